This is an optimization exercise on Yosys and OpenROAD, whose aim is small area, a short achievable clock period and few clock cycles per item, not a production implementation. Only simulation tests tie the RTL to the original design; equivalence was not proved. The runs stand in the order in which they began. Some may have run side by side, so a run need not build on the results above it, and the first need not be the original design. Not every run is shown, and edits may drop behaviour that the tests do not exercise.

[config.mk]
export PLATFORM = sky130hd
export DESIGN_NAME = bbs_generator
export DESIGN_NICKNAME = bbs_generator
export VERILOG_FILES = /design/flow/design.v
export SDC_FILE = /design/flow/constraint.sdc
export NUM_CORES = 4
export LEC_CHECK = 0
export CAP_MARGIN = 20
export CORE_MARGIN = 2
export CORE_UTILIZATION = 40
export SETUP_SLACK_MARGIN = 0.5
export SLEW_MARGIN = 20
[constraint.sdc]
create_clock -name core_clock -period 12.0 [get_ports {CLOCK_50}]
set_input_delay 2.4000 -clock core_clock [delete_from_list [all_inputs] [get_ports {CLOCK_50}]]
set_output_delay 2.4000 -clock core_clock [all_outputs]
set_load 0.01 [all_outputs]
[design.v]
module sq_mod_p (
    input  wire [30:0] a,
    input  wire [63:0] sd,
    output wire [30:0] r
);
    wire tp1 = a[0] ^ (a[0] & a[30]) ^ (a[1] & a[29]);
    wire tp2 = (a[0] & (a[0] & a[30])) | (a[0] & (a[1] & a[29])) | ((a[0] & a[30]) & (a[1] & a[29]));
    wire tp3 = (a[2] & a[28]) ^ (a[3] & a[27]) ^ (a[4] & a[26]);
    wire tp4 = ((a[2] & a[28]) & (a[3] & a[27])) | ((a[2] & a[28]) & (a[4] & a[26])) | ((a[3] & a[27]) & (a[4] & a[26]));
    wire tp5 = (a[5] & a[25]) ^ (a[6] & a[24]) ^ (a[7] & a[23]);
    wire tp6 = ((a[5] & a[25]) & (a[6] & a[24])) | ((a[5] & a[25]) & (a[7] & a[23])) | ((a[6] & a[24]) & (a[7] & a[23]));
    wire tp7 = (a[8] & a[22]) ^ (a[9] & a[21]) ^ (a[10] & a[20]);
    wire tp8 = ((a[8] & a[22]) & (a[9] & a[21])) | ((a[8] & a[22]) & (a[10] & a[20])) | ((a[9] & a[21]) & (a[10] & a[20]));
    wire tp9 = (a[11] & a[19]) ^ (a[12] & a[18]) ^ (a[13] & a[17]);
    wire tp10 = ((a[11] & a[19]) & (a[12] & a[18])) | ((a[11] & a[19]) & (a[13] & a[17])) | ((a[12] & a[18]) & (a[13] & a[17]));
    wire tp11 = (a[1] & a[30]) ^ (a[2] & a[29]) ^ (a[3] & a[28]);
    wire tp12 = ((a[1] & a[30]) & (a[2] & a[29])) | ((a[1] & a[30]) & (a[3] & a[28])) | ((a[2] & a[29]) & (a[3] & a[28]));
    wire tp13 = (a[4] & a[27]) ^ (a[5] & a[26]) ^ (a[6] & a[25]);
    wire tp14 = ((a[4] & a[27]) & (a[5] & a[26])) | ((a[4] & a[27]) & (a[6] & a[25])) | ((a[5] & a[26]) & (a[6] & a[25]));
    wire tp15 = (a[7] & a[24]) ^ (a[8] & a[23]) ^ (a[9] & a[22]);
    wire tp16 = ((a[7] & a[24]) & (a[8] & a[23])) | ((a[7] & a[24]) & (a[9] & a[22])) | ((a[8] & a[23]) & (a[9] & a[22]));
    wire tp17 = (a[10] & a[21]) ^ (a[11] & a[20]) ^ (a[12] & a[19]);
    wire tp18 = ((a[10] & a[21]) & (a[11] & a[20])) | ((a[10] & a[21]) & (a[12] & a[19])) | ((a[11] & a[20]) & (a[12] & a[19]));
    wire tp19 = (a[13] & a[18]) ^ (a[14] & a[17]) ^ (a[15] & a[16]);
    wire tp20 = ((a[13] & a[18]) & (a[14] & a[17])) | ((a[13] & a[18]) & (a[15] & a[16])) | ((a[14] & a[17]) & (a[15] & a[16]));
    wire tp21 = (a[0] & a[1]) ^ a[1] ^ (a[2] & a[30]);
    wire tp22 = ((a[0] & a[1]) & a[1]) | ((a[0] & a[1]) & (a[2] & a[30])) | (a[1] & (a[2] & a[30]));
    wire tp23 = (a[3] & a[29]) ^ (a[4] & a[28]) ^ (a[5] & a[27]);
    wire tp24 = ((a[3] & a[29]) & (a[4] & a[28])) | ((a[3] & a[29]) & (a[5] & a[27])) | ((a[4] & a[28]) & (a[5] & a[27]));
    wire tp25 = (a[6] & a[26]) ^ (a[7] & a[25]) ^ (a[8] & a[24]);
    wire tp26 = ((a[6] & a[26]) & (a[7] & a[25])) | ((a[6] & a[26]) & (a[8] & a[24])) | ((a[7] & a[25]) & (a[8] & a[24]));
    wire tp27 = (a[9] & a[23]) ^ (a[10] & a[22]) ^ (a[11] & a[21]);
    wire tp28 = ((a[9] & a[23]) & (a[10] & a[22])) | ((a[9] & a[23]) & (a[11] & a[21])) | ((a[10] & a[22]) & (a[11] & a[21]));
    wire tp29 = (a[12] & a[20]) ^ (a[13] & a[19]) ^ (a[14] & a[18]);
    wire tp30 = ((a[12] & a[20]) & (a[13] & a[19])) | ((a[12] & a[20]) & (a[14] & a[18])) | ((a[13] & a[19]) & (a[14] & a[18]));
    wire tp31 = (a[0] & a[2]) ^ (a[3] & a[30]) ^ (a[4] & a[29]);
    wire tp32 = ((a[0] & a[2]) & (a[3] & a[30])) | ((a[0] & a[2]) & (a[4] & a[29])) | ((a[3] & a[30]) & (a[4] & a[29]));
    wire tp33 = (a[5] & a[28]) ^ (a[6] & a[27]) ^ (a[7] & a[26]);
    wire tp34 = ((a[5] & a[28]) & (a[6] & a[27])) | ((a[5] & a[28]) & (a[7] & a[26])) | ((a[6] & a[27]) & (a[7] & a[26]));
    wire tp35 = (a[8] & a[25]) ^ (a[9] & a[24]) ^ (a[10] & a[23]);
    wire tp36 = ((a[8] & a[25]) & (a[9] & a[24])) | ((a[8] & a[25]) & (a[10] & a[23])) | ((a[9] & a[24]) & (a[10] & a[23]));
    wire tp37 = (a[11] & a[22]) ^ (a[12] & a[21]) ^ (a[13] & a[20]);
    wire tp38 = ((a[11] & a[22]) & (a[12] & a[21])) | ((a[11] & a[22]) & (a[13] & a[20])) | ((a[12] & a[21]) & (a[13] & a[20]));
    wire tp39 = (a[14] & a[19]) ^ (a[15] & a[18]) ^ (a[16] & a[17]);
    wire tp40 = ((a[14] & a[19]) & (a[15] & a[18])) | ((a[14] & a[19]) & (a[16] & a[17])) | ((a[15] & a[18]) & (a[16] & a[17]));
    wire tp41 = (a[0] & a[3]) ^ (a[1] & a[2]) ^ a[2];
    wire tp42 = ((a[0] & a[3]) & (a[1] & a[2])) | ((a[0] & a[3]) & a[2]) | ((a[1] & a[2]) & a[2]);
    wire tp43 = (a[4] & a[30]) ^ (a[5] & a[29]) ^ (a[6] & a[28]);
    wire tp44 = ((a[4] & a[30]) & (a[5] & a[29])) | ((a[4] & a[30]) & (a[6] & a[28])) | ((a[5] & a[29]) & (a[6] & a[28]));
    wire tp45 = (a[7] & a[27]) ^ (a[8] & a[26]) ^ (a[9] & a[25]);
    wire tp46 = ((a[7] & a[27]) & (a[8] & a[26])) | ((a[7] & a[27]) & (a[9] & a[25])) | ((a[8] & a[26]) & (a[9] & a[25]));
    wire tp47 = (a[10] & a[24]) ^ (a[11] & a[23]) ^ (a[12] & a[22]);
    wire tp48 = ((a[10] & a[24]) & (a[11] & a[23])) | ((a[10] & a[24]) & (a[12] & a[22])) | ((a[11] & a[23]) & (a[12] & a[22]));
    wire tp49 = (a[13] & a[21]) ^ (a[14] & a[20]) ^ (a[15] & a[19]);
    wire tp50 = ((a[13] & a[21]) & (a[14] & a[20])) | ((a[13] & a[21]) & (a[15] & a[19])) | ((a[14] & a[20]) & (a[15] & a[19]));
    wire tp51 = (a[0] & a[4]) ^ (a[1] & a[3]) ^ (a[5] & a[30]);
    wire tp52 = ((a[0] & a[4]) & (a[1] & a[3])) | ((a[0] & a[4]) & (a[5] & a[30])) | ((a[1] & a[3]) & (a[5] & a[30]));
    wire tp53 = (a[6] & a[29]) ^ (a[7] & a[28]) ^ (a[8] & a[27]);
    wire tp54 = ((a[6] & a[29]) & (a[7] & a[28])) | ((a[6] & a[29]) & (a[8] & a[27])) | ((a[7] & a[28]) & (a[8] & a[27]));
    wire tp55 = (a[9] & a[26]) ^ (a[10] & a[25]) ^ (a[11] & a[24]);
    wire tp56 = ((a[9] & a[26]) & (a[10] & a[25])) | ((a[9] & a[26]) & (a[11] & a[24])) | ((a[10] & a[25]) & (a[11] & a[24]));
    wire tp57 = (a[12] & a[23]) ^ (a[13] & a[22]) ^ (a[14] & a[21]);
    wire tp58 = ((a[12] & a[23]) & (a[13] & a[22])) | ((a[12] & a[23]) & (a[14] & a[21])) | ((a[13] & a[22]) & (a[14] & a[21]));
    wire tp59 = (a[15] & a[20]) ^ (a[16] & a[19]) ^ (a[17] & a[18]);
    wire tp60 = ((a[15] & a[20]) & (a[16] & a[19])) | ((a[15] & a[20]) & (a[17] & a[18])) | ((a[16] & a[19]) & (a[17] & a[18]));
    wire tp61 = (a[0] & a[5]) ^ (a[1] & a[4]) ^ (a[2] & a[3]);
    wire tp62 = ((a[0] & a[5]) & (a[1] & a[4])) | ((a[0] & a[5]) & (a[2] & a[3])) | ((a[1] & a[4]) & (a[2] & a[3]));
    wire tp63 = a[3] ^ (a[6] & a[30]) ^ (a[7] & a[29]);
    wire tp64 = (a[3] & (a[6] & a[30])) | (a[3] & (a[7] & a[29])) | ((a[6] & a[30]) & (a[7] & a[29]));
    wire tp65 = (a[8] & a[28]) ^ (a[9] & a[27]) ^ (a[10] & a[26]);
    wire tp66 = ((a[8] & a[28]) & (a[9] & a[27])) | ((a[8] & a[28]) & (a[10] & a[26])) | ((a[9] & a[27]) & (a[10] & a[26]));
    wire tp67 = (a[11] & a[25]) ^ (a[12] & a[24]) ^ (a[13] & a[23]);
    wire tp68 = ((a[11] & a[25]) & (a[12] & a[24])) | ((a[11] & a[25]) & (a[13] & a[23])) | ((a[12] & a[24]) & (a[13] & a[23]));
    wire tp69 = (a[14] & a[22]) ^ (a[15] & a[21]) ^ (a[16] & a[20]);
    wire tp70 = ((a[14] & a[22]) & (a[15] & a[21])) | ((a[14] & a[22]) & (a[16] & a[20])) | ((a[15] & a[21]) & (a[16] & a[20]));
    wire tp71 = (a[0] & a[6]) ^ (a[1] & a[5]) ^ (a[2] & a[4]);
    wire tp72 = ((a[0] & a[6]) & (a[1] & a[5])) | ((a[0] & a[6]) & (a[2] & a[4])) | ((a[1] & a[5]) & (a[2] & a[4]));
    wire tp73 = (a[7] & a[30]) ^ (a[8] & a[29]) ^ (a[9] & a[28]);
    wire tp74 = ((a[7] & a[30]) & (a[8] & a[29])) | ((a[7] & a[30]) & (a[9] & a[28])) | ((a[8] & a[29]) & (a[9] & a[28]));
    wire tp75 = (a[10] & a[27]) ^ (a[11] & a[26]) ^ (a[12] & a[25]);
    wire tp76 = ((a[10] & a[27]) & (a[11] & a[26])) | ((a[10] & a[27]) & (a[12] & a[25])) | ((a[11] & a[26]) & (a[12] & a[25]));
    wire tp77 = (a[13] & a[24]) ^ (a[14] & a[23]) ^ (a[15] & a[22]);
    wire tp78 = ((a[13] & a[24]) & (a[14] & a[23])) | ((a[13] & a[24]) & (a[15] & a[22])) | ((a[14] & a[23]) & (a[15] & a[22]));
    wire tp79 = (a[16] & a[21]) ^ (a[17] & a[20]) ^ (a[18] & a[19]);
    wire tp80 = ((a[16] & a[21]) & (a[17] & a[20])) | ((a[16] & a[21]) & (a[18] & a[19])) | ((a[17] & a[20]) & (a[18] & a[19]));
    wire tp81 = (a[0] & a[7]) ^ (a[1] & a[6]) ^ (a[2] & a[5]);
    wire tp82 = ((a[0] & a[7]) & (a[1] & a[6])) | ((a[0] & a[7]) & (a[2] & a[5])) | ((a[1] & a[6]) & (a[2] & a[5]));
    wire tp83 = (a[3] & a[4]) ^ a[4] ^ (a[8] & a[30]);
    wire tp84 = ((a[3] & a[4]) & a[4]) | ((a[3] & a[4]) & (a[8] & a[30])) | (a[4] & (a[8] & a[30]));
    wire tp85 = (a[9] & a[29]) ^ (a[10] & a[28]) ^ (a[11] & a[27]);
    wire tp86 = ((a[9] & a[29]) & (a[10] & a[28])) | ((a[9] & a[29]) & (a[11] & a[27])) | ((a[10] & a[28]) & (a[11] & a[27]));
    wire tp87 = (a[12] & a[26]) ^ (a[13] & a[25]) ^ (a[14] & a[24]);
    wire tp88 = ((a[12] & a[26]) & (a[13] & a[25])) | ((a[12] & a[26]) & (a[14] & a[24])) | ((a[13] & a[25]) & (a[14] & a[24]));
    wire tp89 = (a[15] & a[23]) ^ (a[16] & a[22]) ^ (a[17] & a[21]);
    wire tp90 = ((a[15] & a[23]) & (a[16] & a[22])) | ((a[15] & a[23]) & (a[17] & a[21])) | ((a[16] & a[22]) & (a[17] & a[21]));
    wire tp91 = (a[0] & a[8]) ^ (a[1] & a[7]) ^ (a[2] & a[6]);
    wire tp92 = ((a[0] & a[8]) & (a[1] & a[7])) | ((a[0] & a[8]) & (a[2] & a[6])) | ((a[1] & a[7]) & (a[2] & a[6]));
    wire tp93 = (a[3] & a[5]) ^ (a[9] & a[30]) ^ (a[10] & a[29]);
    wire tp94 = ((a[3] & a[5]) & (a[9] & a[30])) | ((a[3] & a[5]) & (a[10] & a[29])) | ((a[9] & a[30]) & (a[10] & a[29]));
    wire tp95 = (a[11] & a[28]) ^ (a[12] & a[27]) ^ (a[13] & a[26]);
    wire tp96 = ((a[11] & a[28]) & (a[12] & a[27])) | ((a[11] & a[28]) & (a[13] & a[26])) | ((a[12] & a[27]) & (a[13] & a[26]));
    wire tp97 = (a[14] & a[25]) ^ (a[15] & a[24]) ^ (a[16] & a[23]);
    wire tp98 = ((a[14] & a[25]) & (a[15] & a[24])) | ((a[14] & a[25]) & (a[16] & a[23])) | ((a[15] & a[24]) & (a[16] & a[23]));
    wire tp99 = (a[17] & a[22]) ^ (a[18] & a[21]) ^ (a[19] & a[20]);
    wire tp100 = ((a[17] & a[22]) & (a[18] & a[21])) | ((a[17] & a[22]) & (a[19] & a[20])) | ((a[18] & a[21]) & (a[19] & a[20]));
    wire tp101 = (a[0] & a[9]) ^ (a[1] & a[8]) ^ (a[2] & a[7]);
    wire tp102 = ((a[0] & a[9]) & (a[1] & a[8])) | ((a[0] & a[9]) & (a[2] & a[7])) | ((a[1] & a[8]) & (a[2] & a[7]));
    wire tp103 = (a[3] & a[6]) ^ (a[4] & a[5]) ^ a[5];
    wire tp104 = ((a[3] & a[6]) & (a[4] & a[5])) | ((a[3] & a[6]) & a[5]) | ((a[4] & a[5]) & a[5]);
    wire tp105 = (a[10] & a[30]) ^ (a[11] & a[29]) ^ (a[12] & a[28]);
    wire tp106 = ((a[10] & a[30]) & (a[11] & a[29])) | ((a[10] & a[30]) & (a[12] & a[28])) | ((a[11] & a[29]) & (a[12] & a[28]));
    wire tp107 = (a[13] & a[27]) ^ (a[14] & a[26]) ^ (a[15] & a[25]);
    wire tp108 = ((a[13] & a[27]) & (a[14] & a[26])) | ((a[13] & a[27]) & (a[15] & a[25])) | ((a[14] & a[26]) & (a[15] & a[25]));
    wire tp109 = (a[16] & a[24]) ^ (a[17] & a[23]) ^ (a[18] & a[22]);
    wire tp110 = ((a[16] & a[24]) & (a[17] & a[23])) | ((a[16] & a[24]) & (a[18] & a[22])) | ((a[17] & a[23]) & (a[18] & a[22]));
    wire tp111 = (a[0] & a[10]) ^ (a[1] & a[9]) ^ (a[2] & a[8]);
    wire tp112 = ((a[0] & a[10]) & (a[1] & a[9])) | ((a[0] & a[10]) & (a[2] & a[8])) | ((a[1] & a[9]) & (a[2] & a[8]));
    wire tp113 = (a[3] & a[7]) ^ (a[4] & a[6]) ^ (a[11] & a[30]);
    wire tp114 = ((a[3] & a[7]) & (a[4] & a[6])) | ((a[3] & a[7]) & (a[11] & a[30])) | ((a[4] & a[6]) & (a[11] & a[30]));
    wire tp115 = (a[12] & a[29]) ^ (a[13] & a[28]) ^ (a[14] & a[27]);
    wire tp116 = ((a[12] & a[29]) & (a[13] & a[28])) | ((a[12] & a[29]) & (a[14] & a[27])) | ((a[13] & a[28]) & (a[14] & a[27]));
    wire tp117 = (a[15] & a[26]) ^ (a[16] & a[25]) ^ (a[17] & a[24]);
    wire tp118 = ((a[15] & a[26]) & (a[16] & a[25])) | ((a[15] & a[26]) & (a[17] & a[24])) | ((a[16] & a[25]) & (a[17] & a[24]));
    wire tp119 = (a[18] & a[23]) ^ (a[19] & a[22]) ^ (a[20] & a[21]);
    wire tp120 = ((a[18] & a[23]) & (a[19] & a[22])) | ((a[18] & a[23]) & (a[20] & a[21])) | ((a[19] & a[22]) & (a[20] & a[21]));
    wire tp121 = (a[0] & a[11]) ^ (a[1] & a[10]) ^ (a[2] & a[9]);
    wire tp122 = ((a[0] & a[11]) & (a[1] & a[10])) | ((a[0] & a[11]) & (a[2] & a[9])) | ((a[1] & a[10]) & (a[2] & a[9]));
    wire tp123 = (a[3] & a[8]) ^ (a[4] & a[7]) ^ (a[5] & a[6]);
    wire tp124 = ((a[3] & a[8]) & (a[4] & a[7])) | ((a[3] & a[8]) & (a[5] & a[6])) | ((a[4] & a[7]) & (a[5] & a[6]));
    wire tp125 = a[6] ^ (a[12] & a[30]) ^ (a[13] & a[29]);
    wire tp126 = (a[6] & (a[12] & a[30])) | (a[6] & (a[13] & a[29])) | ((a[12] & a[30]) & (a[13] & a[29]));
    wire tp127 = (a[14] & a[28]) ^ (a[15] & a[27]) ^ (a[16] & a[26]);
    wire tp128 = ((a[14] & a[28]) & (a[15] & a[27])) | ((a[14] & a[28]) & (a[16] & a[26])) | ((a[15] & a[27]) & (a[16] & a[26]));
    wire tp129 = (a[17] & a[25]) ^ (a[18] & a[24]) ^ (a[19] & a[23]);
    wire tp130 = ((a[17] & a[25]) & (a[18] & a[24])) | ((a[17] & a[25]) & (a[19] & a[23])) | ((a[18] & a[24]) & (a[19] & a[23]));
    wire tp131 = (a[0] & a[12]) ^ (a[1] & a[11]) ^ (a[2] & a[10]);
    wire tp132 = ((a[0] & a[12]) & (a[1] & a[11])) | ((a[0] & a[12]) & (a[2] & a[10])) | ((a[1] & a[11]) & (a[2] & a[10]));
    wire tp133 = (a[3] & a[9]) ^ (a[4] & a[8]) ^ (a[5] & a[7]);
    wire tp134 = ((a[3] & a[9]) & (a[4] & a[8])) | ((a[3] & a[9]) & (a[5] & a[7])) | ((a[4] & a[8]) & (a[5] & a[7]));
    wire tp135 = (a[13] & a[30]) ^ (a[14] & a[29]) ^ (a[15] & a[28]);
    wire tp136 = ((a[13] & a[30]) & (a[14] & a[29])) | ((a[13] & a[30]) & (a[15] & a[28])) | ((a[14] & a[29]) & (a[15] & a[28]));
    wire tp137 = (a[16] & a[27]) ^ (a[17] & a[26]) ^ (a[18] & a[25]);
    wire tp138 = ((a[16] & a[27]) & (a[17] & a[26])) | ((a[16] & a[27]) & (a[18] & a[25])) | ((a[17] & a[26]) & (a[18] & a[25]));
    wire tp139 = (a[19] & a[24]) ^ (a[20] & a[23]) ^ (a[21] & a[22]);
    wire tp140 = ((a[19] & a[24]) & (a[20] & a[23])) | ((a[19] & a[24]) & (a[21] & a[22])) | ((a[20] & a[23]) & (a[21] & a[22]));
    wire tp141 = (a[0] & a[13]) ^ (a[1] & a[12]) ^ (a[2] & a[11]);
    wire tp142 = ((a[0] & a[13]) & (a[1] & a[12])) | ((a[0] & a[13]) & (a[2] & a[11])) | ((a[1] & a[12]) & (a[2] & a[11]));
    wire tp143 = (a[3] & a[10]) ^ (a[4] & a[9]) ^ (a[5] & a[8]);
    wire tp144 = ((a[3] & a[10]) & (a[4] & a[9])) | ((a[3] & a[10]) & (a[5] & a[8])) | ((a[4] & a[9]) & (a[5] & a[8]));
    wire tp145 = (a[6] & a[7]) ^ a[7] ^ (a[14] & a[30]);
    wire tp146 = ((a[6] & a[7]) & a[7]) | ((a[6] & a[7]) & (a[14] & a[30])) | (a[7] & (a[14] & a[30]));
    wire tp147 = (a[15] & a[29]) ^ (a[16] & a[28]) ^ (a[17] & a[27]);
    wire tp148 = ((a[15] & a[29]) & (a[16] & a[28])) | ((a[15] & a[29]) & (a[17] & a[27])) | ((a[16] & a[28]) & (a[17] & a[27]));
    wire tp149 = (a[18] & a[26]) ^ (a[19] & a[25]) ^ (a[20] & a[24]);
    wire tp150 = ((a[18] & a[26]) & (a[19] & a[25])) | ((a[18] & a[26]) & (a[20] & a[24])) | ((a[19] & a[25]) & (a[20] & a[24]));
    wire tp151 = (a[0] & a[14]) ^ (a[1] & a[13]) ^ (a[2] & a[12]);
    wire tp152 = ((a[0] & a[14]) & (a[1] & a[13])) | ((a[0] & a[14]) & (a[2] & a[12])) | ((a[1] & a[13]) & (a[2] & a[12]));
    wire tp153 = (a[3] & a[11]) ^ (a[4] & a[10]) ^ (a[5] & a[9]);
    wire tp154 = ((a[3] & a[11]) & (a[4] & a[10])) | ((a[3] & a[11]) & (a[5] & a[9])) | ((a[4] & a[10]) & (a[5] & a[9]));
    wire tp155 = (a[6] & a[8]) ^ (a[15] & a[30]) ^ (a[16] & a[29]);
    wire tp156 = ((a[6] & a[8]) & (a[15] & a[30])) | ((a[6] & a[8]) & (a[16] & a[29])) | ((a[15] & a[30]) & (a[16] & a[29]));
    wire tp157 = (a[17] & a[28]) ^ (a[18] & a[27]) ^ (a[19] & a[26]);
    wire tp158 = ((a[17] & a[28]) & (a[18] & a[27])) | ((a[17] & a[28]) & (a[19] & a[26])) | ((a[18] & a[27]) & (a[19] & a[26]));
    wire tp159 = (a[20] & a[25]) ^ (a[21] & a[24]) ^ (a[22] & a[23]);
    wire tp160 = ((a[20] & a[25]) & (a[21] & a[24])) | ((a[20] & a[25]) & (a[22] & a[23])) | ((a[21] & a[24]) & (a[22] & a[23]));
    wire tp161 = (a[0] & a[15]) ^ (a[1] & a[14]) ^ (a[2] & a[13]);
    wire tp162 = ((a[0] & a[15]) & (a[1] & a[14])) | ((a[0] & a[15]) & (a[2] & a[13])) | ((a[1] & a[14]) & (a[2] & a[13]));
    wire tp163 = (a[3] & a[12]) ^ (a[4] & a[11]) ^ (a[5] & a[10]);
    wire tp164 = ((a[3] & a[12]) & (a[4] & a[11])) | ((a[3] & a[12]) & (a[5] & a[10])) | ((a[4] & a[11]) & (a[5] & a[10]));
    wire tp165 = (a[6] & a[9]) ^ (a[7] & a[8]) ^ a[8];
    wire tp166 = ((a[6] & a[9]) & (a[7] & a[8])) | ((a[6] & a[9]) & a[8]) | ((a[7] & a[8]) & a[8]);
    wire tp167 = (a[16] & a[30]) ^ (a[17] & a[29]) ^ (a[18] & a[28]);
    wire tp168 = ((a[16] & a[30]) & (a[17] & a[29])) | ((a[16] & a[30]) & (a[18] & a[28])) | ((a[17] & a[29]) & (a[18] & a[28]));
    wire tp169 = (a[19] & a[27]) ^ (a[20] & a[26]) ^ (a[21] & a[25]);
    wire tp170 = ((a[19] & a[27]) & (a[20] & a[26])) | ((a[19] & a[27]) & (a[21] & a[25])) | ((a[20] & a[26]) & (a[21] & a[25]));
    wire tp171 = (a[0] & a[16]) ^ (a[1] & a[15]) ^ (a[2] & a[14]);
    wire tp172 = ((a[0] & a[16]) & (a[1] & a[15])) | ((a[0] & a[16]) & (a[2] & a[14])) | ((a[1] & a[15]) & (a[2] & a[14]));
    wire tp173 = (a[3] & a[13]) ^ (a[4] & a[12]) ^ (a[5] & a[11]);
    wire tp174 = ((a[3] & a[13]) & (a[4] & a[12])) | ((a[3] & a[13]) & (a[5] & a[11])) | ((a[4] & a[12]) & (a[5] & a[11]));
    wire tp175 = (a[6] & a[10]) ^ (a[7] & a[9]) ^ (a[17] & a[30]);
    wire tp176 = ((a[6] & a[10]) & (a[7] & a[9])) | ((a[6] & a[10]) & (a[17] & a[30])) | ((a[7] & a[9]) & (a[17] & a[30]));
    wire tp177 = (a[18] & a[29]) ^ (a[19] & a[28]) ^ (a[20] & a[27]);
    wire tp178 = ((a[18] & a[29]) & (a[19] & a[28])) | ((a[18] & a[29]) & (a[20] & a[27])) | ((a[19] & a[28]) & (a[20] & a[27]));
    wire tp179 = (a[21] & a[26]) ^ (a[22] & a[25]) ^ (a[23] & a[24]);
    wire tp180 = ((a[21] & a[26]) & (a[22] & a[25])) | ((a[21] & a[26]) & (a[23] & a[24])) | ((a[22] & a[25]) & (a[23] & a[24]));
    wire tp181 = (a[0] & a[17]) ^ (a[1] & a[16]) ^ (a[2] & a[15]);
    wire tp182 = ((a[0] & a[17]) & (a[1] & a[16])) | ((a[0] & a[17]) & (a[2] & a[15])) | ((a[1] & a[16]) & (a[2] & a[15]));
    wire tp183 = (a[3] & a[14]) ^ (a[4] & a[13]) ^ (a[5] & a[12]);
    wire tp184 = ((a[3] & a[14]) & (a[4] & a[13])) | ((a[3] & a[14]) & (a[5] & a[12])) | ((a[4] & a[13]) & (a[5] & a[12]));
    wire tp185 = (a[6] & a[11]) ^ (a[7] & a[10]) ^ (a[8] & a[9]);
    wire tp186 = ((a[6] & a[11]) & (a[7] & a[10])) | ((a[6] & a[11]) & (a[8] & a[9])) | ((a[7] & a[10]) & (a[8] & a[9]));
    wire tp187 = a[9] ^ (a[18] & a[30]) ^ (a[19] & a[29]);
    wire tp188 = (a[9] & (a[18] & a[30])) | (a[9] & (a[19] & a[29])) | ((a[18] & a[30]) & (a[19] & a[29]));
    wire tp189 = (a[20] & a[28]) ^ (a[21] & a[27]) ^ (a[22] & a[26]);
    wire tp190 = ((a[20] & a[28]) & (a[21] & a[27])) | ((a[20] & a[28]) & (a[22] & a[26])) | ((a[21] & a[27]) & (a[22] & a[26]));
    wire tp191 = (a[0] & a[18]) ^ (a[1] & a[17]) ^ (a[2] & a[16]);
    wire tp192 = ((a[0] & a[18]) & (a[1] & a[17])) | ((a[0] & a[18]) & (a[2] & a[16])) | ((a[1] & a[17]) & (a[2] & a[16]));
    wire tp193 = (a[3] & a[15]) ^ (a[4] & a[14]) ^ (a[5] & a[13]);
    wire tp194 = ((a[3] & a[15]) & (a[4] & a[14])) | ((a[3] & a[15]) & (a[5] & a[13])) | ((a[4] & a[14]) & (a[5] & a[13]));
    wire tp195 = (a[6] & a[12]) ^ (a[7] & a[11]) ^ (a[8] & a[10]);
    wire tp196 = ((a[6] & a[12]) & (a[7] & a[11])) | ((a[6] & a[12]) & (a[8] & a[10])) | ((a[7] & a[11]) & (a[8] & a[10]));
    wire tp197 = (a[19] & a[30]) ^ (a[20] & a[29]) ^ (a[21] & a[28]);
    wire tp198 = ((a[19] & a[30]) & (a[20] & a[29])) | ((a[19] & a[30]) & (a[21] & a[28])) | ((a[20] & a[29]) & (a[21] & a[28]));
    wire tp199 = (a[22] & a[27]) ^ (a[23] & a[26]) ^ (a[24] & a[25]);
    wire tp200 = ((a[22] & a[27]) & (a[23] & a[26])) | ((a[22] & a[27]) & (a[24] & a[25])) | ((a[23] & a[26]) & (a[24] & a[25]));
    wire tp201 = (a[0] & a[19]) ^ (a[1] & a[18]) ^ (a[2] & a[17]);
    wire tp202 = ((a[0] & a[19]) & (a[1] & a[18])) | ((a[0] & a[19]) & (a[2] & a[17])) | ((a[1] & a[18]) & (a[2] & a[17]));
    wire tp203 = (a[3] & a[16]) ^ (a[4] & a[15]) ^ (a[5] & a[14]);
    wire tp204 = ((a[3] & a[16]) & (a[4] & a[15])) | ((a[3] & a[16]) & (a[5] & a[14])) | ((a[4] & a[15]) & (a[5] & a[14]));
    wire tp205 = (a[6] & a[13]) ^ (a[7] & a[12]) ^ (a[8] & a[11]);
    wire tp206 = ((a[6] & a[13]) & (a[7] & a[12])) | ((a[6] & a[13]) & (a[8] & a[11])) | ((a[7] & a[12]) & (a[8] & a[11]));
    wire tp207 = (a[9] & a[10]) ^ a[10] ^ (a[20] & a[30]);
    wire tp208 = ((a[9] & a[10]) & a[10]) | ((a[9] & a[10]) & (a[20] & a[30])) | (a[10] & (a[20] & a[30]));
    wire tp209 = (a[21] & a[29]) ^ (a[22] & a[28]) ^ (a[23] & a[27]);
    wire tp210 = ((a[21] & a[29]) & (a[22] & a[28])) | ((a[21] & a[29]) & (a[23] & a[27])) | ((a[22] & a[28]) & (a[23] & a[27]));
    wire tp211 = (a[0] & a[20]) ^ (a[1] & a[19]) ^ (a[2] & a[18]);
    wire tp212 = ((a[0] & a[20]) & (a[1] & a[19])) | ((a[0] & a[20]) & (a[2] & a[18])) | ((a[1] & a[19]) & (a[2] & a[18]));
    wire tp213 = (a[3] & a[17]) ^ (a[4] & a[16]) ^ (a[5] & a[15]);
    wire tp214 = ((a[3] & a[17]) & (a[4] & a[16])) | ((a[3] & a[17]) & (a[5] & a[15])) | ((a[4] & a[16]) & (a[5] & a[15]));
    wire tp215 = (a[6] & a[14]) ^ (a[7] & a[13]) ^ (a[8] & a[12]);
    wire tp216 = ((a[6] & a[14]) & (a[7] & a[13])) | ((a[6] & a[14]) & (a[8] & a[12])) | ((a[7] & a[13]) & (a[8] & a[12]));
    wire tp217 = (a[9] & a[11]) ^ (a[21] & a[30]) ^ (a[22] & a[29]);
    wire tp218 = ((a[9] & a[11]) & (a[21] & a[30])) | ((a[9] & a[11]) & (a[22] & a[29])) | ((a[21] & a[30]) & (a[22] & a[29]));
    wire tp219 = (a[23] & a[28]) ^ (a[24] & a[27]) ^ (a[25] & a[26]);
    wire tp220 = ((a[23] & a[28]) & (a[24] & a[27])) | ((a[23] & a[28]) & (a[25] & a[26])) | ((a[24] & a[27]) & (a[25] & a[26]));
    wire tp221 = (a[0] & a[21]) ^ (a[1] & a[20]) ^ (a[2] & a[19]);
    wire tp222 = ((a[0] & a[21]) & (a[1] & a[20])) | ((a[0] & a[21]) & (a[2] & a[19])) | ((a[1] & a[20]) & (a[2] & a[19]));
    wire tp223 = (a[3] & a[18]) ^ (a[4] & a[17]) ^ (a[5] & a[16]);
    wire tp224 = ((a[3] & a[18]) & (a[4] & a[17])) | ((a[3] & a[18]) & (a[5] & a[16])) | ((a[4] & a[17]) & (a[5] & a[16]));
    wire tp225 = (a[6] & a[15]) ^ (a[7] & a[14]) ^ (a[8] & a[13]);
    wire tp226 = ((a[6] & a[15]) & (a[7] & a[14])) | ((a[6] & a[15]) & (a[8] & a[13])) | ((a[7] & a[14]) & (a[8] & a[13]));
    wire tp227 = (a[9] & a[12]) ^ (a[10] & a[11]) ^ a[11];
    wire tp228 = ((a[9] & a[12]) & (a[10] & a[11])) | ((a[9] & a[12]) & a[11]) | ((a[10] & a[11]) & a[11]);
    wire tp229 = (a[22] & a[30]) ^ (a[23] & a[29]) ^ (a[24] & a[28]);
    wire tp230 = ((a[22] & a[30]) & (a[23] & a[29])) | ((a[22] & a[30]) & (a[24] & a[28])) | ((a[23] & a[29]) & (a[24] & a[28]));
    wire tp231 = (a[0] & a[22]) ^ (a[1] & a[21]) ^ (a[2] & a[20]);
    wire tp232 = ((a[0] & a[22]) & (a[1] & a[21])) | ((a[0] & a[22]) & (a[2] & a[20])) | ((a[1] & a[21]) & (a[2] & a[20]));
    wire tp233 = (a[3] & a[19]) ^ (a[4] & a[18]) ^ (a[5] & a[17]);
    wire tp234 = ((a[3] & a[19]) & (a[4] & a[18])) | ((a[3] & a[19]) & (a[5] & a[17])) | ((a[4] & a[18]) & (a[5] & a[17]));
    wire tp235 = (a[6] & a[16]) ^ (a[7] & a[15]) ^ (a[8] & a[14]);
    wire tp236 = ((a[6] & a[16]) & (a[7] & a[15])) | ((a[6] & a[16]) & (a[8] & a[14])) | ((a[7] & a[15]) & (a[8] & a[14]));
    wire tp237 = (a[9] & a[13]) ^ (a[10] & a[12]) ^ (a[23] & a[30]);
    wire tp238 = ((a[9] & a[13]) & (a[10] & a[12])) | ((a[9] & a[13]) & (a[23] & a[30])) | ((a[10] & a[12]) & (a[23] & a[30]));
    wire tp239 = (a[24] & a[29]) ^ (a[25] & a[28]) ^ (a[26] & a[27]);
    wire tp240 = ((a[24] & a[29]) & (a[25] & a[28])) | ((a[24] & a[29]) & (a[26] & a[27])) | ((a[25] & a[28]) & (a[26] & a[27]));
    wire tp241 = (a[0] & a[23]) ^ (a[1] & a[22]) ^ (a[2] & a[21]);
    wire tp242 = ((a[0] & a[23]) & (a[1] & a[22])) | ((a[0] & a[23]) & (a[2] & a[21])) | ((a[1] & a[22]) & (a[2] & a[21]));
    wire tp243 = (a[3] & a[20]) ^ (a[4] & a[19]) ^ (a[5] & a[18]);
    wire tp244 = ((a[3] & a[20]) & (a[4] & a[19])) | ((a[3] & a[20]) & (a[5] & a[18])) | ((a[4] & a[19]) & (a[5] & a[18]));
    wire tp245 = (a[6] & a[17]) ^ (a[7] & a[16]) ^ (a[8] & a[15]);
    wire tp246 = ((a[6] & a[17]) & (a[7] & a[16])) | ((a[6] & a[17]) & (a[8] & a[15])) | ((a[7] & a[16]) & (a[8] & a[15]));
    wire tp247 = (a[9] & a[14]) ^ (a[10] & a[13]) ^ (a[11] & a[12]);
    wire tp248 = ((a[9] & a[14]) & (a[10] & a[13])) | ((a[9] & a[14]) & (a[11] & a[12])) | ((a[10] & a[13]) & (a[11] & a[12]));
    wire tp249 = a[12] ^ (a[24] & a[30]) ^ (a[25] & a[29]);
    wire tp250 = (a[12] & (a[24] & a[30])) | (a[12] & (a[25] & a[29])) | ((a[24] & a[30]) & (a[25] & a[29]));
    wire tp251 = (a[0] & a[24]) ^ (a[1] & a[23]) ^ (a[2] & a[22]);
    wire tp252 = ((a[0] & a[24]) & (a[1] & a[23])) | ((a[0] & a[24]) & (a[2] & a[22])) | ((a[1] & a[23]) & (a[2] & a[22]));
    wire tp253 = (a[3] & a[21]) ^ (a[4] & a[20]) ^ (a[5] & a[19]);
    wire tp254 = ((a[3] & a[21]) & (a[4] & a[20])) | ((a[3] & a[21]) & (a[5] & a[19])) | ((a[4] & a[20]) & (a[5] & a[19]));
    wire tp255 = (a[6] & a[18]) ^ (a[7] & a[17]) ^ (a[8] & a[16]);
    wire tp256 = ((a[6] & a[18]) & (a[7] & a[17])) | ((a[6] & a[18]) & (a[8] & a[16])) | ((a[7] & a[17]) & (a[8] & a[16]));
    wire tp257 = (a[9] & a[15]) ^ (a[10] & a[14]) ^ (a[11] & a[13]);
    wire tp258 = ((a[9] & a[15]) & (a[10] & a[14])) | ((a[9] & a[15]) & (a[11] & a[13])) | ((a[10] & a[14]) & (a[11] & a[13]));
    wire tp259 = (a[25] & a[30]) ^ (a[26] & a[29]) ^ (a[27] & a[28]);
    wire tp260 = ((a[25] & a[30]) & (a[26] & a[29])) | ((a[25] & a[30]) & (a[27] & a[28])) | ((a[26] & a[29]) & (a[27] & a[28]));
    wire tp261 = (a[0] & a[25]) ^ (a[1] & a[24]) ^ (a[2] & a[23]);
    wire tp262 = ((a[0] & a[25]) & (a[1] & a[24])) | ((a[0] & a[25]) & (a[2] & a[23])) | ((a[1] & a[24]) & (a[2] & a[23]));
    wire tp263 = (a[3] & a[22]) ^ (a[4] & a[21]) ^ (a[5] & a[20]);
    wire tp264 = ((a[3] & a[22]) & (a[4] & a[21])) | ((a[3] & a[22]) & (a[5] & a[20])) | ((a[4] & a[21]) & (a[5] & a[20]));
    wire tp265 = (a[6] & a[19]) ^ (a[7] & a[18]) ^ (a[8] & a[17]);
    wire tp266 = ((a[6] & a[19]) & (a[7] & a[18])) | ((a[6] & a[19]) & (a[8] & a[17])) | ((a[7] & a[18]) & (a[8] & a[17]));
    wire tp267 = (a[9] & a[16]) ^ (a[10] & a[15]) ^ (a[11] & a[14]);
    wire tp268 = ((a[9] & a[16]) & (a[10] & a[15])) | ((a[9] & a[16]) & (a[11] & a[14])) | ((a[10] & a[15]) & (a[11] & a[14]));
    wire tp269 = (a[12] & a[13]) ^ a[13] ^ (a[26] & a[30]);
    wire tp270 = ((a[12] & a[13]) & a[13]) | ((a[12] & a[13]) & (a[26] & a[30])) | (a[13] & (a[26] & a[30]));
    wire tp271 = (a[0] & a[26]) ^ (a[1] & a[25]) ^ (a[2] & a[24]);
    wire tp272 = ((a[0] & a[26]) & (a[1] & a[25])) | ((a[0] & a[26]) & (a[2] & a[24])) | ((a[1] & a[25]) & (a[2] & a[24]));
    wire tp273 = (a[3] & a[23]) ^ (a[4] & a[22]) ^ (a[5] & a[21]);
    wire tp274 = ((a[3] & a[23]) & (a[4] & a[22])) | ((a[3] & a[23]) & (a[5] & a[21])) | ((a[4] & a[22]) & (a[5] & a[21]));
    wire tp275 = (a[6] & a[20]) ^ (a[7] & a[19]) ^ (a[8] & a[18]);
    wire tp276 = ((a[6] & a[20]) & (a[7] & a[19])) | ((a[6] & a[20]) & (a[8] & a[18])) | ((a[7] & a[19]) & (a[8] & a[18]));
    wire tp277 = (a[9] & a[17]) ^ (a[10] & a[16]) ^ (a[11] & a[15]);
    wire tp278 = ((a[9] & a[17]) & (a[10] & a[16])) | ((a[9] & a[17]) & (a[11] & a[15])) | ((a[10] & a[16]) & (a[11] & a[15]));
    wire tp279 = (a[12] & a[14]) ^ (a[27] & a[30]) ^ (a[28] & a[29]);
    wire tp280 = ((a[12] & a[14]) & (a[27] & a[30])) | ((a[12] & a[14]) & (a[28] & a[29])) | ((a[27] & a[30]) & (a[28] & a[29]));
    wire tp281 = (a[0] & a[27]) ^ (a[1] & a[26]) ^ (a[2] & a[25]);
    wire tp282 = ((a[0] & a[27]) & (a[1] & a[26])) | ((a[0] & a[27]) & (a[2] & a[25])) | ((a[1] & a[26]) & (a[2] & a[25]));
    wire tp283 = (a[3] & a[24]) ^ (a[4] & a[23]) ^ (a[5] & a[22]);
    wire tp284 = ((a[3] & a[24]) & (a[4] & a[23])) | ((a[3] & a[24]) & (a[5] & a[22])) | ((a[4] & a[23]) & (a[5] & a[22]));
    wire tp285 = (a[6] & a[21]) ^ (a[7] & a[20]) ^ (a[8] & a[19]);
    wire tp286 = ((a[6] & a[21]) & (a[7] & a[20])) | ((a[6] & a[21]) & (a[8] & a[19])) | ((a[7] & a[20]) & (a[8] & a[19]));
    wire tp287 = (a[9] & a[18]) ^ (a[10] & a[17]) ^ (a[11] & a[16]);
    wire tp288 = ((a[9] & a[18]) & (a[10] & a[17])) | ((a[9] & a[18]) & (a[11] & a[16])) | ((a[10] & a[17]) & (a[11] & a[16]));
    wire tp289 = (a[12] & a[15]) ^ (a[13] & a[14]) ^ a[14];
    wire tp290 = ((a[12] & a[15]) & (a[13] & a[14])) | ((a[12] & a[15]) & a[14]) | ((a[13] & a[14]) & a[14]);
    wire tp291 = (a[0] & a[28]) ^ (a[1] & a[27]) ^ (a[2] & a[26]);
    wire tp292 = ((a[0] & a[28]) & (a[1] & a[27])) | ((a[0] & a[28]) & (a[2] & a[26])) | ((a[1] & a[27]) & (a[2] & a[26]));
    wire tp293 = (a[3] & a[25]) ^ (a[4] & a[24]) ^ (a[5] & a[23]);
    wire tp294 = ((a[3] & a[25]) & (a[4] & a[24])) | ((a[3] & a[25]) & (a[5] & a[23])) | ((a[4] & a[24]) & (a[5] & a[23]));
    wire tp295 = (a[6] & a[22]) ^ (a[7] & a[21]) ^ (a[8] & a[20]);
    wire tp296 = ((a[6] & a[22]) & (a[7] & a[21])) | ((a[6] & a[22]) & (a[8] & a[20])) | ((a[7] & a[21]) & (a[8] & a[20]));
    wire tp297 = (a[9] & a[19]) ^ (a[10] & a[18]) ^ (a[11] & a[17]);
    wire tp298 = ((a[9] & a[19]) & (a[10] & a[18])) | ((a[9] & a[19]) & (a[11] & a[17])) | ((a[10] & a[18]) & (a[11] & a[17]));
    wire tp299 = (a[12] & a[16]) ^ (a[13] & a[15]) ^ (a[29] & a[30]);
    wire tp300 = ((a[12] & a[16]) & (a[13] & a[15])) | ((a[12] & a[16]) & (a[29] & a[30])) | ((a[13] & a[15]) & (a[29] & a[30]));
    wire tp301 = (a[0] & a[29]) ^ (a[1] & a[28]) ^ (a[2] & a[27]);
    wire tp302 = ((a[0] & a[29]) & (a[1] & a[28])) | ((a[0] & a[29]) & (a[2] & a[27])) | ((a[1] & a[28]) & (a[2] & a[27]));
    wire tp303 = (a[3] & a[26]) ^ (a[4] & a[25]) ^ (a[5] & a[24]);
    wire tp304 = ((a[3] & a[26]) & (a[4] & a[25])) | ((a[3] & a[26]) & (a[5] & a[24])) | ((a[4] & a[25]) & (a[5] & a[24]));
    wire tp305 = (a[6] & a[23]) ^ (a[7] & a[22]) ^ (a[8] & a[21]);
    wire tp306 = ((a[6] & a[23]) & (a[7] & a[22])) | ((a[6] & a[23]) & (a[8] & a[21])) | ((a[7] & a[22]) & (a[8] & a[21]));
    wire tp307 = (a[9] & a[20]) ^ (a[10] & a[19]) ^ (a[11] & a[18]);
    wire tp308 = ((a[9] & a[20]) & (a[10] & a[19])) | ((a[9] & a[20]) & (a[11] & a[18])) | ((a[10] & a[19]) & (a[11] & a[18]));
    wire tp309 = (a[12] & a[17]) ^ (a[13] & a[16]) ^ (a[14] & a[15]);
    wire tp310 = ((a[12] & a[17]) & (a[13] & a[16])) | ((a[12] & a[17]) & (a[14] & a[15])) | ((a[13] & a[16]) & (a[14] & a[15]));
    wire tp311 = (a[14] & a[16]) ^ tp1 ^ tp3;
    wire tp312 = ((a[14] & a[16]) & tp1) | ((a[14] & a[16]) & tp3) | (tp1 & tp3);
    wire tp313 = tp5 ^ tp7 ^ tp9;
    wire tp314 = (tp5 & tp7) | (tp5 & tp9) | (tp7 & tp9);
    wire tp315 = tp302 ^ tp304 ^ tp306;
    wire tp316 = (tp302 & tp304) | (tp302 & tp306) | (tp304 & tp306);
    wire tp317 = a[16] ^ tp11 ^ tp13;
    wire tp318 = (a[16] & tp11) | (a[16] & tp13) | (tp11 & tp13);
    wire tp319 = tp15 ^ tp17 ^ tp19;
    wire tp320 = (tp15 & tp17) | (tp15 & tp19) | (tp17 & tp19);
    wire tp321 = tp2 ^ tp4 ^ tp6;
    wire tp322 = (tp2 & tp4) | (tp2 & tp6) | (tp4 & tp6);
    wire tp323 = (a[15] & a[17]) ^ tp21 ^ tp23;
    wire tp324 = ((a[15] & a[17]) & tp21) | ((a[15] & a[17]) & tp23) | (tp21 & tp23);
    wire tp325 = tp25 ^ tp27 ^ tp29;
    wire tp326 = (tp25 & tp27) | (tp25 & tp29) | (tp27 & tp29);
    wire tp327 = tp12 ^ tp14 ^ tp16;
    wire tp328 = (tp12 & tp14) | (tp12 & tp16) | (tp14 & tp16);
    wire tp329 = a[17] ^ tp31 ^ tp33;
    wire tp330 = (a[17] & tp31) | (a[17] & tp33) | (tp31 & tp33);
    wire tp331 = tp35 ^ tp37 ^ tp39;
    wire tp332 = (tp35 & tp37) | (tp35 & tp39) | (tp37 & tp39);
    wire tp333 = tp22 ^ tp24 ^ tp26;
    wire tp334 = (tp22 & tp24) | (tp22 & tp26) | (tp24 & tp26);
    wire tp335 = (a[16] & a[18]) ^ tp41 ^ tp43;
    wire tp336 = ((a[16] & a[18]) & tp41) | ((a[16] & a[18]) & tp43) | (tp41 & tp43);
    wire tp337 = tp45 ^ tp47 ^ tp49;
    wire tp338 = (tp45 & tp47) | (tp45 & tp49) | (tp47 & tp49);
    wire tp339 = tp32 ^ tp34 ^ tp36;
    wire tp340 = (tp32 & tp34) | (tp32 & tp36) | (tp34 & tp36);
    wire tp341 = a[18] ^ tp51 ^ tp53;
    wire tp342 = (a[18] & tp51) | (a[18] & tp53) | (tp51 & tp53);
    wire tp343 = tp55 ^ tp57 ^ tp59;
    wire tp344 = (tp55 & tp57) | (tp55 & tp59) | (tp57 & tp59);
    wire tp345 = tp42 ^ tp44 ^ tp46;
    wire tp346 = (tp42 & tp44) | (tp42 & tp46) | (tp44 & tp46);
    wire tp347 = (a[17] & a[19]) ^ tp61 ^ tp63;
    wire tp348 = ((a[17] & a[19]) & tp61) | ((a[17] & a[19]) & tp63) | (tp61 & tp63);
    wire tp349 = tp65 ^ tp67 ^ tp69;
    wire tp350 = (tp65 & tp67) | (tp65 & tp69) | (tp67 & tp69);
    wire tp351 = tp52 ^ tp54 ^ tp56;
    wire tp352 = (tp52 & tp54) | (tp52 & tp56) | (tp54 & tp56);
    wire tp353 = a[19] ^ tp71 ^ tp73;
    wire tp354 = (a[19] & tp71) | (a[19] & tp73) | (tp71 & tp73);
    wire tp355 = tp75 ^ tp77 ^ tp79;
    wire tp356 = (tp75 & tp77) | (tp75 & tp79) | (tp77 & tp79);
    wire tp357 = tp62 ^ tp64 ^ tp66;
    wire tp358 = (tp62 & tp64) | (tp62 & tp66) | (tp64 & tp66);
    wire tp359 = (a[18] & a[20]) ^ tp81 ^ tp83;
    wire tp360 = ((a[18] & a[20]) & tp81) | ((a[18] & a[20]) & tp83) | (tp81 & tp83);
    wire tp361 = tp85 ^ tp87 ^ tp89;
    wire tp362 = (tp85 & tp87) | (tp85 & tp89) | (tp87 & tp89);
    wire tp363 = tp72 ^ tp74 ^ tp76;
    wire tp364 = (tp72 & tp74) | (tp72 & tp76) | (tp74 & tp76);
    wire tp365 = a[20] ^ tp91 ^ tp93;
    wire tp366 = (a[20] & tp91) | (a[20] & tp93) | (tp91 & tp93);
    wire tp367 = tp95 ^ tp97 ^ tp99;
    wire tp368 = (tp95 & tp97) | (tp95 & tp99) | (tp97 & tp99);
    wire tp369 = tp82 ^ tp84 ^ tp86;
    wire tp370 = (tp82 & tp84) | (tp82 & tp86) | (tp84 & tp86);
    wire tp371 = (a[19] & a[21]) ^ tp101 ^ tp103;
    wire tp372 = ((a[19] & a[21]) & tp101) | ((a[19] & a[21]) & tp103) | (tp101 & tp103);
    wire tp373 = tp105 ^ tp107 ^ tp109;
    wire tp374 = (tp105 & tp107) | (tp105 & tp109) | (tp107 & tp109);
    wire tp375 = tp92 ^ tp94 ^ tp96;
    wire tp376 = (tp92 & tp94) | (tp92 & tp96) | (tp94 & tp96);
    wire tp377 = a[21] ^ tp111 ^ tp113;
    wire tp378 = (a[21] & tp111) | (a[21] & tp113) | (tp111 & tp113);
    wire tp379 = tp115 ^ tp117 ^ tp119;
    wire tp380 = (tp115 & tp117) | (tp115 & tp119) | (tp117 & tp119);
    wire tp381 = tp102 ^ tp104 ^ tp106;
    wire tp382 = (tp102 & tp104) | (tp102 & tp106) | (tp104 & tp106);
    wire tp383 = (a[20] & a[22]) ^ tp121 ^ tp123;
    wire tp384 = ((a[20] & a[22]) & tp121) | ((a[20] & a[22]) & tp123) | (tp121 & tp123);
    wire tp385 = tp125 ^ tp127 ^ tp129;
    wire tp386 = (tp125 & tp127) | (tp125 & tp129) | (tp127 & tp129);
    wire tp387 = tp112 ^ tp114 ^ tp116;
    wire tp388 = (tp112 & tp114) | (tp112 & tp116) | (tp114 & tp116);
    wire tp389 = a[22] ^ tp131 ^ tp133;
    wire tp390 = (a[22] & tp131) | (a[22] & tp133) | (tp131 & tp133);
    wire tp391 = tp135 ^ tp137 ^ tp139;
    wire tp392 = (tp135 & tp137) | (tp135 & tp139) | (tp137 & tp139);
    wire tp393 = tp122 ^ tp124 ^ tp126;
    wire tp394 = (tp122 & tp124) | (tp122 & tp126) | (tp124 & tp126);
    wire tp395 = (a[21] & a[23]) ^ tp141 ^ tp143;
    wire tp396 = ((a[21] & a[23]) & tp141) | ((a[21] & a[23]) & tp143) | (tp141 & tp143);
    wire tp397 = tp145 ^ tp147 ^ tp149;
    wire tp398 = (tp145 & tp147) | (tp145 & tp149) | (tp147 & tp149);
    wire tp399 = tp132 ^ tp134 ^ tp136;
    wire tp400 = (tp132 & tp134) | (tp132 & tp136) | (tp134 & tp136);
    wire tp401 = a[23] ^ tp151 ^ tp153;
    wire tp402 = (a[23] & tp151) | (a[23] & tp153) | (tp151 & tp153);
    wire tp403 = tp155 ^ tp157 ^ tp159;
    wire tp404 = (tp155 & tp157) | (tp155 & tp159) | (tp157 & tp159);
    wire tp405 = tp142 ^ tp144 ^ tp146;
    wire tp406 = (tp142 & tp144) | (tp142 & tp146) | (tp144 & tp146);
    wire tp407 = (a[22] & a[24]) ^ tp161 ^ tp163;
    wire tp408 = ((a[22] & a[24]) & tp161) | ((a[22] & a[24]) & tp163) | (tp161 & tp163);
    wire tp409 = tp165 ^ tp167 ^ tp169;
    wire tp410 = (tp165 & tp167) | (tp165 & tp169) | (tp167 & tp169);
    wire tp411 = tp152 ^ tp154 ^ tp156;
    wire tp412 = (tp152 & tp154) | (tp152 & tp156) | (tp154 & tp156);
    wire tp413 = a[24] ^ tp171 ^ tp173;
    wire tp414 = (a[24] & tp171) | (a[24] & tp173) | (tp171 & tp173);
    wire tp415 = tp175 ^ tp177 ^ tp179;
    wire tp416 = (tp175 & tp177) | (tp175 & tp179) | (tp177 & tp179);
    wire tp417 = tp162 ^ tp164 ^ tp166;
    wire tp418 = (tp162 & tp164) | (tp162 & tp166) | (tp164 & tp166);
    wire tp419 = (a[23] & a[25]) ^ tp181 ^ tp183;
    wire tp420 = ((a[23] & a[25]) & tp181) | ((a[23] & a[25]) & tp183) | (tp181 & tp183);
    wire tp421 = tp185 ^ tp187 ^ tp189;
    wire tp422 = (tp185 & tp187) | (tp185 & tp189) | (tp187 & tp189);
    wire tp423 = tp172 ^ tp174 ^ tp176;
    wire tp424 = (tp172 & tp174) | (tp172 & tp176) | (tp174 & tp176);
    wire tp425 = a[25] ^ tp191 ^ tp193;
    wire tp426 = (a[25] & tp191) | (a[25] & tp193) | (tp191 & tp193);
    wire tp427 = tp195 ^ tp197 ^ tp199;
    wire tp428 = (tp195 & tp197) | (tp195 & tp199) | (tp197 & tp199);
    wire tp429 = tp182 ^ tp184 ^ tp186;
    wire tp430 = (tp182 & tp184) | (tp182 & tp186) | (tp184 & tp186);
    wire tp431 = (a[24] & a[26]) ^ tp201 ^ tp203;
    wire tp432 = ((a[24] & a[26]) & tp201) | ((a[24] & a[26]) & tp203) | (tp201 & tp203);
    wire tp433 = tp205 ^ tp207 ^ tp209;
    wire tp434 = (tp205 & tp207) | (tp205 & tp209) | (tp207 & tp209);
    wire tp435 = tp192 ^ tp194 ^ tp196;
    wire tp436 = (tp192 & tp194) | (tp192 & tp196) | (tp194 & tp196);
    wire tp437 = a[26] ^ tp211 ^ tp213;
    wire tp438 = (a[26] & tp211) | (a[26] & tp213) | (tp211 & tp213);
    wire tp439 = tp215 ^ tp217 ^ tp219;
    wire tp440 = (tp215 & tp217) | (tp215 & tp219) | (tp217 & tp219);
    wire tp441 = tp202 ^ tp204 ^ tp206;
    wire tp442 = (tp202 & tp204) | (tp202 & tp206) | (tp204 & tp206);
    wire tp443 = (a[25] & a[27]) ^ tp221 ^ tp223;
    wire tp444 = ((a[25] & a[27]) & tp221) | ((a[25] & a[27]) & tp223) | (tp221 & tp223);
    wire tp445 = tp225 ^ tp227 ^ tp229;
    wire tp446 = (tp225 & tp227) | (tp225 & tp229) | (tp227 & tp229);
    wire tp447 = tp212 ^ tp214 ^ tp216;
    wire tp448 = (tp212 & tp214) | (tp212 & tp216) | (tp214 & tp216);
    wire tp449 = a[27] ^ tp231 ^ tp233;
    wire tp450 = (a[27] & tp231) | (a[27] & tp233) | (tp231 & tp233);
    wire tp451 = tp235 ^ tp237 ^ tp239;
    wire tp452 = (tp235 & tp237) | (tp235 & tp239) | (tp237 & tp239);
    wire tp453 = tp222 ^ tp224 ^ tp226;
    wire tp454 = (tp222 & tp224) | (tp222 & tp226) | (tp224 & tp226);
    wire tp455 = (a[26] & a[28]) ^ tp241 ^ tp243;
    wire tp456 = ((a[26] & a[28]) & tp241) | ((a[26] & a[28]) & tp243) | (tp241 & tp243);
    wire tp457 = tp245 ^ tp247 ^ tp249;
    wire tp458 = (tp245 & tp247) | (tp245 & tp249) | (tp247 & tp249);
    wire tp459 = tp232 ^ tp234 ^ tp236;
    wire tp460 = (tp232 & tp234) | (tp232 & tp236) | (tp234 & tp236);
    wire tp461 = a[28] ^ tp251 ^ tp253;
    wire tp462 = (a[28] & tp251) | (a[28] & tp253) | (tp251 & tp253);
    wire tp463 = tp255 ^ tp257 ^ tp259;
    wire tp464 = (tp255 & tp257) | (tp255 & tp259) | (tp257 & tp259);
    wire tp465 = tp242 ^ tp244 ^ tp246;
    wire tp466 = (tp242 & tp244) | (tp242 & tp246) | (tp244 & tp246);
    wire tp467 = (a[27] & a[29]) ^ tp261 ^ tp263;
    wire tp468 = ((a[27] & a[29]) & tp261) | ((a[27] & a[29]) & tp263) | (tp261 & tp263);
    wire tp469 = tp265 ^ tp267 ^ tp269;
    wire tp470 = (tp265 & tp267) | (tp265 & tp269) | (tp267 & tp269);
    wire tp471 = tp252 ^ tp254 ^ tp256;
    wire tp472 = (tp252 & tp254) | (tp252 & tp256) | (tp254 & tp256);
    wire tp473 = a[29] ^ tp271 ^ tp273;
    wire tp474 = (a[29] & tp271) | (a[29] & tp273) | (tp271 & tp273);
    wire tp475 = tp275 ^ tp277 ^ tp279;
    wire tp476 = (tp275 & tp277) | (tp275 & tp279) | (tp277 & tp279);
    wire tp477 = tp262 ^ tp264 ^ tp266;
    wire tp478 = (tp262 & tp264) | (tp262 & tp266) | (tp264 & tp266);
    wire tp479 = (a[28] & a[30]) ^ tp281 ^ tp283;
    wire tp480 = ((a[28] & a[30]) & tp281) | ((a[28] & a[30]) & tp283) | (tp281 & tp283);
    wire tp481 = tp285 ^ tp287 ^ tp289;
    wire tp482 = (tp285 & tp287) | (tp285 & tp289) | (tp287 & tp289);
    wire tp483 = tp272 ^ tp274 ^ tp276;
    wire tp484 = (tp272 & tp274) | (tp272 & tp276) | (tp274 & tp276);
    wire tp485 = a[30] ^ tp291 ^ tp293;
    wire tp486 = (a[30] & tp291) | (a[30] & tp293) | (tp291 & tp293);
    wire tp487 = tp295 ^ tp297 ^ tp299;
    wire tp488 = (tp295 & tp297) | (tp295 & tp299) | (tp297 & tp299);
    wire tp489 = tp282 ^ tp284 ^ tp286;
    wire tp490 = (tp282 & tp284) | (tp282 & tp286) | (tp284 & tp286);
    wire tp491 = a[15] ^ tp301 ^ tp303;
    wire tp492 = (a[15] & tp301) | (a[15] & tp303) | (tp301 & tp303);
    wire tp493 = tp305 ^ tp307 ^ tp309;
    wire tp494 = (tp305 & tp307) | (tp305 & tp309) | (tp307 & tp309);
    wire tp495 = tp292 ^ tp294 ^ tp296;
    wire tp496 = (tp292 & tp294) | (tp292 & tp296) | (tp294 & tp296);
    wire tp497 = tp308 ^ tp310 ^ tp311;
    wire tp498 = (tp308 & tp310) | (tp308 & tp311) | (tp310 & tp311);
    wire tp499 = tp313 ^ tp315 ^ tp492;
    wire tp500 = (tp313 & tp315) | (tp313 & tp492) | (tp315 & tp492);
    wire tp501 = tp8 ^ tp10 ^ tp317;
    wire tp502 = (tp8 & tp10) | (tp8 & tp317) | (tp10 & tp317);
    wire tp503 = tp319 ^ tp321 ^ tp312;
    wire tp504 = (tp319 & tp321) | (tp319 & tp312) | (tp321 & tp312);
    wire tp505 = tp18 ^ tp20 ^ tp323;
    wire tp506 = (tp18 & tp20) | (tp18 & tp323) | (tp20 & tp323);
    wire tp507 = tp325 ^ tp327 ^ tp318;
    wire tp508 = (tp325 & tp327) | (tp325 & tp318) | (tp327 & tp318);
    wire tp509 = tp28 ^ tp30 ^ tp329;
    wire tp510 = (tp28 & tp30) | (tp28 & tp329) | (tp30 & tp329);
    wire tp511 = tp331 ^ tp333 ^ tp324;
    wire tp512 = (tp331 & tp333) | (tp331 & tp324) | (tp333 & tp324);
    wire tp513 = tp38 ^ tp40 ^ tp335;
    wire tp514 = (tp38 & tp40) | (tp38 & tp335) | (tp40 & tp335);
    wire tp515 = tp337 ^ tp339 ^ tp330;
    wire tp516 = (tp337 & tp339) | (tp337 & tp330) | (tp339 & tp330);
    wire tp517 = tp48 ^ tp50 ^ tp341;
    wire tp518 = (tp48 & tp50) | (tp48 & tp341) | (tp50 & tp341);
    wire tp519 = tp343 ^ tp345 ^ tp336;
    wire tp520 = (tp343 & tp345) | (tp343 & tp336) | (tp345 & tp336);
    wire tp521 = tp58 ^ tp60 ^ tp347;
    wire tp522 = (tp58 & tp60) | (tp58 & tp347) | (tp60 & tp347);
    wire tp523 = tp349 ^ tp351 ^ tp342;
    wire tp524 = (tp349 & tp351) | (tp349 & tp342) | (tp351 & tp342);
    wire tp525 = tp68 ^ tp70 ^ tp353;
    wire tp526 = (tp68 & tp70) | (tp68 & tp353) | (tp70 & tp353);
    wire tp527 = tp355 ^ tp357 ^ tp348;
    wire tp528 = (tp355 & tp357) | (tp355 & tp348) | (tp357 & tp348);
    wire tp529 = tp78 ^ tp80 ^ tp359;
    wire tp530 = (tp78 & tp80) | (tp78 & tp359) | (tp80 & tp359);
    wire tp531 = tp361 ^ tp363 ^ tp354;
    wire tp532 = (tp361 & tp363) | (tp361 & tp354) | (tp363 & tp354);
    wire tp533 = tp88 ^ tp90 ^ tp365;
    wire tp534 = (tp88 & tp90) | (tp88 & tp365) | (tp90 & tp365);
    wire tp535 = tp367 ^ tp369 ^ tp360;
    wire tp536 = (tp367 & tp369) | (tp367 & tp360) | (tp369 & tp360);
    wire tp537 = tp98 ^ tp100 ^ tp371;
    wire tp538 = (tp98 & tp100) | (tp98 & tp371) | (tp100 & tp371);
    wire tp539 = tp373 ^ tp375 ^ tp366;
    wire tp540 = (tp373 & tp375) | (tp373 & tp366) | (tp375 & tp366);
    wire tp541 = tp108 ^ tp110 ^ tp377;
    wire tp542 = (tp108 & tp110) | (tp108 & tp377) | (tp110 & tp377);
    wire tp543 = tp379 ^ tp381 ^ tp372;
    wire tp544 = (tp379 & tp381) | (tp379 & tp372) | (tp381 & tp372);
    wire tp545 = tp118 ^ tp120 ^ tp383;
    wire tp546 = (tp118 & tp120) | (tp118 & tp383) | (tp120 & tp383);
    wire tp547 = tp385 ^ tp387 ^ tp378;
    wire tp548 = (tp385 & tp387) | (tp385 & tp378) | (tp387 & tp378);
    wire tp549 = tp128 ^ tp130 ^ tp389;
    wire tp550 = (tp128 & tp130) | (tp128 & tp389) | (tp130 & tp389);
    wire tp551 = tp391 ^ tp393 ^ tp384;
    wire tp552 = (tp391 & tp393) | (tp391 & tp384) | (tp393 & tp384);
    wire tp553 = tp138 ^ tp140 ^ tp395;
    wire tp554 = (tp138 & tp140) | (tp138 & tp395) | (tp140 & tp395);
    wire tp555 = tp397 ^ tp399 ^ tp390;
    wire tp556 = (tp397 & tp399) | (tp397 & tp390) | (tp399 & tp390);
    wire tp557 = tp148 ^ tp150 ^ tp401;
    wire tp558 = (tp148 & tp150) | (tp148 & tp401) | (tp150 & tp401);
    wire tp559 = tp403 ^ tp405 ^ tp396;
    wire tp560 = (tp403 & tp405) | (tp403 & tp396) | (tp405 & tp396);
    wire tp561 = tp158 ^ tp160 ^ tp407;
    wire tp562 = (tp158 & tp160) | (tp158 & tp407) | (tp160 & tp407);
    wire tp563 = tp409 ^ tp411 ^ tp402;
    wire tp564 = (tp409 & tp411) | (tp409 & tp402) | (tp411 & tp402);
    wire tp565 = tp168 ^ tp170 ^ tp413;
    wire tp566 = (tp168 & tp170) | (tp168 & tp413) | (tp170 & tp413);
    wire tp567 = tp415 ^ tp417 ^ tp408;
    wire tp568 = (tp415 & tp417) | (tp415 & tp408) | (tp417 & tp408);
    wire tp569 = tp178 ^ tp180 ^ tp419;
    wire tp570 = (tp178 & tp180) | (tp178 & tp419) | (tp180 & tp419);
    wire tp571 = tp421 ^ tp423 ^ tp414;
    wire tp572 = (tp421 & tp423) | (tp421 & tp414) | (tp423 & tp414);
    wire tp573 = tp188 ^ tp190 ^ tp425;
    wire tp574 = (tp188 & tp190) | (tp188 & tp425) | (tp190 & tp425);
    wire tp575 = tp427 ^ tp429 ^ tp420;
    wire tp576 = (tp427 & tp429) | (tp427 & tp420) | (tp429 & tp420);
    wire tp577 = tp198 ^ tp200 ^ tp431;
    wire tp578 = (tp198 & tp200) | (tp198 & tp431) | (tp200 & tp431);
    wire tp579 = tp433 ^ tp435 ^ tp426;
    wire tp580 = (tp433 & tp435) | (tp433 & tp426) | (tp435 & tp426);
    wire tp581 = tp208 ^ tp210 ^ tp437;
    wire tp582 = (tp208 & tp210) | (tp208 & tp437) | (tp210 & tp437);
    wire tp583 = tp439 ^ tp441 ^ tp432;
    wire tp584 = (tp439 & tp441) | (tp439 & tp432) | (tp441 & tp432);
    wire tp585 = tp218 ^ tp220 ^ tp443;
    wire tp586 = (tp218 & tp220) | (tp218 & tp443) | (tp220 & tp443);
    wire tp587 = tp445 ^ tp447 ^ tp438;
    wire tp588 = (tp445 & tp447) | (tp445 & tp438) | (tp447 & tp438);
    wire tp589 = tp228 ^ tp230 ^ tp449;
    wire tp590 = (tp228 & tp230) | (tp228 & tp449) | (tp230 & tp449);
    wire tp591 = tp451 ^ tp453 ^ tp444;
    wire tp592 = (tp451 & tp453) | (tp451 & tp444) | (tp453 & tp444);
    wire tp593 = tp238 ^ tp240 ^ tp455;
    wire tp594 = (tp238 & tp240) | (tp238 & tp455) | (tp240 & tp455);
    wire tp595 = tp457 ^ tp459 ^ tp450;
    wire tp596 = (tp457 & tp459) | (tp457 & tp450) | (tp459 & tp450);
    wire tp597 = tp248 ^ tp250 ^ tp461;
    wire tp598 = (tp248 & tp250) | (tp248 & tp461) | (tp250 & tp461);
    wire tp599 = tp463 ^ tp465 ^ tp456;
    wire tp600 = (tp463 & tp465) | (tp463 & tp456) | (tp465 & tp456);
    wire tp601 = tp258 ^ tp260 ^ tp467;
    wire tp602 = (tp258 & tp260) | (tp258 & tp467) | (tp260 & tp467);
    wire tp603 = tp469 ^ tp471 ^ tp462;
    wire tp604 = (tp469 & tp471) | (tp469 & tp462) | (tp471 & tp462);
    wire tp605 = tp268 ^ tp270 ^ tp473;
    wire tp606 = (tp268 & tp270) | (tp268 & tp473) | (tp270 & tp473);
    wire tp607 = tp475 ^ tp477 ^ tp468;
    wire tp608 = (tp475 & tp477) | (tp475 & tp468) | (tp477 & tp468);
    wire tp609 = tp278 ^ tp280 ^ tp479;
    wire tp610 = (tp278 & tp280) | (tp278 & tp479) | (tp280 & tp479);
    wire tp611 = tp481 ^ tp483 ^ tp474;
    wire tp612 = (tp481 & tp483) | (tp481 & tp474) | (tp483 & tp474);
    wire tp613 = tp288 ^ tp290 ^ tp485;
    wire tp614 = (tp288 & tp290) | (tp288 & tp485) | (tp290 & tp485);
    wire tp615 = tp487 ^ tp489 ^ tp480;
    wire tp616 = (tp487 & tp489) | (tp487 & tp480) | (tp489 & tp480);
    wire tp617 = tp298 ^ tp300 ^ tp491;
    wire tp618 = (tp298 & tp300) | (tp298 & tp491) | (tp300 & tp491);
    wire tp619 = tp493 ^ tp495 ^ tp486;
    wire tp620 = (tp493 & tp495) | (tp493 & tp486) | (tp495 & tp486);
    wire tp621 = tp494 ^ tp496 ^ tp497;
    wire tp622 = (tp494 & tp496) | (tp494 & tp497) | (tp496 & tp497);
    wire tp623 = tp499 ^ tp618 ^ tp620;
    wire tp624 = (tp499 & tp618) | (tp499 & tp620) | (tp618 & tp620);
    wire tp625 = tp314 ^ tp316 ^ tp501;
    wire tp626 = (tp314 & tp316) | (tp314 & tp501) | (tp316 & tp501);
    wire tp627 = tp503 ^ tp498 ^ tp500;
    wire tp628 = (tp503 & tp498) | (tp503 & tp500) | (tp498 & tp500);
    wire tp629 = tp320 ^ tp322 ^ tp505;
    wire tp630 = (tp320 & tp322) | (tp320 & tp505) | (tp322 & tp505);
    wire tp631 = tp507 ^ tp502 ^ tp504;
    wire tp632 = (tp507 & tp502) | (tp507 & tp504) | (tp502 & tp504);
    wire tp633 = tp326 ^ tp328 ^ tp509;
    wire tp634 = (tp326 & tp328) | (tp326 & tp509) | (tp328 & tp509);
    wire tp635 = tp511 ^ tp506 ^ tp508;
    wire tp636 = (tp511 & tp506) | (tp511 & tp508) | (tp506 & tp508);
    wire tp637 = tp332 ^ tp334 ^ tp513;
    wire tp638 = (tp332 & tp334) | (tp332 & tp513) | (tp334 & tp513);
    wire tp639 = tp515 ^ tp510 ^ tp512;
    wire tp640 = (tp515 & tp510) | (tp515 & tp512) | (tp510 & tp512);
    wire tp641 = tp338 ^ tp340 ^ tp517;
    wire tp642 = (tp338 & tp340) | (tp338 & tp517) | (tp340 & tp517);
    wire tp643 = tp519 ^ tp514 ^ tp516;
    wire tp644 = (tp519 & tp514) | (tp519 & tp516) | (tp514 & tp516);
    wire tp645 = tp344 ^ tp346 ^ tp521;
    wire tp646 = (tp344 & tp346) | (tp344 & tp521) | (tp346 & tp521);
    wire tp647 = tp523 ^ tp518 ^ tp520;
    wire tp648 = (tp523 & tp518) | (tp523 & tp520) | (tp518 & tp520);
    wire tp649 = tp350 ^ tp352 ^ tp525;
    wire tp650 = (tp350 & tp352) | (tp350 & tp525) | (tp352 & tp525);
    wire tp651 = tp527 ^ tp522 ^ tp524;
    wire tp652 = (tp527 & tp522) | (tp527 & tp524) | (tp522 & tp524);
    wire tp653 = tp356 ^ tp358 ^ tp529;
    wire tp654 = (tp356 & tp358) | (tp356 & tp529) | (tp358 & tp529);
    wire tp655 = tp531 ^ tp526 ^ tp528;
    wire tp656 = (tp531 & tp526) | (tp531 & tp528) | (tp526 & tp528);
    wire tp657 = tp362 ^ tp364 ^ tp533;
    wire tp658 = (tp362 & tp364) | (tp362 & tp533) | (tp364 & tp533);
    wire tp659 = tp535 ^ tp530 ^ tp532;
    wire tp660 = (tp535 & tp530) | (tp535 & tp532) | (tp530 & tp532);
    wire tp661 = tp368 ^ tp370 ^ tp537;
    wire tp662 = (tp368 & tp370) | (tp368 & tp537) | (tp370 & tp537);
    wire tp663 = tp539 ^ tp534 ^ tp536;
    wire tp664 = (tp539 & tp534) | (tp539 & tp536) | (tp534 & tp536);
    wire tp665 = tp374 ^ tp376 ^ tp541;
    wire tp666 = (tp374 & tp376) | (tp374 & tp541) | (tp376 & tp541);
    wire tp667 = tp543 ^ tp538 ^ tp540;
    wire tp668 = (tp543 & tp538) | (tp543 & tp540) | (tp538 & tp540);
    wire tp669 = tp380 ^ tp382 ^ tp545;
    wire tp670 = (tp380 & tp382) | (tp380 & tp545) | (tp382 & tp545);
    wire tp671 = tp547 ^ tp542 ^ tp544;
    wire tp672 = (tp547 & tp542) | (tp547 & tp544) | (tp542 & tp544);
    wire tp673 = tp386 ^ tp388 ^ tp549;
    wire tp674 = (tp386 & tp388) | (tp386 & tp549) | (tp388 & tp549);
    wire tp675 = tp551 ^ tp546 ^ tp548;
    wire tp676 = (tp551 & tp546) | (tp551 & tp548) | (tp546 & tp548);
    wire tp677 = tp392 ^ tp394 ^ tp553;
    wire tp678 = (tp392 & tp394) | (tp392 & tp553) | (tp394 & tp553);
    wire tp679 = tp555 ^ tp550 ^ tp552;
    wire tp680 = (tp555 & tp550) | (tp555 & tp552) | (tp550 & tp552);
    wire tp681 = tp398 ^ tp400 ^ tp557;
    wire tp682 = (tp398 & tp400) | (tp398 & tp557) | (tp400 & tp557);
    wire tp683 = tp559 ^ tp554 ^ tp556;
    wire tp684 = (tp559 & tp554) | (tp559 & tp556) | (tp554 & tp556);
    wire tp685 = tp404 ^ tp406 ^ tp561;
    wire tp686 = (tp404 & tp406) | (tp404 & tp561) | (tp406 & tp561);
    wire tp687 = tp563 ^ tp558 ^ tp560;
    wire tp688 = (tp563 & tp558) | (tp563 & tp560) | (tp558 & tp560);
    wire tp689 = tp410 ^ tp412 ^ tp565;
    wire tp690 = (tp410 & tp412) | (tp410 & tp565) | (tp412 & tp565);
    wire tp691 = tp567 ^ tp562 ^ tp564;
    wire tp692 = (tp567 & tp562) | (tp567 & tp564) | (tp562 & tp564);
    wire tp693 = tp416 ^ tp418 ^ tp569;
    wire tp694 = (tp416 & tp418) | (tp416 & tp569) | (tp418 & tp569);
    wire tp695 = tp571 ^ tp566 ^ tp568;
    wire tp696 = (tp571 & tp566) | (tp571 & tp568) | (tp566 & tp568);
    wire tp697 = tp422 ^ tp424 ^ tp573;
    wire tp698 = (tp422 & tp424) | (tp422 & tp573) | (tp424 & tp573);
    wire tp699 = tp575 ^ tp570 ^ tp572;
    wire tp700 = (tp575 & tp570) | (tp575 & tp572) | (tp570 & tp572);
    wire tp701 = tp428 ^ tp430 ^ tp577;
    wire tp702 = (tp428 & tp430) | (tp428 & tp577) | (tp430 & tp577);
    wire tp703 = tp579 ^ tp574 ^ tp576;
    wire tp704 = (tp579 & tp574) | (tp579 & tp576) | (tp574 & tp576);
    wire tp705 = tp434 ^ tp436 ^ tp581;
    wire tp706 = (tp434 & tp436) | (tp434 & tp581) | (tp436 & tp581);
    wire tp707 = tp583 ^ tp578 ^ tp580;
    wire tp708 = (tp583 & tp578) | (tp583 & tp580) | (tp578 & tp580);
    wire tp709 = tp440 ^ tp442 ^ tp585;
    wire tp710 = (tp440 & tp442) | (tp440 & tp585) | (tp442 & tp585);
    wire tp711 = tp587 ^ tp582 ^ tp584;
    wire tp712 = (tp587 & tp582) | (tp587 & tp584) | (tp582 & tp584);
    wire tp713 = tp446 ^ tp448 ^ tp589;
    wire tp714 = (tp446 & tp448) | (tp446 & tp589) | (tp448 & tp589);
    wire tp715 = tp591 ^ tp586 ^ tp588;
    wire tp716 = (tp591 & tp586) | (tp591 & tp588) | (tp586 & tp588);
    wire tp717 = tp452 ^ tp454 ^ tp593;
    wire tp718 = (tp452 & tp454) | (tp452 & tp593) | (tp454 & tp593);
    wire tp719 = tp595 ^ tp590 ^ tp592;
    wire tp720 = (tp595 & tp590) | (tp595 & tp592) | (tp590 & tp592);
    wire tp721 = tp458 ^ tp460 ^ tp597;
    wire tp722 = (tp458 & tp460) | (tp458 & tp597) | (tp460 & tp597);
    wire tp723 = tp599 ^ tp594 ^ tp596;
    wire tp724 = (tp599 & tp594) | (tp599 & tp596) | (tp594 & tp596);
    wire tp725 = tp464 ^ tp466 ^ tp601;
    wire tp726 = (tp464 & tp466) | (tp464 & tp601) | (tp466 & tp601);
    wire tp727 = tp603 ^ tp598 ^ tp600;
    wire tp728 = (tp603 & tp598) | (tp603 & tp600) | (tp598 & tp600);
    wire tp729 = tp470 ^ tp472 ^ tp605;
    wire tp730 = (tp470 & tp472) | (tp470 & tp605) | (tp472 & tp605);
    wire tp731 = tp607 ^ tp602 ^ tp604;
    wire tp732 = (tp607 & tp602) | (tp607 & tp604) | (tp602 & tp604);
    wire tp733 = tp476 ^ tp478 ^ tp609;
    wire tp734 = (tp476 & tp478) | (tp476 & tp609) | (tp478 & tp609);
    wire tp735 = tp611 ^ tp606 ^ tp608;
    wire tp736 = (tp611 & tp606) | (tp611 & tp608) | (tp606 & tp608);
    wire tp737 = tp482 ^ tp484 ^ tp613;
    wire tp738 = (tp482 & tp484) | (tp482 & tp613) | (tp484 & tp613);
    wire tp739 = tp615 ^ tp610 ^ tp612;
    wire tp740 = (tp615 & tp610) | (tp615 & tp612) | (tp610 & tp612);
    wire tp741 = tp488 ^ tp490 ^ tp617;
    wire tp742 = (tp488 & tp490) | (tp488 & tp617) | (tp490 & tp617);
    wire tp743 = tp619 ^ tp614 ^ tp616;
    wire tp744 = (tp619 & tp614) | (tp619 & tp616) | (tp614 & tp616);
    wire tp745 = tp621 ^ tp623 ^ tp742;
    wire tp746 = (tp621 & tp623) | (tp621 & tp742) | (tp623 & tp742);
    wire tp747 = tp625 ^ tp627 ^ tp622;
    wire tp748 = (tp625 & tp627) | (tp625 & tp622) | (tp627 & tp622);
    wire tp749 = tp629 ^ tp631 ^ tp626;
    wire tp750 = (tp629 & tp631) | (tp629 & tp626) | (tp631 & tp626);
    wire tp751 = tp633 ^ tp635 ^ tp630;
    wire tp752 = (tp633 & tp635) | (tp633 & tp630) | (tp635 & tp630);
    wire tp753 = tp637 ^ tp639 ^ tp634;
    wire tp754 = (tp637 & tp639) | (tp637 & tp634) | (tp639 & tp634);
    wire tp755 = tp641 ^ tp643 ^ tp638;
    wire tp756 = (tp641 & tp643) | (tp641 & tp638) | (tp643 & tp638);
    wire tp757 = tp645 ^ tp647 ^ tp642;
    wire tp758 = (tp645 & tp647) | (tp645 & tp642) | (tp647 & tp642);
    wire tp759 = tp649 ^ tp651 ^ tp646;
    wire tp760 = (tp649 & tp651) | (tp649 & tp646) | (tp651 & tp646);
    wire tp761 = tp653 ^ tp655 ^ tp650;
    wire tp762 = (tp653 & tp655) | (tp653 & tp650) | (tp655 & tp650);
    wire tp763 = tp657 ^ tp659 ^ tp654;
    wire tp764 = (tp657 & tp659) | (tp657 & tp654) | (tp659 & tp654);
    wire tp765 = tp661 ^ tp663 ^ tp658;
    wire tp766 = (tp661 & tp663) | (tp661 & tp658) | (tp663 & tp658);
    wire tp767 = tp665 ^ tp667 ^ tp662;
    wire tp768 = (tp665 & tp667) | (tp665 & tp662) | (tp667 & tp662);
    wire tp769 = tp669 ^ tp671 ^ tp666;
    wire tp770 = (tp669 & tp671) | (tp669 & tp666) | (tp671 & tp666);
    wire tp771 = tp673 ^ tp675 ^ tp670;
    wire tp772 = (tp673 & tp675) | (tp673 & tp670) | (tp675 & tp670);
    wire tp773 = tp677 ^ tp679 ^ tp674;
    wire tp774 = (tp677 & tp679) | (tp677 & tp674) | (tp679 & tp674);
    wire tp775 = tp681 ^ tp683 ^ tp678;
    wire tp776 = (tp681 & tp683) | (tp681 & tp678) | (tp683 & tp678);
    wire tp777 = tp685 ^ tp687 ^ tp682;
    wire tp778 = (tp685 & tp687) | (tp685 & tp682) | (tp687 & tp682);
    wire tp779 = tp689 ^ tp691 ^ tp686;
    wire tp780 = (tp689 & tp691) | (tp689 & tp686) | (tp691 & tp686);
    wire tp781 = tp693 ^ tp695 ^ tp690;
    wire tp782 = (tp693 & tp695) | (tp693 & tp690) | (tp695 & tp690);
    wire tp783 = tp697 ^ tp699 ^ tp694;
    wire tp784 = (tp697 & tp699) | (tp697 & tp694) | (tp699 & tp694);
    wire tp785 = tp701 ^ tp703 ^ tp698;
    wire tp786 = (tp701 & tp703) | (tp701 & tp698) | (tp703 & tp698);
    wire tp787 = tp705 ^ tp707 ^ tp702;
    wire tp788 = (tp705 & tp707) | (tp705 & tp702) | (tp707 & tp702);
    wire tp789 = tp709 ^ tp711 ^ tp706;
    wire tp790 = (tp709 & tp711) | (tp709 & tp706) | (tp711 & tp706);
    wire tp791 = tp713 ^ tp715 ^ tp710;
    wire tp792 = (tp713 & tp715) | (tp713 & tp710) | (tp715 & tp710);
    wire tp793 = tp717 ^ tp719 ^ tp714;
    wire tp794 = (tp717 & tp719) | (tp717 & tp714) | (tp719 & tp714);
    wire tp795 = tp721 ^ tp723 ^ tp718;
    wire tp796 = (tp721 & tp723) | (tp721 & tp718) | (tp723 & tp718);
    wire tp797 = tp725 ^ tp727 ^ tp722;
    wire tp798 = (tp725 & tp727) | (tp725 & tp722) | (tp727 & tp722);
    wire tp799 = tp729 ^ tp731 ^ tp726;
    wire tp800 = (tp729 & tp731) | (tp729 & tp726) | (tp731 & tp726);
    wire tp801 = tp733 ^ tp735 ^ tp730;
    wire tp802 = (tp733 & tp735) | (tp733 & tp730) | (tp735 & tp730);
    wire tp803 = tp737 ^ tp739 ^ tp734;
    wire tp804 = (tp737 & tp739) | (tp737 & tp734) | (tp739 & tp734);
    wire tp805 = tp741 ^ tp743 ^ tp738;
    wire tp806 = (tp741 & tp743) | (tp741 & tp738) | (tp743 & tp738);
    wire tp807 = tp744 ^ tp745 ^ sd[0];
    wire tp808 = (tp744 & tp745) | (tp744 & sd[0]) | (tp745 & sd[0]);
    wire tp809 = sd[31] ^ sd[62] ^ tp806;
    wire tp810 = (sd[31] & sd[62]) | (sd[31] & tp806) | (sd[62] & tp806);
    wire tp811 = tp624 ^ tp747 ^ sd[1];
    wire tp812 = (tp624 & tp747) | (tp624 & sd[1]) | (tp747 & sd[1]);
    wire tp813 = sd[32] ^ sd[63] ^ tp746;
    wire tp814 = (sd[32] & sd[63]) | (sd[32] & tp746) | (sd[63] & tp746);
    wire tp815 = tp628 ^ tp749 ^ sd[2];
    wire tp816 = (tp628 & tp749) | (tp628 & sd[2]) | (tp749 & sd[2]);
    wire tp817 = tp632 ^ tp751 ^ sd[3];
    wire tp818 = (tp632 & tp751) | (tp632 & sd[3]) | (tp751 & sd[3]);
    wire tp819 = tp636 ^ tp753 ^ sd[4];
    wire tp820 = (tp636 & tp753) | (tp636 & sd[4]) | (tp753 & sd[4]);
    wire tp821 = tp640 ^ tp755 ^ sd[5];
    wire tp822 = (tp640 & tp755) | (tp640 & sd[5]) | (tp755 & sd[5]);
    wire tp823 = tp644 ^ tp757 ^ sd[6];
    wire tp824 = (tp644 & tp757) | (tp644 & sd[6]) | (tp757 & sd[6]);
    wire tp825 = tp648 ^ tp759 ^ sd[7];
    wire tp826 = (tp648 & tp759) | (tp648 & sd[7]) | (tp759 & sd[7]);
    wire tp827 = tp652 ^ tp761 ^ sd[8];
    wire tp828 = (tp652 & tp761) | (tp652 & sd[8]) | (tp761 & sd[8]);
    wire tp829 = tp656 ^ tp763 ^ sd[9];
    wire tp830 = (tp656 & tp763) | (tp656 & sd[9]) | (tp763 & sd[9]);
    wire tp831 = tp660 ^ tp765 ^ sd[10];
    wire tp832 = (tp660 & tp765) | (tp660 & sd[10]) | (tp765 & sd[10]);
    wire tp833 = tp664 ^ tp767 ^ sd[11];
    wire tp834 = (tp664 & tp767) | (tp664 & sd[11]) | (tp767 & sd[11]);
    wire tp835 = tp668 ^ tp769 ^ sd[12];
    wire tp836 = (tp668 & tp769) | (tp668 & sd[12]) | (tp769 & sd[12]);
    wire tp837 = tp672 ^ tp771 ^ sd[13];
    wire tp838 = (tp672 & tp771) | (tp672 & sd[13]) | (tp771 & sd[13]);
    wire tp839 = tp676 ^ tp773 ^ sd[14];
    wire tp840 = (tp676 & tp773) | (tp676 & sd[14]) | (tp773 & sd[14]);
    wire tp841 = tp680 ^ tp775 ^ sd[15];
    wire tp842 = (tp680 & tp775) | (tp680 & sd[15]) | (tp775 & sd[15]);
    wire tp843 = tp684 ^ tp777 ^ sd[16];
    wire tp844 = (tp684 & tp777) | (tp684 & sd[16]) | (tp777 & sd[16]);
    wire tp845 = tp688 ^ tp779 ^ sd[17];
    wire tp846 = (tp688 & tp779) | (tp688 & sd[17]) | (tp779 & sd[17]);
    wire tp847 = tp692 ^ tp781 ^ sd[18];
    wire tp848 = (tp692 & tp781) | (tp692 & sd[18]) | (tp781 & sd[18]);
    wire tp849 = tp696 ^ tp783 ^ sd[19];
    wire tp850 = (tp696 & tp783) | (tp696 & sd[19]) | (tp783 & sd[19]);
    wire tp851 = tp700 ^ tp785 ^ sd[20];
    wire tp852 = (tp700 & tp785) | (tp700 & sd[20]) | (tp785 & sd[20]);
    wire tp853 = tp704 ^ tp787 ^ sd[21];
    wire tp854 = (tp704 & tp787) | (tp704 & sd[21]) | (tp787 & sd[21]);
    wire tp855 = tp708 ^ tp789 ^ sd[22];
    wire tp856 = (tp708 & tp789) | (tp708 & sd[22]) | (tp789 & sd[22]);
    wire tp857 = tp712 ^ tp791 ^ sd[23];
    wire tp858 = (tp712 & tp791) | (tp712 & sd[23]) | (tp791 & sd[23]);
    wire tp859 = tp716 ^ tp793 ^ sd[24];
    wire tp860 = (tp716 & tp793) | (tp716 & sd[24]) | (tp793 & sd[24]);
    wire tp861 = tp720 ^ tp795 ^ sd[25];
    wire tp862 = (tp720 & tp795) | (tp720 & sd[25]) | (tp795 & sd[25]);
    wire tp863 = tp724 ^ tp797 ^ sd[26];
    wire tp864 = (tp724 & tp797) | (tp724 & sd[26]) | (tp797 & sd[26]);
    wire tp865 = tp728 ^ tp799 ^ sd[27];
    wire tp866 = (tp728 & tp799) | (tp728 & sd[27]) | (tp799 & sd[27]);
    wire tp867 = tp732 ^ tp801 ^ sd[28];
    wire tp868 = (tp732 & tp801) | (tp732 & sd[28]) | (tp801 & sd[28]);
    wire tp869 = tp736 ^ tp803 ^ sd[29];
    wire tp870 = (tp736 & tp803) | (tp736 & sd[29]) | (tp803 & sd[29]);
    wire tp871 = tp740 ^ tp805 ^ sd[30];
    wire tp872 = (tp740 & tp805) | (tp740 & sd[30]) | (tp805 & sd[30]);
    wire tp873 = tp807 ^ tp809 ^ tp872;
    wire tp874 = (tp807 & tp809) | (tp807 & tp872) | (tp809 & tp872);
    wire tp875 = tp811 ^ tp813 ^ tp808;
    wire tp876 = (tp811 & tp813) | (tp811 & tp808) | (tp813 & tp808);
    wire tp877 = sd[33] ^ tp748 ^ tp815;
    wire tp878 = (sd[33] & tp748) | (sd[33] & tp815) | (tp748 & tp815);
    wire tp879 = sd[34] ^ tp750 ^ tp817;
    wire tp880 = (sd[34] & tp750) | (sd[34] & tp817) | (tp750 & tp817);
    wire tp881 = sd[35] ^ tp752 ^ tp819;
    wire tp882 = (sd[35] & tp752) | (sd[35] & tp819) | (tp752 & tp819);
    wire tp883 = sd[36] ^ tp754 ^ tp821;
    wire tp884 = (sd[36] & tp754) | (sd[36] & tp821) | (tp754 & tp821);
    wire tp885 = sd[37] ^ tp756 ^ tp823;
    wire tp886 = (sd[37] & tp756) | (sd[37] & tp823) | (tp756 & tp823);
    wire tp887 = sd[38] ^ tp758 ^ tp825;
    wire tp888 = (sd[38] & tp758) | (sd[38] & tp825) | (tp758 & tp825);
    wire tp889 = sd[39] ^ tp760 ^ tp827;
    wire tp890 = (sd[39] & tp760) | (sd[39] & tp827) | (tp760 & tp827);
    wire tp891 = sd[40] ^ tp762 ^ tp829;
    wire tp892 = (sd[40] & tp762) | (sd[40] & tp829) | (tp762 & tp829);
    wire tp893 = sd[41] ^ tp764 ^ tp831;
    wire tp894 = (sd[41] & tp764) | (sd[41] & tp831) | (tp764 & tp831);
    wire tp895 = sd[42] ^ tp766 ^ tp833;
    wire tp896 = (sd[42] & tp766) | (sd[42] & tp833) | (tp766 & tp833);
    wire tp897 = sd[43] ^ tp768 ^ tp835;
    wire tp898 = (sd[43] & tp768) | (sd[43] & tp835) | (tp768 & tp835);
    wire tp899 = sd[44] ^ tp770 ^ tp837;
    wire tp900 = (sd[44] & tp770) | (sd[44] & tp837) | (tp770 & tp837);
    wire tp901 = sd[45] ^ tp772 ^ tp839;
    wire tp902 = (sd[45] & tp772) | (sd[45] & tp839) | (tp772 & tp839);
    wire tp903 = sd[46] ^ tp774 ^ tp841;
    wire tp904 = (sd[46] & tp774) | (sd[46] & tp841) | (tp774 & tp841);
    wire tp905 = sd[47] ^ tp776 ^ tp843;
    wire tp906 = (sd[47] & tp776) | (sd[47] & tp843) | (tp776 & tp843);
    wire tp907 = sd[48] ^ tp778 ^ tp845;
    wire tp908 = (sd[48] & tp778) | (sd[48] & tp845) | (tp778 & tp845);
    wire tp909 = sd[49] ^ tp780 ^ tp847;
    wire tp910 = (sd[49] & tp780) | (sd[49] & tp847) | (tp780 & tp847);
    wire tp911 = sd[50] ^ tp782 ^ tp849;
    wire tp912 = (sd[50] & tp782) | (sd[50] & tp849) | (tp782 & tp849);
    wire tp913 = sd[51] ^ tp784 ^ tp851;
    wire tp914 = (sd[51] & tp784) | (sd[51] & tp851) | (tp784 & tp851);
    wire tp915 = sd[52] ^ tp786 ^ tp853;
    wire tp916 = (sd[52] & tp786) | (sd[52] & tp853) | (tp786 & tp853);
    wire tp917 = sd[53] ^ tp788 ^ tp855;
    wire tp918 = (sd[53] & tp788) | (sd[53] & tp855) | (tp788 & tp855);
    wire tp919 = sd[54] ^ tp790 ^ tp857;
    wire tp920 = (sd[54] & tp790) | (sd[54] & tp857) | (tp790 & tp857);
    wire tp921 = sd[55] ^ tp792 ^ tp859;
    wire tp922 = (sd[55] & tp792) | (sd[55] & tp859) | (tp792 & tp859);
    wire tp923 = sd[56] ^ tp794 ^ tp861;
    wire tp924 = (sd[56] & tp794) | (sd[56] & tp861) | (tp794 & tp861);
    wire tp925 = sd[57] ^ tp796 ^ tp863;
    wire tp926 = (sd[57] & tp796) | (sd[57] & tp863) | (tp796 & tp863);
    wire tp927 = sd[58] ^ tp798 ^ tp865;
    wire tp928 = (sd[58] & tp798) | (sd[58] & tp865) | (tp798 & tp865);
    wire tp929 = sd[59] ^ tp800 ^ tp867;
    wire tp930 = (sd[59] & tp800) | (sd[59] & tp867) | (tp800 & tp867);
    wire tp931 = sd[60] ^ tp802 ^ tp869;
    wire tp932 = (sd[60] & tp802) | (sd[60] & tp869) | (tp802 & tp869);
    wire tp933 = sd[61] ^ tp804 ^ tp871;
    wire tp934 = (sd[61] & tp804) | (sd[61] & tp871) | (tp804 & tp871);
    wire tp935 = tp810 ^ tp875 ^ tp874;
    wire tp936 = (tp810 & tp875) | (tp810 & tp874) | (tp875 & tp874);
    wire tp937 = tp812 ^ tp814 ^ tp877;
    wire tp938 = (tp812 & tp814) | (tp812 & tp877) | (tp814 & tp877);
    wire tp939 = tp816 ^ tp879 ^ tp878;
    wire tp940 = (tp816 & tp879) | (tp816 & tp878) | (tp879 & tp878);
    wire tp941 = tp818 ^ tp881 ^ tp880;
    wire tp942 = (tp818 & tp881) | (tp818 & tp880) | (tp881 & tp880);
    wire tp943 = tp820 ^ tp883 ^ tp882;
    wire tp944 = (tp820 & tp883) | (tp820 & tp882) | (tp883 & tp882);
    wire tp945 = tp822 ^ tp885 ^ tp884;
    wire tp946 = (tp822 & tp885) | (tp822 & tp884) | (tp885 & tp884);
    wire tp947 = tp824 ^ tp887 ^ tp886;
    wire tp948 = (tp824 & tp887) | (tp824 & tp886) | (tp887 & tp886);
    wire tp949 = tp826 ^ tp889 ^ tp888;
    wire tp950 = (tp826 & tp889) | (tp826 & tp888) | (tp889 & tp888);
    wire tp951 = tp828 ^ tp891 ^ tp890;
    wire tp952 = (tp828 & tp891) | (tp828 & tp890) | (tp891 & tp890);
    wire tp953 = tp830 ^ tp893 ^ tp892;
    wire tp954 = (tp830 & tp893) | (tp830 & tp892) | (tp893 & tp892);
    wire tp955 = tp832 ^ tp895 ^ tp894;
    wire tp956 = (tp832 & tp895) | (tp832 & tp894) | (tp895 & tp894);
    wire tp957 = tp834 ^ tp897 ^ tp896;
    wire tp958 = (tp834 & tp897) | (tp834 & tp896) | (tp897 & tp896);
    wire tp959 = tp836 ^ tp899 ^ tp898;
    wire tp960 = (tp836 & tp899) | (tp836 & tp898) | (tp899 & tp898);
    wire tp961 = tp838 ^ tp901 ^ tp900;
    wire tp962 = (tp838 & tp901) | (tp838 & tp900) | (tp901 & tp900);
    wire tp963 = tp840 ^ tp903 ^ tp902;
    wire tp964 = (tp840 & tp903) | (tp840 & tp902) | (tp903 & tp902);
    wire tp965 = tp842 ^ tp905 ^ tp904;
    wire tp966 = (tp842 & tp905) | (tp842 & tp904) | (tp905 & tp904);
    wire tp967 = tp844 ^ tp907 ^ tp906;
    wire tp968 = (tp844 & tp907) | (tp844 & tp906) | (tp907 & tp906);
    wire tp969 = tp846 ^ tp909 ^ tp908;
    wire tp970 = (tp846 & tp909) | (tp846 & tp908) | (tp909 & tp908);
    wire tp971 = tp848 ^ tp911 ^ tp910;
    wire tp972 = (tp848 & tp911) | (tp848 & tp910) | (tp911 & tp910);
    wire tp973 = tp850 ^ tp913 ^ tp912;
    wire tp974 = (tp850 & tp913) | (tp850 & tp912) | (tp913 & tp912);
    wire tp975 = tp852 ^ tp915 ^ tp914;
    wire tp976 = (tp852 & tp915) | (tp852 & tp914) | (tp915 & tp914);
    wire tp977 = tp854 ^ tp917 ^ tp916;
    wire tp978 = (tp854 & tp917) | (tp854 & tp916) | (tp917 & tp916);
    wire tp979 = tp856 ^ tp919 ^ tp918;
    wire tp980 = (tp856 & tp919) | (tp856 & tp918) | (tp919 & tp918);
    wire tp981 = tp858 ^ tp921 ^ tp920;
    wire tp982 = (tp858 & tp921) | (tp858 & tp920) | (tp921 & tp920);
    wire tp983 = tp860 ^ tp923 ^ tp922;
    wire tp984 = (tp860 & tp923) | (tp860 & tp922) | (tp923 & tp922);
    wire tp985 = tp862 ^ tp925 ^ tp924;
    wire tp986 = (tp862 & tp925) | (tp862 & tp924) | (tp925 & tp924);
    wire tp987 = tp864 ^ tp927 ^ tp926;
    wire tp988 = (tp864 & tp927) | (tp864 & tp926) | (tp927 & tp926);
    wire tp989 = tp866 ^ tp929 ^ tp928;
    wire tp990 = (tp866 & tp929) | (tp866 & tp928) | (tp929 & tp928);
    wire tp991 = tp868 ^ tp931 ^ tp930;
    wire tp992 = (tp868 & tp931) | (tp868 & tp930) | (tp931 & tp930);
    wire tp993 = tp870 ^ tp933 ^ tp932;
    wire tp994 = (tp870 & tp933) | (tp870 & tp932) | (tp933 & tp932);
    wire tp995 = tp873 ^ tp934 ^ tp994;
    wire tp996 = (tp873 & tp934) | (tp873 & tp994) | (tp934 & tp994);
    wire tp997 = tp937 ^ tp876 ^ tp936;
    wire tp998 = (tp937 & tp876) | (tp937 & tp936) | (tp876 & tp936);
    wire tp999 = tp939 ^ tp938;
    wire tp1000 = tp939 & tp938;
    wire tp1001 = tp941 ^ tp940;
    wire tp1002 = tp941 & tp940;
    wire tp1003 = tp943 ^ tp942;
    wire tp1004 = tp943 & tp942;
    wire tp1005 = tp945 ^ tp944;
    wire tp1006 = tp945 & tp944;
    wire tp1007 = tp947 ^ tp946;
    wire tp1008 = tp947 & tp946;
    wire tp1009 = tp949 ^ tp948;
    wire tp1010 = tp949 & tp948;
    wire tp1011 = tp951 ^ tp950;
    wire tp1012 = tp951 & tp950;
    wire tp1013 = tp953 ^ tp952;
    wire tp1014 = tp953 & tp952;
    wire tp1015 = tp955 ^ tp954;
    wire tp1016 = tp955 & tp954;
    wire tp1017 = tp957 ^ tp956;
    wire tp1018 = tp957 & tp956;
    wire tp1019 = tp959 ^ tp958;
    wire tp1020 = tp959 & tp958;
    wire tp1021 = tp961 ^ tp960;
    wire tp1022 = tp961 & tp960;
    wire tp1023 = tp963 ^ tp962;
    wire tp1024 = tp963 & tp962;
    wire tp1025 = tp965 ^ tp964;
    wire tp1026 = tp965 & tp964;
    wire tp1027 = tp967 ^ tp966;
    wire tp1028 = tp967 & tp966;
    wire tp1029 = tp969 ^ tp968;
    wire tp1030 = tp969 & tp968;
    wire tp1031 = tp971 ^ tp970;
    wire tp1032 = tp971 & tp970;
    wire tp1033 = tp973 ^ tp972;
    wire tp1034 = tp973 & tp972;
    wire tp1035 = tp975 ^ tp974;
    wire tp1036 = tp975 & tp974;
    wire tp1037 = tp977 ^ tp976;
    wire tp1038 = tp977 & tp976;
    wire tp1039 = tp979 ^ tp978;
    wire tp1040 = tp979 & tp978;
    wire tp1041 = tp981 ^ tp980;
    wire tp1042 = tp981 & tp980;
    wire tp1043 = tp983 ^ tp982;
    wire tp1044 = tp983 & tp982;
    wire tp1045 = tp985 ^ tp984;
    wire tp1046 = tp985 & tp984;
    wire tp1047 = tp987 ^ tp986;
    wire tp1048 = tp987 & tp986;
    wire tp1049 = tp989 ^ tp988;
    wire tp1050 = tp989 & tp988;
    wire tp1051 = tp991 ^ tp990;
    wire tp1052 = tp991 & tp990;
    wire tp1053 = tp993 ^ tp992;
    wire tp1054 = tp993 & tp992;
    wire [30:0] s0 = {tp1053, tp1051, tp1049, tp1047, tp1045, tp1043, tp1041, tp1039, tp1037, tp1035, tp1033, tp1031, tp1029, tp1027, tp1025, tp1023, tp1021, tp1019, tp1017, tp1015, tp1013, tp1011, tp1009, tp1007, tp1005, tp1003, tp1001, tp999, tp997, tp935, tp995};
    wire [30:0] s1 = {tp1052, tp1050, tp1048, tp1046, tp1044, tp1042, tp1040, tp1038, tp1036, tp1034, tp1032, tp1030, tp1028, tp1026, tp1024, tp1022, tp1020, tp1018, tp1016, tp1014, tp1012, tp1010, tp1008, tp1006, tp1004, tp1002, tp1000, tp998, 1'b0, tp996, tp1054};
    wire [31:0] u0 = {1'b0, s0} + {1'b0, s1};
    wire [31:0] u1 = {1'b0, s0} + {1'b0, s1} + 32'd1;
    assign r = u1[31] ? u1[30:0] : u0[30:0];
endmodule
module sq_mod_q (
    input  wire [30:0] b,
    input  wire [63:0] sd,
    output wire [30:0] r
);
    wire tq1 = (b[0] & b[3]) ^ (b[1] & b[2]) ^ b[2];
    wire tq2 = ((b[0] & b[3]) & (b[1] & b[2])) | ((b[0] & b[3]) & b[2]) | ((b[1] & b[2]) & b[2]);
    wire tq3 = (b[0] & b[5]) ^ (b[1] & b[4]) ^ (b[2] & b[3]);
    wire tq4 = ((b[0] & b[5]) & (b[1] & b[4])) | ((b[0] & b[5]) & (b[2] & b[3])) | ((b[1] & b[4]) & (b[2] & b[3]));
    wire tq5 = (b[0] & b[6]) ^ (b[1] & b[5]) ^ (b[2] & b[4]);
    wire tq6 = ((b[0] & b[6]) & (b[1] & b[5])) | ((b[0] & b[6]) & (b[2] & b[4])) | ((b[1] & b[5]) & (b[2] & b[4]));
    wire tq7 = (b[0] & b[7]) ^ (b[1] & b[6]) ^ (b[2] & b[5]);
    wire tq8 = ((b[0] & b[7]) & (b[1] & b[6])) | ((b[0] & b[7]) & (b[2] & b[5])) | ((b[1] & b[6]) & (b[2] & b[5]));
    wire tq9 = (b[0] & b[8]) ^ (b[1] & b[7]) ^ (b[2] & b[6]);
    wire tq10 = ((b[0] & b[8]) & (b[1] & b[7])) | ((b[0] & b[8]) & (b[2] & b[6])) | ((b[1] & b[7]) & (b[2] & b[6]));
    wire tq11 = (b[0] & b[9]) ^ (b[1] & b[8]) ^ (b[2] & b[7]);
    wire tq12 = ((b[0] & b[9]) & (b[1] & b[8])) | ((b[0] & b[9]) & (b[2] & b[7])) | ((b[1] & b[8]) & (b[2] & b[7]));
    wire tq13 = (b[3] & b[6]) ^ (b[4] & b[5]) ^ b[5];
    wire tq14 = ((b[3] & b[6]) & (b[4] & b[5])) | ((b[3] & b[6]) & b[5]) | ((b[4] & b[5]) & b[5]);
    wire tq15 = (b[0] & b[10]) ^ (b[1] & b[9]) ^ (b[2] & b[8]);
    wire tq16 = ((b[0] & b[10]) & (b[1] & b[9])) | ((b[0] & b[10]) & (b[2] & b[8])) | ((b[1] & b[9]) & (b[2] & b[8]));
    wire tq17 = (b[0] & b[11]) ^ (b[1] & b[10]) ^ (b[2] & b[9]);
    wire tq18 = ((b[0] & b[11]) & (b[1] & b[10])) | ((b[0] & b[11]) & (b[2] & b[9])) | ((b[1] & b[10]) & (b[2] & b[9]));
    wire tq19 = (b[3] & b[8]) ^ (b[4] & b[7]) ^ (b[5] & b[6]);
    wire tq20 = ((b[3] & b[8]) & (b[4] & b[7])) | ((b[3] & b[8]) & (b[5] & b[6])) | ((b[4] & b[7]) & (b[5] & b[6]));
    wire tq21 = (b[0] & b[12]) ^ (b[1] & b[11]) ^ (b[2] & b[10]);
    wire tq22 = ((b[0] & b[12]) & (b[1] & b[11])) | ((b[0] & b[12]) & (b[2] & b[10])) | ((b[1] & b[11]) & (b[2] & b[10]));
    wire tq23 = (b[3] & b[9]) ^ (b[4] & b[8]) ^ (b[5] & b[7]);
    wire tq24 = ((b[3] & b[9]) & (b[4] & b[8])) | ((b[3] & b[9]) & (b[5] & b[7])) | ((b[4] & b[8]) & (b[5] & b[7]));
    wire tq25 = (b[0] & b[13]) ^ (b[1] & b[12]) ^ (b[2] & b[11]);
    wire tq26 = ((b[0] & b[13]) & (b[1] & b[12])) | ((b[0] & b[13]) & (b[2] & b[11])) | ((b[1] & b[12]) & (b[2] & b[11]));
    wire tq27 = (b[3] & b[10]) ^ (b[4] & b[9]) ^ (b[5] & b[8]);
    wire tq28 = ((b[3] & b[10]) & (b[4] & b[9])) | ((b[3] & b[10]) & (b[5] & b[8])) | ((b[4] & b[9]) & (b[5] & b[8]));
    wire tq29 = (b[0] & b[14]) ^ (b[1] & b[13]) ^ (b[2] & b[12]);
    wire tq30 = ((b[0] & b[14]) & (b[1] & b[13])) | ((b[0] & b[14]) & (b[2] & b[12])) | ((b[1] & b[13]) & (b[2] & b[12]));
    wire tq31 = (b[3] & b[11]) ^ (b[4] & b[10]) ^ (b[5] & b[9]);
    wire tq32 = ((b[3] & b[11]) & (b[4] & b[10])) | ((b[3] & b[11]) & (b[5] & b[9])) | ((b[4] & b[10]) & (b[5] & b[9]));
    wire tq33 = (b[0] & b[15]) ^ (b[1] & b[14]) ^ (b[2] & b[13]);
    wire tq34 = ((b[0] & b[15]) & (b[1] & b[14])) | ((b[0] & b[15]) & (b[2] & b[13])) | ((b[1] & b[14]) & (b[2] & b[13]));
    wire tq35 = (b[3] & b[12]) ^ (b[4] & b[11]) ^ (b[5] & b[10]);
    wire tq36 = ((b[3] & b[12]) & (b[4] & b[11])) | ((b[3] & b[12]) & (b[5] & b[10])) | ((b[4] & b[11]) & (b[5] & b[10]));
    wire tq37 = (b[6] & b[9]) ^ (b[7] & b[8]) ^ b[8];
    wire tq38 = ((b[6] & b[9]) & (b[7] & b[8])) | ((b[6] & b[9]) & b[8]) | ((b[7] & b[8]) & b[8]);
    wire tq39 = (b[0] & b[16]) ^ (b[1] & b[15]) ^ (b[2] & b[14]);
    wire tq40 = ((b[0] & b[16]) & (b[1] & b[15])) | ((b[0] & b[16]) & (b[2] & b[14])) | ((b[1] & b[15]) & (b[2] & b[14]));
    wire tq41 = (b[3] & b[13]) ^ (b[4] & b[12]) ^ (b[5] & b[11]);
    wire tq42 = ((b[3] & b[13]) & (b[4] & b[12])) | ((b[3] & b[13]) & (b[5] & b[11])) | ((b[4] & b[12]) & (b[5] & b[11]));
    wire tq43 = (b[0] & b[17]) ^ (b[1] & b[16]) ^ (b[2] & b[15]);
    wire tq44 = ((b[0] & b[17]) & (b[1] & b[16])) | ((b[0] & b[17]) & (b[2] & b[15])) | ((b[1] & b[16]) & (b[2] & b[15]));
    wire tq45 = (b[3] & b[14]) ^ (b[4] & b[13]) ^ (b[5] & b[12]);
    wire tq46 = ((b[3] & b[14]) & (b[4] & b[13])) | ((b[3] & b[14]) & (b[5] & b[12])) | ((b[4] & b[13]) & (b[5] & b[12]));
    wire tq47 = (b[6] & b[11]) ^ (b[7] & b[10]) ^ (b[8] & b[9]);
    wire tq48 = ((b[6] & b[11]) & (b[7] & b[10])) | ((b[6] & b[11]) & (b[8] & b[9])) | ((b[7] & b[10]) & (b[8] & b[9]));
    wire tq49 = (b[0] & b[18]) ^ (b[1] & b[17]) ^ (b[2] & b[16]);
    wire tq50 = ((b[0] & b[18]) & (b[1] & b[17])) | ((b[0] & b[18]) & (b[2] & b[16])) | ((b[1] & b[17]) & (b[2] & b[16]));
    wire tq51 = (b[3] & b[15]) ^ (b[4] & b[14]) ^ (b[5] & b[13]);
    wire tq52 = ((b[3] & b[15]) & (b[4] & b[14])) | ((b[3] & b[15]) & (b[5] & b[13])) | ((b[4] & b[14]) & (b[5] & b[13]));
    wire tq53 = (b[6] & b[12]) ^ (b[7] & b[11]) ^ (b[8] & b[10]);
    wire tq54 = ((b[6] & b[12]) & (b[7] & b[11])) | ((b[6] & b[12]) & (b[8] & b[10])) | ((b[7] & b[11]) & (b[8] & b[10]));
    wire tq55 = (b[0] & b[19]) ^ (b[1] & b[18]) ^ (b[2] & b[17]);
    wire tq56 = ((b[0] & b[19]) & (b[1] & b[18])) | ((b[0] & b[19]) & (b[2] & b[17])) | ((b[1] & b[18]) & (b[2] & b[17]));
    wire tq57 = (b[3] & b[16]) ^ (b[4] & b[15]) ^ (b[5] & b[14]);
    wire tq58 = ((b[3] & b[16]) & (b[4] & b[15])) | ((b[3] & b[16]) & (b[5] & b[14])) | ((b[4] & b[15]) & (b[5] & b[14]));
    wire tq59 = (b[6] & b[13]) ^ (b[7] & b[12]) ^ (b[8] & b[11]);
    wire tq60 = ((b[6] & b[13]) & (b[7] & b[12])) | ((b[6] & b[13]) & (b[8] & b[11])) | ((b[7] & b[12]) & (b[8] & b[11]));
    wire tq61 = (b[0] & b[20]) ^ (b[1] & b[19]) ^ (b[2] & b[18]);
    wire tq62 = ((b[0] & b[20]) & (b[1] & b[19])) | ((b[0] & b[20]) & (b[2] & b[18])) | ((b[1] & b[19]) & (b[2] & b[18]));
    wire tq63 = (b[3] & b[17]) ^ (b[4] & b[16]) ^ (b[5] & b[15]);
    wire tq64 = ((b[3] & b[17]) & (b[4] & b[16])) | ((b[3] & b[17]) & (b[5] & b[15])) | ((b[4] & b[16]) & (b[5] & b[15]));
    wire tq65 = (b[6] & b[14]) ^ (b[7] & b[13]) ^ (b[8] & b[12]);
    wire tq66 = ((b[6] & b[14]) & (b[7] & b[13])) | ((b[6] & b[14]) & (b[8] & b[12])) | ((b[7] & b[13]) & (b[8] & b[12]));
    wire tq67 = (b[0] & b[21]) ^ (b[1] & b[20]) ^ (b[2] & b[19]);
    wire tq68 = ((b[0] & b[21]) & (b[1] & b[20])) | ((b[0] & b[21]) & (b[2] & b[19])) | ((b[1] & b[20]) & (b[2] & b[19]));
    wire tq69 = (b[3] & b[18]) ^ (b[4] & b[17]) ^ (b[5] & b[16]);
    wire tq70 = ((b[3] & b[18]) & (b[4] & b[17])) | ((b[3] & b[18]) & (b[5] & b[16])) | ((b[4] & b[17]) & (b[5] & b[16]));
    wire tq71 = (b[6] & b[15]) ^ (b[7] & b[14]) ^ (b[8] & b[13]);
    wire tq72 = ((b[6] & b[15]) & (b[7] & b[14])) | ((b[6] & b[15]) & (b[8] & b[13])) | ((b[7] & b[14]) & (b[8] & b[13]));
    wire tq73 = (b[9] & b[12]) ^ (b[10] & b[11]) ^ b[11];
    wire tq74 = ((b[9] & b[12]) & (b[10] & b[11])) | ((b[9] & b[12]) & b[11]) | ((b[10] & b[11]) & b[11]);
    wire tq75 = (b[0] & b[22]) ^ (b[1] & b[21]) ^ (b[2] & b[20]);
    wire tq76 = ((b[0] & b[22]) & (b[1] & b[21])) | ((b[0] & b[22]) & (b[2] & b[20])) | ((b[1] & b[21]) & (b[2] & b[20]));
    wire tq77 = (b[3] & b[19]) ^ (b[4] & b[18]) ^ (b[5] & b[17]);
    wire tq78 = ((b[3] & b[19]) & (b[4] & b[18])) | ((b[3] & b[19]) & (b[5] & b[17])) | ((b[4] & b[18]) & (b[5] & b[17]));
    wire tq79 = (b[6] & b[16]) ^ (b[7] & b[15]) ^ (b[8] & b[14]);
    wire tq80 = ((b[6] & b[16]) & (b[7] & b[15])) | ((b[6] & b[16]) & (b[8] & b[14])) | ((b[7] & b[15]) & (b[8] & b[14]));
    wire tq81 = (b[0] & b[23]) ^ (b[1] & b[22]) ^ (b[2] & b[21]);
    wire tq82 = ((b[0] & b[23]) & (b[1] & b[22])) | ((b[0] & b[23]) & (b[2] & b[21])) | ((b[1] & b[22]) & (b[2] & b[21]));
    wire tq83 = (b[3] & b[20]) ^ (b[4] & b[19]) ^ (b[5] & b[18]);
    wire tq84 = ((b[3] & b[20]) & (b[4] & b[19])) | ((b[3] & b[20]) & (b[5] & b[18])) | ((b[4] & b[19]) & (b[5] & b[18]));
    wire tq85 = (b[6] & b[17]) ^ (b[7] & b[16]) ^ (b[8] & b[15]);
    wire tq86 = ((b[6] & b[17]) & (b[7] & b[16])) | ((b[6] & b[17]) & (b[8] & b[15])) | ((b[7] & b[16]) & (b[8] & b[15]));
    wire tq87 = (b[9] & b[14]) ^ (b[10] & b[13]) ^ (b[11] & b[12]);
    wire tq88 = ((b[9] & b[14]) & (b[10] & b[13])) | ((b[9] & b[14]) & (b[11] & b[12])) | ((b[10] & b[13]) & (b[11] & b[12]));
    wire tq89 = (b[0] & b[24]) ^ (b[1] & b[23]) ^ (b[2] & b[22]);
    wire tq90 = ((b[0] & b[24]) & (b[1] & b[23])) | ((b[0] & b[24]) & (b[2] & b[22])) | ((b[1] & b[23]) & (b[2] & b[22]));
    wire tq91 = (b[3] & b[21]) ^ (b[4] & b[20]) ^ (b[5] & b[19]);
    wire tq92 = ((b[3] & b[21]) & (b[4] & b[20])) | ((b[3] & b[21]) & (b[5] & b[19])) | ((b[4] & b[20]) & (b[5] & b[19]));
    wire tq93 = (b[6] & b[18]) ^ (b[7] & b[17]) ^ (b[8] & b[16]);
    wire tq94 = ((b[6] & b[18]) & (b[7] & b[17])) | ((b[6] & b[18]) & (b[8] & b[16])) | ((b[7] & b[17]) & (b[8] & b[16]));
    wire tq95 = (b[9] & b[15]) ^ (b[10] & b[14]) ^ (b[11] & b[13]);
    wire tq96 = ((b[9] & b[15]) & (b[10] & b[14])) | ((b[9] & b[15]) & (b[11] & b[13])) | ((b[10] & b[14]) & (b[11] & b[13]));
    wire tq97 = (b[0] & b[25]) ^ (b[1] & b[24]) ^ (b[2] & b[23]);
    wire tq98 = ((b[0] & b[25]) & (b[1] & b[24])) | ((b[0] & b[25]) & (b[2] & b[23])) | ((b[1] & b[24]) & (b[2] & b[23]));
    wire tq99 = (b[3] & b[22]) ^ (b[4] & b[21]) ^ (b[5] & b[20]);
    wire tq100 = ((b[3] & b[22]) & (b[4] & b[21])) | ((b[3] & b[22]) & (b[5] & b[20])) | ((b[4] & b[21]) & (b[5] & b[20]));
    wire tq101 = (b[6] & b[19]) ^ (b[7] & b[18]) ^ (b[8] & b[17]);
    wire tq102 = ((b[6] & b[19]) & (b[7] & b[18])) | ((b[6] & b[19]) & (b[8] & b[17])) | ((b[7] & b[18]) & (b[8] & b[17]));
    wire tq103 = (b[9] & b[16]) ^ (b[10] & b[15]) ^ (b[11] & b[14]);
    wire tq104 = ((b[9] & b[16]) & (b[10] & b[15])) | ((b[9] & b[16]) & (b[11] & b[14])) | ((b[10] & b[15]) & (b[11] & b[14]));
    wire tq105 = (b[0] & b[26]) ^ (b[1] & b[25]) ^ (b[2] & b[24]);
    wire tq106 = ((b[0] & b[26]) & (b[1] & b[25])) | ((b[0] & b[26]) & (b[2] & b[24])) | ((b[1] & b[25]) & (b[2] & b[24]));
    wire tq107 = (b[3] & b[23]) ^ (b[4] & b[22]) ^ (b[5] & b[21]);
    wire tq108 = ((b[3] & b[23]) & (b[4] & b[22])) | ((b[3] & b[23]) & (b[5] & b[21])) | ((b[4] & b[22]) & (b[5] & b[21]));
    wire tq109 = (b[6] & b[20]) ^ (b[7] & b[19]) ^ (b[8] & b[18]);
    wire tq110 = ((b[6] & b[20]) & (b[7] & b[19])) | ((b[6] & b[20]) & (b[8] & b[18])) | ((b[7] & b[19]) & (b[8] & b[18]));
    wire tq111 = (b[9] & b[17]) ^ (b[10] & b[16]) ^ (b[11] & b[15]);
    wire tq112 = ((b[9] & b[17]) & (b[10] & b[16])) | ((b[9] & b[17]) & (b[11] & b[15])) | ((b[10] & b[16]) & (b[11] & b[15]));
    wire tq113 = (b[0] & b[27]) ^ (b[1] & b[26]) ^ (b[2] & b[25]);
    wire tq114 = ((b[0] & b[27]) & (b[1] & b[26])) | ((b[0] & b[27]) & (b[2] & b[25])) | ((b[1] & b[26]) & (b[2] & b[25]));
    wire tq115 = (b[3] & b[24]) ^ (b[4] & b[23]) ^ (b[5] & b[22]);
    wire tq116 = ((b[3] & b[24]) & (b[4] & b[23])) | ((b[3] & b[24]) & (b[5] & b[22])) | ((b[4] & b[23]) & (b[5] & b[22]));
    wire tq117 = (b[6] & b[21]) ^ (b[7] & b[20]) ^ (b[8] & b[19]);
    wire tq118 = ((b[6] & b[21]) & (b[7] & b[20])) | ((b[6] & b[21]) & (b[8] & b[19])) | ((b[7] & b[20]) & (b[8] & b[19]));
    wire tq119 = (b[9] & b[18]) ^ (b[10] & b[17]) ^ (b[11] & b[16]);
    wire tq120 = ((b[9] & b[18]) & (b[10] & b[17])) | ((b[9] & b[18]) & (b[11] & b[16])) | ((b[10] & b[17]) & (b[11] & b[16]));
    wire tq121 = (b[12] & b[15]) ^ (b[13] & b[14]) ^ b[14];
    wire tq122 = ((b[12] & b[15]) & (b[13] & b[14])) | ((b[12] & b[15]) & b[14]) | ((b[13] & b[14]) & b[14]);
    wire tq123 = (b[0] & b[28]) ^ (b[1] & b[27]) ^ (b[2] & b[26]);
    wire tq124 = ((b[0] & b[28]) & (b[1] & b[27])) | ((b[0] & b[28]) & (b[2] & b[26])) | ((b[1] & b[27]) & (b[2] & b[26]));
    wire tq125 = (b[3] & b[25]) ^ (b[4] & b[24]) ^ (b[5] & b[23]);
    wire tq126 = ((b[3] & b[25]) & (b[4] & b[24])) | ((b[3] & b[25]) & (b[5] & b[23])) | ((b[4] & b[24]) & (b[5] & b[23]));
    wire tq127 = (b[6] & b[22]) ^ (b[7] & b[21]) ^ (b[8] & b[20]);
    wire tq128 = ((b[6] & b[22]) & (b[7] & b[21])) | ((b[6] & b[22]) & (b[8] & b[20])) | ((b[7] & b[21]) & (b[8] & b[20]));
    wire tq129 = (b[9] & b[19]) ^ (b[10] & b[18]) ^ (b[11] & b[17]);
    wire tq130 = ((b[9] & b[19]) & (b[10] & b[18])) | ((b[9] & b[19]) & (b[11] & b[17])) | ((b[10] & b[18]) & (b[11] & b[17]));
    wire tq131 = (b[0] & b[29]) ^ (b[1] & b[28]) ^ (b[2] & b[27]);
    wire tq132 = ((b[0] & b[29]) & (b[1] & b[28])) | ((b[0] & b[29]) & (b[2] & b[27])) | ((b[1] & b[28]) & (b[2] & b[27]));
    wire tq133 = (b[3] & b[26]) ^ (b[4] & b[25]) ^ (b[5] & b[24]);
    wire tq134 = ((b[3] & b[26]) & (b[4] & b[25])) | ((b[3] & b[26]) & (b[5] & b[24])) | ((b[4] & b[25]) & (b[5] & b[24]));
    wire tq135 = (b[6] & b[23]) ^ (b[7] & b[22]) ^ (b[8] & b[21]);
    wire tq136 = ((b[6] & b[23]) & (b[7] & b[22])) | ((b[6] & b[23]) & (b[8] & b[21])) | ((b[7] & b[22]) & (b[8] & b[21]));
    wire tq137 = (b[9] & b[20]) ^ (b[10] & b[19]) ^ (b[11] & b[18]);
    wire tq138 = ((b[9] & b[20]) & (b[10] & b[19])) | ((b[9] & b[20]) & (b[11] & b[18])) | ((b[10] & b[19]) & (b[11] & b[18]));
    wire tq139 = (b[12] & b[17]) ^ (b[13] & b[16]) ^ (b[14] & b[15]);
    wire tq140 = ((b[12] & b[17]) & (b[13] & b[16])) | ((b[12] & b[17]) & (b[14] & b[15])) | ((b[13] & b[16]) & (b[14] & b[15]));
    wire tq141 = (b[0] & b[30]) ^ (b[1] & b[29]) ^ (b[2] & b[28]);
    wire tq142 = ((b[0] & b[30]) & (b[1] & b[29])) | ((b[0] & b[30]) & (b[2] & b[28])) | ((b[1] & b[29]) & (b[2] & b[28]));
    wire tq143 = (b[3] & b[27]) ^ (b[4] & b[26]) ^ (b[5] & b[25]);
    wire tq144 = ((b[3] & b[27]) & (b[4] & b[26])) | ((b[3] & b[27]) & (b[5] & b[25])) | ((b[4] & b[26]) & (b[5] & b[25]));
    wire tq145 = (b[6] & b[24]) ^ (b[7] & b[23]) ^ (b[8] & b[22]);
    wire tq146 = ((b[6] & b[24]) & (b[7] & b[23])) | ((b[6] & b[24]) & (b[8] & b[22])) | ((b[7] & b[23]) & (b[8] & b[22]));
    wire tq147 = (b[9] & b[21]) ^ (b[10] & b[20]) ^ (b[11] & b[19]);
    wire tq148 = ((b[9] & b[21]) & (b[10] & b[20])) | ((b[9] & b[21]) & (b[11] & b[19])) | ((b[10] & b[20]) & (b[11] & b[19]));
    wire tq149 = (b[12] & b[18]) ^ (b[13] & b[17]) ^ (b[14] & b[16]);
    wire tq150 = ((b[12] & b[18]) & (b[13] & b[17])) | ((b[12] & b[18]) & (b[14] & b[16])) | ((b[13] & b[17]) & (b[14] & b[16]));
    wire tq151 = (b[1] & b[30]) ^ (b[2] & b[29]) ^ (b[3] & b[28]);
    wire tq152 = ((b[1] & b[30]) & (b[2] & b[29])) | ((b[1] & b[30]) & (b[3] & b[28])) | ((b[2] & b[29]) & (b[3] & b[28]));
    wire tq153 = (b[4] & b[27]) ^ (b[5] & b[26]) ^ (b[6] & b[25]);
    wire tq154 = ((b[4] & b[27]) & (b[5] & b[26])) | ((b[4] & b[27]) & (b[6] & b[25])) | ((b[5] & b[26]) & (b[6] & b[25]));
    wire tq155 = (b[7] & b[24]) ^ (b[8] & b[23]) ^ (b[9] & b[22]);
    wire tq156 = ((b[7] & b[24]) & (b[8] & b[23])) | ((b[7] & b[24]) & (b[9] & b[22])) | ((b[8] & b[23]) & (b[9] & b[22]));
    wire tq157 = (b[10] & b[21]) ^ (b[11] & b[20]) ^ (b[12] & b[19]);
    wire tq158 = ((b[10] & b[21]) & (b[11] & b[20])) | ((b[10] & b[21]) & (b[12] & b[19])) | ((b[11] & b[20]) & (b[12] & b[19]));
    wire tq159 = (b[13] & b[18]) ^ (b[14] & b[17]) ^ (b[15] & b[16]);
    wire tq160 = ((b[13] & b[18]) & (b[14] & b[17])) | ((b[13] & b[18]) & (b[15] & b[16])) | ((b[14] & b[17]) & (b[15] & b[16]));
    wire tq161 = (b[2] & b[30]) ^ (b[3] & b[29]) ^ (b[4] & b[28]);
    wire tq162 = ((b[2] & b[30]) & (b[3] & b[29])) | ((b[2] & b[30]) & (b[4] & b[28])) | ((b[3] & b[29]) & (b[4] & b[28]));
    wire tq163 = (b[5] & b[27]) ^ (b[6] & b[26]) ^ (b[7] & b[25]);
    wire tq164 = ((b[5] & b[27]) & (b[6] & b[26])) | ((b[5] & b[27]) & (b[7] & b[25])) | ((b[6] & b[26]) & (b[7] & b[25]));
    wire tq165 = (b[8] & b[24]) ^ (b[9] & b[23]) ^ (b[10] & b[22]);
    wire tq166 = ((b[8] & b[24]) & (b[9] & b[23])) | ((b[8] & b[24]) & (b[10] & b[22])) | ((b[9] & b[23]) & (b[10] & b[22]));
    wire tq167 = (b[11] & b[21]) ^ (b[12] & b[20]) ^ (b[13] & b[19]);
    wire tq168 = ((b[11] & b[21]) & (b[12] & b[20])) | ((b[11] & b[21]) & (b[13] & b[19])) | ((b[12] & b[20]) & (b[13] & b[19]));
    wire tq169 = (b[3] & b[30]) ^ (b[4] & b[29]) ^ (b[5] & b[28]);
    wire tq170 = ((b[3] & b[30]) & (b[4] & b[29])) | ((b[3] & b[30]) & (b[5] & b[28])) | ((b[4] & b[29]) & (b[5] & b[28]));
    wire tq171 = (b[6] & b[27]) ^ (b[7] & b[26]) ^ (b[8] & b[25]);
    wire tq172 = ((b[6] & b[27]) & (b[7] & b[26])) | ((b[6] & b[27]) & (b[8] & b[25])) | ((b[7] & b[26]) & (b[8] & b[25]));
    wire tq173 = (b[9] & b[24]) ^ (b[10] & b[23]) ^ (b[11] & b[22]);
    wire tq174 = ((b[9] & b[24]) & (b[10] & b[23])) | ((b[9] & b[24]) & (b[11] & b[22])) | ((b[10] & b[23]) & (b[11] & b[22]));
    wire tq175 = (b[12] & b[21]) ^ (b[13] & b[20]) ^ (b[14] & b[19]);
    wire tq176 = ((b[12] & b[21]) & (b[13] & b[20])) | ((b[12] & b[21]) & (b[14] & b[19])) | ((b[13] & b[20]) & (b[14] & b[19]));
    wire tq177 = (b[15] & b[18]) ^ (b[16] & b[17]) ^ b[17];
    wire tq178 = ((b[15] & b[18]) & (b[16] & b[17])) | ((b[15] & b[18]) & b[17]) | ((b[16] & b[17]) & b[17]);
    wire tq179 = (b[4] & b[30]) ^ (b[5] & b[29]) ^ (b[6] & b[28]);
    wire tq180 = ((b[4] & b[30]) & (b[5] & b[29])) | ((b[4] & b[30]) & (b[6] & b[28])) | ((b[5] & b[29]) & (b[6] & b[28]));
    wire tq181 = (b[7] & b[27]) ^ (b[8] & b[26]) ^ (b[9] & b[25]);
    wire tq182 = ((b[7] & b[27]) & (b[8] & b[26])) | ((b[7] & b[27]) & (b[9] & b[25])) | ((b[8] & b[26]) & (b[9] & b[25]));
    wire tq183 = (b[10] & b[24]) ^ (b[11] & b[23]) ^ (b[12] & b[22]);
    wire tq184 = ((b[10] & b[24]) & (b[11] & b[23])) | ((b[10] & b[24]) & (b[12] & b[22])) | ((b[11] & b[23]) & (b[12] & b[22]));
    wire tq185 = (b[13] & b[21]) ^ (b[14] & b[20]) ^ (b[15] & b[19]);
    wire tq186 = ((b[13] & b[21]) & (b[14] & b[20])) | ((b[13] & b[21]) & (b[15] & b[19])) | ((b[14] & b[20]) & (b[15] & b[19]));
    wire tq187 = (b[5] & b[30]) ^ (b[6] & b[29]) ^ (b[7] & b[28]);
    wire tq188 = ((b[5] & b[30]) & (b[6] & b[29])) | ((b[5] & b[30]) & (b[7] & b[28])) | ((b[6] & b[29]) & (b[7] & b[28]));
    wire tq189 = (b[8] & b[27]) ^ (b[9] & b[26]) ^ (b[10] & b[25]);
    wire tq190 = ((b[8] & b[27]) & (b[9] & b[26])) | ((b[8] & b[27]) & (b[10] & b[25])) | ((b[9] & b[26]) & (b[10] & b[25]));
    wire tq191 = (b[11] & b[24]) ^ (b[12] & b[23]) ^ (b[13] & b[22]);
    wire tq192 = ((b[11] & b[24]) & (b[12] & b[23])) | ((b[11] & b[24]) & (b[13] & b[22])) | ((b[12] & b[23]) & (b[13] & b[22]));
    wire tq193 = (b[14] & b[21]) ^ (b[15] & b[20]) ^ (b[16] & b[19]);
    wire tq194 = ((b[14] & b[21]) & (b[15] & b[20])) | ((b[14] & b[21]) & (b[16] & b[19])) | ((b[15] & b[20]) & (b[16] & b[19]));
    wire tq195 = (b[6] & b[30]) ^ (b[7] & b[29]) ^ (b[8] & b[28]);
    wire tq196 = ((b[6] & b[30]) & (b[7] & b[29])) | ((b[6] & b[30]) & (b[8] & b[28])) | ((b[7] & b[29]) & (b[8] & b[28]));
    wire tq197 = (b[9] & b[27]) ^ (b[10] & b[26]) ^ (b[11] & b[25]);
    wire tq198 = ((b[9] & b[27]) & (b[10] & b[26])) | ((b[9] & b[27]) & (b[11] & b[25])) | ((b[10] & b[26]) & (b[11] & b[25]));
    wire tq199 = (b[12] & b[24]) ^ (b[13] & b[23]) ^ (b[14] & b[22]);
    wire tq200 = ((b[12] & b[24]) & (b[13] & b[23])) | ((b[12] & b[24]) & (b[14] & b[22])) | ((b[13] & b[23]) & (b[14] & b[22]));
    wire tq201 = (b[15] & b[21]) ^ (b[16] & b[20]) ^ (b[17] & b[19]);
    wire tq202 = ((b[15] & b[21]) & (b[16] & b[20])) | ((b[15] & b[21]) & (b[17] & b[19])) | ((b[16] & b[20]) & (b[17] & b[19]));
    wire tq203 = (b[7] & b[30]) ^ (b[8] & b[29]) ^ (b[9] & b[28]);
    wire tq204 = ((b[7] & b[30]) & (b[8] & b[29])) | ((b[7] & b[30]) & (b[9] & b[28])) | ((b[8] & b[29]) & (b[9] & b[28]));
    wire tq205 = (b[10] & b[27]) ^ (b[11] & b[26]) ^ (b[12] & b[25]);
    wire tq206 = ((b[10] & b[27]) & (b[11] & b[26])) | ((b[10] & b[27]) & (b[12] & b[25])) | ((b[11] & b[26]) & (b[12] & b[25]));
    wire tq207 = (b[13] & b[24]) ^ (b[14] & b[23]) ^ (b[15] & b[22]);
    wire tq208 = ((b[13] & b[24]) & (b[14] & b[23])) | ((b[13] & b[24]) & (b[15] & b[22])) | ((b[14] & b[23]) & (b[15] & b[22]));
    wire tq209 = (b[16] & b[21]) ^ (b[17] & b[20]) ^ (b[18] & b[19]);
    wire tq210 = ((b[16] & b[21]) & (b[17] & b[20])) | ((b[16] & b[21]) & (b[18] & b[19])) | ((b[17] & b[20]) & (b[18] & b[19]));
    wire tq211 = (b[8] & b[30]) ^ (b[9] & b[29]) ^ (b[10] & b[28]);
    wire tq212 = ((b[8] & b[30]) & (b[9] & b[29])) | ((b[8] & b[30]) & (b[10] & b[28])) | ((b[9] & b[29]) & (b[10] & b[28]));
    wire tq213 = (b[11] & b[27]) ^ (b[12] & b[26]) ^ (b[13] & b[25]);
    wire tq214 = ((b[11] & b[27]) & (b[12] & b[26])) | ((b[11] & b[27]) & (b[13] & b[25])) | ((b[12] & b[26]) & (b[13] & b[25]));
    wire tq215 = (b[14] & b[24]) ^ (b[15] & b[23]) ^ (b[16] & b[22]);
    wire tq216 = ((b[14] & b[24]) & (b[15] & b[23])) | ((b[14] & b[24]) & (b[16] & b[22])) | ((b[15] & b[23]) & (b[16] & b[22]));
    wire tq217 = (b[9] & b[30]) ^ (b[10] & b[29]) ^ (b[11] & b[28]);
    wire tq218 = ((b[9] & b[30]) & (b[10] & b[29])) | ((b[9] & b[30]) & (b[11] & b[28])) | ((b[10] & b[29]) & (b[11] & b[28]));
    wire tq219 = (b[12] & b[27]) ^ (b[13] & b[26]) ^ (b[14] & b[25]);
    wire tq220 = ((b[12] & b[27]) & (b[13] & b[26])) | ((b[12] & b[27]) & (b[14] & b[25])) | ((b[13] & b[26]) & (b[14] & b[25]));
    wire tq221 = (b[15] & b[24]) ^ (b[16] & b[23]) ^ (b[17] & b[22]);
    wire tq222 = ((b[15] & b[24]) & (b[16] & b[23])) | ((b[15] & b[24]) & (b[17] & b[22])) | ((b[16] & b[23]) & (b[17] & b[22]));
    wire tq223 = (b[18] & b[21]) ^ (b[19] & b[20]) ^ b[20];
    wire tq224 = ((b[18] & b[21]) & (b[19] & b[20])) | ((b[18] & b[21]) & b[20]) | ((b[19] & b[20]) & b[20]);
    wire tq225 = (b[10] & b[30]) ^ (b[11] & b[29]) ^ (b[12] & b[28]);
    wire tq226 = ((b[10] & b[30]) & (b[11] & b[29])) | ((b[10] & b[30]) & (b[12] & b[28])) | ((b[11] & b[29]) & (b[12] & b[28]));
    wire tq227 = (b[13] & b[27]) ^ (b[14] & b[26]) ^ (b[15] & b[25]);
    wire tq228 = ((b[13] & b[27]) & (b[14] & b[26])) | ((b[13] & b[27]) & (b[15] & b[25])) | ((b[14] & b[26]) & (b[15] & b[25]));
    wire tq229 = (b[16] & b[24]) ^ (b[17] & b[23]) ^ (b[18] & b[22]);
    wire tq230 = ((b[16] & b[24]) & (b[17] & b[23])) | ((b[16] & b[24]) & (b[18] & b[22])) | ((b[17] & b[23]) & (b[18] & b[22]));
    wire tq231 = (b[11] & b[30]) ^ (b[12] & b[29]) ^ (b[13] & b[28]);
    wire tq232 = ((b[11] & b[30]) & (b[12] & b[29])) | ((b[11] & b[30]) & (b[13] & b[28])) | ((b[12] & b[29]) & (b[13] & b[28]));
    wire tq233 = (b[14] & b[27]) ^ (b[15] & b[26]) ^ (b[16] & b[25]);
    wire tq234 = ((b[14] & b[27]) & (b[15] & b[26])) | ((b[14] & b[27]) & (b[16] & b[25])) | ((b[15] & b[26]) & (b[16] & b[25]));
    wire tq235 = (b[17] & b[24]) ^ (b[18] & b[23]) ^ (b[19] & b[22]);
    wire tq236 = ((b[17] & b[24]) & (b[18] & b[23])) | ((b[17] & b[24]) & (b[19] & b[22])) | ((b[18] & b[23]) & (b[19] & b[22]));
    wire tq237 = (b[12] & b[30]) ^ (b[13] & b[29]) ^ (b[14] & b[28]);
    wire tq238 = ((b[12] & b[30]) & (b[13] & b[29])) | ((b[12] & b[30]) & (b[14] & b[28])) | ((b[13] & b[29]) & (b[14] & b[28]));
    wire tq239 = (b[15] & b[27]) ^ (b[16] & b[26]) ^ (b[17] & b[25]);
    wire tq240 = ((b[15] & b[27]) & (b[16] & b[26])) | ((b[15] & b[27]) & (b[17] & b[25])) | ((b[16] & b[26]) & (b[17] & b[25]));
    wire tq241 = (b[18] & b[24]) ^ (b[19] & b[23]) ^ (b[20] & b[22]);
    wire tq242 = ((b[18] & b[24]) & (b[19] & b[23])) | ((b[18] & b[24]) & (b[20] & b[22])) | ((b[19] & b[23]) & (b[20] & b[22]));
    wire tq243 = (b[13] & b[30]) ^ (b[14] & b[29]) ^ (b[15] & b[28]);
    wire tq244 = ((b[13] & b[30]) & (b[14] & b[29])) | ((b[13] & b[30]) & (b[15] & b[28])) | ((b[14] & b[29]) & (b[15] & b[28]));
    wire tq245 = (b[16] & b[27]) ^ (b[17] & b[26]) ^ (b[18] & b[25]);
    wire tq246 = ((b[16] & b[27]) & (b[17] & b[26])) | ((b[16] & b[27]) & (b[18] & b[25])) | ((b[17] & b[26]) & (b[18] & b[25]));
    wire tq247 = (b[19] & b[24]) ^ (b[20] & b[23]) ^ (b[21] & b[22]);
    wire tq248 = ((b[19] & b[24]) & (b[20] & b[23])) | ((b[19] & b[24]) & (b[21] & b[22])) | ((b[20] & b[23]) & (b[21] & b[22]));
    wire tq249 = (b[14] & b[30]) ^ (b[15] & b[29]) ^ (b[16] & b[28]);
    wire tq250 = ((b[14] & b[30]) & (b[15] & b[29])) | ((b[14] & b[30]) & (b[16] & b[28])) | ((b[15] & b[29]) & (b[16] & b[28]));
    wire tq251 = (b[17] & b[27]) ^ (b[18] & b[26]) ^ (b[19] & b[25]);
    wire tq252 = ((b[17] & b[27]) & (b[18] & b[26])) | ((b[17] & b[27]) & (b[19] & b[25])) | ((b[18] & b[26]) & (b[19] & b[25]));
    wire tq253 = (b[15] & b[30]) ^ (b[16] & b[29]) ^ (b[17] & b[28]);
    wire tq254 = ((b[15] & b[30]) & (b[16] & b[29])) | ((b[15] & b[30]) & (b[17] & b[28])) | ((b[16] & b[29]) & (b[17] & b[28]));
    wire tq255 = (b[18] & b[27]) ^ (b[19] & b[26]) ^ (b[20] & b[25]);
    wire tq256 = ((b[18] & b[27]) & (b[19] & b[26])) | ((b[18] & b[27]) & (b[20] & b[25])) | ((b[19] & b[26]) & (b[20] & b[25]));
    wire tq257 = (b[21] & b[24]) ^ (b[22] & b[23]) ^ b[23];
    wire tq258 = ((b[21] & b[24]) & (b[22] & b[23])) | ((b[21] & b[24]) & b[23]) | ((b[22] & b[23]) & b[23]);
    wire tq259 = (b[16] & b[30]) ^ (b[17] & b[29]) ^ (b[18] & b[28]);
    wire tq260 = ((b[16] & b[30]) & (b[17] & b[29])) | ((b[16] & b[30]) & (b[18] & b[28])) | ((b[17] & b[29]) & (b[18] & b[28]));
    wire tq261 = (b[19] & b[27]) ^ (b[20] & b[26]) ^ (b[21] & b[25]);
    wire tq262 = ((b[19] & b[27]) & (b[20] & b[26])) | ((b[19] & b[27]) & (b[21] & b[25])) | ((b[20] & b[26]) & (b[21] & b[25]));
    wire tq263 = (b[17] & b[30]) ^ (b[18] & b[29]) ^ (b[19] & b[28]);
    wire tq264 = ((b[17] & b[30]) & (b[18] & b[29])) | ((b[17] & b[30]) & (b[19] & b[28])) | ((b[18] & b[29]) & (b[19] & b[28]));
    wire tq265 = (b[20] & b[27]) ^ (b[21] & b[26]) ^ (b[22] & b[25]);
    wire tq266 = ((b[20] & b[27]) & (b[21] & b[26])) | ((b[20] & b[27]) & (b[22] & b[25])) | ((b[21] & b[26]) & (b[22] & b[25]));
    wire tq267 = (b[18] & b[30]) ^ (b[19] & b[29]) ^ (b[20] & b[28]);
    wire tq268 = ((b[18] & b[30]) & (b[19] & b[29])) | ((b[18] & b[30]) & (b[20] & b[28])) | ((b[19] & b[29]) & (b[20] & b[28]));
    wire tq269 = (b[21] & b[27]) ^ (b[22] & b[26]) ^ (b[23] & b[25]);
    wire tq270 = ((b[21] & b[27]) & (b[22] & b[26])) | ((b[21] & b[27]) & (b[23] & b[25])) | ((b[22] & b[26]) & (b[23] & b[25]));
    wire tq271 = (b[19] & b[30]) ^ (b[20] & b[29]) ^ (b[21] & b[28]);
    wire tq272 = ((b[19] & b[30]) & (b[20] & b[29])) | ((b[19] & b[30]) & (b[21] & b[28])) | ((b[20] & b[29]) & (b[21] & b[28]));
    wire tq273 = (b[22] & b[27]) ^ (b[23] & b[26]) ^ (b[24] & b[25]);
    wire tq274 = ((b[22] & b[27]) & (b[23] & b[26])) | ((b[22] & b[27]) & (b[24] & b[25])) | ((b[23] & b[26]) & (b[24] & b[25]));
    wire tq275 = (b[20] & b[30]) ^ (b[21] & b[29]) ^ (b[22] & b[28]);
    wire tq276 = ((b[20] & b[30]) & (b[21] & b[29])) | ((b[20] & b[30]) & (b[22] & b[28])) | ((b[21] & b[29]) & (b[22] & b[28]));
    wire tq277 = (b[21] & b[30]) ^ (b[22] & b[29]) ^ (b[23] & b[28]);
    wire tq278 = ((b[21] & b[30]) & (b[22] & b[29])) | ((b[21] & b[30]) & (b[23] & b[28])) | ((b[22] & b[29]) & (b[23] & b[28]));
    wire tq279 = (b[24] & b[27]) ^ (b[25] & b[26]) ^ b[26];
    wire tq280 = ((b[24] & b[27]) & (b[25] & b[26])) | ((b[24] & b[27]) & b[26]) | ((b[25] & b[26]) & b[26]);
    wire tq281 = (b[22] & b[30]) ^ (b[23] & b[29]) ^ (b[24] & b[28]);
    wire tq282 = ((b[22] & b[30]) & (b[23] & b[29])) | ((b[22] & b[30]) & (b[24] & b[28])) | ((b[23] & b[29]) & (b[24] & b[28]));
    wire tq283 = (b[23] & b[30]) ^ (b[24] & b[29]) ^ (b[25] & b[28]);
    wire tq284 = ((b[23] & b[30]) & (b[24] & b[29])) | ((b[23] & b[30]) & (b[25] & b[28])) | ((b[24] & b[29]) & (b[25] & b[28]));
    wire tq285 = (b[24] & b[30]) ^ (b[25] & b[29]) ^ (b[26] & b[28]);
    wire tq286 = ((b[24] & b[30]) & (b[25] & b[29])) | ((b[24] & b[30]) & (b[26] & b[28])) | ((b[25] & b[29]) & (b[26] & b[28]));
    wire tq287 = (b[25] & b[30]) ^ (b[26] & b[29]) ^ (b[27] & b[28]);
    wire tq288 = ((b[25] & b[30]) & (b[26] & b[29])) | ((b[25] & b[30]) & (b[27] & b[28])) | ((b[26] & b[29]) & (b[27] & b[28]));
    wire tq289 = (b[27] & b[30]) ^ (b[28] & b[29]) ^ b[29];
    wire tq290 = ((b[27] & b[30]) & (b[28] & b[29])) | ((b[27] & b[30]) & b[29]) | ((b[28] & b[29]) & b[29]);
    wire tq291 = (b[0] & b[4]) ^ (b[1] & b[3]) ^ tq2;
    wire tq292 = ((b[0] & b[4]) & (b[1] & b[3])) | ((b[0] & b[4]) & tq2) | ((b[1] & b[3]) & tq2);
    wire tq293 = (b[3] & b[4]) ^ b[4] ^ tq7;
    wire tq294 = ((b[3] & b[4]) & b[4]) | ((b[3] & b[4]) & tq7) | (b[4] & tq7);
    wire tq295 = (b[3] & b[5]) ^ tq9 ^ tq8;
    wire tq296 = ((b[3] & b[5]) & tq9) | ((b[3] & b[5]) & tq8) | (tq9 & tq8);
    wire tq297 = tq11 ^ tq13 ^ tq10;
    wire tq298 = (tq11 & tq13) | (tq11 & tq10) | (tq13 & tq10);
    wire tq299 = (b[3] & b[7]) ^ (b[4] & b[6]) ^ tq15;
    wire tq300 = ((b[3] & b[7]) & (b[4] & b[6])) | ((b[3] & b[7]) & tq15) | ((b[4] & b[6]) & tq15);
    wire tq301 = b[6] ^ tq17 ^ tq19;
    wire tq302 = (b[6] & tq17) | (b[6] & tq19) | (tq17 & tq19);
    wire tq303 = tq21 ^ tq23 ^ tq18;
    wire tq304 = (tq21 & tq23) | (tq21 & tq18) | (tq23 & tq18);
    wire tq305 = (b[6] & b[7]) ^ b[7] ^ tq25;
    wire tq306 = ((b[6] & b[7]) & b[7]) | ((b[6] & b[7]) & tq25) | (b[7] & tq25);
    wire tq307 = tq27 ^ tq22 ^ tq24;
    wire tq308 = (tq27 & tq22) | (tq27 & tq24) | (tq22 & tq24);
    wire tq309 = (b[6] & b[8]) ^ tq29 ^ tq31;
    wire tq310 = ((b[6] & b[8]) & tq29) | ((b[6] & b[8]) & tq31) | (tq29 & tq31);
    wire tq311 = tq33 ^ tq35 ^ tq37;
    wire tq312 = (tq33 & tq35) | (tq33 & tq37) | (tq35 & tq37);
    wire tq313 = (b[6] & b[10]) ^ (b[7] & b[9]) ^ tq39;
    wire tq314 = ((b[6] & b[10]) & (b[7] & b[9])) | ((b[6] & b[10]) & tq39) | ((b[7] & b[9]) & tq39);
    wire tq315 = tq41 ^ tq34 ^ tq36;
    wire tq316 = (tq41 & tq34) | (tq41 & tq36) | (tq34 & tq36);
    wire tq317 = b[9] ^ tq43 ^ tq45;
    wire tq318 = (b[9] & tq43) | (b[9] & tq45) | (tq43 & tq45);
    wire tq319 = tq47 ^ tq40 ^ tq42;
    wire tq320 = (tq47 & tq40) | (tq47 & tq42) | (tq40 & tq42);
    wire tq321 = tq49 ^ tq51 ^ tq53;
    wire tq322 = (tq49 & tq51) | (tq49 & tq53) | (tq51 & tq53);
    wire tq323 = tq44 ^ tq46 ^ tq48;
    wire tq324 = (tq44 & tq46) | (tq44 & tq48) | (tq46 & tq48);
    wire tq325 = (b[9] & b[10]) ^ b[10] ^ tq55;
    wire tq326 = ((b[9] & b[10]) & b[10]) | ((b[9] & b[10]) & tq55) | (b[10] & tq55);
    wire tq327 = tq57 ^ tq59 ^ tq50;
    wire tq328 = (tq57 & tq59) | (tq57 & tq50) | (tq59 & tq50);
    wire tq329 = (b[9] & b[11]) ^ tq61 ^ tq63;
    wire tq330 = ((b[9] & b[11]) & tq61) | ((b[9] & b[11]) & tq63) | (tq61 & tq63);
    wire tq331 = tq65 ^ tq56 ^ tq58;
    wire tq332 = (tq65 & tq56) | (tq65 & tq58) | (tq56 & tq58);
    wire tq333 = tq67 ^ tq69 ^ tq71;
    wire tq334 = (tq67 & tq69) | (tq67 & tq71) | (tq69 & tq71);
    wire tq335 = tq73 ^ tq62 ^ tq64;
    wire tq336 = (tq73 & tq62) | (tq73 & tq64) | (tq62 & tq64);
    wire tq337 = (b[9] & b[13]) ^ (b[10] & b[12]) ^ tq75;
    wire tq338 = ((b[9] & b[13]) & (b[10] & b[12])) | ((b[9] & b[13]) & tq75) | ((b[10] & b[12]) & tq75);
    wire tq339 = tq77 ^ tq79 ^ tq68;
    wire tq340 = (tq77 & tq79) | (tq77 & tq68) | (tq79 & tq68);
    wire tq341 = tq70 ^ tq72 ^ tq74;
    wire tq342 = (tq70 & tq72) | (tq70 & tq74) | (tq72 & tq74);
    wire tq343 = b[12] ^ tq81 ^ tq83;
    wire tq344 = (b[12] & tq81) | (b[12] & tq83) | (tq81 & tq83);
    wire tq345 = tq85 ^ tq87 ^ tq76;
    wire tq346 = (tq85 & tq87) | (tq85 & tq76) | (tq87 & tq76);
    wire tq347 = tq89 ^ tq91 ^ tq93;
    wire tq348 = (tq89 & tq91) | (tq89 & tq93) | (tq91 & tq93);
    wire tq349 = tq95 ^ tq82 ^ tq84;
    wire tq350 = (tq95 & tq82) | (tq95 & tq84) | (tq82 & tq84);
    wire tq351 = (b[12] & b[13]) ^ b[13] ^ tq97;
    wire tq352 = ((b[12] & b[13]) & b[13]) | ((b[12] & b[13]) & tq97) | (b[13] & tq97);
    wire tq353 = tq99 ^ tq101 ^ tq103;
    wire tq354 = (tq99 & tq101) | (tq99 & tq103) | (tq101 & tq103);
    wire tq355 = tq90 ^ tq92 ^ tq94;
    wire tq356 = (tq90 & tq92) | (tq90 & tq94) | (tq92 & tq94);
    wire tq357 = (b[12] & b[14]) ^ tq105 ^ tq107;
    wire tq358 = ((b[12] & b[14]) & tq105) | ((b[12] & b[14]) & tq107) | (tq105 & tq107);
    wire tq359 = tq109 ^ tq111 ^ tq98;
    wire tq360 = (tq109 & tq111) | (tq109 & tq98) | (tq111 & tq98);
    wire tq361 = tq100 ^ tq102 ^ tq104;
    wire tq362 = (tq100 & tq102) | (tq100 & tq104) | (tq102 & tq104);
    wire tq363 = tq113 ^ tq115 ^ tq117;
    wire tq364 = (tq113 & tq115) | (tq113 & tq117) | (tq115 & tq117);
    wire tq365 = tq119 ^ tq121 ^ tq106;
    wire tq366 = (tq119 & tq121) | (tq119 & tq106) | (tq121 & tq106);
    wire tq367 = tq108 ^ tq110 ^ tq112;
    wire tq368 = (tq108 & tq110) | (tq108 & tq112) | (tq110 & tq112);
    wire tq369 = (b[12] & b[16]) ^ (b[13] & b[15]) ^ tq123;
    wire tq370 = ((b[12] & b[16]) & (b[13] & b[15])) | ((b[12] & b[16]) & tq123) | ((b[13] & b[15]) & tq123);
    wire tq371 = tq125 ^ tq127 ^ tq129;
    wire tq372 = (tq125 & tq127) | (tq125 & tq129) | (tq127 & tq129);
    wire tq373 = tq114 ^ tq116 ^ tq118;
    wire tq374 = (tq114 & tq116) | (tq114 & tq118) | (tq116 & tq118);
    wire tq375 = b[15] ^ tq131 ^ tq133;
    wire tq376 = (b[15] & tq131) | (b[15] & tq133) | (tq131 & tq133);
    wire tq377 = tq135 ^ tq137 ^ tq139;
    wire tq378 = (tq135 & tq137) | (tq135 & tq139) | (tq137 & tq139);
    wire tq379 = tq124 ^ tq126 ^ tq128;
    wire tq380 = (tq124 & tq126) | (tq124 & tq128) | (tq126 & tq128);
    wire tq381 = tq141 ^ tq143 ^ tq145;
    wire tq382 = (tq141 & tq143) | (tq141 & tq145) | (tq143 & tq145);
    wire tq383 = tq147 ^ tq149 ^ tq132;
    wire tq384 = (tq147 & tq149) | (tq147 & tq132) | (tq149 & tq132);
    wire tq385 = tq134 ^ tq136 ^ tq138;
    wire tq386 = (tq134 & tq136) | (tq134 & tq138) | (tq136 & tq138);
    wire tq387 = b[16] ^ tq151 ^ tq153;
    wire tq388 = (b[16] & tq151) | (b[16] & tq153) | (tq151 & tq153);
    wire tq389 = tq155 ^ tq157 ^ tq159;
    wire tq390 = (tq155 & tq157) | (tq155 & tq159) | (tq157 & tq159);
    wire tq391 = tq142 ^ tq144 ^ tq146;
    wire tq392 = (tq142 & tq144) | (tq142 & tq146) | (tq144 & tq146);
    wire tq393 = (b[14] & b[18]) ^ (b[15] & b[17]) ^ tq161;
    wire tq394 = ((b[14] & b[18]) & (b[15] & b[17])) | ((b[14] & b[18]) & tq161) | ((b[15] & b[17]) & tq161);
    wire tq395 = tq163 ^ tq165 ^ tq167;
    wire tq396 = (tq163 & tq165) | (tq163 & tq167) | (tq165 & tq167);
    wire tq397 = tq152 ^ tq154 ^ tq156;
    wire tq398 = (tq152 & tq154) | (tq152 & tq156) | (tq154 & tq156);
    wire tq399 = tq169 ^ tq171 ^ tq173;
    wire tq400 = (tq169 & tq171) | (tq169 & tq173) | (tq171 & tq173);
    wire tq401 = tq175 ^ tq177 ^ tq162;
    wire tq402 = (tq175 & tq177) | (tq175 & tq162) | (tq177 & tq162);
    wire tq403 = tq164 ^ tq166 ^ tq168;
    wire tq404 = (tq164 & tq166) | (tq164 & tq168) | (tq166 & tq168);
    wire tq405 = (b[16] & b[18]) ^ tq179 ^ tq181;
    wire tq406 = ((b[16] & b[18]) & tq179) | ((b[16] & b[18]) & tq181) | (tq179 & tq181);
    wire tq407 = tq183 ^ tq185 ^ tq170;
    wire tq408 = (tq183 & tq185) | (tq183 & tq170) | (tq185 & tq170);
    wire tq409 = tq172 ^ tq174 ^ tq176;
    wire tq410 = (tq172 & tq174) | (tq172 & tq176) | (tq174 & tq176);
    wire tq411 = (b[17] & b[18]) ^ b[18] ^ tq187;
    wire tq412 = ((b[17] & b[18]) & b[18]) | ((b[17] & b[18]) & tq187) | (b[18] & tq187);
    wire tq413 = tq189 ^ tq191 ^ tq193;
    wire tq414 = (tq189 & tq191) | (tq189 & tq193) | (tq191 & tq193);
    wire tq415 = tq180 ^ tq182 ^ tq184;
    wire tq416 = (tq180 & tq182) | (tq180 & tq184) | (tq182 & tq184);
    wire tq417 = tq195 ^ tq197 ^ tq199;
    wire tq418 = (tq195 & tq197) | (tq195 & tq199) | (tq197 & tq199);
    wire tq419 = tq201 ^ tq188 ^ tq190;
    wire tq420 = (tq201 & tq188) | (tq201 & tq190) | (tq188 & tq190);
    wire tq421 = b[19] ^ tq203 ^ tq205;
    wire tq422 = (b[19] & tq203) | (b[19] & tq205) | (tq203 & tq205);
    wire tq423 = tq207 ^ tq209 ^ tq196;
    wire tq424 = (tq207 & tq209) | (tq207 & tq196) | (tq209 & tq196);
    wire tq425 = tq198 ^ tq200 ^ tq202;
    wire tq426 = (tq198 & tq200) | (tq198 & tq202) | (tq200 & tq202);
    wire tq427 = (b[17] & b[21]) ^ (b[18] & b[20]) ^ tq211;
    wire tq428 = ((b[17] & b[21]) & (b[18] & b[20])) | ((b[17] & b[21]) & tq211) | ((b[18] & b[20]) & tq211);
    wire tq429 = tq213 ^ tq215 ^ tq204;
    wire tq430 = (tq213 & tq215) | (tq213 & tq204) | (tq215 & tq204);
    wire tq431 = tq206 ^ tq208 ^ tq210;
    wire tq432 = (tq206 & tq208) | (tq206 & tq210) | (tq208 & tq210);
    wire tq433 = tq217 ^ tq219 ^ tq221;
    wire tq434 = (tq217 & tq219) | (tq217 & tq221) | (tq219 & tq221);
    wire tq435 = tq223 ^ tq212 ^ tq214;
    wire tq436 = (tq223 & tq212) | (tq223 & tq214) | (tq212 & tq214);
    wire tq437 = (b[19] & b[21]) ^ tq225 ^ tq227;
    wire tq438 = ((b[19] & b[21]) & tq225) | ((b[19] & b[21]) & tq227) | (tq225 & tq227);
    wire tq439 = tq229 ^ tq218 ^ tq220;
    wire tq440 = (tq229 & tq218) | (tq229 & tq220) | (tq218 & tq220);
    wire tq441 = (b[20] & b[21]) ^ b[21] ^ tq231;
    wire tq442 = ((b[20] & b[21]) & b[21]) | ((b[20] & b[21]) & tq231) | (b[21] & tq231);
    wire tq443 = tq233 ^ tq235 ^ tq226;
    wire tq444 = (tq233 & tq235) | (tq233 & tq226) | (tq235 & tq226);
    wire tq445 = tq237 ^ tq239 ^ tq241;
    wire tq446 = (tq237 & tq239) | (tq237 & tq241) | (tq239 & tq241);
    wire tq447 = tq232 ^ tq234 ^ tq236;
    wire tq448 = (tq232 & tq234) | (tq232 & tq236) | (tq234 & tq236);
    wire tq449 = b[22] ^ tq243 ^ tq245;
    wire tq450 = (b[22] & tq243) | (b[22] & tq245) | (tq243 & tq245);
    wire tq451 = tq247 ^ tq238 ^ tq240;
    wire tq452 = (tq247 & tq238) | (tq247 & tq240) | (tq238 & tq240);
    wire tq453 = (b[20] & b[24]) ^ (b[21] & b[23]) ^ tq249;
    wire tq454 = ((b[20] & b[24]) & (b[21] & b[23])) | ((b[20] & b[24]) & tq249) | ((b[21] & b[23]) & tq249);
    wire tq455 = tq251 ^ tq244 ^ tq246;
    wire tq456 = (tq251 & tq244) | (tq251 & tq246) | (tq244 & tq246);
    wire tq457 = tq253 ^ tq255 ^ tq257;
    wire tq458 = (tq253 & tq255) | (tq253 & tq257) | (tq255 & tq257);
    wire tq459 = (b[22] & b[24]) ^ tq259 ^ tq261;
    wire tq460 = ((b[22] & b[24]) & tq259) | ((b[22] & b[24]) & tq261) | (tq259 & tq261);
    wire tq461 = tq254 ^ tq256 ^ tq258;
    wire tq462 = (tq254 & tq256) | (tq254 & tq258) | (tq256 & tq258);
    wire tq463 = (b[23] & b[24]) ^ b[24] ^ tq263;
    wire tq464 = ((b[23] & b[24]) & b[24]) | ((b[23] & b[24]) & tq263) | (b[24] & tq263);
    wire tq465 = tq265 ^ tq260 ^ tq262;
    wire tq466 = (tq265 & tq260) | (tq265 & tq262) | (tq260 & tq262);
    wire tq467 = tq267 ^ tq269 ^ tq264;
    wire tq468 = (tq267 & tq269) | (tq267 & tq264) | (tq269 & tq264);
    wire tq469 = b[25] ^ tq271 ^ tq273;
    wire tq470 = (b[25] & tq271) | (b[25] & tq273) | (tq271 & tq273);
    wire tq471 = (b[23] & b[27]) ^ (b[24] & b[26]) ^ tq275;
    wire tq472 = ((b[23] & b[27]) & (b[24] & b[26])) | ((b[23] & b[27]) & tq275) | ((b[24] & b[26]) & tq275);
    wire tq473 = tq277 ^ tq279 ^ tq276;
    wire tq474 = (tq277 & tq279) | (tq277 & tq276) | (tq279 & tq276);
    wire tq475 = (b[25] & b[27]) ^ tq281 ^ tq278;
    wire tq476 = ((b[25] & b[27]) & tq281) | ((b[25] & b[27]) & tq278) | (tq281 & tq278);
    wire tq477 = (b[26] & b[27]) ^ b[27] ^ tq283;
    wire tq478 = ((b[26] & b[27]) & b[27]) | ((b[26] & b[27]) & tq283) | (b[27] & tq283);
    wire tq479 = b[28] ^ tq287 ^ tq286;
    wire tq480 = (b[28] & tq287) | (b[28] & tq286) | (tq287 & tq286);
    wire tq481 = (b[26] & b[30]) ^ (b[27] & b[29]) ^ tq288;
    wire tq482 = ((b[26] & b[30]) & (b[27] & b[29])) | ((b[26] & b[30]) & tq288) | ((b[27] & b[29]) & tq288);
    wire tq483 = b[3] ^ tq3 ^ tq292;
    wire tq484 = (b[3] & tq3) | (b[3] & tq292) | (tq3 & tq292);
    wire tq485 = tq12 ^ tq14 ^ tq299;
    wire tq486 = (tq12 & tq14) | (tq12 & tq299) | (tq14 & tq299);
    wire tq487 = tq16 ^ tq301 ^ tq300;
    wire tq488 = (tq16 & tq301) | (tq16 & tq300) | (tq301 & tq300);
    wire tq489 = tq20 ^ tq303 ^ tq302;
    wire tq490 = (tq20 & tq303) | (tq20 & tq302) | (tq303 & tq302);
    wire tq491 = tq305 ^ tq307 ^ tq304;
    wire tq492 = (tq305 & tq307) | (tq305 & tq304) | (tq307 & tq304);
    wire tq493 = tq26 ^ tq28 ^ tq309;
    wire tq494 = (tq26 & tq28) | (tq26 & tq309) | (tq28 & tq309);
    wire tq495 = tq30 ^ tq32 ^ tq311;
    wire tq496 = (tq30 & tq32) | (tq30 & tq311) | (tq32 & tq311);
    wire tq497 = tq38 ^ tq313 ^ tq315;
    wire tq498 = (tq38 & tq313) | (tq38 & tq315) | (tq313 & tq315);
    wire tq499 = tq317 ^ tq319 ^ tq314;
    wire tq500 = (tq317 & tq319) | (tq317 & tq314) | (tq319 & tq314);
    wire tq501 = tq321 ^ tq323 ^ tq318;
    wire tq502 = (tq321 & tq323) | (tq321 & tq318) | (tq323 & tq318);
    wire tq503 = tq52 ^ tq54 ^ tq325;
    wire tq504 = (tq52 & tq54) | (tq52 & tq325) | (tq54 & tq325);
    wire tq505 = tq327 ^ tq322 ^ tq324;
    wire tq506 = (tq327 & tq322) | (tq327 & tq324) | (tq322 & tq324);
    wire tq507 = tq60 ^ tq329 ^ tq331;
    wire tq508 = (tq60 & tq329) | (tq60 & tq331) | (tq329 & tq331);
    wire tq509 = tq66 ^ tq333 ^ tq335;
    wire tq510 = (tq66 & tq333) | (tq66 & tq335) | (tq333 & tq335);
    wire tq511 = tq337 ^ tq339 ^ tq341;
    wire tq512 = (tq337 & tq339) | (tq337 & tq341) | (tq339 & tq341);
    wire tq513 = tq78 ^ tq80 ^ tq343;
    wire tq514 = (tq78 & tq80) | (tq78 & tq343) | (tq80 & tq343);
    wire tq515 = tq345 ^ tq338 ^ tq340;
    wire tq516 = (tq345 & tq338) | (tq345 & tq340) | (tq338 & tq340);
    wire tq517 = tq86 ^ tq88 ^ tq347;
    wire tq518 = (tq86 & tq88) | (tq86 & tq347) | (tq88 & tq347);
    wire tq519 = tq349 ^ tq344 ^ tq346;
    wire tq520 = (tq349 & tq344) | (tq349 & tq346) | (tq344 & tq346);
    wire tq521 = tq96 ^ tq351 ^ tq353;
    wire tq522 = (tq96 & tq351) | (tq96 & tq353) | (tq351 & tq353);
    wire tq523 = tq355 ^ tq348 ^ tq350;
    wire tq524 = (tq355 & tq348) | (tq355 & tq350) | (tq348 & tq350);
    wire tq525 = tq289 ^ tq357 ^ tq359;
    wire tq526 = (tq289 & tq357) | (tq289 & tq359) | (tq357 & tq359);
    wire tq527 = tq361 ^ tq352 ^ tq354;
    wire tq528 = (tq361 & tq352) | (tq361 & tq354) | (tq352 & tq354);
    wire tq529 = tq289 ^ tq363 ^ tq365;
    wire tq530 = (tq289 & tq363) | (tq289 & tq365) | (tq363 & tq365);
    wire tq531 = tq367 ^ tq358 ^ tq360;
    wire tq532 = (tq367 & tq358) | (tq367 & tq360) | (tq358 & tq360);
    wire tq533 = tq120 ^ tq122 ^ tq369;
    wire tq534 = (tq120 & tq122) | (tq120 & tq369) | (tq122 & tq369);
    wire tq535 = tq371 ^ tq373 ^ tq364;
    wire tq536 = (tq371 & tq373) | (tq371 & tq364) | (tq373 & tq364);
    wire tq537 = tq366 ^ tq368 ^ tq479;
    wire tq538 = (tq366 & tq368) | (tq366 & tq479) | (tq368 & tq479);
    wire tq539 = tq130 ^ tq375 ^ tq377;
    wire tq540 = (tq130 & tq375) | (tq130 & tq377) | (tq375 & tq377);
    wire tq541 = tq379 ^ tq370 ^ tq372;
    wire tq542 = (tq379 & tq370) | (tq379 & tq372) | (tq370 & tq372);
    wire tq543 = tq140 ^ tq289 ^ tq381;
    wire tq544 = (tq140 & tq289) | (tq140 & tq381) | (tq289 & tq381);
    wire tq545 = tq383 ^ tq385 ^ tq376;
    wire tq546 = (tq383 & tq385) | (tq383 & tq376) | (tq385 & tq376);
    wire tq547 = tq378 ^ tq380 ^ tq482;
    wire tq548 = (tq378 & tq380) | (tq378 & tq482) | (tq380 & tq482);
    wire tq549 = tq148 ^ tq150 ^ tq387;
    wire tq550 = (tq148 & tq150) | (tq148 & tq387) | (tq150 & tq387);
    wire tq551 = tq389 ^ tq391 ^ tq382;
    wire tq552 = (tq389 & tq391) | (tq389 & tq382) | (tq391 & tq382);
    wire tq553 = tq158 ^ tq160 ^ tq393;
    wire tq554 = (tq158 & tq160) | (tq158 & tq393) | (tq160 & tq393);
    wire tq555 = tq395 ^ tq397 ^ tq388;
    wire tq556 = (tq395 & tq397) | (tq395 & tq388) | (tq397 & tq388);
    wire tq557 = tq399 ^ tq401 ^ tq403;
    wire tq558 = (tq399 & tq401) | (tq399 & tq403) | (tq401 & tq403);
    wire tq559 = tq394 ^ tq396 ^ tq398;
    wire tq560 = (tq394 & tq396) | (tq394 & tq398) | (tq396 & tq398);
    wire tq561 = tq178 ^ tq405 ^ tq407;
    wire tq562 = (tq178 & tq405) | (tq178 & tq407) | (tq405 & tq407);
    wire tq563 = tq409 ^ tq400 ^ tq402;
    wire tq564 = (tq409 & tq400) | (tq409 & tq402) | (tq400 & tq402);
    wire tq565 = tq186 ^ tq411 ^ tq413;
    wire tq566 = (tq186 & tq411) | (tq186 & tq413) | (tq411 & tq413);
    wire tq567 = tq415 ^ tq406 ^ tq408;
    wire tq568 = (tq415 & tq406) | (tq415 & tq408) | (tq406 & tq408);
    wire tq569 = tq192 ^ tq194 ^ tq417;
    wire tq570 = (tq192 & tq194) | (tq192 & tq417) | (tq194 & tq417);
    wire tq571 = tq419 ^ tq412 ^ tq414;
    wire tq572 = (tq419 & tq412) | (tq419 & tq414) | (tq412 & tq414);
    wire tq573 = tq421 ^ tq423 ^ tq425;
    wire tq574 = (tq421 & tq423) | (tq421 & tq425) | (tq423 & tq425);
    wire tq575 = tq427 ^ tq429 ^ tq431;
    wire tq576 = (tq427 & tq429) | (tq427 & tq431) | (tq429 & tq431);
    wire tq577 = tq422 ^ tq424 ^ tq426;
    wire tq578 = (tq422 & tq424) | (tq422 & tq426) | (tq424 & tq426);
    wire tq579 = tq216 ^ tq433 ^ tq435;
    wire tq580 = (tq216 & tq433) | (tq216 & tq435) | (tq433 & tq435);
    wire tq581 = tq428 ^ tq430 ^ tq432;
    wire tq582 = (tq428 & tq430) | (tq428 & tq432) | (tq430 & tq432);
    wire tq583 = tq222 ^ tq224 ^ tq437;
    wire tq584 = (tq222 & tq224) | (tq222 & tq437) | (tq224 & tq437);
    wire tq585 = tq439 ^ tq434 ^ tq436;
    wire tq586 = (tq439 & tq434) | (tq439 & tq436) | (tq434 & tq436);
    wire tq587 = tq228 ^ tq230 ^ tq441;
    wire tq588 = (tq228 & tq230) | (tq228 & tq441) | (tq230 & tq441);
    wire tq589 = tq443 ^ tq438 ^ tq440;
    wire tq590 = (tq443 & tq438) | (tq443 & tq440) | (tq438 & tq440);
    wire tq591 = tq445 ^ tq447 ^ tq442;
    wire tq592 = (tq445 & tq447) | (tq445 & tq442) | (tq447 & tq442);
    wire tq593 = tq242 ^ tq449 ^ tq451;
    wire tq594 = (tq242 & tq449) | (tq242 & tq451) | (tq449 & tq451);
    wire tq595 = tq248 ^ tq453 ^ tq455;
    wire tq596 = (tq248 & tq453) | (tq248 & tq455) | (tq453 & tq455);
    wire tq597 = tq250 ^ tq252 ^ tq457;
    wire tq598 = (tq250 & tq252) | (tq250 & tq457) | (tq252 & tq457);
    wire tq599 = tq459 ^ tq461 ^ tq458;
    wire tq600 = (tq459 & tq461) | (tq459 & tq458) | (tq461 & tq458);
    wire tq601 = tq463 ^ tq465 ^ tq460;
    wire tq602 = (tq463 & tq465) | (tq463 & tq460) | (tq465 & tq460);
    wire tq603 = tq266 ^ tq467 ^ tq464;
    wire tq604 = (tq266 & tq467) | (tq266 & tq464) | (tq467 & tq464);
    wire tq605 = tq268 ^ tq270 ^ tq469;
    wire tq606 = (tq268 & tq270) | (tq268 & tq469) | (tq270 & tq469);
    wire tq607 = tq272 ^ tq274 ^ tq471;
    wire tq608 = (tq272 & tq274) | (tq272 & tq471) | (tq274 & tq471);
    wire tq609 = tq280 ^ tq475 ^ tq474;
    wire tq610 = (tq280 & tq475) | (tq280 & tq474) | (tq475 & tq474);
    wire tq611 = tq282 ^ tq477 ^ tq476;
    wire tq612 = (tq282 & tq477) | (tq282 & tq476) | (tq477 & tq476);
    wire tq613 = tq285 ^ tq284 ^ tq478;
    wire tq614 = (tq285 & tq284) | (tq285 & tq478) | (tq284 & tq478);
    wire tq615 = tq5 ^ tq4 ^ tq484;
    wire tq616 = (tq5 & tq4) | (tq5 & tq484) | (tq4 & tq484);
    wire tq617 = tq306 ^ tq308 ^ tq493;
    wire tq618 = (tq306 & tq308) | (tq306 & tq493) | (tq308 & tq493);
    wire tq619 = tq310 ^ tq495 ^ tq494;
    wire tq620 = (tq310 & tq495) | (tq310 & tq494) | (tq495 & tq494);
    wire tq621 = tq312 ^ tq497 ^ tq496;
    wire tq622 = (tq312 & tq497) | (tq312 & tq496) | (tq497 & tq496);
    wire tq623 = tq316 ^ tq499 ^ tq498;
    wire tq624 = (tq316 & tq499) | (tq316 & tq498) | (tq499 & tq498);
    wire tq625 = tq320 ^ tq501 ^ tq500;
    wire tq626 = (tq320 & tq501) | (tq320 & tq500) | (tq501 & tq500);
    wire tq627 = tq503 ^ tq505 ^ tq502;
    wire tq628 = (tq503 & tq505) | (tq503 & tq502) | (tq505 & tq502);
    wire tq629 = tq326 ^ tq328 ^ tq507;
    wire tq630 = (tq326 & tq328) | (tq326 & tq507) | (tq328 & tq507);
    wire tq631 = tq330 ^ tq332 ^ tq509;
    wire tq632 = (tq330 & tq332) | (tq330 & tq509) | (tq332 & tq509);
    wire tq633 = tq334 ^ tq336 ^ tq511;
    wire tq634 = (tq334 & tq336) | (tq334 & tq511) | (tq336 & tq511);
    wire tq635 = tq342 ^ tq513 ^ tq515;
    wire tq636 = (tq342 & tq513) | (tq342 & tq515) | (tq513 & tq515);
    wire tq637 = tq479 ^ tq517 ^ tq519;
    wire tq638 = (tq479 & tq517) | (tq479 & tq519) | (tq517 & tq519);
    wire tq639 = tq514 ^ tq516 ^ tq614;
    wire tq640 = (tq514 & tq516) | (tq514 & tq614) | (tq516 & tq614);
    wire tq641 = tq479 ^ tq521 ^ tq523;
    wire tq642 = (tq479 & tq521) | (tq479 & tq523) | (tq521 & tq523);
    wire tq643 = tq518 ^ tq520 ^ tq609;
    wire tq644 = (tq518 & tq520) | (tq518 & tq609) | (tq520 & tq609);
    wire tq645 = tq356 ^ tq482 ^ tq525;
    wire tq646 = (tq356 & tq482) | (tq356 & tq525) | (tq482 & tq525);
    wire tq647 = tq527 ^ tq522 ^ tq524;
    wire tq648 = (tq527 & tq522) | (tq527 & tq524) | (tq522 & tq524);
    wire tq649 = tq362 ^ tq482 ^ tq529;
    wire tq650 = (tq362 & tq482) | (tq362 & tq529) | (tq482 & tq529);
    wire tq651 = tq531 ^ tq526 ^ tq528;
    wire tq652 = (tq531 & tq526) | (tq531 & tq528) | (tq526 & tq528);
    wire tq653 = tq533 ^ tq535 ^ tq537;
    wire tq654 = (tq533 & tq535) | (tq533 & tq537) | (tq535 & tq537);
    wire tq655 = tq530 ^ tq532 ^ tq614;
    wire tq656 = (tq530 & tq532) | (tq530 & tq614) | (tq532 & tq614);
    wire tq657 = tq374 ^ tq539 ^ tq541;
    wire tq658 = (tq374 & tq539) | (tq374 & tq541) | (tq539 & tq541);
    wire tq659 = tq534 ^ tq536 ^ tq538;
    wire tq660 = (tq534 & tq536) | (tq534 & tq538) | (tq536 & tq538);
    wire tq661 = tq543 ^ tq545 ^ tq547;
    wire tq662 = (tq543 & tq545) | (tq543 & tq547) | (tq545 & tq547);
    wire tq663 = tq384 ^ tq386 ^ tq549;
    wire tq664 = (tq384 & tq386) | (tq384 & tq549) | (tq386 & tq549);
    wire tq665 = tq551 ^ tq544 ^ tq546;
    wire tq666 = (tq551 & tq544) | (tq551 & tq546) | (tq544 & tq546);
    wire tq667 = tq390 ^ tq392 ^ tq553;
    wire tq668 = (tq390 & tq392) | (tq390 & tq553) | (tq392 & tq553);
    wire tq669 = tq555 ^ tq550 ^ tq552;
    wire tq670 = (tq555 & tq550) | (tq555 & tq552) | (tq550 & tq552);
    wire tq671 = tq557 ^ tq559 ^ tq554;
    wire tq672 = (tq557 & tq559) | (tq557 & tq554) | (tq559 & tq554);
    wire tq673 = tq404 ^ tq561 ^ tq563;
    wire tq674 = (tq404 & tq561) | (tq404 & tq563) | (tq561 & tq563);
    wire tq675 = tq410 ^ tq565 ^ tq567;
    wire tq676 = (tq410 & tq565) | (tq410 & tq567) | (tq565 & tq567);
    wire tq677 = tq416 ^ tq569 ^ tq571;
    wire tq678 = (tq416 & tq569) | (tq416 & tq571) | (tq569 & tq571);
    wire tq679 = tq418 ^ tq420 ^ tq573;
    wire tq680 = (tq418 & tq420) | (tq418 & tq573) | (tq420 & tq573);
    wire tq681 = tq575 ^ tq577 ^ tq574;
    wire tq682 = (tq575 & tq577) | (tq575 & tq574) | (tq577 & tq574);
    wire tq683 = tq579 ^ tq581 ^ tq576;
    wire tq684 = (tq579 & tq581) | (tq579 & tq576) | (tq581 & tq576);
    wire tq685 = tq583 ^ tq585 ^ tq580;
    wire tq686 = (tq583 & tq585) | (tq583 & tq580) | (tq585 & tq580);
    wire tq687 = tq587 ^ tq589 ^ tq584;
    wire tq688 = (tq587 & tq589) | (tq587 & tq584) | (tq589 & tq584);
    wire tq689 = tq444 ^ tq591 ^ tq588;
    wire tq690 = (tq444 & tq591) | (tq444 & tq588) | (tq591 & tq588);
    wire tq691 = tq446 ^ tq448 ^ tq593;
    wire tq692 = (tq446 & tq448) | (tq446 & tq593) | (tq448 & tq593);
    wire tq693 = tq450 ^ tq452 ^ tq595;
    wire tq694 = (tq450 & tq452) | (tq450 & tq595) | (tq452 & tq595);
    wire tq695 = tq454 ^ tq456 ^ tq597;
    wire tq696 = (tq454 & tq456) | (tq454 & tq597) | (tq456 & tq597);
    wire tq697 = tq462 ^ tq601 ^ tq600;
    wire tq698 = (tq462 & tq601) | (tq462 & tq600) | (tq601 & tq600);
    wire tq699 = tq466 ^ tq603 ^ tq602;
    wire tq700 = (tq466 & tq603) | (tq466 & tq602) | (tq603 & tq602);
    wire tq701 = tq468 ^ tq605 ^ tq604;
    wire tq702 = (tq468 & tq605) | (tq468 & tq604) | (tq605 & tq604);
    wire tq703 = tq470 ^ tq607 ^ tq606;
    wire tq704 = (tq470 & tq607) | (tq470 & tq606) | (tq607 & tq606);
    wire tq705 = tq473 ^ tq472 ^ tq608;
    wire tq706 = (tq473 & tq472) | (tq473 & tq608) | (tq472 & tq608);
    wire tq707 = tq6 ^ tq293 ^ tq616;
    wire tq708 = (tq6 & tq293) | (tq6 & tq616) | (tq293 & tq616);
    wire tq709 = tq621 ^ tq620 ^ tq697;
    wire tq710 = (tq621 & tq620) | (tq621 & tq697) | (tq620 & tq697);
    wire tq711 = tq623 ^ tq622 ^ tq697;
    wire tq712 = (tq623 & tq622) | (tq623 & tq697) | (tq622 & tq697);
    wire tq713 = tq504 ^ tq506 ^ tq629;
    wire tq714 = (tq504 & tq506) | (tq504 & tq629) | (tq506 & tq629);
    wire tq715 = tq508 ^ tq609 ^ tq631;
    wire tq716 = (tq508 & tq609) | (tq508 & tq631) | (tq609 & tq631);
    wire tq717 = tq510 ^ tq609 ^ tq633;
    wire tq718 = (tq510 & tq609) | (tq510 & tq633) | (tq609 & tq633);
    wire tq719 = tq512 ^ tq635 ^ tq634;
    wire tq720 = (tq512 & tq635) | (tq512 & tq634) | (tq635 & tq634);
    wire tq721 = tq637 ^ tq639 ^ tq636;
    wire tq722 = (tq637 & tq639) | (tq637 & tq636) | (tq639 & tq636);
    wire tq723 = tq614 ^ tq641 ^ tq643;
    wire tq724 = (tq614 & tq641) | (tq614 & tq643) | (tq641 & tq643);
    wire tq725 = tq638 ^ tq640 ^ tq706;
    wire tq726 = (tq638 & tq640) | (tq638 & tq706) | (tq640 & tq706);
    wire tq727 = tq645 ^ tq647 ^ tq642;
    wire tq728 = (tq645 & tq647) | (tq645 & tq642) | (tq647 & tq642);
    wire tq729 = tq649 ^ tq651 ^ tq646;
    wire tq730 = (tq649 & tq651) | (tq649 & tq646) | (tq651 & tq646);
    wire tq731 = tq653 ^ tq655 ^ tq650;
    wire tq732 = (tq653 & tq655) | (tq653 & tq650) | (tq655 & tq650);
    wire tq733 = tq657 ^ tq659 ^ tq654;
    wire tq734 = (tq657 & tq659) | (tq657 & tq654) | (tq659 & tq654);
    wire tq735 = tq540 ^ tq542 ^ tq661;
    wire tq736 = (tq540 & tq542) | (tq540 & tq661) | (tq542 & tq661);
    wire tq737 = tq548 ^ tq663 ^ tq665;
    wire tq738 = (tq548 & tq663) | (tq548 & tq665) | (tq663 & tq665);
    wire tq739 = tq667 ^ tq669 ^ tq664;
    wire tq740 = (tq667 & tq669) | (tq667 & tq664) | (tq669 & tq664);
    wire tq741 = tq556 ^ tq671 ^ tq668;
    wire tq742 = (tq556 & tq671) | (tq556 & tq668) | (tq671 & tq668);
    wire tq743 = tq558 ^ tq560 ^ tq673;
    wire tq744 = (tq558 & tq560) | (tq558 & tq673) | (tq560 & tq673);
    wire tq745 = tq562 ^ tq564 ^ tq675;
    wire tq746 = (tq562 & tq564) | (tq562 & tq675) | (tq564 & tq675);
    wire tq747 = tq566 ^ tq568 ^ tq677;
    wire tq748 = (tq566 & tq568) | (tq566 & tq677) | (tq568 & tq677);
    wire tq749 = tq570 ^ tq572 ^ tq679;
    wire tq750 = (tq570 & tq572) | (tq570 & tq679) | (tq572 & tq679);
    wire tq751 = tq578 ^ tq683 ^ tq682;
    wire tq752 = (tq578 & tq683) | (tq578 & tq682) | (tq683 & tq682);
    wire tq753 = tq582 ^ tq685 ^ tq684;
    wire tq754 = (tq582 & tq685) | (tq582 & tq684) | (tq685 & tq684);
    wire tq755 = tq586 ^ tq687 ^ tq686;
    wire tq756 = (tq586 & tq687) | (tq586 & tq686) | (tq687 & tq686);
    wire tq757 = tq590 ^ tq689 ^ tq688;
    wire tq758 = (tq590 & tq689) | (tq590 & tq688) | (tq689 & tq688);
    wire tq759 = tq592 ^ tq691 ^ tq690;
    wire tq760 = (tq592 & tq691) | (tq592 & tq690) | (tq691 & tq690);
    wire tq761 = tq594 ^ tq693 ^ tq692;
    wire tq762 = (tq594 & tq693) | (tq594 & tq692) | (tq693 & tq692);
    wire tq763 = tq596 ^ tq695 ^ tq694;
    wire tq764 = (tq596 & tq695) | (tq596 & tq694) | (tq695 & tq694);
    wire tq765 = tq599 ^ tq598 ^ tq696;
    wire tq766 = (tq599 & tq598) | (tq599 & tq696) | (tq598 & tq696);
    wire tq767 = (b[0] & b[1]) ^ b[1] ^ sd[2];
    wire tq768 = ((b[0] & b[1]) & b[1]) | ((b[0] & b[1]) & sd[2]) | (b[1] & sd[2]);
    wire tq769 = tq295 ^ tq294 ^ sd[9];
    wire tq770 = (tq295 & tq294) | (tq295 & sd[9]) | (tq294 & sd[9]);
    wire tq771 = tq708 ^ tq751 ^ sd[40];
    wire tq772 = (tq708 & tq751) | (tq708 & sd[40]) | (tq751 & sd[40]);
    wire tq773 = tq297 ^ tq296 ^ sd[10];
    wire tq774 = (tq297 & tq296) | (tq297 & sd[10]) | (tq296 & sd[10]);
    wire tq775 = tq298 ^ tq485 ^ sd[11];
    wire tq776 = (tq298 & tq485) | (tq298 & sd[11]) | (tq485 & sd[11]);
    wire tq777 = tq487 ^ tq486 ^ sd[12];
    wire tq778 = (tq487 & tq486) | (tq487 & sd[12]) | (tq486 & sd[12]);
    wire tq779 = tq489 ^ tq488 ^ sd[13];
    wire tq780 = (tq489 & tq488) | (tq489 & sd[13]) | (tq488 & sd[13]);
    wire tq781 = tq491 ^ tq490 ^ sd[14];
    wire tq782 = (tq491 & tq490) | (tq491 & sd[14]) | (tq490 & sd[14]);
    wire tq783 = tq492 ^ tq617 ^ sd[15];
    wire tq784 = (tq492 & tq617) | (tq492 & sd[15]) | (tq617 & sd[15]);
    wire tq785 = tq619 ^ tq618 ^ sd[16];
    wire tq786 = (tq619 & tq618) | (tq619 & sd[16]) | (tq618 & sd[16]);
    wire tq787 = tq709 ^ sd[17] ^ sd[48];
    wire tq788 = (tq709 & sd[17]) | (tq709 & sd[48]) | (sd[17] & sd[48]);
    wire tq789 = tq711 ^ sd[18] ^ sd[48];
    wire tq790 = (tq711 & sd[18]) | (tq711 & sd[48]) | (sd[18] & sd[48]);
    wire tq791 = tq625 ^ tq624 ^ sd[19];
    wire tq792 = (tq625 & tq624) | (tq625 & sd[19]) | (tq624 & sd[19]);
    wire tq793 = tq627 ^ tq626 ^ sd[20];
    wire tq794 = (tq627 & tq626) | (tq627 & sd[20]) | (tq626 & sd[20]);
    wire tq795 = tq628 ^ tq697 ^ tq713;
    wire tq796 = (tq628 & tq697) | (tq628 & tq713) | (tq697 & tq713);
    wire tq797 = sd[21] ^ sd[48] ^ tq766;
    wire tq798 = (sd[21] & sd[48]) | (sd[21] & tq766) | (sd[48] & tq766);
    wire tq799 = tq630 ^ tq706 ^ tq715;
    wire tq800 = (tq630 & tq706) | (tq630 & tq715) | (tq706 & tq715);
    wire tq801 = sd[22] ^ sd[53] ^ tq714;
    wire tq802 = (sd[22] & sd[53]) | (sd[22] & tq714) | (sd[53] & tq714);
    wire tq803 = tq632 ^ tq706 ^ tq717;
    wire tq804 = (tq632 & tq706) | (tq632 & tq717) | (tq706 & tq717);
    wire tq805 = sd[23] ^ sd[53] ^ tq716;
    wire tq806 = (sd[23] & sd[53]) | (sd[23] & tq716) | (sd[53] & tq716);
    wire tq807 = tq719 ^ sd[24] ^ tq718;
    wire tq808 = (tq719 & sd[24]) | (tq719 & tq718) | (sd[24] & tq718);
    wire tq809 = tq721 ^ sd[25] ^ sd[56];
    wire tq810 = (tq721 & sd[25]) | (tq721 & sd[56]) | (sd[25] & sd[56]);
    wire tq811 = tq723 ^ tq725 ^ sd[26];
    wire tq812 = (tq723 & tq725) | (tq723 & sd[26]) | (tq725 & sd[26]);
    wire tq813 = sd[56] ^ sd[53] ^ tq722;
    wire tq814 = (sd[56] & sd[53]) | (sd[56] & tq722) | (sd[53] & tq722);
    wire tq815 = tq644 ^ tq727 ^ sd[27];
    wire tq816 = (tq644 & tq727) | (tq644 & sd[27]) | (tq727 & sd[27]);
    wire tq817 = sd[58] ^ tq724 ^ tq726;
    wire tq818 = (sd[58] & tq724) | (sd[58] & tq726) | (tq724 & tq726);
    wire tq819 = tq648 ^ tq729 ^ sd[28];
    wire tq820 = (tq648 & tq729) | (tq648 & sd[28]) | (tq729 & sd[28]);
    wire tq821 = tq652 ^ tq731 ^ sd[29];
    wire tq822 = (tq652 & tq731) | (tq652 & sd[29]) | (tq731 & sd[29]);
    wire tq823 = tq656 ^ tq733 ^ sd[30];
    wire tq824 = (tq656 & tq733) | (tq656 & sd[30]) | (tq733 & sd[30]);
    wire tq825 = tq658 ^ tq660 ^ tq735;
    wire tq826 = (tq658 & tq660) | (tq658 & tq735) | (tq660 & tq735);
    wire tq827 = sd[31] ^ sd[58] ^ sd[61];
    wire tq828 = (sd[31] & sd[58]) | (sd[31] & sd[61]) | (sd[58] & sd[61]);
    wire tq829 = tq662 ^ tq737 ^ sd[32];
    wire tq830 = (tq662 & tq737) | (tq662 & sd[32]) | (tq737 & sd[32]);
    wire tq831 = sd[62] ^ sd[63] ^ tq736;
    wire tq832 = (sd[62] & sd[63]) | (sd[62] & tq736) | (sd[63] & tq736);
    wire tq833 = tq666 ^ tq739 ^ sd[33];
    wire tq834 = (tq666 & tq739) | (tq666 & sd[33]) | (tq739 & sd[33]);
    wire tq835 = tq670 ^ tq741 ^ sd[34];
    wire tq836 = (tq670 & tq741) | (tq670 & sd[34]) | (tq741 & sd[34]);
    wire tq837 = tq672 ^ tq743 ^ sd[35];
    wire tq838 = (tq672 & tq743) | (tq672 & sd[35]) | (tq743 & sd[35]);
    wire tq839 = tq674 ^ tq745 ^ sd[36];
    wire tq840 = (tq674 & tq745) | (tq674 & sd[36]) | (tq745 & sd[36]);
    wire tq841 = tq676 ^ tq747 ^ sd[37];
    wire tq842 = (tq676 & tq747) | (tq676 & sd[37]) | (tq747 & sd[37]);
    wire tq843 = tq678 ^ tq749 ^ sd[38];
    wire tq844 = (tq678 & tq749) | (tq678 & sd[38]) | (tq749 & sd[38]);
    wire tq845 = tq681 ^ tq680 ^ sd[39];
    wire tq846 = (tq681 & tq680) | (tq681 & sd[39]) | (tq680 & sd[39]);
    wire tq847 = tq753 ^ sd[41] ^ tq752;
    wire tq848 = (tq753 & sd[41]) | (tq753 & tq752) | (sd[41] & tq752);
    wire tq849 = tq755 ^ sd[42] ^ tq754;
    wire tq850 = (tq755 & sd[42]) | (tq755 & tq754) | (sd[42] & tq754);
    wire tq851 = tq757 ^ sd[43] ^ tq756;
    wire tq852 = (tq757 & sd[43]) | (tq757 & tq756) | (sd[43] & tq756);
    wire tq853 = tq759 ^ sd[44] ^ tq758;
    wire tq854 = (tq759 & sd[44]) | (tq759 & tq758) | (sd[44] & tq758);
    wire tq855 = tq761 ^ sd[45] ^ tq760;
    wire tq856 = (tq761 & sd[45]) | (tq761 & tq760) | (sd[45] & tq760);
    wire tq857 = tq763 ^ sd[46] ^ tq762;
    wire tq858 = (tq763 & sd[46]) | (tq763 & tq762) | (sd[46] & tq762);
    wire tq859 = tq765 ^ sd[47] ^ tq764;
    wire tq860 = (tq765 & sd[47]) | (tq765 & tq764) | (sd[47] & tq764);
    wire tq861 = tq699 ^ tq698 ^ sd[49];
    wire tq862 = (tq699 & tq698) | (tq699 & sd[49]) | (tq698 & sd[49]);
    wire tq863 = tq701 ^ tq700 ^ sd[50];
    wire tq864 = (tq701 & tq700) | (tq701 & sd[50]) | (tq700 & sd[50]);
    wire tq865 = tq703 ^ tq702 ^ sd[51];
    wire tq866 = (tq703 & tq702) | (tq703 & sd[51]) | (tq702 & sd[51]);
    wire tq867 = tq705 ^ tq704 ^ sd[52];
    wire tq868 = (tq705 & tq704) | (tq705 & sd[52]) | (tq704 & sd[52]);
    wire tq869 = tq611 ^ tq610 ^ sd[54];
    wire tq870 = (tq611 & tq610) | (tq611 & sd[54]) | (tq610 & sd[54]);
    wire tq871 = tq613 ^ tq612 ^ sd[55];
    wire tq872 = (tq613 & tq612) | (tq613 & sd[55]) | (tq612 & sd[55]);
    wire tq873 = tq481 ^ tq480 ^ sd[57];
    wire tq874 = (tq481 & tq480) | (tq481 & sd[57]) | (tq480 & sd[57]);
    wire tq875 = (b[28] & b[30]) ^ tq290 ^ sd[59];
    wire tq876 = ((b[28] & b[30]) & tq290) | ((b[28] & b[30]) & sd[59]) | (tq290 & sd[59]);
    wire tq877 = (b[29] & b[30]) ^ b[30] ^ sd[60];
    wire tq878 = ((b[29] & b[30]) & b[30]) | ((b[29] & b[30]) & sd[60]) | (b[30] & sd[60]);
    wire tq879 = (b[0] & b[2]) ^ sd[3] ^ tq768;
    wire tq880 = ((b[0] & b[2]) & sd[3]) | ((b[0] & b[2]) & tq768) | (sd[3] & tq768);
    wire tq881 = tq769 ^ tq771 ^ tq846;
    wire tq882 = (tq769 & tq771) | (tq769 & tq846) | (tq771 & tq846);
    wire tq883 = tq751 ^ sd[40] ^ tq773;
    wire tq884 = (tq751 & sd[40]) | (tq751 & tq773) | (sd[40] & tq773);
    wire tq885 = tq770 ^ tq772 ^ tq846;
    wire tq886 = (tq770 & tq772) | (tq770 & tq846) | (tq772 & tq846);
    wire tq887 = tq775 ^ tq774 ^ tq847;
    wire tq888 = (tq775 & tq774) | (tq775 & tq847) | (tq774 & tq847);
    wire tq889 = tq777 ^ tq776 ^ tq849;
    wire tq890 = (tq777 & tq776) | (tq777 & tq849) | (tq776 & tq849);
    wire tq891 = tq848 ^ tq851 ^ tq850;
    wire tq892 = (tq848 & tq851) | (tq848 & tq850) | (tq851 & tq850);
    wire tq893 = tq751 ^ sd[40] ^ tq779;
    wire tq894 = (tq751 & sd[40]) | (tq751 & tq779) | (sd[40] & tq779);
    wire tq895 = tq778 ^ tq846 ^ tq851;
    wire tq896 = (tq778 & tq846) | (tq778 & tq851) | (tq846 & tq851);
    wire tq897 = tq850 ^ tq853 ^ tq852;
    wire tq898 = (tq850 & tq853) | (tq850 & tq852) | (tq853 & tq852);
    wire tq899 = tq781 ^ tq780 ^ tq847;
    wire tq900 = (tq781 & tq780) | (tq781 & tq847) | (tq780 & tq847);
    wire tq901 = tq853 ^ tq852 ^ tq855;
    wire tq902 = (tq853 & tq852) | (tq853 & tq855) | (tq852 & tq855);
    wire tq903 = tq783 ^ tq782 ^ tq849;
    wire tq904 = (tq783 & tq782) | (tq783 & tq849) | (tq782 & tq849);
    wire tq905 = tq848 ^ tq855 ^ tq854;
    wire tq906 = (tq848 & tq855) | (tq848 & tq854) | (tq855 & tq854);
    wire tq907 = tq785 ^ tq784 ^ tq851;
    wire tq908 = (tq785 & tq784) | (tq785 & tq851) | (tq784 & tq851);
    wire tq909 = tq850 ^ tq857 ^ tq856;
    wire tq910 = (tq850 & tq857) | (tq850 & tq856) | (tq857 & tq856);
    wire tq911 = tq766 ^ tq787 ^ tq786;
    wire tq912 = (tq766 & tq787) | (tq766 & tq786) | (tq787 & tq786);
    wire tq913 = tq853 ^ tq852 ^ tq859;
    wire tq914 = (tq853 & tq852) | (tq853 & tq859) | (tq852 & tq859);
    wire tq915 = tq710 ^ tq766 ^ tq789;
    wire tq916 = (tq710 & tq766) | (tq710 & tq789) | (tq766 & tq789);
    wire tq917 = tq788 ^ tq855 ^ tq854;
    wire tq918 = (tq788 & tq855) | (tq788 & tq854) | (tq855 & tq854);
    wire tq919 = tq712 ^ tq791 ^ tq790;
    wire tq920 = (tq712 & tq791) | (tq712 & tq790) | (tq791 & tq790);
    wire tq921 = tq857 ^ tq856 ^ tq861;
    wire tq922 = (tq857 & tq856) | (tq857 & tq861) | (tq856 & tq861);
    wire tq923 = tq793 ^ tq792 ^ tq859;
    wire tq924 = (tq793 & tq792) | (tq793 & tq859) | (tq792 & tq859);
    wire tq925 = tq858 ^ tq863 ^ tq862;
    wire tq926 = (tq858 & tq863) | (tq858 & tq862) | (tq863 & tq862);
    wire tq927 = tq795 ^ tq797 ^ tq794;
    wire tq928 = (tq795 & tq797) | (tq795 & tq794) | (tq797 & tq794);
    wire tq929 = tq860 ^ tq865 ^ tq864;
    wire tq930 = (tq860 & tq865) | (tq860 & tq864) | (tq865 & tq864);
    wire tq931 = tq799 ^ tq801 ^ tq796;
    wire tq932 = (tq799 & tq801) | (tq799 & tq796) | (tq801 & tq796);
    wire tq933 = tq798 ^ tq861 ^ tq867;
    wire tq934 = (tq798 & tq861) | (tq798 & tq867) | (tq861 & tq867);
    wire tq935 = tq803 ^ tq805 ^ tq800;
    wire tq936 = (tq803 & tq805) | (tq803 & tq800) | (tq805 & tq800);
    wire tq937 = tq802 ^ tq863 ^ tq862;
    wire tq938 = (tq802 & tq863) | (tq802 & tq862) | (tq863 & tq862);
    wire tq939 = tq807 ^ tq804 ^ tq806;
    wire tq940 = (tq807 & tq804) | (tq807 & tq806) | (tq804 & tq806);
    wire tq941 = tq865 ^ tq864 ^ tq869;
    wire tq942 = (tq865 & tq864) | (tq865 & tq869) | (tq864 & tq869);
    wire tq943 = tq720 ^ tq809 ^ tq808;
    wire tq944 = (tq720 & tq809) | (tq720 & tq808) | (tq809 & tq808);
    wire tq945 = tq867 ^ tq866 ^ tq871;
    wire tq946 = (tq867 & tq866) | (tq867 & tq871) | (tq866 & tq871);
    wire tq947 = tq811 ^ tq813 ^ tq810;
    wire tq948 = (tq811 & tq813) | (tq811 & tq810) | (tq813 & tq810);
    wire tq949 = tq868 ^ tq872 ^ tq873;
    wire tq950 = (tq868 & tq872) | (tq868 & tq873) | (tq872 & tq873);
    wire tq951 = tq815 ^ tq817 ^ tq812;
    wire tq952 = (tq815 & tq817) | (tq815 & tq812) | (tq817 & tq812);
    wire tq953 = tq814 ^ tq869 ^ tq873;
    wire tq954 = (tq814 & tq869) | (tq814 & tq873) | (tq869 & tq873);
    wire tq955 = sd[58] ^ tq728 ^ tq819;
    wire tq956 = (sd[58] & tq728) | (sd[58] & tq819) | (tq728 & tq819);
    wire tq957 = tq816 ^ tq818 ^ tq871;
    wire tq958 = (tq816 & tq818) | (tq816 & tq871) | (tq818 & tq871);
    wire tq959 = tq870 ^ tq874 ^ tq875;
    wire tq960 = (tq870 & tq874) | (tq870 & tq875) | (tq874 & tq875);
    wire tq961 = sd[56] ^ tq730 ^ tq821;
    wire tq962 = (sd[56] & tq730) | (sd[56] & tq821) | (tq730 & tq821);
    wire tq963 = tq820 ^ tq872 ^ tq875;
    wire tq964 = (tq820 & tq872) | (tq820 & tq875) | (tq872 & tq875);
    wire tq965 = sd[61] ^ tq732 ^ tq823;
    wire tq966 = (sd[61] & tq732) | (sd[61] & tq823) | (tq732 & tq823);
    wire tq967 = tq822 ^ tq873 ^ tq877;
    wire tq968 = (tq822 & tq873) | (tq822 & tq877) | (tq873 & tq877);
    wire tq969 = sd[62] ^ tq734 ^ tq825;
    wire tq970 = (sd[62] & tq734) | (sd[62] & tq825) | (tq734 & tq825);
    wire tq971 = tq827 ^ tq824 ^ tq874;
    wire tq972 = (tq827 & tq824) | (tq827 & tq874) | (tq824 & tq874);
    wire tq973 = tq829 ^ tq831 ^ tq826;
    wire tq974 = (tq829 & tq831) | (tq829 & tq826) | (tq831 & tq826);
    wire tq975 = sd[63] ^ tq738 ^ tq833;
    wire tq976 = (sd[63] & tq738) | (sd[63] & tq833) | (tq738 & tq833);
    wire tq977 = tq830 ^ tq832 ^ tq877;
    wire tq978 = (tq830 & tq832) | (tq830 & tq877) | (tq832 & tq877);
    wire tq979 = sd[61] ^ tq740 ^ tq835;
    wire tq980 = (sd[61] & tq740) | (sd[61] & tq835) | (tq740 & tq835);
    wire tq981 = sd[62] ^ tq742 ^ tq837;
    wire tq982 = (sd[62] & tq742) | (sd[62] & tq837) | (tq742 & tq837);
    wire tq983 = sd[63] ^ tq744 ^ tq839;
    wire tq984 = (sd[63] & tq744) | (sd[63] & tq839) | (tq744 & tq839);
    wire tq985 = tq746 ^ tq841 ^ tq840;
    wire tq986 = (tq746 & tq841) | (tq746 & tq840) | (tq841 & tq840);
    wire tq987 = tq748 ^ tq843 ^ tq842;
    wire tq988 = (tq748 & tq843) | (tq748 & tq842) | (tq843 & tq842);
    wire tq989 = tq750 ^ tq845 ^ tq844;
    wire tq990 = (tq750 & tq845) | (tq750 & tq844) | (tq845 & tq844);
    wire tq991 = tq1 ^ sd[4] ^ tq880;
    wire tq992 = (tq1 & sd[4]) | (tq1 & tq880) | (sd[4] & tq880);
    wire tq993 = tq483 ^ sd[6] ^ tq985;
    wire tq994 = (tq483 & sd[6]) | (tq483 & tq985) | (sd[6] & tq985);
    wire tq995 = tq615 ^ sd[7] ^ tq985;
    wire tq996 = (tq615 & sd[7]) | (tq615 & tq985) | (sd[7] & tq985);
    wire tq997 = tq984 ^ tq987 ^ tq986;
    wire tq998 = (tq984 & tq987) | (tq984 & tq986) | (tq987 & tq986);
    wire tq999 = tq707 ^ sd[8] ^ tq987;
    wire tq1000 = (tq707 & sd[8]) | (tq707 & tq987) | (sd[8] & tq987);
    wire tq1001 = tq986 ^ tq989 ^ tq988;
    wire tq1002 = (tq986 & tq989) | (tq986 & tq988) | (tq989 & tq988);
    wire tq1003 = tq881 ^ tq989 ^ tq988;
    wire tq1004 = (tq881 & tq989) | (tq881 & tq988) | (tq989 & tq988);
    wire tq1005 = tq847 ^ tq883 ^ tq885;
    wire tq1006 = (tq847 & tq883) | (tq847 & tq885) | (tq883 & tq885);
    wire tq1007 = tq882 ^ tq985 ^ tq984;
    wire tq1008 = (tq882 & tq985) | (tq882 & tq984) | (tq985 & tq984);
    wire tq1009 = tq849 ^ tq848 ^ tq887;
    wire tq1010 = (tq849 & tq848) | (tq849 & tq887) | (tq848 & tq887);
    wire tq1011 = tq884 ^ tq886 ^ tq987;
    wire tq1012 = (tq884 & tq886) | (tq884 & tq987) | (tq886 & tq987);
    wire tq1013 = tq889 ^ tq891 ^ tq888;
    wire tq1014 = (tq889 & tq891) | (tq889 & tq888) | (tq891 & tq888);
    wire tq1015 = tq893 ^ tq895 ^ tq897;
    wire tq1016 = (tq893 & tq895) | (tq893 & tq897) | (tq895 & tq897);
    wire tq1017 = tq890 ^ tq892 ^ tq990;
    wire tq1018 = (tq890 & tq892) | (tq890 & tq990) | (tq892 & tq990);
    wire tq1019 = tq854 ^ tq899 ^ tq901;
    wire tq1020 = (tq854 & tq899) | (tq854 & tq901) | (tq899 & tq901);
    wire tq1021 = tq894 ^ tq896 ^ tq898;
    wire tq1022 = (tq894 & tq896) | (tq894 & tq898) | (tq896 & tq898);
    wire tq1023 = tq857 ^ tq856 ^ tq903;
    wire tq1024 = (tq857 & tq856) | (tq857 & tq903) | (tq856 & tq903);
    wire tq1025 = tq905 ^ tq900 ^ tq902;
    wire tq1026 = (tq905 & tq900) | (tq905 & tq902) | (tq900 & tq902);
    wire tq1027 = tq859 ^ tq858 ^ tq907;
    wire tq1028 = (tq859 & tq858) | (tq859 & tq907) | (tq858 & tq907);
    wire tq1029 = tq909 ^ tq904 ^ tq906;
    wire tq1030 = (tq909 & tq904) | (tq909 & tq906) | (tq904 & tq906);
    wire tq1031 = tq858 ^ tq860 ^ tq911;
    wire tq1032 = (tq858 & tq860) | (tq858 & tq911) | (tq860 & tq911);
    wire tq1033 = tq913 ^ tq908 ^ tq910;
    wire tq1034 = (tq913 & tq908) | (tq913 & tq910) | (tq908 & tq910);
    wire tq1035 = tq860 ^ tq861 ^ tq915;
    wire tq1036 = (tq860 & tq861) | (tq860 & tq915) | (tq861 & tq915);
    wire tq1037 = tq917 ^ tq912 ^ tq914;
    wire tq1038 = (tq917 & tq912) | (tq917 & tq914) | (tq912 & tq914);
    wire tq1039 = tq863 ^ tq862 ^ tq919;
    wire tq1040 = (tq863 & tq862) | (tq863 & tq919) | (tq862 & tq919);
    wire tq1041 = tq921 ^ tq916 ^ tq918;
    wire tq1042 = (tq921 & tq916) | (tq921 & tq918) | (tq916 & tq918);
    wire tq1043 = tq865 ^ tq864 ^ tq923;
    wire tq1044 = (tq865 & tq864) | (tq865 & tq923) | (tq864 & tq923);
    wire tq1045 = tq925 ^ tq920 ^ tq922;
    wire tq1046 = (tq925 & tq920) | (tq925 & tq922) | (tq920 & tq922);
    wire tq1047 = tq867 ^ tq866 ^ tq927;
    wire tq1048 = (tq867 & tq866) | (tq867 & tq927) | (tq866 & tq927);
    wire tq1049 = tq929 ^ tq924 ^ tq926;
    wire tq1050 = (tq929 & tq924) | (tq929 & tq926) | (tq924 & tq926);
    wire tq1051 = tq866 ^ tq868 ^ tq931;
    wire tq1052 = (tq866 & tq868) | (tq866 & tq931) | (tq868 & tq931);
    wire tq1053 = tq933 ^ tq928 ^ tq930;
    wire tq1054 = (tq933 & tq928) | (tq933 & tq930) | (tq928 & tq930);
    wire tq1055 = tq868 ^ tq869 ^ tq935;
    wire tq1056 = (tq868 & tq869) | (tq868 & tq935) | (tq869 & tq935);
    wire tq1057 = tq937 ^ tq932 ^ tq934;
    wire tq1058 = (tq937 & tq932) | (tq937 & tq934) | (tq932 & tq934);
    wire tq1059 = tq871 ^ tq870 ^ tq939;
    wire tq1060 = (tq871 & tq870) | (tq871 & tq939) | (tq870 & tq939);
    wire tq1061 = tq941 ^ tq936 ^ tq938;
    wire tq1062 = (tq941 & tq936) | (tq941 & tq938) | (tq936 & tq938);
    wire tq1063 = tq870 ^ tq872 ^ tq943;
    wire tq1064 = (tq870 & tq872) | (tq870 & tq943) | (tq872 & tq943);
    wire tq1065 = tq945 ^ tq940 ^ tq942;
    wire tq1066 = (tq945 & tq940) | (tq945 & tq942) | (tq940 & tq942);
    wire tq1067 = tq947 ^ tq949 ^ tq944;
    wire tq1068 = (tq947 & tq949) | (tq947 & tq944) | (tq949 & tq944);
    wire tq1069 = tq874 ^ tq951 ^ tq953;
    wire tq1070 = (tq874 & tq951) | (tq874 & tq953) | (tq951 & tq953);
    wire tq1071 = tq955 ^ tq957 ^ tq959;
    wire tq1072 = (tq955 & tq957) | (tq955 & tq959) | (tq957 & tq959);
    wire tq1073 = tq877 ^ tq876 ^ tq961;
    wire tq1074 = (tq877 & tq876) | (tq877 & tq961) | (tq876 & tq961);
    wire tq1075 = tq963 ^ tq956 ^ tq958;
    wire tq1076 = (tq963 & tq956) | (tq963 & tq958) | (tq956 & tq958);
    wire tq1077 = tq876 ^ tq878 ^ tq965;
    wire tq1078 = (tq876 & tq878) | (tq876 & tq965) | (tq878 & tq965);
    wire tq1079 = tq967 ^ tq962 ^ tq964;
    wire tq1080 = (tq967 & tq962) | (tq967 & tq964) | (tq962 & tq964);
    wire tq1081 = tq878 ^ tq969 ^ tq971;
    wire tq1082 = (tq878 & tq969) | (tq878 & tq971) | (tq969 & tq971);
    wire tq1083 = tq828 ^ tq875 ^ tq973;
    wire tq1084 = (tq828 & tq875) | (tq828 & tq973) | (tq875 & tq973);
    wire tq1085 = tq876 ^ tq975 ^ tq977;
    wire tq1086 = (tq876 & tq975) | (tq876 & tq977) | (tq975 & tq977);
    wire tq1087 = tq834 ^ tq878 ^ tq979;
    wire tq1088 = (tq834 & tq878) | (tq834 & tq979) | (tq878 & tq979);
    wire tq1089 = tq836 ^ tq981 ^ tq980;
    wire tq1090 = (tq836 & tq981) | (tq836 & tq980) | (tq981 & tq980);
    wire tq1091 = tq838 ^ tq983 ^ tq982;
    wire tq1092 = (tq838 & tq983) | (tq838 & tq982) | (tq983 & tq982);
    wire tq1093 = tq991 ^ tq1089 ^ tq1088;
    wire tq1094 = (tq991 & tq1089) | (tq991 & tq1088) | (tq1089 & tq1088);
    wire tq1095 = tq291 ^ sd[5] ^ tq992;
    wire tq1096 = (tq291 & sd[5]) | (tq291 & tq992) | (sd[5] & tq992);
    wire tq1097 = tq1089 ^ tq1088 ^ tq1091;
    wire tq1098 = (tq1089 & tq1088) | (tq1089 & tq1091) | (tq1088 & tq1091);
    wire tq1099 = tq984 ^ tq993 ^ tq1091;
    wire tq1100 = (tq984 & tq993) | (tq984 & tq1091) | (tq993 & tq1091);
    wire tq1101 = tq995 ^ tq997 ^ tq994;
    wire tq1102 = (tq995 & tq997) | (tq995 & tq994) | (tq997 & tq994);
    wire tq1103 = tq999 ^ tq1001 ^ tq996;
    wire tq1104 = (tq999 & tq1001) | (tq999 & tq996) | (tq1001 & tq996);
    wire tq1105 = tq998 ^ tq1089 ^ tq1088;
    wire tq1106 = (tq998 & tq1089) | (tq998 & tq1088) | (tq1089 & tq1088);
    wire tq1107 = tq990 ^ tq1003 ^ tq1000;
    wire tq1108 = (tq990 & tq1003) | (tq990 & tq1000) | (tq1003 & tq1000);
    wire tq1109 = tq1002 ^ tq1091 ^ tq1090;
    wire tq1110 = (tq1002 & tq1091) | (tq1002 & tq1090) | (tq1091 & tq1090);
    wire tq1111 = tq990 ^ tq1005 ^ tq1007;
    wire tq1112 = (tq990 & tq1005) | (tq990 & tq1007) | (tq1005 & tq1007);
    wire tq1113 = tq986 ^ tq1009 ^ tq1011;
    wire tq1114 = (tq986 & tq1009) | (tq986 & tq1011) | (tq1009 & tq1011);
    wire tq1115 = tq989 ^ tq988 ^ tq1013;
    wire tq1116 = (tq989 & tq988) | (tq989 & tq1013) | (tq988 & tq1013);
    wire tq1117 = tq1015 ^ tq1017 ^ tq1014;
    wire tq1118 = (tq1015 & tq1017) | (tq1015 & tq1014) | (tq1017 & tq1014);
    wire tq1119 = tq1019 ^ tq1021 ^ tq1016;
    wire tq1120 = (tq1019 & tq1021) | (tq1019 & tq1016) | (tq1021 & tq1016);
    wire tq1121 = tq1023 ^ tq1025 ^ tq1020;
    wire tq1122 = (tq1023 & tq1025) | (tq1023 & tq1020) | (tq1025 & tq1020);
    wire tq1123 = tq1027 ^ tq1029 ^ tq1024;
    wire tq1124 = (tq1027 & tq1029) | (tq1027 & tq1024) | (tq1029 & tq1024);
    wire tq1125 = tq1031 ^ tq1033 ^ tq1028;
    wire tq1126 = (tq1031 & tq1033) | (tq1031 & tq1028) | (tq1033 & tq1028);
    wire tq1127 = tq1035 ^ tq1037 ^ tq1032;
    wire tq1128 = (tq1035 & tq1037) | (tq1035 & tq1032) | (tq1037 & tq1032);
    wire tq1129 = tq1039 ^ tq1041 ^ tq1036;
    wire tq1130 = (tq1039 & tq1041) | (tq1039 & tq1036) | (tq1041 & tq1036);
    wire tq1131 = tq1043 ^ tq1045 ^ tq1040;
    wire tq1132 = (tq1043 & tq1045) | (tq1043 & tq1040) | (tq1045 & tq1040);
    wire tq1133 = tq1047 ^ tq1049 ^ tq1044;
    wire tq1134 = (tq1047 & tq1049) | (tq1047 & tq1044) | (tq1049 & tq1044);
    wire tq1135 = tq1051 ^ tq1053 ^ tq1048;
    wire tq1136 = (tq1051 & tq1053) | (tq1051 & tq1048) | (tq1053 & tq1048);
    wire tq1137 = tq1055 ^ tq1057 ^ tq1052;
    wire tq1138 = (tq1055 & tq1057) | (tq1055 & tq1052) | (tq1057 & tq1052);
    wire tq1139 = tq1059 ^ tq1061 ^ tq1056;
    wire tq1140 = (tq1059 & tq1061) | (tq1059 & tq1056) | (tq1061 & tq1056);
    wire tq1141 = tq1063 ^ tq1065 ^ tq1060;
    wire tq1142 = (tq1063 & tq1065) | (tq1063 & tq1060) | (tq1065 & tq1060);
    wire tq1143 = tq946 ^ tq1067 ^ tq1064;
    wire tq1144 = (tq946 & tq1067) | (tq946 & tq1064) | (tq1067 & tq1064);
    wire tq1145 = tq948 ^ tq950 ^ tq1069;
    wire tq1146 = (tq948 & tq950) | (tq948 & tq1069) | (tq950 & tq1069);
    wire tq1147 = tq952 ^ tq954 ^ tq1071;
    wire tq1148 = (tq952 & tq954) | (tq952 & tq1071) | (tq954 & tq1071);
    wire tq1149 = tq960 ^ tq1073 ^ tq1075;
    wire tq1150 = (tq960 & tq1073) | (tq960 & tq1075) | (tq1073 & tq1075);
    wire tq1151 = tq1077 ^ tq1079 ^ tq1074;
    wire tq1152 = (tq1077 & tq1079) | (tq1077 & tq1074) | (tq1079 & tq1074);
    wire tq1153 = tq966 ^ tq968 ^ tq1081;
    wire tq1154 = (tq966 & tq968) | (tq966 & tq1081) | (tq968 & tq1081);
    wire tq1155 = tq970 ^ tq972 ^ tq1083;
    wire tq1156 = (tq970 & tq972) | (tq970 & tq1083) | (tq972 & tq1083);
    wire tq1157 = tq974 ^ tq1085 ^ tq1084;
    wire tq1158 = (tq974 & tq1085) | (tq974 & tq1084) | (tq1085 & tq1084);
    wire tq1159 = tq976 ^ tq978 ^ tq1087;
    wire tq1160 = (tq976 & tq978) | (tq976 & tq1087) | (tq978 & tq1087);
    wire tq1161 = tq767 ^ tq1157 ^ tq1156;
    wire tq1162 = (tq767 & tq1157) | (tq767 & tq1156) | (tq1157 & tq1156);
    wire tq1163 = tq879 ^ tq1157 ^ tq1156;
    wire tq1164 = (tq879 & tq1157) | (tq879 & tq1156) | (tq1157 & tq1156);
    wire tq1165 = tq1090 ^ tq1095 ^ tq1097;
    wire tq1166 = (tq1090 & tq1095) | (tq1090 & tq1097) | (tq1095 & tq1097);
    wire tq1167 = tq1090 ^ tq1092 ^ tq1099;
    wire tq1168 = (tq1090 & tq1092) | (tq1090 & tq1099) | (tq1092 & tq1099);
    wire tq1169 = tq1096 ^ tq1098 ^ tq1157;
    wire tq1170 = (tq1096 & tq1098) | (tq1096 & tq1157) | (tq1098 & tq1157);
    wire tq1171 = tq1092 ^ tq1101 ^ tq1100;
    wire tq1172 = (tq1092 & tq1101) | (tq1092 & tq1100) | (tq1101 & tq1100);
    wire tq1173 = tq1103 ^ tq1105 ^ tq1102;
    wire tq1174 = (tq1103 & tq1105) | (tq1103 & tq1102) | (tq1105 & tq1102);
    wire tq1175 = tq1107 ^ tq1109 ^ tq1104;
    wire tq1176 = (tq1107 & tq1109) | (tq1107 & tq1104) | (tq1109 & tq1104);
    wire tq1177 = tq1004 ^ tq1092 ^ tq1111;
    wire tq1178 = (tq1004 & tq1092) | (tq1004 & tq1111) | (tq1092 & tq1111);
    wire tq1179 = tq1006 ^ tq1008 ^ tq1113;
    wire tq1180 = (tq1006 & tq1008) | (tq1006 & tq1113) | (tq1008 & tq1113);
    wire tq1181 = tq1010 ^ tq1012 ^ tq1115;
    wire tq1182 = (tq1010 & tq1012) | (tq1010 & tq1115) | (tq1012 & tq1115);
    wire tq1183 = tq1018 ^ tq1119 ^ tq1118;
    wire tq1184 = (tq1018 & tq1119) | (tq1018 & tq1118) | (tq1119 & tq1118);
    wire tq1185 = tq1022 ^ tq1121 ^ tq1120;
    wire tq1186 = (tq1022 & tq1121) | (tq1022 & tq1120) | (tq1121 & tq1120);
    wire tq1187 = tq1026 ^ tq1123 ^ tq1122;
    wire tq1188 = (tq1026 & tq1123) | (tq1026 & tq1122) | (tq1123 & tq1122);
    wire tq1189 = tq1030 ^ tq1125 ^ tq1124;
    wire tq1190 = (tq1030 & tq1125) | (tq1030 & tq1124) | (tq1125 & tq1124);
    wire tq1191 = tq1034 ^ tq1127 ^ tq1126;
    wire tq1192 = (tq1034 & tq1127) | (tq1034 & tq1126) | (tq1127 & tq1126);
    wire tq1193 = tq1038 ^ tq1129 ^ tq1128;
    wire tq1194 = (tq1038 & tq1129) | (tq1038 & tq1128) | (tq1129 & tq1128);
    wire tq1195 = tq1042 ^ tq1131 ^ tq1130;
    wire tq1196 = (tq1042 & tq1131) | (tq1042 & tq1130) | (tq1131 & tq1130);
    wire tq1197 = tq1046 ^ tq1133 ^ tq1132;
    wire tq1198 = (tq1046 & tq1133) | (tq1046 & tq1132) | (tq1133 & tq1132);
    wire tq1199 = tq1050 ^ tq1135 ^ tq1134;
    wire tq1200 = (tq1050 & tq1135) | (tq1050 & tq1134) | (tq1135 & tq1134);
    wire tq1201 = tq1054 ^ tq1137 ^ tq1136;
    wire tq1202 = (tq1054 & tq1137) | (tq1054 & tq1136) | (tq1137 & tq1136);
    wire tq1203 = tq1058 ^ tq1139 ^ tq1138;
    wire tq1204 = (tq1058 & tq1139) | (tq1058 & tq1138) | (tq1139 & tq1138);
    wire tq1205 = tq1062 ^ tq1141 ^ tq1140;
    wire tq1206 = (tq1062 & tq1141) | (tq1062 & tq1140) | (tq1141 & tq1140);
    wire tq1207 = tq1066 ^ tq1143 ^ tq1142;
    wire tq1208 = (tq1066 & tq1143) | (tq1066 & tq1142) | (tq1143 & tq1142);
    wire tq1209 = tq1068 ^ tq1145 ^ tq1144;
    wire tq1210 = (tq1068 & tq1145) | (tq1068 & tq1144) | (tq1145 & tq1144);
    wire tq1211 = tq1070 ^ tq1147 ^ tq1146;
    wire tq1212 = (tq1070 & tq1147) | (tq1070 & tq1146) | (tq1147 & tq1146);
    wire tq1213 = tq1072 ^ tq1149 ^ tq1148;
    wire tq1214 = (tq1072 & tq1149) | (tq1072 & tq1148) | (tq1149 & tq1148);
    wire tq1215 = tq1076 ^ tq1151 ^ tq1150;
    wire tq1216 = (tq1076 & tq1151) | (tq1076 & tq1150) | (tq1151 & tq1150);
    wire tq1217 = tq1078 ^ tq1080 ^ tq1153;
    wire tq1218 = (tq1078 & tq1080) | (tq1078 & tq1153) | (tq1080 & tq1153);
    wire tq1219 = tq1082 ^ tq1155 ^ tq1154;
    wire tq1220 = (tq1082 & tq1155) | (tq1082 & tq1154) | (tq1155 & tq1154);
    wire tq1221 = tq1086 ^ tq1159 ^ tq1158;
    wire tq1222 = (tq1086 & tq1159) | (tq1086 & tq1158) | (tq1159 & tq1158);
    wire tq1223 = sd[1] ^ tq1219 ^ tq1218;
    wire tq1224 = (sd[1] & tq1219) | (sd[1] & tq1218) | (tq1219 & tq1218);
    wire tq1225 = tq1161 ^ tq1219 ^ tq1218;
    wire tq1226 = (tq1161 & tq1219) | (tq1161 & tq1218) | (tq1219 & tq1218);
    wire tq1227 = tq1163 ^ tq1162 ^ tq1220;
    wire tq1228 = (tq1163 & tq1162) | (tq1163 & tq1220) | (tq1162 & tq1220);
    wire tq1229 = tq1093 ^ tq1160 ^ tq1164;
    wire tq1230 = (tq1093 & tq1160) | (tq1093 & tq1164) | (tq1160 & tq1164);
    wire tq1231 = tq1094 ^ tq1160 ^ tq1165;
    wire tq1232 = (tq1094 & tq1160) | (tq1094 & tq1165) | (tq1160 & tq1165);
    wire tq1233 = tq1219 ^ tq1218 ^ tq1222;
    wire tq1234 = (tq1219 & tq1218) | (tq1219 & tq1222) | (tq1218 & tq1222);
    wire tq1235 = tq1156 ^ tq1167 ^ tq1169;
    wire tq1236 = (tq1156 & tq1167) | (tq1156 & tq1169) | (tq1167 & tq1169);
    wire tq1237 = tq1171 ^ tq1168 ^ tq1170;
    wire tq1238 = (tq1171 & tq1168) | (tq1171 & tq1170) | (tq1168 & tq1170);
    wire tq1239 = tq1160 ^ tq1173 ^ tq1172;
    wire tq1240 = (tq1160 & tq1173) | (tq1160 & tq1172) | (tq1173 & tq1172);
    wire tq1241 = tq1106 ^ tq1175 ^ tq1174;
    wire tq1242 = (tq1106 & tq1175) | (tq1106 & tq1174) | (tq1175 & tq1174);
    wire tq1243 = tq1108 ^ tq1110 ^ tq1177;
    wire tq1244 = (tq1108 & tq1110) | (tq1108 & tq1177) | (tq1110 & tq1177);
    wire tq1245 = tq1112 ^ tq1179 ^ tq1178;
    wire tq1246 = (tq1112 & tq1179) | (tq1112 & tq1178) | (tq1179 & tq1178);
    wire tq1247 = tq1114 ^ tq1181 ^ tq1180;
    wire tq1248 = (tq1114 & tq1181) | (tq1114 & tq1180) | (tq1181 & tq1180);
    wire tq1249 = tq1117 ^ tq1116 ^ tq1182;
    wire tq1250 = (tq1117 & tq1116) | (tq1117 & tq1182) | (tq1116 & tq1182);
    wire tq1251 = tq1152 ^ tq1217 ^ tq1216;
    wire tq1252 = (tq1152 & tq1217) | (tq1152 & tq1216) | (tq1217 & tq1216);
    wire tq1253 = b[0] ^ sd[0] ^ tq1251;
    wire tq1254 = (b[0] & sd[0]) | (b[0] & tq1251) | (sd[0] & tq1251);
    wire tq1255 = tq1223 ^ tq1251 ^ tq1252;
    wire tq1256 = (tq1223 & tq1251) | (tq1223 & tq1252) | (tq1251 & tq1252);
    wire tq1257 = tq1220 ^ tq1225 ^ tq1224;
    wire tq1258 = (tq1220 & tq1225) | (tq1220 & tq1224) | (tq1225 & tq1224);
    wire tq1259 = tq1221 ^ tq1227 ^ tq1226;
    wire tq1260 = (tq1221 & tq1227) | (tq1221 & tq1226) | (tq1227 & tq1226);
    wire tq1261 = tq1221 ^ tq1222 ^ tq1229;
    wire tq1262 = (tq1221 & tq1222) | (tq1221 & tq1229) | (tq1222 & tq1229);
    wire tq1263 = tq1231 ^ tq1233 ^ tq1230;
    wire tq1264 = (tq1231 & tq1233) | (tq1231 & tq1230) | (tq1233 & tq1230);
    wire tq1265 = tq1166 ^ tq1220 ^ tq1235;
    wire tq1266 = (tq1166 & tq1220) | (tq1166 & tq1235) | (tq1220 & tq1235);
    wire tq1267 = tq1221 ^ tq1237 ^ tq1236;
    wire tq1268 = (tq1221 & tq1237) | (tq1221 & tq1236) | (tq1237 & tq1236);
    wire tq1269 = tq1222 ^ tq1239 ^ tq1238;
    wire tq1270 = (tq1222 & tq1239) | (tq1222 & tq1238) | (tq1239 & tq1238);
    wire tq1271 = tq1176 ^ tq1243 ^ tq1242;
    wire tq1272 = (tq1176 & tq1243) | (tq1176 & tq1242) | (tq1243 & tq1242);
    wire tq1273 = tq1252 ^ tq1257 ^ tq1256;
    wire tq1274 = (tq1252 & tq1257) | (tq1252 & tq1256) | (tq1257 & tq1256);
    wire tq1275 = tq1228 ^ tq1251 ^ tq1261;
    wire tq1276 = (tq1228 & tq1251) | (tq1228 & tq1261) | (tq1251 & tq1261);
    wire tq1277 = tq1252 ^ tq1263 ^ tq1262;
    wire tq1278 = (tq1252 & tq1263) | (tq1252 & tq1262) | (tq1263 & tq1262);
    wire tq1279 = tq1232 ^ tq1234 ^ tq1265;
    wire tq1280 = (tq1232 & tq1234) | (tq1232 & tq1265) | (tq1234 & tq1265);
    wire tq1281 = tq1241 ^ tq1240 ^ tq1270;
    wire tq1282 = (tq1241 & tq1240) | (tq1241 & tq1270) | (tq1240 & tq1270);
    wire tq1283 = tq1245 ^ tq1244 ^ tq1272;
    wire tq1284 = (tq1245 & tq1244) | (tq1245 & tq1272) | (tq1244 & tq1272);
    wire tq1285 = tq1259 ^ tq1258 ^ tq1274;
    wire tq1286 = (tq1259 & tq1258) | (tq1259 & tq1274) | (tq1258 & tq1274);
    wire tq1287 = tq1275 ^ tq1260;
    wire tq1288 = tq1275 & tq1260;
    wire tq1289 = tq1277 ^ tq1276;
    wire tq1290 = tq1277 & tq1276;
    wire tq1291 = tq1279 ^ tq1264 ^ tq1278;
    wire tq1292 = (tq1279 & tq1264) | (tq1279 & tq1278) | (tq1264 & tq1278);
    wire tq1293 = tq1267 ^ tq1266 ^ tq1280;
    wire tq1294 = (tq1267 & tq1266) | (tq1267 & tq1280) | (tq1266 & tq1280);
    wire tq1295 = tq1269 ^ tq1268;
    wire tq1296 = tq1269 & tq1268;
    wire tq1297 = tq1247 ^ tq1246 ^ tq1284;
    wire tq1298 = (tq1247 & tq1246) | (tq1247 & tq1284) | (tq1246 & tq1284);
    wire tq1299 = tq1249 ^ tq1248;
    wire tq1300 = tq1249 & tq1248;
    wire tq1301 = tq1183 ^ tq1250;
    wire tq1302 = tq1183 & tq1250;
    wire tq1303 = tq1185 ^ tq1184;
    wire tq1304 = tq1185 & tq1184;
    wire tq1305 = tq1187 ^ tq1186;
    wire tq1306 = tq1187 & tq1186;
    wire tq1307 = tq1189 ^ tq1188;
    wire tq1308 = tq1189 & tq1188;
    wire tq1309 = tq1191 ^ tq1190;
    wire tq1310 = tq1191 & tq1190;
    wire tq1311 = tq1193 ^ tq1192;
    wire tq1312 = tq1193 & tq1192;
    wire tq1313 = tq1195 ^ tq1194;
    wire tq1314 = tq1195 & tq1194;
    wire tq1315 = tq1197 ^ tq1196;
    wire tq1316 = tq1197 & tq1196;
    wire tq1317 = tq1199 ^ tq1198;
    wire tq1318 = tq1199 & tq1198;
    wire tq1319 = tq1201 ^ tq1200;
    wire tq1320 = tq1201 & tq1200;
    wire tq1321 = tq1203 ^ tq1202;
    wire tq1322 = tq1203 & tq1202;
    wire tq1323 = tq1205 ^ tq1204;
    wire tq1324 = tq1205 & tq1204;
    wire tq1325 = tq1207 ^ tq1206;
    wire tq1326 = tq1207 & tq1206;
    wire tq1327 = tq1209 ^ tq1208;
    wire tq1328 = tq1209 & tq1208;
    wire tq1329 = tq1211 ^ tq1210;
    wire tq1330 = tq1211 & tq1210;
    wire tq1331 = tq1213 ^ tq1212;
    wire tq1332 = tq1213 & tq1212;
    wire tq1333 = tq1215 ^ tq1214;
    wire tq1334 = tq1215 & tq1214;
    wire [30:0] s0 = {tq1333, tq1331, tq1329, tq1327, tq1325, tq1323, tq1321, tq1319, tq1317, tq1315, tq1313, tq1311, tq1309, tq1307, tq1305, tq1303, tq1301, tq1299, tq1297, tq1283, tq1271, tq1281, tq1295, tq1293, tq1291, tq1289, tq1287, tq1285, tq1273, tq1255, tq1253};
    wire [30:0] s1 = {tq1332, tq1330, tq1328, tq1326, tq1324, tq1322, tq1320, tq1318, tq1316, tq1314, tq1312, tq1310, tq1308, tq1306, tq1304, tq1302, tq1300, tq1298, 1'b0, 1'b0, tq1282, tq1296, tq1294, tq1292, tq1290, tq1288, tq1286, 1'b0, 1'b0, tq1254, 1'b0};
    wire e = tq1334;
    wire [32:0] y0 = {2'b0, s0} + {2'b0, s1};
    wire [32:0] y1 = {2'b0, s0} + {2'b0, s1} + 33'd19;
    wire [32:0] y2 = {2'b0, s0} + {2'b0, s1} + 33'd38;
    wire [32:0] y3 = {2'b0, s0} + {2'b0, s1} + 33'd57;
    wire [2:0] h1 = {1'b0, y1[32:31]} + {2'b0, e};
    wire [2:0] h2 = {1'b0, y2[32:31]} + {2'b0, e};
    wire [2:0] h3 = {1'b0, y3[32:31]} + {2'b0, e};
    assign r = (h3 >= 3'd3) ? y3[30:0] : (h2 >= 3'd2) ? y2[30:0] :
               (h1 >= 3'd1) ? y1[30:0] : y0[30:0];
endmodule
module crt_pq (
    input  wire [30:0] a,
    input  wire [30:0] b,
    output wire [61:0] x
);
    wire [31:0] e0 = {1'b0, b} + {1'b0, ~a};
    wire [31:0] e1 = {1'b0, b} + {1'b0, ~a} + 32'd1;
    wire [30:0] d  = e1[31] ? e1[30:0] : e0[30:0];
    wire [30:0] dn = ~d;
    wire tc1 = dn[28] ^ d[25] ^ dn[22];
    wire tc2 = (dn[28] & d[25]) | (dn[28] & dn[22]) | (d[25] & dn[22]);
    wire tc3 = d[19] ^ dn[16] ^ d[13];
    wire tc4 = (d[19] & dn[16]) | (d[19] & d[13]) | (dn[16] & d[13]);
    wire tc5 = dn[10] ^ d[7] ^ dn[4];
    wire tc6 = (dn[10] & d[7]) | (dn[10] & dn[4]) | (d[7] & dn[4]);
    wire tc7 = dn[29] ^ d[26] ^ dn[23];
    wire tc8 = (dn[29] & d[26]) | (dn[29] & dn[23]) | (d[26] & dn[23]);
    wire tc9 = d[20] ^ dn[17] ^ d[14];
    wire tc10 = (d[20] & dn[17]) | (d[20] & d[14]) | (dn[17] & d[14]);
    wire tc11 = dn[11] ^ d[8] ^ dn[5];
    wire tc12 = (dn[11] & d[8]) | (dn[11] & dn[5]) | (d[8] & dn[5]);
    wire tc13 = dn[30] ^ d[27] ^ dn[24];
    wire tc14 = (dn[30] & d[27]) | (dn[30] & dn[24]) | (d[27] & dn[24]);
    wire tc15 = d[21] ^ dn[18] ^ d[15];
    wire tc16 = (d[21] & dn[18]) | (d[21] & d[15]) | (dn[18] & d[15]);
    wire tc17 = dn[12] ^ d[9] ^ dn[6];
    wire tc18 = (dn[12] & d[9]) | (dn[12] & dn[6]) | (d[9] & dn[6]);
    wire tc19 = dn[0] ^ d[28] ^ dn[25];
    wire tc20 = (dn[0] & d[28]) | (dn[0] & dn[25]) | (d[28] & dn[25]);
    wire tc21 = d[22] ^ dn[19] ^ d[16];
    wire tc22 = (d[22] & dn[19]) | (d[22] & d[16]) | (dn[19] & d[16]);
    wire tc23 = dn[13] ^ d[10] ^ dn[7];
    wire tc24 = (dn[13] & d[10]) | (dn[13] & dn[7]) | (d[10] & dn[7]);
    wire tc25 = dn[1] ^ d[29] ^ dn[26];
    wire tc26 = (dn[1] & d[29]) | (dn[1] & dn[26]) | (d[29] & dn[26]);
    wire tc27 = d[23] ^ dn[20] ^ d[17];
    wire tc28 = (d[23] & dn[20]) | (d[23] & d[17]) | (dn[20] & d[17]);
    wire tc29 = dn[14] ^ d[11] ^ dn[8];
    wire tc30 = (dn[14] & d[11]) | (dn[14] & dn[8]) | (d[11] & dn[8]);
    wire tc31 = dn[2] ^ d[30] ^ dn[27];
    wire tc32 = (dn[2] & d[30]) | (dn[2] & dn[27]) | (d[30] & dn[27]);
    wire tc33 = d[24] ^ dn[21] ^ d[18];
    wire tc34 = (d[24] & dn[21]) | (d[24] & d[18]) | (dn[21] & d[18]);
    wire tc35 = dn[15] ^ d[12] ^ dn[9];
    wire tc36 = (dn[15] & d[12]) | (dn[15] & dn[9]) | (d[12] & dn[9]);
    wire tc37 = dn[3] ^ d[0] ^ dn[28];
    wire tc38 = (dn[3] & d[0]) | (dn[3] & dn[28]) | (d[0] & dn[28]);
    wire tc39 = d[25] ^ dn[22] ^ d[19];
    wire tc40 = (d[25] & dn[22]) | (d[25] & d[19]) | (dn[22] & d[19]);
    wire tc41 = dn[16] ^ d[13] ^ dn[10];
    wire tc42 = (dn[16] & d[13]) | (dn[16] & dn[10]) | (d[13] & dn[10]);
    wire tc43 = dn[4] ^ d[1] ^ dn[29];
    wire tc44 = (dn[4] & d[1]) | (dn[4] & dn[29]) | (d[1] & dn[29]);
    wire tc45 = d[26] ^ dn[23] ^ d[20];
    wire tc46 = (d[26] & dn[23]) | (d[26] & d[20]) | (dn[23] & d[20]);
    wire tc47 = dn[17] ^ d[14] ^ dn[11];
    wire tc48 = (dn[17] & d[14]) | (dn[17] & dn[11]) | (d[14] & dn[11]);
    wire tc49 = dn[5] ^ d[2] ^ dn[30];
    wire tc50 = (dn[5] & d[2]) | (dn[5] & dn[30]) | (d[2] & dn[30]);
    wire tc51 = d[27] ^ dn[24] ^ d[21];
    wire tc52 = (d[27] & dn[24]) | (d[27] & d[21]) | (dn[24] & d[21]);
    wire tc53 = dn[18] ^ d[15] ^ dn[12];
    wire tc54 = (dn[18] & d[15]) | (dn[18] & dn[12]) | (d[15] & dn[12]);
    wire tc55 = dn[6] ^ d[3] ^ dn[0];
    wire tc56 = (dn[6] & d[3]) | (dn[6] & dn[0]) | (d[3] & dn[0]);
    wire tc57 = d[28] ^ dn[25] ^ d[22];
    wire tc58 = (d[28] & dn[25]) | (d[28] & d[22]) | (dn[25] & d[22]);
    wire tc59 = dn[19] ^ d[16] ^ dn[13];
    wire tc60 = (dn[19] & d[16]) | (dn[19] & dn[13]) | (d[16] & dn[13]);
    wire tc61 = dn[7] ^ d[4] ^ dn[1];
    wire tc62 = (dn[7] & d[4]) | (dn[7] & dn[1]) | (d[4] & dn[1]);
    wire tc63 = d[29] ^ dn[26] ^ d[23];
    wire tc64 = (d[29] & dn[26]) | (d[29] & d[23]) | (dn[26] & d[23]);
    wire tc65 = dn[20] ^ d[17] ^ dn[14];
    wire tc66 = (dn[20] & d[17]) | (dn[20] & dn[14]) | (d[17] & dn[14]);
    wire tc67 = dn[8] ^ d[5] ^ dn[2];
    wire tc68 = (dn[8] & d[5]) | (dn[8] & dn[2]) | (d[5] & dn[2]);
    wire tc69 = d[30] ^ dn[27] ^ d[24];
    wire tc70 = (d[30] & dn[27]) | (d[30] & d[24]) | (dn[27] & d[24]);
    wire tc71 = dn[21] ^ d[18] ^ dn[15];
    wire tc72 = (dn[21] & d[18]) | (dn[21] & dn[15]) | (d[18] & dn[15]);
    wire tc73 = dn[9] ^ d[6] ^ dn[3];
    wire tc74 = (dn[9] & d[6]) | (dn[9] & dn[3]) | (d[6] & dn[3]);
    wire tc75 = d[0] ^ dn[28] ^ d[25];
    wire tc76 = (d[0] & dn[28]) | (d[0] & d[25]) | (dn[28] & d[25]);
    wire tc77 = dn[22] ^ d[19] ^ dn[16];
    wire tc78 = (dn[22] & d[19]) | (dn[22] & dn[16]) | (d[19] & dn[16]);
    wire tc79 = dn[10] ^ d[7] ^ dn[4];
    wire tc80 = (dn[10] & d[7]) | (dn[10] & dn[4]) | (d[7] & dn[4]);
    wire tc81 = d[1] ^ dn[29] ^ d[26];
    wire tc82 = (d[1] & dn[29]) | (d[1] & d[26]) | (dn[29] & d[26]);
    wire tc83 = dn[23] ^ d[20] ^ dn[17];
    wire tc84 = (dn[23] & d[20]) | (dn[23] & dn[17]) | (d[20] & dn[17]);
    wire tc85 = dn[11] ^ d[8] ^ dn[5];
    wire tc86 = (dn[11] & d[8]) | (dn[11] & dn[5]) | (d[8] & dn[5]);
    wire tc87 = d[2] ^ dn[30] ^ d[27];
    wire tc88 = (d[2] & dn[30]) | (d[2] & d[27]) | (dn[30] & d[27]);
    wire tc89 = dn[24] ^ d[21] ^ dn[18];
    wire tc90 = (dn[24] & d[21]) | (dn[24] & dn[18]) | (d[21] & dn[18]);
    wire tc91 = dn[12] ^ d[9] ^ dn[6];
    wire tc92 = (dn[12] & d[9]) | (dn[12] & dn[6]) | (d[9] & dn[6]);
    wire tc93 = d[3] ^ dn[0] ^ d[28];
    wire tc94 = (d[3] & dn[0]) | (d[3] & d[28]) | (dn[0] & d[28]);
    wire tc95 = dn[25] ^ d[22] ^ dn[19];
    wire tc96 = (dn[25] & d[22]) | (dn[25] & dn[19]) | (d[22] & dn[19]);
    wire tc97 = dn[13] ^ d[10] ^ dn[7];
    wire tc98 = (dn[13] & d[10]) | (dn[13] & dn[7]) | (d[10] & dn[7]);
    wire tc99 = d[4] ^ dn[1] ^ d[29];
    wire tc100 = (d[4] & dn[1]) | (d[4] & d[29]) | (dn[1] & d[29]);
    wire tc101 = dn[26] ^ d[23] ^ dn[20];
    wire tc102 = (dn[26] & d[23]) | (dn[26] & dn[20]) | (d[23] & dn[20]);
    wire tc103 = dn[14] ^ d[11] ^ dn[8];
    wire tc104 = (dn[14] & d[11]) | (dn[14] & dn[8]) | (d[11] & dn[8]);
    wire tc105 = d[5] ^ dn[2] ^ d[30];
    wire tc106 = (d[5] & dn[2]) | (d[5] & d[30]) | (dn[2] & d[30]);
    wire tc107 = dn[27] ^ d[24] ^ dn[21];
    wire tc108 = (dn[27] & d[24]) | (dn[27] & dn[21]) | (d[24] & dn[21]);
    wire tc109 = dn[15] ^ d[12] ^ dn[9];
    wire tc110 = (dn[15] & d[12]) | (dn[15] & dn[9]) | (d[12] & dn[9]);
    wire tc111 = d[6] ^ dn[3] ^ d[0];
    wire tc112 = (d[6] & dn[3]) | (d[6] & d[0]) | (dn[3] & d[0]);
    wire tc113 = dn[28] ^ d[25] ^ dn[22];
    wire tc114 = (dn[28] & d[25]) | (dn[28] & dn[22]) | (d[25] & dn[22]);
    wire tc115 = dn[16] ^ d[13] ^ dn[10];
    wire tc116 = (dn[16] & d[13]) | (dn[16] & dn[10]) | (d[13] & dn[10]);
    wire tc117 = d[7] ^ dn[4] ^ d[1];
    wire tc118 = (d[7] & dn[4]) | (d[7] & d[1]) | (dn[4] & d[1]);
    wire tc119 = dn[29] ^ d[26] ^ dn[23];
    wire tc120 = (dn[29] & d[26]) | (dn[29] & dn[23]) | (d[26] & dn[23]);
    wire tc121 = dn[17] ^ d[14] ^ dn[11];
    wire tc122 = (dn[17] & d[14]) | (dn[17] & dn[11]) | (d[14] & dn[11]);
    wire tc123 = d[8] ^ dn[5] ^ d[2];
    wire tc124 = (d[8] & dn[5]) | (d[8] & d[2]) | (dn[5] & d[2]);
    wire tc125 = dn[30] ^ d[27] ^ dn[24];
    wire tc126 = (dn[30] & d[27]) | (dn[30] & dn[24]) | (d[27] & dn[24]);
    wire tc127 = dn[18] ^ d[15] ^ dn[12];
    wire tc128 = (dn[18] & d[15]) | (dn[18] & dn[12]) | (d[15] & dn[12]);
    wire tc129 = d[9] ^ dn[6] ^ d[3];
    wire tc130 = (d[9] & dn[6]) | (d[9] & d[3]) | (dn[6] & d[3]);
    wire tc131 = dn[0] ^ d[28] ^ dn[25];
    wire tc132 = (dn[0] & d[28]) | (dn[0] & dn[25]) | (d[28] & dn[25]);
    wire tc133 = dn[19] ^ d[16] ^ dn[13];
    wire tc134 = (dn[19] & d[16]) | (dn[19] & dn[13]) | (d[16] & dn[13]);
    wire tc135 = d[10] ^ dn[7] ^ d[4];
    wire tc136 = (d[10] & dn[7]) | (d[10] & d[4]) | (dn[7] & d[4]);
    wire tc137 = dn[1] ^ d[29] ^ dn[26];
    wire tc138 = (dn[1] & d[29]) | (dn[1] & dn[26]) | (d[29] & dn[26]);
    wire tc139 = dn[20] ^ d[17] ^ dn[14];
    wire tc140 = (dn[20] & d[17]) | (dn[20] & dn[14]) | (d[17] & dn[14]);
    wire tc141 = d[11] ^ dn[8] ^ d[5];
    wire tc142 = (d[11] & dn[8]) | (d[11] & d[5]) | (dn[8] & d[5]);
    wire tc143 = dn[2] ^ d[30] ^ dn[27];
    wire tc144 = (dn[2] & d[30]) | (dn[2] & dn[27]) | (d[30] & dn[27]);
    wire tc145 = dn[21] ^ d[18] ^ dn[15];
    wire tc146 = (dn[21] & d[18]) | (dn[21] & dn[15]) | (d[18] & dn[15]);
    wire tc147 = d[12] ^ dn[9] ^ d[6];
    wire tc148 = (d[12] & dn[9]) | (d[12] & d[6]) | (dn[9] & d[6]);
    wire tc149 = dn[3] ^ d[0] ^ dn[28];
    wire tc150 = (dn[3] & d[0]) | (dn[3] & dn[28]) | (d[0] & dn[28]);
    wire tc151 = dn[22] ^ d[19] ^ dn[16];
    wire tc152 = (dn[22] & d[19]) | (dn[22] & dn[16]) | (d[19] & dn[16]);
    wire tc153 = d[13] ^ dn[10] ^ d[7];
    wire tc154 = (d[13] & dn[10]) | (d[13] & d[7]) | (dn[10] & d[7]);
    wire tc155 = dn[4] ^ d[1] ^ dn[29];
    wire tc156 = (dn[4] & d[1]) | (dn[4] & dn[29]) | (d[1] & dn[29]);
    wire tc157 = dn[23] ^ d[20] ^ dn[17];
    wire tc158 = (dn[23] & d[20]) | (dn[23] & dn[17]) | (d[20] & dn[17]);
    wire tc159 = d[14] ^ dn[11] ^ d[8];
    wire tc160 = (d[14] & dn[11]) | (d[14] & d[8]) | (dn[11] & d[8]);
    wire tc161 = dn[5] ^ d[2] ^ dn[30];
    wire tc162 = (dn[5] & d[2]) | (dn[5] & dn[30]) | (d[2] & dn[30]);
    wire tc163 = dn[24] ^ d[21] ^ dn[18];
    wire tc164 = (dn[24] & d[21]) | (dn[24] & dn[18]) | (d[21] & dn[18]);
    wire tc165 = d[15] ^ dn[12] ^ d[9];
    wire tc166 = (d[15] & dn[12]) | (d[15] & d[9]) | (dn[12] & d[9]);
    wire tc167 = dn[6] ^ d[3] ^ dn[0];
    wire tc168 = (dn[6] & d[3]) | (dn[6] & dn[0]) | (d[3] & dn[0]);
    wire tc169 = dn[25] ^ d[22] ^ dn[19];
    wire tc170 = (dn[25] & d[22]) | (dn[25] & dn[19]) | (d[22] & dn[19]);
    wire tc171 = d[16] ^ dn[13] ^ d[10];
    wire tc172 = (d[16] & dn[13]) | (d[16] & d[10]) | (dn[13] & d[10]);
    wire tc173 = dn[7] ^ d[4] ^ dn[1];
    wire tc174 = (dn[7] & d[4]) | (dn[7] & dn[1]) | (d[4] & dn[1]);
    wire tc175 = dn[26] ^ d[23] ^ dn[20];
    wire tc176 = (dn[26] & d[23]) | (dn[26] & dn[20]) | (d[23] & dn[20]);
    wire tc177 = d[17] ^ dn[14] ^ d[11];
    wire tc178 = (d[17] & dn[14]) | (d[17] & d[11]) | (dn[14] & d[11]);
    wire tc179 = dn[8] ^ d[5] ^ dn[2];
    wire tc180 = (dn[8] & d[5]) | (dn[8] & dn[2]) | (d[5] & dn[2]);
    wire tc181 = dn[27] ^ d[24] ^ dn[21];
    wire tc182 = (dn[27] & d[24]) | (dn[27] & dn[21]) | (d[24] & dn[21]);
    wire tc183 = d[18] ^ dn[15] ^ d[12];
    wire tc184 = (d[18] & dn[15]) | (d[18] & d[12]) | (dn[15] & d[12]);
    wire tc185 = dn[9] ^ d[6] ^ dn[3];
    wire tc186 = (dn[9] & d[6]) | (dn[9] & dn[3]) | (d[6] & dn[3]);
    wire tc187 = d[0] ^ tc1 ^ tc3;
    wire tc188 = (d[0] & tc1) | (d[0] & tc3) | (tc1 & tc3);
    wire tc189 = tc5 ^ tc182 ^ tc184;
    wire tc190 = (tc5 & tc182) | (tc5 & tc184) | (tc182 & tc184);
    wire tc191 = d[1] ^ tc7 ^ tc9;
    wire tc192 = (d[1] & tc7) | (d[1] & tc9) | (tc7 & tc9);
    wire tc193 = tc11 ^ tc2 ^ tc4;
    wire tc194 = (tc11 & tc2) | (tc11 & tc4) | (tc2 & tc4);
    wire tc195 = d[2] ^ tc13 ^ tc15;
    wire tc196 = (d[2] & tc13) | (d[2] & tc15) | (tc13 & tc15);
    wire tc197 = tc17 ^ tc8 ^ tc10;
    wire tc198 = (tc17 & tc8) | (tc17 & tc10) | (tc8 & tc10);
    wire tc199 = d[3] ^ tc19 ^ tc21;
    wire tc200 = (d[3] & tc19) | (d[3] & tc21) | (tc19 & tc21);
    wire tc201 = tc23 ^ tc14 ^ tc16;
    wire tc202 = (tc23 & tc14) | (tc23 & tc16) | (tc14 & tc16);
    wire tc203 = d[4] ^ tc25 ^ tc27;
    wire tc204 = (d[4] & tc25) | (d[4] & tc27) | (tc25 & tc27);
    wire tc205 = tc29 ^ tc20 ^ tc22;
    wire tc206 = (tc29 & tc20) | (tc29 & tc22) | (tc20 & tc22);
    wire tc207 = d[5] ^ tc31 ^ tc33;
    wire tc208 = (d[5] & tc31) | (d[5] & tc33) | (tc31 & tc33);
    wire tc209 = tc35 ^ tc26 ^ tc28;
    wire tc210 = (tc35 & tc26) | (tc35 & tc28) | (tc26 & tc28);
    wire tc211 = d[6] ^ tc37 ^ tc39;
    wire tc212 = (d[6] & tc37) | (d[6] & tc39) | (tc37 & tc39);
    wire tc213 = tc41 ^ tc32 ^ tc34;
    wire tc214 = (tc41 & tc32) | (tc41 & tc34) | (tc32 & tc34);
    wire tc215 = d[7] ^ tc43 ^ tc45;
    wire tc216 = (d[7] & tc43) | (d[7] & tc45) | (tc43 & tc45);
    wire tc217 = tc47 ^ tc38 ^ tc40;
    wire tc218 = (tc47 & tc38) | (tc47 & tc40) | (tc38 & tc40);
    wire tc219 = d[8] ^ tc49 ^ tc51;
    wire tc220 = (d[8] & tc49) | (d[8] & tc51) | (tc49 & tc51);
    wire tc221 = tc53 ^ tc44 ^ tc46;
    wire tc222 = (tc53 & tc44) | (tc53 & tc46) | (tc44 & tc46);
    wire tc223 = d[9] ^ tc55 ^ tc57;
    wire tc224 = (d[9] & tc55) | (d[9] & tc57) | (tc55 & tc57);
    wire tc225 = tc59 ^ tc50 ^ tc52;
    wire tc226 = (tc59 & tc50) | (tc59 & tc52) | (tc50 & tc52);
    wire tc227 = d[10] ^ tc61 ^ tc63;
    wire tc228 = (d[10] & tc61) | (d[10] & tc63) | (tc61 & tc63);
    wire tc229 = tc65 ^ tc56 ^ tc58;
    wire tc230 = (tc65 & tc56) | (tc65 & tc58) | (tc56 & tc58);
    wire tc231 = d[11] ^ tc67 ^ tc69;
    wire tc232 = (d[11] & tc67) | (d[11] & tc69) | (tc67 & tc69);
    wire tc233 = tc71 ^ tc62 ^ tc64;
    wire tc234 = (tc71 & tc62) | (tc71 & tc64) | (tc62 & tc64);
    wire tc235 = d[12] ^ tc73 ^ tc75;
    wire tc236 = (d[12] & tc73) | (d[12] & tc75) | (tc73 & tc75);
    wire tc237 = tc77 ^ tc68 ^ tc70;
    wire tc238 = (tc77 & tc68) | (tc77 & tc70) | (tc68 & tc70);
    wire tc239 = d[13] ^ tc79 ^ tc81;
    wire tc240 = (d[13] & tc79) | (d[13] & tc81) | (tc79 & tc81);
    wire tc241 = tc83 ^ tc74 ^ tc76;
    wire tc242 = (tc83 & tc74) | (tc83 & tc76) | (tc74 & tc76);
    wire tc243 = d[14] ^ tc85 ^ tc87;
    wire tc244 = (d[14] & tc85) | (d[14] & tc87) | (tc85 & tc87);
    wire tc245 = tc89 ^ tc80 ^ tc82;
    wire tc246 = (tc89 & tc80) | (tc89 & tc82) | (tc80 & tc82);
    wire tc247 = d[15] ^ tc91 ^ tc93;
    wire tc248 = (d[15] & tc91) | (d[15] & tc93) | (tc91 & tc93);
    wire tc249 = tc95 ^ tc86 ^ tc88;
    wire tc250 = (tc95 & tc86) | (tc95 & tc88) | (tc86 & tc88);
    wire tc251 = d[16] ^ tc97 ^ tc99;
    wire tc252 = (d[16] & tc97) | (d[16] & tc99) | (tc97 & tc99);
    wire tc253 = tc101 ^ tc92 ^ tc94;
    wire tc254 = (tc101 & tc92) | (tc101 & tc94) | (tc92 & tc94);
    wire tc255 = d[17] ^ tc103 ^ tc105;
    wire tc256 = (d[17] & tc103) | (d[17] & tc105) | (tc103 & tc105);
    wire tc257 = tc107 ^ tc98 ^ tc100;
    wire tc258 = (tc107 & tc98) | (tc107 & tc100) | (tc98 & tc100);
    wire tc259 = d[18] ^ tc109 ^ tc111;
    wire tc260 = (d[18] & tc109) | (d[18] & tc111) | (tc109 & tc111);
    wire tc261 = tc113 ^ tc104 ^ tc106;
    wire tc262 = (tc113 & tc104) | (tc113 & tc106) | (tc104 & tc106);
    wire tc263 = d[19] ^ tc115 ^ tc117;
    wire tc264 = (d[19] & tc115) | (d[19] & tc117) | (tc115 & tc117);
    wire tc265 = tc119 ^ tc110 ^ tc112;
    wire tc266 = (tc119 & tc110) | (tc119 & tc112) | (tc110 & tc112);
    wire tc267 = d[20] ^ tc121 ^ tc123;
    wire tc268 = (d[20] & tc121) | (d[20] & tc123) | (tc121 & tc123);
    wire tc269 = tc125 ^ tc116 ^ tc118;
    wire tc270 = (tc125 & tc116) | (tc125 & tc118) | (tc116 & tc118);
    wire tc271 = d[21] ^ tc127 ^ tc129;
    wire tc272 = (d[21] & tc127) | (d[21] & tc129) | (tc127 & tc129);
    wire tc273 = tc131 ^ tc122 ^ tc124;
    wire tc274 = (tc131 & tc122) | (tc131 & tc124) | (tc122 & tc124);
    wire tc275 = d[22] ^ tc133 ^ tc135;
    wire tc276 = (d[22] & tc133) | (d[22] & tc135) | (tc133 & tc135);
    wire tc277 = tc137 ^ tc128 ^ tc130;
    wire tc278 = (tc137 & tc128) | (tc137 & tc130) | (tc128 & tc130);
    wire tc279 = d[23] ^ tc139 ^ tc141;
    wire tc280 = (d[23] & tc139) | (d[23] & tc141) | (tc139 & tc141);
    wire tc281 = tc143 ^ tc134 ^ tc136;
    wire tc282 = (tc143 & tc134) | (tc143 & tc136) | (tc134 & tc136);
    wire tc283 = d[24] ^ tc145 ^ tc147;
    wire tc284 = (d[24] & tc145) | (d[24] & tc147) | (tc145 & tc147);
    wire tc285 = tc149 ^ tc140 ^ tc142;
    wire tc286 = (tc149 & tc140) | (tc149 & tc142) | (tc140 & tc142);
    wire tc287 = d[25] ^ tc151 ^ tc153;
    wire tc288 = (d[25] & tc151) | (d[25] & tc153) | (tc151 & tc153);
    wire tc289 = tc155 ^ tc146 ^ tc148;
    wire tc290 = (tc155 & tc146) | (tc155 & tc148) | (tc146 & tc148);
    wire tc291 = d[26] ^ tc157 ^ tc159;
    wire tc292 = (d[26] & tc157) | (d[26] & tc159) | (tc157 & tc159);
    wire tc293 = tc161 ^ tc152 ^ tc154;
    wire tc294 = (tc161 & tc152) | (tc161 & tc154) | (tc152 & tc154);
    wire tc295 = d[27] ^ tc163 ^ tc165;
    wire tc296 = (d[27] & tc163) | (d[27] & tc165) | (tc163 & tc165);
    wire tc297 = tc167 ^ tc158 ^ tc160;
    wire tc298 = (tc167 & tc158) | (tc167 & tc160) | (tc158 & tc160);
    wire tc299 = d[28] ^ tc169 ^ tc171;
    wire tc300 = (d[28] & tc169) | (d[28] & tc171) | (tc169 & tc171);
    wire tc301 = tc173 ^ tc164 ^ tc166;
    wire tc302 = (tc173 & tc164) | (tc173 & tc166) | (tc164 & tc166);
    wire tc303 = d[29] ^ tc175 ^ tc177;
    wire tc304 = (d[29] & tc175) | (d[29] & tc177) | (tc175 & tc177);
    wire tc305 = tc179 ^ tc170 ^ tc172;
    wire tc306 = (tc179 & tc170) | (tc179 & tc172) | (tc170 & tc172);
    wire tc307 = d[30] ^ tc181 ^ tc183;
    wire tc308 = (d[30] & tc181) | (d[30] & tc183) | (tc181 & tc183);
    wire tc309 = tc185 ^ tc176 ^ tc178;
    wire tc310 = (tc185 & tc176) | (tc185 & tc178) | (tc176 & tc178);
    wire tc311 = tc186 ^ tc187 ^ tc189;
    wire tc312 = (tc186 & tc187) | (tc186 & tc189) | (tc187 & tc189);
    wire tc313 = tc6 ^ tc191 ^ tc193;
    wire tc314 = (tc6 & tc191) | (tc6 & tc193) | (tc191 & tc193);
    wire tc315 = tc12 ^ tc195 ^ tc197;
    wire tc316 = (tc12 & tc195) | (tc12 & tc197) | (tc195 & tc197);
    wire tc317 = tc18 ^ tc199 ^ tc201;
    wire tc318 = (tc18 & tc199) | (tc18 & tc201) | (tc199 & tc201);
    wire tc319 = tc24 ^ tc203 ^ tc205;
    wire tc320 = (tc24 & tc203) | (tc24 & tc205) | (tc203 & tc205);
    wire tc321 = tc30 ^ tc207 ^ tc209;
    wire tc322 = (tc30 & tc207) | (tc30 & tc209) | (tc207 & tc209);
    wire tc323 = tc36 ^ tc211 ^ tc213;
    wire tc324 = (tc36 & tc211) | (tc36 & tc213) | (tc211 & tc213);
    wire tc325 = tc42 ^ tc215 ^ tc217;
    wire tc326 = (tc42 & tc215) | (tc42 & tc217) | (tc215 & tc217);
    wire tc327 = tc48 ^ tc219 ^ tc221;
    wire tc328 = (tc48 & tc219) | (tc48 & tc221) | (tc219 & tc221);
    wire tc329 = tc54 ^ tc223 ^ tc225;
    wire tc330 = (tc54 & tc223) | (tc54 & tc225) | (tc223 & tc225);
    wire tc331 = tc60 ^ tc227 ^ tc229;
    wire tc332 = (tc60 & tc227) | (tc60 & tc229) | (tc227 & tc229);
    wire tc333 = tc66 ^ tc231 ^ tc233;
    wire tc334 = (tc66 & tc231) | (tc66 & tc233) | (tc231 & tc233);
    wire tc335 = tc72 ^ tc235 ^ tc237;
    wire tc336 = (tc72 & tc235) | (tc72 & tc237) | (tc235 & tc237);
    wire tc337 = tc78 ^ tc239 ^ tc241;
    wire tc338 = (tc78 & tc239) | (tc78 & tc241) | (tc239 & tc241);
    wire tc339 = tc84 ^ tc243 ^ tc245;
    wire tc340 = (tc84 & tc243) | (tc84 & tc245) | (tc243 & tc245);
    wire tc341 = tc90 ^ tc247 ^ tc249;
    wire tc342 = (tc90 & tc247) | (tc90 & tc249) | (tc247 & tc249);
    wire tc343 = tc96 ^ tc251 ^ tc253;
    wire tc344 = (tc96 & tc251) | (tc96 & tc253) | (tc251 & tc253);
    wire tc345 = tc102 ^ tc255 ^ tc257;
    wire tc346 = (tc102 & tc255) | (tc102 & tc257) | (tc255 & tc257);
    wire tc347 = tc108 ^ tc259 ^ tc261;
    wire tc348 = (tc108 & tc259) | (tc108 & tc261) | (tc259 & tc261);
    wire tc349 = tc114 ^ tc263 ^ tc265;
    wire tc350 = (tc114 & tc263) | (tc114 & tc265) | (tc263 & tc265);
    wire tc351 = tc120 ^ tc267 ^ tc269;
    wire tc352 = (tc120 & tc267) | (tc120 & tc269) | (tc267 & tc269);
    wire tc353 = tc126 ^ tc271 ^ tc273;
    wire tc354 = (tc126 & tc271) | (tc126 & tc273) | (tc271 & tc273);
    wire tc355 = tc132 ^ tc275 ^ tc277;
    wire tc356 = (tc132 & tc275) | (tc132 & tc277) | (tc275 & tc277);
    wire tc357 = tc138 ^ tc279 ^ tc281;
    wire tc358 = (tc138 & tc279) | (tc138 & tc281) | (tc279 & tc281);
    wire tc359 = tc144 ^ tc283 ^ tc285;
    wire tc360 = (tc144 & tc283) | (tc144 & tc285) | (tc283 & tc285);
    wire tc361 = tc150 ^ tc287 ^ tc289;
    wire tc362 = (tc150 & tc287) | (tc150 & tc289) | (tc287 & tc289);
    wire tc363 = tc156 ^ tc291 ^ tc293;
    wire tc364 = (tc156 & tc291) | (tc156 & tc293) | (tc291 & tc293);
    wire tc365 = tc162 ^ tc295 ^ tc297;
    wire tc366 = (tc162 & tc295) | (tc162 & tc297) | (tc295 & tc297);
    wire tc367 = tc168 ^ tc299 ^ tc301;
    wire tc368 = (tc168 & tc299) | (tc168 & tc301) | (tc299 & tc301);
    wire tc369 = tc174 ^ tc303 ^ tc305;
    wire tc370 = (tc174 & tc303) | (tc174 & tc305) | (tc303 & tc305);
    wire tc371 = tc180 ^ tc307 ^ tc309;
    wire tc372 = (tc180 & tc307) | (tc180 & tc309) | (tc307 & tc309);
    wire tc373 = tc308 ^ tc310 ^ tc311;
    wire tc374 = (tc308 & tc310) | (tc308 & tc311) | (tc310 & tc311);
    wire tc375 = tc188 ^ tc190 ^ tc313;
    wire tc376 = (tc188 & tc190) | (tc188 & tc313) | (tc190 & tc313);
    wire tc377 = tc192 ^ tc194 ^ tc315;
    wire tc378 = (tc192 & tc194) | (tc192 & tc315) | (tc194 & tc315);
    wire tc379 = tc196 ^ tc198 ^ tc317;
    wire tc380 = (tc196 & tc198) | (tc196 & tc317) | (tc198 & tc317);
    wire tc381 = tc200 ^ tc202 ^ tc319;
    wire tc382 = (tc200 & tc202) | (tc200 & tc319) | (tc202 & tc319);
    wire tc383 = tc204 ^ tc206 ^ tc321;
    wire tc384 = (tc204 & tc206) | (tc204 & tc321) | (tc206 & tc321);
    wire tc385 = tc208 ^ tc210 ^ tc323;
    wire tc386 = (tc208 & tc210) | (tc208 & tc323) | (tc210 & tc323);
    wire tc387 = tc212 ^ tc214 ^ tc325;
    wire tc388 = (tc212 & tc214) | (tc212 & tc325) | (tc214 & tc325);
    wire tc389 = tc216 ^ tc218 ^ tc327;
    wire tc390 = (tc216 & tc218) | (tc216 & tc327) | (tc218 & tc327);
    wire tc391 = tc220 ^ tc222 ^ tc329;
    wire tc392 = (tc220 & tc222) | (tc220 & tc329) | (tc222 & tc329);
    wire tc393 = tc224 ^ tc226 ^ tc331;
    wire tc394 = (tc224 & tc226) | (tc224 & tc331) | (tc226 & tc331);
    wire tc395 = tc228 ^ tc230 ^ tc333;
    wire tc396 = (tc228 & tc230) | (tc228 & tc333) | (tc230 & tc333);
    wire tc397 = tc232 ^ tc234 ^ tc335;
    wire tc398 = (tc232 & tc234) | (tc232 & tc335) | (tc234 & tc335);
    wire tc399 = tc236 ^ tc238 ^ tc337;
    wire tc400 = (tc236 & tc238) | (tc236 & tc337) | (tc238 & tc337);
    wire tc401 = tc240 ^ tc242 ^ tc339;
    wire tc402 = (tc240 & tc242) | (tc240 & tc339) | (tc242 & tc339);
    wire tc403 = tc244 ^ tc246 ^ tc341;
    wire tc404 = (tc244 & tc246) | (tc244 & tc341) | (tc246 & tc341);
    wire tc405 = tc248 ^ tc250 ^ tc343;
    wire tc406 = (tc248 & tc250) | (tc248 & tc343) | (tc250 & tc343);
    wire tc407 = tc252 ^ tc254 ^ tc345;
    wire tc408 = (tc252 & tc254) | (tc252 & tc345) | (tc254 & tc345);
    wire tc409 = tc256 ^ tc258 ^ tc347;
    wire tc410 = (tc256 & tc258) | (tc256 & tc347) | (tc258 & tc347);
    wire tc411 = tc260 ^ tc262 ^ tc349;
    wire tc412 = (tc260 & tc262) | (tc260 & tc349) | (tc262 & tc349);
    wire tc413 = tc264 ^ tc266 ^ tc351;
    wire tc414 = (tc264 & tc266) | (tc264 & tc351) | (tc266 & tc351);
    wire tc415 = tc268 ^ tc270 ^ tc353;
    wire tc416 = (tc268 & tc270) | (tc268 & tc353) | (tc270 & tc353);
    wire tc417 = tc272 ^ tc274 ^ tc355;
    wire tc418 = (tc272 & tc274) | (tc272 & tc355) | (tc274 & tc355);
    wire tc419 = tc276 ^ tc278 ^ tc357;
    wire tc420 = (tc276 & tc278) | (tc276 & tc357) | (tc278 & tc357);
    wire tc421 = tc280 ^ tc282 ^ tc359;
    wire tc422 = (tc280 & tc282) | (tc280 & tc359) | (tc282 & tc359);
    wire tc423 = tc284 ^ tc286 ^ tc361;
    wire tc424 = (tc284 & tc286) | (tc284 & tc361) | (tc286 & tc361);
    wire tc425 = tc288 ^ tc290 ^ tc363;
    wire tc426 = (tc288 & tc290) | (tc288 & tc363) | (tc290 & tc363);
    wire tc427 = tc292 ^ tc294 ^ tc365;
    wire tc428 = (tc292 & tc294) | (tc292 & tc365) | (tc294 & tc365);
    wire tc429 = tc296 ^ tc298 ^ tc367;
    wire tc430 = (tc296 & tc298) | (tc296 & tc367) | (tc298 & tc367);
    wire tc431 = tc300 ^ tc302 ^ tc369;
    wire tc432 = (tc300 & tc302) | (tc300 & tc369) | (tc302 & tc369);
    wire tc433 = tc304 ^ tc306 ^ tc371;
    wire tc434 = (tc304 & tc306) | (tc304 & tc371) | (tc306 & tc371);
    wire tc435 = tc373 ^ tc372 ^ tc434;
    wire tc436 = (tc373 & tc372) | (tc373 & tc434) | (tc372 & tc434);
    wire tc437 = tc375 ^ tc312 ^ tc374;
    wire tc438 = (tc375 & tc312) | (tc375 & tc374) | (tc312 & tc374);
    wire tc439 = tc377 ^ tc314 ^ tc376;
    wire tc440 = (tc377 & tc314) | (tc377 & tc376) | (tc314 & tc376);
    wire tc441 = tc379 ^ tc316 ^ tc378;
    wire tc442 = (tc379 & tc316) | (tc379 & tc378) | (tc316 & tc378);
    wire tc443 = tc381 ^ tc318 ^ tc380;
    wire tc444 = (tc381 & tc318) | (tc381 & tc380) | (tc318 & tc380);
    wire tc445 = tc383 ^ tc320 ^ tc382;
    wire tc446 = (tc383 & tc320) | (tc383 & tc382) | (tc320 & tc382);
    wire tc447 = tc385 ^ tc322 ^ tc384;
    wire tc448 = (tc385 & tc322) | (tc385 & tc384) | (tc322 & tc384);
    wire tc449 = tc387 ^ tc324 ^ tc386;
    wire tc450 = (tc387 & tc324) | (tc387 & tc386) | (tc324 & tc386);
    wire tc451 = tc389 ^ tc326 ^ tc388;
    wire tc452 = (tc389 & tc326) | (tc389 & tc388) | (tc326 & tc388);
    wire tc453 = tc391 ^ tc328 ^ tc390;
    wire tc454 = (tc391 & tc328) | (tc391 & tc390) | (tc328 & tc390);
    wire tc455 = tc393 ^ tc330 ^ tc392;
    wire tc456 = (tc393 & tc330) | (tc393 & tc392) | (tc330 & tc392);
    wire tc457 = tc395 ^ tc332 ^ tc394;
    wire tc458 = (tc395 & tc332) | (tc395 & tc394) | (tc332 & tc394);
    wire tc459 = tc397 ^ tc334 ^ tc396;
    wire tc460 = (tc397 & tc334) | (tc397 & tc396) | (tc334 & tc396);
    wire tc461 = tc399 ^ tc336 ^ tc398;
    wire tc462 = (tc399 & tc336) | (tc399 & tc398) | (tc336 & tc398);
    wire tc463 = tc401 ^ tc338 ^ tc400;
    wire tc464 = (tc401 & tc338) | (tc401 & tc400) | (tc338 & tc400);
    wire tc465 = tc403 ^ tc340 ^ tc402;
    wire tc466 = (tc403 & tc340) | (tc403 & tc402) | (tc340 & tc402);
    wire tc467 = tc405 ^ tc342 ^ tc404;
    wire tc468 = (tc405 & tc342) | (tc405 & tc404) | (tc342 & tc404);
    wire tc469 = tc407 ^ tc344 ^ tc406;
    wire tc470 = (tc407 & tc344) | (tc407 & tc406) | (tc344 & tc406);
    wire tc471 = tc409 ^ tc346 ^ tc408;
    wire tc472 = (tc409 & tc346) | (tc409 & tc408) | (tc346 & tc408);
    wire tc473 = tc411 ^ tc348 ^ tc410;
    wire tc474 = (tc411 & tc348) | (tc411 & tc410) | (tc348 & tc410);
    wire tc475 = tc413 ^ tc350 ^ tc412;
    wire tc476 = (tc413 & tc350) | (tc413 & tc412) | (tc350 & tc412);
    wire tc477 = tc415 ^ tc352 ^ tc414;
    wire tc478 = (tc415 & tc352) | (tc415 & tc414) | (tc352 & tc414);
    wire tc479 = tc417 ^ tc354 ^ tc416;
    wire tc480 = (tc417 & tc354) | (tc417 & tc416) | (tc354 & tc416);
    wire tc481 = tc419 ^ tc356 ^ tc418;
    wire tc482 = (tc419 & tc356) | (tc419 & tc418) | (tc356 & tc418);
    wire tc483 = tc421 ^ tc358 ^ tc420;
    wire tc484 = (tc421 & tc358) | (tc421 & tc420) | (tc358 & tc420);
    wire tc485 = tc423 ^ tc360 ^ tc422;
    wire tc486 = (tc423 & tc360) | (tc423 & tc422) | (tc360 & tc422);
    wire tc487 = tc425 ^ tc362 ^ tc424;
    wire tc488 = (tc425 & tc362) | (tc425 & tc424) | (tc362 & tc424);
    wire tc489 = tc427 ^ tc364 ^ tc426;
    wire tc490 = (tc427 & tc364) | (tc427 & tc426) | (tc364 & tc426);
    wire tc491 = tc429 ^ tc366 ^ tc428;
    wire tc492 = (tc429 & tc366) | (tc429 & tc428) | (tc366 & tc428);
    wire tc493 = tc431 ^ tc368 ^ tc430;
    wire tc494 = (tc431 & tc368) | (tc431 & tc430) | (tc368 & tc430);
    wire tc495 = tc433 ^ tc370 ^ tc432;
    wire tc496 = (tc433 & tc370) | (tc433 & tc432) | (tc370 & tc432);
    wire [30:0] s0 = {tc495, tc493, tc491, tc489, tc487, tc485, tc483, tc481, tc479, tc477, tc475, tc473, tc471, tc469, tc467, tc465, tc463, tc461, tc459, tc457, tc455, tc453, tc451, tc449, tc447, tc445, tc443, tc441, tc439, tc437, tc435};
    wire [30:0] s1 = {tc494, tc492, tc490, tc488, tc486, tc484, tc482, tc480, tc478, tc476, tc474, tc472, tc470, tc468, tc466, tc464, tc462, tc460, tc458, tc456, tc454, tc452, tc450, tc448, tc446, tc444, tc442, tc440, tc438, tc436, tc496};
    wire [31:0] u0 = {1'b0, s0} + {1'b0, s1};
    wire [31:0] u1 = {1'b0, s0} + {1'b0, s1} + 32'd1;
    wire both_ones = (&s0) & (&s1);
    wire [30:0] s = (u1[31] ? u1[30:0] : u0[30:0]) & {31{~both_ones}};
    assign x = {31'd0, b} + {s, 31'd0} - {27'd0, s, 4'd0} - {30'd0, s, 1'd0} - {31'd0, s};
endmodule
module decode_7seg(
    input [3:0] in,
    output reg [6:0] seg
);
    always @(*) begin
        case (in)
            4'h0: seg = ~7'b0111111;
            4'h1: seg = ~7'b0000110;
            4'h2: seg = ~7'b1011011;
            4'h3: seg = ~7'b1001111;
            4'h4: seg = ~7'b1100110;
            4'h5: seg = ~7'b1101101;
            4'h6: seg = ~7'b1111101;
            4'h7: seg = ~7'b0000111;
            4'h8: seg = ~7'b1111111;
            4'h9: seg = ~7'b1101111;
            4'hA: seg = ~7'b1110111;
            4'hB: seg = ~7'b1111100;
            4'hC: seg = ~7'b1011000;
            4'hD: seg = ~7'b1011110;
            4'hE: seg = ~7'b1111001;
            4'hF: seg = ~7'b1110001;
            default: seg = 7'b0000000;
        endcase
    end
endmodule
module bbs_generator(
    input  wire CLOCK_50,
    input  wire res,
    input  wire [63:0] seed,
    output wire [9:0] LEDR,
    output reg  valid,
    output wire [63:0] x_out,
    output wire [6:0] HEX0,
    output wire [6:0] HEX1,
    output wire [6:0] HEX2,
    output wire [6:0] HEX3,
    output wire [6:0] HEX4,
    output wire [6:0] HEX5
);
    reg  [1:0]  phase;       
    reg  [30:0] a_reg, b_reg;
    reg  [61:0] x_reg;
    reg  [23:0] counter;
    wire [63:0] sd = seed & {64{phase == 2'd0}};
    wire [30:0] a_next, b_next;
    wire [61:0] x_next;
    sq_mod_p sqp (.a(a_reg), .sd(sd), .r(a_next));
    sq_mod_q sqq (.b(b_reg), .sd(sd), .r(b_next));
    crt_pq   crt (.a(a_reg), .b(b_reg), .x(x_next));
    always @(posedge CLOCK_50 or posedge res) begin
        if (res) begin
            phase   <= 2'd0;
            a_reg   <= 31'd0;
            b_reg   <= 31'd0;
            x_reg   <= 62'd0;
            counter <= 24'd0;
            valid   <= 1'b0;
        end else begin
            if (phase != 2'd2)
                phase <= phase + 2'd1;
            a_reg <= a_next;
            b_reg <= b_next;
            x_reg <= x_next;
            valid <= (phase == 2'd2);
            if (phase == 2'd2 && !x_next[0])
                counter <= counter + 24'd1;
        end
    end
    assign x_out = {2'b00, x_reg};
    assign LEDR  = {8'd0, ~x_reg[0], x_reg[0]};
    decode_7seg d0 (.in(counter[3:0]),   .seg(HEX0));
    decode_7seg d1 (.in(counter[7:4]),   .seg(HEX1));
    decode_7seg d2 (.in(counter[11:8]),  .seg(HEX2));
    decode_7seg d3 (.in(counter[15:12]), .seg(HEX3));
    decode_7seg d4 (.in(counter[19:16]), .seg(HEX4));
    decode_7seg d5 (.in(counter[23:20]), .seg(HEX5));
endmodule
[run.sh]
#!/bin/bash
# synth_recipe.tcl (not shown) runs the flow's synth.tcl, then flattens the netlist and writes it again
# the make line also repeats each setting of config.mk as NAME=value (left out here)
make -C /OpenROAD-flow-scripts/flow DESIGN_CONFIG=/design/flow/config.mk WORK_HOME=/design/flow/orfs CLKGATE_MAP_FILE= SYNTH_SCRIPT=/design/flow/synth_recipe.tcl finish
==> summary.json, run 1 <==
{
  "sta": {
    "worst_pin_slew_ns": 1.032,
    "fmax_mhz": 72.52,
    "timing_max_transition_violations_final": 0,
    "final_hold_violation_count": 0,
    "timing.final.crit_period_ns": 13.79,
    "unrepaired_setup_endpoints_after_global_routing": "yes",
    "setup_viol": 89,
    "timing.final.ws_setup_ns": -1.788,
    "maxSlewHeadroom_pct": 31.22,
    "portion_of_the_clock_cycle_consumed_by_the_worst_path_in_the_final_layout_pct": 114.9,
    "post_route_clock_skew_ns": 0.01844,
    "fin_hold_ws_ns": 0.4768
  },
  "synthesis": {
    "synth-seq-area-share_pct": 6.319,
    "cells_after_synth": 6780,
    "synth.mux.area_fraction_pct": 1.163,
    "post_synth_and_or_nand_nor_area_fraction_pct": 15.91,
    "synth_area_in_compound_gates_pct": 8.252,
    "synth-main-ff-cell": "dfrtp_1",
    "ys_warn_count": 2,
    "synth_area_per_cell_um2": 8.820,
    "synthAdderAreaFrac_pct": 49.75,
    "synth_top_family_by_area": "adder cells",
    "synth_unique_cells": 127,
    "async_reset_ff_share_pct": 100.0,
    "synth.cell_area_um2": 59800,
    "xor_xnor_portion_of_the_synthesized_cell_area_pct": 7.641,
    "edff_count_synth": 0,
    "synth-seq-cells": 151
  },
  "critical_path": {
    "timing.critical_path.slowest_cell_delay_ns": 0.59,
    "worst_r2r_endpoint": "x_reg[23]",
    "timing.rr.start": "b_reg[0]",
    "critPathSlowestCell": "or4b_4",
    "reg2reg_setup_slack_ns": -1.79,
    "required_ns": 12.39,
    "start_kind": "flop",
    "critPathArrivalTime_ns": 14.18,
    "critical_path_end_type": "flop",
    "worst-setup-path-type": "flop to flop",
    "critical-path-top-cell-by-count": "buf_4",
    "worst-path-max-fanout": 6,
    "rr_worst_depth": 66
  },
  "outcome": {
    "run_status": "complete, but fails checks",
    "so.violations": "setup timing"
  },
  "cells_and_area": {
    "largest_reg_flops": 62,
    "final.fill_count": 13219,
    "final_non_filler_cell_area_um2": 80680,
    "flow.area_growth_from_synthesis_pct": 34.91,
    "layoutNonFillerInstCount": 10332,
    "layout_commonest_cell": "buf_4",
    "finalCoreUtilization_pct": 54.51,
    "post_route_cells_drive_above_1_share_pct": 29.35,
    "multi_input_comb_area_um2": 53310,
    "nNetsFinal": 10040,
    "final_cell_mix": "1531 x buf_4, 1367 x inv_1, 1224 x fa_1, 689 x nor2_1, 565 x nand2_1",
    "seqCellArea_um2": 3802
  },
  "clock_network": {
    "cts_root_buf": "clkbuf_16",
    "worst_setup_hold_path_clk_slew_ns": 0.07,
    "ctsHoldBuffers": 0,
    "cts_max_path_buffers": 2,
    "tritoncts": "done",
    "cts_htree_levels": 4,
    "cts_inserted_buffers": 17,
    "clock_sinks": 151,
    "insertion_delay_ns": 0.53
  },
  "global_route": {
    "grt_max_degree": 89,
    "first_global_vias": 58613,
    "wire_length_of_the_first_global_routing_pass_mm": 360.2,
    "gr-usage-all-layers_pct": 31.81,
    "globalRouteOverflowTotal": 0,
    "grt_antenna_before_repair": 6
  },
  "floorplanning": {
    "fp.dieArea_um2": 152600,
    "initial_core_utilization_pct": 40.40,
    "die_width_um": 390.7,
    "io_pins": 183,
    "die-height_um": 390.7,
    "std_cell_rows": 141,
    "floorplan_core_area_um2": 148000
  },
  "detailed_routing": {
    "antenna_left": 0,
    "wirelength_mm": 237.4,
    "vias": 54692,
    "wire_per_inst_um": 22.98,
    "drt_iter0_markers": 4615,
    "via_per_inst": 5.293,
    "post-route-drc-count": 0,
    "firstDrtPassIters": 6
  },
  "place": {
    "input_output_buffers": 172,
    "post_place_cells": 10074,
    "gp_routability_congestion": 1.027,
    "hpwl_dp_mm": 195.6,
    "placedInstanceArea_um2": 75240
  },
  "min_path": {
    "min_path_type": "flop to flop",
    "hold_start": "phase[0]",
    "holdPathEnd": "phase[0]",
    "whs_path_depth": 1
  },
  "flow_run": {
    "maxCapViolCount": 0
  }
}
synthesized netlist by cell type, drive strengths merged (13+ instances only):
master	count	area [µm²]
o31ai	21	190.2
nor2	727	2734
fa	1258	25180
dfrtp	151	3779
a31oi	29	209.0
nand2b	26	165.2
a21oi	246	1257
nand3	87	445.4
nor2b	28	175.2
and2	172	1076
and4	14	125.1
o21a	30	225.2
nor4	43	441.7
a21boi	13	101.4
buf	65	335.3
mux2i	38	391.6
a21o	89	668.1
or4	15	112.6
o21ai	146	734.5
or3	28	175.2
a31o	13	113.9
o21bai	28	210.2
a211oi	17	147.6
ha	329	4116
and3	41	257.8
inv	1440	5405
or2	31	196.4
o211ai	16	130.1
nand4	75	481.7
maj3	45	452.9
xor2	123	1224
nor3	82	446.7
nand2	596	2240
clkinv	24	90.09
xnor2	341	3276
clkbuf	191	718.2
critical path, delay by kind of cell (launching register included):
family	cells	cell delay, ns
fa+ha+maj	11	3.98
simple gates	16	3.73
buf+inv	22	2.56
compound gates	9	1.65
xor+xnor	7	1.22
flops	1	0.43
mux	1	0.08
through the flow:
stage	setup WS [ns]	TNS [ns]
5_1_grt	-2.332	-157.30
2_1_floorplan	-1.615	-68.42
6_report	-1.788	-115.14
4_1_cts	-1.529	-99.10
3_5_place_dp	-2.176	-148.25
3_3_place_gp	-1.938	-130.70
area by class of cell:
class                           instances  share of cell area, %
Timing Repair Buffer                 1834                  18.58
Tap cell                             1930                  2.993
Antenna cell                            2               0.006204
Clock inverter                         15                 0.1985
Sequential cell                       151                  4.713
Inverter                             1464                  6.909
Clock buffer                           17                 0.5273
Multi-Input combinational cell       4919                  66.08
timing repair:
item	4_1_cts	5_1_grt
resized for setup	375	241
pin swaps	211	135
setup buffers	171	52
setup endpoints to repair	110	143
gates cloned	1	0
logic make-up (layout without fill, tap and decap cells):
group / count (synthesis) / count (layout)
other: 1 / 12
and+or+nand+nor: 2007 / 2008
xor gates and xnor gates: 467 / 467
AOI/OAI and AO/OA: 748 / 748
buffers and inverters: 1720 / 3330
muxes: 54 / 54
DFF: 151 / 151
adders and majority gates: 1632 / 1632
layer usage:
| metal | wire length (µm) | global-route usage (%) |
|---|---|---|
| met2 | 107000 | 50.41 |
| met5 | 33 | 0 |
| met3 | 22700 | 7.164 |
| met4 | 15620 | 16.33 |
| met1 | 92020 | 40.77 |
how the worst max path moves through the flow:
stage                   from   endpoint  slack (ns)  depth (start not counted)
global route        b_reg[0]  x_reg[53]       -2.33                         66
detailed placement  a_reg[0]  x_reg[53]       -2.18                         64
CTS                 b_reg[0]  x_reg[53]       -1.53                         64
finish              b_reg[0]  x_reg[23]       -1.79                         66
floorplan           a_reg[6]  x_reg[61]       -1.61                         64
global placement    a_reg[0]  x_reg[53]       -1.94                         61
Testbench counts, summed over its fixed seeds: cycles 216, numbers 192.
Power of run 1 is left out: the tool's default activity adds up to more than one toggle a clock period on the data nets, which glitch-free logic cannot reach.
## Run 2: large edit since run 1, in outline
design.v: 3008 -> 2950 lines; modules unchanged: 3
  sq_mod_p: edited, 1065 -> 941 lines, not shown
  sq_mod_q: edited, 1352 -> 1418 lines, shown in part
==> module sq_mod_q as of run 2, first 24 of 1418 lines <==
module sq_mod_q (
    input  wire [30:0] b,
    input  wire [63:0] sd,
    output wire [30:0] r
);
    wire tq1 = (b[0] & b[3]) ^ (b[1] & b[2]) ^ b[2];
    wire tq2 = ((b[0] & b[3]) & (b[1] & b[2])) | ((b[0] & b[3]) & b[2]) | ((b[1] & b[2]) & b[2]);
    wire tq3 = (b[0] & b[5]) ^ (b[1] & b[4]) ^ (b[2] & b[3]);
    wire tq4 = ((b[0] & b[5]) & (b[1] & b[4])) | ((b[0] & b[5]) & (b[2] & b[3])) | ((b[1] & b[4]) & (b[2] & b[3]));
    wire tq5 = (b[0] & b[6]) ^ (b[1] & b[5]) ^ (b[2] & b[4]);
    wire tq6 = ((b[0] & b[6]) & (b[1] & b[5])) | ((b[0] & b[6]) & (b[2] & b[4])) | ((b[1] & b[5]) & (b[2] & b[4]));
    wire tq7 = (b[0] & b[7]) ^ (b[1] & b[6]) ^ (b[2] & b[5]);
    wire tq8 = ((b[0] & b[7]) & (b[1] & b[6])) | ((b[0] & b[7]) & (b[2] & b[5])) | ((b[1] & b[6]) & (b[2] & b[5]));
    wire tq9 = (b[0] & b[8]) ^ (b[1] & b[7]) ^ (b[2] & b[6]);
    wire tq10 = ((b[0] & b[8]) & (b[1] & b[7])) | ((b[0] & b[8]) & (b[2] & b[6])) | ((b[1] & b[7]) & (b[2] & b[6]));
    wire tq11 = (b[0] & b[9]) ^ (b[1] & b[8]) ^ (b[2] & b[7]);
    wire tq12 = ((b[0] & b[9]) & (b[1] & b[8])) | ((b[0] & b[9]) & (b[2] & b[7])) | ((b[1] & b[8]) & (b[2] & b[7]));
    wire tq13 = (b[3] & b[6]) ^ (b[4] & b[5]) ^ b[5];
    wire tq14 = ((b[3] & b[6]) & (b[4] & b[5])) | ((b[3] & b[6]) & b[5]) | ((b[4] & b[5]) & b[5]);
    wire tq15 = (b[0] & b[10]) ^ (b[1] & b[9]) ^ (b[2] & b[8]);
    wire tq16 = ((b[0] & b[10]) & (b[1] & b[9])) | ((b[0] & b[10]) & (b[2] & b[8])) | ((b[1] & b[9]) & (b[2] & b[8]));
    wire tq17 = (b[0] & b[11]) ^ (b[1] & b[10]) ^ (b[2] & b[9]);
    wire tq18 = ((b[0] & b[11]) & (b[1] & b[10])) | ((b[0] & b[11]) & (b[2] & b[9])) | ((b[1] & b[10]) & (b[2] & b[9]));
    wire tq19 = (b[3] & b[8]) ^ (b[4] & b[7]) ^ (b[5] & b[6]);
==> summary.json, run 2 <==
{
  "cells_and_area": {
    "final.fill_count": {"value": 13260, "change": "was 13219"},
    "largest_reg_flops": {"value": 62, "change": "unchanged"},
    "flow.area_growth_from_synthesis": {"value": 32.30, "unit": "%", "change": "was 34.91%"},
    "nNetsFinal": {"value": 9656, "change": "was 10040"},
    "post_route_cells_drive_above_1_share": {"value": 27.98, "unit": "%", "change": "was 29.35%"}
  },
  "sta": {
    "maxSlewHeadroom": {"value": 35.81, "unit": "%", "change": "was 31.22%"},
    "unrepaired_setup_endpoints_after_global_routing": {"value": "yes", "change": "unchanged"},
    "fmax": {"value": 71.62, "unit": "MHz", "change": "was 72.52 MHz"},
    "worst_pin_slew": {"value": 0.9559, "unit": "ns", "change": "was 1.032 ns"},
    "post_route_clock_skew": {"value": 0.02798, "unit": "ns", "change": "was 0.01844 ns"},
    "setup_viol": {"value": 102, "change": "was 89"},
    "timing.final.ws_setup": {"value": -1.962, "unit": "ns", "change": "was -1.788 ns"}
  },
  "synthesis": {
    "synth-seq-cells": {"value": 151, "change": "unchanged"},
    "synthAdderAreaFrac": {"value": 49.82, "unit": "%", "change": "was 49.75%"},
    "synth_area_per_cell": {"value": 8.800, "unit": "µm²", "change": "was 8.820 µm²"},
    "synth_area_leader_cell": {"value": "fa_1", "change": "unchanged"},
    "synth-main-ff-cell": {"value": "dfrtp_1", "change": "unchanged"},
    "synth_top_family_by_area": {"value": "adder cells", "change": "unchanged"},
    "xor_xnor_portion_of_the_synthesized_cell_area": {"value": 6.872, "unit": "%", "change": "was 7.641%"}
  },
  "detailed_routing": {
    "wirelength": {"value": 225.4, "unit": "mm", "change": "was 237.4 mm"},
    "firstDrtPassIters": {"value": 8, "change": "was 6"},
    "drt_iter0_markers": {"value": 4304, "change": "was 4615"},
    "post-route-drc-count": {"value": 0, "change": "unchanged"},
    "wire_per_inst": {"value": 22.65, "unit": "µm", "change": "was 22.98 µm"},
    "via_per_inst": {"value": 5.352, "change": "was 5.293"}
  },
  "global_route": {
    "globalRouteOverflowTotal": {"value": 0, "change": "unchanged"},
    "gr-usage-all-layers": {"value": 30.09, "unit": "%", "change": "was 31.81%"},
    "wire_length_of_the_first_global_routing_pass": {"value": 340.3, "unit": "mm", "change": "was 360.2 mm"},
    "grt_max_degree": {"value": 72, "change": "was 89"}
  },
  "floorplanning": {
    "floorplan_core_area": {"value": 145700, "unit": "µm²", "change": "was 148000 µm²"},
    "initial_core_utilization": {"value": 40.30, "unit": "%", "change": "was 40.40%"},
    "die-height": {"value": 387.2, "unit": "µm", "change": "was 390.7 µm"},
    "io_pins": {"value": 183, "change": "unchanged"}
  },
  "clock_network": {
    "insertion_delay": {"value": 0.54, "unit": "ns", "change": "was 0.53 ns"},
    "cts_root_buf": {"value": "clkbuf_16", "change": "unchanged"},
    "cts_htree_levels": {"value": 4, "change": "unchanged"},
    "ctsHoldBuffers": {"value": 0, "change": "unchanged"},
    "tritoncts": {"value": "done", "change": "unchanged"}
  },
  "place": {
    "input_output_buffers": {"value": 172, "change": "unchanged"},
    "gp_routability_congestion": {"value": 1.020, "change": "was 1.027"}
  },
  "outcome": {
    "run_status": {"value": "complete, but fails checks", "change": "unchanged"},
    "so.violations": {"value": "setup timing", "change": "unchanged"}
  },
  "flow_run": {
    "maxCapViolCount": {"value": 0, "change": "unchanged"}
  },
  "critical_path": {
    "required": {"value": 12.41, "unit": "ns", "change": "was 12.39 ns"},
    "crit_cells": {"value": 61, "change": "was 66"},
    "reg2reg_setup_slack": {"value": -1.96, "unit": "ns", "change": "was -1.79 ns"},
    "critical_path_end_type": {"value": "flop", "change": "unchanged"}
  },
  "min_path": {
    "whs_path_depth": {"value": 1, "change": "unchanged"},
    "min_path_type": {"value": "flop to flop", "change": "unchanged"}
  }
}
## run 2: per-layer routing
metal / up-vias / GRT usage, % / routed length, µm
met3: 548 / 6.230 / 19970
li1: 23339 / - / -
met4: 6 / 14.16 / 13140
met2: 2472 / 47.89 / 103100
met5: - / 0.5742 / 140
met1: 26891 / 39.22 / 89020
## run 2: worst reg2reg max path: cells and delay by family, from the launching register on
kind                       cells  cell delay (ns)
adders and majority gates      9             3.64
buffers and inverters         11             1.39
AOI/OAI and AO/OA             23             4.52
and+or+nand+nor               12             2.74
xor gates and xnor gates       6             1.09
DFF                            1             0.47
## run 2: final cells by class
| cell class | instances | area [µm²] | area share [%] |
|---|---|---|---|
| Sequential cell | 151 | 3800 | 4.890 |
| Antenna cell | 5 | 12.51 | 0.01610 |
| Clock buffer | 20 | 446.7 | 0.5748 |
| Inverter | 1275 | 4860 | 6.253 |
| Tap cell | 1917 | 2399 | 3.086 |
| Timing Repair Buffer | 1579 | 13050 | 16.79 |
| Multi-Input combinational cell | 4991 | 53010 | 68.21 |
| Clock inverter | 12 | 141.4 | 0.1819 |
## run 2: kinds of logic (layout without fill, tap and decap cells)
logic type / Yosys count / after routing
compound gates: 811 / 811
simple gates: 2076 / 2076
buf+inv: 1542 / 2886
other cells: 1 / 15
flops: 151 / 151
fa+ha+maj: 1603 / 1603
mux: 55 / 55
xor+xnor: 436 / 436
## run 2: stage by stage
stage	cells	setup WS (ns)	area (µm²)	util (%)	hold slack, ns
3_5_place_dp	9713	-2.277	71970	49.38	0.4666
2_1_floorplan	6684	-1.450	60010	-	0.4465
5_1_grt	9945	-2.355	77700	53.31	0.5102
3_3_place_gp	9713	-2.073	71970	49.38	0.4607
6_report	9950	-1.962	77710	53.32	0.4827
4_1_cts	9830	-1.703	74630	51.21	0.4812
## run 2: path summary, 6_finish.rpt
kind / from / to
setup / recovery: a_reg[15] / x_reg[48]
hold / removal: phase[0] / phase[0]
setup reg to reg: a_reg[15] / x_reg[48]
hold reg to reg: phase[0] / phase[0]
max in group asynchronous: res / a_reg[3]
min in group asynchronous: res / x_reg[18]
## run 2: repair_timing
item	CTS	global route
gates resized for setup	286	459
setup endpoints to repair	115	129
cloned	0	3
buffers inserted	85	112
pin swaps	128	237
Testbench counts for the RTL of run 2, summed over its fixed seeds: cycles 216, numbers 192.
Power of run 2 is left out for the same reason.
==> run 3, diff against run 2 <==
--- a/config.mk
+++ b/config.mk
@@ -6,7 +6,8 @@
 export NUM_CORES = 4
 export LEC_CHECK = 0
+export ABC_CLOCK_PERIOD_IN_PS = 4000
 export CAP_MARGIN = 20
 export CORE_MARGIN = 2
 export CORE_UTILIZATION = 40
-export SETUP_SLACK_MARGIN = 0.5
+export SETUP_SLACK_MARGIN = 3
 export SLEW_MARGIN = 20
==> summary.json, run 3 <==
{
  "outcome": {
    "run_status": {"value": "complete, but fails checks", "change": "unchanged"},
    "so.violations": {"value": "setup timing", "change": "unchanged"}
  },
  "place": {
    "dpl_worst_slack": {"value": -2.173, "unit": "ns", "change": "was -2.277 ns"},
    "hpwl_dp": {"value": 181.2, "unit": "mm", "change": "was 181.9 mm"}
  },
  "critical_path": {
    "timing.critical_path.slowest_cell_delay": {"value": 0.55, "unit": "ns", "change": "was 0.51 ns"},
    "required": {"value": 12.43, "unit": "ns", "change": "was 12.41 ns"},
    "worst_r2r_endpoint": {"value": "x_reg[48]", "change": "unchanged"},
    "worst-path-max-fanout": {"value": 8, "change": "unchanged"},
    "critPathArrivalTime": {"value": 14.18, "unit": "ns", "change": "was 14.37 ns"},
    "reg2reg_setup_slack": {"value": -1.75, "unit": "ns", "change": "was -1.96 ns"},
    "rr_worst_depth": {"value": 61, "change": "unchanged"},
    "critPathSlowestCell": {"value": "fa_1", "change": "unchanged"}
  },
  "synthesis": {
    "synth-seq-cells": {"value": 151, "change": "unchanged"},
    "synth-main-ff-cell": {"value": "dfrtp_1", "change": "unchanged"},
    "cells_after_synth": {"value": 6675, "change": "unchanged"},
    "synth.top_cells.by_area": {"value": "fa_1 42%, inv_1 8.0%, ha_1 7.2%", "change": "unchanged"},
    "ys_warn_count": {"value": 2, "change": "unchanged"},
    "synth.cell_area": {"value": 58740, "unit": "µm²", "change": "unchanged"},
    "synth_top_cells_by_count": {"value": "1251 x inv_1, 1236 x fa_1, 741 x nor2_1", "change": "unchanged"},
    "synth_area_leader_cell": {"value": "fa_1", "change": "unchanged"}
  },
  "global_route": {
    "grt_antenna_before_repair": {"value": 2, "change": "was 5"},
    "first_global_vias": {"value": 55645, "change": "was 55683"},
    "globalRouteOverflowTotal": {"value": 0, "change": "unchanged"},
    "gr-usage-all-layers": {"value": 29.85, "unit": "%", "change": "was 30.09%"}
  },
  "detailed_routing": {
    "firstDrtPassIters": {"value": 7, "change": "was 8"},
    "post-route-drc-count": {"value": 0, "change": "unchanged"},
    "drt_iter0_markers": {"value": 4173, "change": "was 4304"},
    "via_per_inst": {"value": 5.325, "change": "was 5.352"}
  },
  "sta": {
    "fmax": {"value": 72.73, "unit": "MHz", "change": "was 71.62 MHz"},
    "setup_viol": {"value": 98, "change": "was 102"},
    "timing.final.ws_setup": {"value": -1.749, "unit": "ns", "change": "was -1.962 ns"},
    "timing.final.crit_period": {"value": 13.75, "unit": "ns", "change": "was 13.96 ns"},
    "maxSlewHeadroom": {"value": 36.84, "unit": "%", "change": "was 35.81%"},
    "worst_pin_slew": {"value": 0.9327, "unit": "ns", "change": "was 0.9559 ns"},
    "portion_of_the_clock_cycle_consumed_by_the_worst_path_in_the_final_layout": {"value": 114.6, "unit": "%", "change": "was 116.4%"}
  },
  "min_path": {
    "min_path_type": {"value": "flop to flop", "change": "unchanged"},
    "whs_path_depth": {"value": 1, "change": "unchanged"},
    "holdPathEnd": {"value": "phase[0]", "change": "unchanged"}
  },
  "clock_network": {
    "tritoncts": {"value": "done", "change": "unchanged"},
    "worst_setup_hold_path_clk_slew": {"value": 0.08, "unit": "ns", "change": "about the same"},
    "cts_root_buf": {"value": "clkbuf_16", "change": "unchanged"},
    "insertion_delay": {"value": 0.53, "unit": "ns", "change": "was 0.54 ns"}
  },
  "cells_and_area": {
    "nNetsFinal": {"value": 9603, "change": "was 9656"},
    "layout_commonest_cell": {"value": "buf_4", "change": "unchanged"},
    "final_cell_mix": {"value": "1255 x buf_4, 1211 x fa_1, 1195 x inv_1, 690 x nor2_1, 519 x nand2_1", "change": "was 1283 x buf_4, 1204 x fa_1, 1196 x inv_1, 693 x nor2_1, 518 x nand2_1"},
    "flow.area_growth_from_synthesis": {"value": 31.12, "unit": "%", "change": "was 32.30%"},
    "final.fill_count": {"value": 13476, "change": "was 13260"}
  },
  "floorplanning": {
    "fp.dieArea": {"value": 149900, "unit": "µm²", "change": "unchanged"},
    "std_cell_rows": {"value": 140, "change": "unchanged"}
  }
}
==> run 3: cell counts after synthesis <==
Identical to the previous run, type by type.
==> run 3: metrics by stage <==
| stage | util, % | cells |
|---|---|---|
| after CTS | 51.34 | 9830 |
| after global placement | 49.45 | 9725 |
| after floorplan | - | 6684 |
| after global routing | 52.85 | 9892 |
| after detailed placement | 49.45 | 9725 |
| final | 52.85 | 9892 |
==> run 3: area by class of cell <==
cell class	count	share of cell area, %
Clock inverter	13	0.2518
Timing Repair Buffer	1526	16.32
Sequential cell	151	4.930
Tap cell	1917	3.114
Inverter	1275	6.310
Clock buffer	19	0.5751
Multi-Input combinational cell	4991	68.49
==> run 3: worst max-delay path by stage <==
stage	from	to	slack (ns)
floorplan	a_reg[6]	x_reg[48]	-1.45
global placement	a_reg[16]	x_reg[48]	-2.02
detailed placement	a_reg[18]	x_reg[54]	-2.17
CTS	b_reg[5]	x_reg[54]	-1.61
global route	a_reg[6]	x_reg[48]	-2.30
finish	a_reg[5]	x_reg[48]	-1.75
==> run 3: kinds of logic (layout without fill, tap and decap cells) <==
logic type               after synthesis  count (layout)  share of synthesized area (%)
multiplexers                          55              55                          1.191
AO/OA/AOI/OAI                        811             811                          8.985
adder cells (fa/ha/maj)             1603            1603                          49.82
flip-flops                           151             151                          6.433
other                                  1              10                       0.006384
AND/OR/NAND/NOR                     2076            2076                          16.71
XOR/XNOR                             436             436                          6.872
buffers and inverters               1542            2833                          9.984
==> run 3: repair_timing <==
| action | CTS | global route |
|---|---|---|
| setup buffers | 73 | 62 |
| setup endpoints to repair | 148 | 148 |
| pin swaps | 122 | 166 |
| resized for setup | 296 | 381 |
| hold buffers | 0 | 0 |
==> run 3: critical path: cells and delay by family (launching register included) <==
kind                     cells  cell delay [ns]
adder cells (fa/ha/maj)      9             3.63
AO/OA/AOI/OAI               17             3.56
XOR/XNOR                     6             1.09
buffers and inverters       13             1.59
AND/OR/NAND/NOR             16             3.36
flip-flops                   1             0.43
==> run 3: layer usage <==
metal  vias to the layer above  wire length, µm  global-route usage [%]  part of all wire [%]
met5                         -               12                       0                0.0054
met4                         2            14300                   15.50                   6.5
met3                       617            19550                   5.883                   8.8
met2                      2534            99590                   46.94                    45
met1                     26291            88280                   39.08                    40
li1                      23231                -                       -                     -
Power of run 3 is left out for the same reason.
==> run 4: too many edits to list; what changed since run 3 <==
design.v: 2950 -> 3370 lines; modules unchanged: 2
  fa: new, 4 lines
  ha: new, 4 lines
  sq_mod_p: edited, 941 -> 959 lines, not shown
  sq_mod_q: edited, 1418 -> 1504 lines, shown in part
  crt_pq: edited, 513 -> 821 lines, not shown
==> module fa as of run 4 <==
module fa (input wire a, input wire b, input wire c, output wire s, output wire co);
    assign s  = a ^ b ^ c;
    assign co = (a & b) | (a & c) | (b & c);
endmodule
==> module ha as of run 4 <==
module ha (input wire a, input wire b, output wire s, output wire co);
    assign s  = a ^ b;
    assign co = a & b;
endmodule
==> module sq_mod_q as of run 4, first 24 of 1504 lines <==
module sq_mod_q (
    input  wire [30:0] b,
    input  wire [63:0] sd,
    output wire [30:0] r
);
    wire tq1, tq2;
    fa tq1_fa (.a((b[0] & b[3])), .b((b[1] & b[2])), .c(b[2]), .s(tq1), .co(tq2));
    wire tq3, tq4;
    fa tq3_fa (.a((b[0] & b[5])), .b((b[1] & b[4])), .c((b[2] & b[3])), .s(tq3), .co(tq4));
    wire tq5, tq6;
    fa tq5_fa (.a((b[0] & b[6])), .b((b[1] & b[5])), .c((b[2] & b[4])), .s(tq5), .co(tq6));
    wire tq7, tq8;
    fa tq7_fa (.a((b[0] & b[7])), .b((b[1] & b[6])), .c((b[2] & b[5])), .s(tq7), .co(tq8));
    wire tq9, tq10;
    fa tq9_fa (.a((b[0] & b[8])), .b((b[1] & b[7])), .c((b[2] & b[6])), .s(tq9), .co(tq10));
    wire tq11, tq12;
    fa tq11_fa (.a((b[0] & b[9])), .b((b[1] & b[8])), .c((b[2] & b[7])), .s(tq11), .co(tq12));
    wire tq13, tq14;
    fa tq13_fa (.a((b[3] & b[6])), .b((b[4] & b[5])), .c(b[5]), .s(tq13), .co(tq14));
    wire tq15, tq16;
    fa tq15_fa (.a((b[0] & b[10])), .b((b[1] & b[9])), .c((b[2] & b[8])), .s(tq15), .co(tq16));
    wire tq17, tq18;
    fa tq17_fa (.a((b[0] & b[11])), .b((b[1] & b[10])), .c((b[2] & b[9])), .s(tq17), .co(tq18));
    wire tq19, tq20;
--- a/config.mk
+++ b/config.mk
@@ -6,8 +6,9 @@
 export NUM_CORES = 4
 export LEC_CHECK = 0
-export ABC_CLOCK_PERIOD_IN_PS = 4000
 export CAP_MARGIN = 20
 export CORE_MARGIN = 2
 export CORE_UTILIZATION = 40
-export SETUP_SLACK_MARGIN = 3
+export SETUP_SLACK_MARGIN = 0.5
 export SLEW_MARGIN = 20
+export SYNTH_HIERARCHICAL = 1
+export SYNTH_MINIMUM_KEEP_SIZE = 0
==> summary.json, run 4 <==
{
  "outcome": {
    "run_status": {"value": "no timing/DRC/antenna violations", "change": "was complete, but fails checks"}
  },
  "flow_run": {
    "maxCapViolCount": {"value": 0, "change": "unchanged"}
  },
  "synthesis": {
    "ys_warn_count": {"value": 8, "change": "was 2"},
    "synth.cell_area": {"value": 58990, "unit": "µm²", "change": "was 58740 µm²"},
    "cells_after_synth": {"value": 5567, "change": "was 6675"},
    "synth_area_leader_cell": {"value": "fa_1", "change": "unchanged"},
    "synth.most_common_cell": {"value": "fa_1", "change": "was inv_1"},
    "edff_count_synth": {"value": 0, "change": "unchanged"},
    "synth_top_cells_by_count": {"value": "1438 x fa_1, 1024 x and2_1, 392 x ha_1", "change": "was 1251 x inv_1, 1236 x fa_1, 741 x nor2_1"},
    "synth.top_cells.by_area": {"value": "fa_1 49%, and2_1 11%, ha_1 8.3%", "change": "was fa_1 42%, inv_1 8.0%, ha_1 7.2%"},
    "synth-seq-area-share": {"value": 6.405, "unit": "%", "change": "was 6.433%"},
    "synth_unique_cells": {"value": 120, "change": "was 106"},
    "async_reset_ff_share": {"value": 100.0, "unit": "%", "change": "unchanged"},
    "synth_area_per_cell": {"value": 10.60, "unit": "µm²", "change": "was 8.800 µm²"}
  },
  "critical_path": {
    "required": {"value": 12.39, "unit": "ns", "change": "was 12.43 ns"},
    "worst_r2r_endpoint": {"value": "x_reg[58]", "change": "was x_reg[48]"},
    "critical_path_buf_inv_count": {"value": 7, "change": "was 13"},
    "timing.rr.start": {"value": "a_reg[22]", "change": "was a_reg[5]"},
    "critPathTopFamily": {"value": "adder cells", "change": "unchanged"},
    "critical-path-top-cell-by-count": "fa_1",
    "timing.critical_path.from": {"value": "a_reg[22]", "change": "was a_reg[5]"}
  },
  "floorplanning": {
    "io_pins": {"value": 183, "change": "unchanged"},
    "die-height": {"value": 388.0, "unit": "µm", "change": "was 387.2 µm"}
  },
  "place": {
    "gp_routability_congestion": {"value": 0.9780, "change": "was 1.018"},
    "hpwl_dp": {"value": 161.3, "unit": "mm", "change": "was 181.2 mm"}
  },
  "clock_network": {
    "worst_setup_hold_path_clk_slew": {"value": 0.07, "unit": "ns", "change": "was 0.08 ns"},
    "tritoncts": {"value": "done", "change": "unchanged"},
    "cts_root_buf": {"value": "clkbuf_16", "change": "unchanged"},
    "clock_sinks": {"value": 151, "change": "unchanged"}
  },
  "sta": {
    "worst_pin_slew": {"value": 1.125, "unit": "ns", "change": "was 0.9327 ns"},
    "maxSlewHeadroom": {"value": 24.41, "unit": "%", "change": "was 36.84%"},
    "setup_viol": {"value": 0, "change": "was 98"},
    "timing_max_transition_violations_final": {"value": 0, "change": "unchanged"},
    "post_route_clock_skew": {"value": 0.02295, "unit": "ns", "change": "was 0.03280 ns"},
    "fmax": {"value": 85.04, "unit": "MHz", "change": "was 72.73 MHz"}
  },
  "min_path": {
    "min_path_type": {"value": "flop to flop", "change": "unchanged"}
  },
  "cells_and_area": {
    "layout_commonest_cell": {"value": "fa_1", "change": "was buf_4"},
    "largest_reg_flops": {"value": 62, "change": "unchanged"},
    "nNetsFinal": {"value": 8043, "change": "was 9603"},
    "final_cell_mix": {"value": "1403 x fa_1, 1021 x and2_1, 603 x buf_4, 332 x ha_1, 233 x a21oi_1", "change": "was 1255 x buf_4, 1211 x fa_1, 1195 x inv_1, 690 x nor2_1, 519 x nand2_1"},
    "flow.area_growth_from_synthesis": {"value": 18.85, "unit": "%", "change": "was 31.12%"},
    "final.fill_count": {"value": 13527, "change": "was 13476"}
  },
  "global_route": {
    "grt_antenna_before_repair": {"value": 11, "change": "was 2"},
    "first_global_vias": {"value": 49957, "change": "was 55645"},
    "grt_max_degree": {"value": 63, "change": "was 60"}
  },
  "detailed_routing": {
    "via_per_inst": {"value": 5.641, "change": "was 5.325"},
    "firstDrtPassIters": {"value": 5, "change": "was 7"},
    "wirelength": {"value": 207.0, "unit": "mm", "change": "was 221.7 mm"},
    "vias": {"value": 45593, "change": "was 52675"}
  }
}
-- run 4: how the worst min path moves through the flow --
stage | end | slack [ns] | cells after the start
finish | phase[0] | 0.47 | 1
global route | phase[0] | 0.49 | 1
CTS | phase[0] | 0.47 | 1
detailed placement | phase[0] | 0.46 | 1
global placement | phase[0] | 0.46 | 1
floorplan | phase[0] | 0.44 | 1
-- run 4: cell families (layout without fill, tap and decap cells) --
kind of cell | after synthesis | after routing | share of synthesized area, %
and+or+nand+nor | 1939 | 1940 | 19.03
adders and majority gates | 1830 | 1830 | 57.11
AOI/OAI and AO/OA | 888 | 888 | 9.869
buffers and inverters | 505 | 1055 | 3.555
xor gates and xnor gates | 225 | 225 | 3.417
DFF | 151 | 151 | 6.405
muxes | 27 | 27 | 0.5918
other | 2 | 50 | 0.01273
-- run 4: repair_timing --
item,CTS,global route
cloned,0,1
hold buffers,0,0
setup buffers,52,35
resized for setup,259,160
endpoints found under the setup margin,43,59
pin swaps,204,92
-- run 4: area by class of cell --
class                           count  area [µm²]  area share, %
Multi-Input combinational cell   4952       55600          79.31
Timing Repair Buffer              830        7003          9.989
Sequential cell                   151        3781          5.393
Tap cell                         1917        2399          3.421
Inverter                          195       737.0          1.051
Clock buffer                       19       452.9         0.6460
Clock inverter                     11       113.9         0.1624
Antenna cell                        8       20.02        0.02855
-- run 4: layer usage --
| layer | GRT usage (%) | wire length (µm) | vias to the layer above |
|---|---|---|---|
| met5 | 0 | 19 | - |
| met4 | 7.832 | 6315 | 2 |
| met3 | 5.517 | 15590 | 304 |
| met2 | 44.83 | 96910 | 1825 |
| met1 | 38.63 | 88150 | 23982 |
| li1 | - | - | 19480 |
-- run 4: through the flow --
stage	TNS (ns)	hold slack [ns]	setup slack [ns]	std cells	instance area, µm²
5_1_grt	-0.8649	0.4862	-0.1419	8075	70090
3_3_place_gp	-5.660	0.4573	-0.4288	7957	66590
2_1_floorplan	0	0.4375	0.5039	5607	59390
6_report	0	0.4692	0.2413	8083	70110
4_1_cts	0	0.4721	0.3073	8039	68920
3_5_place_dp	-9.435	0.4580	-0.5828	7957	66590
Testbench counts for the RTL of run 4, summed over its fixed seeds: cycles 216, numbers 192.
Power of run 4 is left out for the same reason.
==> run 5, diff against run 4 <==
--- a/config.mk
+++ b/config.mk
@@ -9,5 +9,5 @@
 export CORE_MARGIN = 2
 export CORE_UTILIZATION = 40
-export SETUP_SLACK_MARGIN = 0.5
+export SETUP_SLACK_MARGIN = 2.5
 export SLEW_MARGIN = 20
 export SYNTH_HIERARCHICAL = 1
==> summary.json, run 5 <==
{
  "outcome": {
    "run_status": {"value": "no timing/DRC/antenna violations", "change": "unchanged"}
  },
  "global_route": {
    "grt_max_degree": {"value": 95, "change": "was 63"},
    "globalRouteOverflowTotal": {"value": 0, "change": "unchanged"},
    "wire_length_of_the_first_global_routing_pass": {"value": 316.4, "unit": "mm", "change": "was 315.9 mm"},
    "gr-max-usage-layer": {"value": "met2", "change": "unchanged"},
    "grt_util_met1": {"value": 38.38, "unit": "%", "change": "was 38.63%"},
    "gr-usage-met3": {"value": 4.949, "unit": "%", "change": "was 5.517%"}
  },
  "cells_and_area": {
    "final_cell_mix": {"value": "1407 x fa_1, 1024 x and2_1, 486 x buf_4, 341 x ha_1, 224 x a21oi_1", "change": "was 1403 x fa_1, 1021 x and2_1, 603 x buf_4, 332 x ha_1, 233 x a21oi_1"},
    "seqCellArea": {"value": 3782, "unit": "µm²", "change": "was 3781 µm²"},
    "nNetsFinal": {"value": 7926, "change": "was 8043"}
  },
  "floorplanning": {
    "fp.dieArea": {"value": 150600, "unit": "µm²", "change": "unchanged"},
    "die-height": {"value": 388.0, "unit": "µm", "change": "unchanged"},
    "io_pins": {"value": 183, "change": "unchanged"},
    "std_cell_rows": {"value": 140, "change": "unchanged"}
  },
  "detailed_routing": {
    "vias": {"value": 45489, "change": "was 45593"},
    "wire_per_inst": {"value": 25.93, "unit": "µm", "change": "was 25.61 µm"},
    "wirelength": {"value": 206.6, "unit": "mm", "change": "was 207.0 mm"}
  },
  "place": {
    "post_place_cells": {"value": 7836, "change": "was 7957"},
    "hpwl_dp": {"value": 161.4, "unit": "mm", "change": "was 161.3 mm"},
    "gp_routability_congestion": {"value": 0.9908, "change": "was 0.9780"}
  },
  "critical_path": {
    "critical_path_end_type": {"value": "flop", "change": "unchanged"},
    "critPathArrivalTime": {"value": 12.14, "unit": "ns", "change": "was 12.15 ns"},
    "worst_r2r_endpoint": {"value": "x_reg[49]", "change": "was x_reg[58]"},
    "timing.rr.start": {"value": "a_reg[4]", "change": "was a_reg[22]"},
    "critPathCapture": {"value": "x_reg[49]", "change": "was x_reg[58]"},
    "rr_worst_depth": {"value": 44, "change": "was 47"}
  },
  "sta": {
    "fmax": {"value": 85.36, "unit": "MHz", "change": "was 85.04 MHz"},
    "setup_total_neg_slack": {"value": 0, "unit": "ns", "change": "unchanged"},
    "portion_of_the_clock_cycle_consumed_by_the_worst_path_in_the_final_layout": {"value": 97.62, "unit": "%", "change": "was 97.99%"},
    "post_route_clock_skew": {"value": 0.01951, "unit": "ns", "change": "was 0.02295 ns"},
    "setup_viol": {"value": 0, "change": "unchanged"},
    "timing.final.crit_period": {"value": 11.71, "unit": "ns", "change": "was 11.76 ns"},
    "final_hold_violation_count": {"value": 0, "change": "unchanged"},
    "worst_pin_slew": {"value": 0.9923, "unit": "ns", "change": "was 1.125 ns"}
  },
  "synthesis": {
    "edff_count_synth": {"value": 0, "change": "unchanged"},
    "synth_unique_cells": {"value": 120, "change": "unchanged"},
    "synth_top_cells_by_count": {"value": "1438 x fa_1, 1024 x and2_1, 392 x ha_1", "change": "unchanged"},
    "synth-main-ff-cell": {"value": "dfrtp_1", "change": "unchanged"},
    "synth.most_common_cell": {"value": "fa_1", "change": "unchanged"},
    "yosys.area.top_type_share": {"value": 48.80, "unit": "%", "change": "unchanged"},
    "ys_warn_count": {"value": 8, "change": "unchanged"},
    "synth_area_leader_cell": {"value": "fa_1", "change": "unchanged"},
    "async_reset_ff_share": {"value": 100.0, "unit": "%", "change": "unchanged"}
  },
  "clock_network": {
    "cts_max_path_buffers": {"value": 2, "change": "unchanged"},
    "cts_root_buf": {"value": "clkbuf_16", "change": "unchanged"},
    "tritoncts": {"value": "done", "change": "unchanged"},
    "worst_setup_hold_path_clk_slew": {"value": 0.08, "unit": "ns", "change": "was 0.07 ns"},
    "clock_sinks": {"value": 151, "change": "unchanged"}
  },
  "min_path": {
    "min_path_type": {"value": "flop to flop", "change": "unchanged"}
  }
}
[run 5: cell counts after synthesis]
No cell type changed its count.
[run 5: metrics by stage]
step | util [%] | instance area [µm²] | setup slack, ns | hold WS, ns
after floorplan | - | 60160 | 0.9308 | 0.4375
after global placement | 45.42 | 66360 | -0.2663 | 0.4560
after detailed placement | 45.42 | 66360 | -0.2227 | 0.4604
after CTS | 46.71 | 68240 | 0.3957 | 0.4820
after global routing | 47.53 | 69440 | -0.1151 | 0.5001
final | 47.54 | 69450 | 0.2854 | 0.4853
[run 5: layout make-up]
| class | instances | share of cell area (%) |
|---|---|---|
| multi-input cells | 4951 | 80.35 |
| repair buffers | 714 | 8.779 |
| flip-flops and latches | 151 | 5.446 |
| well taps | 1917 | 3.454 |
| inverters | 195 | 1.065 |
| clock buffers | 17 | 0.6125 |
| clock inverters | 15 | 0.2720 |
| diodes | 7 | 0.02522 |
[run 5: what timing repair did]
item	in CTS	in global routing
endpoints found under the hold margin	0	0
endpoints found under the setup margin	115	113
gates cloned	0	0
pin swaps	121	108
buffers inserted	60	32
gates resized for setup	157	175
[run 5: kinds of logic (layout without fill, tap and decap cells)]
family                     count (synthesis)  count (layout)  share of synthesized area [%]
xor gates and xnor gates                 225             225                          3.417
other                                      2              49                        0.01273
and+or+nand+nor                         1939            1939                          19.03
AOI/OAI and AO/OA                        888             888                          9.869
adders and majority gates               1830            1830                          57.11
buffers and inverters                    505             941                          3.555
muxes                                     27              27                         0.5918
DFF                                      151             151                          6.405
[run 5: worst min-delay path by stage]
stage / from / to / depth (start not counted)
final: phase[0] / phase[0] / 1
after floorplan: phase[0] / phase[0] / 1
after global routing: phase[0] / phase[0] / 1
after CTS: phase[0] / phase[0] / 1
after detailed placement: phase[0] / phase[0] / 1
after global placement: phase[0] / phase[0] / 1
[run 5: per-layer routing]
metal,wire (µm),vias up
met5,0,-
met4,7737,0
met3,14880,318
met2,96510,1812
met1,87460,24112
li1,-,19247
[run 5: critical path, delay by kind of cell, from the launching register on]
kind	cells	cell delay, ns
adders and majority gates	13	5.27
AOI/OAI and AO/OA	18	4.01
and+or+nand+nor	7	1.19
buffers and inverters	4	0.47
DFF	1	0.36
xor gates and xnor gates	2	0.32
Power of run 5 is left out for the same reason.
==> run 6: too many edits to list; what changed since run 5 <==
design.v: 3370 -> 5583 lines; modules unchanged: 3
  bc: new, 4 lines
  gc: new, 3 lines
  sq_mod_p: edited, 959 -> 1189 lines, not shown
  sq_mod_q: edited, 1504 -> 2476 lines, not shown
  crt_s: new, 1008 lines, not shown
  crt_x: new, 812 lines, not shown
  bbs_generator: edited, 52 -> 57 lines, not shown
  removed: crt_pq
==> module bc as of run 6 <==
module bc (input wire gh, input wire ph, input wire gl, input wire pl, output wire g, output wire p);
    assign g = gh | (ph & gl);
    assign p = ph & pl;
endmodule
==> module gc as of run 6 <==
module gc (input wire gh, input wire ph, input wire gl, output wire g);
    assign g = gh | (ph & gl);
endmodule
--- a/config.mk
+++ b/config.mk
@@ -8,6 +8,6 @@
 export CAP_MARGIN = 20
 export CORE_MARGIN = 2
-export CORE_UTILIZATION = 40
-export SETUP_SLACK_MARGIN = 2.5
+export CORE_UTILIZATION = 60
+export SETUP_SLACK_MARGIN = 0.5
 export SLEW_MARGIN = 20
 export SYNTH_HIERARCHICAL = 1
==> summary.json, run 6 <==
{
  "outcome": {
    "run_status": {"value": "no timing/DRC/antenna violations", "change": "unchanged"}
  },
  "synthesis": {
    "synth_unique_cells": {"value": 52, "change": "was 120"},
    "edff_count_synth": {"value": 0, "change": "unchanged"},
    "async_reset_ff_share": {"value": 100.0, "unit": "%", "change": "unchanged"},
    "cells_after_synth": {"value": 5640, "change": "was 5567"},
    "synth-seq-cells": {"value": 151, "change": "unchanged"},
    "synth_area_leader_cell": {"value": "fa_1", "change": "unchanged"}
  },
  "sta": {
    "setup_viol": {"value": 0, "change": "unchanged"},
    "worst_pin_slew": {"value": 1.116, "unit": "ns", "change": "was 0.9923 ns"},
    "portion_of_the_clock_cycle_consumed_by_the_worst_path_in_the_final_layout": {"value": 89.66, "unit": "%", "change": "was 97.62%"},
    "setup_total_neg_slack": {"value": 0, "unit": "ns", "change": "unchanged"},
    "fin_hold_ws": {"value": 0.4772, "unit": "ns", "change": "was 0.4853 ns"},
    "post_route_clock_skew": {"value": 0.02237, "unit": "ns", "change": "was 0.01951 ns"},
    "fmax": {"value": 92.95, "unit": "MHz", "change": "was 85.36 MHz"}
  },
  "flow_run": {
    "maxCapViolCount": {"value": 0, "change": "unchanged"}
  },
  "critical_path": {
    "worst-setup-path-type": {"value": "flop to flop", "change": "unchanged"},
    "timing.critical_path.slowest_cell_delay": {"value": 0.99, "unit": "ns", "change": "was 0.56 ns"},
    "critical_path_end_type": {"value": "flop", "change": "unchanged"},
    "critPathSlowestCell": {"value": "dfrtp_1", "change": "was fa_1"},
    "critical_path_buf_inv_count": {"value": 4, "change": "unchanged"},
    "worst-path-max-fanout": {"value": 62, "change": "was 7"},
    "required": {"value": 12.43, "unit": "ns", "change": "was 12.42 ns"},
    "start_kind": {"value": "flop", "change": "unchanged"},
    "critPathArrivalTime": {"value": 11.18, "unit": "ns", "change": "was 12.14 ns"}
  },
  "global_route": {
    "grt_antenna_before_repair": {"value": 14, "change": "was 12"},
    "globalRouteOverflowTotal": {"value": 0, "change": "unchanged"},
    "grt_max_degree": {"value": 65, "change": "was 95"},
    "gr-usage-all-layers": {"value": 37.43, "unit": "%", "change": "was 27.94%"},
    "first_global_vias": {"value": 47478, "change": "was 50075"}
  },
  "cells_and_area": {
    "post_route_cells_drive_above_1_share": {"value": 7.029, "unit": "%", "change": "was 18.73%"},
    "final_cell_mix": {"value": "1613 x and2_1, 1407 x fa_1, 713 x a21o_1, 490 x ha_1, 172 x clkdlybuf4s50_1", "change": "was 1407 x fa_1, 1024 x and2_1, 486 x buf_4, 341 x ha_1, 224 x a21oi_1"},
    "final.fill_count": {"value": 8383, "change": "was 13551"},
    "layout_commonest_cell": {"value": "and2_1", "change": "was fa_1"}
  },
  "clock_network": {
    "cts_htree_levels": {"value": 4, "change": "unchanged"},
    "cts_inserted_buffers": {"value": 17, "change": "unchanged"},
    "cts_root_buf": {"value": "clkbuf_16", "change": "unchanged"},
    "cts_resized": {"value": 0, "change": "was 157"},
    "cts_max_path_buffers": {"value": 2, "change": "unchanged"}
  },
  "floorplanning": {
    "floorplan_core_area": {"value": 101900, "unit": "µm²", "change": "was 146100 µm²"},
    "die_width": {"value": 324.7, "unit": "µm", "change": "was 388.0 µm"},
    "die-height": {"value": 324.7, "unit": "µm", "change": "was 388.0 µm"}
  },
  "detailed_routing": {
    "vias": {"value": 43438, "change": "was 45489"},
    "wire_per_inst": {"value": 26.71, "unit": "µm", "change": "was 25.93 µm"},
    "post-route-drc-count": {"value": 0, "change": "unchanged"},
    "via_per_inst": {"value": 6.103, "change": "was 5.710"}
  },
  "min_path": {
    "min_path_type": {"value": "flop to flop", "change": "unchanged"}
  },
  "place": {
    "gp_routability_congestion": {"value": 1.003, "change": "was 0.9908"},
    "hpwl_dp": {"value": 151.6, "unit": "mm", "change": "was 161.4 mm"},
    "input_output_buffers": {"value": 172, "change": "unchanged"}
  }
}
## run 6: cell families (layout without fill, tap and decap cells)
| family | after synthesis | in the layout | share of synthesized area [%] |
|---|---|---|---|
| AOI/OAI and AO/OA | 1015 | 1015 | 12.32 |
| other | 4 | 52 | 0.02432 |
| DFF | 151 | 151 | 6.123 |
| xor gates and xnor gates | 272 | 272 | 3.860 |
| and+or+nand+nor | 1894 | 1894 | 19.00 |
| muxes | 14 | 14 | 0.3528 |
| buffers and inverters | 392 | 453 | 2.727 |
| adders and majority gates | 1898 | 1898 | 55.60 |
## run 6: final timing paths
check                          start          end  slack, ns  cells past startpoint
min in group asynchronous        res  counter[10]       2.31                      2
max                        b_reg[22]     b_reg[4]       1.24                     28
max in group asynchronous        res    b_reg[20]       7.76                      4
min reg2reg                 phase[0]     phase[0]       0.48                      1
min                         phase[0]     phase[0]       0.48                      1
max reg2reg                b_reg[22]     b_reg[4]       1.24                     28
## run 6: metal layers
layer	track usage (%)	routed length, µm	share of wire (%)	vias up
met5	0	179	0.094	-
met4	13.51	7286	3.8	26
met3	11.05	18560	9.8	390
met2	57.40	86680	46	1874
met1	50.80	77410	41	22608
li1	-	-	-	18540
## run 6: Yosys stat by module (local to each module, per instance)
module / cells / cell area [µm²] / times used / flops+latches
sq_mod_q: 954 / 6248 / 1 / 0
crt_s: 247 / 1725 / 1 / 0
decode_7seg: 32 / 234.0 / 6 / 0
bbs_generator: 313 / 4886 / 1 / 151
crt_x: 95 / 665.6 / 1 / 0
bc: 2 / 13.76 / 530 / 0
ha: 1 / 12.51 / 412 / 0
sq_mod_p: 778 / 4800 / 1 / 0
gc: 1 / 7.507 / 182 / 0
fa: 1 / 20.02 / 1407 / 0
## run 6: metrics by stage
stage          cells  instance area, µm²
2_1_floorplan   5687               61890
3_3_place_gp    7084               65020
3_5_place_dp    7084               65020
4_1_cts         7116               65610
5_1_grt         7116               65610
6_report        7117               65610
## run 6: cell type report
type                       count  area [µm²]  share of cell area [%]
sequential                   151        3780                   5.761
timing repair buffer         287        2585                   3.940
inverter                     134       508.0                  0.7743
clock inverter                15       157.7                  0.2403
multi-input combinational   5144       56440                   86.02
antenna                        1       2.502                0.003814
tap                         1368        1712                   2.609
clock buffer                  17       425.4                  0.6484
Testbench counts for the RTL of run 6, summed over its fixed seeds: cycles 216, numbers 192.
Power of run 6 is left out for the same reason.
==> run 7, diff against run 6 <==
--- a/config.mk
+++ b/config.mk
@@ -9,5 +9,5 @@
 export CORE_MARGIN = 2
 export CORE_UTILIZATION = 60
-export SETUP_SLACK_MARGIN = 0.5
+export SETUP_SLACK_MARGIN = 3
 export SLEW_MARGIN = 20
 export SYNTH_HIERARCHICAL = 1
==> summary.json, run 7 <==
{
  "critical_path": {
    "critical_path_end_type": {"value": "flop", "change": "unchanged"},
    "worst-setup-path-type": {"value": "flop to flop", "change": "unchanged"},
    "timing.critical_path.slowest_cell_delay": {"value": 0.63, "unit": "ns", "change": "was 0.99 ns"},
    "worst-path-max-fanout": {"value": 8, "change": "was 62"},
    "start_kind": {"value": "flop", "change": "unchanged"},
    "critical-path-top-cell-by-count": {"value": "fa_1", "change": "unchanged"},
    "critical_path_buf_inv_count": {"value": 6, "change": "was 4"},
    "critPathArrivalTime": {"value": 9.93, "unit": "ns", "change": "was 11.18 ns"},
    "critPathTopFamily": {"value": "adder cells", "change": "unchanged"}
  },
  "detailed_routing": {
    "vias": {"value": 45355, "change": "was 43438"},
    "drt_iter0_markers": {"value": 3866, "change": "was 3309"},
    "antenna_left": {"value": 0, "change": "unchanged"}
  },
  "clock_network": {
    "insertion_delay": {"value": 0.52, "unit": "ns", "change": "was 0.53 ns"},
    "cts_max_path_buffers": {"value": 2, "change": "unchanged"},
    "clock_sinks": {"value": 151, "change": "unchanged"},
    "cts_root_buf": {"value": "clkbuf_16", "change": "unchanged"},
    "cts_htree_levels": {"value": 4, "change": "unchanged"},
    "tritoncts": {"value": "done", "change": "unchanged"}
  },
  "sta": {
    "fin_hold_ws": {"value": 0.4803, "unit": "ns", "change": "was 0.4772 ns"},
    "portion_of_the_clock_cycle_consumed_by_the_worst_path_in_the_final_layout": {"value": 79.31, "unit": "%", "change": "was 89.66%"},
    "post_route_clock_skew": {"value": 0.01509, "unit": "ns", "change": "was 0.02237 ns"},
    "unrepaired_setup_endpoints_after_global_routing": {"value": "yes", "change": "was no"},
    "fmax": {"value": 105.1, "unit": "MHz", "change": "was 92.95 MHz"},
    "final_hold_violation_count": {"value": 0, "change": "unchanged"},
    "setup_viol": {"value": 0, "change": "unchanged"},
    "setup_total_neg_slack": {"value": 0, "unit": "ns", "change": "unchanged"},
    "timing.final.crit_period": {"value": 9.517, "unit": "ns", "change": "was 10.76 ns"},
    "worst_pin_slew": {"value": 0.8699, "unit": "ns", "change": "was 1.116 ns"}
  },
  "synthesis": {
    "synth-seq-cells": {"value": 151, "change": "unchanged"},
    "synth-main-ff-cell": {"value": "dfrtp_1", "change": "unchanged"},
    "synth-seq-area-share": {"value": 6.123, "unit": "%", "change": "unchanged"},
    "ys_warn_count": {"value": 8, "change": "unchanged"},
    "synth.most_common_cell": {"value": "and2_1", "change": "unchanged"},
    "synth_top_cells_by_count": {"value": "1613 x and2_1, 1407 x fa_1, 713 x a21o_1", "change": "unchanged"},
    "synth_area_leader_cell": {"value": "fa_1", "change": "unchanged"},
    "synth_unique_cells": {"value": 52, "change": "unchanged"},
    "synth_area_per_cell": {"value": 10.94, "unit": "µm²", "change": "unchanged"},
    "synth.top_cells.by_area": {"value": "fa_1 46%, and2_1 16%, ha_1 10%", "change": "unchanged"}
  },
  "floorplanning": {
    "die_width": {"value": 324.7, "unit": "µm", "change": "unchanged"},
    "floorplan_core_area": {"value": 101900, "unit": "µm²", "change": "unchanged"},
    "std_cell_rows": {"value": 117, "change": "unchanged"},
    "initial_core_utilization": {"value": 60.57, "unit": "%", "change": "unchanged"}
  },
  "cells_and_area": {
    "nNetsFinal": {"value": 7964, "change": "was 7699"},
    "final.fill_count": {"value": 7720, "change": "was 8383"},
    "flow.area_growth_from_synthesis": {"value": 13.96, "unit": "%", "change": "was 6.314%"}
  },
  "outcome": {
    "run_status": {"value": "no timing/DRC/antenna violations", "change": "unchanged"}
  },
  "global_route": {
    "grt_max_degree": {"value": 94, "change": "was 65"},
    "grt_antenna_before_repair": {"value": 15, "change": "was 14"}
  },
  "place": {
    "input_output_buffers": {"value": 172, "change": "unchanged"}
  }
}
## run 7: cell counts after synthesis
No cell type changed its count.
## run 7: final timing paths
kind                                 from   endpoint  slack, ns  depth (start not counted)
worst max-delay path            b_reg[19]  b_reg[16]       2.48                         30
worst min-delay path             phase[0]   phase[0]       0.48                          1
worst max register to register  b_reg[19]  b_reg[16]       2.48                         30
worst min register to register   phase[0]   phase[0]       0.48                          1
max in group asynchronous             res  b_reg[24]       8.15                          4
min in group asynchronous             res  a_reg[23]       2.23                          2
## run 7: timing repair
item	CTS	global route
gates resized for setup	269	183
pin swaps	88	136
hold buffers	0	0
setup endpoints to repair	86	62
endpoints found under the hold margin	0	0
cloned	14	4
setup buffers	154	94
## run 7: stage by stage
step,util [%],std cells,setup slack [ns],area (µm²)
3_5_place_dp,63.88,7082,1.479,65080
5_1_grt,69.01,7382,2.331,70320
3_3_place_gp,63.85,7081,1.212,65050
2_1_floorplan,-,5687,3.002,61960
4_1_cts,67.19,7282,2.634,68450
6_report,69.02,7385,2.483,70320
## run 7: kinds of logic (layout without fill, tap and decap cells)
group	count (synthesis)	count (layout)	synth area share, %
adder cells (fa/ha/maj)	1898	1898	55.60
buffers and inverters	392	714	2.727
AND/OR/NAND/NOR	1894	1897	19.00
XOR/XNOR	272	272	3.860
flip-flops	151	151	6.123
other	4	55	0.02432
AO/OA/AOI/OAI	1015	1016	12.32
multiplexers	14	14	0.3528
## run 7: routing by layer
layer / wire [µm] / global-route usage, % / vias to the layer above / share of wire (%)
met4: 8992 / 15.52 / 6 / 4.5
met5: 31 / 0 / - / 0.015
met3: 22240 / 11.66 / 427 / 11
met2: 90030 / 58.36 / 2352 / 45
li1: - / - / 19098 / -
met1: 79300 / 52.43 / 23472 / 40
## run 7: cell type report
class | count | area, µm² | area share, %
Antenna cell | 4 | 10.01 | 0.01423
Clock buffer | 18 | 439.2 | 0.6245
Clock inverter | 14 | 206.4 | 0.2936
Inverter | 134 | 568.0 | 0.8077
Multi-Input combinational cell | 5148 | 58130 | 82.66
Sequential cell | 151 | 3892 | 5.535
Tap cell | 1368 | 1712 | 2.434
Timing Repair Buffer | 548 | 5368 | 7.633
Power of run 7 is left out for the same reason.
==> run 8, diff against run 7 <==
--- a/config.mk
+++ b/config.mk
@@ -9,5 +9,5 @@
 export CORE_MARGIN = 2
 export CORE_UTILIZATION = 60
-export SETUP_SLACK_MARGIN = 3
+export SETUP_SLACK_MARGIN = 4.5
 export SLEW_MARGIN = 20
 export SYNTH_HIERARCHICAL = 1
==> summary.json, run 8 <==
{
  "synthesis": {
    "synth_unique_cells": {"value": 52, "change": "unchanged"},
    "synth.top_cells.by_area": {"value": "fa_1 46%, and2_1 16%, ha_1 10%", "change": "unchanged"},
    "edff_count_synth": {"value": 0, "change": "unchanged"},
    "cells_after_synth": {"value": 5640, "change": "unchanged"},
    "synth-seq-cells": {"value": 151, "change": "unchanged"},
    "synth.cell_area": {"value": 61710, "unit": "µm²", "change": "unchanged"},
    "synth-seq-area-share": {"value": 6.123, "unit": "%", "change": "unchanged"},
    "synth.most_common_cell": {"value": "and2_1", "change": "unchanged"}
  },
  "floorplanning": {
    "die_width": {"value": 324.7, "unit": "µm", "change": "unchanged"},
    "fp.dieArea": {"value": 105400, "unit": "µm²", "change": "unchanged"},
    "io_pins": {"value": 183, "change": "unchanged"}
  },
  "sta": {
    "unrepaired_setup_endpoints_after_global_routing": {"value": "yes", "change": "unchanged"},
    "timing_max_transition_violations_final": {"value": 0, "change": "unchanged"},
    "timing.final.ws_setup": {"value": 2.226, "unit": "ns", "change": "was 2.483 ns"},
    "setup_total_neg_slack": {"value": 0, "unit": "ns", "change": "unchanged"},
    "setup_viol": {"value": 0, "change": "unchanged"},
    "post_route_clock_skew": {"value": 0.03229, "unit": "ns", "change": "was 0.01509 ns"}
  },
  "clock_network": {
    "ctsHoldBuffers": {"value": 0, "change": "unchanged"},
    "cts_max_path_buffers": {"value": 2, "change": "unchanged"},
    "cts_root_buf": {"value": "clkbuf_16", "change": "unchanged"},
    "tritoncts": {"value": "done", "change": "unchanged"},
    "worst_setup_hold_path_clk_slew": {"value": 0.09, "unit": "ns", "change": "was 0.07 ns"},
    "clock_sinks": {"value": 151, "change": "unchanged"},
    "cts_htree_levels": {"value": 4, "change": "unchanged"}
  },
  "critical_path": {
    "critical_path_end_type": {"value": "flop", "change": "unchanged"},
    "start_kind": {"value": "flop", "change": "unchanged"},
    "reg2reg_setup_slack": {"value": 2.23, "unit": "ns", "change": "was 2.48 ns"},
    "critPathTopFamily": {"value": "adder cells", "change": "unchanged"},
    "critical-path-top-cell-by-count": {"value": "fa_1", "change": "unchanged"},
    "rr_worst_depth": {"value": 26, "change": "was 30"},
    "worst_r2r_endpoint": {"value": "b_reg[17]", "change": "was b_reg[16]"},
    "critPathSlowestCell": {"value": "fa_2", "change": "unchanged"},
    "worst-path-max-fanout": {"value": 7, "change": "was 8"}
  },
  "min_path": {
    "holdPathEnd": {"value": "phase[0]", "change": "unchanged"},
    "min_path_type": {"value": "flop to flop", "change": "unchanged"},
    "whs_path_depth": {"value": 1, "change": "unchanged"},
    "hold_start": {"value": "phase[0]", "change": "unchanged"}
  },
  "detailed_routing": {
    "wire_per_inst": {"value": 26.50, "unit": "µm", "change": "was 27.16 µm"},
    "post-route-drc-count": {"value": 0, "change": "unchanged"},
    "vias": {"value": 44378, "change": "was 45355"},
    "wirelength": {"value": 193.3, "unit": "mm", "change": "was 200.6 mm"}
  },
  "place": {
    "gp_routability_congestion": {"value": 0.9860, "change": "was 0.9933"}
  },
  "global_route": {
    "gr-usage-all-layers": {"value": 37.68, "unit": "%", "change": "was 38.64%"},
    "first_global_vias": {"value": 47950, "change": "was 48333"},
    "grt_max_degree": {"value": 73, "change": "was 94"}
  },
  "cells_and_area": {
    "nNetsFinal": {"value": 7874, "change": "was 7964"},
    "flow.area_growth_from_synthesis": {"value": 13.22, "unit": "%", "change": "was 13.96%"},
    "final_cell_mix": {"value": "1591 x and2_1, 1336 x fa_1, 689 x a21o_1, 429 x ha_1, 201 x buf_4", "change": "was 1587 x and2_1, 1336 x fa_1, 692 x a21o_1, 414 x ha_1, 289 x buf_4"}
  },
  "outcome": {
    "run_status": {"value": "no timing/DRC/antenna violations", "change": "unchanged"}
  }
}
run 8: cell counts after synthesis:
No cell type changed its count.
run 8: metal layers:
metal,wire [µm],share of wire (%),global-route usage (%)
met1,78000,40,50.80
met2,88590,46,58.24
met3,17960,9.3,9.673
met4,8742,4.5,15.91
met5,21,0.011,0
run 8: timing repair:
action,in CTS,in global routing
setup buffers,139,40
endpoints found under the hold margin,0,0
setup endpoints to repair,121,149
cloned,10,2
pin swaps,103,94
resized for setup,223,144
run 8: kinds of logic (layout without fill, tap and decap cells):
kind of cell    count (synthesis)  count (layout)  synth area share (%)
flops                         151             151                 6.123
compound gates               1015            1017                 12.32
other cells                     4              55               0.02432
xor+xnor                      272             273                 3.860
simple gates                 1894            1897                 19.00
buf+inv                       392             622                 2.727
mux                            14              14                0.3528
fa+ha+maj                    1898            1898                 55.60
run 8: final cells by class:
class | instances | area (µm²)
clock buffer | 18 | 429.2
antenna | 4 | 10.01
sequential | 151 | 3872
fill | 7829 | 32020
clock inverter | 14 | 177.7
tap | 1368 | 1712
inverter | 134 | 543.0
multi-input combinational | 5150 | 58560
timing repair buffer | 456 | 4563
run 8: stage by stage:
step           hold slack [ns]  util (%)  instances  area (µm²)
5_1_grt                 0.5199     68.57       7292       69860
6_report                0.4976     68.58       7295       69870
4_1_cts                 0.4969     67.66       7249       68940
3_5_place_dp            0.4819     64.71       7068       65930
2_1_floorplan           0.4455         -       5687       62950
3_3_place_gp            0.4614     64.71       7068       65930
run 8: how the worst max path moves through the flow:
| stage | startpoint | to | cells after the start |
|---|---|---|---|
| after global routing | b_reg[28] | b_reg[17] | 26 |
| after CTS | b_reg[7] | b_reg[17] | 27 |
| after detailed placement | b_reg[27] | b_reg[18] | 25 |
| final | b_reg[22] | b_reg[17] | 26 |
| after global placement | b_reg[21] | b_reg[18] | 27 |
| after floorplan | b_reg[19] | b_reg[22] | 29 |
run 8: modules after synthesis (local to each module, per instance), a selection:
module         cell area, µm²  flip-flops and latches  times used  cells
sq_mod_p                 4800                       0           1    778
gc                      7.507                       0         182      1
crt_s                    1725                       0           1    247
bc                      13.76                       0         530      2
bbs_generator            4886                     151           1    313
crt_x                   665.6                       0           1     95
decode_7seg             234.0                       0           6     32
Power of run 8 is left out for the same reason.
==> run 9, diff against run 8 <==
--- a/config.mk
+++ b/config.mk
@@ -8,6 +8,6 @@
 export CAP_MARGIN = 20
 export CORE_MARGIN = 2
-export CORE_UTILIZATION = 60
-export SETUP_SLACK_MARGIN = 4.5
+export CORE_UTILIZATION = 70
+export SETUP_SLACK_MARGIN = 3
 export SLEW_MARGIN = 20
 export SYNTH_HIERARCHICAL = 1
==> summary.json, run 9 <==
{
  "critical_path": {
    "critical-path-top-cell-by-count": {"value": "fa_1", "change": "unchanged"},
    "timing.critical_path.from": {"value": "b_reg[30]", "change": "was b_reg[22]"},
    "timing.rr.start": {"value": "b_reg[30]", "change": "was b_reg[22]"},
    "start_kind": {"value": "flop", "change": "unchanged"},
    "critPathArrivalTime": {"value": 10.16, "unit": "ns", "change": "was 10.13 ns"},
    "worst-path-max-fanout": {"value": 6, "change": "was 7"},
    "crit_cells": {"value": 31, "change": "was 26"},
    "critical_path_end_type": {"value": "flop", "change": "unchanged"}
  },
  "global_route": {
    "grt_antenna_before_repair": {"value": 24, "change": "was 9"},
    "first_global_vias": {"value": 50171, "change": "was 47950"}
  },
  "clock_network": {
    "worst_setup_hold_path_clk_slew": {"value": 0.08, "unit": "ns", "change": "was 0.09 ns"},
    "insertion_delay": {"value": 0.51, "unit": "ns", "change": "was 0.53 ns"},
    "cts_max_path_buffers": {"value": 2, "change": "unchanged"},
    "cts_inserted_buffers": {"value": 17, "change": "unchanged"},
    "tritoncts": {"value": "done", "change": "unchanged"}
  },
  "sta": {
    "setup_total_neg_slack": {"value": 0, "unit": "ns", "change": "unchanged"},
    "maxSlewHeadroom": {"value": 22.18, "unit": "%", "change": "was 38.68%"},
    "setup_viol": {"value": 0, "change": "unchanged"},
    "worst_pin_slew": {"value": 1.167, "unit": "ns", "change": "was 0.9198 ns"},
    "unrepaired_setup_endpoints_after_global_routing": {"value": "yes", "change": "unchanged"},
    "final_hold_violation_count": {"value": 0, "change": "unchanged"},
    "fmax": {"value": 101.8, "unit": "MHz", "change": "was 102.3 MHz"},
    "timing_max_transition_violations_final": {"value": 0, "change": "unchanged"}
  },
  "synthesis": {
    "synth_area_in_compound_gates": {"value": 12.31, "unit": "%", "change": "unchanged"},
    "synth.most_common_cell": {"value": "and2_1", "change": "unchanged"},
    "synth_area_per_cell": {"value": 10.94, "unit": "µm²", "change": "unchanged"},
    "post_synth_and_or_nand_nor_area_fraction": {"value": 19.00, "unit": "%", "change": "unchanged"},
    "synth-main-ff-cell": {"value": "dfrtp_1", "change": "unchanged"},
    "synth_top_family_by_area": {"value": "adder cells", "change": "unchanged"},
    "synth-seq-area-share": {"value": 6.123, "unit": "%", "change": "unchanged"},
    "synth.mux.area_fraction": {"value": 0.3528, "unit": "%", "change": "unchanged"},
    "yosys.area.top_type_share": {"value": 45.64, "unit": "%", "change": "unchanged"},
    "edff_count_synth": {"value": 0, "change": "unchanged"},
    "synth_area_leader_cell": {"value": "fa_1", "change": "unchanged"}
  },
  "detailed_routing": {
    "vias": {"value": 47223, "change": "was 44378"},
    "post-route-drc-count": {"value": 0, "change": "unchanged"},
    "antenna_left": {"value": 0, "change": "unchanged"}
  },
  "min_path": {
    "hold_start": {"value": "phase[0]", "change": "unchanged"},
    "min_path_type": {"value": "flop to flop", "change": "unchanged"}
  },
  "place": {
    "gp_routability_congestion": {"value": 1.049, "change": "was 0.9860"},
    "input_output_buffers": {"value": 172, "change": "unchanged"}
  },
  "floorplanning": {
    "die_width": {"value": 300.9, "unit": "µm", "change": "was 324.7 µm"},
    "floorplan_core_area": {"value": 87020, "unit": "µm²", "change": "was 101900 µm²"},
    "die-height": {"value": 300.9, "unit": "µm", "change": "was 324.7 µm"}
  },
  "cells_and_area": {
    "layout_commonest_cell": {"value": "and2_1", "change": "unchanged"},
    "flow.area_growth_from_synthesis": {"value": 12.84, "unit": "%", "change": "was 13.22%"},
    "nNetsFinal": {"value": 7913, "change": "was 7874"},
    "multi_input_comb_area": {"value": 58430, "unit": "µm²", "change": "was 58560 µm²"}
  },
  "outcome": {
    "run_status": {"value": "no timing/DRC/antenna violations", "change": "unchanged"}
  }
}
==> run 9: cell type report <==
class | instances | area share, %
Clock buffer | 18 | 0.6163
Antenna cell | 15 | 0.05390
Inverter | 134 | 0.8193
Sequential cell | 151 | 5.489
Tap cell | 1155 | 2.075
Clock inverter | 14 | 0.2210
Timing Repair Buffer | 490 | 6.826
Multi-Input combinational cell | 5155 | 83.90
==> run 9: logic make-up after synthesis <==
kind of cell / count (synthesis)
fa+ha+maj: 1898
other cells: 4
simple gates: 1894
flops: 151
xor+xnor: 272
compound gates: 1015
mux: 14
buf+inv: 392
==> run 9: metrics by stage <==
step	hold WS, ns	worst slack, ns	util, %	cell area (µm²)	instances
after floorplan	0.4453	3.002	-	61960	5687
after global placement	0.4614	0.5906	74.39	64730	6861
after detailed placement	0.4642	0.4964	74.42	64760	6862
after CTS	0.4782	2.351	78.12	67990	7033
after global routing	0.5257	2.070	79.98	69610	7119
final	0.4824	2.174	80.02	69640	7132
==> run 9: modules after synthesis, one instance, submodules excluded, excerpt <==
module	area [µm²]	flops+latches
bc	13.76	0
crt_s	1725	0
crt_x	665.6	0
decode_7seg	234.0	0
fa	20.02	0
gc	7.507	0
ha	12.51	0
sq_mod_p	4800	0
sq_mod_q	6248	0
==> run 9: final timing paths <==
kind / end / slack, ns
hold reg to reg: phase[0] / 0.48
hold / removal: phase[0] / 0.48
setup reg to reg: b_reg[7] / 2.17
max in group asynchronous: b_reg[9] / 7.95
setup / recovery: b_reg[7] / 2.17
min in group asynchronous: s_reg[17] / 2.46
==> run 9: layer usage <==
layer / track usage (%) / share of wire, %
met3: 17.03 / 13
met2: 67.78 / 45
met1: 58.34 / 36
met4: 21.88 / 6.1
met5: 0 / 0.060
==> run 9: repair_timing <==
action,4_1_cts,5_1_grt
gates cloned,13,3
hold buffers,0,0
pin swaps,122,166
setup buffers,126,80
resized for setup,290,170
setup endpoints to repair,86,55
Power of run 9 is left out for the same reason.
## Run 10: large edit since run 9, in outline
design.v: 5583 -> 5276 lines; modules unchanged: 8
  qsel: new, 7 lines
  sq_mod_q: edited, 2476 -> 2488 lines, not shown
  crt_x: edited, 812 -> 486 lines, not shown
==> module qsel as of run 10 <==
module qsel (input wire co1, input wire t1, input wire co2, input wire t2,
             input wire co3, input wire t3, input wire e, output wire [3:0] o);
    wire s3 = co3 & (t3 | e);
    wire s2 = co2 | (t2 & e);
    wire s1 = co1 | t1 | e;
    assign o = {s3, ~s3 & s2, ~s3 & ~s2 & s1, ~s3 & ~s2 & ~s1};
endmodule
--- a/config.mk
+++ b/config.mk
@@ -8,5 +8,5 @@
 export CAP_MARGIN = 20
 export CORE_MARGIN = 2
-export CORE_UTILIZATION = 70
+export CORE_UTILIZATION = 60
 export SETUP_SLACK_MARGIN = 3
 export SLEW_MARGIN = 20
==> summary.json, run 10 <==
{
  "outcome": {
    "run_status": {"value": "no timing/DRC/antenna violations", "change": "unchanged"}
  },
  "detailed_routing": {
    "firstDrtPassIters": {"value": 6, "change": "was 8"},
    "post-route-drc-count": {"value": 0, "change": "unchanged"},
    "routed-wl-met3": {"value": 18.55, "unit": "mm", "change": "was 26.74 mm"},
    "wire_per_inst": {"value": 28.03, "unit": "µm", "change": "was 28.30 µm"},
    "total_met2_wirelength_after_detailed_routing": {"value": 91.58, "unit": "mm", "change": "was 90.60 mm"},
    "antenna_left": {"value": 0, "change": "unchanged"}
  },
  "sta": {
    "final_hold_violation_count": {"value": 0, "change": "unchanged"},
    "post_route_clock_skew": {"value": 0.03530, "unit": "ns", "change": "was 0.02206 ns"},
    "unrepaired_setup_endpoints_after_global_routing": {"value": "yes", "change": "unchanged"},
    "timing.final.ws_setup": {"value": 2.345, "unit": "ns", "change": "was 2.174 ns"},
    "timing.final.crit_period": {"value": 9.655, "unit": "ns", "change": "was 9.826 ns"},
    "setup_total_neg_slack": {"value": 0, "unit": "ns", "change": "unchanged"},
    "worst_pin_slew": {"value": 0.9759, "unit": "ns", "change": "was 1.167 ns"},
    "fmax": {"value": 103.6, "unit": "MHz", "change": "was 101.8 MHz"},
    "maxSlewHeadroom": {"value": 34.94, "unit": "%", "change": "was 22.18%"},
    "setup_viol": {"value": 0, "change": "unchanged"}
  },
  "critical_path": {
    "critPathSlowestCell": {"value": "fa_2", "change": "unchanged"},
    "timing.rr.start": {"value": "b_reg[27]", "change": "was b_reg[30]"},
    "timing.critical_path.slowest_cell_delay": {"value": 0.67, "unit": "ns", "change": "was 0.64 ns"},
    "required": {"value": 12.45, "unit": "ns", "change": "was 12.34 ns"},
    "worst-setup-path-type": {"value": "flop to flop", "change": "unchanged"},
    "critical_path_end_type": {"value": "flop", "change": "unchanged"}
  },
  "cells_and_area": {
    "nNetsFinal": {"value": 7773, "change": "was 7913"},
    "flow.area_growth_from_synthesis": {"value": 15.24, "unit": "%", "change": "was 12.84%"},
    "post_route_cells_drive_above_1_share": {"value": 19.75, "unit": "%", "change": "was 15.35%"}
  },
  "global_route": {
    "wire_length_of_the_first_global_routing_pass": {"value": 298.9, "unit": "mm", "change": "was 302.5 mm"},
    "globalRouteOverflowTotal": {"value": 0, "change": "unchanged"},
    "grt_max_degree": {"value": 75, "change": "was 91"},
    "grt_antenna_before_repair": {"value": 5, "change": "was 24"}
  },
  "place": {
    "hpwl_dp": {"value": 148.4, "unit": "mm", "change": "was 148.8 mm"},
    "dpl_worst_slack": {"value": 1.259, "unit": "ns", "change": "was 0.4964 ns"},
    "gp_routability_congestion": {"value": 0.9839, "change": "was 1.049"}
  },
  "min_path": {
    "min_path_type": {"value": "flop to flop", "change": "unchanged"},
    "hold_start": {"value": "phase[0]", "change": "unchanged"}
  },
  "clock_network": {
    "cts_inserted_buffers": {"value": 17, "change": "unchanged"},
    "insertion_delay": {"value": 0.53, "unit": "ns", "change": "was 0.51 ns"},
    "cts_htree_levels": {"value": 4, "change": "unchanged"},
    "clock_sinks": {"value": 151, "change": "unchanged"}
  },
  "synthesis": {
    "synth.cell_area": {"value": 60320, "unit": "µm²", "change": "was 61710 µm²"},
    "synth_unique_cells": {"value": 57, "change": "was 52"},
    "synth.most_common_cell": {"value": "and2_1", "change": "unchanged"},
    "ys_warn_count": {"value": 8, "change": "unchanged"},
    "async_reset_ff_share": {"value": 100.0, "unit": "%", "change": "unchanged"},
    "synth_area_leader_cell": {"value": "fa_1", "change": "unchanged"}
  },
  "floorplanning": {
    "std_cell_rows": {"value": 116, "change": "was 108"},
    "fp.dieArea": {"value": 103100, "unit": "µm²", "change": "was 90550 µm²"},
    "die-height": {"value": 321.1, "unit": "µm", "change": "was 300.9 µm"},
    "initial_core_utilization": {"value": 60.41, "unit": "%", "change": "was 70.91%"}
  }
}
run 10: path summary, 6_finish.rpt:
kind                             end  slack (ns)  cells after the start
max in group asynchronous  b_reg[22]        8.35                      3
hold / removal              phase[0]        0.49                      1
hold reg to reg             phase[0]        0.49                      1
setup reg to reg           b_reg[13]        2.34                     30
min in group asynchronous   a_reg[7]        2.24                      2
setup / recovery           b_reg[13]        2.34                     30
run 10: worst max-delay path: cells and delay by family (launching register included):
| family | cells | cell delay [ns] |
|---|---|---|
| flip-flops | 1 | 0.57 |
| AO/OA/AOI/OAI | 7 | 1.22 |
| XOR/XNOR | 1 | 0.20 |
| adder cells (fa/ha/maj) | 13 | 5.85 |
| AND/OR/NAND/NOR | 4 | 1.08 |
| buffers and inverters | 5 | 0.63 |
run 10: kinds of logic after synthesis:
group                    Yosys count  synth area share (%)
other                              4               0.02488
multiplexers                      14                0.3609
AND/OR/NAND/NOR                 1918                 19.58
flip-flops                       151                 6.264
AO/OA/AOI/OAI                    879                 11.06
adder cells (fa/ha/maj)         1848                 55.80
XOR/XNOR                         273                 3.964
buffers and inverters            392                 2.949
run 10: per-stage QoR:
stage	hold slack, ns	area, µm²	std cells
finish	0.4854	69520	7171
global route	0.5115	69520	7170
CTS	0.4877	67250	7034
detailed placement	0.4695	63750	6845
global placement	0.4624	63710	6844
floorplan	0.4401	60650	5500
run 10: timing repair:
action | 4_1_cts | 5_1_grt
resized for setup | 426 | 247
setup buffers | 157 | 134
pin swaps | 119 | 129
cloned | 1 | 2
endpoints found under the setup margin | 112 | 80
endpoints found under the hold margin | 0 | 0
run 10: area by class of cell:
type / count / area, µm² / share of cell area, %
clock buffers: 18 / 439.2 / 0.6317
well taps: 1298 / 1624 / 2.336
inverters: 140 / 645.6 / 0.9287
diodes: 1 / 2.502 / 0.003600
multi-input cells: 4957 / 57260 / 82.36
repair buffers: 593 / 5440 / 7.825
clock inverters: 13 / 217.7 / 0.3132
flip-flops and latches: 151 / 3892 / 5.599
run 10: routing by layer:
metal | vias to the layer above | global-route usage (%)
li1 | 18542 | -
met1 | 23252 | 53.96
met2 | 2275 | 61.24
met3 | 539 | 8.122
met4 | 6 | 17.57
met5 | - | 0
Testbench counts for the RTL of run 10, summed over its fixed seeds: cycles 216, numbers 192.
Power of run 10 is left out for the same reason.
## Run 11: large edit since run 10, in outline
design.v: 5276 -> 5182 lines; modules unchanged: 6
  sq_mod_p: edited, 1189 -> 1143 lines, not shown
  sq_mod_q: edited, 2488 -> 2488 lines, shown in part
  crt_s: edited, 1008 -> 1008 lines, not shown
  crt_x: edited, 486 -> 438 lines, not shown
  bbs_generator: edited, 57 -> 57 lines, not shown
==> module sq_mod_q, changes in run 11, first 30 of 1545 lines <==
@@ -297,207 +297,207 @@
     fa tq291_fa (.a((b[0] & b[4])), .b((b[1] & b[3])), .c(tq2), .s(tq291), .co(tq292));
     wire tq293, tq294;
-    fa tq293_fa (.a((b[3] & b[4])), .b(b[4]), .c(tq7), .s(tq293), .co(tq294));
+    fa tq293_fa (.a((b[3] & b[4])), .b(b[4]), .c(tq6), .s(tq293), .co(tq294));
     wire tq295, tq296;
-    fa tq295_fa (.a((b[3] & b[5])), .b(tq9), .c(tq8), .s(tq295), .co(tq296));
+    fa tq295_fa (.a((b[3] & b[5])), .b(tq8), .c(tq9), .s(tq295), .co(tq296));
     wire tq297, tq298;
-    fa tq297_fa (.a(tq11), .b(tq13), .c(tq10), .s(tq297), .co(tq298));
+    fa tq297_fa (.a(tq10), .b(tq11), .c(tq13), .s(tq297), .co(tq298));
     wire tq299, tq300;
-    fa tq299_fa (.a((b[3] & b[7])), .b((b[4] & b[6])), .c(tq15), .s(tq299), .co(tq300));
+    fa tq299_fa (.a((b[3] & b[7])), .b((b[4] & b[6])), .c(tq12), .s(tq299), .co(tq300));
     wire tq301, tq302;
-    fa tq301_fa (.a(b[6]), .b(tq17), .c(tq19), .s(tq301), .co(tq302));
+    fa tq301_fa (.a(b[6]), .b(tq16), .c(tq17), .s(tq301), .co(tq302));
     wire tq303, tq304;
-    fa tq303_fa (.a(tq21), .b(tq23), .c(tq18), .s(tq303), .co(tq304));
+    fa tq303_fa (.a(tq18), .b(tq20), .c(tq21), .s(tq303), .co(tq304));
     wire tq305, tq306;
-    fa tq305_fa (.a((b[6] & b[7])), .b(b[7]), .c(tq25), .s(tq305), .co(tq306));
+    fa tq305_fa (.a((b[6] & b[7])), .b(b[7]), .c(tq22), .s(tq305), .co(tq306));
     wire tq307, tq308;
-    fa tq307_fa (.a(tq27), .b(tq22), .c(tq24), .s(tq307), .co(tq308));
+    fa tq307_fa (.a(tq24), .b(tq25), .c(tq27), .s(tq307), .co(tq308));
     wire tq309, tq310;
-    fa tq309_fa (.a((b[6] & b[8])), .b(tq29), .c(tq31), .s(tq309), .co(tq310));
+    fa tq309_fa (.a((b[6] & b[8])), .b(tq26), .c(tq28), .s(tq309), .co(tq310));
     wire tq311, tq312;
==> summary.json, run 11 <==
{
  "global_route": {
    "globalRouteOverflowTotal": {"value": 0, "change": "unchanged"},
    "first_global_vias": {"value": 46865, "change": "was 47548"},
    "gr-usage-met2": {"value": 59.94, "unit": "%", "change": "was 61.24%"},
    "gr-max-usage-layer": {"value": "met2", "change": "unchanged"},
    "wire_length_of_the_first_global_routing_pass": {"value": 297.1, "unit": "mm", "change": "was 298.9 mm"}
  },
  "synthesis": {
    "synth_unique_cells": {"value": 57, "change": "unchanged"},
    "ys_warn_count": {"value": 8, "change": "unchanged"},
    "synth_top_cells_by_count": {"value": "1506 x and2_1, 1404 x fa_1, 575 x a21o_1", "change": "was 1553 x and2_1, 1404 x fa_1, 622 x a21o_1"},
    "synth.most_common_cell": {"value": "and2_1", "change": "unchanged"},
    "synth.top_cells.by_area": {"value": "fa_1 47%, and2_1 16%, ha_1 9.3%", "change": "was fa_1 47%, and2_1 16%, ha_1 9.2%"},
    "yosys.area.top_type_share": {"value": 46.78, "unit": "%", "change": "was 46.59%"},
    "synth-seq-area-share": {"value": 6.289, "unit": "%", "change": "was 6.264%"},
    "synth-main-ff-cell": {"value": "dfrtp_1", "change": "unchanged"},
    "synth_area_leader_cell": {"value": "fa_1", "change": "unchanged"},
    "edff_count_synth": {"value": 0, "change": "unchanged"}
  },
  "clock_network": {
    "tritoncts": {"value": "done", "change": "unchanged"},
    "worst_setup_hold_path_clk_slew": {"value": 0.08, "unit": "ns", "change": "about the same"},
    "ctsHoldBuffers": {"value": 0, "change": "unchanged"},
    "cts_htree_levels": {"value": 4, "change": "unchanged"}
  },
  "detailed_routing": {
    "post-route-drc-count": {"value": 0, "change": "unchanged"},
    "route.layer.met1.wl": {"value": 77.86, "unit": "mm", "change": "was 79.58 mm"},
    "routed-wl-met3": {"value": 19.43, "unit": "mm", "change": "was 18.55 mm"},
    "wire_per_inst": {"value": 28.07, "unit": "µm", "change": "was 28.03 µm"},
    "wirelength": {"value": 196.0, "unit": "mm", "change": "was 201.0 mm"},
    "firstDrtPassIters": {"value": 5, "change": "was 6"},
    "total_met2_wirelength_after_detailed_routing": {"value": 88.32, "unit": "mm", "change": "was 91.58 mm"},
    "antenna_left": {"value": 0, "change": "unchanged"}
  },
  "cells_and_area": {
    "nNetsFinal": {"value": 7579, "change": "was 7773"},
    "post_route_cells_drive_above_1_share": {"value": 15.50, "unit": "%", "change": "was 19.75%"},
    "layout_commonest_cell": {"value": "and2_1", "change": "unchanged"},
    "final.fill_count": {"value": 7787, "change": "was 7550"},
    "flow.area_growth_from_synthesis": {"value": 11.11, "unit": "%", "change": "was 15.24%"}
  },
  "sta": {
    "timing.final.ws_setup": {"value": 2.905, "unit": "ns", "change": "was 2.345 ns"},
    "fmax": {"value": 109.9, "unit": "MHz", "change": "was 103.6 MHz"},
    "portion_of_the_clock_cycle_consumed_by_the_worst_path_in_the_final_layout": {"value": 75.79, "unit": "%", "change": "was 80.46%"},
    "timing.final.crit_period": {"value": 9.095, "unit": "ns", "change": "was 9.655 ns"},
    "setup_total_neg_slack": {"value": 0, "unit": "ns", "change": "unchanged"},
    "post_route_clock_skew": {"value": 0.04055, "unit": "ns", "change": "was 0.03530 ns"},
    "unrepaired_setup_endpoints_after_global_routing": {"value": "yes", "change": "unchanged"}
  },
  "floorplanning": {
    "std_cell_rows": {"value": 116, "change": "unchanged"},
    "io_pins": {"value": 183, "change": "unchanged"}
  },
  "critical_path": {
    "critPathSlowestCell": {"value": "fa_2", "change": "unchanged"},
    "worst-setup-path-type": {"value": "flop to flop", "change": "unchanged"},
    "start_kind": {"value": "flop", "change": "unchanged"},
    "reg2reg_setup_slack": {"value": 2.90, "unit": "ns", "change": "was 2.34 ns"},
    "worst-path-max-fanout": {"value": 15, "change": "was 8"}
  },
  "min_path": {
    "holdPathEnd": {"value": "phase[0]", "change": "unchanged"}
  },
  "outcome": {
    "run_status": {"value": "no timing/DRC/antenna violations", "change": "unchanged"}
  },
  "place": {
    "hpwl_dp": {"value": 153.2, "unit": "mm", "change": "was 148.4 mm"}
  }
}
==> run 11: metrics by stage <==
| step | area, µm² | utilization [%] | hold slack (ns) |
|---|---|---|---|
| 3_5_place_dp | 63190 | 63.37 | 0.4630 |
| 3_3_place_gp | 63170 | 63.35 | 0.4617 |
| 5_1_grt | 66740 | 66.94 | 0.5012 |
| 4_1_cts | 65540 | 65.73 | 0.4791 |
| 6_report | 66770 | 66.96 | 0.4710 |
| 2_1_floorplan | 60170 | - | 0.4162 |
==> run 11: worst max path at each step <==
stage,slack [ns],startpoint,end,depth (start not counted)
2_1_floorplan,3.04,b_reg[30],b_reg[0],28
3_3_place_gp,1.30,b_reg[27],b_reg[13],27
3_5_place_dp,1.30,b_reg[28],b_reg[13],25
4_1_cts,2.93,b_reg[30],b_reg[13],27
5_1_grt,2.74,b_reg[30],b_reg[14],27
6_report,2.90,b_reg[29],b_reg[8],27
==> run 11: repair_timing <==
| item | 4_1_cts | 5_1_grt |
|---|---|---|
| setup endpoints to repair | 90 | 90 |
| buffers inserted | 84 | 68 |
| pin swaps | 46 | 66 |
| gates cloned | 3 | 0 |
| gates resized for setup | 280 | 169 |
| endpoints found under the hold margin | 0 | 0 |
==> run 11: modules after synthesis, one instance, submodules excluded, a selection <==
module	flip-flops and latches	times used	area, µm²
qsel	0	4	61.31
crt_x	0	1	1142
fa	0	1403	20.02
decode_7seg	0	6	234.0
crt_s	0	1	1725
sq_mod_q	0	1	5997
bbs_generator	151	1	5296
bc	0	418	13.76
==> run 11: cell type report <==
type	count	area [µm²]	share of cell area, %
Clock inverter	14	200.2	0.2998
Inverter	141	596.8	0.8939
Antenna cell	9	22.52	0.03373
Clock buffer	18	439.2	0.6578
Timing Repair Buffer	445	3934	5.892
Sequential cell	151	3875	5.804
Multi-Input combinational cell	4908	56070	83.99
Tap cell	1298	1624	2.432
==> run 11: cells by family after synthesis <==
kind of cell	Yosys count	share of synthesized area, %
compound gates	832	10.52
xor+xnor	292	4.256
fa+ha+maj	1850	56.06
buf+inv	403	3.051
flops	151	6.289
mux	15	0.3811
other cells	4	0.02498
simple gates	1892	19.42
Testbench counts for the RTL of run 11, summed over its fixed seeds: cycles 216, numbers 192.
Power of run 11 is left out for the same reason.
## Run 12: large edit since run 11, in outline
design.v: 5182 -> 5186 lines; modules unchanged: 9
  hai: new, 4 lines
  sq_mod_p: edited, 1143 -> 1143 lines, not shown
  sq_mod_q: edited, 2488 -> 2488 lines, not shown
==> module hai as of run 12 <==
module hai (input wire a, input wire b, output wire s, output wire co);
    assign s  = ~(a ^ b);
    assign co = a | b;
endmodule
==> summary.json, run 12 <==
{
  "floorplanning": {
    "initial_core_utilization": {"value": 60.40, "unit": "%", "change": "was 60.26%"},
    "floorplan_core_area": {"value": 98130, "unit": "µm²", "change": "was 99710 µm²"},
    "die_width": {"value": 318.3, "unit": "µm", "change": "was 320.5 µm"},
    "die-height": {"value": 318.3, "unit": "µm", "change": "was 320.5 µm"},
    "fp.dieArea": {"value": 101300, "unit": "µm²", "change": "was 102700 µm²"}
  },
  "flow_run": {
    "maxCapViolCount": {"value": 0, "change": "unchanged"}
  },
  "synthesis": {
    "synth.top_cells.by_area": {"value": "fa_1 47%, ha_1 9.4%, a21o_1 7.3%", "change": "was fa_1 47%, and2_1 16%, ha_1 9.3%"},
    "synth-main-ff-cell": {"value": "dfrtp_1", "change": "unchanged"},
    "synth_area_leader_cell": {"value": "fa_1", "change": "unchanged"},
    "async_reset_ff_share": {"value": 100.0, "unit": "%", "change": "unchanged"},
    "synth-seq-area-share": {"value": 6.375, "unit": "%", "change": "was 6.289%"},
    "synthAdderAreaFrac": {"value": 56.83, "unit": "%", "change": "was 56.06%"},
    "edff_count_synth": {"value": 0, "change": "unchanged"},
    "synth_top_cells_by_count": {"value": "1404 x fa_1, 1121 x nand2_1, 607 x inv_1", "change": "was 1506 x and2_1, 1404 x fa_1, 575 x a21o_1"},
    "synth_area_in_compound_gates": {"value": 10.66, "unit": "%", "change": "was 10.52%"},
    "cells_after_synth": {"value": 5916, "change": "was 5439"}
  },
  "cells_and_area": {
    "nNetsFinal": {"value": 8113, "change": "was 7579"},
    "post_route_cells_drive_above_1_share": {"value": 12.53, "unit": "%", "change": "was 15.50%"},
    "layoutNonFillerInstCount": {"value": 7503, "change": "was 6984"}
  },
  "critical_path": {
    "worst-setup-path-type": {"value": "flop to flop", "change": "unchanged"},
    "rr_worst_depth": {"value": 29, "change": "was 27"},
    "critical_path_end_type": {"value": "flop", "change": "unchanged"},
    "critical-path-top-cell-by-count": {"value": "fa_1", "change": "unchanged"},
    "critPathArrivalTime": {"value": 9.42, "unit": "ns", "change": "was 9.53 ns"},
    "reg2reg_setup_slack": {"value": 3.05, "unit": "ns", "change": "was 2.90 ns"},
    "timing.rr.start": {"value": "b_reg[2]", "change": "was b_reg[29]"}
  },
  "sta": {
    "fmax": {"value": 111.7, "unit": "MHz", "change": "was 109.9 MHz"},
    "unrepaired_setup_endpoints_after_global_routing": {"value": "yes", "change": "unchanged"},
    "final_hold_violation_count": {"value": 0, "change": "unchanged"},
    "post_route_clock_skew": {"value": 0.03021, "unit": "ns", "change": "was 0.04055 ns"},
    "fin_hold_ws": {"value": 0.4946, "unit": "ns", "change": "was 0.4710 ns"},
    "worst_pin_slew": {"value": 1.050, "unit": "ns", "change": "was 0.9845 ns"},
    "timing_max_transition_violations_final": {"value": 0, "change": "unchanged"}
  },
  "detailed_routing": {
    "via_per_inst": {"value": 6.113, "change": "was 6.165"},
    "wirelength": {"value": 199.8, "unit": "mm", "change": "was 196.0 mm"},
    "wire_per_inst": {"value": 26.63, "unit": "µm", "change": "was 28.07 µm"},
    "post-route-drc-count": {"value": 0, "change": "unchanged"}
  },
  "global_route": {
    "gr-usage-all-layers": {"value": 40.00, "unit": "%", "change": "was 39.48%"},
    "first_global_vias": {"value": 49265, "change": "was 46865"},
    "globalRouteOverflowTotal": {"value": 0, "change": "unchanged"},
    "wire_length_of_the_first_global_routing_pass": {"value": 300.2, "unit": "mm", "change": "was 297.1 mm"}
  },
  "clock_network": {
    "clock_sinks": {"value": 151, "change": "unchanged"},
    "ctsHoldBuffers": {"value": 0, "change": "unchanged"}
  },
  "min_path": {
    "holdPathEnd": {"value": "phase[0]", "change": "unchanged"},
    "whs_path_depth": {"value": 1, "change": "unchanged"},
    "hold_start": {"value": "phase[0]", "change": "unchanged"}
  },
  "place": {
    "gp_routability_congestion": {"value": 0.9948, "change": "was 0.9949"},
    "hpwl_dp": {"value": 154.1, "unit": "mm", "change": "was 153.2 mm"}
  },
  "outcome": {
    "run_status": {"value": "no timing/DRC/antenna violations", "change": "unchanged"}
  }
}
## run 12: cell types whose count changed after synthesis
cell      before   now
nor2_1        57    53
and2_1      1506   580
nand2b_1       7     8
clkbuf_2      44    10
inv_1        130   607
buf_2         77   111
nand2_1       77  1121
or2_2        127    12
## run 12: layout make-up
class | instances | area [µm²]
multi-input cells | 4907 | 53070
inverters | 618 | 2410
flip-flops and latches | 151 | 3901
fillers | 7714 | 31760
diodes | 5 | 12.51
clock buffers | 17 | 425.4
repair buffers | 503 | 4740
clock inverters | 15 | 196.4
well taps | 1287 | 1610
## run 12: through the flow
stage | worst slack (ns) | area [µm²] | utilization [%]
after floorplan | 3.257 | 59350 | -
after global placement | 1.711 | 62450 | 63.64
after detailed placement | 1.652 | 62450 | 63.64
after CTS | 2.907 | 64980 | 66.22
after global routing | 2.855 | 66360 | 67.62
final | 3.048 | 66370 | 67.63
## run 12: worst max-delay path by stage
stage | slack, ns | startpoint | depth (start not counted) | endpoint
2_1_floorplan | 3.26 | b_reg[27] | 27 | b_reg[0]
5_1_grt | 2.86 | s_reg[12] | 25 | x_out[57]
4_1_cts | 2.91 | s_reg[4] | 23 | x_out[43]
6_report | 3.05 | b_reg[2] | 29 | b_reg[15]
3_5_place_dp | 1.65 | b_reg[30] | 26 | b_reg[14]
3_3_place_gp | 1.71 | b_reg[14] | 28 | b_reg[14]
## run 12: timing repair
item                                    4_1_cts  5_1_grt
endpoints found under the setup margin       88       86
buffers inserted                            117       80
gates resized for setup                     261      186
hold endpoints to repair                      0        0
pin swaps                                    22       29
gates cloned                                  2        2
## run 12: cell families after synthesis
family | count (synthesis)
AO/OA/AOI/OAI | 832
XOR/XNOR | 292
adder cells (fa/ha/maj) | 1850
buffers and inverters | 880
flip-flops | 151
multiplexers | 15
other | 4
AND/OR/NAND/NOR | 1892
## run 12: critical path, delay by kind of cell, from the launching register on
family / cells / cell delay [ns]
compound gates: 7 / 1.19
xor+xnor: 1 / 0.22
fa+ha+maj: 12 / 5.35
buf+inv: 5 / 0.68
flops: 1 / 0.57
simple gates: 4 / 0.85
## run 12: per-layer routing
metal	part of all wire, %	vias to the layer above	GRT usage, %
met5	0.036	-	0
met4	6.3	12	20.80
met3	11	721	12.32
met2	46	2718	62.65
met1	37	23270	50.24
li1	-	19145	-
Testbench counts for the RTL of run 12, summed over its fixed seeds: cycles 216, numbers 192.
Power of run 12 is left out for the same reason.
--- run 13: outline of the changes from run 12 ---
design.v: 5186 -> 5194 lines; modules unchanged: 10
  qsel: edited, 7 -> 6 lines
  pgk00: new, 6 lines
  pgk01: new, 6 lines
  pgk10: new, 6 lines
  pgk11: new, 6 lines
  sq_mod_q: edited, 2488 -> 2473 lines, not shown
==> module qsel as of run 13 <==
module qsel (input wire co1, input wire t1, input wire co2, input wire t2,
             input wire co3, input wire t3, input wire e, output wire [2:0] o);
    assign o[2] = co3 & (t3 | e);
    assign o[1] = co2 | (t2 & e);
    assign o[0] = co1 | t1 | e;
endmodule
==> module pgk00 as of run 13 <==
module pgk00 (input wire x, input wire y, input wire x1, input wire y1, output wire p, output wire g);
    wire u = x ^ y;
    wire t = x1 & y1;
    assign p = u ^ t;
    assign g = u & t;
endmodule
==> module pgk01 as of run 13 <==
module pgk01 (input wire x, input wire y, input wire x1, input wire y1, output wire p, output wire g);
    wire u = ~(x ^ y);
    wire t = x1 & y1;
    assign p = u ^ t;
    assign g = u & t;
endmodule
==> module pgk10 as of run 13 <==
module pgk10 (input wire x, input wire y, input wire x1, input wire y1, output wire p, output wire g);
    wire u = x ^ y;
    wire t = x1 | y1;
    assign p = u ^ t;
    assign g = u & t;
endmodule
==> module pgk11 as of run 13 <==
module pgk11 (input wire x, input wire y, input wire x1, input wire y1, output wire p, output wire g);
    wire u = ~(x ^ y);
    wire t = x1 | y1;
    assign p = u ^ t;
    assign g = u & t;
endmodule
==> summary.json, run 13 <==
{
  "place": {
    "dpl_worst_slack": {"value": 1.619, "unit": "ns", "change": "was 1.652 ns"},
    "gp_routability_congestion": {"value": 0.9751, "change": "was 0.9948"},
    "post_place_cells": {"value": 7358, "change": "was 7265"}
  },
  "critical_path": {
    "critPathSlowestCell": {"value": "fa_1", "change": "was fa_2"},
    "critPathArrivalTime": {"value": 9.39, "unit": "ns", "change": "was 9.42 ns"},
    "critical_path_end_type": {"value": "flop", "change": "unchanged"},
    "critPathTopFamily": {"value": "adder cells", "change": "unchanged"},
    "rr_worst_depth": {"value": 29, "change": "unchanged"},
    "required": {"value": 12.40, "unit": "ns", "change": "was 12.47 ns"},
    "critical-path-top-cell-by-count": {"value": "a21o_1", "change": "was fa_1"},
    "worst_r2r_endpoint": {"value": "s_reg[1]", "change": "was b_reg[15]"},
    "critical_path_buf_inv_count": {"value": 5, "change": "unchanged"}
  },
  "floorplanning": {
    "fp.dieArea": {"value": 102400, "unit": "µm²", "change": "was 101300 µm²"},
    "floorplan_core_area": {"value": 98710, "unit": "µm²", "change": "was 98130 µm²"},
    "std_cell_rows": {"value": 115, "change": "unchanged"},
    "die_width": {"value": 320.0, "unit": "µm", "change": "was 318.3 µm"},
    "die-height": {"value": 320.0, "unit": "µm", "change": "was 318.3 µm"}
  },
  "synthesis": {
    "async_reset_ff_share": {"value": 100.0, "unit": "%", "change": "unchanged"},
    "synth.top_cells.by_area": {"value": "fa_1 47%, ha_1 8.5%, a21o_1 7.2%", "change": "was fa_1 47%, ha_1 9.4%, a21o_1 7.3%"},
    "synth-seq-area-share": {"value": 6.305, "unit": "%", "change": "was 6.375%"},
    "cells_after_synth": {"value": 5998, "change": "was 5916"},
    "synth.cell_area": {"value": 59930, "unit": "µm²", "change": "was 59280 µm²"},
    "synth-main-ff-cell": {"value": "dfrtp_1", "change": "unchanged"},
    "edff_count_synth": {"value": 0, "change": "unchanged"}
  },
  "cells_and_area": {
    "finalCoreUtilization": {"value": 67.18, "unit": "%", "change": "was 67.63%"},
    "multi_input_comb_area": {"value": 53820, "unit": "µm²", "change": "was 53070 µm²"},
    "flow.area_growth_from_synthesis": {"value": 10.66, "unit": "%", "change": "was 11.97%"},
    "nNetsFinal": {"value": 8113, "change": "unchanged"}
  },
  "global_route": {
    "first_global_vias": {"value": 48038, "change": "was 49265"},
    "globalRouteOverflowTotal": {"value": 0, "change": "unchanged"},
    "grt_max_degree": {"value": 100, "change": "was 62"},
    "wire_length_of_the_first_global_routing_pass": {"value": 302.2, "unit": "mm", "change": "was 300.2 mm"},
    "grt_antenna_before_repair": {"value": 10, "change": "was 13"}
  },
  "sta": {
    "unrepaired_setup_endpoints_after_global_routing": {"value": "yes", "change": "unchanged"},
    "post_route_clock_skew": {"value": 0.02272, "unit": "ns", "change": "was 0.03021 ns"},
    "timing_max_transition_violations_final": {"value": 0, "change": "unchanged"},
    "timing.final.crit_period": {"value": 8.984, "unit": "ns", "change": "was 8.952 ns"},
    "fmax": {"value": 111.3, "unit": "MHz", "change": "was 111.7 MHz"},
    "timing.final.ws_setup": {"value": 3.016, "unit": "ns", "change": "was 3.048 ns"}
  },
  "clock_network": {
    "worst_setup_hold_path_clk_slew": {"value": 0.08, "unit": "ns", "change": "about the same"},
    "insertion_delay": {"value": 0.53, "unit": "ns", "change": "was 0.55 ns"},
    "cts_max_path_buffers": {"value": 2, "change": "unchanged"},
    "clock_sinks": {"value": 151, "change": "unchanged"},
    "ctsHoldBuffers": {"value": 0, "change": "unchanged"}
  },
  "outcome": {
    "run_status": {"value": "no timing/DRC/antenna violations", "change": "unchanged"}
  },
  "min_path": {
    "min_path_type": {"value": "flop to flop", "change": "unchanged"}
  },
  "detailed_routing": {
    "antenna_left": {"value": 0, "change": "unchanged"},
    "vias": {"value": 46038, "change": "was 45866"},
    "via_per_inst": {"value": 6.108, "change": "was 6.113"}
  }
}
-- run 13: cell count changes after synthesis, sizes merged, moves of 21 or more --
cell / before / now
o22ai: 0 / 30
xnor2: 125 / 195
a221o: 0 / 30
and2: 580 / 658
xor2: 167 / 193
nor2: 53 / 84
nand2: 1121 / 1089
clkbuf: 117 / 201
a22oi: 62 / 0
a21oi: 93 / 72
ha: 445 / 408
buf: 145 / 48
-- run 13: cell families after synthesis --
group                    synth area share (%)
AND/OR/NAND/NOR                         15.68
AO/OA/AOI/OAI                           10.34
XOR/XNOR                                5.671
flip-flops                              6.305
buffers and inverters                   5.681
adder cells (fa/ha/maj)                 55.44
other                                 0.02505
multiplexers                           0.8623
-- run 13: Yosys stat by module, one instance, submodules excluded, excerpt --
module,area (µm²),flip-flops and latches,cells inside
pgk10,27.53,0,3
decode_7seg,246.5,0,30
sq_mod_q,4404,0,925
crt_s,1725,0,247
pgk00,27.53,0,3
sq_mod_p,3837,0,873
hai,27.53,0,5
bc,13.76,0,2
-- run 13: cell type report --
type / instances / share of cell area (%)
Antenna cell: 2 / 0.007547
Clock buffer: 18 / 0.6472
Clock inverter: 14 / 0.2264
Inverter: 604 / 3.525
Multi-Input combinational cell: 5022 / 81.16
Sequential cell: 151 / 5.853
Tap cell: 1287 / 2.428
Timing Repair Buffer: 439 / 6.155
-- run 13: metal layers --
metal	global-route usage (%)	wire, µm	up-vias
met4	14.26	8270	18
met5	0	111	-
met1	56.07	80240	23487
met2	58.33	86200	2742
met3	13.11	25030	495
li1	-	-	19296
-- run 13: worst min path at each step --
stage,from,end,slack (ns),cells after the start
2_1_floorplan,b_reg[0],bq_reg[0],0.42,0
3_3_place_gp,phase[0],phase[0],0.46,1
3_5_place_dp,phase[0],phase[0],0.47,1
4_1_cts,phase[0],phase[0],0.49,1
5_1_grt,phase[0],phase[0],0.51,1
6_report,phase[0],phase[0],0.48,1
-- run 13: repair_timing --
item                       4_1_cts  5_1_grt
setup endpoints to repair       89       88
gates cloned                     1        3
setup buffers                   64       76
gates resized for setup        229      206
pin swaps                       31       52
Testbench counts for the RTL of run 13, summed over its fixed seeds: cycles 216, numbers 192.
Power of run 13 is left out for the same reason.
==> run 14, diff against run 13 <==
==> design.v: back to that of run 12 <==
--- a/config.mk
+++ b/config.mk
@@ -9,5 +9,5 @@
 export CORE_MARGIN = 2
 export CORE_UTILIZATION = 60
-export SETUP_SLACK_MARGIN = 3
+export SETUP_SLACK_MARGIN = 4
 export SLEW_MARGIN = 20
 export SYNTH_HIERARCHICAL = 1
==> summary.json, run 14 <==
{
  "sta": {
    "unrepaired_setup_endpoints_after_global_routing": {"value": "yes", "change": "unchanged"},
    "post_route_clock_skew": {"value": 0.02936, "unit": "ns", "change": "was 0.02272 ns"},
    "fin_hold_ws": {"value": 0.4838, "unit": "ns", "change": "was 0.4849 ns"},
    "worst_pin_slew": {"value": 1.032, "unit": "ns", "change": "was 1.064 ns"},
    "final_hold_violation_count": {"value": 0, "change": "unchanged"},
    "timing_max_transition_violations_final": {"value": 0, "change": "unchanged"},
    "setup_viol": {"value": 0, "change": "unchanged"},
    "portion_of_the_clock_cycle_consumed_by_the_worst_path_in_the_final_layout": {"value": 75.76, "unit": "%", "change": "was 74.87%"},
    "fmax": {"value": 110.0, "unit": "MHz", "change": "was 111.3 MHz"},
    "timing.final.crit_period": {"value": 9.092, "unit": "ns", "change": "was 8.984 ns"}
  },
  "critical_path": {
    "critPathSlowestCell": {"value": "fa_2", "change": "was fa_1"},
    "start_kind": {"value": "flop", "change": "unchanged"},
    "required": {"value": 12.41, "unit": "ns", "change": "was 12.40 ns"},
    "critical_path_buf_inv_count": {"value": 5, "change": "unchanged"},
    "critPathCapture": {"value": "b_reg[1]", "change": "was s_reg[1]"},
    "rr_worst_depth": {"value": 29, "change": "unchanged"},
    "timing.critical_path.slowest_cell_delay": {"value": 0.60, "unit": "ns", "change": "was 0.75 ns"},
    "timing.rr.start": {"value": "b_reg[26]", "change": "was b_reg[5]"},
    "worst_r2r_endpoint": {"value": "b_reg[1]", "change": "was s_reg[1]"}
  },
  "floorplanning": {
    "die-height": {"value": 318.3, "unit": "µm", "change": "was 320.0 µm"},
    "io_pins": {"value": 183, "change": "unchanged"},
    "floorplan_core_area": {"value": 98130, "unit": "µm²", "change": "was 98710 µm²"}
  },
  "detailed_routing": {
    "firstDrtPassIters": {"value": 6, "change": "unchanged"},
    "vias": {"value": 48188, "change": "was 46038"},
    "post-route-drc-count": {"value": 0, "change": "unchanged"},
    "topRoutingLayerUsed": {"value": "met5", "change": "unchanged"}
  },
  "synthesis": {
    "synth_unique_cells": {"value": 57, "change": "was 58"},
    "synth.cell_area": {"value": 59280, "unit": "µm²", "change": "was 59930 µm²"},
    "synth-main-ff-cell": {"value": "dfrtp_1", "change": "unchanged"},
    "cells_after_synth": {"value": 5916, "change": "was 5998"},
    "edff_count_synth": {"value": 0, "change": "unchanged"},
    "synth.top_cells.by_area": {"value": "fa_1 47%, ha_1 9.4%, a21o_1 7.3%", "change": "was fa_1 47%, ha_1 8.5%, a21o_1 7.2%"},
    "async_reset_ff_share": {"value": 100.0, "unit": "%", "change": "unchanged"},
    "yosys.area.top_type_share": {"value": 47.42, "unit": "%", "change": "was 46.90%"}
  },
  "place": {
    "input_output_buffers": {"value": 172, "change": "unchanged"},
    "gp_routability_congestion": {"value": 1.026, "change": "was 0.9751"},
    "placedInstanceArea": {"value": 62580, "unit": "µm²", "change": "was 63210 µm²"},
    "hpwl_dp": {"value": 159.0, "unit": "mm", "change": "was 157.9 mm"}
  },
  "cells_and_area": {
    "finalCoreUtilization": {"value": 71.71, "unit": "%", "change": "was 67.18%"},
    "post_route_cells_drive_above_1_share": {"value": 19.51, "unit": "%", "change": "was 11.28%"},
    "final_cell_mix": {"value": "1254 x fa_1, 1096 x nand2_1, 555 x and2_1, 551 x a21o_1, 546 x inv_1", "change": "was 1349 x fa_1, 1066 x nand2_1, 652 x and2_1, 563 x a21o_1, 555 x inv_1"},
    "final.fill_count": {"value": 7168, "change": "was 7881"},
    "flow.area_growth_from_synthesis": {"value": 18.72, "unit": "%", "change": "was 10.66%"},
    "final_non_filler_cell_area": {"value": 70370, "unit": "µm²", "change": "was 66310 µm²"}
  },
  "global_route": {
    "first_global_vias": {"value": 51036, "change": "was 48038"}
  },
  "outcome": {
    "run_status": {"value": "no timing/DRC/antenna violations", "change": "unchanged"}
  },
  "clock_network": {
    "cts_max_path_buffers": {"value": 2, "change": "unchanged"},
    "insertion_delay": {"value": 0.52, "unit": "ns", "change": "was 0.53 ns"}
  },
  "min_path": {
    "min_path_type": {"value": "flop to flop", "change": "unchanged"}
  }
}
[run 14: cells by family after synthesis]
kind of cell	share of synthesized area (%)
fa+ha+maj	56.83
other cells	0.02532
simple gates	15.30
flops	6.375
xor+xnor	4.315
mux	0.3863
buf+inv	6.113
compound gates	10.66
[run 14: per-module statistics from Yosys (local to each module, per instance), a selection]
module	area, µm²	flip-flops and latches
ha	12.51	0
bc	13.76	0
crt_s	1725	0
crt_x	1142	0
sq_mod_p	3837	0
decode_7seg	234.0	0
bbs_generator	5296	151
hai	27.53	0
qsel	61.31	0
[run 14: worst reg2reg max path, delay by kind of cell (launching register included)]
kind / cells / cell delay [ns]
buffers and inverters: 5 / 0.75
adder cells (fa/ha/maj): 12 / 5.29
AND/OR/NAND/NOR: 4 / 0.96
XOR/XNOR: 1 / 0.24
AO/OA/AOI/OAI: 7 / 1.25
flip-flops: 1 / 0.53
[run 14: layer usage]
metal / track usage, % / up-vias
li1: - / 19388
met1: 56.55 / 24315
met2: 64.73 / 3568
met3: 17.90 / 899
met4: 23.05 / 18
met5: 0.8983 / -
[run 14: how the worst min path moves through the flow]
stage / startpoint / to / slack (ns)
2_1_floorplan: b_reg[0] / bq_reg[0] / 0.42
3_3_place_gp: phase[0] / phase[0] / 0.46
3_5_place_dp: phase[0] / phase[0] / 0.47
4_1_cts: phase[0] / phase[0] / 0.48
5_1_grt: phase[0] / phase[0] / 0.50
6_report: phase[0] / phase[0] / 0.48
[run 14: through the flow]
step / std cells / setup slack [ns]
after CTS: 7529 / 3.113
after floorplan: 5937 / 3.730
after global placement: 7237 / 1.748
after detailed placement: 7238 / 1.699
final: 7617 / 2.908
after global routing: 7611 / 2.844
[run 14: cell type report]
type	instances	area [µm²]	area share, %
inverter	618	2445	3.474
clock inverter	15	202.7	0.2880
antenna	11	27.53	0.03912
multi-input combinational	4913	55160	78.38
tap	1287	1610	2.288
timing repair buffer	605	6635	9.429
clock buffer	17	425.4	0.6045
sequential	151	3866	5.494
[run 14: timing repair]
action                                  4_1_cts  5_1_grt
pin swaps                                   176      156
buffers inserted                            229       73
resized for setup                           768      238
endpoints found under the setup margin      124      123
gates cloned                                 30        4
Testbench counts for the RTL of run 14, summed over its fixed seeds: cycles 216, numbers 192.
Power of run 14 is left out for the same reason.
## Run 15: large edit since run 14, in outline
design.v: 5186 -> 4390 lines; modules unchanged: 10
  qsel: edited, 7 -> 6 lines, not shown
  csel: new, 3 lines
  fsum: new, 3 lines
  pgk00: new, 6 lines
  pgk01: new, 6 lines, not shown
  pgk10: new, 6 lines
  pgk11: new, 6 lines, not shown
  sq_mod_q: edited, 2488 -> 1663 lines, not shown
==> module csel as of run 15 <==
module csel (input wire [2:0] o, input wire c0, input wire c1, input wire c2, input wire c3, output wire c);
    assign c = o[1] ? (o[2] ? c3 : c2) : (o[0] ? c1 : c0);
endmodule
==> module fsum as of run 15 <==
module fsum (input wire p, input wire gg, input wire pp, input wire c, output wire s);
    assign s = p ^ (gg | (pp & c));
endmodule
==> module pgk00 as of run 15 <==
module pgk00 (input wire x, input wire y, input wire x1, input wire y1, output wire p, output wire g);
    wire u = x ^ y;
    wire t = x1 & y1;
    assign p = u ^ t;
    assign g = u & t;
endmodule
==> module pgk10 as of run 15 <==
module pgk10 (input wire x, input wire y, input wire x1, input wire y1, output wire p, output wire g);
    wire u = x ^ y;
    wire t = x1 | y1;
    assign p = u ^ t;
    assign g = u & t;
endmodule
--- a/config.mk
+++ b/config.mk
@@ -9,5 +9,5 @@
 export CORE_MARGIN = 2
 export CORE_UTILIZATION = 60
-export SETUP_SLACK_MARGIN = 4
+export SETUP_SLACK_MARGIN = 3
 export SLEW_MARGIN = 20
 export SYNTH_HIERARCHICAL = 1
==> summary.json, run 15 <==
{
  "critical_path": {
    "rr_worst_depth": {"value": 27, "change": "was 29"},
    "crit_cells": {"value": 27, "change": "was 29"},
    "critical_path_buf_inv_count": {"value": 4, "change": "was 5"},
    "timing.critical_path.from": {"value": "b_reg[23]", "change": "was b_reg[26]"},
    "worst_r2r_endpoint": {"value": "b_reg[13]", "change": "was b_reg[1]"},
    "worst-setup-path-type": {"value": "flop to flop", "change": "unchanged"},
    "critPathArrivalTime": {"value": 9.51, "unit": "ns", "change": "was 9.50 ns"},
    "timing.critical_path.slowest_cell_delay": {"value": 0.58, "unit": "ns", "change": "was 0.60 ns"}
  },
  "global_route": {
    "grt_util_met1": {"value": 51.13, "unit": "%", "change": "was 56.55%"},
    "gr-usage-all-layers": {"value": 38.92, "unit": "%", "change": "was 44.21%"},
    "first_global_vias": {"value": 44768, "change": "was 51036"},
    "gr-usage-met2": {"value": 59.31, "unit": "%", "change": "was 64.73%"}
  },
  "synthesis": {
    "cells_after_synth": {"value": 5391, "change": "was 5916"},
    "ys_warn_count": {"value": 8, "change": "unchanged"},
    "synth-main-ff-cell": {"value": "dfrtp_1", "change": "unchanged"},
    "synth_unique_cells": {"value": 69, "change": "was 57"},
    "synth.top_cells.by_area": {"value": "fa_1 51%, ha_1 7.6%, nand2_1 7.4%", "change": "was fa_1 47%, ha_1 9.4%, a21o_1 7.3%"},
    "synth.cell_area": {"value": 55100, "unit": "µm²", "change": "was 59280 µm²"},
    "async_reset_ff_share": {"value": 100.0, "unit": "%", "change": "unchanged"},
    "synth_top_cells_by_count": {"value": "1408 x fa_1, 1093 x nand2_1, 626 x inv_1", "change": "was 1404 x fa_1, 1121 x nand2_1, 607 x inv_1"},
    "yosys.area.top_type_share": {"value": 51.16, "unit": "%", "change": "was 47.42%"},
    "synth_area_per_cell": {"value": 10.22, "unit": "µm²", "change": "was 10.02 µm²"}
  },
  "detailed_routing": {
    "firstDrtPassIters": {"value": 8, "change": "was 6"},
    "wire_per_inst": {"value": 25.55, "unit": "µm", "change": "was 29.08 µm"},
    "antenna_left": {"value": 0, "change": "unchanged"},
    "post-route-drc-count": {"value": 0, "change": "unchanged"},
    "vias": {"value": 41171, "change": "was 48188"},
    "wirelength": {"value": 177.3, "unit": "mm", "change": "was 221.5 mm"}
  },
  "place": {
    "placedInstanceArea": {"value": 58110, "unit": "µm²", "change": "was 62580 µm²"},
    "input_output_buffers": {"value": 172, "change": "unchanged"}
  },
  "sta": {
    "portion_of_the_clock_cycle_consumed_by_the_worst_path_in_the_final_layout": {"value": 75.75, "unit": "%", "change": "was 75.76%"},
    "fmax": {"value": 110.0, "unit": "MHz", "change": "about the same"},
    "post_route_clock_skew": {"value": 0.01939, "unit": "ns", "change": "was 0.02936 ns"},
    "timing.final.crit_period": {"value": 9.090, "unit": "ns", "change": "was 9.092 ns"},
    "timing.final.ws_setup": {"value": 2.910, "unit": "ns", "change": "was 2.908 ns"},
    "final_hold_violation_count": {"value": 0, "change": "unchanged"}
  },
  "outcome": {
    "run_status": {"value": "no timing/DRC/antenna violations", "change": "unchanged"}
  },
  "clock_network": {
    "cts_root_buf": {"value": "clkbuf_16", "change": "unchanged"},
    "cts_inserted_buffers": {"value": 17, "change": "unchanged"},
    "worst_setup_hold_path_clk_slew": {"value": 0.08, "unit": "ns", "change": "was 0.09 ns"},
    "cts_max_path_buffers": {"value": 2, "change": "unchanged"},
    "clock_sinks": {"value": 151, "change": "unchanged"}
  },
  "cells_and_area": {
    "flow.area_growth_from_synthesis": {"value": 14.00, "unit": "%", "change": "was 18.72%"},
    "final_non_filler_cell_area": {"value": 62810, "unit": "µm²", "change": "was 70370 µm²"},
    "post_route_cells_drive_above_1_share": {"value": 15.95, "unit": "%", "change": "was 19.51%"}
  },
  "floorplanning": {
    "floorplan_core_area": {"value": 91390, "unit": "µm²", "change": "was 98130 µm²"},
    "die_width": {"value": 307.0, "unit": "µm", "change": "was 318.3 µm"},
    "io_pins": {"value": 183, "change": "unchanged"}
  },
  "flow_run": {
    "maxCapViolCount": {"value": 0, "change": "unchanged"}
  }
}
[run 15: changes by cell type after synthesis, moves of 40 or more]
cell / before / now
ha_1: 445 / 336
a21o_1: 575 / 321
xor2_1: 167 / 73
clkbuf_1: 107 / 200
xnor2_1: 125 / 165
a22oi_1: 62 / 0
mux2i_1: 6 / 48
and2_1: 580 / 464
buf_2: 111 / 16
[run 15: what timing repair did]
action                                  in CTS  in global routing
hold buffers                                 0                  0
pin swaps                                   61                 78
endpoints found under the setup margin      88                 86
setup buffers                              132                138
cloned                                       4                  1
resized for setup                          269                211
[run 15: worst min path at each step]
stage                      to  cells past startpoint  startpoint  slack [ns]
finish               phase[0]                      1    phase[0]        0.48
CTS                  phase[0]                      1    phase[0]        0.48
global placement     phase[0]                      1    phase[0]        0.46
global route         phase[0]                      1    phase[0]        0.49
detailed placement   phase[0]                      1    phase[0]        0.47
floorplan           bq_reg[0]                      0    b_reg[0]        0.42
[run 15: per-stage QoR]
stage               hold slack (ns)  instances  utilization (%)
finish                       0.4804       6941            68.73
detailed placement           0.4681       6627            63.58
CTS                          0.4824       6795            66.60
global placement             0.4633       6627            63.58
floorplan                    0.4246       5408                -
global route                 0.4884       6937            68.72
[run 15: final cells by class]
class	count	area [µm²]	area share, %
multi-input cells	4372	49110	78.18
repair buffers	559	5248	8.354
flip-flops and latches	151	3899	6.207
inverters	637	2510	3.996
well taps	1186	1484	2.362
clock buffers	18	439.2	0.6992
clock inverters	14	117.6	0.1872
diodes	4	10.01	0.01594
[run 15: kinds of logic after synthesis]
| kind of cell | Yosys count | share of synthesized area, % |
|---|---|---|
| adder cells (fa/ha/maj) | 1745 | 58.81 |
| AO/OA/AOI/OAI | 538 | 7.716 |
| buffers and inverters | 886 | 6.411 |
| flip-flops | 151 | 6.858 |
| AND/OR/NAND/NOR | 1766 | 14.93 |
| XOR/XNOR | 238 | 3.783 |
| multiplexers | 63 | 1.465 |
| other | 4 | 0.02724 |
[run 15: Yosys stat by module, one instance, submodules excluded, excerpt]
module | cells inside | flops+latches
sq_mod_q | 882 | 0
sq_mod_p | 873 | 0
crt_s | 247 | 0
pgk00 | 3 | 0
hai | 5 | 0
bc | 2 | 0
gc | 1 | 0
Testbench counts for the RTL of run 15, summed over its fixed seeds: cycles 216, numbers 192.
Power of run 15 is left out for the same reason.
==> run 16: too many edits to list; what changed since run 15 <==
design.v: 4390 -> 4376 lines; modules unchanged: 9
  qsel: edited, 6 -> 7 lines
  sq_mod_q: edited, 1663 -> 1675 lines, not shown
  bbs_generator: edited, 57 -> 60 lines
  removed: csel, fsum, pgk00, pgk01, pgk10, pgk11
==> module qsel as of run 16 <==
module qsel (input wire co1, input wire t1, input wire co2, input wire t2,
             input wire co3, input wire t3, input wire e, output wire [3:0] o);
    wire s3 = co3 & (t3 | e);
    wire s2 = co2 | (t2 & e);
    wire s1 = co1 | t1 | e;
    assign o = {s3, ~s3 & s2, ~s3 & ~s2 & s1, ~s3 & ~s2 & ~s1};
endmodule
==> module bbs_generator, changes in run 16 <==
@@ -22,5 +22,8 @@
     sq_mod_p sqp (.a(a_reg), .sd(sd), .r(a_next));
     sq_mod_q sqq (.b(b_reg), .sd(sd), .r(b_next));
-    crt_s    crs (.a(a_reg), .b(b_reg), .s(s_next));
+    wire b_ge = (&b_reg[30:5]) & (b_reg[4:0] >= 5'd13);
+    wire [4:0] b_lo = b_reg[4:0] + 5'd19;
+    wire [30:0] b_c = b_ge ? {26'd0, b_lo} : b_reg;
+    crt_s    crs (.a(a_reg), .b(b_c), .s(s_next));
     crt_x    crx (.b(bq_reg), .s(s_reg), .x(x));
     wire x0 = bq_reg[0] ^ s_reg[0];
@@ -41,5 +44,5 @@
             b_reg  <= b_next;
             s_reg  <= s_next;
-            bq_reg <= b_reg;
+            bq_reg <= b_c;
             valid  <= (phase == 2'd2);
             if (valid)
==> summary.json, run 16 <==
{
  "floorplanning": {
    "io_pins": {"value": 183, "change": "unchanged"},
    "std_cell_rows": {"value": 110, "change": "was 111"},
    "die_width": {"value": 305.1, "unit": "µm", "change": "was 307.0 µm"},
    "die-height": {"value": 305.1, "unit": "µm", "change": "was 307.0 µm"}
  },
  "sta": {
    "timing.final.crit_period": {"value": 9.125, "unit": "ns", "change": "was 9.090 ns"},
    "portion_of_the_clock_cycle_consumed_by_the_worst_path_in_the_final_layout": {"value": 76.04, "unit": "%", "change": "was 75.75%"},
    "final_hold_violation_count": {"value": 0, "change": "unchanged"},
    "worst_pin_slew": {"value": 1.106, "unit": "ns", "change": "was 1.075 ns"},
    "fmax": {"value": 109.6, "unit": "MHz", "change": "was 110.0 MHz"},
    "setup_total_neg_slack": {"value": 0, "unit": "ns", "change": "unchanged"},
    "unrepaired_setup_endpoints_after_global_routing": {"value": "yes", "change": "unchanged"},
    "timing.final.ws_setup": {"value": 2.875, "unit": "ns", "change": "was 2.910 ns"}
  },
  "detailed_routing": {
    "vias": {"value": 42409, "change": "was 41171"},
    "firstDrtPassIters": {"value": 7, "change": "was 8"},
    "drt_iter0_markers": {"value": 4114, "change": "was 3593"},
    "wire_per_inst": {"value": 27.40, "unit": "µm", "change": "was 25.55 µm"}
  },
  "clock_network": {
    "clock_sinks": {"value": 151, "change": "unchanged"},
    "cts_htree_levels": {"value": 4, "change": "unchanged"},
    "worst_setup_hold_path_clk_slew": {"value": 0.10, "unit": "ns", "change": "was 0.08 ns"},
    "cts_max_path_buffers": {"value": 2, "change": "unchanged"},
    "cts_root_buf": {"value": "clkbuf_16", "change": "unchanged"},
    "ctsHoldBuffers": {"value": 0, "change": "unchanged"}
  },
  "synthesis": {
    "ys_warn_count": {"value": 8, "change": "unchanged"},
    "synth_top_cells_by_count": {"value": "1404 x fa_1, 1112 x nand2_1, 607 x inv_1", "change": "was 1408 x fa_1, 1093 x nand2_1, 626 x inv_1"},
    "synth.most_common_cell": {"value": "fa_1", "change": "unchanged"},
    "synth-seq-cells": {"value": 151, "change": "unchanged"},
    "synth_area_in_compound_gates": {"value": 7.492, "unit": "%", "change": "was 7.716%"},
    "synth_area_per_cell": {"value": 10.25, "unit": "µm²", "change": "was 10.22 µm²"},
    "cells_after_synth": {"value": 5308, "change": "was 5391"},
    "synth_unique_cells": {"value": 66, "change": "was 69"},
    "synth-main-ff-cell": {"value": "dfrtp_1", "change": "unchanged"}
  },
  "critical_path": {
    "critical_path_buf_inv_count": {"value": 3, "change": "was 4"},
    "critPathArrivalTime": {"value": 6.72, "unit": "ns", "change": "was 9.51 ns"},
    "reg2reg_setup_slack": {"value": 2.89, "unit": "ns", "change": "was 2.91 ns"},
    "required": {"value": 9.60, "unit": "ns", "change": "was 12.42 ns"},
    "start_kind": {"value": "flop", "change": "unchanged"}
  },
  "global_route": {
    "globalRouteOverflowTotal": {"value": 0, "change": "unchanged"},
    "gr-usage-all-layers": {"value": 39.59, "unit": "%", "change": "was 38.92%"},
    "wire_length_of_the_first_global_routing_pass": {"value": 271.3, "unit": "mm", "change": "was 270.3 mm"},
    "grt_max_degree": {"value": 60, "change": "was 91"}
  },
  "cells_and_area": {
    "flow.area_growth_from_synthesis": {"value": 18.69, "unit": "%", "change": "was 14.00%"},
    "finalCoreUtilization": {"value": 71.83, "unit": "%", "change": "was 68.73%"},
    "nNetsFinal": {"value": 7499, "change": "was 7548"},
    "final_cell_mix": {"value": "1245 x fa_1, 1091 x nand2_1, 547 x inv_1, 425 x and2_1, 331 x a21o_1", "change": "was 1321 x fa_1, 1074 x nand2_1, 576 x inv_1, 445 x and2_1, 312 x a21o_1"},
    "layout_commonest_cell": {"value": "fa_1", "change": "unchanged"}
  },
  "place": {
    "dpl_worst_slack": {"value": 1.136, "unit": "ns", "change": "was 1.572 ns"},
    "hpwl_dp": {"value": 128.1, "unit": "mm", "change": "was 134.7 mm"}
  },
  "min_path": {
    "min_path_type": {"value": "flop to flop", "change": "unchanged"}
  },
  "outcome": {
    "run_status": {"value": "no timing/DRC/antenna violations", "change": "unchanged"}
  }
}
-- run 16: changes by cell type after synthesis, moves of 8 or more --
cell	change
xnor2_1	-12
a21oi_2	-24
mux2i_1	-34
nand2_1	+19
xor2_1	+8
nand3_1	+10
nor2_1	-15
nand4_1	+9
inv_1	-19
a21oi_1	-10
ha_1	-15
a21o_1	+19
-- run 16: layout make-up --
| type | count | area [µm²] | area share (%) |
|---|---|---|---|
| Antenna cell | 5 | 12.51 | 0.01938 |
| Clock buffer | 21 | 470.5 | 0.7287 |
| Clock inverter | 11 | 126.4 | 0.1958 |
| Inverter | 612 | 2426 | 3.758 |
| Multi-Input combinational cell | 4318 | 49730 | 77.03 |
| Sequential cell | 151 | 3849 | 5.962 |
| Tap cell | 1176 | 1471 | 2.279 |
| Timing Repair Buffer | 608 | 6470 | 10.02 |
-- run 16: routing by layer --
layer  up-vias  track usage (%)  share of wire (%)
met1     21812            53.28                 37
met4        32            16.38                5.9
met3       677            11.58                 12
li1      17146                -                  -
met5         -           0.4134               0.11
met2      2742            60.55                 45
-- run 16: path summary, 6_finish.rpt --
check | startpoint | endpoint | depth (start not counted)
min in group asynchronous | res | counter[0] | 2
max in group asynchronous | res | b_reg[25] | 4
setup / recovery | s_reg[25] | x_out[47] | 25
hold reg to reg | phase[0] | phase[0] | 1
hold / removal | phase[0] | phase[0] | 1
setup reg to reg | b_reg[30] | s_reg[1] | 37
-- run 16: through the flow --
| step | instances | hold slack (ns) |
|---|---|---|
| global route | 6897 | 0.5162 |
| floorplan | 5324 | 0.4465 |
| detailed placement | 6516 | 0.4679 |
| global placement | 6516 | 0.4646 |
| CTS | 6668 | 0.4820 |
| finish | 6902 | 0.4825 |
-- run 16: per-module statistics from Yosys (local to each module, per instance), excerpt --
module	copies in the design	flip-flops and latches
ha	190	0
sq_mod_p	1	0
decode_7seg	6	0
bc	274	0
fa	1403	0
bbs_generator	1	151
hai	71	0
-- run 16: repair_timing --
item,in CTS,in global routing
buffers inserted,100,209
pin swaps,42,185
resized for setup,294,460
hold endpoints to repair,0,0
endpoints found under the setup margin,88,86
cloned,20,20
Testbench counts for the RTL of run 16, summed over its fixed seeds: cycles 216, numbers 192.
Power of run 16 is left out for the same reason.
## Run 17: large edit since run 16, in outline
design.v: 4376 -> 4585 lines; modules unchanged: 8
  sq_mod_q: edited, 1675 -> 1773 lines, not shown
  crt_s: edited, 1008 -> 1071 lines, not shown
  crt_x: edited, 438 -> 486 lines, not shown
  bbs_generator: edited, 60 -> 60 lines
==> module bbs_generator, changes in run 17 <==
@@ -25,5 +25,5 @@
     wire [4:0] b_lo = b_reg[4:0] + 5'd19;
     wire [30:0] b_c = b_ge ? {26'd0, b_lo} : b_reg;
-    crt_s    crs (.a(a_reg), .b(b_c), .s(s_next));
+    crt_s    crs (.a(a_reg), .b(b_reg), .ge(b_ge), .s(s_next));
     crt_x    crx (.b(bq_reg), .s(s_reg), .x(x));
     wire x0 = bq_reg[0] ^ s_reg[0];
==> summary.json, run 17 <==
{
  "synthesis": {
    "synth-main-ff-cell": {"value": "dfrtp_1", "change": "unchanged"},
    "synth_unique_cells": {"value": 65, "change": "was 66"},
    "synth.top_cells.by_area": {"value": "fa_1 50%, ha_1 7.9%, nand2_1 7.5%", "change": "was fa_1 52%, nand2_1 7.7%, ha_1 7.4%"},
    "synth.cell_area": {"value": 55700, "unit": "µm²", "change": "was 54390 µm²"},
    "synth.most_common_cell": {"value": "fa_1", "change": "unchanged"},
    "yosys.area.top_type_share": {"value": 50.50, "unit": "%", "change": "was 51.67%"},
    "edff_count_synth": {"value": 0, "change": "unchanged"}
  },
  "floorplanning": {
    "fp.dieArea": {"value": 95280, "unit": "µm²", "change": "was 93080 µm²"},
    "floorplan_core_area": {"value": 91800, "unit": "µm²", "change": "was 89870 µm²"},
    "std_cell_rows": {"value": 111, "change": "was 110"},
    "die_width": {"value": 308.7, "unit": "µm", "change": "was 305.1 µm"}
  },
  "place": {
    "input_output_buffers": {"value": 172, "change": "unchanged"},
    "dpl_worst_slack": {"value": 1.834, "unit": "ns", "change": "was 1.136 ns"},
    "placedInstanceArea": {"value": 58670, "unit": "µm²", "change": "was 57200 µm²"}
  },
  "cells_and_area": {
    "final.fill_count": {"value": 7008, "change": "was 6495"},
    "layoutNonFillerInstCount": {"value": 7032, "change": "was 6902"},
    "final_non_filler_cell_area": {"value": 63520, "unit": "µm²", "change": "was 64560 µm²"},
    "finalCoreUtilization": {"value": 69.19, "unit": "%", "change": "was 71.83%"},
    "flow.area_growth_from_synthesis": {"value": 14.04, "unit": "%", "change": "was 18.69%"}
  },
  "critical_path": {
    "critPathTopFamily": {"value": "adder cells", "change": "unchanged"},
    "worst-path-max-fanout": {"value": 12, "change": "was 5"},
    "start_kind": {"value": "flop", "change": "unchanged"},
    "worst-setup-path-type": {"value": "flop to flop", "change": "was flop to primary output"},
    "critical-path-top-cell-by-count": {"value": "fa_1", "change": "was a21o_1"},
    "critPathArrivalTime": {"value": 9.39, "unit": "ns", "change": "was 6.72 ns"}
  },
  "sta": {
    "setup_viol": {"value": 0, "change": "unchanged"},
    "timing.final.crit_period": {"value": 9.007, "unit": "ns", "change": "was 9.125 ns"},
    "timing.final.ws_setup": {"value": 2.993, "unit": "ns", "change": "was 2.875 ns"},
    "fmax": {"value": 111.0, "unit": "MHz", "change": "was 109.6 MHz"},
    "maxSlewHeadroom": {"value": 32.16, "unit": "%", "change": "was 26.27%"},
    "fin_hold_ws": {"value": 0.4785, "unit": "ns", "change": "was 0.4825 ns"}
  },
  "global_route": {
    "globalRouteOverflowTotal": {"value": 0, "change": "unchanged"},
    "wire_length_of_the_first_global_routing_pass": {"value": 276.5, "unit": "mm", "change": "was 271.3 mm"},
    "grt_antenna_before_repair": {"value": 6, "change": "was 19"},
    "first_global_vias": {"value": 45255, "change": "was 44370"}
  },
  "clock_network": {
    "worst_setup_hold_path_clk_slew": {"value": 0.07, "unit": "ns", "change": "was 0.10 ns"},
    "clock_sinks": {"value": 151, "change": "unchanged"},
    "cts_max_path_buffers": {"value": 2, "change": "unchanged"},
    "cts_root_buf": {"value": "clkbuf_16", "change": "unchanged"},
    "cts_inserted_buffers": {"value": 17, "change": "unchanged"},
    "ctsHoldBuffers": {"value": 0, "change": "unchanged"}
  },
  "detailed_routing": {
    "wirelength": {"value": 187.9, "unit": "mm", "change": "was 189.1 mm"},
    "via_per_inst": {"value": 6.075, "change": "was 6.144"},
    "wire_per_inst": {"value": 26.72, "unit": "µm", "change": "was 27.40 µm"},
    "post-route-drc-count": {"value": 0, "change": "unchanged"},
    "drt_iter0_markers": {"value": 3875, "change": "was 4114"}
  },
  "min_path": {
    "min_path_type": {"value": "flop to flop", "change": "unchanged"},
    "hold_start": {"value": "phase[0]", "change": "unchanged"}
  },
  "outcome": {
    "run_status": {"value": "no timing/DRC/antenna violations", "change": "unchanged"}
  }
}
## run 17: worst reg2reg max path: cells and delay by family (launching register included)
family                     cells  cell delay (ns)
adders and majority gates     13             5.30
DFF                            1             0.51
buffers and inverters          4             0.74
xor gates and xnor gates       1             0.14
AOI/OAI and AO/OA              6             1.23
and+or+nand+nor                6             1.00
## run 17: final cells by class
class	count	area (µm²)	share of cell area, %
well taps	1243	1555	2.448
flip-flops and latches	151	3860	6.077
clock inverters	13	136.4	0.2147
clock buffers	19	452.9	0.7130
multi-input cells	4486	49880	78.52
inverters	609	2366	3.725
diodes	2	5.005	0.007879
repair buffers	509	5270	8.297
## run 17: how the worst max path moves through the flow
stage | start | end | slack (ns) | cells past startpoint
2_1_floorplan | b_reg[0] | b_reg[29] | 3.30 | 28
3_3_place_gp | b_reg[28] | b_reg[30] | 1.96 | 29
3_5_place_dp | b_reg[28] | b_reg[30] | 1.83 | 27
4_1_cts | b_reg[1] | b_reg[30] | 2.97 | 29
5_1_grt | b_reg[0] | b_reg[30] | 2.85 | 31
6_report | b_reg[17] | b_reg[22] | 2.99 | 30
## run 17: kinds of logic (layout without fill, tap and decap cells)
| logic type | after synthesis | in the layout | share of synthesized area, % |
|---|---|---|---|
| simple gates | 1849 | 1850 | 15.79 |
| compound gates | 594 | 594 | 8.300 |
| fa+ha+maj | 1757 | 1757 | 58.40 |
| flops | 151 | 151 | 6.784 |
| buf+inv | 855 | 1150 | 6.115 |
| other cells | 3 | 21 | 0.02022 |
| xor+xnor | 237 | 237 | 3.754 |
| mux | 29 | 29 | 0.8379 |
## run 17: what timing repair did
action	4_1_cts	5_1_grt
hold endpoints to repair	0	0
pin swaps	18	99
resized for setup	228	300
setup buffers	68	147
setup endpoints to repair	88	86
cloned	8	15
## run 17: layer usage
metal | track usage [%] | part of all wire (%) | wire length (µm) | vias up
met5 | 0 | 0.048 | 90 | -
met4 | 19.00 | 6.0 | 11320 | 12
met3 | 13.60 | 13 | 24050 | 696
met2 | 59.88 | 44 | 83150 | 2827
met1 | 52.02 | 37 | 69270 | 21646
li1 | - | - | - | 17535
Testbench counts for the RTL of run 17, summed over its fixed seeds: cycles 216, numbers 192.
Power of run 17 is left out for the same reason.
==> run 18, diff against run 17 <==
--- a/config.mk
+++ b/config.mk
@@ -9,5 +9,5 @@
 export CORE_MARGIN = 2
 export CORE_UTILIZATION = 60
-export SETUP_SLACK_MARGIN = 3
+export SETUP_SLACK_MARGIN = 2.5
 export SLEW_MARGIN = 20
 export SYNTH_HIERARCHICAL = 1
==> summary.json, run 18 <==
{
  "global_route": {
    "globalRouteOverflowTotal": {"value": 0, "change": "unchanged"},
    "grt_max_degree": {"value": 70, "change": "unchanged"},
    "gr-usage-all-layers": {"value": 38.69, "unit": "%", "change": "was 39.77%"},
    "grt_antenna_before_repair": {"value": 1, "change": "was 6"}
  },
  "critical_path": {
    "worst-setup-path-type": {"value": "flop to primary output", "change": "was flop to flop"},
    "critical-path-top-cell-by-count": {"value": "a21o_1", "change": "was fa_1"},
    "required": {"value": 9.60, "unit": "ns", "change": "was 12.38 ns"},
    "critical_path_end_type": {"value": "primary output", "change": "was flop"},
    "start_kind": {"value": "flop", "change": "unchanged"},
    "critPathSlowestCell": {"value": "clkdlybuf4s50_1", "change": "was fa_1"},
    "critPathArrivalTime": {"value": 6.98, "unit": "ns", "change": "was 9.39 ns"},
    "worst-path-max-fanout": {"value": 17, "change": "was 12"},
    "critPathTopFamily": {"value": "adder cells", "change": "unchanged"}
  },
  "synthesis": {
    "synth_area_leader_cell": {"value": "fa_1", "change": "unchanged"},
    "async_reset_ff_share": {"value": 100.0, "unit": "%", "change": "unchanged"},
    "synth-seq-area-share": {"value": 6.784, "unit": "%", "change": "unchanged"},
    "synth-main-ff-cell": {"value": "dfrtp_1", "change": "unchanged"},
    "synth_unique_cells": {"value": 65, "change": "unchanged"},
    "synth.most_common_cell": {"value": "fa_1", "change": "unchanged"},
    "synth.top_cells.by_area": {"value": "fa_1 50%, ha_1 7.9%, nand2_1 7.5%", "change": "unchanged"},
    "synth_area_per_cell": {"value": 10.17, "unit": "µm²", "change": "unchanged"}
  },
  "clock_network": {
    "cts_max_path_buffers": {"value": 2, "change": "unchanged"},
    "clock_sinks": {"value": 151, "change": "unchanged"},
    "cts_htree_levels": {"value": 4, "change": "unchanged"},
    "insertion_delay": {"value": 0.52, "unit": "ns", "change": "about the same"}
  },
  "sta": {
    "worst_pin_slew": {"value": 0.9886, "unit": "ns", "change": "was 1.018 ns"},
    "timing_max_transition_violations_final": {"value": 0, "change": "unchanged"},
    "timing.final.crit_period": {"value": 9.375, "unit": "ns", "change": "was 9.007 ns"},
    "final_hold_violation_count": {"value": 0, "change": "unchanged"},
    "unrepaired_setup_endpoints_after_global_routing": {"value": "yes", "change": "unchanged"},
    "maxSlewHeadroom": {"value": 34.09, "unit": "%", "change": "was 32.16%"},
    "post_route_clock_skew": {"value": 0.02295, "unit": "ns", "change": "was 0.02077 ns"}
  },
  "cells_and_area": {
    "layout_commonest_cell": {"value": "fa_1", "change": "unchanged"},
    "layoutNonFillerInstCount": {"value": 6836, "change": "was 7032"},
    "finalCoreUtilization": {"value": 65.68, "unit": "%", "change": "was 69.19%"},
    "final.fill_count": {"value": 7434, "change": "was 7008"}
  },
  "place": {
    "hpwl_dp": {"value": 138.7, "unit": "mm", "change": "unchanged"},
    "input_output_buffers": {"value": 172, "change": "unchanged"},
    "dpl_worst_slack": {"value": 1.834, "unit": "ns", "change": "unchanged"}
  },
  "detailed_routing": {
    "antenna_left": {"value": 0, "change": "unchanged"},
    "wire_per_inst": {"value": 25.58, "unit": "µm", "change": "was 26.72 µm"},
    "firstDrtPassIters": {"value": 6, "change": "was 8"},
    "vias": {"value": 40795, "change": "was 42716"},
    "via_per_inst": {"value": 5.968, "change": "was 6.075"},
    "post-route-drc-count": {"value": 0, "change": "unchanged"}
  },
  "flow_run": {
    "maxCapViolCount": {"value": 0, "change": "unchanged"}
  },
  "floorplanning": {
    "io_pins": {"value": 183, "change": "unchanged"},
    "floorplan_core_area": {"value": 91800, "unit": "µm²", "change": "unchanged"}
  },
  "outcome": {
    "run_status": {"value": "no timing/DRC/antenna violations", "change": "unchanged"}
  }
}
## run 18: cell count changes in the layout (fill, tap and decap cells not counted), sizes merged, moves of 6 or more
cell / before / now
inv: 601 / 607
clkdlybuf4s50: 147 / 163
clkinvlp: 17 / 11
buf: 322 / 141
clkbuf: 46 / 21
bufbuf: 6 / 0
## run 18: final timing paths
path	startpoint	cells past startpoint	endpoint	slack, ns
setup / recovery	s_reg[9]	24	x_out[48]	2.62
hold / removal	phase[0]	1	phase[0]	0.48
setup reg to reg	b_reg[29]	28	b_reg[30]	2.76
hold reg to reg	phase[0]	1	phase[0]	0.48
max in group asynchronous	res	3	b_reg[23]	8.39
min in group asynchronous	res	2	a_reg[5]	2.23
## run 18: routing by layer
| metal | track usage, % | wire (µm) | vias up |
|---|---|---|---|
| met5 | 0 | 9 | - |
| met4 | 16.91 | 8316 | 2 |
| met3 | 11.97 | 20260 | 431 |
| met2 | 58.44 | 78630 | 2292 |
| met1 | 51.97 | 67670 | 20927 |
| li1 | - | - | 17143 |
## run 18: what timing repair did
| item | CTS | global route |
|---|---|---|
| pin swaps | 3 | 2 |
| cloned | 1 | 1 |
| setup endpoints to repair | 85 | 84 |
| gates resized for setup | 53 | 136 |
| buffers inserted | 6 | 36 |
## run 18: kinds of logic after synthesis
group,Yosys count,synth area share (%)
AO/OA/AOI/OAI,594,8.300
adder cells (fa/ha/maj),1757,58.40
other,3,0.02022
AND/OR/NAND/NOR,1849,15.79
flip-flops,151,6.784
XOR/XNOR,237,3.754
buffers and inverters,855,6.115
multiplexers,29,0.8379
## run 18: cell type report
cell class | count | area (µm²) | area share (%)
clock inverter | 13 | 136.4 | 0.2262
inverter | 609 | 2321 | 3.849
clock buffer | 19 | 452.9 | 0.7512
timing repair buffer | 315 | 3127 | 5.186
sequential | 151 | 3830 | 6.352
tap | 1243 | 1555 | 2.579
multi-input combinational | 4486 | 48870 | 81.06
## run 18: worst register-to-register path, delay by kind of cell, from the launching register on
family / cells / cell delay (ns)
compound gates: 6 / 1.28
buf+inv: 2 / 0.47
flops: 1 / 0.55
xor+xnor: 1 / 0.17
fa+ha+maj: 13 / 5.73
simple gates: 6 / 0.96
Power of run 18 is left out for the same reason.
==> run 19: too many edits to list; what changed since run 18 <==
design.v: 4585 -> 4585 lines; modules unchanged: 10
  sq_mod_p: edited, 1143 -> 1143 lines, not shown
  sq_mod_q: edited, 1773 -> 1773 lines, not shown
--- a/config.mk
+++ b/config.mk
@@ -9,5 +9,5 @@
 export CORE_MARGIN = 2
 export CORE_UTILIZATION = 60
-export SETUP_SLACK_MARGIN = 2.5
+export SETUP_SLACK_MARGIN = 3
 export SLEW_MARGIN = 20
 export SYNTH_HIERARCHICAL = 1
==> summary.json, run 19 <==
{
  "outcome": {
    "run_status": {"value": "no timing/DRC/antenna violations", "change": "unchanged"}
  },
  "global_route": {
    "grt_antenna_before_repair": {"value": 9, "change": "was 1"},
    "globalRouteOverflowTotal": {"value": 0, "change": "unchanged"},
    "gr-usage-all-layers": {"value": 39.79, "unit": "%", "change": "was 38.69%"},
    "grt_max_degree": {"value": 93, "change": "was 70"},
    "first_global_vias": {"value": 44936, "change": "was 44620"}
  },
  "synthesis": {
    "synth_unique_cells": {"value": 68, "change": "was 65"},
    "ys_warn_count": {"value": 8, "change": "unchanged"},
    "synth_top_cells_by_count": {"value": "1405 x fa_1, 973 x nand2_1, 527 x and2_1", "change": "was 1405 x fa_1, 1106 x nand2_1, 604 x inv_1"},
    "synth-seq-area-share": {"value": 6.901, "unit": "%", "change": "was 6.784%"},
    "cells_after_synth": {"value": 5163, "change": "was 5475"},
    "synth-main-ff-cell": {"value": "dfrtp_1", "change": "unchanged"},
    "edff_count_synth": {"value": 0, "change": "unchanged"},
    "async_reset_ff_share": {"value": 100.0, "unit": "%", "change": "unchanged"}
  },
  "cells_and_area": {
    "num_antenna_cells": {"value": 1, "change": "was 0"},
    "top_area_cell_class": {"value": "multi-input combinational cells", "change": "unchanged"},
    "n_sequential_cell": {"value": 151, "change": "unchanged"},
    "nNonClkBuffers": {"value": 555, "change": "was 315"},
    "final.fill_count": {"value": 6775, "change": "was 7434"},
    "multi_input_area_share": {"value": 79.54, "unit": "%", "change": "was 81.06%"},
    "multi_input_cells": {"value": 4495, "change": "was 4486"},
    "finalCoreUtilization": {"value": 69.62, "unit": "%", "change": "was 65.68%"},
    "nNetsFinal": {"value": 7332, "change": "was 7402"},
    "clkbuf_count": {"value": 18, "change": "was 19"}
  },
  "clock_network": {
    "clock_sinks": {"value": 151, "change": "unchanged"},
    "worst_setup_hold_path_clk_slew": {"value": 0.08, "unit": "ns", "change": "was 0.07 ns"},
    "tritoncts": {"value": "done", "change": "unchanged"},
    "cts_root_buf": {"value": "clkbuf_16", "change": "unchanged"}
  },
  "floorplanning": {
    "std_cell_rows": {"value": 110, "change": "was 111"},
    "floorplan_core_area": {"value": 90290, "unit": "µm²", "change": "was 91800 µm²"},
    "io_pins": {"value": 183, "change": "unchanged"},
    "fp.dieArea": {"value": 93690, "unit": "µm²", "change": "was 95280 µm²"},
    "die-height": {"value": 306.1, "unit": "µm", "change": "was 308.7 µm"},
    "die_width": {"value": 306.1, "unit": "µm", "change": "was 308.7 µm"}
  },
  "detailed_routing": {
    "firstDrtPassIters": {"value": 6, "change": "unchanged"},
    "via_per_inst": {"value": 6.209, "change": "was 5.968"},
    "post-route-drc-count": {"value": 0, "change": "unchanged"},
    "wirelength": {"value": 185.0, "unit": "mm", "change": "was 174.9 mm"}
  },
  "min_path": {
    "min_path_type": {"value": "flop to flop", "change": "unchanged"}
  },
  "flow_run": {
    "maxCapViolCount": {"value": 0, "change": "unchanged"}
  },
  "place": {
    "input_output_buffers": {"value": 172, "change": "unchanged"},
    "dpl_worst_slack": {"value": 1.786, "unit": "ns", "change": "was 1.834 ns"},
    "gp_routability_congestion": {"value": 1.003, "change": "was 1.027"}
  },
  "sta": {
    "fmax": {"value": 111.1, "unit": "MHz", "change": "was 106.7 MHz"},
    "maxSlewHeadroom": {"value": 28.38, "unit": "%", "change": "was 34.09%"},
    "timing_max_transition_violations_final": {"value": 0, "change": "unchanged"},
    "setup_total_neg_slack": {"value": 0, "unit": "ns", "change": "unchanged"}
  },
  "critical_path": {
    "required": {"value": 9.60, "unit": "ns", "change": "about the same"},
    "worst-path-max-fanout": {"value": 7, "change": "was 17"}
  }
}
-- run 19: layer usage --
layer	vias to the layer above	global-route usage [%]	part of all wire, %	wire, µm
met4	16	19.77	6.3	11680
met5	-	0	0.055	102
met1	21181	50.43	37	67510
li1	17025	-	-	-
met3	691	14.60	12	23020
met2	2685	60.65	45	82640
-- run 19: worst paths after layout --
path                            from          to  slack, ns  cells past startpoint
max                        s_reg[22]   x_out[48]       3.00                     25
min                         phase[0]    phase[0]       0.48                      1
max reg2reg                b_reg[30]    b_reg[0]       3.04                     28
min reg2reg                 phase[0]    phase[0]       0.48                      1
max in group asynchronous        res   b_reg[30]       7.91                      3
min in group asynchronous        res  bq_reg[23]       2.48                      2
-- run 19: through the flow --
stage	instances	hold WS [ns]
floorplan	5179	0.4465
global placement	6384	0.4618
detailed placement	6385	0.4699
CTS	6510	0.4829
global route	6699	0.5131
finish	6700	0.4809
-- run 19: cells by family after synthesis --
| kind of cell | after synthesis | synth area share, % |
|---|---|---|
| buf+inv | 535 | 4.010 |
| simple gates | 1856 | 16.58 |
| mux | 35 | 0.9209 |
| other cells | 3 | 0.02056 |
| compound gates | 590 | 8.382 |
| fa+ha+maj | 1757 | 59.41 |
| flops | 151 | 6.901 |
| xor+xnor | 236 | 3.775 |
-- run 19: modules after synthesis, one instance, submodules excluded, a selection --
module	copies in the design	cells
bbs_generator	1	415
sq_mod_p	1	809
sq_mod_q	1	801
crt_s	1	247
decode_7seg	6	30
hai	24	5
fa	1404	1
ha	267	1
gc	64	1
-- run 19: critical path: stages, from the launching register on --
cell	delay [ns]
dfrtp_2	0.46
clkinvlp_4	0.20
fa_2	0.61
fa_1	0.46
ha_4	0.27
ha_4	0.24
and2_1	0.16
and2_1	0.19
a21o_4	0.26
a21o_1	0.18
a21o_1	0.21
a21o_1	0.20
xnor2_2	0.14
ha_2	0.20
xor2_2	0.17
xnor2_1	0.21
ha_1	0.28
a21o_1	0.20
a31oi_4	0.17
ha_1	0.17
nor2b_4	0.19
buf_4	0.14
nand3_4	0.12
nor4_4	0.33
xnor2_1	0.15
buf_2	0.16
-- run 19: what timing repair did --
action                     CTS  global route
setup endpoints to repair   89            87
resized for setup          264           238
pin swaps                   20            67
setup buffers               76           179
cloned                      17            10
Testbench counts for the RTL of run 19, summed over its fixed seeds: cycles 216, numbers 192.
Power of run 19 is left out for the same reason.
==> run 20, diff against run 19 <==
--- a/config.mk
+++ b/config.mk
@@ -9,5 +9,5 @@
 export CORE_MARGIN = 2
 export CORE_UTILIZATION = 60
-export SETUP_SLACK_MARGIN = 3
+export SETUP_SLACK_MARGIN = 2
 export SLEW_MARGIN = 20
 export SYNTH_HIERARCHICAL = 1
==> summary.json, run 20 <==
{
  "global_route": {
    "grt_max_degree": {"value": 93, "change": "unchanged"},
    "grt_antenna_before_repair": {"value": 7, "change": "was 9"},
    "first_global_vias": {"value": 44055, "change": "was 44936"},
    "wire_length_of_the_first_global_routing_pass": {"value": 266.9, "unit": "mm", "change": "was 275.2 mm"},
    "grt_util_met1": {"value": 50.17, "unit": "%", "change": "was 50.43%"},
    "gr-usage-met2": {"value": 59.21, "unit": "%", "change": "was 60.65%"},
    "gr-usage-met3": {"value": 12.12, "unit": "%", "change": "was 14.60%"},
    "gr-max-usage-layer": {"value": "met2", "change": "unchanged"}
  },
  "floorplanning": {
    "io_pins": {"value": 183, "change": "unchanged"},
    "die_width": {"value": 306.1, "unit": "µm", "change": "unchanged"},
    "fp.dieArea": {"value": 93690, "unit": "µm²", "change": "unchanged"},
    "initial_core_utilization": {"value": 60.65, "unit": "%", "change": "unchanged"},
    "die-height": {"value": 306.1, "unit": "µm", "change": "unchanged"}
  },
  "synthesis": {
    "synth_unique_cells": {"value": 68, "change": "unchanged"},
    "synth_area_per_cell": {"value": 10.61, "unit": "µm²", "change": "unchanged"},
    "synth.most_common_cell": {"value": "fa_1", "change": "unchanged"},
    "edff_count_synth": {"value": 0, "change": "unchanged"},
    "synth.top_cells.by_area": {"value": "fa_1 51%, ha_1 8.0%, dfrtp_1 6.9%", "change": "unchanged"},
    "ys_warn_count": {"value": 8, "change": "unchanged"},
    "synth-seq-area-share": {"value": 6.901, "unit": "%", "change": "unchanged"}
  },
  "detailed_routing": {
    "post-route-drc-count": {"value": 0, "change": "unchanged"},
    "topRoutingLayerUsed": {"value": "met5", "change": "unchanged"},
    "wire_per_inst": {"value": 26.57, "unit": "µm", "change": "was 27.61 µm"},
    "vias": {"value": 39372, "change": "was 41598"},
    "via_per_inst": {"value": 6.124, "change": "was 6.209"}
  },
  "cells_and_area": {
    "num_antenna_cells": {"value": 0, "change": "was 1"},
    "seqCellArea": {"value": 3792, "unit": "µm²", "change": "was 3840 µm²"},
    "multi_input_comb_area": {"value": 48940, "unit": "µm²", "change": "was 50000 µm²"}
  },
  "clock_network": {
    "clock_sinks": {"value": 151, "change": "unchanged"},
    "cts_inserted_buffers": {"value": 17, "change": "unchanged"},
    "insertion_delay": {"value": 0.52, "unit": "ns", "change": "about the same"}
  },
  "min_path": {
    "min_path_type": {"value": "flop to flop", "change": "unchanged"},
    "whs_path_depth": {"value": 1, "change": "unchanged"}
  },
  "flow_run": {
    "maxCapViolCount": {"value": 0, "change": "unchanged"}
  },
  "outcome": {
    "run_status": {"value": "no timing/DRC/antenna violations", "change": "unchanged"}
  },
  "place": {
    "input_output_buffers": {"value": 172, "change": "unchanged"},
    "hpwl_dp": {"value": 134.2, "unit": "mm", "change": "unchanged"}
  },
  "critical_path": {
    "timing.critical_path.slowest_cell_delay": {"value": 0.63, "unit": "ns", "change": "was 0.61 ns"},
    "rr_worst_depth": {"value": 26, "change": "was 28"},
    "critPathSlowestCell": {"value": "fa_1", "change": "was fa_2"},
    "timing.rr.start": {"value": "b_reg[8]", "change": "was b_reg[30]"},
    "start_kind": {"value": "flop", "change": "unchanged"},
    "worst-path-max-fanout": {"value": 33, "change": "was 7"}
  },
  "sta": {
    "timing_max_transition_violations_final": {"value": 0, "change": "unchanged"},
    "post_route_clock_skew": {"value": 0.01765, "unit": "ns", "change": "was 0.01760 ns"},
    "fmax": {"value": 103.3, "unit": "MHz", "change": "was 111.1 MHz"},
    "timing.final.crit_period": {"value": 9.683, "unit": "ns", "change": "was 8.998 ns"},
    "unrepaired_setup_endpoints_after_global_routing": {"value": "no", "change": "was yes"},
    "setup_total_neg_slack": {"value": 0, "unit": "ns", "change": "unchanged"}
  }
}
==> run 20: changes by cell type in the layout (fill, tap and decap cells not counted), sizes merged, moves of 6 or more <==
cell / delta
clkinvlp: -26
clkbuf: -15
inv: +27
dlygate4sd2: -11
clkdlybuf4s50: +24
buf: -246
bufbuf: -15
clkdlybuf4s15: -6
==> run 20: how the worst max path moves through the flow <==
stage,end,slack [ns],cells after the start
6_report,b_reg[6],2.32,26
5_1_grt,x_out[61],1.99,24
2_1_floorplan,b_reg[6],3.26,27
3_3_place_gp,s_reg[1],1.90,28
3_5_place_dp,s_reg[1],1.79,28
4_1_cts,b_reg[5],2.00,26
==> run 20: area by class of cell <==
class,count,share of cell area [%]
inverter,290,1.887
sequential,151,6.476
tap,1176,2.512
clock buffer,18,0.7328
multi-input combinational,4494,83.57
clock inverter,14,0.3077
timing repair buffer,286,4.517
==> run 20: Yosys stat by module, one instance, submodules excluded <==
module | cells | area (µm²)
decode_7seg | 30 | 242.7
crt_s | 247 | 1725
bc | 2 | 13.76
sq_mod_p | 809 | 3752
gc | 1 | 7.507
fa | 1 | 20.02
crt_x | 162 | 1142
sq_mod_q | 801 | 3732
ha | 1 | 12.51
bbs_generator | 415 | 5583
hai | 5 | 27.53
==> run 20: cells by family (layout without fill, tap and decap cells) <==
group	after synthesis	count (layout)	synth area share, %
AND/OR/NAND/NOR	1856	1857	16.58
adder cells (fa/ha/maj)	1757	1757	59.41
AO/OA/AOI/OAI	590	590	8.382
other	3	19	0.02056
XOR/XNOR	236	236	3.775
buffers and inverters	535	608	4.010
multiplexers	35	35	0.9209
flip-flops	151	151	6.901
==> run 20: metrics by stage <==
step	util, %	cell area (µm²)	setup slack (ns)	hold WS [ns]	instances
2_1_floorplan	-	54820	3.257	0.4465	5179
3_3_place_gp	63.88	57670	1.902	0.4618	6384
3_5_place_dp	63.89	57690	1.786	0.4699	6385
4_1_cts	64.61	58330	2.001	0.4829	6417
5_1_grt	64.86	58560	1.987	0.5131	6429
6_report	64.86	58560	2.317	0.4806	6429
==> run 20: repair_timing <==
action / 4_1_cts / 5_1_grt
hold buffers: 0 / 0
hold endpoints to repair: 0 / 0
gates resized for setup: 9 / 42
endpoints found under the setup margin: 59 / 83
setup buffers: 0 / 11
pin swaps: 0 / 3
gates cloned: 0 / 1
Power of run 20 is left out for the same reason.
==> run 21, diff against run 20 <==
--- a/config.mk
+++ b/config.mk
@@ -9,5 +9,5 @@
 export CORE_MARGIN = 2
 export CORE_UTILIZATION = 60
-export SETUP_SLACK_MARGIN = 2
+export SETUP_SLACK_MARGIN = 1.5
 export SLEW_MARGIN = 20
 export SYNTH_HIERARCHICAL = 1
==> summary.json, run 21 <==
{
  "critical_path": {
    "critical_path_end_type": {"value": "flop", "change": "unchanged"},
    "critPathTopFamily": {"value": "adder cells", "change": "unchanged"},
    "worst-setup-path-type": {"value": "flop to flop", "change": "unchanged"},
    "required": {"value": 12.44, "unit": "ns", "change": "about the same"},
    "timing.critical_path.slowest_cell_delay": {"value": 0.84, "unit": "ns", "change": "was 0.63 ns"},
    "start_kind": {"value": "flop", "change": "unchanged"},
    "reg2reg_setup_slack": {"value": 1.94, "unit": "ns", "change": "was 2.32 ns"},
    "critPathSlowestCell": {"value": "dfrtp_1", "change": "was fa_1"}
  },
  "sta": {
    "timing.final.ws_setup": {"value": 1.943, "unit": "ns", "change": "was 2.317 ns"},
    "setup_total_neg_slack": {"value": 0, "unit": "ns", "change": "unchanged"},
    "setup_viol": {"value": 0, "change": "unchanged"},
    "fmax": {"value": 99.44, "unit": "MHz", "change": "was 103.3 MHz"},
    "timing.final.crit_period": {"value": 10.06, "unit": "ns", "change": "was 9.683 ns"}
  },
  "cells_and_area": {
    "post_route_cells_drive_above_1_share": {"value": 5.686, "unit": "%", "change": "was 6.263%"},
    "multi_input_comb_area": {"value": 48870, "unit": "µm²", "change": "was 48940 µm²"},
    "flow.area_growth_from_synthesis": {"value": 6.535, "unit": "%", "change": "was 6.953%"},
    "seqCellArea": {"value": 3780, "unit": "µm²", "change": "was 3792 µm²"},
    "final.fill_count": {"value": 7353, "change": "was 7339"}
  },
  "floorplanning": {
    "initial_core_utilization": {"value": 60.65, "unit": "%", "change": "unchanged"},
    "floorplan_core_area": {"value": 90290, "unit": "µm²", "change": "unchanged"},
    "die_width": {"value": 306.1, "unit": "µm", "change": "unchanged"}
  },
  "detailed_routing": {
    "via_per_inst": {"value": 6.115, "change": "was 6.124"},
    "topRoutingLayerUsed": {"value": "met5", "change": "unchanged"},
    "drt_iter0_markers": {"value": 3178, "change": "was 3211"},
    "wire_per_inst": {"value": 26.52, "unit": "µm", "change": "was 26.57 µm"},
    "post-route-drc-count": {"value": 0, "change": "unchanged"},
    "wirelength": {"value": 170.2, "unit": "mm", "change": "was 170.8 mm"}
  },
  "synthesis": {
    "synth.cell_area": {"value": 54760, "unit": "µm²", "change": "unchanged"},
    "yosys.area.top_type_share": {"value": 51.37, "unit": "%", "change": "unchanged"},
    "ys_warn_count": {"value": 8, "change": "unchanged"},
    "synth-seq-area-share": {"value": 6.901, "unit": "%", "change": "unchanged"},
    "edff_count_synth": {"value": 0, "change": "unchanged"},
    "cells_after_synth": {"value": 5163, "change": "unchanged"},
    "synth.most_common_cell": {"value": "fa_1", "change": "unchanged"},
    "async_reset_ff_share": {"value": 100.0, "unit": "%", "change": "unchanged"}
  },
  "flow_run": {
    "maxCapViolCount": {"value": 0, "change": "unchanged"}
  },
  "global_route": {
    "grt_max_degree": {"value": 93, "change": "unchanged"},
    "gr-max-usage-layer": {"value": "met2", "change": "unchanged"},
    "gr-usage-met2": {"value": 59.21, "unit": "%", "change": "unchanged"},
    "grt_util_met1": {"value": 50.18, "unit": "%", "change": "was 50.17%"},
    "gr-usage-all-layers": {"value": 38.39, "unit": "%", "change": "was 38.40%"},
    "first_global_vias": {"value": 44080, "change": "was 44055"}
  },
  "clock_network": {
    "cts_inserted_buffers": {"value": 17, "change": "unchanged"},
    "cts_root_buf": {"value": "clkbuf_16", "change": "unchanged"},
    "worst_setup_hold_path_clk_slew": {"value": 0.08, "unit": "ns", "change": "was 0.07 ns"}
  },
  "place": {
    "dpl_worst_slack": {"value": 1.786, "unit": "ns", "change": "unchanged"},
    "input_output_buffers": {"value": 172, "change": "unchanged"}
  },
  "outcome": {
    "run_status": {"value": "no timing/DRC/antenna violations", "change": "unchanged"}
  },
  "min_path": {
    "min_path_type": {"value": "flop to flop", "change": "unchanged"}
  }
}
[run 21: changes by cell type in the layout (fill, tap and decap cells not counted), moves of 2 or more]
cell	delta
clkinvlp_4	-2
dfrtp_4	-2
dfrtp_1	+6
buf_8	-2
a21o_2	-2
or2_2	-2
inv_1	+2
nor4_1	+3
a21o_1	+3
dfrtp_2	-4
nor4_2	-3
buf_4	+3
buf_6	-12
[run 21: path summary, 6_finish.rpt]
check	startpoint	end	depth (start not counted)
min	phase[0]	phase[0]	1
max	b_reg[30]	b_reg[6]	26
min reg2reg	phase[0]	phase[0]	1
min in group asynchronous	res	bq_reg[23]	2
max in group asynchronous	res	b_reg[27]	3
max reg2reg	b_reg[30]	b_reg[6]	26
[run 21: area by class of cell]
cell class | count | share of cell area, %
multi-input combinational | 4493 | 83.78
sequential | 151 | 6.480
timing repair buffer | 275 | 4.290
tap | 1176 | 2.522
inverter | 290 | 1.881
clock buffer | 18 | 0.7357
clock inverter | 14 | 0.3089
[run 21: cell families (layout without fill, tap and decap cells)]
| logic type | after synthesis | in the layout | synth area share, % |
|---|---|---|---|
| flip-flops | 151 | 151 | 6.901 |
| buffers and inverters | 535 | 597 | 4.010 |
| other | 3 | 19 | 0.02056 |
| adder cells (fa/ha/maj) | 1757 | 1757 | 59.41 |
| multiplexers | 35 | 35 | 0.9209 |
| AND/OR/NAND/NOR | 1856 | 1856 | 16.58 |
| AO/OA/AOI/OAI | 590 | 590 | 8.382 |
| XOR/XNOR | 236 | 236 | 3.775 |
[run 21: repair_timing]
action | 4_1_cts | 5_1_grt
hold buffers | 0 | 0
resized for setup | 0 | 9
hold endpoints to repair | 0 | 0
setup endpoints to repair | 0 | 51
[run 21: through the flow]
stage | utilization [%] | hold slack (ns) | cells
floorplan | - | 0.4465 | 5179
global placement | 63.88 | 0.4618 | 6384
detailed placement | 63.89 | 0.4699 | 6385
CTS | 64.57 | 0.4829 | 6417
global route | 64.61 | 0.5134 | 6417
finish | 64.61 | 0.4812 | 6417
[run 21: Yosys stat by module, one instance, submodules excluded, excerpt]
module    cells inside  area (µm²)  flops+latches
sq_mod_q           801        3732              0
sq_mod_p           809        3752              0
hai                  5       27.53              0
ha                   1       12.51              0
crt_s              247        1725              0
fa                   1       20.02              0
Power of run 21 is left out for the same reason.
==> run 22, diff against run 21 <==
--- a/design.v
+++ b/design.v
@@ -2926,18 +2926,21 @@
     wire h1 = yt_co ^ e;    
     wire h2 = yt_co & e;    
-    wire [6:0] l0 = {1'b0, t[5:0]};
-    wire [6:0] l19 = {1'b0, t[5:0]} + 7'd19;
-    wire [6:0] l38 = {1'b0, t[5:0]} + 7'd38;
-    wire [6:0] l = h2 ? l38 : (h1 ? l19 : l0);
+    wire [6:0] w0 = {1'b0, t[5:0]};
+    wire [6:0] w1 = {1'b0, t[5:0]} + 7'd19;
+    wire [6:0] w2 = {1'b0, t[5:0]} + 7'd38;
+    wire [6:0] w3 = {1'b0, t[5:0]} + 7'd57;
+    wire c6 = h2 ? w2[6] : (h1 ? w1[6] : w0[6]);
+    wire [24:0] z = {yt_p[30:7] ^ yt_g[29:6], yt_p[6] ^ yt_G[5]};
     wire [25:0] ones;
     assign ones[0] = 1'b1;
     genvar gi;
     generate for (gi = 1; gi < 26; gi = gi + 1) begin : op
-        assign ones[gi] = ones[gi-1] & t[gi+5];
+        assign ones[gi] = &z[gi-1:0];
     end endgenerate
-    wire [24:0] hi = t[30:6] ^ ({25{l[6]}} & ones[24:0]);
-    wire ovf = l[6] & ones[25];
-    wire [6:0] l2 = {1'b0, l[5:0]} + 7'd19;
-    assign r = ovf ? {24'd0, l2} : {hi, l[5:0]};
+    wire ovf = c6 & ones[25];
+    wire [5:0] la = h2 ? w2[5:0] : (h1 ? w1[5:0] : w0[5:0]);
+    wire [5:0] lb = h2 ? w3[5:0] : (h1 ? w2[5:0] : w1[5:0]);
+    wire [24:0] hi = t[30:6] ^ ({25{c6}} & ones[24:0]);
+    assign r = ovf ? {25'd0, lb} : {hi, la};
 endmodule
 module crt_s (
--- a/config.mk
+++ b/config.mk
@@ -9,5 +9,5 @@
 export CORE_MARGIN = 2
 export CORE_UTILIZATION = 60
-export SETUP_SLACK_MARGIN = 1.5
+export SETUP_SLACK_MARGIN = 2.5
 export SLEW_MARGIN = 20
 export SYNTH_HIERARCHICAL = 1
==> summary.json, run 22 <==
{
  "clock_network": {
    "tritoncts": {"value": "done", "change": "unchanged"},
    "cts_htree_levels": {"value": 4, "change": "unchanged"},
    "cts_inserted_buffers": {"value": 17, "change": "unchanged"},
    "clock_sinks": {"value": 151, "change": "unchanged"},
    "insertion_delay": {"value": 0.48, "unit": "ns", "change": "was 0.52 ns"},
    "ctsHoldBuffers": {"value": 0, "change": "unchanged"},
    "cts_max_path_buffers": {"value": 2, "change": "unchanged"}
  },
  "critical_path": {
    "critical_path_end_type": {"value": "primary output", "change": "was flop"},
    "critPathArrivalTime": {"value": 6.98, "unit": "ns", "change": "was 10.49 ns"},
    "worst-path-max-fanout": {"value": 17, "change": "was 19"},
    "required": {"value": 9.60, "unit": "ns", "change": "was 12.44 ns"}
  },
  "global_route": {
    "grt_max_degree": {"value": 80, "change": "was 93"},
    "globalRouteOverflowTotal": {"value": 0, "change": "unchanged"},
    "gr-usage-all-layers": {"value": 38.89, "unit": "%", "change": "was 38.39%"}
  },
  "synthesis": {
    "synth.top_cells.by_area": {"value": "fa_1 51%, ha_1 7.9%, dfrtp_1 6.8%", "change": "was fa_1 51%, ha_1 8.0%, dfrtp_1 6.9%"},
    "synth-main-ff-cell": {"value": "dfrtp_1", "change": "unchanged"},
    "synth_area_per_cell": {"value": 10.56, "unit": "µm²", "change": "was 10.61 µm²"},
    "async_reset_ff_share": {"value": 100.0, "unit": "%", "change": "unchanged"},
    "synth_unique_cells": {"value": 68, "change": "unchanged"},
    "ys_warn_count": {"value": 8, "change": "unchanged"},
    "synth_area_leader_cell": {"value": "fa_1", "change": "unchanged"}
  },
  "floorplanning": {
    "floorplan_core_area": {"value": 91390, "unit": "µm²", "change": "was 90290 µm²"},
    "io_pins": {"value": 183, "change": "unchanged"},
    "die-height": {"value": 307.3, "unit": "µm", "change": "was 306.1 µm"},
    "die_width": {"value": 307.3, "unit": "µm", "change": "was 306.1 µm"},
    "initial_core_utilization": {"value": 60.41, "unit": "%", "change": "was 60.65%"},
    "std_cell_rows": {"value": 111, "change": "was 110"}
  },
  "detailed_routing": {
    "wirelength": {"value": 178.0, "unit": "mm", "change": "was 170.2 mm"},
    "firstDrtPassIters": {"value": 7, "change": "was 6"},
    "drt_iter0_markers": {"value": 3717, "change": "was 3178"},
    "post-route-drc-count": {"value": 0, "change": "unchanged"}
  },
  "cells_and_area": {
    "post_route_cells_drive_above_1_share": {"value": 8.978, "unit": "%", "change": "was 5.686%"},
    "layout_commonest_cell": {"value": "fa_1", "change": "unchanged"},
    "nNetsFinal": {"value": 7196, "change": "was 7050"},
    "final_cell_mix": {"value": "1388 x fa_1, 985 x nand2_1, 530 x and2_1, 407 x a21o_1, 343 x ha_1", "change": "was 1405 x fa_1, 972 x nand2_1, 527 x and2_1, 410 x a21o_1, 350 x ha_1"},
    "final.fill_count": {"value": 7358, "change": "was 7353"}
  },
  "sta": {
    "timing_max_transition_violations_final": {"value": 0, "change": "unchanged"},
    "final_hold_violation_count": {"value": 0, "change": "unchanged"},
    "maxSlewHeadroom": {"value": 28.98, "unit": "%", "change": "was 27.78%"},
    "worst_pin_slew": {"value": 1.058, "unit": "ns", "change": "was 1.076 ns"},
    "post_route_clock_skew": {"value": 0.01912, "unit": "ns", "change": "was 0.01941 ns"},
    "setup_viol": {"value": 0, "change": "unchanged"},
    "unrepaired_setup_endpoints_after_global_routing": {"value": "yes", "change": "unchanged"},
    "portion_of_the_clock_cycle_consumed_by_the_worst_path_in_the_final_layout": {"value": 78.14, "unit": "%", "change": "was 83.81%"},
    "setup_total_neg_slack": {"value": 0, "unit": "ns", "change": "unchanged"},
    "fmax": {"value": 106.6, "unit": "MHz", "change": "was 99.44 MHz"}
  },
  "place": {
    "input_output_buffers": {"value": 172, "change": "unchanged"},
    "hpwl_dp": {"value": 137.6, "unit": "mm", "change": "was 134.2 mm"}
  },
  "outcome": {
    "run_status": {"value": "no timing/DRC/antenna violations", "change": "unchanged"}
  }
}
-- run 22: through the flow --
stage / utilization, % / hold slack (ns) / worst slack, ns / std cells
3_5_place_dp: 63.78 / 0.4672 / 1.465 / 6474
5_1_grt: 65.89 / 0.5052 / 2.317 / 6577
3_3_place_gp: 63.78 / 0.4641 / 1.567 / 6474
6_report: 65.89 / 0.4840 / 2.623 / 6577
4_1_cts: 64.92 / 0.4769 / 2.513 / 6528
2_1_floorplan: - / 0.4465 / 3.167 / 5245
-- run 22: per-layer routing --
metal  share of wire, %  vias to the layer above  track usage, %
met2                 45                     2485           60.42
met4                4.7                        4           14.76
met3                 11                      509           11.12
met1                 38                    20912           52.25
li1                   -                    16875               -
met5              0.017                        -          0.1550
-- run 22: logic make-up after synthesis --
kind of cell | count (synthesis) | synth area share, %
DFF | 151 | 6.844
AOI/OAI and AO/OA | 627 | 8.854
other | 3 | 0.02040
buffers and inverters | 541 | 4.011
and+or+nand+nor | 1869 | 16.52
muxes | 37 | 0.9496
xor gates and xnor gates | 248 | 3.968
adders and majority gates | 1753 | 58.83
-- run 22: critical path: cells and delay by family (launching register included) --
kind / cells / cell delay, ns
xor gates and xnor gates: 4 / 0.58
DFF: 1 / 0.39
and+or+nand+nor: 5 / 0.97
adders and majority gates: 7 / 2.35
AOI/OAI and AO/OA: 6 / 1.26
buffers and inverters: 3 / 0.96
-- run 22: final timing paths --
path	from	end	slack [ns]	cells past startpoint
worst max-delay path	s_reg[7]	x_out[50]	2.62	25
worst min-delay path	phase[0]	phase[0]	0.48	1
worst max register to register	b_reg[30]	b_reg[25]	2.68	27
worst min register to register	phase[0]	phase[0]	0.48	1
max in group asynchronous	res	b_reg[7]	8.20	3
min in group asynchronous	res	bq_reg[23]	2.46	2
-- run 22: cell type report --
cell class | count | area [µm²] | share of cell area, %
multi-input cells | 4556 | 49630 | 82.41
flip-flops and latches | 151 | 3844 | 6.383
repair buffers | 363 | 3517 | 5.841
well taps | 1186 | 1484 | 2.464
inverters | 289 | 1115 | 1.851
clock buffers | 17 | 425.4 | 0.7065
clock inverters | 15 | 205.2 | 0.3408
-- run 22: timing repair --
item | in CTS | in global routing
pin swaps | 1 | 7
endpoints found under the setup margin | 86 | 82
resized for setup | 92 | 103
setup buffers | 20 | 42
gates cloned | 2 | 6
Testbench counts for the RTL of run 22, summed over its fixed seeds: cycles 216, numbers 192.
Power of run 22 is left out for the same reason.
==> run 23, diff against run 22 <==
--- a/design.v
+++ b/design.v
@@ -2926,21 +2926,18 @@
     wire h1 = yt_co ^ e;    
     wire h2 = yt_co & e;    
-    wire [6:0] w0 = {1'b0, t[5:0]};
-    wire [6:0] w1 = {1'b0, t[5:0]} + 7'd19;
-    wire [6:0] w2 = {1'b0, t[5:0]} + 7'd38;
-    wire [6:0] w3 = {1'b0, t[5:0]} + 7'd57;
-    wire c6 = h2 ? w2[6] : (h1 ? w1[6] : w0[6]);
-    wire [24:0] z = {yt_p[30:7] ^ yt_g[29:6], yt_p[6] ^ yt_G[5]};
+    wire [6:0] l0 = {1'b0, t[5:0]};
+    wire [6:0] l19 = {1'b0, t[5:0]} + 7'd19;
+    wire [6:0] l38 = {1'b0, t[5:0]} + 7'd38;
+    wire [6:0] l = h2 ? l38 : (h1 ? l19 : l0);
     wire [25:0] ones;
     assign ones[0] = 1'b1;
     genvar gi;
     generate for (gi = 1; gi < 26; gi = gi + 1) begin : op
-        assign ones[gi] = &z[gi-1:0];
+        assign ones[gi] = ones[gi-1] & t[gi+5];
     end endgenerate
-    wire ovf = c6 & ones[25];
-    wire [5:0] la = h2 ? w2[5:0] : (h1 ? w1[5:0] : w0[5:0]);
-    wire [5:0] lb = h2 ? w3[5:0] : (h1 ? w2[5:0] : w1[5:0]);
-    wire [24:0] hi = t[30:6] ^ ({25{c6}} & ones[24:0]);
-    assign r = ovf ? {25'd0, lb} : {hi, la};
+    wire [24:0] hi = t[30:6] ^ ({25{l[6]}} & ones[24:0]);
+    wire ovf = l[6] & ones[25];
+    wire [6:0] l2 = {1'b0, l[5:0]} + 7'd19;
+    assign r = ovf ? {24'd0, l2} : {hi, l[5:0]};
 endmodule
 module crt_s (
==> summary.json, run 23 <==
{
  "cells_and_area": {
    "post_route_cells_drive_above_1_share": {"value": 8.297, "unit": "%", "change": "was 8.978%"},
    "multi_input_area_share": {"value": 82.47, "unit": "%", "change": "was 82.41%"},
    "layout.non_clock_inverters": {"value": 290, "change": "was 289"},
    "multi_input_comb_area": {"value": 49120, "unit": "µm²", "change": "was 49630 µm²"},
    "n_sequential_cell": {"value": 151, "change": "unchanged"},
    "final.fill_count": {"value": 7216, "change": "was 7358"},
    "nNonClkBuffers": {"value": 324, "change": "was 363"},
    "top_area_cell_class": {"value": "multi-input combinational cells", "change": "unchanged"}
  },
  "detailed_routing": {
    "wirelength": {"value": 173.8, "unit": "mm", "change": "was 178.0 mm"},
    "drt_iter0_markers": {"value": 3232, "change": "was 3717"},
    "vias": {"value": 39547, "change": "was 40785"},
    "antenna_left": {"value": 0, "change": "unchanged"},
    "post-route-drc-count": {"value": 0, "change": "unchanged"}
  },
  "flow_run": {
    "maxCapViolCount": {"value": 0, "change": "unchanged"}
  },
  "synthesis": {
    "yosys.area.top_type_share": {"value": 51.37, "unit": "%", "change": "was 50.95%"},
    "synth-main-ff-cell": {"value": "dfrtp_1", "change": "unchanged"},
    "synth-seq-cells": {"value": 151, "change": "unchanged"},
    "async_reset_ff_share": {"value": 100.0, "unit": "%", "change": "unchanged"},
    "synth.top_cells.by_area": {"value": "fa_1 51%, ha_1 8.0%, dfrtp_1 6.9%", "change": "was fa_1 51%, ha_1 7.9%, dfrtp_1 6.8%"}
  },
  "floorplanning": {
    "std_cell_rows": {"value": 110, "change": "was 111"},
    "tap_cells": {"value": 1176, "change": "was 1186"},
    "initial_core_utilization": {"value": 60.65, "unit": "%", "change": "was 60.41%"},
    "die_width": {"value": 306.1, "unit": "µm", "change": "was 307.3 µm"},
    "fp.dieArea": {"value": 93690, "unit": "µm²", "change": "was 94460 µm²"}
  },
  "min_path": {
    "whs_path_depth": {"value": 1, "change": "unchanged"}
  },
  "critical_path": {
    "timing.critical_path.from": {"value": "s_reg[7]", "change": "unchanged"},
    "critPathTopFamily": {"value": "adder cells", "change": "unchanged"},
    "critPathArrivalTime": {"value": 6.91, "unit": "ns", "change": "was 6.98 ns"},
    "crit_cells": {"value": 24, "change": "was 25"},
    "worst_r2r_endpoint": {"value": "b_reg[5]", "change": "was b_reg[25]"},
    "timing.rr.start": {"value": "b_reg[24]", "change": "was b_reg[30]"},
    "start_kind": {"value": "flop", "change": "unchanged"},
    "critical_path_end_type": {"value": "primary output", "change": "unchanged"}
  },
  "sta": {
    "post_route_clock_skew": {"value": 0.02170, "unit": "ns", "change": "was 0.01912 ns"},
    "maxSlewHeadroom": {"value": 26.99, "unit": "%", "change": "was 28.98%"},
    "worst_pin_slew": {"value": 1.087, "unit": "ns", "change": "was 1.058 ns"},
    "final_hold_violation_count": {"value": 0, "change": "unchanged"},
    "unrepaired_setup_endpoints_after_global_routing": {"value": "yes", "change": "unchanged"},
    "fin_hold_ws": {"value": 0.4808, "unit": "ns", "change": "was 0.4840 ns"}
  },
  "place": {
    "gp_routability_congestion": {"value": 1.003, "change": "was 1.006"},
    "input_output_buffers": {"value": 172, "change": "unchanged"}
  },
  "clock_network": {
    "cts_max_path_buffers": {"value": 2, "change": "unchanged"},
    "cts_root_buf": {"value": "clkbuf_16", "change": "unchanged"},
    "cts_inserted_buffers": {"value": 17, "change": "unchanged"},
    "cts_htree_levels": {"value": 4, "change": "unchanged"}
  },
  "global_route": {
    "grt_antenna_before_repair": {"value": 7, "change": "was 3"},
    "wire_length_of_the_first_global_routing_pass": {"value": 267.6, "unit": "mm", "change": "was 272.0 mm"},
    "globalRouteOverflowTotal": {"value": 0, "change": "unchanged"}
  },
  "outcome": {
    "run_status": {"value": "no timing/DRC/antenna violations", "change": "unchanged"}
  }
}
[run 23: changes by cell type in the layout (fill, tap and decap cells not counted), moves of 7 or more]
| cell | delta |
|---|---|
| buf_12 | +7 |
| fa_2 | +8 |
| o21ai_0 | -8 |
| dfrtp_2 | +7 |
| nand2_1 | -14 |
| o211ai_1 | -11 |
| xnor2_1 | -10 |
| nor2_1 | +13 |
| dfrtp_4 | -10 |
| fa_1 | -8 |
| o31ai_1 | -8 |
| buf_4 | -50 |
[run 23: Yosys stat by module (local to each module, per instance)]
module / flip-flops and latches / cells inside / times used / cell area (µm²)
bbs_generator: 151 / 415 / 1 / 5583
sq_mod_p: 0 / 809 / 1 / 3752
sq_mod_q: 0 / 801 / 1 / 3732
crt_s: 0 / 247 / 1 / 1725
crt_x: 0 / 162 / 1 / 1142
decode_7seg: 0 / 30 / 6 / 242.7
hai: 0 / 5 / 24 / 27.53
fa: 0 / 1 / 1404 / 20.02
bc: 0 / 2 / 347 / 13.76
ha: 0 / 1 / 267 / 12.51
gc: 0 / 1 / 64 / 7.507
[run 23: timing repair]
item,4_1_cts,5_1_grt
endpoints found under the hold margin,0,0
endpoints found under the setup margin,88,78
pin swaps,3,3
gates resized for setup,71,147
hold buffers,0,0
setup buffers,11,28
gates cloned,1,10
[run 23: metrics by stage]
stage	cells	utilization (%)	setup WS (ns)	cell area [µm²]
2_1_floorplan	5179	-	3.257	54820
3_3_place_gp	6384	63.88	1.902	57670
3_5_place_dp	6385	63.89	1.786	57690
4_1_cts	6429	64.92	2.500	58620
5_1_grt	6467	65.97	2.386	59560
6_report	6467	65.97	2.691	59560
[run 23: kinds of logic (layout without fill, tap and decap cells)]
kind of cell               Yosys count  after routing  synth area share [%]
xor gates and xnor gates           236            236                 3.775
muxes                               35             35                0.9209
buffers and inverters              535            646                 4.010
and+or+nand+nor                   1856           1857                 16.58
adders and majority gates         1757           1757                 59.41
DFF                                151            151                 6.901
other                                3             19               0.02056
AOI/OAI and AO/OA                  590            590                 8.382
[run 23: metal layers]
layer | up-vias | GRT usage [%] | share of wire (%)
met2 | 2334 | 59.24 | 45
met4 | 8 | 18.01 | 5.1
met5 | - | 0 | 0.026
met1 | 20179 | 50.17 | 38
met3 | 498 | 12.30 | 11
li1 | 16528 | - | -
Testbench counts for the RTL of run 23, summed over its fixed seeds: cycles 216, numbers 192.
Power of run 23 is left out for the same reason.
==> run 24, diff against run 23 <==
--- a/design.v
+++ b/design.v
@@ -2926,18 +2926,21 @@
     wire h1 = yt_co ^ e;    
     wire h2 = yt_co & e;    
-    wire [6:0] l0 = {1'b0, t[5:0]};
-    wire [6:0] l19 = {1'b0, t[5:0]} + 7'd19;
-    wire [6:0] l38 = {1'b0, t[5:0]} + 7'd38;
-    wire [6:0] l = h2 ? l38 : (h1 ? l19 : l0);
+    wire [6:0] w0 = {1'b0, t[5:0]};
+    wire [6:0] w1 = {1'b0, t[5:0]} + 7'd19;
+    wire [6:0] w2 = {1'b0, t[5:0]} + 7'd38;
+    wire [6:0] w3 = {1'b0, t[5:0]} + 7'd57;
+    wire c6 = h2 ? w2[6] : (h1 ? w1[6] : w0[6]);
+    wire [24:0] z = {yt_p[30:7] ^ yt_g[29:6], yt_p[6] ^ yt_G[5]};
     wire [25:0] ones;
     assign ones[0] = 1'b1;
     genvar gi;
     generate for (gi = 1; gi < 26; gi = gi + 1) begin : op
-        assign ones[gi] = ones[gi-1] & t[gi+5];
+        assign ones[gi] = &z[gi-1:0];
     end endgenerate
-    wire [24:0] hi = t[30:6] ^ ({25{l[6]}} & ones[24:0]);
-    wire ovf = l[6] & ones[25];
-    wire [6:0] l2 = {1'b0, l[5:0]} + 7'd19;
-    assign r = ovf ? {24'd0, l2} : {hi, l[5:0]};
+    wire ovf = c6 & ones[25];
+    wire [5:0] la = h2 ? w2[5:0] : (h1 ? w1[5:0] : w0[5:0]);
+    wire [5:0] lb = h2 ? w3[5:0] : (h1 ? w2[5:0] : w1[5:0]);
+    wire [24:0] hi = t[30:6] ^ ({25{c6}} & ones[24:0]);
+    assign r = ovf ? {25'd0, lb} : {hi, la};
 endmodule
 module crt_s (
@@ -4495,5 +4498,11 @@
     wire [4:0] m = 5'd19 - L[35:31];
     wire [5:0] lo = {1'b0, s[4:0]} - {1'b0, m};
-    wire [25:0] hi = s[30:5] - {25'd0, lo[5]};
+    wire [25:0] zeros;
+    assign zeros[0] = 1'b1;
+    genvar gi;
+    generate for (gi = 1; gi < 26; gi = gi + 1) begin : op
+        assign zeros[gi] = zeros[gi-1] & ~s[gi+4];
+    end endgenerate
+    wire [25:0] hi = s[30:5] ^ ({26{lo[5]}} & zeros);
     assign x = {hi, lo[4:0], L[30:0]};
 endmodule
==> summary.json, run 24 <==
{
  "sta": {
    "worst_pin_slew": {"value": 0.9944, "unit": "ns", "change": "was 1.087 ns"},
    "timing.final.ws_setup": {"value": 2.747, "unit": "ns", "change": "was 2.691 ns"},
    "setup_viol": {"value": 0, "change": "unchanged"},
    "unrepaired_setup_endpoints_after_global_routing": {"value": "no", "change": "was yes"},
    "timing.final.crit_period": {"value": 9.253, "unit": "ns", "change": "was 9.309 ns"},
    "fmax": {"value": 108.1, "unit": "MHz", "change": "was 107.4 MHz"},
    "post_route_clock_skew": {"value": 0.01858, "unit": "ns", "change": "was 0.02170 ns"}
  },
  "detailed_routing": {
    "total_met2_wirelength_after_detailed_routing": {"value": 80.00, "unit": "mm", "change": "was 78.64 mm"},
    "topRoutingLayerUsed": {"value": "met5", "change": "unchanged"},
    "via_per_inst": {"value": 6.188, "change": "was 6.115"},
    "route.layer.met1.wl": {"value": 68.29, "unit": "mm", "change": "was 66.41 mm"},
    "routed-wl-met3": {"value": 18.41, "unit": "mm", "change": "was 19.77 mm"},
    "antenna_left": {"value": 0, "change": "unchanged"}
  },
  "cells_and_area": {
    "layout_commonest_cell": {"value": "fa_1", "change": "unchanged"},
    "layoutNonFillerInstCount": {"value": 6540, "change": "was 6467"},
    "post_route_cells_drive_above_1_share": {"value": 7.583, "unit": "%", "change": "was 8.297%"},
    "flow.area_growth_from_synthesis": {"value": 8.152, "unit": "%", "change": "was 8.775%"}
  },
  "synthesis": {
    "synth.most_common_cell": {"value": "fa_1", "change": "unchanged"},
    "synth_area_leader_cell": {"value": "fa_1", "change": "unchanged"},
    "synth-seq-cells": {"value": 151, "change": "unchanged"},
    "edff_count_synth": {"value": 0, "change": "unchanged"},
    "async_reset_ff_share": {"value": 100.0, "unit": "%", "change": "unchanged"},
    "synth.cell_area": {"value": 55180, "unit": "µm²", "change": "was 54760 µm²"},
    "synth_unique_cells": {"value": 66, "change": "was 68"}
  },
  "global_route": {
    "first_global_vias": {"value": 44158, "change": "was 44178"},
    "globalRouteOverflowTotal": {"value": 0, "change": "unchanged"},
    "gr-usage-met2": {"value": 59.84, "unit": "%", "change": "was 59.24%"},
    "gr-max-usage-layer": {"value": "met2", "change": "unchanged"},
    "gr-usage-met3": {"value": 9.504, "unit": "%", "change": "was 12.30%"},
    "grt_max_degree": {"value": 90, "change": "was 93"},
    "grt_antenna_before_repair": {"value": 3, "change": "was 7"}
  },
  "place": {
    "input_output_buffers": {"value": 172, "change": "unchanged"},
    "gp_routability_congestion": {"value": 1.022, "change": "was 1.003"},
    "hpwl_dp": {"value": 137.6, "unit": "mm", "change": "was 134.2 mm"}
  },
  "min_path": {
    "whs_path_depth": {"value": 1, "change": "unchanged"}
  },
  "floorplanning": {
    "die-height": {"value": 307.3, "unit": "µm", "change": "was 306.1 µm"},
    "initial_core_utilization": {"value": 60.38, "unit": "%", "change": "was 60.65%"},
    "io_pins": {"value": 183, "change": "unchanged"},
    "std_cell_rows": {"value": 111, "change": "was 110"},
    "fp.dieArea": {"value": 94410, "unit": "µm²", "change": "was 93690 µm²"}
  },
  "critical_path": {
    "required": {"value": 12.40, "unit": "ns", "change": "was 9.60 ns"},
    "rr_worst_depth": {"value": 27, "change": "was 28"},
    "worst-setup-path-type": {"value": "flop to flop", "change": "was flop to primary output"}
  },
  "clock_network": {
    "worst_setup_hold_path_clk_slew": {"value": 0.08, "unit": "ns", "change": "about the same"},
    "cts_inserted_buffers": {"value": 17, "change": "unchanged"},
    "cts_max_path_buffers": {"value": 2, "change": "unchanged"},
    "clock_sinks": {"value": 151, "change": "unchanged"},
    "tritoncts": {"value": "done", "change": "unchanged"}
  },
  "outcome": {
    "run_status": {"value": "no timing/DRC/antenna violations", "change": "unchanged"}
  }
}
[run 24: cell count changes in the layout (fill, tap and decap cells not counted), moves of 15 or more]
cell and change:
nand2_1 +19, nor2_1 -15, dfrtp_2 -16, dfrtp_4 +19, o21ai_0 +15, buf_4 +16
[run 24: repair_timing]
action | CTS | global route
hold endpoints to repair | 0 | 0
setup buffers | 13 | 31
pin swaps | 1 | 3
endpoints found under the setup margin | 79 | 88
gates resized for setup | 50 | 74
gates cloned | 0 | 1
[run 24: kinds of logic after synthesis]
group	after synthesis	share of synthesized area, %
compound gates	638	8.986
xor+xnor	240	3.843
fa+ha+maj	1752	58.84
buf+inv	546	4.063
flops	151	6.848
mux	37	0.9501
other cells	3	0.02041
simple gates	1863	16.45
[run 24: layout make-up]
class / count / area, µm²
Timing Repair Buffer: 332 / 3231
Multi-Input combinational cell: 4550 / 49380
Inverter: 289 / 1094
Tap cell: 1186 / 1484
Sequential cell: 151 / 3866
Fill cell: 7472 / 31710
Clock buffer: 17 / 425.4
Clock inverter: 15 / 201.4
[run 24: final timing paths]
path	start	end	slack (ns)
worst max-delay path	b_reg[28]	b_reg[11]	2.75
worst min-delay path	phase[0]	phase[0]	0.48
worst max register to register	b_reg[28]	b_reg[11]	2.75
worst min register to register	phase[0]	phase[0]	0.48
max in group asynchronous	res	b_reg[4]	7.98
min in group asynchronous	res	bq_reg[16]	2.45
[run 24: through the flow]
| step | utilization (%) | cell area (µm²) |
|---|---|---|
| 2_1_floorplan | - | 55240 |
| 3_3_place_gp | 63.65 | 58170 |
| 3_5_place_dp | 63.66 | 58170 |
| 4_1_cts | 64.60 | 59030 |
| 5_1_grt | 65.30 | 59680 |
| 6_report | 65.30 | 59680 |
[run 24: critical path, cell delays in order (launching register included)]
cell,delay [ns]
dfrtp_4,0.56
buf_6,0.25
nand2_1,0.10
fa_1,0.53
fa_1,0.51
fa_1,0.55
fa_1,0.46
fa_1,0.41
fa_1,0.44
fa_1,0.43
fa_1,0.50
fa_1,0.52
fa_1,0.56
nand2b_1,0.07
ha_1,0.37
and2_1,0.19
and2_1,0.17
a21o_1,0.23
a21o_1,0.20
a21o_1,0.20
ha_4,0.32
nor2b_4,0.21
nand3_1,0.13
a21oi_4,0.24
buf_4,0.19
o21ai_2,0.09
or4_1,0.50
a21oi_1,0.21
Testbench counts for the RTL of run 24, summed over its fixed seeds: cycles 216, numbers 192.
Power of run 24 is left out for the same reason.
==> run 25, diff against run 24 <==
--- a/design.v
+++ b/design.v
@@ -2926,21 +2926,18 @@
     wire h1 = yt_co ^ e;    
     wire h2 = yt_co & e;    
-    wire [6:0] w0 = {1'b0, t[5:0]};
-    wire [6:0] w1 = {1'b0, t[5:0]} + 7'd19;
-    wire [6:0] w2 = {1'b0, t[5:0]} + 7'd38;
-    wire [6:0] w3 = {1'b0, t[5:0]} + 7'd57;
-    wire c6 = h2 ? w2[6] : (h1 ? w1[6] : w0[6]);
-    wire [24:0] z = {yt_p[30:7] ^ yt_g[29:6], yt_p[6] ^ yt_G[5]};
+    wire [6:0] l0 = {1'b0, t[5:0]};
+    wire [6:0] l19 = {1'b0, t[5:0]} + 7'd19;
+    wire [6:0] l38 = {1'b0, t[5:0]} + 7'd38;
+    wire [6:0] l = h2 ? l38 : (h1 ? l19 : l0);
     wire [25:0] ones;
     assign ones[0] = 1'b1;
     genvar gi;
     generate for (gi = 1; gi < 26; gi = gi + 1) begin : op
-        assign ones[gi] = &z[gi-1:0];
+        assign ones[gi] = ones[gi-1] & t[gi+5];
     end endgenerate
-    wire ovf = c6 & ones[25];
-    wire [5:0] la = h2 ? w2[5:0] : (h1 ? w1[5:0] : w0[5:0]);
-    wire [5:0] lb = h2 ? w3[5:0] : (h1 ? w2[5:0] : w1[5:0]);
-    wire [24:0] hi = t[30:6] ^ ({25{c6}} & ones[24:0]);
-    assign r = ovf ? {25'd0, lb} : {hi, la};
+    wire [24:0] hi = t[30:6] ^ ({25{l[6]}} & ones[24:0]);
+    wire ovf = l[6] & ones[25];
+    wire [6:0] l2 = {1'b0, l[5:0]} + 7'd19;
+    assign r = ovf ? {24'd0, l2} : {hi, l[5:0]};
 endmodule
 module crt_s (
@@ -4498,11 +4495,5 @@
     wire [4:0] m = 5'd19 - L[35:31];
     wire [5:0] lo = {1'b0, s[4:0]} - {1'b0, m};
-    wire [25:0] zeros;
-    assign zeros[0] = 1'b1;
-    genvar gi;
-    generate for (gi = 1; gi < 26; gi = gi + 1) begin : op
-        assign zeros[gi] = zeros[gi-1] & ~s[gi+4];
-    end endgenerate
-    wire [25:0] hi = s[30:5] ^ ({26{lo[5]}} & zeros);
+    wire [25:0] hi = s[30:5] - {25'd0, lo[5]};
     assign x = {hi, lo[4:0], L[30:0]};
 endmodule
--- a/config.mk
+++ b/config.mk
@@ -8,5 +8,5 @@
 export CAP_MARGIN = 20
 export CORE_MARGIN = 2
-export CORE_UTILIZATION = 60
+export CORE_UTILIZATION = 70
 export SETUP_SLACK_MARGIN = 2.5
 export SLEW_MARGIN = 20
==> summary.json, run 25 <==
{
  "cells_and_area": {
    "layout_commonest_cell": {"value": "fa_1", "change": "unchanged"},
    "flow.area_growth_from_synthesis": {"value": 8.704, "unit": "%", "change": "was 8.152%"},
    "post_route_cells_drive_above_1_share": {"value": 8.302, "unit": "%", "change": "was 7.583%"}
  },
  "critical_path": {
    "worst-setup-path-type": {"value": "flop to flop", "change": "unchanged"},
    "timing.critical_path.slowest_cell_delay": {"value": 0.76, "unit": "ns", "change": "was 0.56 ns"},
    "required": {"value": 12.38, "unit": "ns", "change": "was 12.40 ns"},
    "reg2reg_setup_slack": {"value": 2.59, "unit": "ns", "change": "was 2.75 ns"},
    "start_kind": {"value": "flop", "change": "unchanged"},
    "critical-path-top-cell-by-count": {"value": "fa_1", "change": "unchanged"},
    "worst-path-max-fanout": {"value": 17, "change": "was 20"},
    "critPathSlowestCell": {"value": "fa_1", "change": "was dfrtp_4"},
    "timing.rr.start": {"value": "b_reg[5]", "change": "was b_reg[28]"},
    "critical_path_end_type": {"value": "flop", "change": "unchanged"}
  },
  "floorplanning": {
    "floorplan_core_area": {"value": 77470, "unit": "µm²", "change": "was 91390 µm²"},
    "std_cell_rows": {"value": 102, "change": "was 111"},
    "fp.dieArea": {"value": 80480, "unit": "µm²", "change": "was 94410 µm²"},
    "initial_core_utilization": {"value": 70.68, "unit": "%", "change": "was 60.38%"}
  },
  "synthesis": {
    "synth_unique_cells": {"value": 68, "change": "was 66"},
    "synth-seq-area-share": {"value": 6.901, "unit": "%", "change": "was 6.848%"},
    "synth_area_per_cell": {"value": 10.61, "unit": "µm²", "change": "was 10.55 µm²"},
    "synth_top_cells_by_count": {"value": "1405 x fa_1, 973 x nand2_1, 527 x and2_1", "change": "was 1405 x fa_1, 990 x nand2_1, 531 x and2_1"},
    "synth-main-ff-cell": {"value": "dfrtp_1", "change": "unchanged"},
    "synth.top_cells.by_area": {"value": "fa_1 51%, ha_1 8.0%, dfrtp_1 6.9%", "change": "was fa_1 51%, ha_1 7.9%, dfrtp_1 6.8%"},
    "async_reset_ff_share": {"value": 100.0, "unit": "%", "change": "unchanged"},
    "ys_warn_count": {"value": 8, "change": "unchanged"},
    "synth-seq-cells": {"value": 151, "change": "unchanged"},
    "synth.most_common_cell": {"value": "fa_1", "change": "unchanged"}
  },
  "min_path": {
    "hold_start": {"value": "phase[0]", "change": "unchanged"},
    "holdPathEnd": {"value": "phase[0]", "change": "unchanged"}
  },
  "sta": {
    "setup_viol": {"value": 0, "change": "unchanged"},
    "post_route_clock_skew": {"value": 0.02303, "unit": "ns", "change": "was 0.01858 ns"},
    "worst_pin_slew": {"value": 1.040, "unit": "ns", "change": "was 0.9944 ns"},
    "fmax": {"value": 106.3, "unit": "MHz", "change": "was 108.1 MHz"},
    "timing_max_transition_violations_final": {"value": 0, "change": "unchanged"},
    "maxSlewHeadroom": {"value": 30.17, "unit": "%", "change": "was 33.23%"}
  },
  "detailed_routing": {
    "vias": {"value": 41621, "change": "was 40467"},
    "drt_iter0_markers": {"value": 4901, "change": "was 3782"},
    "via_per_inst": {"value": 6.564, "change": "was 6.188"},
    "firstDrtPassIters": {"value": 7, "change": "unchanged"}
  },
  "clock_network": {
    "cts_max_path_buffers": {"value": 2, "change": "unchanged"},
    "cts_htree_levels": {"value": 4, "change": "unchanged"},
    "insertion_delay": {"value": 0.51, "unit": "ns", "change": "was 0.50 ns"},
    "ctsHoldBuffers": {"value": 0, "change": "unchanged"}
  },
  "outcome": {
    "run_status": {"value": "no timing/DRC/antenna violations", "change": "unchanged"}
  },
  "place": {
    "gp_routability_congestion": {"value": 1.030, "change": "was 1.022"},
    "input_output_buffers": {"value": 172, "change": "unchanged"}
  },
  "flow_run": {
    "maxCapViolCount": {"value": 0, "change": "unchanged"}
  },
  "global_route": {
    "grt_antenna_before_repair": {"value": 7, "change": "was 3"},
    "wire_length_of_the_first_global_routing_pass": {"value": 262.0, "unit": "mm", "change": "was 271.4 mm"}
  }
}
## run 25: cells by family after synthesis
logic type / Yosys count / share of synthesized area (%)
xor+xnor: 236 / 3.775
compound gates: 590 / 8.382
other cells: 3 / 0.02056
mux: 35 / 0.9209
buf+inv: 535 / 4.010
flops: 151 / 6.901
fa+ha+maj: 1757 / 59.41
simple gates: 1856 / 16.58
## run 25: layout make-up
class | count | area (µm²)
well taps | 1040 | 1301
multi-input cells | 4495 | 49140
clock buffers | 18 | 439.2
inverters | 290 | 1120
diodes | 1 | 2.502
repair buffers | 332 | 3566
fillers | 5114 | 17940
flip-flops and latches | 151 | 3825
clock inverters | 14 | 130.1
## run 25: stage by stage
step / hold WS, ns / instance area, µm² / cells / setup WS [ns]
after floorplan: 0.4465 / 54820 / 5179 / 3.257
after global placement: 0.4624 / 57490 / 6246 / 2.101
after detailed placement: 0.4632 / 57490 / 6246 / 1.903
after CTS: 0.4808 / 58500 / 6286 / 2.498
after global routing: 0.5240 / 59520 / 6340 / 2.397
final: 0.5053 / 59520 / 6341 / 2.591
## run 25: critical path, delay by kind of cell (launching register included)
| kind | cells | cell delay, ns |
|---|---|---|
| adders and majority gates | 13 | 6.01 |
| and+or+nand+nor | 5 | 1.10 |
| AOI/OAI and AO/OA | 5 | 0.98 |
| DFF | 1 | 0.51 |
| xor gates and xnor gates | 2 | 0.43 |
| buffers and inverters | 1 | 0.23 |
## run 25: per-layer routing
metal  global-route usage (%)  routed length, µm  vias to the layer above
met2                    65.60              76880                     3291
met5                        0                122                        -
met1                    55.79              60320                    20891
met4                    23.27              12250                       10
li1                         -                  -                    16562
met3                    15.03              24280                      867
## run 25: worst max-delay path by stage
stage,startpoint,to,slack [ns]
2_1_floorplan,b_reg[0],b_reg[6],3.26
3_3_place_gp,b_reg[1],s_reg[1],2.10
3_5_place_dp,b_reg[29],b_reg[4],1.90
4_1_cts,s_reg[7],x_out[58],2.50
5_1_grt,s_reg[8],x_out[48],2.40
6_report,b_reg[5],b_reg[4],2.59
## run 25: timing repair
item | CTS | global route
endpoints found under the setup margin | 87 | 85
setup buffers | 8 | 41
gates cloned | 0 | 12
gates resized for setup | 110 | 113
pin swaps | 4 | 7
Testbench counts for the RTL of run 25, summed over its fixed seeds: cycles 216, numbers 192.
Power of run 25 is left out for the same reason.
--- run 26: outline of the changes from run 25 ---
design.v: 4585 -> 4529 lines; modules unchanged: 7
  sq_mod_q: edited, 1773 -> 1776 lines, not shown
  crt_s: edited, 1071 -> 1008 lines, shown in part
  crt_x: edited, 486 -> 495 lines
  bbs_generator: edited, 60 -> 62 lines, not shown
  removed: qsel
==> module crt_s, changes in run 26, first 22 of 365 lines <==
@@ -2,5 +2,4 @@
     input  wire [30:0] a,
     input  wire [30:0] b,
-    input  wire        ge,
     output wire [30:0] s
 );
@@ -444,7 +443,7 @@
     fa tc185_fa (.a(dn[9]), .b(d[6]), .c(dn[3]), .s(tc185), .co(tc186));
     wire tc187, tc188;
-    fa tc187_fa (.a(d[0]), .b(ge), .c(tc182), .s(tc187), .co(tc188));
+    fa tc187_fa (.a(d[0]), .b(tc182), .c(tc184), .s(tc187), .co(tc188));
     wire tc189, tc190;
-    fa tc189_fa (.a(tc184), .b(tc186), .c(tc1), .s(tc189), .co(tc190));
+    fa tc189_fa (.a(tc186), .b(tc1), .c(tc3), .s(tc189), .co(tc190));
     wire tc191, tc192;
     fa tc191_fa (.a(d[1]), .b(tc2), .c(tc4), .s(tc191), .co(tc192));
@@ -568,253 +567,191 @@
     fa tc309_fa (.a(tc180), .b(tc181), .c(tc183), .s(tc309), .co(tc310));
     wire tc311, tc312;
-    fa tc311_fa (.a(tc3), .b(tc5), .c(tc308), .s(tc311), .co(tc312));
+    fa tc311_fa (.a(tc5), .b(tc308), .c(tc187), .s(tc311), .co(tc312));
     wire tc313, tc314;
==> module crt_x, changes in run 26 <==
@@ -2,4 +2,5 @@
     input  wire [30:0] b,
     input  wire [30:0] s,
+    input  wire        ge,
     output wire [61:0] x
 );
@@ -482,5 +483,13 @@
     wire [4:0] m = 5'd19 - L[35:31];
     wire [5:0] lo = {1'b0, s[4:0]} - {1'b0, m};
-    wire [25:0] hi = s[30:5] - {25'd0, lo[5]};
-    assign x = {hi, lo[4:0], L[30:0]};
+    wire [25:0] zeros;
+    assign zeros[0] = 1'b1;
+    genvar gi;
+    generate for (gi = 1; gi < 26; gi = gi + 1) begin : op
+        assign zeros[gi] = zeros[gi-1] & ~s[gi+4];
+    end endgenerate
+    wire [25:0] hi = s[30:5] ^ ({26{lo[5]}} & zeros);
+    wire corr = ge & (&s[30:1]) & ~s[0];
+    wire [4:0] bc = b[4:0] + 5'd19;
+    assign x = corr ? {57'd0, bc} : {hi, lo[4:0], L[30:0]};
 endmodule
--- a/config.mk
+++ b/config.mk
@@ -8,5 +8,5 @@
 export CAP_MARGIN = 20
 export CORE_MARGIN = 2
-export CORE_UTILIZATION = 70
+export CORE_UTILIZATION = 60
 export SETUP_SLACK_MARGIN = 2.5
 export SLEW_MARGIN = 20
==> summary.json, run 26 <==
{
  "outcome": {
    "run_status": {"value": "no timing/DRC/antenna violations", "change": "unchanged"}
  },
  "detailed_routing": {
    "drt_iter0_markers": {"value": 3494, "change": "was 4901"},
    "firstDrtPassIters": {"value": 5, "change": "was 7"},
    "wirelength": {"value": 178.2, "unit": "mm", "change": "was 173.8 mm"},
    "post-route-drc-count": {"value": 0, "change": "unchanged"},
    "antenna_left": {"value": 0, "change": "unchanged"}
  },
  "synthesis": {
    "synth-seq-area-share": {"value": 6.912, "unit": "%", "change": "was 6.901%"},
    "post_synth_and_or_nand_nor_area_fraction": {"value": 16.74, "unit": "%", "change": "was 16.58%"},
    "synth.cell_area": {"value": 55030, "unit": "µm²", "change": "was 54760 µm²"},
    "synth_unique_cells": {"value": 72, "change": "was 68"},
    "ys_warn_count": {"value": 8, "change": "unchanged"},
    "synth-main-ff-cell": {"value": "dfrtp_1", "change": "unchanged"},
    "async_reset_ff_share": {"value": 100.0, "unit": "%", "change": "unchanged"},
    "xor_xnor_portion_of_the_synthesized_cell_area": {"value": 3.647, "unit": "%", "change": "was 3.775%"},
    "cells_after_synth": {"value": 5258, "change": "was 5163"},
    "yosys.area.top_type_share": {"value": 51.07, "unit": "%", "change": "was 51.37%"},
    "synth.most_common_cell": {"value": "fa_1", "change": "unchanged"}
  },
  "cells_and_area": {
    "final.fill_count": {"value": 7378, "change": "was 5114"},
    "final_cell_mix": {"value": "1388 x fa_1, 991 x nand2_1, 506 x and2_1, 408 x a21o_1, 312 x ha_1", "change": "was 1389 x fa_1, 971 x nand2_1, 525 x and2_1, 407 x a21o_1, 349 x ha_1"},
    "layout_commonest_cell": {"value": "fa_1", "change": "unchanged"},
    "finalCoreUtilization": {"value": 65.67, "unit": "%", "change": "was 76.84%"}
  },
  "clock_network": {
    "cts_root_buf": {"value": "clkbuf_16", "change": "unchanged"},
    "tritoncts": {"value": "done", "change": "unchanged"},
    "cts_inserted_buffers": {"value": 17, "change": "unchanged"},
    "cts_htree_levels": {"value": 4, "change": "unchanged"}
  },
  "critical_path": {
    "rr_worst_depth": {"value": 30, "change": "was 26"},
    "worst-path-max-fanout": {"value": 9, "change": "was 17"},
    "worst_r2r_endpoint": {"value": "b_reg[25]", "change": "was b_reg[4]"},
    "start_kind": {"value": "flop", "change": "unchanged"},
    "reg2reg_setup_slack": {"value": 2.73, "unit": "ns", "change": "was 2.59 ns"},
    "worst-setup-path-type": {"value": "flop to flop", "change": "unchanged"}
  },
  "flow_run": {
    "maxCapViolCount": {"value": 0, "change": "unchanged"}
  },
  "floorplanning": {
    "fp.dieArea": {"value": 94160, "unit": "µm²", "change": "was 80480 µm²"},
    "die_width": {"value": 306.9, "unit": "µm", "change": "was 283.7 µm"},
    "die-height": {"value": 306.9, "unit": "µm", "change": "was 283.7 µm"},
    "io_pins": {"value": 183, "change": "unchanged"}
  },
  "sta": {
    "portion_of_the_clock_cycle_consumed_by_the_worst_path_in_the_final_layout": {"value": 77.22, "unit": "%", "change": "was 78.40%"},
    "worst_pin_slew": {"value": 1.049, "unit": "ns", "change": "was 1.040 ns"},
    "timing.final.crit_period": {"value": 9.267, "unit": "ns", "change": "was 9.409 ns"},
    "timing.final.ws_setup": {"value": 2.733, "unit": "ns", "change": "was 2.591 ns"},
    "fmax": {"value": 107.9, "unit": "MHz", "change": "was 106.3 MHz"},
    "setup_viol": {"value": 0, "change": "unchanged"}
  },
  "min_path": {
    "whs_path_depth": {"value": 1, "change": "unchanged"},
    "holdPathEnd": {"value": "phase[0]", "change": "unchanged"}
  },
  "place": {
    "gp_routability_congestion": {"value": 1.026, "change": "was 1.030"},
    "input_output_buffers": {"value": 172, "change": "unchanged"}
  },
  "global_route": {
    "first_global_vias": {"value": 44831, "change": "was 44818"},
    "wire_length_of_the_first_global_routing_pass": {"value": 274.4, "unit": "mm", "change": "was 262.0 mm"},
    "grt_antenna_before_repair": {"value": 4, "change": "was 7"}
  }
}
## run 26: changes by cell type in the layout (fill, tap and decap cells not counted), sizes merged, moves of 21 or more
cell   previous run  this run
buf             150       194
o21ai            48        70
and2            530       508
nor2             90       114
xor2             72        47
ha              351       316
nand2           973       994
## run 26: how the worst max path moves through the flow
| stage | startpoint | endpoint | slack (ns) |
|---|---|---|---|
| finish | b_reg[25] | b_reg[25] | 2.73 |
| detailed placement | b_reg[27] | b_reg[5] | 1.47 |
| floorplan | b_reg[30] | b_reg[11] | 3.21 |
| global placement | b_reg[30] | b_reg[5] | 1.22 |
| CTS | b_reg[29] | b_reg[17] | 2.52 |
| global route | b_reg[30] | b_reg[17] | 2.46 |
## run 26: kinds of logic after synthesis
kind of cell / Yosys count
other: 3
DFF: 152
adders and majority gates: 1720
AOI/OAI and AO/OA: 670
muxes: 38
buffers and inverters: 546
xor gates and xnor gates: 227
and+or+nand+nor: 1902
## run 26: layer usage
metal  GRT usage [%]  wire, µm  vias up
met5               0        62        -
met2           60.46     80960     2352
met4           15.63      7965        8
met3           11.50     19440      452
li1                -         -    16997
met1           53.18     69780    21144
## run 26: layout make-up
type | count | area, µm² | area share [%]
multi-input combinational | 4578 | 49310 | 82.29
inverter | 286 | 1105 | 1.844
clock buffer | 19 | 442.9 | 0.7392
clock inverter | 13 | 158.9 | 0.2652
sequential | 152 | 3916 | 6.536
timing repair buffer | 367 | 3506 | 5.851
tap | 1186 | 1484 | 2.477
## run 26: stage by stage
stage	area, µm²	cells	hold WS, ns
after floorplan	55090	5274	0.4444
after global placement	57980	6482	0.4625
after detailed placement	57980	6482	0.4666
after CTS	59190	6548	0.4830
after global routing	59920	6601	0.5095
final	59920	6601	0.4829
## run 26: critical path: cells and delay by family, from the launching register on
kind,cells,cell delay [ns]
flip-flops,1,0.57
buffers and inverters,5,0.63
AND/OR/NAND/NOR,7,1.39
AO/OA/AOI/OAI,6,1.13
adder cells (fa/ha/maj),12,5.44
## run 26: timing repair
item | CTS | global route
gates resized for setup | 115 | 64
hold buffers | 0 | 0
cloned | 1 | 1
pin swaps | 1 | 5
buffers inserted | 33 | 51
setup endpoints to repair | 84 | 84
Testbench counts for the RTL of run 26, summed over its fixed seeds: cycles 216, numbers 192.
Power of run 26 is left out for the same reason.
==> run 27, diff against run 26 <==
--- a/config.mk
+++ b/config.mk
@@ -9,5 +9,5 @@
 export CORE_MARGIN = 2
 export CORE_UTILIZATION = 60
-export SETUP_SLACK_MARGIN = 2.5
+export SETUP_SLACK_MARGIN = 3
 export SLEW_MARGIN = 20
 export SYNTH_HIERARCHICAL = 1
==> summary.json, run 27 <==
{
  "outcome": {
    "run_status": {"value": "no timing/DRC/antenna violations", "change": "unchanged"}
  },
  "global_route": {
    "gr-usage-all-layers": {"value": 40.11, "unit": "%", "change": "was 39.39%"},
    "grt_max_degree": {"value": 74, "change": "unchanged"},
    "wire_length_of_the_first_global_routing_pass": {"value": 278.9, "unit": "mm", "change": "was 274.4 mm"},
    "first_global_vias": {"value": 45465, "change": "was 44831"}
  },
  "detailed_routing": {
    "vias": {"value": 41466, "change": "was 40953"},
    "firstDrtPassIters": {"value": 6, "change": "was 5"},
    "wire_per_inst": {"value": 27.13, "unit": "µm", "change": "was 27.00 µm"},
    "drt_iter0_markers": {"value": 3566, "change": "was 3494"}
  },
  "sta": {
    "worst_pin_slew": {"value": 1.049, "unit": "ns", "change": "about the same"},
    "portion_of_the_clock_cycle_consumed_by_the_worst_path_in_the_final_layout": {"value": 74.92, "unit": "%", "change": "was 77.22%"},
    "maxSlewHeadroom": {"value": 29.58, "unit": "%", "change": "about the same"},
    "setup_viol": {"value": 0, "change": "unchanged"},
    "timing.final.crit_period": {"value": 8.990, "unit": "ns", "change": "was 9.267 ns"},
    "final_hold_violation_count": {"value": 0, "change": "unchanged"},
    "unrepaired_setup_endpoints_after_global_routing": {"value": "yes", "change": "unchanged"},
    "timing.final.ws_setup": {"value": 3.010, "unit": "ns", "change": "was 2.733 ns"}
  },
  "clock_network": {
    "cts_root_buf": {"value": "clkbuf_16", "change": "unchanged"},
    "cts_max_path_buffers": {"value": 2, "change": "unchanged"},
    "insertion_delay": {"value": 0.52, "unit": "ns", "change": "about the same"},
    "tritoncts": {"value": "done", "change": "unchanged"}
  },
  "synthesis": {
    "synth-seq-cells": {"value": 152, "change": "unchanged"},
    "synth_top_cells_by_count": {"value": "1404 x fa_1, 993 x nand2_1, 508 x and2_1", "change": "unchanged"},
    "synth_area_per_cell": {"value": 10.47, "unit": "µm²", "change": "unchanged"},
    "synth_unique_cells": {"value": 72, "change": "unchanged"},
    "synth.most_common_cell": {"value": "fa_1", "change": "unchanged"},
    "async_reset_ff_share": {"value": 100.0, "unit": "%", "change": "unchanged"},
    "ys_warn_count": {"value": 8, "change": "unchanged"}
  },
  "cells_and_area": {
    "nNetsFinal": {"value": 7257, "change": "was 7188"},
    "finalCoreUtilization": {"value": 67.05, "unit": "%", "change": "was 65.67%"},
    "flow.area_growth_from_synthesis": {"value": 11.17, "unit": "%", "change": "was 8.881%"},
    "post_route_cells_drive_above_1_share": {"value": 12.04, "unit": "%", "change": "was 8.938%"}
  },
  "place": {
    "input_output_buffers": {"value": 172, "change": "unchanged"},
    "gp_routability_congestion": {"value": 1.026, "change": "unchanged"}
  },
  "critical_path": {
    "worst-setup-path-type": {"value": "flop to flop", "change": "unchanged"},
    "worst_r2r_endpoint": {"value": "b_reg[21]", "change": "was b_reg[25]"},
    "critPathSlowestCell": {"value": "fa_2", "change": "unchanged"},
    "timing.critical_path.from": {"value": "b_reg[30]", "change": "was b_reg[25]"},
    "required": {"value": 12.45, "unit": "ns", "change": "was 12.42 ns"},
    "critical_path_buf_inv_count": {"value": 4, "change": "was 5"},
    "critPathTopFamily": {"value": "adder cells", "change": "unchanged"},
    "reg2reg_setup_slack": {"value": 3.01, "unit": "ns", "change": "was 2.73 ns"},
    "timing.critical_path.slowest_cell_delay": {"value": 0.62, "unit": "ns", "change": "was 0.70 ns"},
    "critPathArrivalTime": {"value": 9.44, "unit": "ns", "change": "was 9.69 ns"},
    "timing.rr.start": {"value": "b_reg[30]", "change": "was b_reg[25]"}
  },
  "floorplanning": {
    "die-height": {"value": 306.9, "unit": "µm", "change": "unchanged"},
    "io_pins": {"value": 183, "change": "unchanged"},
    "initial_core_utilization": {"value": 60.31, "unit": "%", "change": "unchanged"}
  },
  "min_path": {
    "min_path_type": {"value": "flop to flop", "change": "unchanged"}
  }
}
==> run 27: cell counts after synthesis <==
No cell type changed its count.
==> run 27: cell families (layout without fill, tap and decap cells) <==
logic type,Yosys count,after routing,share of synthesized area (%)
flops,152,152,6.912
mux,38,38,0.9708
buf+inv,546,753,4.058
compound gates,670,671,9.394
fa+ha+maj,1720,1720,58.26
xor+xnor,227,227,3.647
other cells,3,19,0.02046
simple gates,1902,1904,16.74
==> run 27: through the flow <==
step / instance area, µm² / cells
after CTS: 60260 / 6617
final: 61180 / 6670
after detailed placement: 57980 / 6482
after floorplan: 55090 / 5274
after global placement: 57980 / 6482
after global routing: 61180 / 6670
==> run 27: worst min-delay path by stage <==
| stage | start | depth (start not counted) | to |
|---|---|---|---|
| finish | phase[0] | 1 | phase[0] |
| global route | phase[0] | 1 | phase[0] |
| CTS | phase[0] | 1 | phase[0] |
| floorplan | b_reg[0] | 0 | bq_reg[0] |
| global placement | phase[0] | 1 | phase[0] |
| detailed placement | phase[0] | 1 | phase[0] |
==> run 27: metal layers <==
layer  part of all wire (%)  vias to the layer above  global-route usage, %
met5                  0.030                        -                      0
met2                     45                     2394                  61.54
met3                     11                      520                  11.94
met4                    4.9                        8                  17.25
li1                       -                    17158                      -
met1                     39                    21386                  53.44
==> run 27: what timing repair did <==
| action | CTS | global route |
|---|---|---|
| resized for setup | 224 | 140 |
| setup endpoints to repair | 88 | 83 |
| pin swaps | 32 | 57 |
| setup buffers | 99 | 52 |
| gates cloned | 4 | 0 |
==> run 27: area by class of cell <==
class,count,area [µm²],share of cell area [%]
well taps,1186,1484,2.425
multi-input cells,4579,49880,81.52
clock buffers,19,442.9,0.7239
inverters,286,1126,1.841
repair buffers,435,4165,6.808
clock inverters,13,158.9,0.2597
flip-flops and latches,152,3929,6.421
==> run 27: per-module statistics from Yosys (local to each module, per instance), a selection <==
module       cell area [µm²]  cells  flops+latches
sq_mod_q                4245    873              0
sq_mod_p                3752    809              0
crt_s                   1725    247              0
crt_x                   1530    248              0
decode_7seg            232.7     29              0
bc                     13.76      2              0
ha                     12.51      1              0
gc                     7.507      1              0
Power of run 27 is left out for the same reason.
==> run 28, diff against run 27 <==
--- a/config.mk
+++ b/config.mk
@@ -9,5 +9,5 @@
 export CORE_MARGIN = 2
 export CORE_UTILIZATION = 60
-export SETUP_SLACK_MARGIN = 3
+export SETUP_SLACK_MARGIN = 3.25
 export SLEW_MARGIN = 20
 export SYNTH_HIERARCHICAL = 1
==> summary.json, run 28 <==
{
  "outcome": {
    "run_status": {"value": "no timing/DRC/antenna violations", "change": "unchanged"}
  },
  "synthesis": {
    "edff_count_synth": {"value": 0, "change": "unchanged"},
    "synth_unique_cells": {"value": 72, "change": "unchanged"},
    "yosys.area.top_type_share": {"value": 51.07, "unit": "%", "change": "unchanged"},
    "synth.most_common_cell": {"value": "fa_1", "change": "unchanged"},
    "synth_area_per_cell": {"value": 10.47, "unit": "µm²", "change": "unchanged"},
    "ys_warn_count": {"value": 8, "change": "unchanged"},
    "synth_area_leader_cell": {"value": "fa_1", "change": "unchanged"},
    "synth.top_cells.by_area": {"value": "fa_1 51%, ha_1 7.2%, dfrtp_1 6.9%", "change": "unchanged"},
    "synth.cell_area": {"value": 55030, "unit": "µm²", "change": "unchanged"},
    "synth-seq-cells": {"value": 152, "change": "unchanged"},
    "async_reset_ff_share": {"value": 100.0, "unit": "%", "change": "unchanged"},
    "synth_top_cells_by_count": {"value": "1404 x fa_1, 993 x nand2_1, 508 x and2_1", "change": "unchanged"},
    "synth-seq-area-share": {"value": 6.912, "unit": "%", "change": "unchanged"}
  },
  "sta": {
    "fmax": {"value": 112.8, "unit": "MHz", "change": "was 111.2 MHz"},
    "worst_pin_slew": {"value": 1.116, "unit": "ns", "change": "was 1.049 ns"},
    "setup_viol": {"value": 0, "change": "unchanged"},
    "timing_max_transition_violations_final": {"value": 0, "change": "unchanged"},
    "post_route_clock_skew": {"value": 0.01571, "unit": "ns", "change": "was 0.02119 ns"},
    "setup_total_neg_slack": {"value": 0, "unit": "ns", "change": "unchanged"},
    "unrepaired_setup_endpoints_after_global_routing": {"value": "yes", "change": "unchanged"}
  },
  "cells_and_area": {
    "final_cell_mix": {"value": "1320 x fa_1, 985 x nand2_1, 494 x and2_1, 405 x a21o_1, 297 x buf_4", "change": "was 1369 x fa_1, 986 x nand2_1, 502 x and2_1, 407 x a21o_1, 288 x ha_1"},
    "finalCoreUtilization": {"value": 69.15, "unit": "%", "change": "was 67.05%"},
    "layoutNonFillerInstCount": {"value": 6811, "change": "was 6670"}
  },
  "clock_network": {
    "cts_root_buf": {"value": "clkbuf_16", "change": "unchanged"},
    "ctsHoldBuffers": {"value": 0, "change": "unchanged"},
    "tritoncts": {"value": "done", "change": "unchanged"}
  },
  "global_route": {
    "first_global_vias": {"value": 45973, "change": "was 45465"},
    "globalRouteOverflowTotal": {"value": 0, "change": "unchanged"},
    "wire_length_of_the_first_global_routing_pass": {"value": 280.7, "unit": "mm", "change": "was 278.9 mm"}
  },
  "place": {
    "post_place_cells": {"value": 6490, "change": "was 6482"}
  },
  "critical_path": {
    "reg2reg_setup_slack": {"value": 3.14, "unit": "ns", "change": "was 3.01 ns"},
    "worst_r2r_endpoint": {"value": "b_reg[4]", "change": "was b_reg[21]"},
    "crit_cells": {"value": 29, "change": "unchanged"},
    "rr_worst_depth": {"value": 29, "change": "unchanged"},
    "critPathCapture": {"value": "b_reg[4]", "change": "was b_reg[21]"},
    "start_kind": {"value": "flop", "change": "unchanged"},
    "timing.rr.start": {"value": "b_reg[30]", "change": "unchanged"},
    "worst-path-max-fanout": {"value": 7, "change": "was 8"},
    "critPathSlowestCell": {"value": "fa_1", "change": "was fa_2"},
    "critical_path_end_type": {"value": "flop", "change": "unchanged"}
  },
  "min_path": {
    "min_path_type": {"value": "flop to flop", "change": "unchanged"},
    "holdPathEnd": {"value": "phase[0]", "change": "unchanged"}
  },
  "detailed_routing": {
    "wirelength": {"value": 187.6, "unit": "mm", "change": "was 181.0 mm"},
    "antenna_left": {"value": 0, "change": "unchanged"},
    "drt_iter0_markers": {"value": 4078, "change": "was 3566"}
  },
  "floorplanning": {
    "die_width": {"value": 306.9, "unit": "µm", "change": "unchanged"},
    "initial_core_utilization": {"value": 60.31, "unit": "%", "change": "unchanged"},
    "std_cell_rows": {"value": 111, "change": "unchanged"}
  }
}
[run 28: cell types whose count changed in the layout (fill, tap and decap cells not counted), sizes merged]
cell / change
clkdlybuf4s50: -3
buf: +134
clkdlybuf4s15: -1
clkinvlp: +18
bufinv: -1
o2111ai: +1
bufbuf: +1
inv: -14
dlymetal6s2s: -3
clkbuf: +9
diode: +2
clkinv: -2
[run 28: per-module statistics from Yosys, one instance, submodules excluded]
| module | times used | cells | area (µm²) |
|---|---|---|---|
| ha | 237 | 1 | 12.51 |
| gc | 64 | 1 | 7.507 |
| crt_x | 1 | 248 | 1530 |
| bc | 347 | 2 | 13.76 |
| bbs_generator | 1 | 389 | 5414 |
| decode_7seg | 6 | 29 | 232.7 |
| sq_mod_p | 1 | 809 | 3752 |
| sq_mod_q | 1 | 873 | 4245 |
| fa | 1403 | 1 | 20.02 |
| crt_s | 1 | 247 | 1725 |
| hai | 24 | 5 | 27.53 |
[run 28: worst register-to-register path, delay by kind of cell (launching register included)]
family,cells,cell delay [ns]
AOI/OAI and AO/OA,5,1.06
xor gates and xnor gates,1,0.16
adders and majority gates,12,5.18
buffers and inverters,4,0.65
DFF,1,0.56
muxes,1,0.30
and+or+nand+nor,6,0.79
[run 28: kinds of logic (layout without fill, tap and decap cells)]
family / count (synthesis) / after routing / share of synthesized area (%)
and+or+nand+nor: 1902 / 1904 / 16.74
adders and majority gates: 1720 / 1720 / 58.26
AOI/OAI and AO/OA: 670 / 672 / 9.394
buffers and inverters: 546 / 891 / 4.058
xor gates and xnor gates: 227 / 227 / 3.647
DFF: 152 / 152 / 6.912
muxes: 38 / 38 / 0.9708
other: 3 / 21 / 0.02046
[run 28: timing repair]
item	in CTS	in global routing
setup buffers	122	150
setup endpoints to repair	88	88
cloned	7	8
resized for setup	342	224
pin swaps	48	70
[run 28: routing by layer]
| layer | global-route usage, % | share of wire, % |
|---|---|---|
| met2 | 62.52 | 45 |
| met5 | 1.189 | 0.096 |
| met3 | 12.53 | 12 |
| met4 | 15.70 | 4.9 |
| met1 | 53.54 | 38 |
[run 28: final cells by class]
cell class                 instances  area [µm²]
multi-input combinational       4580       50290
fill                            6998       28150
timing repair buffer             573        5608
sequential                       152        3914
tap                             1186        1484
inverter                         286        1207
clock buffer                      18       429.2
clock inverter                    14       157.7
antenna                            2       5.005
Power of run 28 is left out for the same reason.
==> run 29, diff against run 28 <==
--- a/config.mk
+++ b/config.mk
@@ -9,5 +9,6 @@
 export CORE_MARGIN = 2
 export CORE_UTILIZATION = 60
-export SETUP_SLACK_MARGIN = 3.25
+export PLACE_DENSITY = 0.7
+export SETUP_SLACK_MARGIN = 3
 export SLEW_MARGIN = 20
 export SYNTH_HIERARCHICAL = 1
==> summary.json, run 29 <==
{
  "synthesis": {
    "synth-seq-area-share": {"value": 6.912, "unit": "%", "change": "unchanged"},
    "cells_after_synth": {"value": 5258, "change": "unchanged"},
    "synth.cell_area": {"value": 55030, "unit": "µm²", "change": "unchanged"},
    "async_reset_ff_share": {"value": 100.0, "unit": "%", "change": "unchanged"},
    "synth_area_leader_cell": {"value": "fa_1", "change": "unchanged"},
    "synth-seq-cells": {"value": 152, "change": "unchanged"},
    "synth-main-ff-cell": {"value": "dfrtp_1", "change": "unchanged"}
  },
  "sta": {
    "portion_of_the_clock_cycle_consumed_by_the_worst_path_in_the_final_layout": {"value": 74.70, "unit": "%", "change": "was 73.87%"},
    "worst_pin_slew": {"value": 1.013, "unit": "ns", "change": "was 1.116 ns"},
    "setup_total_neg_slack": {"value": 0, "unit": "ns", "change": "unchanged"},
    "post_route_clock_skew": {"value": 0.01328, "unit": "ns", "change": "was 0.01571 ns"},
    "unrepaired_setup_endpoints_after_global_routing": {"value": "yes", "change": "unchanged"},
    "maxSlewHeadroom": {"value": 32.46, "unit": "%", "change": "was 25.58%"},
    "timing.final.crit_period": {"value": 8.964, "unit": "ns", "change": "was 8.864 ns"},
    "final_hold_violation_count": {"value": 0, "change": "unchanged"}
  },
  "critical_path": {
    "timing.critical_path.slowest_cell_delay": {"value": 0.62, "unit": "ns", "change": "was 0.58 ns"},
    "required": {"value": 12.42, "unit": "ns", "change": "was 12.31 ns"},
    "worst-path-max-fanout": {"value": 15, "change": "was 7"},
    "start_kind": {"value": "flop", "change": "unchanged"},
    "critical_path_end_type": {"value": "flop", "change": "unchanged"},
    "critPathArrivalTime": {"value": 9.38, "unit": "ns", "change": "was 9.18 ns"},
    "critical-path-top-cell-by-count": {"value": "fa_1", "change": "unchanged"}
  },
  "floorplanning": {
    "die-height": {"value": 306.9, "unit": "µm", "change": "unchanged"},
    "fp.dieArea": {"value": 94160, "unit": "µm²", "change": "unchanged"},
    "io_pins": {"value": 183, "change": "unchanged"},
    "floorplan_core_area": {"value": 91250, "unit": "µm²", "change": "unchanged"}
  },
  "place": {
    "input_output_buffers": {"value": 172, "change": "unchanged"},
    "placedInstanceArea": {"value": 57920, "unit": "µm²", "change": "was 58040 µm²"},
    "gp_routability_congestion": {"value": 1.030, "change": "was 1.024"}
  },
  "detailed_routing": {
    "firstDrtPassIters": {"value": 5, "change": "was 8"},
    "post-route-drc-count": {"value": 0, "change": "unchanged"},
    "vias": {"value": 42029, "change": "was 42599"},
    "drt_iter0_markers": {"value": 4276, "change": "was 4078"},
    "antenna_left": {"value": 0, "change": "unchanged"},
    "wirelength": {"value": 179.7, "unit": "mm", "change": "was 187.6 mm"}
  },
  "clock_network": {
    "clock_sinks": {"value": 152, "change": "unchanged"},
    "ctsHoldBuffers": {"value": 0, "change": "unchanged"},
    "cts_root_buf": {"value": "clkbuf_16", "change": "unchanged"},
    "worst_setup_hold_path_clk_slew": {"value": 0.08, "unit": "ns", "change": "was 0.07 ns"}
  },
  "global_route": {
    "grt_max_degree": {"value": 84, "change": "was 65"},
    "wire_length_of_the_first_global_routing_pass": {"value": 275.8, "unit": "mm", "change": "was 280.7 mm"},
    "first_global_vias": {"value": 45173, "change": "was 45973"}
  },
  "cells_and_area": {
    "flow.area_growth_from_synthesis": {"value": 11.47, "unit": "%", "change": "was 14.65%"},
    "final_non_filler_cell_area": {"value": 61340, "unit": "µm²", "change": "was 63090 µm²"},
    "final_cell_mix": {"value": "1334 x fa_1, 986 x nand2_1, 499 x and2_1, 406 x a21o_1, 291 x ha_1", "change": "was 1320 x fa_1, 985 x nand2_1, 494 x and2_1, 405 x a21o_1, 297 x buf_4"},
    "nNetsFinal": {"value": 7283, "change": "was 7396"},
    "num_antenna_cells": {"value": 0, "change": "was 2"}
  },
  "outcome": {
    "run_status": {"value": "no timing/DRC/antenna violations", "change": "unchanged"}
  },
  "flow_run": {
    "maxCapViolCount": {"value": 0, "change": "unchanged"}
  }
}
run 29: cell counts after synthesis:
No cell type changed its count.
run 29: path summary, 6_finish.rpt:
check / startpoint / to / slack, ns / cells past startpoint
min in group asynchronous: res / phase[1] / 2.37 / 2
setup reg to reg: b_reg[12] / b_reg[21] / 3.04 / 28
hold reg to reg: phase[0] / phase[0] / 0.48 / 1
setup / recovery: b_reg[12] / b_reg[21] / 3.04 / 28
hold / removal: phase[0] / phase[0] / 0.48 / 1
max in group asynchronous: res / s_reg[18] / 8.31 / 3
run 29: cells by family after synthesis:
family,count (synthesis),share of synthesized area [%]
buffers and inverters,546,4.058
muxes,38,0.9708
other,3,0.02046
adders and majority gates,1720,58.26
AOI/OAI and AO/OA,670,9.394
xor gates and xnor gates,227,3.647
and+or+nand+nor,1902,16.74
DFF,152,6.912
run 29: repair_timing:
item	4_1_cts	5_1_grt
gates resized for setup	195	183
pin swaps	30	71
endpoints found under the setup margin	88	88
gates cloned	3	2
setup buffers	84	101
run 29: metal layers:
layer | wire [µm] | track usage (%) | vias up
li1 | - | - | 17212
met1 | 68860 | 53.15 | 21632
met2 | 80690 | 60.31 | 2693
met3 | 21630 | 12.88 | 490
met4 | 8520 | 14.87 | 2
met5 | 16 | 0 | -
run 29: final cells by class:
type	count	area (µm²)
clock buffers	17	425.4
clock inverters	15	161.4
fillers	7105	29900
inverters	286	1149
multi-input cells	4579	49820
flip-flops and latches	152	3925
well taps	1186	1484
repair buffers	461	4384
run 29: worst max-delay path: cells and delay by family, from the launching register on:
family	cells	cell delay, ns
and+or+nand+nor	6	1.07
AOI/OAI and AO/OA	7	1.29
buffers and inverters	3	0.54
DFF	1	0.44
adders and majority gates	12	5.53
run 29: through the flow:
| stage | utilization [%] | instances | hold slack [ns] | setup WS [ns] |
|---|---|---|---|---|
| 2_1_floorplan | - | 5274 | 0.4444 | 3.210 |
| 3_3_place_gp | 63.47 | 6474 | 0.4655 | 1.530 |
| 3_5_place_dp | 63.47 | 6474 | 0.4634 | 1.484 |
| 4_1_cts | 65.64 | 6593 | 0.4782 | 2.980 |
| 5_1_grt | 67.23 | 6696 | 0.5010 | 2.933 |
| 6_report | 67.23 | 6696 | 0.4799 | 3.036 |
Power of run 29 is left out for the same reason.

[afterwards: timing with drivers on the ports]
No port has a modelled driver above. Below, the same layouts with a new extraction and two added sets of constraints.
Step 1 sets driving cells, clkbuf_16 on the clock port and buf_2 on the other inputs (assumed; they add their load-dependent delay and slew).
Step 2 adds t to the input delays and takes it off the output delays; t is the mean of the earliest and latest rising clock arrival at the registers after step 1. Input paths then give back, and output paths get back, about the clock's delay inside the block.
Three values: ideal, step 1, step 2; two values: the first two.
| run | t (ns) | slack for setup (ns) | hold WS [ns] | latest minus earliest clock arrival (ns) | slew at the worst register clock pin (ns) |
|---|---|---|---|---|---|
| run 1 | 0.589 | -1.788 / -1.788 / -1.788 | 0.477 / 0.477 / 0.477 | 0.019 / 0.018 | 0.08 / 0.08 |
| run 2 | 0.613 | -1.962 / -1.962 / -1.962 | 0.483 / 0.483 / 0.483 | 0.035 / 0.036 | 0.09 / 0.09 |
| run 3 | 0.597 | -1.749 / -1.749 / -1.749 | 0.479 / 0.479 / 0.479 | 0.033 / 0.033 | 0.09 / 0.09 |
| run 4 | 0.581 | 0.241 / 0.241 / 0.241 | 0.469 / 0.469 / 0.469 | 0.023 / 0.023 | 0.08 / 0.08 |
| run 5 | 0.577 | 0.285 / 0.285 / 0.285 | 0.485 / 0.485 / 0.485 | 0.019 / 0.019 | 0.08 / 0.08 |
| run 6 | 0.591 | 1.241 / 1.241 / 1.241 | 0.477 / 0.477 / 0.477 | 0.023 / 0.023 | 0.09 / 0.09 |
| run 7 | 0.587 | 2.483 / 2.483 / 2.483 | 0.480 / 0.480 / 0.480 | 0.016 / 0.016 | 0.08 / 0.08 |
| run 8 | 0.590 | 2.226 / 2.226 / 2.226 | 0.498 / 0.498 / 0.498 | 0.034 / 0.034 | 0.10 / 0.10 |
| run 9 | 0.566 | 2.174 / 2.174 / 2.174 | 0.482 / 0.482 / 0.482 | 0.022 / 0.022 | 0.09 / 0.09 |
| run 10 | 0.591 | 2.345 / 2.345 / 2.345 | 0.485 / 0.485 / 0.485 | 0.036 / 0.036 | 0.09 / 0.09 |
| run 11 | 0.589 | 2.905 / 2.905 / 2.755 | 0.471 / 0.471 / 0.471 | 0.043 / 0.043 | 0.11 / 0.11 |
| run 12 | 0.602 | 3.048 / 3.034 / 2.517 | 0.495 / 0.495 / 0.495 | 0.030 / 0.030 | 0.11 / 0.11 |
| run 13 | 0.595 | 3.016 / 2.992 / 2.651 | 0.485 / 0.485 / 0.485 | 0.026 / 0.025 | 0.09 / 0.09 |
| run 14 | 0.582 | 2.908 / 2.908 / 2.496 | 0.484 / 0.484 / 0.484 | 0.030 / 0.030 | 0.10 / 0.10 |
| run 15 | 0.574 | 2.910 / 2.910 / 2.438 | 0.480 / 0.480 / 0.480 | 0.019 / 0.020 | 0.08 / 0.08 |
| run 16 | 0.583 | 2.875 / 2.798 / 2.562 | 0.483 / 0.483 / 0.483 | 0.035 / 0.035 | 0.10 / 0.10 |
| run 17 | 0.585 | 2.993 / 2.993 / 2.609 | 0.479 / 0.479 / 0.479 | 0.021 / 0.021 | 0.08 / 0.08 |
| run 18 | 0.577 | 2.625 / 2.553 / 2.433 | 0.480 / 0.480 / 0.480 | 0.023 / 0.023 | 0.09 / 0.09 |
| run 19 | 0.587 | 3.002 / 2.928 / 2.813 | 0.481 / 0.481 / 0.481 | 0.020 / 0.020 | 0.08 / 0.08 |
| run 20 | 0.590 | 2.317 / 2.268 / 2.317 | 0.481 / 0.481 / 0.481 | 0.021 / 0.020 | 0.09 / 0.09 |
| run 21 | 0.589 | 1.943 / 1.939 / 1.943 | 0.481 / 0.481 / 0.481 | 0.021 / 0.022 | 0.08 / 0.08 |
| run 22 | 0.540 | 2.623 / 2.553 / 2.516 | 0.484 / 0.484 / 0.484 | 0.019 / 0.019 | 0.08 / 0.08 |
| run 23 | 0.591 | 2.691 / 2.617 / 2.564 | 0.481 / 0.481 / 0.481 | 0.022 / 0.023 | 0.09 / 0.09 |
| run 24 | 0.556 | 2.747 / 2.747 / 2.469 | 0.478 / 0.478 / 0.478 | 0.019 / 0.018 | 0.08 / 0.08 |
| run 25 | 0.562 | 2.591 / 2.548 / 2.591 | 0.505 / 0.505 / 0.505 | 0.023 / 0.023 | 0.09 / 0.09 |
| run 26 | 0.577 | 2.733 / 2.711 / 2.553 | 0.483 / 0.483 / 0.483 | 0.023 / 0.023 | 0.09 / 0.09 |
| run 27 | 0.577 | 3.010 / 2.995 / 2.735 | 0.482 / 0.482 / 0.482 | 0.022 / 0.022 | 0.09 / 0.09 |
| run 28 | 0.563 | 3.136 / 3.136 / 2.823 | 0.475 / 0.475 / 0.475 | 0.018 / 0.018 | 0.08 / 0.08 |
| run 29 | 0.558 | 3.036 / 3.036 / 2.812 | 0.480 / 0.480 / 0.480 | 0.016 / 0.017 | 0.08 / 0.08 |
For run 12, which loses most, drivers alone change the setup slack by -0.014 ns; drivers and shift together by -0.531 ns.
